Background: an optimization exercise with open tools, aiming at small area, a short achievable clock period and few clock cycles per item. Do not read the settings as production practice.
Where RTL was checked, it was by simulation tests only, not by an equivalence proof against the original.
Runs are listed by start time; runs that overlapped did not see each other's results, and the first one shown may already differ from the original design.
The series may have gaps, and a smaller design here may also do less where the tests do not look.
The RTL of runs 8, 13 to 17, 20, 23, 26 and 28 was laid out without a check of its function.
No activity file was given, so power comes from the tool's default toggle rates.

===== run.sh =====
#!/bin/bash
# synth_recipe.tcl (not shown) runs the flow's synth.tcl, then flattens the netlist and writes it again
# the make line also repeats each setting of config.mk as NAME=value (left out here)
make -C /OpenROAD-flow-scripts/flow DESIGN_CONFIG=/design/flow/config.mk WORK_HOME=/design/flow/orfs CLKGATE_MAP_FILE= SYNTH_SCRIPT=/design/flow/synth_recipe.tcl finish

===== config.mk =====
export PLATFORM = sky130hd
export DESIGN_NAME = cnn_top
export DESIGN_NICKNAME = cnn_top
export VERILOG_FILES = /design/flow/design.v
export SDC_FILE = /design/flow/constraint.sdc
export NUM_CORES = 8
export LEC_CHECK = 0
export ABC_AREA = 1
export CAP_MARGIN = 20
export CORE_MARGIN = 2
export CORE_UTILIZATION = 30
export PLACE_DENSITY = 0.5
export SLEW_MARGIN = 20
export SYNTH_MEMORY_MAX_BITS = 65536

===== constraint.sdc =====
create_clock -name core_clock -period 16.0 [get_ports {clk}]
set_input_delay 3.2000 -clock core_clock [delete_from_list [all_inputs] [get_ports {clk}]]
set_output_delay 3.2000 -clock core_clock [all_outputs]
set_load 0.01 [all_outputs]

===== design.v =====
`timescale 1ns / 1ps
module control_fsm(
    input clk,
    input reset,
    input start,
    output reg busy,
    output reg [9:0] addr,
    output reg [1:0] band,
    output reg [3:0] m,
    output reg [3:0] i,
    output reg e,
    output reg ep,
    output reg en,
    output fin
);
    wire short_b = (band >= 2'd1);
    wire last_i = (i == (short_b ? 4'd9 : 4'd11));
    assign fin = (band == 2'd3) && (i == 4'd7) && (e == 1'b0);
    always @(posedge clk) begin
        ep <= busy ? ~e : start;
        en <= busy ? e : ~start;
    end
    always @(posedge clk or posedge reset) begin
        if (reset) begin
            busy <= 1'b0; addr <= 10'd0; band <= 2'd0; m <= 4'd0; i <= 4'd0; e <= 1'b0;
        end else if (!busy) begin
            busy <= start; e <= start; addr <= {9'd0, start};
        end else if (fin) begin
            busy <= 1'b0; addr <= 10'd0; band <= 2'd0; m <= 4'd0; i <= 4'd0; e <= 1'b0;
        end else if (!e) begin
            e <= 1'b1; addr <= addr + 10'd1;
        end else begin
            e <= 1'b0;
            if (!last_i) begin
                i <= i + 4'd1; addr <= addr + 10'd27;
            end else begin
                i <= 4'd0;
                if (m != 4'd13) begin
                    m <= m + 4'd1;
                    addr <= addr - (short_b ? 10'd251 : 10'd307);
                end else begin
                    m <= 4'd0; band <= band + 2'd1; addr <= addr - 10'd55;
                end
            end
        end
    end
endmodule
`timescale 1ns / 1ps
module processing_unit(
    input clk,
    input short_band,
    input ep,                    
    input en,                    
    input [7:0] pixel_in,
    output reg [15:0] conv
);
    localparam NDL = 28;
    localparam HB = 12;
    localparam HS = 10;
    reg [7:0] d [0:NDL-1];
    integer k;
    always @(posedge clk) begin
        d[0] <= pixel_in;
        for (k = 1; k < NDL; k = k + 1) d[k] <= d[k-1];
        if (short_band) d[2*HB-2] <= d[2*HS-3];
    end
    wire [7:0] y21 = ep ? d[0] : d[2*HB-2];
    wire [7:0] y11 = en ? d[2*HB] : d[2];
    wire [7:0] y01 = en ? d[2*HB+2] : d[4];
    wire [7:0] y20 = d[2*HB-1];
    wire [7:0] y10 = d[2*HB+1];
    wire [7:0] y00 = d[2*HB+3];
    wire ca_1;
    assign ca_1 = y20[2] ^ y20[4];
    wire ca_2;
    assign ca_2 = y20[2] & y20[4];
    wire ca_3;
    assign ca_3 = y20[3] ^ y20[5] ^ y20[6];
    wire ca_4;
    assign ca_4 = (y20[3] & y20[5]) | (y20[3] & y20[6]) | (y20[5] & y20[6]);
    wire ca_5;
    assign ca_5 = y10[5] ^ 1'b1 ^ ~y10[1];
    wire ca_6;
    assign ca_6 = (y10[5] & 1'b1) | (y10[5] & ~y10[1]) | (1'b1 & ~y10[1]);
    wire ca_7;
    assign ca_7 = y20[4] ^ y20[6];
    wire ca_8;
    assign ca_8 = y20[4] & y20[6];
    wire ca_9;
    assign ca_9 = y20[0] ^ y20[2] ^ y20[3];
    wire ca_10;
    assign ca_10 = (y20[0] & y20[2]) | (y20[0] & y20[3]) | (y20[2] & y20[3]);
    wire ca_11;
    assign ca_11 = y20[1] ^ y20[3] ^ y20[4];
    wire ca_12;
    assign ca_12 = (y20[1] & y20[3]) | (y20[1] & y20[4]) | (y20[3] & y20[4]);
    wire ca_13;
    assign ca_13 = y10[3] ^ y00[5];
    wire ca_14;
    assign ca_14 = y10[3] & y00[5];
    wire ca_15;
    assign ca_15 = y20[5] ^ y10[4] ^ y00[6];
    wire ca_16;
    assign ca_16 = (y20[5] & y10[4]) | (y20[5] & y00[6]) | (y10[4] & y00[6]);
    wire ca_17;
    assign ca_17 = 1'b1 ^ ~y10[0] ^ ca_1;
    wire ca_18;
    assign ca_18 = (1'b1 & ~y10[0]) | (1'b1 & ca_1) | (~y10[0] & ca_1);
    wire ca_19;
    assign ca_19 = y21[0] ^ y21[2] ^ y21[4];
    wire ca_20;
    assign ca_20 = (y21[0] & y21[2]) | (y21[0] & y21[4]) | (y21[2] & y21[4]);
    wire ca_21;
    assign ca_21 = ~y00[0] ^ ~y00[7] ^ ca_2;
    wire ca_22;
    assign ca_22 = (~y00[0] & ~y00[7]) | (~y00[0] & ca_2) | (~y00[7] & ca_2);
    wire ca_23;
    assign ca_23 = ca_3 ^ ca_5 ^ y21[1];
    wire ca_24;
    assign ca_24 = (ca_3 & ca_5) | (ca_3 & y21[1]) | (ca_5 & y21[1]);
    wire ca_25;
    assign ca_25 = y21[3] ^ y21[5] ^ y01[3];
    wire ca_26;
    assign ca_26 = (y21[3] & y21[5]) | (y21[3] & y01[3]) | (y21[5] & y01[3]);
    wire ca_27;
    assign ca_27 = ~y21[7] ^ ~y11[5];
    wire ca_28;
    assign ca_28 = ~y21[7] & ~y11[5];
    wire ca_29;
    assign ca_29 = y10[6] ^ ~y20[7] ^ ~y10[2];
    wire ca_30;
    assign ca_30 = (y10[6] & ~y20[7]) | (y10[6] & ~y10[2]) | (~y20[7] & ~y10[2]);
    wire ca_31;
    assign ca_31 = ~y00[1] ^ ca_7 ^ ca_4;
    wire ca_32;
    assign ca_32 = (~y00[1] & ca_7) | (~y00[1] & ca_4) | (ca_7 & ca_4);
    wire ca_33;
    assign ca_33 = ca_6 ^ y21[2] ^ y21[4];
    wire ca_34;
    assign ca_34 = (ca_6 & y21[2]) | (ca_6 & y21[4]) | (y21[2] & y21[4]);
    wire ca_35;
    assign ca_35 = y21[6] ^ y01[4] ^ ~y11[6];
    wire ca_36;
    assign ca_36 = (y21[6] & y01[4]) | (y21[6] & ~y11[6]) | (y01[4] & ~y11[6]);
    wire ca_37;
    assign ca_37 = y20[5] ^ 1'b1 ^ ~y20[7];
    wire ca_38;
    assign ca_38 = (y20[5] & 1'b1) | (y20[5] & ~y20[7]) | (1'b1 & ~y20[7]);
    wire ca_39;
    assign ca_39 = ~y10[3] ^ ~y10[7] ^ ~y00[2];
    wire ca_40;
    assign ca_40 = (~y10[3] & ~y10[7]) | (~y10[3] & ~y00[2]) | (~y10[7] & ~y00[2]);
    wire ca_41;
    assign ca_41 = ca_8 ^ y21[3] ^ y21[5];
    wire ca_42;
    assign ca_42 = (ca_8 & y21[3]) | (ca_8 & y21[5]) | (y21[3] & y21[5]);
    wire ca_43;
    assign ca_43 = y11[7] ^ y01[5] ^ ~y21[7];
    wire ca_44;
    assign ca_44 = (y11[7] & y01[5]) | (y11[7] & ~y21[7]) | (y01[5] & ~y21[7]);
    wire ca_45;
    assign ca_45 = y20[6] ^ 1'b1 ^ ~y10[4];
    wire ca_46;
    assign ca_46 = (y20[6] & 1'b1) | (y20[6] & ~y10[4]) | (1'b1 & ~y10[4]);
    wire ca_47;
    assign ca_47 = ~y00[3] ^ y21[4];
    wire ca_48;
    assign ca_48 = ~y00[3] & y21[4];
    wire ca_49;
    assign ca_49 = 1'b1 ^ ~y20[7];
    wire ca_50;
    assign ca_50 = 1'b1 & ~y20[7];
    wire ca_51;
    assign ca_51 = y20[0] ^ y20[1] ^ y10[0];
    wire ca_52;
    assign ca_52 = (y20[0] & y20[1]) | (y20[0] & y10[0]) | (y20[1] & y10[0]);
    wire ca_53;
    assign ca_53 = y00[2] ^ 1'b1;
    wire ca_54;
    assign ca_54 = y00[2] & 1'b1;
    wire ca_55;
    assign ca_55 = y20[1] ^ y20[2] ^ y10[1];
    wire ca_56;
    assign ca_56 = (y20[1] & y20[2]) | (y20[1] & y10[1]) | (y20[2] & y10[1]);
    wire ca_57;
    assign ca_57 = y00[3] ^ y21[1] ^ y21[3];
    wire ca_58;
    assign ca_58 = (y00[3] & y21[1]) | (y00[3] & y21[3]) | (y21[1] & y21[3]);
    wire ca_59;
    assign ca_59 = y10[2] ^ y00[4] ^ ca_9;
    wire ca_60;
    assign ca_60 = (y10[2] & y00[4]) | (y10[2] & ca_9) | (y00[4] & ca_9);
    wire ca_61;
    assign ca_61 = y21[0] ^ y21[2] ^ y21[4];
    wire ca_62;
    assign ca_62 = (y21[0] & y21[2]) | (y21[0] & y21[4]) | (y21[2] & y21[4]);
    wire ca_63;
    assign ca_63 = y01[0] ^ y01[4];
    wire ca_64;
    assign ca_64 = y01[0] & y01[4];
    wire ca_65;
    assign ca_65 = ca_13 ^ ca_10 ^ ca_11;
    wire ca_66;
    assign ca_66 = (ca_13 & ca_10) | (ca_13 & ca_11) | (ca_10 & ca_11);
    wire ca_67;
    assign ca_67 = y21[1] ^ y21[3] ^ y21[5];
    wire ca_68;
    assign ca_68 = (y21[1] & y21[3]) | (y21[1] & y21[5]) | (y21[3] & y21[5]);
    wire ca_69;
    assign ca_69 = y01[1] ^ y01[5] ^ ~y11[3];
    wire ca_70;
    assign ca_70 = (y01[1] & y01[5]) | (y01[1] & ~y11[3]) | (y01[5] & ~y11[3]);
    wire ca_71;
    assign ca_71 = ca_14 ^ ca_12 ^ ca_15;
    wire ca_72;
    assign ca_72 = (ca_14 & ca_12) | (ca_14 & ca_15) | (ca_12 & ca_15);
    wire ca_73;
    assign ca_73 = y21[6] ^ y01[2] ^ y01[6];
    wire ca_74;
    assign ca_74 = (y21[6] & y01[2]) | (y21[6] & y01[6]) | (y01[2] & y01[6]);
    wire ca_75;
    assign ca_75 = ~y11[4] ^ ca_17 ^ ca_19;
    wire ca_76;
    assign ca_76 = (~y11[4] & ca_17) | (~y11[4] & ca_19) | (ca_17 & ca_19);
    wire ca_77;
    assign ca_77 = ca_16 ^ ca_18 ^ ca_21;
    wire ca_78;
    assign ca_78 = (ca_16 & ca_18) | (ca_16 & ca_21) | (ca_18 & ca_21);
    wire ca_79;
    assign ca_79 = ~y01[0] ^ ~y01[7] ^ ca_27;
    wire ca_80;
    assign ca_80 = (~y01[0] & ~y01[7]) | (~y01[0] & ca_27) | (~y01[7] & ca_27);
    wire ca_81;
    assign ca_81 = ca_20 ^ ca_23 ^ ca_25;
    wire ca_82;
    assign ca_82 = (ca_20 & ca_23) | (ca_20 & ca_25) | (ca_23 & ca_25);
    wire ca_83;
    assign ca_83 = ca_29 ^ ca_22 ^ ~y01[1];
    wire ca_84;
    assign ca_84 = (ca_29 & ca_22) | (ca_29 & ~y01[1]) | (ca_22 & ~y01[1]);
    wire ca_85;
    assign ca_85 = ca_31 ^ ca_28 ^ ca_24;
    wire ca_86;
    assign ca_86 = (ca_31 & ca_28) | (ca_31 & ca_24) | (ca_28 & ca_24);
    wire ca_87;
    assign ca_87 = ca_26 ^ ca_33 ^ ca_35;
    wire ca_88;
    assign ca_88 = (ca_26 & ca_33) | (ca_26 & ca_35) | (ca_33 & ca_35);
    wire ca_89;
    assign ca_89 = ca_30 ^ ca_37 ^ ca_39;
    wire ca_90;
    assign ca_90 = (ca_30 & ca_37) | (ca_30 & ca_39) | (ca_37 & ca_39);
    wire ca_91;
    assign ca_91 = ~y01[2] ^ ca_32 ^ ca_34;
    wire ca_92;
    assign ca_92 = (~y01[2] & ca_32) | (~y01[2] & ca_34) | (ca_32 & ca_34);
    wire ca_93;
    assign ca_93 = ca_36 ^ ca_41 ^ ca_43;
    wire ca_94;
    assign ca_94 = (ca_36 & ca_41) | (ca_36 & ca_43) | (ca_41 & ca_43);
    wire ca_95;
    assign ca_95 = ca_38 ^ ca_40 ^ ca_45;
    wire ca_96;
    assign ca_96 = (ca_38 & ca_40) | (ca_38 & ca_45) | (ca_40 & ca_45);
    wire ca_97;
    assign ca_97 = y21[6] ^ y01[6] ^ ~y01[3];
    wire ca_98;
    assign ca_98 = (y21[6] & y01[6]) | (y21[6] & ~y01[3]) | (y01[6] & ~y01[3]);
    wire ca_99;
    assign ca_99 = ca_47 ^ ca_42 ^ ca_44;
    wire ca_100;
    assign ca_100 = (ca_47 & ca_42) | (ca_47 & ca_44) | (ca_42 & ca_44);
    wire ca_101;
    assign ca_101 = ~y10[5] ^ ~y00[4] ^ ca_49;
    wire ca_102;
    assign ca_102 = (~y10[5] & ~y00[4]) | (~y10[5] & ca_49) | (~y00[4] & ca_49);
    wire ca_103;
    assign ca_103 = ca_46 ^ y21[5] ^ ~y21[7];
    wire ca_104;
    assign ca_104 = (ca_46 & y21[5]) | (ca_46 & ~y21[7]) | (y21[5] & ~y21[7]);
    wire ca_105;
    assign ca_105 = ~y01[4] ^ ~y01[7] ^ ca_48;
    wire ca_106;
    assign ca_106 = (~y01[4] & ~y01[7]) | (~y01[4] & ca_48) | (~y01[7] & ca_48);
    wire ca_107;
    assign ca_107 = 1'b1 ^ ~y10[6] ^ ~y00[5];
    wire ca_108;
    assign ca_108 = (1'b1 & ~y10[6]) | (1'b1 & ~y00[5]) | (~y10[6] & ~y00[5]);
    wire ca_109;
    assign ca_109 = ca_50 ^ y21[6];
    wire ca_110;
    assign ca_110 = ca_50 & y21[6];
    wire ca_111;
    assign ca_111 = ca_53 ^ ca_51 ^ y21[0];
    wire ca_112;
    assign ca_112 = (ca_53 & ca_51) | (ca_53 & y21[0]) | (ca_51 & y21[0]);
    wire ca_113;
    assign ca_113 = ca_54 ^ ca_52 ^ ca_55;
    wire ca_114;
    assign ca_114 = (ca_54 & ca_52) | (ca_54 & ca_55) | (ca_52 & ca_55);
    wire ca_115;
    assign ca_115 = y01[3] ^ ~y11[1];
    wire ca_116;
    assign ca_116 = y01[3] & ~y11[1];
    wire ca_117;
    assign ca_117 = ca_56 ^ ~y11[2] ^ ca_63;
    wire ca_118;
    assign ca_118 = (ca_56 & ~y11[2]) | (ca_56 & ca_63) | (~y11[2] & ca_63);
    wire ca_119;
    assign ca_119 = ca_59 ^ ca_58 ^ ca_61;
    wire ca_120;
    assign ca_120 = (ca_59 & ca_58) | (ca_59 & ca_61) | (ca_58 & ca_61);
    wire ca_121;
    assign ca_121 = ca_60 ^ ca_64 ^ ca_65;
    wire ca_122;
    assign ca_122 = (ca_60 & ca_64) | (ca_60 & ca_65) | (ca_64 & ca_65);
    wire ca_123;
    assign ca_123 = ca_62 ^ ca_67 ^ ca_69;
    wire ca_124;
    assign ca_124 = (ca_62 & ca_67) | (ca_62 & ca_69) | (ca_67 & ca_69);
    wire ca_125;
    assign ca_125 = ca_66 ^ ca_71 ^ ca_68;
    wire ca_126;
    assign ca_126 = (ca_66 & ca_71) | (ca_66 & ca_68) | (ca_71 & ca_68);
    wire ca_127;
    assign ca_127 = ca_70 ^ ca_73 ^ ca_75;
    wire ca_128;
    assign ca_128 = (ca_70 & ca_73) | (ca_70 & ca_75) | (ca_73 & ca_75);
    wire ca_129;
    assign ca_129 = ca_72 ^ ca_74 ^ ca_77;
    wire ca_130;
    assign ca_130 = (ca_72 & ca_74) | (ca_72 & ca_77) | (ca_74 & ca_77);
    wire ca_131;
    assign ca_131 = ca_79 ^ ca_76 ^ ca_81;
    wire ca_132;
    assign ca_132 = (ca_79 & ca_76) | (ca_79 & ca_81) | (ca_76 & ca_81);
    wire ca_133;
    assign ca_133 = ca_78 ^ ca_83 ^ ca_80;
    wire ca_134;
    assign ca_134 = (ca_78 & ca_83) | (ca_78 & ca_80) | (ca_83 & ca_80);
    wire ca_135;
    assign ca_135 = ca_82 ^ ca_85 ^ ca_87;
    wire ca_136;
    assign ca_136 = (ca_82 & ca_85) | (ca_82 & ca_87) | (ca_85 & ca_87);
    wire ca_137;
    assign ca_137 = ca_89 ^ ca_84 ^ ca_86;
    wire ca_138;
    assign ca_138 = (ca_89 & ca_84) | (ca_89 & ca_86) | (ca_84 & ca_86);
    wire ca_139;
    assign ca_139 = ca_91 ^ ca_88 ^ ca_93;
    wire ca_140;
    assign ca_140 = (ca_91 & ca_88) | (ca_91 & ca_93) | (ca_88 & ca_93);
    wire ca_141;
    assign ca_141 = ca_90 ^ ca_95 ^ ca_97;
    wire ca_142;
    assign ca_142 = (ca_90 & ca_95) | (ca_90 & ca_97) | (ca_95 & ca_97);
    wire ca_143;
    assign ca_143 = ca_92 ^ ca_94 ^ ca_99;
    wire ca_144;
    assign ca_144 = (ca_92 & ca_94) | (ca_92 & ca_99) | (ca_94 & ca_99);
    wire ca_145;
    assign ca_145 = ca_101 ^ ca_96 ^ ca_98;
    wire ca_146;
    assign ca_146 = (ca_101 & ca_96) | (ca_101 & ca_98) | (ca_96 & ca_98);
    wire ca_147;
    assign ca_147 = ca_103 ^ ca_105 ^ ca_100;
    wire ca_148;
    assign ca_148 = (ca_103 & ca_105) | (ca_103 & ca_100) | (ca_105 & ca_100);
    wire ca_149;
    assign ca_149 = ca_107 ^ ca_102 ^ ~y01[5];
    wire ca_150;
    assign ca_150 = (ca_107 & ca_102) | (ca_107 & ~y01[5]) | (ca_102 & ~y01[5]);
    wire ca_151;
    assign ca_151 = ca_109 ^ ca_104 ^ ca_106;
    wire ca_152;
    assign ca_152 = (ca_109 & ca_104) | (ca_109 & ca_106) | (ca_104 & ca_106);
    wire ca_153;
    assign ca_153 = y10[7] ^ ~y00[6] ^ ca_108;
    wire ca_154;
    assign ca_154 = (y10[7] & ~y00[6]) | (y10[7] & ca_108) | (~y00[6] & ca_108);
    wire ca_155;
    assign ca_155 = ~y21[7] ^ ~y01[6] ^ ca_110;
    wire ca_156;
    assign ca_156 = (~y21[7] & ~y01[6]) | (~y21[7] & ca_110) | (~y01[6] & ca_110);
    wire ca_157;
    assign ca_157 = y20[0] ^ y00[1];
    wire ca_158;
    assign ca_158 = y20[0] & y00[1];
    wire ca_159;
    assign ca_159 = y21[2] ^ y01[2] ^ ~y11[0];
    wire ca_160;
    assign ca_160 = (y21[2] & y01[2]) | (y21[2] & ~y11[0]) | (y01[2] & ~y11[0]);
    wire ca_161;
    assign ca_161 = ca_113 ^ ca_115 ^ ca_112;
    wire ca_162;
    assign ca_162 = (ca_113 & ca_115) | (ca_113 & ca_112) | (ca_115 & ca_112);
    wire ca_163;
    assign ca_163 = ca_114 ^ ca_116 ^ ca_117;
    wire ca_164;
    assign ca_164 = (ca_114 & ca_116) | (ca_114 & ca_117) | (ca_116 & ca_117);
    wire ca_165;
    assign ca_165 = ca_118 ^ ca_121 ^ ca_120;
    wire ca_166;
    assign ca_166 = (ca_118 & ca_121) | (ca_118 & ca_120) | (ca_121 & ca_120);
    wire ca_167;
    assign ca_167 = ca_122 ^ ca_125 ^ ca_124;
    wire ca_168;
    assign ca_168 = (ca_122 & ca_125) | (ca_122 & ca_124) | (ca_125 & ca_124);
    wire ca_169;
    assign ca_169 = ca_126 ^ ca_129 ^ ca_128;
    wire ca_170;
    assign ca_170 = (ca_126 & ca_129) | (ca_126 & ca_128) | (ca_129 & ca_128);
    wire ca_171;
    assign ca_171 = ca_130 ^ ca_133 ^ ca_132;
    wire ca_172;
    assign ca_172 = (ca_130 & ca_133) | (ca_130 & ca_132) | (ca_133 & ca_132);
    wire ca_173;
    assign ca_173 = ca_134 ^ ca_137 ^ ca_136;
    wire ca_174;
    assign ca_174 = (ca_134 & ca_137) | (ca_134 & ca_136) | (ca_137 & ca_136);
    wire ca_175;
    assign ca_175 = ca_141 ^ ca_138 ^ ca_140;
    wire ca_176;
    assign ca_176 = (ca_141 & ca_138) | (ca_141 & ca_140) | (ca_138 & ca_140);
    wire ca_177;
    assign ca_177 = ca_142 ^ ca_145 ^ ca_144;
    wire ca_178;
    assign ca_178 = (ca_142 & ca_145) | (ca_142 & ca_144) | (ca_145 & ca_144);
    wire ca_179;
    assign ca_179 = ca_149 ^ ca_146 ^ ca_151;
    wire ca_180;
    assign ca_180 = (ca_149 & ca_146) | (ca_149 & ca_151) | (ca_146 & ca_151);
    wire ca_181;
    assign ca_181 = ca_153 ^ ca_150 ^ ca_155;
    wire ca_182;
    assign ca_182 = (ca_153 & ca_150) | (ca_153 & ca_155) | (ca_150 & ca_155);
    wire ca_183;
    assign ca_183 = y00[7] ^ y01[7] ^ ca_154;
    wire ca_184;
    assign ca_184 = (y00[7] & y01[7]) | (y00[7] & ca_154) | (y01[7] & ca_154);
    wire ca_185;
    assign ca_185 = y00[0] ^ y21[0];
    wire ca_186;
    assign ca_186 = y00[0] & y21[0];
    wire ca_187;
    assign ca_187 = ca_157 ^ y21[1] ^ y01[1];
    wire ca_188;
    assign ca_188 = (ca_157 & y21[1]) | (ca_157 & y01[1]) | (y21[1] & y01[1]);
    wire ca_189;
    assign ca_189 = ca_158 ^ ca_111 ^ ca_159;
    wire ca_190;
    assign ca_190 = (ca_158 & ca_111) | (ca_158 & ca_159) | (ca_111 & ca_159);
    wire ca_191;
    assign ca_191 = ca_160 ^ ca_57 ^ ca_161;
    wire ca_192;
    assign ca_192 = (ca_160 & ca_57) | (ca_160 & ca_161) | (ca_57 & ca_161);
    wire ca_193;
    assign ca_193 = ca_162 ^ ca_119 ^ ca_163;
    wire ca_194;
    assign ca_194 = (ca_162 & ca_119) | (ca_162 & ca_163) | (ca_119 & ca_163);
    wire ca_195;
    assign ca_195 = ca_123 ^ ca_164 ^ ca_165;
    wire ca_196;
    assign ca_196 = (ca_123 & ca_164) | (ca_123 & ca_165) | (ca_164 & ca_165);
    wire ca_197;
    assign ca_197 = ca_166 ^ ca_167 ^ ca_127;
    wire ca_198;
    assign ca_198 = (ca_166 & ca_167) | (ca_166 & ca_127) | (ca_167 & ca_127);
    wire ca_199;
    assign ca_199 = ca_168 ^ ca_131 ^ ca_169;
    wire ca_200;
    assign ca_200 = (ca_168 & ca_131) | (ca_168 & ca_169) | (ca_131 & ca_169);
    wire ca_201;
    assign ca_201 = ca_135 ^ ca_170 ^ ca_171;
    wire ca_202;
    assign ca_202 = (ca_135 & ca_170) | (ca_135 & ca_171) | (ca_170 & ca_171);
    wire ca_203;
    assign ca_203 = ca_139 ^ ca_172 ^ ca_173;
    wire ca_204;
    assign ca_204 = (ca_139 & ca_172) | (ca_139 & ca_173) | (ca_172 & ca_173);
    wire ca_205;
    assign ca_205 = ca_143 ^ ca_174 ^ ca_175;
    wire ca_206;
    assign ca_206 = (ca_143 & ca_174) | (ca_143 & ca_175) | (ca_174 & ca_175);
    wire ca_207;
    assign ca_207 = ca_147 ^ ca_176 ^ ca_177;
    wire ca_208;
    assign ca_208 = (ca_147 & ca_176) | (ca_147 & ca_177) | (ca_176 & ca_177);
    wire ca_209;
    assign ca_209 = ca_148 ^ ca_179 ^ ca_178;
    wire ca_210;
    assign ca_210 = (ca_148 & ca_179) | (ca_148 & ca_178) | (ca_179 & ca_178);
    wire ca_211;
    assign ca_211 = ca_152 ^ ca_181 ^ ca_180;
    wire ca_212;
    assign ca_212 = (ca_152 & ca_181) | (ca_152 & ca_180) | (ca_181 & ca_180);
    wire ca_213;
    assign ca_213 = ca_156 ^ ca_183 ^ ca_182;
    wire ca_214;
    assign ca_214 = (ca_156 & ca_183) | (ca_156 & ca_182) | (ca_183 & ca_182);
    reg [15:0] ps, pc;
    always @(posedge clk) begin
        ps <= {ca_184, ca_213, ca_211, ca_208, ca_206, ca_204, ca_202, ca_200, ca_198, ca_196, ca_194, ca_192, ca_190, ca_188, ca_186, y01[0]};
        pc <= {ca_214, ca_212, ca_210, ca_209, ca_207, ca_205, ca_203, ca_201, ca_199, ca_197, ca_195, ca_193, ca_191, ca_189, ca_187, ca_185};
    end
    wire [7:0] x22 = d[0];
    wire [7:0] x12 = d[2];
    wire cb_1;
    assign cb_1 = x22[2] ^ x12[0] ^ ps[4];
    wire cb_2;
    assign cb_2 = (x22[2] & x12[0]) | (x22[2] & ps[4]) | (x12[0] & ps[4]);
    wire cb_3;
    assign cb_3 = x22[3] ^ x12[1] ^ ps[5];
    wire cb_4;
    assign cb_4 = (x22[3] & x12[1]) | (x22[3] & ps[5]) | (x12[1] & ps[5]);
    wire cb_5;
    assign cb_5 = x22[4] ^ x12[2] ^ ps[6];
    wire cb_6;
    assign cb_6 = (x22[4] & x12[2]) | (x22[4] & ps[6]) | (x12[2] & ps[6]);
    wire cb_7;
    assign cb_7 = x22[0] ^ x22[5] ^ x22[7];
    wire cb_8;
    assign cb_8 = (x22[0] & x22[5]) | (x22[0] & x22[7]) | (x22[5] & x22[7]);
    wire cb_9;
    assign cb_9 = x12[3] ^ ps[7] ^ pc[7];
    wire cb_10;
    assign cb_10 = (x12[3] & ps[7]) | (x12[3] & pc[7]) | (ps[7] & pc[7]);
    wire cb_11;
    assign cb_11 = x22[1] ^ x22[6] ^ x12[4];
    wire cb_12;
    assign cb_12 = (x22[1] & x22[6]) | (x22[1] & x12[4]) | (x22[6] & x12[4]);
    wire cb_13;
    assign cb_13 = x12[7] ^ ps[8];
    wire cb_14;
    assign cb_14 = x12[7] & ps[8];
    wire cb_15;
    assign cb_15 = x22[2] ^ x12[5] ^ ps[9];
    wire cb_16;
    assign cb_16 = (x22[2] & x12[5]) | (x22[2] & ps[9]) | (x12[5] & ps[9]);
    wire cb_17;
    assign cb_17 = x22[3] ^ x12[6];
    wire cb_18;
    assign cb_18 = x22[3] & x12[6];
    wire cb_19;
    assign cb_19 = x22[4] ^ x22[7];
    wire cb_20;
    assign cb_20 = x22[4] & x22[7];
    wire cb_21;
    assign cb_21 = ps[1] ^ pc[1];
    wire cb_22;
    assign cb_22 = ps[1] & pc[1];
    wire cb_23;
    assign cb_23 = x22[0] ^ ps[2] ^ pc[2];
    wire cb_24;
    assign cb_24 = (x22[0] & ps[2]) | (x22[0] & pc[2]) | (ps[2] & pc[2]);
    wire cb_25;
    assign cb_25 = x22[1] ^ ps[3] ^ pc[3];
    wire cb_26;
    assign cb_26 = (x22[1] & ps[3]) | (x22[1] & pc[3]) | (ps[3] & pc[3]);
    wire cb_27;
    assign cb_27 = pc[4] ^ 1'b1 ^ ~x22[0];
    wire cb_28;
    assign cb_28 = (pc[4] & 1'b1) | (pc[4] & ~x22[0]) | (1'b1 & ~x22[0]);
    wire cb_29;
    assign cb_29 = ~x22[4] ^ ~x12[3];
    wire cb_30;
    assign cb_30 = ~x22[4] & ~x12[3];
    wire cb_31;
    assign cb_31 = pc[5] ^ ~x22[1] ^ ~x22[5];
    wire cb_32;
    assign cb_32 = (pc[5] & ~x22[1]) | (pc[5] & ~x22[5]) | (~x22[1] & ~x22[5]);
    wire cb_33;
    assign cb_33 = ~x12[4] ^ cb_2 ^ cb_3;
    wire cb_34;
    assign cb_34 = (~x12[4] & cb_2) | (~x12[4] & cb_3) | (cb_2 & cb_3);
    wire cb_35;
    assign cb_35 = pc[6] ^ ~x22[2] ^ ~x22[6];
    wire cb_36;
    assign cb_36 = (pc[6] & ~x22[2]) | (pc[6] & ~x22[6]) | (~x22[2] & ~x22[6]);
    wire cb_37;
    assign cb_37 = ~x12[5] ^ cb_4 ^ cb_5;
    wire cb_38;
    assign cb_38 = (~x12[5] & cb_4) | (~x12[5] & cb_5) | (cb_4 & cb_5);
    wire cb_39;
    assign cb_39 = 1'b1 ^ ~x22[3] ^ ~x12[6];
    wire cb_40;
    assign cb_40 = (1'b1 & ~x22[3]) | (1'b1 & ~x12[6]) | (~x22[3] & ~x12[6]);
    wire cb_41;
    assign cb_41 = cb_6 ^ cb_7 ^ cb_9;
    wire cb_42;
    assign cb_42 = (cb_6 & cb_7) | (cb_6 & cb_9) | (cb_7 & cb_9);
    wire cb_43;
    assign cb_43 = pc[8] ^ ~x22[4] ^ cb_13;
    wire cb_44;
    assign cb_44 = (pc[8] & ~x22[4]) | (pc[8] & cb_13) | (~x22[4] & cb_13);
    wire cb_45;
    assign cb_45 = cb_8 ^ cb_10 ^ cb_11;
    wire cb_46;
    assign cb_46 = (cb_8 & cb_10) | (cb_8 & cb_11) | (cb_10 & cb_11);
    wire cb_47;
    assign cb_47 = pc[9] ^ ~x22[5] ^ ~x22[7];
    wire cb_48;
    assign cb_48 = (pc[9] & ~x22[5]) | (pc[9] & ~x22[7]) | (~x22[5] & ~x22[7]);
    wire cb_49;
    assign cb_49 = cb_14 ^ cb_12 ^ cb_15;
    wire cb_50;
    assign cb_50 = (cb_14 & cb_12) | (cb_14 & cb_15) | (cb_12 & cb_15);
    wire cb_51;
    assign cb_51 = ps[10] ^ pc[10] ^ 1'b1;
    wire cb_52;
    assign cb_52 = (ps[10] & pc[10]) | (ps[10] & 1'b1) | (pc[10] & 1'b1);
    wire cb_53;
    assign cb_53 = ~x22[6] ^ cb_17 ^ cb_16;
    wire cb_54;
    assign cb_54 = (~x22[6] & cb_17) | (~x22[6] & cb_16) | (cb_17 & cb_16);
    wire cb_55;
    assign cb_55 = ps[11] ^ pc[11] ^ 1'b1;
    wire cb_56;
    assign cb_56 = (ps[11] & pc[11]) | (ps[11] & 1'b1) | (pc[11] & 1'b1);
    wire cb_57;
    assign cb_57 = ~x12[7] ^ cb_18 ^ cb_19;
    wire cb_58;
    assign cb_58 = (~x12[7] & cb_18) | (~x12[7] & cb_19) | (cb_18 & cb_19);
    wire cb_59;
    assign cb_59 = x22[5] ^ ps[12] ^ pc[12];
    wire cb_60;
    assign cb_60 = (x22[5] & ps[12]) | (x22[5] & pc[12]) | (ps[12] & pc[12]);
    wire cb_61;
    assign cb_61 = x22[6] ^ ps[13];
    wire cb_62;
    assign cb_62 = x22[6] & ps[13];
    wire cb_63;
    assign cb_63 = ps[0] ^ pc[0];
    wire cb_64;
    assign cb_64 = ps[0] & pc[0];
    wire cb_65;
    assign cb_65 = 1'b1 ^ ~x22[1] ^ ~x12[0];
    wire cb_66;
    assign cb_66 = (1'b1 & ~x22[1]) | (1'b1 & ~x12[0]) | (~x22[1] & ~x12[0]);
    wire cb_67;
    assign cb_67 = ~x22[2] ^ ~x12[1] ^ cb_22;
    wire cb_68;
    assign cb_68 = (~x22[2] & ~x12[1]) | (~x22[2] & cb_22) | (~x12[1] & cb_22);
    wire cb_69;
    assign cb_69 = ~x22[3] ^ ~x12[2] ^ cb_24;
    wire cb_70;
    assign cb_70 = (~x22[3] & ~x12[2]) | (~x22[3] & cb_24) | (~x12[2] & cb_24);
    wire cb_71;
    assign cb_71 = cb_29 ^ cb_26 ^ cb_1;
    wire cb_72;
    assign cb_72 = (cb_29 & cb_26) | (cb_29 & cb_1) | (cb_26 & cb_1);
    wire cb_73;
    assign cb_73 = cb_30 ^ cb_28 ^ cb_31;
    wire cb_74;
    assign cb_74 = (cb_30 & cb_28) | (cb_30 & cb_31) | (cb_28 & cb_31);
    wire cb_75;
    assign cb_75 = cb_32 ^ cb_35 ^ cb_34;
    wire cb_76;
    assign cb_76 = (cb_32 & cb_35) | (cb_32 & cb_34) | (cb_35 & cb_34);
    wire cb_77;
    assign cb_77 = cb_36 ^ cb_39 ^ cb_38;
    wire cb_78;
    assign cb_78 = (cb_36 & cb_39) | (cb_36 & cb_38) | (cb_39 & cb_38);
    wire cb_79;
    assign cb_79 = cb_40 ^ cb_43 ^ cb_42;
    wire cb_80;
    assign cb_80 = (cb_40 & cb_43) | (cb_40 & cb_42) | (cb_43 & cb_42);
    wire cb_81;
    assign cb_81 = cb_47 ^ cb_44 ^ cb_46;
    wire cb_82;
    assign cb_82 = (cb_47 & cb_44) | (cb_47 & cb_46) | (cb_44 & cb_46);
    wire cb_83;
    assign cb_83 = cb_48 ^ cb_51 ^ cb_50;
    wire cb_84;
    assign cb_84 = (cb_48 & cb_51) | (cb_48 & cb_50) | (cb_51 & cb_50);
    wire cb_85;
    assign cb_85 = cb_52 ^ cb_55 ^ cb_57;
    wire cb_86;
    assign cb_86 = (cb_52 & cb_55) | (cb_52 & cb_57) | (cb_55 & cb_57);
    wire cb_87;
    assign cb_87 = cb_20 ^ cb_56 ^ cb_59;
    wire cb_88;
    assign cb_88 = (cb_20 & cb_56) | (cb_20 & cb_59) | (cb_56 & cb_59);
    wire cb_89;
    assign cb_89 = pc[13] ^ 1'b1 ^ cb_61;
    wire cb_90;
    assign cb_90 = (pc[13] & 1'b1) | (pc[13] & cb_61) | (1'b1 & cb_61);
    wire cb_91;
    assign cb_91 = ps[14] ^ pc[14] ^ ~x22[7];
    wire cb_92;
    assign cb_92 = (ps[14] & pc[14]) | (ps[14] & ~x22[7]) | (pc[14] & ~x22[7]);
    wire cb_93;
    assign cb_93 = ps[15] ^ pc[15];
    wire cb_94;
    assign cb_94 = 1'b1 ^ ~x22[0];
    wire cb_95;
    assign cb_95 = 1'b1 & ~x22[0];
    wire cb_96;
    assign cb_96 = cb_64 ^ cb_21 ^ cb_65;
    wire cb_97;
    assign cb_97 = (cb_64 & cb_21) | (cb_64 & cb_65) | (cb_21 & cb_65);
    wire cb_98;
    assign cb_98 = cb_66 ^ cb_23 ^ cb_67;
    wire cb_99;
    assign cb_99 = (cb_66 & cb_23) | (cb_66 & cb_67) | (cb_23 & cb_67);
    wire cb_100;
    assign cb_100 = cb_25 ^ cb_68 ^ cb_69;
    wire cb_101;
    assign cb_101 = (cb_25 & cb_68) | (cb_25 & cb_69) | (cb_68 & cb_69);
    wire cb_102;
    assign cb_102 = cb_27 ^ cb_70 ^ cb_71;
    wire cb_103;
    assign cb_103 = (cb_27 & cb_70) | (cb_27 & cb_71) | (cb_70 & cb_71);
    wire cb_104;
    assign cb_104 = cb_72 ^ cb_33 ^ cb_73;
    wire cb_105;
    assign cb_105 = (cb_72 & cb_33) | (cb_72 & cb_73) | (cb_33 & cb_73);
    wire cb_106;
    assign cb_106 = cb_74 ^ cb_37 ^ cb_75;
    wire cb_107;
    assign cb_107 = (cb_74 & cb_37) | (cb_74 & cb_75) | (cb_37 & cb_75);
    wire cb_108;
    assign cb_108 = cb_41 ^ cb_76 ^ cb_77;
    wire cb_109;
    assign cb_109 = (cb_41 & cb_76) | (cb_41 & cb_77) | (cb_76 & cb_77);
    wire cb_110;
    assign cb_110 = cb_45 ^ cb_78 ^ cb_79;
    wire cb_111;
    assign cb_111 = (cb_45 & cb_78) | (cb_45 & cb_79) | (cb_78 & cb_79);
    wire cb_112;
    assign cb_112 = cb_49 ^ cb_80 ^ cb_81;
    wire cb_113;
    assign cb_113 = (cb_49 & cb_80) | (cb_49 & cb_81) | (cb_80 & cb_81);
    wire cb_114;
    assign cb_114 = cb_53 ^ cb_82 ^ cb_83;
    wire cb_115;
    assign cb_115 = (cb_53 & cb_82) | (cb_53 & cb_83) | (cb_82 & cb_83);
    wire cb_116;
    assign cb_116 = cb_54 ^ cb_85 ^ cb_84;
    wire cb_117;
    assign cb_117 = (cb_54 & cb_85) | (cb_54 & cb_84) | (cb_85 & cb_84);
    wire cb_118;
    assign cb_118 = cb_58 ^ cb_87 ^ cb_86;
    wire cb_119;
    assign cb_119 = (cb_58 & cb_87) | (cb_58 & cb_86) | (cb_87 & cb_86);
    wire cb_120;
    assign cb_120 = cb_60 ^ cb_89 ^ cb_88;
    wire cb_121;
    assign cb_121 = (cb_60 & cb_89) | (cb_60 & cb_88) | (cb_89 & cb_88);
    wire cb_122;
    assign cb_122 = cb_62 ^ cb_91 ^ cb_90;
    wire cb_123;
    assign cb_123 = (cb_62 & cb_91) | (cb_62 & cb_90) | (cb_91 & cb_90);
    wire cb_124;
    assign cb_124 = 1'b1 ^ cb_93 ^ cb_92;
    always @(posedge clk)
        conv <= {cb_124, cb_122, cb_120, cb_118, cb_115, cb_113, cb_111, cb_109, cb_107, cb_105, cb_103, cb_101, cb_99, cb_97, cb_95, cb_63} + {cb_123, cb_121, cb_119, cb_117, cb_116, cb_114, cb_112, cb_110, cb_108, cb_106, cb_104, cb_102, cb_100, cb_98, cb_96, cb_94};
endmodule
`timescale 1ns / 1ps
module max_pooling_layer_26x26(
    input clk,
    input first,
    input [15:0] conv,
    output reg [14:0] qmax
);
    wire [14:0] relu = conv[15] ? 15'd0 : conv[14:0];
    always @(posedge clk)
        qmax <= (first || relu > qmax) ? relu : qmax;
endmodule
`timescale 1ns / 1ps
module dense_layer(
    input clk,
    input busy,
    input init,
    input load_q,
    input [1:0] band,
    input [3:0] m,
    input [2:0] ip,
    input [14:0] q,
    output signed [31:0] score0,
    output signed [31:0] score1
);
    reg signed [27:0] acc0, acc1;
    assign score0 = acc0;
    assign score1 = acc1;
    reg [15:0] wt;
    always @(*) begin
        case ({band, m, ip})
            9'd10: wt = 16'hc944;
            9'd11: wt = 16'hb5fc;
            9'd12: wt = 16'hc939;
            9'd13: wt = 16'hdb18;
            9'd16: wt = 16'hff4b;
            9'd18: wt = 16'h231c;
            9'd19: wt = 16'h4cd4;
            9'd20: wt = 16'h33d4;
            9'd21: wt = 16'hb32d;
            9'd24: wt = 16'hffce;
            9'd26: wt = 16'h42cc;
            9'd27: wt = 16'h55f8;
            9'd28: wt = 16'h35b0;
            9'd29: wt = 16'h30f5;
            9'd32: wt = 16'h15f9;
            9'd34: wt = 16'h189c;
            9'd35: wt = 16'h64d5;
            9'd36: wt = 16'h59dd;
            9'd37: wt = 16'h51c3;
            9'd40: wt = 16'h52de;
            9'd42: wt = 16'h2cb3;
            9'd43: wt = 16'h5381;
            9'd44: wt = 16'h07ee;
            9'd45: wt = 16'h47e1;
            9'd48: wt = 16'h59f0;
            9'd50: wt = 16'h65b4;
            9'd51: wt = 16'h43e2;
            9'd52: wt = 16'h0d9a;
            9'd53: wt = 16'h24c4;
            9'd56: wt = 16'h3cda;
            9'd58: wt = 16'h44d3;
            9'd59: wt = 16'h3000;
            9'd60: wt = 16'he811;
            9'd61: wt = 16'h2ef2;
            9'd64: wt = 16'hd7db;
            9'd66: wt = 16'h54bc;
            9'd67: wt = 16'hfddc;
            9'd68: wt = 16'h37d9;
            9'd69: wt = 16'he9e6;
            9'd72: wt = 16'hedc6;
            9'd74: wt = 16'he8b7;
            9'd75: wt = 16'hdc32;
            9'd76: wt = 16'h2907;
            9'd77: wt = 16'h0e3d;
            9'd80: wt = 16'he211;
            9'd82: wt = 16'hc028;
            9'd83: wt = 16'hde51;
            9'd84: wt = 16'hec35;
            9'd85: wt = 16'hc42f;
            9'd88: wt = 16'he432;
            9'd90: wt = 16'hc130;
            9'd91: wt = 16'hd923;
            9'd92: wt = 16'hdf37;
            9'd93: wt = 16'hc12a;
            9'd96: wt = 16'h0d15;
            9'd98: wt = 16'hb124;
            9'd99: wt = 16'hbf3c;
            9'd100: wt = 16'h06ff;
            9'd101: wt = 16'hf809;
            9'd104: wt = 16'h263e;
            9'd106: wt = 16'h0924;
            9'd107: wt = 16'hfaf5;
            9'd108: wt = 16'hfd08;
            9'd109: wt = 16'he232;
            9'd128: wt = 16'hdf07;
            9'd138: wt = 16'hf047;
            9'd139: wt = 16'hd85c;
            9'd140: wt = 16'h2917;
            9'd144: wt = 16'hdc6e;
            9'd146: wt = 16'h26f5;
            9'd147: wt = 16'h0721;
            9'd148: wt = 16'h08e9;
            9'd152: wt = 16'h0945;
            9'd154: wt = 16'hf930;
            9'd155: wt = 16'h2ade;
            9'd156: wt = 16'hbe22;
            9'd160: wt = 16'hd5f2;
            9'd162: wt = 16'h0ded;
            9'd163: wt = 16'h02dd;
            9'd164: wt = 16'h0307;
            9'd168: wt = 16'h132a;
            9'd170: wt = 16'hecde;
            9'd171: wt = 16'h05cd;
            9'd172: wt = 16'hf803;
            9'd176: wt = 16'h2c15;
            9'd178: wt = 16'h66ca;
            9'd179: wt = 16'h54c6;
            9'd180: wt = 16'hfbd2;
            9'd184: wt = 16'h021c;
            9'd186: wt = 16'h25d4;
            9'd187: wt = 16'h0fd5;
            9'd188: wt = 16'h41de;
            9'd192: wt = 16'hf4ee;
            9'd194: wt = 16'h42b9;
            9'd195: wt = 16'h51b0;
            9'd196: wt = 16'h34e1;
            9'd200: wt = 16'h1ad9;
            9'd202: wt = 16'h0d01;
            9'd203: wt = 16'h22f8;
            9'd204: wt = 16'h4dd1;
            9'd208: wt = 16'h00d8;
            9'd210: wt = 16'h2bff;
            9'd211: wt = 16'h58d5;
            9'd212: wt = 16'h04fb;
            9'd216: wt = 16'hddbe;
            9'd218: wt = 16'h3bd7;
            9'd219: wt = 16'h1221;
            9'd220: wt = 16'hf2fd;
            9'd224: wt = 16'h0fd1;
            9'd226: wt = 16'h1316;
            9'd227: wt = 16'hbe4d;
            9'd228: wt = 16'heb5f;
            9'd232: wt = 16'he712;
            9'd234: wt = 16'hfbdc;
            9'd235: wt = 16'h1020;
            9'd236: wt = 16'hae0c;
            9'd256: wt = 16'h9d41;
            9'd266: wt = 16'hcbef;
            9'd267: wt = 16'h1a12;
            9'd268: wt = 16'hc8ff;
            9'd272: wt = 16'hdcf6;
            9'd274: wt = 16'hd832;
            9'd275: wt = 16'h1ced;
            9'd276: wt = 16'ha859;
            9'd280: wt = 16'hdf26;
            9'd282: wt = 16'h2040;
            9'd283: wt = 16'h1a10;
            9'd284: wt = 16'hf625;
            9'd288: wt = 16'he00c;
            9'd290: wt = 16'hf126;
            9'd291: wt = 16'h28d3;
            9'd292: wt = 16'hb712;
            9'd296: wt = 16'hc61d;
            9'd298: wt = 16'hc309;
            9'd299: wt = 16'hfa37;
            9'd300: wt = 16'he710;
            9'd304: wt = 16'he027;
            9'd306: wt = 16'hd03f;
            9'd307: wt = 16'hc601;
            9'd308: wt = 16'h1b17;
            9'd312: wt = 16'hed09;
            9'd314: wt = 16'h2f0a;
            9'd315: wt = 16'he921;
            9'd316: wt = 16'h08c0;
            9'd320: wt = 16'h0ff2;
            9'd322: wt = 16'hf920;
            9'd323: wt = 16'h1e0c;
            9'd324: wt = 16'h043a;
            9'd328: wt = 16'h2809;
            9'd330: wt = 16'h251d;
            9'd331: wt = 16'hccee;
            9'd332: wt = 16'h43c7;
            9'd336: wt = 16'he33d;
            9'd338: wt = 16'hed1e;
            9'd339: wt = 16'hdd1f;
            9'd340: wt = 16'h1627;
            9'd344: wt = 16'h0d0e;
            9'd346: wt = 16'h341b;
            9'd347: wt = 16'hf825;
            9'd348: wt = 16'hd418;
            9'd352: wt = 16'he130;
            9'd354: wt = 16'hf800;
            9'd355: wt = 16'haf49;
            9'd356: wt = 16'hdf40;
            9'd362: wt = 16'hbe24;
            9'd363: wt = 16'h1831;
            9'd364: wt = 16'hc16d;
            9'd384: wt = 16'h8d52;
            default: wt = 16'h0000;
        endcase
    end
    function [2:0] booth;
        input [2:0] b;
        case (b)
            3'b001, 3'b010: booth = 3'b010;
            3'b011:         booth = 3'b001;
            3'b100:         booth = 3'b101;
            3'b101, 3'b110: booth = 3'b110;
            default:        booth = 3'b000;
        endcase
    endfunction
    reg [5:0] wr0, wr1;       
    reg pv0, pv1;             
    reg [2:0] dig0, dig1;     
    reg [20:0] qs;            
    reg [3:0] cy0, cy1;
    always @(posedge clk) begin
        if (!busy) begin
            wr0 <= 6'd0; wr1 <= 6'd0; pv0 <= 1'b0; pv1 <= 1'b0;
            dig0 <= 3'd0; dig1 <= 3'd0;
        end else if (load_q) begin
            wr0 <= wt[7:2];  pv0 <= wt[1];  dig0 <= booth({wt[1:0], 1'b0});
            wr1 <= wt[15:10]; pv1 <= wt[9]; dig1 <= booth({wt[9:8], 1'b0});
        end else begin
            wr0 <= {2'b00, wr0[5:2]}; pv0 <= wr0[1]; dig0 <= booth({wr0[1:0], pv0});
            wr1 <= {2'b00, wr1[5:2]}; pv1 <= wr1[1]; dig1 <= booth({wr1[1:0], pv1});
        end
        qs <= load_q ? {6'd0, q} : {qs[18:0], 2'b00};
    end
    wire pp0_0 = ((dig0[1] & qs[0])) ^ dig0[2];
    wire pp0_1 = ((dig0[1] & qs[1]) | (dig0[0] & qs[0])) ^ dig0[2];
    wire pp0_2 = ((dig0[1] & qs[2]) | (dig0[0] & qs[1])) ^ dig0[2];
    wire pp0_3 = ((dig0[1] & qs[3]) | (dig0[0] & qs[2])) ^ dig0[2];
    wire pp0_4 = ((dig0[1] & qs[4]) | (dig0[0] & qs[3])) ^ dig0[2];
    wire pp0_5 = ((dig0[1] & qs[5]) | (dig0[0] & qs[4])) ^ dig0[2];
    wire pp0_6 = ((dig0[1] & qs[6]) | (dig0[0] & qs[5])) ^ dig0[2];
    wire pp0_7 = ((dig0[1] & qs[7]) | (dig0[0] & qs[6])) ^ dig0[2];
    wire pp0_8 = ((dig0[1] & qs[8]) | (dig0[0] & qs[7])) ^ dig0[2];
    wire pp0_9 = ((dig0[1] & qs[9]) | (dig0[0] & qs[8])) ^ dig0[2];
    wire pp0_10 = ((dig0[1] & qs[10]) | (dig0[0] & qs[9])) ^ dig0[2];
    wire pp0_11 = ((dig0[1] & qs[11]) | (dig0[0] & qs[10])) ^ dig0[2];
    wire pp0_12 = ((dig0[1] & qs[12]) | (dig0[0] & qs[11])) ^ dig0[2];
    wire pp0_13 = ((dig0[1] & qs[13]) | (dig0[0] & qs[12])) ^ dig0[2];
    wire pp0_14 = ((dig0[1] & qs[14]) | (dig0[0] & qs[13])) ^ dig0[2];
    wire pp0_15 = ((dig0[1] & qs[15]) | (dig0[0] & qs[14])) ^ dig0[2];
    wire pp0_16 = ((dig0[1] & qs[16]) | (dig0[0] & qs[15])) ^ dig0[2];
    wire pp0_17 = ((dig0[1] & qs[17]) | (dig0[0] & qs[16])) ^ dig0[2];
    wire pp0_18 = ((dig0[1] & qs[18]) | (dig0[0] & qs[17])) ^ dig0[2];
    wire pp0_19 = ((dig0[1] & qs[19]) | (dig0[0] & qs[18])) ^ dig0[2];
    wire pp0_20 = ((dig0[1] & qs[20]) | (dig0[0] & qs[19])) ^ dig0[2];
    wire pp0_21 = ((dig0[0] & qs[20])) ^ dig0[2];
    wire a0_0_s0 = acc0[0] ^ pp0_0 ^ dig0[2];
    wire a0_0_c0 = (acc0[0] & pp0_0) | (acc0[0] & dig0[2]) | (pp0_0 & dig0[2]);
    wire a0_0_s1 = acc0[1] ^ pp0_1 ^ a0_0_c0;
    wire a0_0_c1 = (acc0[1] & pp0_1) | (acc0[1] & a0_0_c0) | (pp0_1 & a0_0_c0);
    wire a0_0_s2 = acc0[2] ^ pp0_2 ^ a0_0_c1;
    wire a0_0_c2 = (acc0[2] & pp0_2) | (acc0[2] & a0_0_c1) | (pp0_2 & a0_0_c1);
    wire a0_0_s3 = acc0[3] ^ pp0_3 ^ a0_0_c2;
    wire a0_0_c3 = (acc0[3] & pp0_3) | (acc0[3] & a0_0_c2) | (pp0_3 & a0_0_c2);
    wire a0_0_s4 = acc0[4] ^ pp0_4 ^ a0_0_c3;
    wire a0_0_c4 = (acc0[4] & pp0_4) | (acc0[4] & a0_0_c3) | (pp0_4 & a0_0_c3);
    wire a0_0_s5 = acc0[5] ^ pp0_5 ^ a0_0_c4;
    wire a0_0_c5 = (acc0[5] & pp0_5) | (acc0[5] & a0_0_c4) | (pp0_5 & a0_0_c4);
    wire [5:0] sum0_0 = {a0_0_s5, a0_0_s4, a0_0_s3, a0_0_s2, a0_0_s1, a0_0_s0};
    wire co0_0 = a0_0_c5;
    wire a0_1_s0 = acc0[6] ^ pp0_6 ^ cy0[0];
    wire a0_1_c0 = (acc0[6] & pp0_6) | (acc0[6] & cy0[0]) | (pp0_6 & cy0[0]);
    wire a0_1_s1 = acc0[7] ^ pp0_7 ^ a0_1_c0;
    wire a0_1_c1 = (acc0[7] & pp0_7) | (acc0[7] & a0_1_c0) | (pp0_7 & a0_1_c0);
    wire a0_1_s2 = acc0[8] ^ pp0_8 ^ a0_1_c1;
    wire a0_1_c2 = (acc0[8] & pp0_8) | (acc0[8] & a0_1_c1) | (pp0_8 & a0_1_c1);
    wire a0_1_s3 = acc0[9] ^ pp0_9 ^ a0_1_c2;
    wire a0_1_c3 = (acc0[9] & pp0_9) | (acc0[9] & a0_1_c2) | (pp0_9 & a0_1_c2);
    wire a0_1_s4 = acc0[10] ^ pp0_10 ^ a0_1_c3;
    wire a0_1_c4 = (acc0[10] & pp0_10) | (acc0[10] & a0_1_c3) | (pp0_10 & a0_1_c3);
    wire a0_1_s5 = acc0[11] ^ pp0_11 ^ a0_1_c4;
    wire a0_1_c5 = (acc0[11] & pp0_11) | (acc0[11] & a0_1_c4) | (pp0_11 & a0_1_c4);
    wire [5:0] sum0_1 = {a0_1_s5, a0_1_s4, a0_1_s3, a0_1_s2, a0_1_s1, a0_1_s0};
    wire co0_1 = a0_1_c5;
    wire a0_2_s0 = acc0[12] ^ pp0_12 ^ cy0[1];
    wire a0_2_c0 = (acc0[12] & pp0_12) | (acc0[12] & cy0[1]) | (pp0_12 & cy0[1]);
    wire a0_2_s1 = acc0[13] ^ pp0_13 ^ a0_2_c0;
    wire a0_2_c1 = (acc0[13] & pp0_13) | (acc0[13] & a0_2_c0) | (pp0_13 & a0_2_c0);
    wire a0_2_s2 = acc0[14] ^ pp0_14 ^ a0_2_c1;
    wire a0_2_c2 = (acc0[14] & pp0_14) | (acc0[14] & a0_2_c1) | (pp0_14 & a0_2_c1);
    wire a0_2_s3 = acc0[15] ^ pp0_15 ^ a0_2_c2;
    wire a0_2_c3 = (acc0[15] & pp0_15) | (acc0[15] & a0_2_c2) | (pp0_15 & a0_2_c2);
    wire a0_2_s4 = acc0[16] ^ pp0_16 ^ a0_2_c3;
    wire a0_2_c4 = (acc0[16] & pp0_16) | (acc0[16] & a0_2_c3) | (pp0_16 & a0_2_c3);
    wire a0_2_s5 = acc0[17] ^ pp0_17 ^ a0_2_c4;
    wire a0_2_c5 = (acc0[17] & pp0_17) | (acc0[17] & a0_2_c4) | (pp0_17 & a0_2_c4);
    wire [5:0] sum0_2 = {a0_2_s5, a0_2_s4, a0_2_s3, a0_2_s2, a0_2_s1, a0_2_s0};
    wire co0_2 = a0_2_c5;
    wire a0_3_s0 = acc0[18] ^ pp0_18 ^ cy0[2];
    wire a0_3_c0 = (acc0[18] & pp0_18) | (acc0[18] & cy0[2]) | (pp0_18 & cy0[2]);
    wire a0_3_s1 = acc0[19] ^ pp0_19 ^ a0_3_c0;
    wire a0_3_c1 = (acc0[19] & pp0_19) | (acc0[19] & a0_3_c0) | (pp0_19 & a0_3_c0);
    wire a0_3_s2 = acc0[20] ^ pp0_20 ^ a0_3_c1;
    wire a0_3_c2 = (acc0[20] & pp0_20) | (acc0[20] & a0_3_c1) | (pp0_20 & a0_3_c1);
    wire a0_3_s3 = acc0[21] ^ pp0_21 ^ a0_3_c2;
    wire a0_3_c3 = (acc0[21] & pp0_21) | (acc0[21] & a0_3_c2) | (pp0_21 & a0_3_c2);
    wire a0_3_s4 = acc0[22] ^ dig0[2] ^ a0_3_c3;
    wire a0_3_c4 = (acc0[22] & dig0[2]) | (acc0[22] & a0_3_c3) | (dig0[2] & a0_3_c3);
    wire a0_3_s5 = acc0[23] ^ dig0[2] ^ a0_3_c4;
    wire a0_3_c5 = (acc0[23] & dig0[2]) | (acc0[23] & a0_3_c4) | (dig0[2] & a0_3_c4);
    wire [5:0] sum0_3 = {a0_3_s5, a0_3_s4, a0_3_s3, a0_3_s2, a0_3_s1, a0_3_s0};
    wire co0_3 = a0_3_c5;
    wire a0_4_s0 = acc0[24] ^ dig0[2] ^ cy0[3];
    wire a0_4_c0 = (acc0[24] & dig0[2]) | (acc0[24] & cy0[3]) | (dig0[2] & cy0[3]);
    wire a0_4_s1 = acc0[25] ^ dig0[2] ^ a0_4_c0;
    wire a0_4_c1 = (acc0[25] & dig0[2]) | (acc0[25] & a0_4_c0) | (dig0[2] & a0_4_c0);
    wire a0_4_s2 = acc0[26] ^ dig0[2] ^ a0_4_c1;
    wire a0_4_c2 = (acc0[26] & dig0[2]) | (acc0[26] & a0_4_c1) | (dig0[2] & a0_4_c1);
    wire a0_4_s3 = acc0[27] ^ dig0[2] ^ a0_4_c2;
    wire a0_4_c3 = (acc0[27] & dig0[2]) | (acc0[27] & a0_4_c2) | (dig0[2] & a0_4_c2);
    wire [3:0] sum0_4 = {a0_4_s3, a0_4_s2, a0_4_s1, a0_4_s0};
    wire pp1_0 = ((dig1[1] & qs[0])) ^ dig1[2];
    wire pp1_1 = ((dig1[1] & qs[1]) | (dig1[0] & qs[0])) ^ dig1[2];
    wire pp1_2 = ((dig1[1] & qs[2]) | (dig1[0] & qs[1])) ^ dig1[2];
    wire pp1_3 = ((dig1[1] & qs[3]) | (dig1[0] & qs[2])) ^ dig1[2];
    wire pp1_4 = ((dig1[1] & qs[4]) | (dig1[0] & qs[3])) ^ dig1[2];
    wire pp1_5 = ((dig1[1] & qs[5]) | (dig1[0] & qs[4])) ^ dig1[2];
    wire pp1_6 = ((dig1[1] & qs[6]) | (dig1[0] & qs[5])) ^ dig1[2];
    wire pp1_7 = ((dig1[1] & qs[7]) | (dig1[0] & qs[6])) ^ dig1[2];
    wire pp1_8 = ((dig1[1] & qs[8]) | (dig1[0] & qs[7])) ^ dig1[2];
    wire pp1_9 = ((dig1[1] & qs[9]) | (dig1[0] & qs[8])) ^ dig1[2];
    wire pp1_10 = ((dig1[1] & qs[10]) | (dig1[0] & qs[9])) ^ dig1[2];
    wire pp1_11 = ((dig1[1] & qs[11]) | (dig1[0] & qs[10])) ^ dig1[2];
    wire pp1_12 = ((dig1[1] & qs[12]) | (dig1[0] & qs[11])) ^ dig1[2];
    wire pp1_13 = ((dig1[1] & qs[13]) | (dig1[0] & qs[12])) ^ dig1[2];
    wire pp1_14 = ((dig1[1] & qs[14]) | (dig1[0] & qs[13])) ^ dig1[2];
    wire pp1_15 = ((dig1[1] & qs[15]) | (dig1[0] & qs[14])) ^ dig1[2];
    wire pp1_16 = ((dig1[1] & qs[16]) | (dig1[0] & qs[15])) ^ dig1[2];
    wire pp1_17 = ((dig1[1] & qs[17]) | (dig1[0] & qs[16])) ^ dig1[2];
    wire pp1_18 = ((dig1[1] & qs[18]) | (dig1[0] & qs[17])) ^ dig1[2];
    wire pp1_19 = ((dig1[1] & qs[19]) | (dig1[0] & qs[18])) ^ dig1[2];
    wire pp1_20 = ((dig1[1] & qs[20]) | (dig1[0] & qs[19])) ^ dig1[2];
    wire pp1_21 = ((dig1[0] & qs[20])) ^ dig1[2];
    wire a1_0_s0 = acc1[0] ^ pp1_0 ^ dig1[2];
    wire a1_0_c0 = (acc1[0] & pp1_0) | (acc1[0] & dig1[2]) | (pp1_0 & dig1[2]);
    wire a1_0_s1 = acc1[1] ^ pp1_1 ^ a1_0_c0;
    wire a1_0_c1 = (acc1[1] & pp1_1) | (acc1[1] & a1_0_c0) | (pp1_1 & a1_0_c0);
    wire a1_0_s2 = acc1[2] ^ pp1_2 ^ a1_0_c1;
    wire a1_0_c2 = (acc1[2] & pp1_2) | (acc1[2] & a1_0_c1) | (pp1_2 & a1_0_c1);
    wire a1_0_s3 = acc1[3] ^ pp1_3 ^ a1_0_c2;
    wire a1_0_c3 = (acc1[3] & pp1_3) | (acc1[3] & a1_0_c2) | (pp1_3 & a1_0_c2);
    wire a1_0_s4 = acc1[4] ^ pp1_4 ^ a1_0_c3;
    wire a1_0_c4 = (acc1[4] & pp1_4) | (acc1[4] & a1_0_c3) | (pp1_4 & a1_0_c3);
    wire a1_0_s5 = acc1[5] ^ pp1_5 ^ a1_0_c4;
    wire a1_0_c5 = (acc1[5] & pp1_5) | (acc1[5] & a1_0_c4) | (pp1_5 & a1_0_c4);
    wire [5:0] sum1_0 = {a1_0_s5, a1_0_s4, a1_0_s3, a1_0_s2, a1_0_s1, a1_0_s0};
    wire co1_0 = a1_0_c5;
    wire a1_1_s0 = acc1[6] ^ pp1_6 ^ cy1[0];
    wire a1_1_c0 = (acc1[6] & pp1_6) | (acc1[6] & cy1[0]) | (pp1_6 & cy1[0]);
    wire a1_1_s1 = acc1[7] ^ pp1_7 ^ a1_1_c0;
    wire a1_1_c1 = (acc1[7] & pp1_7) | (acc1[7] & a1_1_c0) | (pp1_7 & a1_1_c0);
    wire a1_1_s2 = acc1[8] ^ pp1_8 ^ a1_1_c1;
    wire a1_1_c2 = (acc1[8] & pp1_8) | (acc1[8] & a1_1_c1) | (pp1_8 & a1_1_c1);
    wire a1_1_s3 = acc1[9] ^ pp1_9 ^ a1_1_c2;
    wire a1_1_c3 = (acc1[9] & pp1_9) | (acc1[9] & a1_1_c2) | (pp1_9 & a1_1_c2);
    wire a1_1_s4 = acc1[10] ^ pp1_10 ^ a1_1_c3;
    wire a1_1_c4 = (acc1[10] & pp1_10) | (acc1[10] & a1_1_c3) | (pp1_10 & a1_1_c3);
    wire a1_1_s5 = acc1[11] ^ pp1_11 ^ a1_1_c4;
    wire a1_1_c5 = (acc1[11] & pp1_11) | (acc1[11] & a1_1_c4) | (pp1_11 & a1_1_c4);
    wire [5:0] sum1_1 = {a1_1_s5, a1_1_s4, a1_1_s3, a1_1_s2, a1_1_s1, a1_1_s0};
    wire co1_1 = a1_1_c5;
    wire a1_2_s0 = acc1[12] ^ pp1_12 ^ cy1[1];
    wire a1_2_c0 = (acc1[12] & pp1_12) | (acc1[12] & cy1[1]) | (pp1_12 & cy1[1]);
    wire a1_2_s1 = acc1[13] ^ pp1_13 ^ a1_2_c0;
    wire a1_2_c1 = (acc1[13] & pp1_13) | (acc1[13] & a1_2_c0) | (pp1_13 & a1_2_c0);
    wire a1_2_s2 = acc1[14] ^ pp1_14 ^ a1_2_c1;
    wire a1_2_c2 = (acc1[14] & pp1_14) | (acc1[14] & a1_2_c1) | (pp1_14 & a1_2_c1);
    wire a1_2_s3 = acc1[15] ^ pp1_15 ^ a1_2_c2;
    wire a1_2_c3 = (acc1[15] & pp1_15) | (acc1[15] & a1_2_c2) | (pp1_15 & a1_2_c2);
    wire a1_2_s4 = acc1[16] ^ pp1_16 ^ a1_2_c3;
    wire a1_2_c4 = (acc1[16] & pp1_16) | (acc1[16] & a1_2_c3) | (pp1_16 & a1_2_c3);
    wire a1_2_s5 = acc1[17] ^ pp1_17 ^ a1_2_c4;
    wire a1_2_c5 = (acc1[17] & pp1_17) | (acc1[17] & a1_2_c4) | (pp1_17 & a1_2_c4);
    wire [5:0] sum1_2 = {a1_2_s5, a1_2_s4, a1_2_s3, a1_2_s2, a1_2_s1, a1_2_s0};
    wire co1_2 = a1_2_c5;
    wire a1_3_s0 = acc1[18] ^ pp1_18 ^ cy1[2];
    wire a1_3_c0 = (acc1[18] & pp1_18) | (acc1[18] & cy1[2]) | (pp1_18 & cy1[2]);
    wire a1_3_s1 = acc1[19] ^ pp1_19 ^ a1_3_c0;
    wire a1_3_c1 = (acc1[19] & pp1_19) | (acc1[19] & a1_3_c0) | (pp1_19 & a1_3_c0);
    wire a1_3_s2 = acc1[20] ^ pp1_20 ^ a1_3_c1;
    wire a1_3_c2 = (acc1[20] & pp1_20) | (acc1[20] & a1_3_c1) | (pp1_20 & a1_3_c1);
    wire a1_3_s3 = acc1[21] ^ pp1_21 ^ a1_3_c2;
    wire a1_3_c3 = (acc1[21] & pp1_21) | (acc1[21] & a1_3_c2) | (pp1_21 & a1_3_c2);
    wire a1_3_s4 = acc1[22] ^ dig1[2] ^ a1_3_c3;
    wire a1_3_c4 = (acc1[22] & dig1[2]) | (acc1[22] & a1_3_c3) | (dig1[2] & a1_3_c3);
    wire a1_3_s5 = acc1[23] ^ dig1[2] ^ a1_3_c4;
    wire a1_3_c5 = (acc1[23] & dig1[2]) | (acc1[23] & a1_3_c4) | (dig1[2] & a1_3_c4);
    wire [5:0] sum1_3 = {a1_3_s5, a1_3_s4, a1_3_s3, a1_3_s2, a1_3_s1, a1_3_s0};
    wire co1_3 = a1_3_c5;
    wire a1_4_s0 = acc1[24] ^ dig1[2] ^ cy1[3];
    wire a1_4_c0 = (acc1[24] & dig1[2]) | (acc1[24] & cy1[3]) | (dig1[2] & cy1[3]);
    wire a1_4_s1 = acc1[25] ^ dig1[2] ^ a1_4_c0;
    wire a1_4_c1 = (acc1[25] & dig1[2]) | (acc1[25] & a1_4_c0) | (dig1[2] & a1_4_c0);
    wire a1_4_s2 = acc1[26] ^ dig1[2] ^ a1_4_c1;
    wire a1_4_c2 = (acc1[26] & dig1[2]) | (acc1[26] & a1_4_c1) | (dig1[2] & a1_4_c1);
    wire a1_4_s3 = acc1[27] ^ dig1[2] ^ a1_4_c2;
    wire a1_4_c3 = (acc1[27] & dig1[2]) | (acc1[27] & a1_4_c2) | (dig1[2] & a1_4_c2);
    wire [3:0] sum1_4 = {a1_4_s3, a1_4_s2, a1_4_s1, a1_4_s0};
    always @(posedge clk) begin
        if (init) begin
            acc0 <= 28'sd50;
            cy0 <= 4'd0;
        end else begin
            acc0 <= {sum0_4, sum0_3, sum0_2, sum0_1, sum0_0};
            cy0 <= {co0_3, co0_2, co0_1, co0_0};
        end
        if (init) begin
            acc1 <= 28'sd100;
            cy1 <= 4'd0;
        end else begin
            acc1 <= {sum1_4, sum1_3, sum1_2, sum1_1, sum1_0};
            cy1 <= {co1_3, co1_2, co1_1, co1_0};
        end
    end
endmodule
`timescale 1ns / 1ps
module cnn_top(
    input clk,
    input reset,
    input start,
    output [9:0] img_addr,
    input  [7:0] img_pixel,
    output reg prediction,
    output reg done,
    output signed [31:0] score0,
    output signed [31:0] score1
);
    wire busy, fin, e, ep, en;
    wire [15:0] conv;
    wire [1:0] band;
    wire [3:0] m;
    wire [3:0] i;
    wire [14:0] qmax;
    wire [1:0] g = {i[0], e};      
    reg init;
    control_fsm SEQ (
        .clk(clk), .reset(reset), .start(start), .busy(busy), .addr(img_addr),
        .band(band), .m(m), .i(i), .e(e), .ep(ep), .en(en), .fin(fin)
    );
    processing_unit CONV (
        .clk(clk), .short_band(band >= 2'd1), .ep(ep), .en(en),
        .pixel_in(img_pixel), .conv(conv)
    );
    max_pooling_layer_26x26 POOL (
        .clk(clk), .first(g == 2'd2), .conv(conv), .qmax(qmax)
    );
    dense_layer DENSE (
        .clk(clk), .busy(busy), .init(init), .load_q(g == 2'd2),
        .band(band), .m(m), .ip(i[3:1]), .q(qmax),
        .score0(score0), .score1(score1)
    );
    always @(posedge clk or posedge reset) begin
        if (reset) begin
            done <= 1'b0;
            init <= 1'b0;
        end else begin
            init <= start;
            if (start) done <= 1'b0;
            else if (fin) done <= 1'b1;
        end
    end
    always @(posedge clk)
        if (fin) prediction <= (score0 > score1) ? 1'b0 : 1'b1;
endmodule

==> results.py, run 1 <==
metrics = {
    "placed_design": {
        "io_buffers": 86,
        "place_hpwl_um": 53500,
        "place.gp.congestion": 0.964,
        "postPlaceCellArea_um2": 24000,
    },
    "critical_path": {
        "critPathRequiredTime_ps": 12800,
        "cp_num_buf_inv": 1,
        "timing.critical_path.max_delay_family": "buffers and inverters",
        "path_cells": "clkdlybuf4s50_1",
        "slowest_delay_ps": 590,
        "worstSetupStartpointType": "flip-flop",
        "crit_start": "SEQ.addr[0]$_DFF_PP0_",
        "endpoint_kind": "output pin",
        "r2r-start": "SEQ.band[1]$_DFFE_PP0P_",
        "cp_slowest_cell": "clkdlybuf4s50_1",
        "crit_fanout": 6,
        "worstPathArrival_ps": 1620,
        "worstSetupPathType": "flip-flop to output pin",
    },
    "cells_and_area": {
        "final_layout_size_suffix_gt1_share_pct": 4.74,
        "regArea_um2": 8670,
        "area_growth_pct": 13.8,
        "final_common_cell": "inv_1",
        "diodes": 0,
        "fill_cells": 7642,
        "fin_nets": 2931,
        "final_cell_mix": "467 x inv_1, 433 x nand2_1, 379 x dfxtp_1, 190 x fa_1, 182 x nor2_1",
        "final_area_um2": 25400,
        "multi_input_area_um2": 11400,
    },
    "cts": {
        "clk_pin_slew_ps": 60,
        "cts_buffer_depth": 3,
        "cts_tree": "done",
        "clock-sinks": 419,
        "htreeDepth": 2,
        "clockRootBuffer": "clkbuf_16",
        "hold_buffers": 0,
        "cts.repair.resized": 0,
        "insertion_delay_ps": 550,
        "numCtsBuffers": 43,
        "cts_setup_buffers": 0,
    },
    "pwr": {
        "peakVddDrop_uv": 158,
        "power_density_nw_per_um2": 174,
        "p_leak_nw": 12.0,
    },
    "global_route": {
        "grt_overflow": 0,
        "grt_pass1_vias": 17900,
        "grt_pass1_wl_um": 109000,
        "grtUsageTotal_pct": 18.5,
        "antenna_found_initial": 0,
        "grt_max_degree": 62,
    },
    "timing": {
        "setup_viol": 0,
        "finalHoldViolations": 0,
        "hold_ws_ps": 323,
        "period_share_pct": 30.1,
        "worst_slew_pin_slew_ps": 1060,
        "fin_setup_tns_ps": 0,
        "rsz0062_at_grt": "false",
        "finClkSkew_ps": 10.0,
        "slew_headroom_pct": 29.5,
        "min_period_ps": 4820,
        "fmax_mhz": 208,
        "slew_viol_final": 0,
    },
    "route": {
        "first_pass_iters": 6,
        "drc": 0,
        "via_per_inst": 4.81,
        "drt-total-wl_um": 71100,
        "final_antenna_net_count": 0,
        "num_vias": 17400,
        "drtIter0Drc": 1342,
        "wl_per_cell_um": 19.6,
    },
    "synth": {
        "ys_seq_area_share_pct": 38.9,
        "synthArstFlopShare_pct": 5.73,
        "ys_seq_elements": 419,
        "synth_edf_count": 16,
        "synth.avg_cell_area_um2": 8.66,
        "ys.flop_type": "dfxtp_1",
        "yosys_warnings": 6,
        "syn_nets": 2880,
        "synth_cell_types": 50,
        "postSynthCellCount": 2575,
        "syn_area_um2": 22300,
    },
    "die": {
        "io-pin-count": 87,
        "row_count": 99,
        "start_util_pct": 30.4,
        "core_um2": 73300,
        "dieArea_um2": 76600,
        "die_h_um": 277,
        "die_x_um": 277,
    },
    "min_path": {
        "min_from": "CONV.d[16][4]$_DFF_P_",
        "hp-class": "flip-flop to flip-flop",
    },
    "flow_run": {
        "drv_cap": 0,
    },
    "run_status": {
        "status": "finished clean",
    },
}
-- metal layers --
| metal | GRT usage, % | part of all wire, % | vias up |
|---|---|---|---|
| met5 | 0 | 0 | - |
| met4 | 6.47 | 3.8 | 0 |
| met3 | 3.72 | 6.5 | 143 |
| met2 | 29.6 | 45 | 621 |
| met1 | 25.0 | 45 | 8438 |
| li1 | - | - | 8187 |
-- cell type report --
type                    count  area share, %
clock buffers              58           4.66
clock inverters            20          0.651
multi-input cells        1580           44.8
inverters                 476           7.05
well taps                 959           4.73
repair buffers            106           3.98
flip-flops and latches    419           34.2
-- final timing paths --
check / to / slack, ps / cells past startpoint
worst max-delay path: img_addr[0] / 11180 / 1
worst min-delay path: CONV.d[17][4]$_DFF_P_ / 320 / 0
worst max register to register: SEQ.addr[8]$_DFF_PP0_ / 11830 / 18
worst min register to register: CONV.d[17][4]$_DFF_P_ / 320 / 0
max in group asynchronous: SEQ.m[3]$_DFFE_PP0P_ / 12220 / 2
min in group asynchronous: SEQ.m[2]$_DFFE_PP0P_ / 3160 / 2
-- sequential cells by signal, summed over array words and instances (netlist names), 4 cells and up --
| name | count |
|---|---|
| POOL.qmax | 15 |
| DENSE.cy0 | 4 |
| CONV.ps | 16 |
| SEQ.i | 4 |
| DENSE.qs | 21 |
| DENSE.cy1 | 4 |
| DENSE.acc1 | 28 |
| DENSE.wr0 | 6 |
| DENSE.acc0 | 28 |
| DENSE.wr1 | 6 |
| CONV.conv | 16 |
| CONV.pc | 16 |
| CONV.d | 224 |
| SEQ.addr | 10 |
| SEQ.m | 4 |
-- synthesized netlist by cell type (all sizes together) (3+ instances only) --
library cell    n  area (µm²)
xnor2           8        70.1
edfxtp         16         480
dfxtp         379        7590
ha            104        1300
o21bai          3        22.5
xor2           56         490
nand3         173         906
a211oi          3        22.5
a22oi           3        22.5
mux2i           3        30.0
inv           473        1780
o211ai         21         158
nand4          17         106
buf            62         363
fa            190        3800
a31oi           9        56.3
dfrtp          24         601
clkbuf         38         143
nand2         443        1690
mux2            5        56.3
o22ai          41         257
clkinv          3        11.3
a21boi          3        22.5
o221ai          5        43.8
or2             5        31.3
nor2          189         719
o21ai         140         701
nor3            6        30.0
a21oi         139         699
-- kinds of logic (layout without fill, tap and decap cells) --
logic type / count (synthesis) / in the layout / synth area share [%]
and+or+nand+nor: 836 / 836 / 15.7
AOI/OAI and AO/OA: 378 / 378 / 9.38
adders and majority gates: 294 / 294 / 22.9
DFF: 419 / 419 / 38.9
xor gates and xnor gates: 64 / 64 / 2.51
buffers and inverters: 576 / 660 / 10.3
muxes: 8 / 8 / 0.387
-- per-stage QoR --
step / util, % / cells / total power [mW] / setup slack [ps]
after global placement: 32.8 / 3540 / 3.45 / 11560
after global routing: 34.6 / 3618 / 4.86 / 11100
after CTS: 34.6 / 3618 / 4.47 / 11140
final: 34.6 / 3618 / 4.41 / 11180
after floorplan: - / 2575 / 2.91 / 12180
after detailed placement: 32.8 / 3540 / 3.49 / 11550
-- power breakdown --
part           internal, mW  leakage, nW  switching (mW)
combinational         0.882         7.72            1.17
clock                 0.539        0.667           0.419
sequential             1.29         3.65           0.108
Testbench counts, summed over its fixed seeds: cycles 32,832, items 36.
==> run 2, diff against run 1 <==
==> flow/run.sh (new file) <==
#!/bin/bash
bash standard.sh SETUP_SLACK_MARGIN=12.0 finish > standard.log 2>&1
==> standard.sh (new file) <==
#!/bin/bash
# synth_recipe.tcl (not shown) runs the flow's synth.tcl, then flattens the netlist and writes it again
# the make line also repeats each setting of config.mk as NAME=value (left out here)
make -C /OpenROAD-flow-scripts/flow DESIGN_CONFIG=/design/flow/config.mk WORK_HOME=/design/flow/orfs CLKGATE_MAP_FILE= SYNTH_SCRIPT=/design/flow/synth_recipe.tcl "${@:-finish}"
removed: run.sh
==> run 2 against run 1 <==
Effect of this change: highest routed layer unchanged; still clean on timing, DRC and antenna; final area grew 2.7%; die area did not move; critical endpoint is now img_addr[2]; sequential share of layout area is 0.50 points lower; worst hold slack about the same; combinational power is 6% higher; sequential power about the same; largest power group unchanged.
==> results.py, run 2 <==
metrics = {
    "cells_and_area": {
        "final_cell_mix": "466 x inv_1, 432 x nand2_1, 320 x dfxtp_1, 190 x fa_1, 182 x nor2_1",
        "diodes": 0,
        "fill_cells": 7621,
        "largest_register_ffs": 224,
        "area_growth_pct": 16.8,
        "fin_nets": 2995,
        "final_layout_size_suffix_gt1_share_pct": 12.3,
        "final_common_cell": "inv_1",
        "reg_top3": "CONV.d: 224 flops, DENSE.acc0: 28 flops, DENSE.acc1: 28 flops",
        "top_register": "CONV.d",
    },
    "route": {
        "drt-total-wl_um": 71600,
        "first_pass_iters": 5,
        "drc": 0,
        "num_vias": 17700,
        "final_antenna_net_count": 0,
        "wl_per_cell_um": 19.5,
        "drtIter0Drc": 1328,
        "via_per_inst": 4.80,
    },
    "cts": {
        "cts_buffer_depth": 3,
        "insertion_delay_ps": 550,
        "hold_buffers": 0,
        "cts_tree": "done",
        "clk_pin_slew_ps": 60,
        "clock-sinks": 419,
        "numCtsBuffers": 43,
        "htreeDepth": 2,
        "clockRootBuffer": "clkbuf_16",
    },
    "synth": {
        "synth_mux_area_share_pct": 0.387,
        "syn_area_um2": 22300,
        "syn_nets": 2880,
        "ys_seq_area_share_pct": 38.9,
        "yosys_warnings": 6,
        "synthSimpleGateAreaFrac_pct": 15.7,
        "synth_edf_count": 16,
        "synthArstFlopShare_pct": 5.73,
        "synth_xor_xnor_area_share_pct": 2.51,
        "synth.top_cells.by_count": "468 x inv_1, 433 x nand2_1, 379 x dfxtp_1",
        "ys.flop_type": "dfxtp_1",
        "yosys.area_share.adder_pct": 22.9,
        "synth_top_family_by_area": "adder cells",
        "synthTopCellsByArea": "dfxtp_1 34%, fa_1 17%, inv_1 7.9%",
        "postSynthCellCount": 2575,
        "synth_top_area_share_pct": 34.0,
        "synth_cell_types": 50,
        "synth_most_common_cell": "inv_1",
        "ys_seq_elements": 419,
        "synth-compound-area-share_pct": 9.38,
        "synth.avg_cell_area_um2": 8.66,
        "synth_top_cell_by_area": "dfxtp_1",
    },
    "timing": {
        "worst_slew_pin_slew_ps": 1060,
        "finClkSkew_ps": 10.6,
        "fin_setup_tns_ps": 0,
        "finalHoldViolations": 0,
        "slew_viol_final": 0,
        "setup_viol": 0,
        "rsz0062_at_grt": "true",
        "period_share_pct": 26.8,
        "slew_headroom_pct": 29.0,
        "hold_ws_ps": 323,
        "fmax_mhz": 233,
        "min_period_ps": 4290,
    },
    "critical_path": {
        "cp_num_buf_inv": 1,
        "rrSetupSlack_ps": 12030,
        "timing.critical_path.max_delay_family": "flip-flops",
        "worstSetupPathDepth": 1,
        "worstSetupStartpointType": "flip-flop",
        "path_cells": "buf_6",
        "critPathRequiredTime_ps": 12800,
        "worst_r2r_endpoint": "DENSE.wr0[1]$_SDFF_PN0_",
        "endpoint_kind": "output pin",
        "worstPathArrival_ps": 1090,
        "crit_fanout": 2,
        "r2r-start": "SEQ.i[3]$_DFFE_PP0P_",
        "cp_slowest_cell": "dfrtp_1",
        "reg2regPathDepth": 13,
        "slowest_delay_ps": 410,
        "worstSetupPathType": "flip-flop to output pin",
    },
    "placed_design": {
        "io_buffers": 86,
        "place_hpwl_um": 53500,
        "place.gp.congestion": 0.964,
    },
    "pwr": {
        "p_leak_nw": 12.5,
        "peakVddDrop_uv": 162,
        "finalPower_mw": 4.56,
        "power_density_nw_per_um2": 175,
    },
    "run_status": {
        "status": "finished clean",
    },
    "global_route": {
        "grt_max_degree": 62,
        "grt_pass1_wl_um": 110000,
        "grt_overflow": 0,
        "antenna_found_initial": 0,
        "grt_pass1_vias": 18200,
        "grtUsageTotal_pct": 18.7,
    },
    "flow_run": {
        "drv_cap": 0,
    },
    "min_path": {
        "min_to": "CONV.d[13][3]$_DFF_P_",
        "hp-class": "flip-flop to flip-flop",
        "holdPathStages": 0,
        "min_from": "CONV.d[12][3]$_DFF_P_",
    },
    "die": {
        "start_util_pct": 30.4,
        "die_x_um": 277,
        "core_um2": 73300,
        "io-pin-count": 87,
        "row_count": 99,
        "die_h_um": 277,
        "dieArea_um2": 76600,
    },
}
## run 2: cell counts after synthesis
No cell type changed its count.
## run 2: through the flow
| stage | area (µm²) | setup slack [ps] | util, % | std cells |
|---|---|---|---|---|
| after global routing | 26100 | 11660 | 35.5 | 3682 |
| after floorplan | 22300 | 12180 | - | 2575 |
| after detailed placement | 24000 | 11550 | 32.8 | 3540 |
| after CTS | 25900 | 11670 | 35.4 | 3672 |
| after global placement | 24000 | 11560 | 32.8 | 3540 |
| final | 26100 | 11710 | 35.5 | 3682 |
## run 2: cell families (layout without fill, tap and decap cells)
logic type	Yosys count	after routing
compound gates	378	378
flops	419	419
xor+xnor	64	64
simple gates	836	836
fa+ha+maj	294	294
mux	8	8
buf+inv	576	724
## run 2: layer usage
layer / vias to the layer above / track usage, % / routed length, µm
met5: - / 0 / 0
met4: 0 / 6.66 / 2710
met3: 143 / 3.74 / 4700
met2: 648 / 29.9 / 32500
met1: 8568 / 25.0 / 31800
li1: 8313 / - / -
## run 2: final cells by class
class                      count  area [µm²]  area share, %
clock inverter                20         165          0.634
sequential                   419        8770           33.7
clock buffer                  58        1180           4.54
inverter                     476        1800           6.90
timing repair buffer         170        1560           5.99
tap                          959        1200           4.60
multi-input combinational   1580       11400           43.7
## run 2: how the worst max path moves through the flow
stage	from	endpoint	slack, ps
5_1_grt	SEQ.addr[9]$_DFF_PP0_	img_addr[9]	11660
6_report	SEQ.addr[2]$_DFF_PP0_	img_addr[2]	11710
4_1_cts	SEQ.addr[0]$_DFF_PP0_	img_addr[0]	11670
3_3_place_gp	reset	SEQ.m[3]$_DFFE_PP0P_	11560
2_1_floorplan	DENSE.acc0[27]$_SDFF_PP0_	score0[28]	12180
3_5_place_dp	reset	SEQ.m[3]$_DFFE_PP0P_	11550
## run 2: report_power, final
group | switching (mW) | leakage (nW) | internal, mW
clock | 0.419 | 0.667 | 0.539
combinational | 1.23 | 8.22 | 0.969
sequential | 0.0993 | 3.66 | 1.31
## run 2: what timing repair did
item,CTS,global route
setup buffers,54,10
setup endpoints to repair,81,96
pin swaps,1,1
gates resized for setup,453,17
==> run 3, diff against run 2 <==
==> flow/run.sh (replaced) <==
#!/bin/bash
bash standard.sh SETUP_SLACK_MARGIN=12.25 finish > standard.log 2>&1
==> run 3 against run 2 <==
Effect of this change: still clean on timing, DRC and antenna; non-clock buffer count is 15 higher; worst setup slack worse by 8.7 ps; core utilization is 0.69 points higher; worst hold slack worse by 5.1 ps; routed wire length is 2.0% higher; fmax is 0.20% lower; first-iteration DRC count is 11% higher.
==> results.py, run 3 <==
metrics = {
    "pwr": {
        "clkPwrFrac_pct": 22.7,
        "finalPower_mw": 4.79,
        "peakVddDrop_uv": 165,
        "power_density_nw_per_um2": 180,
        "power.share.sequential_pct": 29.3,
        "combPwrFrac_pct": 48.0,
        "p_switching_mw": 1.84,
        "netSwitchingFraction_pct": 38.4,
        "p_leak_nw": 12.7,
        "p_int_mw": 2.95,
    },
    "cells_and_area": {
        "reg_top3": "CONV.d: 224 flops, DENSE.acc0: 28 flops, DENSE.acc1: 28 flops",
        "final_cell_mix": "460 x inv_1, 432 x nand2_1, 309 x dfxtp_1, 189 x fa_1, 182 x nor2_1",
        "regArea_um2": 8810,
        "fin_util_pct": 36.2,
        "multi_input_area_um2": 11500,
        "largest_register_ffs": 224,
        "fill_cells": 7573,
        "final_layout_size_suffix_gt1_share_pct": 14.4,
        "area_growth_pct": 19.1,
        "diodes": 0,
        "fin_nets": 3014,
        "top_register": "CONV.d",
        "finalNonFillerCells": 3703,
        "final_common_cell": "inv_1",
    },
    "synth": {
        "synth_edf_count": 16,
        "ys_seq_area_share_pct": 38.9,
        "yosys_warnings": 6,
        "synthArstFlopShare_pct": 5.73,
        "syn_nets": 2880,
        "ys_seq_elements": 419,
        "synth_top_cell_by_area": "dfxtp_1",
        "synth_most_common_cell": "inv_1",
        "synth_cell_types": 50,
        "postSynthCellCount": 2575,
        "synthTopCellsByArea": "dfxtp_1 34%, fa_1 17%, inv_1 7.9%",
        "synth_top_area_share_pct": 34.0,
        "synth.top_cells.by_count": "468 x inv_1, 433 x nand2_1, 379 x dfxtp_1",
        "syn_area_um2": 22300,
        "synth.avg_cell_area_um2": 8.66,
        "ys.flop_type": "dfxtp_1",
    },
    "critical_path": {
        "endpoint_kind": "output pin",
        "cp_slowest_cell": "dfrtp_2",
        "cp_num_buf_inv": 1,
        "worstSetupPathType": "flip-flop to output pin",
        "worstPathArrival_ps": 1100,
        "worstSetupStartpointType": "flip-flop",
        "crit_fanout": 2,
        "critPathRequiredTime_ps": 12800,
        "timing.critical_path.max_delay_family": "flip-flops",
        "slowest_delay_ps": 420,
        "path_cells": "buf_6",
    },
    "die": {
        "start_util_pct": 30.4,
        "io-pin-count": 87,
        "dieArea_um2": 76600,
        "die_h_um": 277,
        "die_x_um": 277,
        "row_count": 99,
        "core_um2": 73300,
    },
    "flow_run": {
        "drv_cap": 0,
    },
    "global_route": {
        "grt_max_degree": 62,
        "grt_pass1_wl_um": 112000,
        "grtUsageTotal_pct": 18.8,
        "antenna_found_initial": 0,
        "grt_overflow": 0,
        "grt_pass1_vias": 18300,
    },
    "cts": {
        "numCtsBuffers": 43,
        "cts_tree": "done",
        "cts_buffer_depth": 3,
        "htreeDepth": 2,
        "clockRootBuffer": "clkbuf_16",
        "insertion_delay_ps": 570,
        "clk_pin_slew_ps": 70,
        "clock-sinks": 419,
    },
    "timing": {
        "slew_headroom_pct": 39.7,
        "fin_setup_tns_ps": 0,
        "min_period_ps": 4300,
        "period_share_pct": 26.9,
        "worst_slew_pin_slew_ps": 905,
        "slew_viol_final": 0,
        "hold_ws_ps": 317,
        "finClkSkew_ps": 17.9,
        "fmax_mhz": 232,
        "finalHoldViolations": 0,
        "rsz0062_at_grt": "true",
        "setup_viol": 0,
    },
    "min_path": {
        "hp-class": "flip-flop to flip-flop",
    },
    "route": {
        "drt-total-wl_um": 73000,
        "first_pass_iters": 5,
        "num_vias": 17800,
        "via_per_inst": 4.81,
        "wl_per_cell_um": 19.7,
        "final_antenna_net_count": 0,
        "drc": 0,
        "drtIter0Drc": 1480,
    },
    "placed_design": {
        "dp.cells": 3539,
        "place.gp.congestion": 1.00,
        "io_buffers": 86,
        "place_hpwl_um": 53300,
    },
    "run_status": {
        "status": "finished clean",
    },
}
-- run 3: final timing paths --
kind | start | endpoint | slack [ps] | cells past startpoint
setup / recovery | SEQ.addr[0]$_DFF_PP0_ | img_addr[0] | 11700 | 1
hold / removal | CONV.d[1][4]$_DFF_P_ | CONV.d[2][4]$_DFF_P_ | 320 | 0
setup reg to reg | SEQ.en$_DFF_P_ | CONV.pc[8]$_DFF_P_ | 12400 | 9
hold reg to reg | CONV.d[1][4]$_DFF_P_ | CONV.d[2][4]$_DFF_P_ | 320 | 0
max in group asynchronous | reset | SEQ.band[0]$_DFFE_PP0P_ | 12610 | 2
min in group asynchronous | reset | done$_DFFE_PP0P_ | 3030 | 2
-- run 3: timing repair --
action / 4_1_cts / 5_1_grt
hold buffers: 0 / 0
gates cloned: 0 / 4
resized for setup: 465 / 57
endpoints found under the setup margin: 124 / 109
pin swaps: 0 / 7
setup buffers: 53 / 27
-- run 3: layout make-up --
| cell class | count | area share [%] |
|---|---|---|
| multi-input combinational | 1580 | 43.2 |
| tap | 959 | 4.52 |
| inverter | 476 | 6.86 |
| sequential | 419 | 33.1 |
| clock inverter | 32 | 1.64 |
| timing repair buffer | 185 | 6.33 |
| timing repair inverter | 4 | 0.0753 |
| clock buffer | 48 | 4.24 |
-- run 3: cell families after synthesis --
kind of cell | synth area share (%)
AOI/OAI and AO/OA | 9.38
xor gates and xnor gates | 2.51
adders and majority gates | 22.9
buffers and inverters | 10.3
DFF | 38.9
muxes | 0.387
and+or+nand+nor | 15.7
-- run 3: metal layers --
layer	part of all wire [%]	track usage [%]	wire (µm)
met1	45	26.0	33100
met5	0	0	0
met2	45	30.2	33000
met4	3.7	6.20	2710
met3	5.8	2.88	4250
-- run 3: through the flow --
step	cell area, µm²	setup slack [ps]
after floorplan	22300	12280
after global placement	24000	11530
after detailed placement	24000	11520
after CTS	26200	11670
after global routing	26600	11660
final	26600	11700
-- run 3: power by group through the flow --
| stage | Sequential, mW | Clock, mW | Combinational (mW) |
|---|---|---|---|
| 6_report | 1.41 | 1.09 | 2.30 |
| 5_1_grt | 1.43 | 1.17 | 2.64 |
| 4_1_cts | 1.41 | 1.12 | 2.19 |
| 3_5_place_dp | 1.43 | 0 | 2.07 |
| 3_3_place_gp | 1.42 | 0 | 2.04 |
| 2_1_floorplan | 1.42 | 0 | 1.49 |
==> run 4, diff against run 3 <==
==> flow/run.sh (replaced) <==
#!/bin/bash
bash standard.sh SETUP_SLACK_MARGIN=11.7 finish > standard.log 2>&1
==> run 4 against run 3 <==
Effect of this change: still clean; register-to-register slack worse by 390 ps; cell count decreased by 1.3%; sequential share of layout area increased by 1.2 points; critical path type unchanged.
==> results.py, run 4 <==
metrics = {
    "run_status": {
        "status": "finished clean",
    },
    "min_path": {
        "hp-class": "flip-flop to flip-flop",
        "holdPathStages": 0,
    },
    "placed_design": {
        "postPlaceCellArea_um2": 24000,
        "dp.cells": 3540,
        "place_hpwl_um": 53500,
        "pre_cts_ws_ps": 11550,
        "place.gp.congestion": 0.964,
        "io_buffers": 86,
    },
    "cts": {
        "cts_tree": "done",
        "clk_pin_slew_ps": 60,
        "numCtsBuffers": 43,
        "cts_buffer_depth": 3,
        "htreeDepth": 2,
        "clockRootBuffer": "clkbuf_16",
        "clock-sinks": 419,
        "insertion_delay_ps": 550,
    },
    "die": {
        "die_x_um": 277,
        "core_um2": 73300,
        "row_count": 99,
        "dieArea_um2": 76600,
        "io-pin-count": 87,
        "die_h_um": 277,
        "start_util_pct": 30.4,
    },
    "timing": {
        "slew_viol_final": 0,
        "finalHoldViolations": 0,
        "fin_setup_tns_ps": 0,
        "setup_ws_ps": 11700,
        "rsz0062_at_grt": "true",
        "fmax_mhz": 233,
        "period_share_pct": 26.9,
        "worst_slew_pin_slew_ps": 1060,
        "hold_ws_ps": 323,
        "setup_viol": 0,
        "min_period_ps": 4300,
        "finClkSkew_ps": 10.4,
        "slew_headroom_pct": 29.5,
    },
    "synth": {
        "synth_cell_types": 50,
        "postSynthCellCount": 2575,
        "synthTopCellsByArea": "dfxtp_1 34%, fa_1 17%, inv_1 7.9%",
        "synth_edf_count": 16,
        "syn_area_um2": 22300,
        "ys_seq_elements": 419,
        "yosys_warnings": 6,
        "syn_nets": 2880,
        "ys.flop_type": "dfxtp_1",
        "synth.top_cells.by_count": "468 x inv_1, 433 x nand2_1, 379 x dfxtp_1",
        "synth_top_cell_by_area": "dfxtp_1",
        "ys_seq_area_share_pct": 38.9,
        "synthArstFlopShare_pct": 5.73,
        "synth_top_area_share_pct": 34.0,
        "synth.avg_cell_area_um2": 8.66,
        "synth_most_common_cell": "inv_1",
    },
    "critical_path": {
        "crit_fanout": 2,
        "worstSetupStartpointType": "flip-flop",
        "slowest_delay_ps": 400,
        "endpoint_kind": "output pin",
        "timing.critical_path.max_delay_family": "flip-flops",
        "cp_num_buf_inv": 1,
        "worstSetupPathType": "flip-flop to output pin",
        "critPathRequiredTime_ps": 12800,
        "worstPathArrival_ps": 1100,
        "worstSetupPathDepth": 1,
        "reg2regPathDepth": 13,
        "cp_slowest_cell": "dfrtp_1",
        "path_cells": "buf_2",
    },
    "global_route": {
        "grt_pass1_wl_um": 110000,
        "antenna_found_initial": 0,
        "grtUsageTotal_pct": 18.6,
        "grt_max_degree": 62,
        "grt_overflow": 0,
        "grt_pass1_vias": 18000,
    },
    "cells_and_area": {
        "final_layout_size_suffix_gt1_share_pct": 10.7,
        "reg_top3": "CONV.d: 224 flops, DENSE.acc0: 28 flops, DENSE.acc1: 28 flops",
        "multi_input_area_um2": 11400,
        "finalNonFillerCells": 3656,
        "regArea_um2": 8760,
        "fill_cells": 7679,
        "top_register": "CONV.d",
        "largest_register_ffs": 224,
        "diodes": 0,
        "area_growth_pct": 14.2,
        "fin_nets": 2969,
        "final_area_um2": 25500,
        "final_cell_mix": "467 x inv_1, 433 x nand2_1, 334 x dfxtp_1, 190 x fa_1, 182 x nor2_1",
        "final_common_cell": "inv_1",
    },
    "pwr": {
        "combPwrFrac_pct": 46.7,
        "clkPwrFrac_pct": 21.7,
        "p_leak_nw": 12.3,
        "netSwitchingFraction_pct": 38.7,
        "power_density_nw_per_um2": 173,
        "peakVddDrop_uv": 158,
        "p_switching_mw": 1.71,
        "power.share.sequential_pct": 31.6,
        "p_int_mw": 2.71,
    },
    "route": {
        "num_vias": 17500,
        "wl_per_cell_um": 19.5,
        "drtIter0Drc": 1295,
        "first_pass_iters": 5,
        "drc": 0,
        "drt-total-wl_um": 71400,
        "via_per_inst": 4.79,
        "final_antenna_net_count": 0,
    },
    "flow_run": {
        "drv_cap": 0,
    },
}
[run 4: cell counts after synthesis]
Identical to the previous run, type by type.
[run 4: timing repair]
| item | in CTS | in global routing |
|---|---|---|
| hold endpoints to repair | 0 | 0 |
| endpoints found under the setup margin | 76 | 26 |
| hold buffers | 0 | 0 |
| pin swaps | 0 | 0 |
| gates resized for setup | 371 | 13 |
| buffers inserted | 32 | 6 |
| cloned | 0 | 0 |
[run 4: final timing paths]
check | from | to | slack, ps
max | SEQ.addr[9]$_DFF_PP0_ | img_addr[9] | 11700
min | CONV.d[16][5]$_DFF_P_ | CONV.d[17][5]$_DFF_P_ | 320
max reg2reg | CONV.d[0][7]$_DFF_P_ | CONV.conv[13]$_DFF_P_ | 12010
min reg2reg | CONV.d[16][5]$_DFF_P_ | CONV.d[17][5]$_DFF_P_ | 320
max in group asynchronous | reset | SEQ.m[3]$_DFFE_PP0P_ | 12220
min in group asynchronous | reset | SEQ.m[2]$_DFFE_PP0P_ | 3150
[run 4: logic make-up after synthesis]
logic type | after synthesis | synth area share, %
simple gates | 836 | 15.7
buf+inv | 576 | 10.3
flops | 419 | 38.9
compound gates | 378 | 9.38
fa+ha+maj | 294 | 22.9
xor+xnor | 64 | 2.51
mux | 8 | 0.387
[run 4: area by class of cell]
type	count	share of cell area [%]
clock inverters	20	0.649
flip-flops and latches	419	34.4
clock buffers	58	4.64
repair buffers	144	3.92
well taps	959	4.71
multi-input cells	1580	44.6
inverters	476	7.04
[run 4: power by group through the flow]
stage	logic [mW]	clock network, mW	registers, mW
2_1_floorplan	1.49	0	1.42
3_3_place_gp	2.03	0	1.42
3_5_place_dp	2.07	0	1.43
4_1_cts	2.08	0.988	1.40
5_1_grt	2.41	1.03	1.42
6_report	2.06	0.958	1.40
[run 4: per-stage QoR]
stage	power [mW]	utilization, %
final	4.41	34.7
after global routing	4.86	34.7
after CTS	4.46	34.6
after detailed placement	3.49	32.8
after global placement	3.45	32.8
after floorplan	2.91	-
[run 4: worst reg2reg max path, cell delays in order, from the launching register on]
cell	delay, ps
dfxtp_1	620
fa_1	530
fa_1	400
inv_1	70
fa_1	430
fa_1	500
inv_1	40
ha_1	340
a21oi_1	140
a21boi_0	330
o21ai_1	170
nand2_1	90
nand2_1	60
xor2_1	140
[run 4: routing by layer]
layer | part of all wire (%) | GRT usage, % | wire length, µm
met1 | 44 | 25.1 | 31700
met5 | 0 | 0 | 0
met2 | 45 | 29.7 | 32100
met3 | 6.8 | 3.73 | 4840
met4 | 3.8 | 6.58 | 2700
==> run 5, diff against run 4 <==
==> flow/run.sh (replaced) <==
#!/bin/bash
# Standard layout with two changes:
#  - synthesis is the standard flow's own script (synth_recipe.tcl) with only the ABC
#    mapping script replaced by flow/abc_map.script (area-oriented mapping);
#    registers are untouched by ABC;
#  - timing repair aims below the clock period: the resizer works on every
#    path with less than 11.7 ns of slack at the design's 16 ns clock.
# Full tool output goes to standard.log (and ORFS's logs under orfs/logs).
W=$PWD
cat > $W/my_synth.tcl <<EOT
proc abc {args} {
  set i [lsearch \$args -script]
  if {\$i >= 0} { lset args [expr {\$i + 1}] $W/flow/abc_map.script }
  yosys abc {*}\$args
}
source $W/synth_recipe.tcl
EOT
bash standard.sh SYNTH_SCRIPT=$W/my_synth.tcl SETUP_SLACK_MARGIN=11.7 finish > standard.log 2>&1
==> flow/abc_map.script (new file) <==
&get -n
&st
&dch -f
&nf -R 1000
&put
topo
==> run 5 against run 4 <==
Effect of this change: routed wire length decreased by 1.0%; fmax decreased by 3.5%; sequential cell count unchanged; area after synthesis decreased by 5.1%; sequential share of layout area increased by 0.23 points; core utilization increased by 1.7 points; still clean on timing, DRC and antenna; global-route usage increased by 0.88 points; final area about the same; first-iteration DRC count unchanged; register-to-register slack got worse by 190 ps.
==> results.py, run 5 <==
metrics = {
    "cts": {
        "cts_tree": "done",
        "numCtsBuffers": 45,
        "clock-sinks": 419,
        "insertion_delay_ps": 580,
        "hold_buffers": 0,
        "clk_pin_slew_ps": 60,
        "htreeDepth": 2,
        "clockRootBuffer": "clkbuf_16",
        "cts_buffer_depth": 3,
    },
    "cells_and_area": {
        "top_register": "CONV.d",
        "fin_nets": 2641,
        "area_growth_pct": 20.2,
        "final_cell_mix": "315 x dfxtp_1, 295 x clkinv_1, 190 x fa_1, 165 x nor2_1, 163 x a21oi_1",
        "final_common_cell": "dfxtp_1",
        "diodes": 0,
        "largest_register_ffs": 224,
        "fin_util_pct": 36.4,
        "reg_top3": "CONV.d: 224 flops, DENSE.acc0: 28 flops, DENSE.acc1: 28 flops",
        "final_layout_size_suffix_gt1_share_pct": 14.2,
    },
    "synth": {
        "syn_area_um2": 21200,
        "synth_top_area_share_pct": 35.8,
        "ys_seq_elements": 419,
        "ys.flop_type": "dfxtp_1",
        "synth_top_cell_by_area": "dfxtp_1",
        "synth.avg_cell_area_um2": 10.0,
        "synthArstFlopShare_pct": 5.73,
        "syn_nets": 2422,
        "synth_cell_types": 52,
        "synth_edf_count": 16,
        "synth_most_common_cell": "dfxtp_1",
        "postSynthCellCount": 2117,
        "yosys_warnings": 6,
        "synth.top_cells.by_count": "379 x dfxtp_1, 300 x clkinv_1, 190 x fa_1",
        "ys_seq_area_share_pct": 40.9,
        "synthTopCellsByArea": "dfxtp_1 36%, fa_1 18%, ha_1 6.1%",
    },
    "critical_path": {
        "cp_slowest_cell": "edfxtp_1",
        "slowest_delay_ps": 480,
        "worstSetupPathType": "flip-flop to output pin",
        "cp_num_buf_inv": 1,
        "crit_fanout": 1,
        "path_cells": "buf_2",
        "worstPathArrival_ps": 1250,
        "timing.critical_path.max_delay_family": "flip-flops",
        "endpoint_kind": "output pin",
        "critPathRequiredTime_ps": 12800,
        "worstSetupStartpointType": "flip-flop",
    },
    "route": {
        "final_antenna_net_count": 0,
        "drt-total-wl_um": 70700,
        "wl_per_cell_um": 21.3,
        "drtIter0Drc": 1295,
        "num_vias": 16500,
        "drc": 0,
        "first_pass_iters": 8,
        "via_per_inst": 4.98,
    },
    "timing": {
        "setup_viol": 0,
        "finClkSkew_ps": 17.8,
        "finalHoldViolations": 0,
        "period_share_pct": 27.8,
        "fin_setup_tns_ps": 0,
        "slew_viol_final": 0,
        "slew_headroom_pct": 34.7,
        "fmax_mhz": 225,
        "rsz0062_at_grt": "true",
        "worst_slew_pin_slew_ps": 967,
        "min_period_ps": 4450,
    },
    "global_route": {
        "grt_use_met3_pct": 3.99,
        "busiest_layer": "met2",
        "grt_pass1_wl_um": 109000,
        "gr-usage-met2_pct": 30.2,
        "grtUsageTotal_pct": 19.5,
        "grt.met1_usage_pct": 26.6,
        "grt_overflow": 0,
        "grt_pass1_vias": 17200,
        "grt_max_degree": 65,
        "antenna_found_initial": 1,
    },
    "placed_design": {
        "io_buffers": 86,
        "place.gp.congestion": 1.01,
        "place_hpwl_um": 52300,
    },
    "die": {
        "core_um2": 69900,
        "die_h_um": 270,
        "row_count": 97,
        "die_x_um": 270,
        "io-pin-count": 87,
        "start_util_pct": 30.3,
        "dieArea_um2": 72700,
    },
    "min_path": {
        "hp-class": "flip-flop to flip-flop",
    },
    "pwr": {
        "power_density_nw_per_um2": 179,
        "peakVddDrop_uv": 146,
        "p_leak_nw": 10.1,
    },
    "flow_run": {
        "drv_cap": 0,
    },
    "run_status": {
        "status": "finished clean",
    },
}
-- run 5: path summary, 6_finish.rpt --
path / startpoint / to / slack, ps / cells past startpoint
worst max-delay path: prediction$_DFFE_PP_ / prediction / 11550 / 1
worst min-delay path: CONV.d[13][1]$_DFF_P_ / CONV.d[14][1]$_DFF_P_ / 320 / 0
worst max register to register: SEQ.i[1]$_DFFE_PP0P_ / DENSE.dig0[2]$_SDFF_PN0_ / 11820 / 14
worst min register to register: CONV.d[13][1]$_DFF_P_ / CONV.d[14][1]$_DFF_P_ / 320 / 0
max in group asynchronous: reset / SEQ.band[1]$_DFFE_PP0P_ / 12570 / 2
min in group asynchronous: reset / SEQ.addr[0]$_DFF_PP0_ / 3000 / 2
-- run 5: kinds of logic (layout without fill, tap and decap cells) --
group	Yosys count	after routing	share of synthesized area (%)
and+or+nand+nor	492	492	10.5
AOI/OAI and AO/OA	505	505	14.5
DFF	419	419	40.9
muxes	27	27	1.41
xor gates and xnor gates	72	72	2.98
buffers and inverters	308	562	5.60
adders and majority gates	294	294	24.1
-- run 5: final cells by class --
class / count / area [µm²]
Clock buffer: 61 / 1310
Sequential cell: 419 / 8810
Timing Repair Buffer: 180 / 1420
Fill cell: 7136 / 44400
Inverter: 300 / 1130
Tap cell: 940 / 1180
Clock inverter: 21 / 244
Multi-Input combinational cell: 1390 / 11400
-- run 5: power breakdown --
part | total, mW | switching (mW) | internal, mW
combinational | 2.04 | 1.07 | 0.969
clock | 1.07 | 0.441 | 0.630
sequential | 1.43 | 0.123 | 1.31
total | 4.55 | 1.64 | 2.91
-- run 5: per-stage QoR --
stage	total power [mW]	area, µm²	hold WS [ps]	worst slack (ps)	instances
2_1_floorplan	2.88	21200	310	11730	2117
3_3_place_gp	3.35	23400	310	11290	3170
3_5_place_dp	3.38	23400	312	11310	3170
4_1_cts	4.54	25300	318	11500	3300
5_1_grt	5.01	25500	322	11520	3311
6_report	4.55	25500	316	11550	3311
-- run 5: per-layer routing --
metal / part of all wire, % / up-vias
met5: 0.018 / -
met1: 45 / 8066
met3: 7.2 / 172
li1: - / 7605
met2: 44 / 640
met4: 4.2 / 2
-- run 5: timing repair --
item,CTS,global route
pin swaps,0,3
setup buffers,48,11
resized for setup,423,34
setup endpoints to repair,82,35
==> run 6, diff against run 5 <==
==> flow/run.sh (replaced) <==
#!/bin/bash
bash standard.sh SETUP_SLACK_MARGIN=11.7 \
  "CTS_ARGS=-sink_clustering_enable -repair_clock_nets -buf_list sky130_fd_sc_hd__clkbuf_4 -dont_use_dummy_load" \
  finish > standard.log 2>&1
removed: flow/abc_map.script
==> run 6 against run 5 <==
Effect of this change: first-iteration DRC count rose by 4.2%; sequential share of layout area fell by 0.13 points; worst hold slack got worse by 55 ps; critical path type unchanged.
==> results.py, run 6 <==
metrics = {
    "run_status": {
        "status": "finished clean",
    },
    "cts": {
        "clock-sinks": 419,
        "clk_pin_slew_ps": 70,
        "htreeDepth": 3,
        "clockRootBuffer": "clkbuf_4",
        "hold_buffers": 0,
        "numCtsBuffers": 99,
        "cts_tree": "done",
        "insertion_delay_ps": 760,
        "cts_buffer_depth": 3,
    },
    "timing": {
        "fmax_mhz": 222,
        "slew_viol_final": 0,
        "setup_ws_ps": 11500,
        "rsz0062_at_grt": "true",
        "setup_viol": 0,
        "hold_ws_ps": 260,
        "worst_slew_pin_slew_ps": 1050,
        "slew_headroom_pct": 29.7,
        "min_period_ps": 4500,
        "finClkSkew_ps": 91.2,
        "period_share_pct": 28.1,
        "fin_setup_tns_ps": 0,
        "finalHoldViolations": 0,
    },
    "synth": {
        "synthTopCellsByArea": "dfxtp_1 34%, fa_1 17%, inv_1 7.9%",
        "syn_area_um2": 22300,
        "ys_seq_area_share_pct": 38.9,
        "synth_top_area_share_pct": 34.0,
        "yosys_warnings": 6,
        "ys_seq_elements": 419,
        "synth_cell_types": 50,
        "ys.flop_type": "dfxtp_1",
        "postSynthCellCount": 2575,
        "synth_edf_count": 16,
        "synth_top_cell_by_area": "dfxtp_1",
        "synth_most_common_cell": "inv_1",
        "synth.avg_cell_area_um2": 8.66,
        "syn_nets": 2880,
        "synth.top_cells.by_count": "468 x inv_1, 433 x nand2_1, 379 x dfxtp_1",
        "synthArstFlopShare_pct": 5.73,
    },
    "critical_path": {
        "crit_fanout": 2,
        "slowest_delay_ps": 420,
        "worstPathArrival_ps": 1300,
        "worstSetupStartpointType": "flip-flop",
        "rrSetupSlack_ps": 12020,
        "reg2regPathDepth": 16,
        "cp_slowest_cell": "dfrtp_2",
        "worstSetupPathDepth": 1,
        "worstSetupPathType": "flip-flop to output pin",
        "path_cells": "buf_6",
        "cp_num_buf_inv": 1,
        "r2r-start": "SEQ.i[2]$_DFFE_PP0P_",
        "crit_start": "SEQ.addr[0]$_DFF_PP0_",
        "critPathRequiredTime_ps": 12800,
        "endpoint_kind": "output pin",
        "timing.critical_path.max_delay_family": "flip-flops",
    },
    "pwr": {
        "peakVddDrop_uv": 157,
        "power_density_nw_per_um2": 165,
        "finalPower_mw": 4.19,
        "p_leak_nw": 12.3,
    },
    "cells_and_area": {
        "area_growth_pct": 14.0,
        "top_register": "CONV.d",
        "finalNonFillerCells": 3702,
        "fin_util_pct": 34.7,
        "fin_nets": 3049,
        "final_layout_size_suffix_gt1_share_pct": 13.0,
        "reg_top3": "CONV.d: 224 flops, DENSE.acc0: 28 flops, DENSE.acc1: 28 flops",
        "final_area_um2": 25400,
        "final_common_cell": "inv_1",
        "final_cell_mix": "467 x inv_1, 433 x nand2_1, 323 x dfxtp_1, 190 x fa_1, 182 x nor2_1",
        "largest_register_ffs": 224,
    },
    "route": {
        "final_antenna_net_count": 0,
        "num_vias": 17800,
        "drc": 0,
        "drt-total-wl_um": 71600,
        "first_pass_iters": 6,
        "drtIter0Drc": 1350,
        "wl_per_cell_um": 19.3,
        "via_per_inst": 4.82,
    },
    "global_route": {
        "grt_pass1_wl_um": 111000,
        "antenna_found_initial": 1,
        "grt_pass1_vias": 18500,
        "grt_overflow": 0,
        "grt_max_degree": 62,
        "grtUsageTotal_pct": 18.8,
    },
    "die": {
        "die_h_um": 277,
        "row_count": 99,
        "io-pin-count": 87,
        "core_um2": 73300,
        "dieArea_um2": 76600,
        "start_util_pct": 30.4,
        "die_x_um": 277,
    },
    "placed_design": {
        "io_buffers": 86,
        "place_hpwl_um": 53500,
        "pre_cts_ws_ps": 11550,
        "dp.cells": 3540,
        "place.gp.congestion": 0.964,
        "postPlaceCellArea_um2": 24000,
    },
    "min_path": {
        "holdPathStages": 0,
        "min_from": "CONV.d[6][4]$_DFF_P_",
        "hp-class": "flip-flop to flip-flop",
    },
    "flow_run": {
        "drv_cap": 0,
    },
}
-- run 6: worst paths after layout --
kind | endpoint
worst min register to register | CONV.d[7][4]$_DFF_P_
worst min-delay path | CONV.d[7][4]$_DFF_P_
worst max register to register | DENSE.dig1[0]$_SDFF_PN0_
worst max-delay path | img_addr[0]
min in group asynchronous | SEQ.i[3]$_DFFE_PP0P_
max in group asynchronous | SEQ.m[3]$_DFFE_PP0P_
-- run 6: layout make-up --
cell class	instances	area, µm²
timing repair buffer	168	1550
sequential	419	8770
multi-input combinational	1580	11400
tap	959	1200
inverter	476	1790
fill	7692	47900
antenna	1	2.50
clock buffer	99	743
-- run 6: kinds of logic (layout without fill, tap and decap cells) --
| group | after synthesis | after routing | synth area share (%) |
|---|---|---|---|
| DFF | 419 | 419 | 38.9 |
| adders and majority gates | 294 | 294 | 22.9 |
| and+or+nand+nor | 836 | 836 | 15.7 |
| xor gates and xnor gates | 64 | 64 | 2.51 |
| muxes | 8 | 8 | 0.387 |
| AOI/OAI and AO/OA | 378 | 378 | 9.38 |
| other | 0 | 1 | 0 |
| buffers and inverters | 576 | 743 | 10.3 |
-- run 6: what timing repair did --
| action | 4_1_cts | 5_1_grt |
|---|---|---|
| endpoints found under the setup margin | 76 | 82 |
| gates cloned | 0 | 0 |
| resized for setup | 450 | 6 |
| buffers inserted | 54 | 8 |
-- run 6: metal layers --
metal	vias up	wire length, µm	part of all wire (%)	GRT usage [%]
li1	8414	-	-	-
met4	0	2850	4.0	7.53
met3	167	4950	6.9	4.24
met2	677	32100	45	29.8
met5	-	0	0	0
met1	8572	31700	44	24.8
-- run 6: power by group --
part | switching (mW) | internal (mW) | total, mW
clock network | 0.358 | 0.280 | 0.638
registers | 0.0995 | 1.31 | 1.40
logic | 1.20 | 0.941 | 2.15
==> run 7, diff against run 6 <==
==> flow/run.sh (replaced) <==
#!/bin/bash
bash standard.sh SETUP_SLACK_MARGIN=11.7 \
  "CTS_ARGS=-sink_clustering_enable -repair_clock_nets -buf_list sky130_fd_sc_hd__clkbuf_8 -root_buf sky130_fd_sc_hd__clkbuf_16 -dont_use_dummy_load" \
  finish > standard.log 2>&1
==> run 7 against run 6 <==
Effect of this change: still clean on timing, DRC and antenna; power grew 1.1%; fmax is 5.6% higher; via count shrank 1.9%; sequential share of layout area is 0.50 points higher; combinational power fell by 5%; clock power grew 24%; routed wire length is 0.68% lower; worst setup slack gained 240 ps; critical endpoint unchanged; largest power group unchanged; highest routed layer unchanged.
==> results.py, run 7 <==
metrics = {
    "placed_design": {
        "dp.cells": 3540,
        "place_hpwl_um": 53500,
        "io_buffers": 86,
        "place.gp.congestion": 0.964,
    },
    "cells_and_area": {
        "area_growth_pct": 12.1,
        "fill_cells": 7700,
        "diodes": 0,
        "largest_register_ffs": 224,
        "top_register": "CONV.d",
        "finalNonFillerCells": 3635,
        "final_cell_mix": "467 x inv_1, 433 x nand2_1, 337 x dfxtp_1, 190 x fa_1, 182 x nor2_1",
        "final_layout_size_suffix_gt1_share_pct": 10.4,
        "fin_nets": 2983,
        "fin_util_pct": 34.1,
        "final_common_cell": "inv_1",
        "reg_top3": "CONV.d: 224 flops, DENSE.acc0: 28 flops, DENSE.acc1: 28 flops",
    },
    "timing": {
        "setup_viol": 0,
        "fin_setup_tns_ps": 0,
        "rsz0062_at_grt": "true",
        "finalHoldViolations": 0,
        "min_period_ps": 4260,
        "slew_headroom_pct": 29.2,
        "hold_ws_ps": 303,
        "worst_slew_pin_slew_ps": 1060,
        "slew_viol_final": 0,
        "fmax_mhz": 235,
        "finClkSkew_ps": 43.5,
        "period_share_pct": 26.6,
    },
    "die": {
        "dieArea_um2": 76600,
        "core_um2": 73300,
        "row_count": 99,
        "io-pin-count": 87,
        "die_h_um": 277,
        "start_util_pct": 30.4,
        "die_x_um": 277,
    },
    "pwr": {
        "power_density_nw_per_um2": 169,
        "finalPower_mw": 4.23,
        "peakVddDrop_uv": 158,
        "p_leak_nw": 12.1,
    },
    "cts": {
        "insertion_delay_ps": 530,
        "clockRootBuffer": "clkbuf_16",
        "clock-sinks": 419,
        "htreeDepth": 3,
        "cts_buffer_depth": 3,
        "clk_pin_slew_ps": 60,
        "cts_tree": "done",
        "numCtsBuffers": 67,
        "hold_buffers": 0,
    },
    "route": {
        "first_pass_iters": 8,
        "drt-total-wl_um": 71100,
        "wl_per_cell_um": 19.6,
        "drtIter0Drc": 1377,
        "num_vias": 17500,
        "final_antenna_net_count": 0,
        "drc": 0,
        "via_per_inst": 4.81,
    },
    "synth": {
        "synthArstFlopShare_pct": 5.73,
        "synth_edf_count": 16,
        "ys.flop_type": "dfxtp_1",
        "ys_seq_area_share_pct": 38.9,
        "syn_area_um2": 22300,
        "postSynthCellCount": 2575,
        "synth_top_area_share_pct": 34.0,
        "synth.avg_cell_area_um2": 8.66,
        "syn_nets": 2880,
        "ys_seq_elements": 419,
        "yosys_warnings": 6,
        "synthTopCellsByArea": "dfxtp_1 34%, fa_1 17%, inv_1 7.9%",
        "synth_top_cell_by_area": "dfxtp_1",
        "synth_cell_types": 50,
        "synth.top_cells.by_count": "468 x inv_1, 433 x nand2_1, 379 x dfxtp_1",
        "synth_most_common_cell": "inv_1",
    },
    "global_route": {
        "grt_pass1_vias": 18100,
        "grt_max_degree": 62,
        "grt_overflow": 0,
        "grtUsageTotal_pct": 18.7,
        "antenna_found_initial": 0,
        "grt_pass1_wl_um": 110000,
    },
    "critical_path": {
        "endpoint_kind": "output pin",
        "worstSetupPathType": "flip-flop to output pin",
        "rrSetupSlack_ps": 11980,
        "worstSetupStartpointType": "flip-flop",
        "r2r-start": "CONV.d[0][7]$_DFF_P_",
        "crit_start": "SEQ.addr[0]$_DFF_PP0_",
        "critPathRequiredTime_ps": 12800,
        "cp_slowest_cell": "dfrtp_2",
        "cp_num_buf_inv": 1,
        "path_cells": "clkbuf_2",
        "timing.critical_path.max_delay_family": "flip-flops",
        "worst_r2r_endpoint": "CONV.conv[13]$_DFF_P_",
        "worstPathArrival_ps": 1060,
        "slowest_delay_ps": 410,
        "endpoint": "img_addr[0]",
        "worstSetupPathDepth": 1,
        "crit_fanout": 2,
        "reg2regPathDepth": 13,
    },
    "flow_run": {
        "drv_cap": 0,
    },
    "run_status": {
        "status": "finished clean",
    },
    "min_path": {
        "hp-class": "flip-flop to flip-flop",
    },
}
-- run 7: cell counts after synthesis --
No cell type changed its count.
-- run 7: timing repair --
action	CTS	global route
setup endpoints to repair	76	24
setup buffers	24	4
gates resized for setup	343	17
-- run 7: final cells by class --
class / count / area (µm²) / share of cell area, %
Clock buffer: 67 / 1020 / 4.09
Inverter: 476 / 1790 / 7.17
Multi-Input combinational cell: 1580 / 11400 / 45.5
Sequential cell: 419 / 8740 / 35.0
Tap cell: 959 / 1200 / 4.80
Timing Repair Buffer: 134 / 866 / 3.46
-- run 7: through the flow --
step	worst slack (ps)	area [µm²]
3_5_place_dp	11550	24000
6_report	11740	25000
4_1_cts	11600	25000
5_1_grt	11700	25000
2_1_floorplan	12180	22300
3_3_place_gp	11560	24000
-- run 7: worst min-delay path by stage --
stage,start,end,slack (ps),cells after the start
2_1_floorplan,CONV.d[9][0]$_DFF_P_,CONV.d[10][0]$_DFF_P_,310,0
3_3_place_gp,CONV.d[1][2]$_DFF_P_,CONV.d[2][2]$_DFF_P_,310,0
3_5_place_dp,CONV.d[3][5]$_DFF_P_,CONV.d[4][5]$_DFF_P_,310,0
4_1_cts,CONV.d[15][3]$_DFF_P_,CONV.d[16][3]$_DFF_P_,300,0
5_1_grt,CONV.d[15][3]$_DFF_P_,CONV.d[16][3]$_DFF_P_,300,0
6_report,CONV.d[15][3]$_DFF_P_,CONV.d[16][3]$_DFF_P_,300,0
-- run 7: logic make-up after synthesis --
logic type,synth area share (%)
and+or+nand+nor,15.7
buffers and inverters,10.3
DFF,38.9
AOI/OAI and AO/OA,9.38
adders and majority gates,22.9
xor gates and xnor gates,2.51
muxes,0.387
-- run 7: power breakdown --
group          switching (mW)  leakage [nW]  total, mW  internal [mW]
Clock                   0.371         0.528      0.792          0.421
Combinational            1.19          7.93       2.04          0.853
Sequential             0.0957          3.65       1.40           1.30
Total                    1.66          12.1       4.23           2.58
-- run 7: layer usage --
layer  GRT usage (%)  share of wire (%)
met1            25.0                 44
met2            29.4                 45
met3            4.05                7.0
met4            7.27                3.9
met5               0                  0
==> run 8, diff against run 7 <==
--- a/design.v
+++ b/design.v
@@ -768,6 +768,1466 @@
         qmax <= (first || relu > qmax) ? relu : qmax;
 endmodule
 `timescale 1ns / 1ps
+module dense_rom(a, w);
+  input [8:0] a;
+  wire [8:0] a;
+  output [15:0] w;
+  wire [15:0] w;
+  wire _0000_;
+  wire _0001_;
+  wire _0002_;
+  wire _0003_;
+  wire _0004_;
+  wire _0005_;
+  wire _0006_;
+  wire _0007_;
+  wire _0008_;
+  wire _0009_;
+  wire _0010_;
+  wire _0011_;
+  wire _0012_;
+  wire _0013_;
+  wire _0014_;
+  wire _0015_;
+  wire _0016_;
+  wire _0017_;
+  wire _0018_;
+  wire _0019_;
+  wire _0020_;
+  wire _0021_;
+  wire _0022_;
+  wire _0023_;
+  wire _0024_;
+  wire _0025_;
+  wire _0026_;
+  wire _0027_;
+  wire _0028_;
+  wire _0029_;
+  wire _0030_;
+  wire _0031_;
+  wire _0032_;
+  wire _0033_;
+  wire _0034_;
+  wire _0035_;
+  wire _0036_;
+  wire _0037_;
+  wire _0038_;
+  wire _0039_;
+  wire _0040_;
+  wire _0041_;
+  wire _0042_;
+  wire _0043_;
+  wire _0044_;
+  wire _0045_;
+  wire _0046_;
+  wire _0047_;
+  wire _0048_;
+  wire _0049_;
+  wire _0050_;
+  wire _0051_;
+  wire _0052_;
+  wire _0053_;
+  wire _0054_;
+  wire _0055_;
+  wire _0056_;
+  wire _0057_;
+  wire _0058_;
+  wire _0059_;
+  wire _0060_;
+  wire _0061_;
+  wire _0062_;
+  wire _0063_;
+  wire _0064_;
+  wire _0065_;
+  wire _0066_;
+  wire _0067_;
+  wire _0068_;
+  wire _0069_;
+  wire _0070_;
+  wire _0071_;
+  wire _0072_;
+  wire _0073_;
+  wire _0074_;
+  wire _0075_;
+  wire _0076_;
+  wire _0077_;
+  wire _0078_;
+  wire _0079_;
+  wire _0080_;
+  wire _0081_;
+  wire _0082_;
+  wire _0083_;
+  wire _0084_;
+  wire _0085_;
+  wire _0086_;
+  wire _0087_;
+  wire _0088_;
+  wire _0089_;
+  wire _0090_;
+  wire _0091_;
+  wire _0092_;
+  wire _0093_;
+  wire _0094_;
+  wire _0095_;
+  wire _0096_;
+  wire _0097_;
+  wire _0098_;
+  wire _0099_;
+  wire _0100_;
+  wire _0101_;
+  wire _0102_;
+  wire _0103_;
+  wire _0104_;
+  wire _0105_;
+  wire _0106_;
+  wire _0107_;
+  wire _0108_;
+  wire _0109_;
+  wire _0110_;
+  wire _0111_;
+  wire _0112_;
+  wire _0113_;
+  wire _0114_;
+  wire _0115_;
+  wire _0116_;
+  wire _0117_;
+  wire _0118_;
+  wire _0119_;
+  wire _0120_;
+  wire _0121_;
+  wire _0122_;
+  wire _0123_;
+  wire _0124_;
+  wire _0125_;
+  wire _0126_;
+  wire _0127_;
+  wire _0128_;
+  wire _0129_;
+  wire _0130_;
+  wire _0131_;
+  wire _0132_;
+  wire _0133_;
+  wire _0134_;
+  wire _0135_;
+  wire _0136_;
+  wire _0137_;
+  wire _0138_;
+  wire _0139_;
+  wire _0140_;
+  wire _0141_;
+  wire _0142_;
+  wire _0143_;
+  wire _0144_;
+  wire _0145_;
+  wire _0146_;
+  wire _0147_;
+  wire _0148_;
+  wire _0149_;
+  wire _0150_;
+  wire _0151_;
+  wire _0152_;
+  wire _0153_;
+  wire _0154_;
+  wire _0155_;
+  wire _0156_;
+  wire _0157_;
+  wire _0158_;
+  wire _0159_;
+  wire _0160_;
+  wire _0161_;
+  wire _0162_;
+  wire _0163_;
+  wire _0164_;
+  wire _0165_;
+  wire _0166_;
+  wire _0167_;
+  wire _0168_;
+  wire _0169_;
+  wire _0170_;
+  wire _0171_;
+  wire _0172_;
+  wire _0173_;
+  wire _0174_;
+  wire _0175_;
+  wire _0176_;
+  wire _0177_;
+  wire _0178_;
+  wire _0179_;
+  wire _0180_;
+  wire _0181_;
+  wire _0182_;
+  wire _0183_;
+  wire _0184_;
+  wire _0185_;
+  wire _0186_;
+  wire _0187_;
+  wire _0188_;
+  wire _0189_;
+  wire _0190_;
+  wire _0191_;
+  wire _0192_;
+  wire _0193_;
+  wire _0194_;
+  wire _0195_;
+  wire _0196_;
+  wire _0197_;
+  wire _0198_;
+  wire _0199_;
+  wire _0200_;
+  wire _0201_;
+  wire _0202_;
+  wire _0203_;
+  wire _0204_;
+  wire _0205_;
+  wire _0206_;
+  wire _0207_;
+  wire _0208_;
+  wire _0209_;
+  wire _0210_;
+  wire _0211_;
+  wire _0212_;
+  wire _0213_;
+  wire _0214_;
+  wire _0215_;
+  wire _0216_;
+  wire _0217_;
+  wire _0218_;
+  wire _0219_;
+  wire _0220_;
+  wire _0221_;
+  wire _0222_;
+  wire _0223_;
+  wire _0224_;
+  wire _0225_;
+  wire _0226_;
+  wire _0227_;
+  wire _0228_;
+  wire _0229_;
+  wire _0230_;
+  wire _0231_;
+  wire _0232_;
+  wire _0233_;
+  wire _0234_;
+  wire _0235_;
+  wire _0236_;
+  wire _0237_;
+  wire _0238_;
+  wire _0239_;
+  wire _0240_;
+  wire _0241_;
+  wire _0242_;
+  wire _0243_;
+  wire _0244_;
+  wire _0245_;
+  wire _0246_;
+  wire _0247_;
+  wire _0248_;
+  wire _0249_;
+  wire _0250_;
+  wire _0251_;
+  wire _0252_;
+  wire _0253_;
+  wire _0254_;
+  wire _0255_;
+  wire _0256_;
+  wire _0257_;
+  wire _0258_;
+  wire _0259_;
+  wire _0260_;
+  wire _0261_;
+  wire _0262_;
+  wire _0263_;
+  wire _0264_;
+  wire _0265_;
+  wire _0266_;
+  wire _0267_;
+  wire _0268_;
+  wire _0269_;
+  wire _0270_;
+  wire _0271_;
+  wire _0272_;
+  wire _0273_;
+  wire _0274_;
+  wire _0275_;
+  wire _0276_;
+  wire _0277_;
+  wire _0278_;
+  wire _0279_;
+  wire _0280_;
+  wire _0281_;
+  wire _0282_;
+  wire _0283_;
+  wire _0284_;
+  wire _0285_;
+  wire _0286_;
+  wire _0287_;
+  wire _0288_;
+  wire _0289_;
+  wire _0290_;
+  wire _0291_;
+  wire _0292_;
+  wire _0293_;
+  wire _0294_;
+  wire _0295_;
+  wire _0296_;
+  wire _0297_;
+  wire _0298_;
+  wire _0299_;
+  wire _0300_;
+  wire _0301_;
+  wire _0302_;
+  wire _0303_;
+  wire _0304_;
+  wire _0305_;
+  wire _0306_;
+  wire _0307_;
+  wire _0308_;
+  wire _0309_;
+  wire _0310_;
+  wire _0311_;
+  wire _0312_;
+  wire _0313_;
+  wire _0314_;
+  wire _0315_;
+  wire _0316_;
+  wire _0317_;
+  wire _0318_;
+  wire _0319_;
+  wire _0320_;
+  wire _0321_;
+  wire _0322_;
+  wire _0323_;
+  wire _0324_;
+  wire _0325_;
+  wire _0326_;
+  wire _0327_;
+  wire _0328_;
+  wire _0329_;
+  wire _0330_;
+  wire _0331_;
+  wire _0332_;
+  wire _0333_;
+  wire _0334_;
+  wire _0335_;
+  wire _0336_;
+  wire _0337_;
+  wire _0338_;
+  wire _0339_;
+  wire _0340_;
+  wire _0341_;
+  wire _0342_;
+  wire _0343_;
+  wire _0344_;
+  wire _0345_;
+  wire _0346_;
+  wire _0347_;
+  wire _0348_;
+  wire _0349_;
+  wire _0350_;
+  wire _0351_;
+  wire _0352_;
+  wire _0353_;
+  wire _0354_;
+  wire _0355_;
+  wire _0356_;
+  wire _0357_;
+  wire _0358_;
+  wire _0359_;
+  wire _0360_;
+  wire _0361_;
+  wire _0362_;
+  wire _0363_;
+  wire _0364_;
+  wire _0365_;
+  wire _0366_;
+  wire _0367_;
+  wire _0368_;
+  wire _0369_;
+  wire _0370_;
+  wire _0371_;
+  wire _0372_;
+  wire _0373_;
+  wire _0374_;
+  wire _0375_;
+  wire _0376_;
+  wire _0377_;
+  wire _0378_;
+  wire _0379_;
+  wire _0380_;
+  wire _0381_;
+  wire _0382_;
+  wire _0383_;
+  wire _0384_;
+  wire _0385_;
+  wire _0386_;
+  wire _0387_;
+  wire _0388_;
+  wire _0389_;
+  wire _0390_;
+  wire _0391_;
+  wire _0392_;
+  wire _0393_;
+  wire _0394_;
+  wire _0395_;
+  wire _0396_;
+  wire _0397_;
+  wire _0398_;
+  wire _0399_;
+  wire _0400_;
+  wire _0401_;
+  wire _0402_;
+  wire _0403_;
+  wire _0404_;
+  wire _0405_;
+  wire _0406_;
+  wire _0407_;
+  wire _0408_;
+  wire _0409_;
+  wire _0410_;
+  wire _0411_;
+  wire _0412_;
+  wire _0413_;
+  wire _0414_;
+  wire _0415_;
+  wire _0416_;
+  wire _0417_;
+  wire _0418_;
+  wire _0419_;
+  wire _0420_;
+  wire _0421_;
+  wire _0422_;
+  wire _0423_;
+  wire _0424_;
+  wire _0425_;
+  wire _0426_;
+  wire _0427_;
+  wire _0428_;
+  wire _0429_;
+  wire _0430_;
+  wire _0431_;
+  wire _0432_;
+  wire _0433_;
+  wire _0434_;
+  wire _0435_;
+  wire _0436_;
+  wire _0437_;
+  wire _0438_;
+  wire _0439_;
+  wire _0440_;
+  wire _0441_;
+  wire _0442_;
+  wire _0443_;
+  wire _0444_;
+  wire _0445_;
+  wire _0446_;
+  wire _0447_;
+  wire _0448_;
+  wire _0449_;
+  wire _0450_;
+  wire _0451_;
+  wire _0452_;
+  wire _0453_;
+  wire _0454_;
+  wire _0455_;
+  wire _0456_;
+  wire _0457_;
+  wire _0458_;
+  wire _0459_;
+  wire _0460_;
+  wire _0461_;
+  wire _0462_;
+  wire _0463_;
+  wire _0464_;
+  wire _0465_;
+  wire _0466_;
+  wire _0467_;
+  wire _0468_;
+  wire _0469_;
+  wire _0470_;
+  wire _0471_;
+  wire _0472_;
+  wire _0473_;
+  wire _0474_;
+  wire _0475_;
+  wire _0476_;
+  wire _0477_;
+  wire _0478_;
+  wire _0479_;
+  wire _0480_;
+  wire _0481_;
+  wire _0482_;
+  wire _0483_;
+  wire _0484_;
+  wire _0485_;
+  wire _0486_;
+  wire _0487_;
+  wire _0488_;
+  wire _0489_;
+  wire _0490_;
+  wire _0491_;
+  wire _0492_;
+  wire _0493_;
+  wire _0494_;
+  wire _0495_;
+  wire _0496_;
+  wire _0497_;
+  wire _0498_;
+  wire _0499_;
+  wire _0500_;
+  wire _0501_;
+  wire _0502_;
+  wire _0503_;
+  wire _0504_;
+  wire _0505_;
+  wire _0506_;
+  wire _0507_;
+  wire _0508_;
+  wire _0509_;
+  wire _0510_;
+  wire _0511_;
+  wire _0512_;
+  wire _0513_;
+  wire _0514_;
+  wire _0515_;
+  wire _0516_;
+  wire _0517_;
+  wire _0518_;
+  wire _0519_;
+  wire _0520_;
+  wire _0521_;
+  wire _0522_;
+  wire _0523_;
+  wire _0524_;
+  wire _0525_;
+  wire _0526_;
+  wire _0527_;
+  wire _0528_;
+  wire _0529_;
+  wire _0530_;
+  wire _0531_;
+  wire _0532_;
+  wire _0533_;
+  wire _0534_;
+  wire _0535_;
+  wire _0536_;
+  wire _0537_;
+  wire _0538_;
+  wire _0539_;
+  wire _0540_;
+  wire _0541_;
+  wire _0542_;
+  wire _0543_;
+  wire _0544_;
+  wire _0545_;
+  wire _0546_;
+  wire _0547_;
+  wire _0548_;
+  wire _0549_;
+  wire _0550_;
+  wire _0551_;
+  wire _0552_;
+  wire _0553_;
+  wire _0554_;
+  wire _0555_;
+  wire _0556_;
+  wire _0557_;
+  wire _0558_;
+  wire _0559_;
+  wire _0560_;
+  wire _0561_;
+  wire _0562_;
+  wire _0563_;
+  wire _0564_;
+  wire _0565_;
+  wire _0566_;
+  wire _0567_;
+  wire _0568_;
+  wire _0569_;
+  wire _0570_;
+  wire _0571_;
+  wire _0572_;
+  wire _0573_;
+  wire _0574_;
+  wire _0575_;
+  wire _0576_;
+  wire _0577_;
+  wire _0578_;
+  wire _0579_;
+  wire _0580_;
+  wire _0581_;
+  wire _0582_;
+  wire _0583_;
+  wire _0584_;
+  wire _0585_;
+  wire _0586_;
+  wire _0587_;
+  wire _0588_;
+  wire _0589_;
+  wire _0590_;
+  wire _0591_;
+  wire _0592_;
+  wire _0593_;
+  wire _0594_;
+  wire _0595_;
+  wire _0596_;
+  wire _0597_;
+  wire _0598_;
+  wire _0599_;
+  wire _0600_;
+  wire _0601_;
+  wire _0602_;
+  wire _0603_;
+  wire _0604_;
+  wire _0605_;
+  wire _0606_;
+  wire _0607_;
+  wire _0608_;
+  wire _0609_;
+  wire _0610_;
+  wire _0611_;
+  wire _0612_;
+  wire _0613_;
+  wire _0614_;
+  wire _0615_;
+  wire _0616_;
+  wire _0617_;
+  wire _0618_;
+  wire _0619_;
+  wire _0620_;
+  wire _0621_;
+  wire _0622_;
+  wire _0623_;
+  wire _0624_;
+  wire _0625_;
+  wire _0626_;
+  wire _0627_;
+  wire _0628_;
+  wire _0629_;
+  wire _0630_;
+  wire _0631_;
+  wire _0632_;
+  wire _0633_;
+  wire _0634_;
+  wire _0635_;
+  wire _0636_;
+  wire _0637_;
+  wire _0638_;
+  wire _0639_;
+  wire _0640_;
+  wire _0641_;
+  wire _0642_;
+  wire _0643_;
+  wire _0644_;
+  wire _0645_;
+  wire _0646_;
+  wire _0647_;
+  wire _0648_;
+  wire _0649_;
+  wire _0650_;
+  wire _0651_;
+  wire _0652_;
+  wire _0653_;
+  wire _0654_;
+  wire _0655_;
+  wire _0656_;
+  wire _0657_;
+  wire _0658_;
+  wire _0659_;
+  wire _0660_;
+  wire _0661_;
+  wire _0662_;
+  wire _0663_;
+  wire _0664_;
+  wire _0665_;
+  wire _0666_;
+  wire _0667_;
+  wire _0668_;
+  wire _0669_;
+  wire _0670_;
+  wire _0671_;
+  wire _0672_;
+  wire _0673_;
+  wire _0674_;
+  wire _0675_;
+  wire _0676_;
+  wire _0677_;
+  wire _0678_;
+  wire _0679_;
+  wire _0680_;
+  wire _0681_;
+  wire _0682_;
+  wire _0683_;
+  wire _0684_;
+  wire _0685_;
+  wire _0686_;
+  wire _0687_;
+  wire _0688_;
+  wire _0689_;
+  wire _0690_;
+  wire _0691_;
+  wire _0692_;
+  wire _0693_;
+  wire _0694_;
+  wire _0695_;
+  wire _0696_;
+  wire _0697_;
+  wire _0698_;
+  wire _0699_;
+  wire _0700_;
+  wire _0701_;
+  wire _0702_;
+  wire _0703_;
+  wire _0704_;
+  wire _0705_;
+  wire _0706_;
+  wire _0707_;
+  wire _0708_;
+  wire _0709_;
+  wire _0710_;
+  wire _0711_;
+  wire _0712_;
+  wire _0713_;
+  wire _0714_;
+  wire _0715_;
+  wire _0716_;
+  wire _0717_;
+  wire _0718_;
+  assign _0159_ = a[5] & a[6];
+  assign _0170_ = ~(a[0] | a[2]);
+  assign _0180_ = ~(a[3] | a[4]);
+  assign _0191_ = _0180_ & _0170_;
+  assign _0202_ = ~(a[1] | a[0]);
+  assign _0213_ = a[4] | ~(a[2]);
+  assign _0224_ = _0202_ & ~(_0213_);
+  assign _0234_ = _0224_ | _0191_;
+  assign _0245_ = a[3] & ~(a[5]);
+  assign _0256_ = ~_0245_;
+  assign _0267_ = a[1] & a[0];
+  assign _0278_ = _0267_ & ~(a[2]);
+  assign _0288_ = ~a[1];
+  assign _0299_ = a[2] & ~(a[0]);
+  assign _0310_ = ~(_0299_ & _0288_);
+  assign _0321_ = _0310_ & ~(_0278_);
+  assign _0331_ = ~(_0321_ | _0256_);
+  assign _0342_ = a[4] & ~(a[5]);
+  assign _0353_ = _0342_ & ~(a[3]);
+  assign _0364_ = a[1] & ~(a[2]);
+  assign _0375_ = ~(_0364_ | _0170_);
+  assign _0385_ = _0353_ & ~(_0375_);
+  assign _0396_ = a[3] | a[5];
+  assign _0407_ = _0364_ & ~(a[0]);
+  assign _0418_ = _0407_ & ~(_0396_);
+  assign _0428_ = ~(_0418_ | _0385_);
+  assign _0439_ = _0331_ | ~(_0428_);
+  assign _0450_ = ~(a[2] | a[3]);
+  assign _0461_ = _0450_ & _0202_;
+  assign _0471_ = _0364_ & _0180_;
+  assign _0482_ = _0471_ | _0224_;
+  assign _0493_ = ~((_0461_ & a[4]) | _0482_);
+  assign _0503_ = a[1] ? a[2] : a[0];
+  assign _0514_ = ~(a[2] | a[4]);
+  assign _0524_ = _0202_ & _0514_;
+  assign _0535_ = ~(_0524_ | _0503_);
+  assign _0546_ = a[1] & ~(a[0]);
+  assign _0556_ = _0546_ | a[2];
+  assign _0567_ = _0535_ & ~(_0556_);
+  assign _0578_ = ~(_0567_ & _0493_);
+  assign _0588_ = a[5] & ~(a[4]);
+  assign _0599_ = ~_0588_;
+  assign _0610_ = ~a[3];
+  assign _0620_ = _0202_ & ~(_0610_);
+  assign _0631_ = _0620_ & ~(_0599_);
+  assign _0642_ = a[1] & ~(a[4]);
+  assign _0652_ = a[5] & ~(a[3]);
+  assign _0663_ = ~((_0652_ | _0642_) & _0170_);
+  assign _0674_ = _0663_ & ~(_0631_);
+  assign _0684_ = ~((_0674_ & _0578_) | a[6]);
+  assign _0695_ = _0684_ ^ _0439_;
+  assign _0696_ = ~((_0234_ & _0159_) | _0695_);
+  assign _0697_ = a[8] & ~(a[7]);
+  assign _0698_ = _0697_ & ~(_0696_);
+  assign _0699_ = a[5] & ~(a[6]);
+  assign _0700_ = a[3] & ~(a[4]);
+  assign _0701_ = ~a[0];
+  assign _0702_ = a[3] & a[4];
+  assign _0703_ = _0702_ & ~(_0701_);
+  assign _0704_ = ~((_0700_ & _0299_) | _0703_);
+  assign _0705_ = a[2] & ~(a[1]);
+  assign _0706_ = _0503_ & ~(_0705_);
+  assign _0707_ = _0704_ & ~(_0706_);
+  assign _0708_ = ~a[2];
+  assign _0709_ = a[4] & ~(a[3]);
+  assign _0710_ = _0709_ & ~(_0708_);
+  assign _0711_ = ~(a[1] | a[2]);
+  assign _0712_ = ~(_0700_ | _0709_);
+  assign _0713_ = ~(_0712_ & _0711_);
+  assign _0714_ = _0713_ & ~(_0710_);
+  assign _0715_ = _0714_ & _0707_;
+  assign _0716_ = _0699_ & ~(_0715_);
+  assign _0717_ = ~(a[4] | a[5]);
+  assign _0718_ = _0705_ & ~(_0717_);
+  assign _0000_ = ~_0718_;
+  assign _0001_ = a[4] & a[5];
+  assign _0002_ = ~_0001_;
+  assign _0003_ = a[5] ? _0180_ : _0700_;
+  assign _0004_ = _0002_ & ~(_0003_);
+  assign _0005_ = _0004_ & ~(_0000_);
+  assign _0006_ = ~_0180_;
+  assign _0007_ = ~(_0705_ & a[0]);
+  assign _0008_ = _0007_ | _0006_;
+  assign _0009_ = ~_0700_;
+  assign _0010_ = _0278_ & ~(_0009_);
+  assign _0011_ = _0008_ & ~(_0010_);
+  assign _0012_ = _0011_ & ~(_0005_);
+  assign _0013_ = _0170_ & ~(a[5]);
+  assign _0014_ = ~_0159_;
+  assign _0015_ = a[6] & ~(_0278_);
+  assign _0016_ = _0014_ & ~(_0015_);
+  assign _0017_ = _0016_ | _0013_;
+  assign _0018_ = _0012_ & ~(_0017_);
+  assign _0019_ = _0342_ & _0170_;
+  assign _0020_ = _0019_ & ~(a[1]);
+  assign _0021_ = ~(a[5] | a[6]);
+  assign _0022_ = _0021_ & ~(_0020_);
+  assign _0023_ = a[4] & ~(a[2]);
+  assign _0024_ = _0023_ & _0267_;
+  assign _0025_ = ~_0024_;
+  assign _0026_ = a[1] & a[3];
+  assign _0027_ = _0026_ & _0170_;
+  assign _0028_ = _0700_ & _0705_;
+  assign _0029_ = _0028_ | _0027_;
+  assign _0030_ = _0025_ & ~(_0029_);
+  assign _0031_ = ~_0364_;
+  assign _0032_ = _0588_ & ~(a[0]);
+  assign _0033_ = _0032_ & ~(_0031_);
+  assign _0034_ = ~(a[8] | a[7]);
+  assign _0035_ = ~_0034_;
+  assign _0036_ = _0035_ | _0033_;
+  assign _0037_ = ~((_0030_ & _0022_) | _0036_);
+  assign _0038_ = _0018_ | ~(_0037_);
+  assign _0039_ = a[7] & ~(a[8]);
+  assign _0040_ = ~_0039_;
+  assign _0041_ = a[0] & ~(a[3]);
+  assign _0042_ = _0041_ & _0364_;
+  assign _0043_ = ~_0042_;
+  assign _0044_ = ~(a[0] | a[3]);
+  assign _0045_ = _0514_ ? _0044_ : _0620_;
+  assign _0046_ = _0043_ & ~(_0045_);
+  assign _0047_ = _0159_ & ~(_0046_);
+  assign _0048_ = ~(_0047_ | _0040_);
+  assign _0049_ = ~(_0588_ & _0610_);
+  assign _0050_ = ~(_0049_ | _0310_);
+  assign _0051_ = a[6] & ~(_0050_);
+  assign _0052_ = ~(_0588_ & _0170_);
+  assign _0053_ = _0052_ & _0051_;
+  assign _0054_ = ~(_0053_ & _0046_);
+  assign _0055_ = ~(_0054_ & _0048_);
+  assign _0056_ = ~_0021_;
+  assign _0057_ = a[2] | a[5];
+  assign _0058_ = _0642_ & ~(_0057_);
+  assign _0059_ = _0058_ & ~(_0610_);
+  assign _0060_ = _0202_ & ~(a[3]);
+  assign _0061_ = _0060_ & ~(_0057_);
+  assign _0062_ = _0407_ & ~(_0256_);
+  assign _0063_ = _0062_ | _0061_;
+  assign _0064_ = _0063_ | _0059_;
+  assign _0065_ = ~_0699_;
+  assign _0066_ = _0364_ & _0709_;
+  assign _0067_ = _0066_ | _0065_;
+  assign _0068_ = a[4] & ~(_0310_);
+  assign _0069_ = ~_0068_;
+  assign _0070_ = ~(_0364_ | _0705_);
+  assign _0071_ = _0070_ | _0009_;
+  assign _0072_ = _0701_ & ~(_0071_);
+  assign _0073_ = _0069_ & ~(_0072_);
+  assign _0074_ = _0524_ & ~(a[3]);
+  assign _0075_ = _0074_ | ~(_0073_);
+  assign _0076_ = ~((_0075_ | _0067_) & (_0064_ | _0056_));
+  assign _0077_ = ~((_0076_ | _0055_) & (_0038_ | _0716_));
+  assign w[14] = _0077_ | _0698_;
+  assign _0078_ = a[1] & ~(a[6]);
+  assign _0079_ = ~a[5];
+  assign _0080_ = ~a[6];
+  assign _0081_ = ~_0652_;
+  assign _0082_ = ~(_0081_ | _0310_);
+  assign _0083_ = _0080_ & ~(_0082_);
+  assign _0084_ = _0353_ & ~(_0031_);
+  assign _0085_ = ~_0342_;
+  assign _0086_ = _0620_ & ~(_0085_);
+  assign _0087_ = _0086_ | _0084_;
+  assign _0088_ = ~(_0267_ & _0245_);
+  assign _0089_ = _0708_ & ~(_0088_);
+  assign _0090_ = _0089_ | _0061_;
+  assign _0091_ = _0090_ | _0087_;
+  assign _0092_ = _0091_ | ~(_0083_);
+  assign _0093_ = ~(_0092_ | _0010_);
+  assign _0094_ = _0079_ & ~(_0093_);
+  assign _0095_ = _0278_ & ~(_0049_);
+  assign _0096_ = _0599_ | _0310_;
+  assign _0097_ = ~((_0052_ | _0610_) & _0096_);
+  assign _0098_ = ~(_0097_ | _0095_);
+  assign _0099_ = ~_0098_;
+  assign _0100_ = ~(a[1] | a[4]);
+  assign _0101_ = a[6] & ~(_0712_);
+  assign _0102_ = ~((_0711_ | _0100_) & _0101_);
+  assign _0103_ = _0407_ & ~(_0006_);
+  assign _0104_ = _0103_ | _0503_;
+  assign _0105_ = _0102_ & ~(_0104_);
+  assign _0106_ = ~((_0099_ | _0094_) & _0105_);
+  assign _0107_ = ~(_0106_ | _0078_);
+  assign _0108_ = _0107_ | _0047_;
+  assign _0109_ = _0108_ & ~(_0599_);
+  assign _0110_ = ~((_0026_ & _0342_) | _0109_);
+  assign _0111_ = ~((_0110_ | a[2]) & a[6]);
+  assign _0112_ = ~_0013_;
+  assign _0113_ = _0712_ & ~(a[1]);
+  assign _0114_ = _0113_ | _0112_;
+  assign _0115_ = _0114_ & ~(_0111_);
+  assign _0116_ = _0711_ & ~(a[0]);
+  assign _0117_ = a[0] & a[3];
+  assign _0118_ = _0117_ & _0364_;
+  assign _0119_ = ~((_0116_ & _0009_) | _0118_);
+  assign _0120_ = a[5] & ~(_0119_);
+  assign _0121_ = ~(_0588_ | _0342_);
+  assign _0122_ = ~(_0121_ | _0310_);
+  assign _0123_ = ~((_0027_ & a[4]) | _0122_);
+  assign _0124_ = ~(_0049_ | _0031_);
+  assign _0125_ = _0124_ | a[6];
+  assign _0126_ = _0125_ | ~(_0123_);
+  assign _0127_ = ~((_0126_ | _0120_) & _0697_);
+  assign _0128_ = ~((_0059_ & a[0]) | _0099_);
+  assign _0129_ = ~((_0128_ | _0288_) & _0080_);
+  assign _0130_ = _0342_ & ~(a[0]);
+  assign _0131_ = ~(_0001_ & a[3]);
+  assign _0132_ = _0131_ & ~(_0130_);
+  assign _0133_ = a[2] | ~(a[0]);
+  assign _0134_ = _0288_ ? a[0] : _0133_;
+  assign _0135_ = _0066_ & ~(a[0]);
+  assign _0136_ = a[4] & ~(_0007_);
+  assign _0137_ = ~(_0136_ | _0135_);
+  assign _0138_ = ~((_0134_ | _0132_) & _0137_);
+  assign _0139_ = _0138_ | _0129_;
+  assign _0140_ = ~a[4];
+  assign _0141_ = a[0] & ~(_0245_);
+  assign _0142_ = _0141_ & ~(_0070_);
+  assign _0143_ = ~((_0142_ | _0620_) & _0140_);
+  assign _0144_ = _0124_ | _0020_;
+  assign _0145_ = _0013_ & ~(_0009_);
+  assign _0146_ = ~(_0396_ | _0310_);
+  assign _0147_ = _0146_ | _0145_;
+  assign _0148_ = _0147_ | _0144_;
+  assign _0149_ = _0143_ & ~(_0148_);
+  assign _0150_ = ~((_0149_ & a[6]) | _0035_);
+  assign _0151_ = ~_0407_;
+  assign _0152_ = ~(_0009_ | _0310_);
+  assign _0153_ = _0152_ | a[6];
+  assign _0154_ = ~(_0153_ | _0331_);
+  assign _0155_ = _0021_ & _0514_;
+  assign _0156_ = ~((_0155_ | _0154_) & (_0151_ | _0180_));
+  assign _0157_ = _0001_ & _0202_;
+  assign _0158_ = _0157_ & ~(a[3]);
+  assign _0160_ = ~(_0158_ | _0156_);
+  assign _0161_ = ~_0160_;
+  assign _0162_ = ~_0717_;
+  assign _0163_ = _0060_ & ~(_0162_);
+  assign _0164_ = ~_0163_;
+  assign _0165_ = _0086_ & ~(_0708_);
+  assign _0166_ = _0407_ & ~(_0085_);
+  assign _0167_ = _0166_ | _0080_;
+  assign _0168_ = _0167_ | _0165_;
+  assign _0169_ = _0164_ & ~(_0168_);
+  assign _0171_ = ~((_0169_ & _0128_) | _0040_);
+  assign _0172_ = ~((_0171_ & _0161_) | (_0150_ & _0139_));
+  assign w[13] = ~((_0127_ | _0115_) & _0172_);
+  assign _0173_ = _0213_ | _0159_;
+  assign _0174_ = _0173_ | _0149_;
+  assign _0175_ = _0695_ | ~(_0711_);
+  assign _0176_ = ~_0546_;
+  assign _0177_ = ~_0202_;
+  assign _0178_ = ~((_0078_ | _0015_) & (_0177_ | _0610_));
+  assign _0179_ = _0450_ & ~(_0288_);
+  assign _0181_ = a[2] | a[6];
+  assign _0182_ = ~(_0181_ | _0179_);
+  assign _0183_ = ~((_0182_ & _0176_) | (_0178_ & _0002_));
+  assign _0184_ = _0175_ & ~(_0183_);
+  assign _0185_ = _0007_ & ~(_0407_);
+  assign _0186_ = ~(_0185_ | _0049_);
+  assign _0187_ = _0086_ | _0080_;
+  assign _0188_ = _0164_ & ~(_0187_);
+  assign _0189_ = _0001_ | _0610_;
+  assign _0190_ = ~(_0189_ & _0162_);
+  assign _0192_ = ~((_0190_ & _0278_) | _0418_);
+  assign _0193_ = _0080_ & ~(_0165_);
+  assign _0194_ = ~(_0166_ | _0385_);
+  assign _0195_ = ~_0170_;
+  assign _0196_ = ~(_0049_ | _0195_);
+  assign _0197_ = _0288_ & ~(_0052_);
+  assign _0198_ = _0197_ | _0196_;
+  assign _0199_ = _0194_ & ~(_0198_);
+  assign _0200_ = ~((_0199_ & _0193_) | (_0192_ & _0188_));
+  assign _0201_ = _0200_ & ~(_0006_);
+  assign _0203_ = _0201_ | a[7];
+  assign _0204_ = _0203_ | _0186_;
+  assign _0205_ = ~((_0184_ & _0174_) | _0204_);
+  assign _0206_ = ~a[7];
+  assign _0207_ = ~a[8];
+  assign _0208_ = _0001_ & ~(a[3]);
+  assign _0209_ = ~_0208_;
+  assign _0210_ = _0209_ | _0321_;
+  assign _0211_ = _0210_ & ~(_0631_);
+  assign _0212_ = _0074_ | _0064_;
+  assign _0214_ = _0193_ & ~(_0212_);
+  assign _0215_ = _0044_ | ~(_0364_);
+  assign _0216_ = _0004_ & ~(_0215_);
+  assign _0217_ = _0588_ & _0364_;
+  assign _0218_ = ~(_0116_ & _0245_);
+  assign _0219_ = _0217_ | ~(_0218_);
+  assign _0220_ = ~(_0219_ | _0216_);
+  assign _0221_ = ~((_0220_ & _0188_) | (_0214_ & _0211_));
+  assign _0222_ = ~((_0221_ | _0206_) & _0207_);
+  assign _0223_ = _0407_ & ~(_0081_);
+  assign _0225_ = _0093_ & ~(_0223_);
+  assign _0226_ = ~(_0085_ | _0310_);
+  assign _0227_ = ~(_0226_ | _0103_);
+  assign _0228_ = ~(_0227_ & _0051_);
+  assign _0229_ = ~((_0228_ | _0216_) & _0697_);
+  assign w[12] = ~((_0229_ | _0225_) & (_0222_ | _0205_));
+  assign _0230_ = ~_0514_;
+  assign _0231_ = _0202_ & ~(_0396_);
+  assign _0232_ = _0231_ & ~(_0230_);
+  assign _0233_ = _0232_ | _0207_;
+  assign _0235_ = _0019_ & ~(_0610_);
+  assign _0236_ = ~_0235_;
+  assign _0237_ = ~_0154_;
+  assign _0238_ = a[6] & ~(_0095_);
+  assign _0239_ = ~(_0003_ & _0202_);
+  assign _0240_ = ~(_0239_ & _0238_);
+  assign _0241_ = _0240_ | _0084_;
+  assign _0242_ = _0709_ & _0202_;
+  assign _0243_ = _0242_ | _0061_;
+  assign _0244_ = _0026_ & _0023_;
+  assign _0246_ = _0701_ ? _0217_ : _0244_;
+  assign _0247_ = _0246_ | _0243_;
+  assign _0248_ = ~((_0247_ | _0237_) & (_0241_ | _0072_));
+  assign _0249_ = ~(_0248_ & _0236_);
+  assign _0250_ = ~(_0249_ & _0233_);
+  assign _0251_ = _0546_ & _0245_;
+  assign _0252_ = _0364_ & ~(_0001_);
+  assign _0253_ = ~_0252_;
+  assign _0254_ = _0450_ & ~(_0079_);
+  assign _0255_ = ~((_0254_ | _0051_) & (_0253_ | _0251_));
+  assign _0257_ = ~_0255_;
+  assign _0258_ = ~((_0180_ & _0079_) | _0032_);
+  assign _0259_ = _0258_ & _0535_;
+  assign _0260_ = ~((_0123_ | _0256_) & _0259_);
+  assign _0261_ = ~((_0260_ & _0080_) | (_0257_ & _0218_));
+  assign _0262_ = ~(_0072_ | _0016_);
+  assign _0263_ = _0008_ & ~(_0145_);
+  assign _0264_ = ~_0524_;
+  assign _0265_ = _0278_ & ~(_0599_);
+  assign _0266_ = ~(_0265_ | _0226_);
+  assign _0268_ = ~((_0081_ | _0264_) & _0266_);
+  assign _0269_ = _0263_ & ~(_0268_);
+  assign _0270_ = _0080_ & ~(_0020_);
+  assign _0271_ = ~(_0131_ | _0007_);
+  assign _0272_ = _0270_ & ~(_0271_);
+  assign _0273_ = ~(_0157_ | _0033_);
+  assign _0274_ = _0273_ & ~(_0082_);
+  assign _0275_ = ~((_0274_ & _0272_) | (_0269_ & _0262_));
+  assign _0276_ = _0071_ | a[5];
+  assign _0277_ = _0133_ & ~(_0276_);
+  assign _0279_ = _0034_ & ~(_0277_);
+  assign _0280_ = ~((_0025_ | _0396_) & _0279_);
+  assign _0281_ = ~((_0280_ | _0275_) & (_0261_ | _0233_));
+  assign w[11] = ~((_0250_ & a[7]) | _0281_);
+  assign _0282_ = ~(a[3] & a[5]);
+  assign _0283_ = _0170_ & ~(_0282_);
+  assign _0284_ = ~(_0283_ | _0042_);
+  assign _0285_ = a[4] & ~(a[6]);
+  assign _0286_ = _0284_ | ~(_0285_);
+  assign _0287_ = _0286_ & ~(_0107_);
+  assign _0289_ = ~_0697_;
+  assign _0290_ = _0703_ | _0289_;
+  assign _0291_ = _0642_ & _0170_;
+  assign _0292_ = ~((_0065_ | _0195_) & (_0191_ | a[5]));
+  assign _0293_ = ~((_0292_ & _0291_) | (_0113_ & _0013_));
+  assign _0294_ = _0152_ | _0146_;
+  assign _0295_ = _0294_ | _0197_;
+  assign _0296_ = _0295_ | ~(_0238_);
+  assign _0297_ = _0296_ | ~(_0293_);
+  assign _0298_ = a[7] & ~(a[6]);
+  assign _0300_ = ~((_0298_ & _0232_) | _0039_);
+  assign _0301_ = _0364_ & ~(_0079_);
+  assign _0302_ = ~_0041_;
+  assign _0303_ = ~((_0302_ & _0301_) | _0461_);
+  assign _0304_ = _0303_ & ~(_0066_);
+  assign _0305_ = ~((_0304_ & _0193_) | _0300_);
+  assign _0306_ = _0712_ | _0195_;
+  assign _0307_ = _0702_ & _0202_;
+  assign _0308_ = ~((_0307_ & a[2]) | _0024_);
+  assign _0309_ = ~((_0306_ | _0135_) & _0308_);
+  assign _0311_ = _0180_ & ~(_0708_);
+  assign _0312_ = _0311_ | _0642_;
+  assign _0313_ = _0312_ | _0022_;
+  assign _0314_ = _0309_ ? _0085_ : _0313_;
+  assign _0315_ = _0129_ | ~(_0314_);
+  assign _0316_ = _0034_ & ~(_0706_);
+  assign _0317_ = ~((_0311_ | _0130_) & (_0041_ | _0450_));
+  assign _0318_ = _0079_ & ~(_0251_);
+  assign _0319_ = _0318_ & _0704_;
+  assign _0320_ = ~((_0599_ | _0177_) & _0238_);
+  assign _0322_ = ~((_0319_ & _0317_) | _0320_);
+  assign _0323_ = _0316_ & ~(_0322_);
+  assign _0324_ = ~((_0323_ & _0315_) | (_0305_ & _0297_));
+  assign w[10] = ~((_0290_ | _0287_) & _0324_);
+  assign _0325_ = ~_0109_;
+  assign _0326_ = _0140_ & ~(_0113_);
+  assign _0327_ = _0170_ & ~(_0026_);
+  assign _0328_ = _0168_ | _0089_;
+  assign _0329_ = ~((_0327_ & _0326_) | _0328_);
+  assign _0330_ = _0024_ & ~(a[5]);
+  assign _0332_ = _0330_ | _0095_;
+  assign _0333_ = _0332_ | _0082_;
+  assign _0334_ = a[5] ? a[3] : _0180_;
+  assign _0335_ = _0334_ & _0116_;
+  assign _0336_ = _0193_ & ~(_0335_);
+  assign _0337_ = _0701_ ? _0066_ : _0244_;
+  assign _0338_ = _0337_ | ~(_0336_);
+  assign _0339_ = ~((_0338_ | _0333_) & _0039_);
+  assign _0340_ = ~((_0329_ & _0325_) | _0339_);
+  assign _0341_ = ~_0702_;
+  assign _0343_ = ~(_0024_ | _0116_);
+  assign _0344_ = _0341_ & ~(_0343_);
+  assign _0345_ = _0202_ & ~(_0023_);
+  assign _0346_ = ~(_0345_ & _0712_);
+  assign _0347_ = ~(_0346_ & _0238_);
+  assign _0348_ = a[6] & ~(_0106_);
+  assign _0349_ = ~(_0019_ | _0631_);
+  assign _0350_ = ~((_0353_ & _0705_) | _0271_);
+  assign _0351_ = ~(_0350_ & _0349_);
+  assign _0352_ = ~((_0351_ | _0348_) & (_0347_ | _0344_));
+  assign _0354_ = _0028_ & ~(_0701_);
+  assign _0355_ = _0208_ & _0278_;
+  assign _0356_ = _0118_ & ~(_0599_);
+  assign _0357_ = ~(_0356_ | _0355_);
+  assign _0358_ = _0357_ & ~(_0354_);
+  assign _0359_ = _0358_ & _0352_;
+  assign _0360_ = ~((_0014_ | _0140_) & _0034_);
+  assign _0361_ = ~_0238_;
+  assign _0362_ = _0044_ & ~(a[2]);
+  assign _0363_ = _0362_ | ~(_0696_);
+  assign _0365_ = ~((_0363_ & _0100_) | _0361_);
+  assign _0366_ = ~_0231_;
+  assign _0367_ = a[4] ? _0366_ : _0284_;
+  assign _0368_ = _0367_ & _0365_;
+  assign _0369_ = _0089_ | _0631_;
+  assign _0370_ = _0083_ & ~(_0369_);
+  assign _0371_ = ~_0370_;
+  assign _0372_ = _0700_ & _0364_;
+  assign _0373_ = ~(_0086_ | _0372_);
+  assign _0374_ = ~((_0027_ & a[5]) | _0355_);
+  assign _0376_ = ~(_0374_ & _0373_);
+  assign _0377_ = ~(_0159_ & _0288_);
+  assign _0378_ = ~((_0377_ | _0050_) & (_0376_ | _0371_));
+  assign _0379_ = _0378_ | _0289_;
+  assign _0380_ = ~((_0379_ | _0368_) & (_0360_ | _0359_));
+  assign w[9] = _0380_ | _0340_;
+  assign _0381_ = _0717_ & _0202_;
+  assign _0382_ = ~(_0381_ | _0152_);
+  assign _0383_ = _0058_ & ~(_0302_);
+  assign _0384_ = ~(_0705_ & _0079_);
+  assign _0386_ = _0712_ & ~(_0384_);
+  assign _0387_ = _0386_ | _0383_;
+  assign _0388_ = _0382_ & ~(_0387_);
+  assign _0389_ = _0111_ | ~(_0388_);
+  assign _0390_ = _0718_ & ~(a[3]);
+  assign _0391_ = _0390_ | _0056_;
+  assign _0392_ = _0071_ & ~(_0391_);
+  assign _0393_ = _0695_ | ~(_0392_);
+  assign _0394_ = _0393_ | _0118_;
+  assign _0395_ = ~_0060_;
+  assign _0397_ = _0395_ & ~(_0067_);
+  assign _0398_ = ~((_0397_ & _0012_) | _0035_);
+  assign _0399_ = ~(_0398_ & _0394_);
+  assign _0400_ = _0389_ & ~(_0399_);
+  assign _0401_ = ~(_0131_ | _0375_);
+  assign _0402_ = _0083_ & ~(_0401_);
+  assign _0403_ = ~((_0402_ & _0096_) | (_0365_ & _0428_));
+  assign _0404_ = _0293_ & ~(_0403_);
+  assign _0405_ = _0701_ & ~(_0276_);
+  assign _0406_ = _0383_ | _0135_;
+  assign _0408_ = _0406_ | _0405_;
+  assign _0409_ = _0408_ & ~(_0154_);
+  assign _0410_ = ~_0053_;
+  assign _0411_ = _0021_ & ~(_0066_);
+  assign _0412_ = ~((_0411_ & _0713_) | _0408_);
+  assign _0413_ = ~((_0412_ & _0410_) | _0235_);
+  assign _0414_ = _0413_ & ~(_0409_);
+  assign _0415_ = a[0] ? a[3] : _0071_;
+  assign _0416_ = ~_0300_;
+  assign _0417_ = _0026_ | ~(_0023_);
+  assign _0419_ = ~((_0417_ | _0079_) & _0416_);
+  assign _0420_ = ~(_0419_ | _0503_);
+  assign _0421_ = ~((_0415_ | _0065_) & _0420_);
+  assign _0422_ = ~((_0421_ | _0414_) & (_0404_ | _0289_));
+  assign w[8] = _0422_ | _0400_;
+  assign _0423_ = _0278_ & ~(_0702_);
+  assign _0424_ = _0701_ & ~(_0642_);
+  assign _0425_ = _0503_ | ~(_0424_);
+  assign _0426_ = _0056_ & ~(_0425_);
+  assign _0427_ = ~((_0426_ | _0423_) & (_0056_ | _0230_));
+  assign _0429_ = _0427_ | a[5];
+  assign _0430_ = _0053_ & ~(_0179_);
+  assign _0431_ = _0301_ | a[6];
+  assign _0432_ = ~(_0431_ | _0196_);
+  assign _0433_ = ~((_0068_ & _0256_) | _0337_);
+  assign _0434_ = ~(_0433_ & _0432_);
+  assign _0435_ = _0310_ & ~(_0364_);
+  assign _0436_ = a[3] & ~(_0435_);
+  assign _0437_ = _0159_ & ~(_0461_);
+  assign _0438_ = _0437_ & ~(_0436_);
+  assign _0440_ = ~(_0438_ | _0040_);
+  assign _0441_ = ~(_0440_ & _0434_);
+  assign _0442_ = ~((_0430_ & _0429_) | _0441_);
+  assign _0443_ = ~(_0411_ & _0696_);
+  assign _0444_ = ~(_0443_ & _0697_);
+  assign _0445_ = ~(_0131_ | _0310_);
+  assign _0446_ = a[5] & ~(_0224_);
+  assign _0447_ = ~((_0446_ | _0080_) & (_0121_ | _0043_));
+  assign _0448_ = _0447_ | _0445_;
+  assign _0449_ = ~((_0448_ | _0405_) & (_0140_ | _0080_));
+  assign _0451_ = _0353_ & ~(_0177_);
+  assign _0452_ = _0451_ | _0062_;
+  assign _0453_ = _0449_ & ~(_0452_);
+  assign _0454_ = _0331_ | _0080_;
+  assign _0455_ = ~(_0454_ | _0232_);
+  assign _0456_ = _0455_ | _0453_;
+  assign _0457_ = _0245_ | ~(_0267_);
+  assign _0458_ = ~((_0457_ & _0006_) | (_0009_ & a[5]));
+  assign _0459_ = _0051_ & ~(_0458_);
+  assign _0460_ = _0459_ & ~(_0013_);
+  assign _0462_ = ~((_0140_ | _0080_) & _0316_);
+  assign _0463_ = ~(_0133_ | _0180_);
+  assign _0464_ = ~((_0299_ | a[3]) & a[4]);
+  assign _0465_ = ~(_0464_ & _0021_);
+  assign _0466_ = ~((_0465_ | _0463_) & (_0131_ | _0321_));
+  assign _0467_ = _0466_ | _0462_;
+  assign _0468_ = ~((_0467_ | _0460_) & (_0456_ | _0444_));
+  assign w[7] = _0468_ | _0442_;
+  assign _0469_ = _0013_ | ~(_0372_);
+  assign _0470_ = ~((_0278_ & a[5]) | _0469_);
+  assign _0472_ = _0060_ & ~(_0001_);
+  assign _0473_ = _0472_ | _0470_;
+  assign _0474_ = _0473_ | _0168_;
+  assign _0475_ = _0474_ | _0241_;
+  assign _0476_ = _0270_ & ~(_0059_);
+  assign _0477_ = _0434_ ? _0206_ : _0476_;
+  assign _0478_ = _0475_ & ~(_0477_);
+  assign _0479_ = _0232_ & ~(_0207_);
+  assign _0480_ = _0478_ ? _0207_ : _0479_;
+  assign _0481_ = _0459_ & ~(_0145_);
+  assign _0483_ = _0288_ & ~(_0396_);
+  assign _0484_ = _0267_ & ~(_0282_);
+  assign _0485_ = _0484_ | _0483_;
+  assign _0486_ = ~((_0485_ & _0080_) | (_0341_ & _0546_));
+  assign _0487_ = a[4] ? _0310_ : _0056_;
+  assign _0488_ = _0486_ & ~(_0487_);
+  assign _0489_ = ~((_0486_ | _0068_) & _0316_);
+  assign _0490_ = _0489_ | _0488_;
+  assign _0491_ = ~((_0454_ | a[5]) & _0697_);
+  assign _0492_ = ~((_0491_ | _0453_) & (_0490_ | _0481_));
+  assign w[6] = _0492_ | _0480_;
+  assign _0494_ = _0089_ | _0588_;
+  assign _0495_ = _0231_ | _0191_;
+  assign _0496_ = _0495_ | _0080_;
+  assign _0497_ = _0699_ & ~(_0118_);
+  assign _0498_ = _0242_ | _0362_;
+  assign _0499_ = _0345_ | ~(_0498_);
+  assign _0500_ = ~((_0499_ & _0497_) | _0438_);
+  assign _0501_ = ~((_0496_ | _0494_) & _0500_);
+  assign _0502_ = _0226_ | _0200_;
+  assign _0504_ = a[5] ? _0642_ : _0556_;
+  assign _0505_ = _0189_ & ~(_0504_);
+  assign _0506_ = _0381_ | _0224_;
+  assign _0507_ = ~((_0506_ | _0505_) & _0051_);
+  assign _0508_ = ~_0316_;
+  assign _0509_ = _0652_ | _0267_;
+  assign _0510_ = _0509_ | _0717_;
+  assign _0511_ = ~(_0510_ | _0424_);
+  assign _0512_ = _0154_ & ~(_0511_);
+  assign _0513_ = ~((_0512_ & _0255_) | _0508_);
+  assign _0515_ = ~((_0513_ & _0507_) | (_0502_ & _0039_));
+  assign w[5] = ~((_0501_ | _0444_) & _0515_);
+  assign _0516_ = ~(_0213_ & a[5]);
+  assign _0517_ = _0267_ & ~(_0079_);
+  assign _0518_ = _0517_ | _0251_;
+  assign _0519_ = ~((_0302_ & _0057_) | a[1]);
+  assign _0520_ = _0519_ | _0706_;
+  assign _0521_ = _0520_ | _0518_;
+  assign _0522_ = ~((_0516_ & _0334_) | _0521_);
+  assign _0523_ = ~((_0423_ & _0209_) | _0062_);
+  assign _0525_ = _0472_ | _0197_;
+  assign _0526_ = _0354_ | _0058_;
+  assign _0527_ = _0526_ | _0525_;
+  assign _0528_ = _0523_ & ~(_0527_);
+  assign _0529_ = ~((_0528_ & _0188_) | a[8]);
+  assign _0530_ = ~((_0522_ | _0129_) & _0529_);
+  assign _0531_ = _0062_ | _0385_;
+  assign _0532_ = _0356_ | _0074_;
+  assign _0533_ = ~(_0532_ | _0531_);
+  assign _0534_ = ~(_0533_ & _0169_);
+  assign _0536_ = _0265_ | _0152_;
+  assign _0537_ = _0536_ | _0451_;
+  assign _0538_ = ~(_0537_ | _0135_);
+  assign _0539_ = ~((_0538_ & _0370_) | _0289_);
+  assign _0540_ = ~((_0539_ & _0534_) | _0416_);
+  assign _0541_ = _0023_ | ~(_0213_);
+  assign _0542_ = _0541_ & ~(_0160_);
+  assign _0543_ = _0699_ & ~(_0244_);
+  assign _0544_ = _0098_ ^ _0202_;
+  assign _0545_ = _0006_ & ~(_0425_);
+  assign _0547_ = ~((_0545_ | _0179_) & _0079_);
+  assign _0548_ = ~((_0547_ & _0053_) | (_0544_ & _0543_));
+  assign _0549_ = ~((_0542_ | _0056_) & _0548_);
+  assign _0550_ = ~((_0058_ & _0117_) | _0040_);
+  assign w[4] = ~((_0550_ & _0549_) | (_0540_ & _0530_));
+  assign _0551_ = ~_0712_;
+  assign _0552_ = _0551_ & ~(_0073_);
+  assign _0553_ = ~_0552_;
+  assign _0554_ = ~((_0553_ & _0427_) | (_0208_ & _0288_));
+  assign _0555_ = _0554_ & ~(_0289_);
+  assign _0557_ = _0429_ | ~(_0552_);
+  assign _0558_ = _0326_ & ~(_0026_);
+  assign _0559_ = ~((_0558_ & _0047_) | _0292_);
+  assign _0560_ = _0557_ & ~(_0559_);
+  assign _0561_ = ~_0353_;
+  assign _0562_ = ~_0028_;
+  assign _0563_ = ~((_0562_ | _0056_) & (_0007_ | _0561_));
+  assign _0564_ = _0563_ | _0631_;
+  assign _0565_ = ~_0066_;
+  assign _0566_ = ~(_0307_ | _0130_);
+  assign _0568_ = ~((_0566_ & _0088_) | (_0181_ & _0565_));
+  assign _0569_ = a[2] ? _0288_ : _0517_;
+  assign _0570_ = a[5] ? _0180_ : _0117_;
+  assign _0571_ = ~((_0570_ & a[6]) | (_0699_ & _0044_));
+  assign _0572_ = _0569_ & ~(_0571_);
+  assign _0573_ = _0572_ | _0568_;
+  assign _0574_ = _0573_ | _0564_;
+  assign _0575_ = _0574_ | _0203_;
+  assign _0576_ = _0516_ | ~(_0620_);
+  assign _0577_ = _0451_ | _0223_;
+  assign _0579_ = _0576_ & ~(_0577_);
+  assign _0580_ = _0217_ | ~(_0298_);
+  assign _0581_ = ~(_0580_ | _0089_);
+  assign _0582_ = ~((_0581_ & _0579_) | a[8]);
+  assign _0583_ = ~((_0582_ & _0575_) | (_0560_ & _0555_));
+  assign _0584_ = ~((_0327_ & _0079_) | _0206_);
+  assign _0585_ = _0584_ & ~(_0122_);
+  assign _0586_ = _0238_ & ~(_0470_);
+  assign w[3] = ~((_0586_ & _0585_) | _0583_);
+  assign _0587_ = _0070_ | _0085_;
+  assign _0589_ = _0587_ | _0436_;
+  assign _0590_ = _0125_ | _0059_;
+  assign _0591_ = ~_0709_;
+  assign _0592_ = ~((_0185_ | _0591_) & _0236_);
+  assign _0593_ = _0592_ | _0590_;
+  assign _0594_ = _0589_ & ~(_0593_);
+  assign _0595_ = a[2] ? a[5] : a[4];
+  assign _0596_ = ~(_0595_ | _0703_);
+  assign _0597_ = ~(_0596_ & _0088_);
+  assign _0598_ = ~((_0100_ & _0044_) | _0597_);
+  assign _0600_ = ~((_0598_ | _0410_) & _0316_);
+  assign _0601_ = ~((_0594_ & _0325_) | _0600_);
+  assign _0602_ = _0117_ | _0717_;
+  assign _0603_ = ~(_0602_ | _0483_);
+  assign _0604_ = _0603_ & ~(a[6]);
+  assign _0605_ = _0535_ & ~(_0710_);
+  assign _0606_ = ~((_0603_ | _0080_) & _0605_);
+  assign _0607_ = ~((_0604_ & _0005_) | _0606_);
+  assign _0608_ = ~((_0607_ & _0394_) | _0232_);
+  assign _0609_ = ~((_0159_ & a[4]) | _0040_);
+  assign _0611_ = ~((_0209_ | _0176_) & _0609_);
+  assign _0612_ = ~_0262_;
+  assign _0613_ = _0065_ | _0524_;
+  assign _0614_ = _0613_ | _0010_;
+  assign _0615_ = ~((_0614_ | _0498_) & (_0612_ | _0020_));
+  assign _0616_ = _0701_ & ~(_0070_);
+  assign _0617_ = _0616_ & ~(_0561_);
+  assign _0618_ = _0617_ ^ _0615_;
+  assign _0619_ = ~((_0618_ | _0444_) & (_0611_ | _0608_));
+  assign w[2] = _0619_ | _0601_;
+  assign _0621_ = _0031_ & ~(_0092_);
+  assign _0622_ = _0156_ | _0001_;
+  assign _0623_ = ~((_0622_ | _0621_) & (_0160_ | _0588_));
+  assign _0624_ = ~((_0435_ | _0514_) & _0188_);
+  assign _0625_ = ~((_0341_ | _0170_) & _0624_);
+  assign _0626_ = _0393_ & ~(_0625_);
+  assign _0627_ = ~((_0626_ & _0623_) | _0010_);
+  assign _0628_ = _0159_ | ~(_0697_);
+  assign _0629_ = _0004_ & ~(_0007_);
+  assign _0630_ = ~((_0652_ | _0264_) & a[6]);
+  assign _0632_ = _0050_ | _0059_;
+  assign _0633_ = ~(_0632_ | _0630_);
+  assign _0634_ = ~((_0134_ | _0256_) & _0633_);
+  assign _0635_ = ~((_0007_ | _0049_) & (_0282_ | _0195_));
+  assign _0636_ = _0211_ & ~(_0635_);
+  assign _0637_ = ~((_0636_ & _0272_) | _0035_);
+  assign _0638_ = ~((_0634_ | _0629_) & _0637_);
+  assign _0639_ = ~_0072_;
+  assign _0640_ = _0021_ & ~(_0331_);
+  assign _0641_ = _0162_ & ~(_0640_);
+  assign _0643_ = ~((_0641_ | _0461_) & (_0345_ | _0067_));
+  assign _0644_ = _0044_ & ~(_0001_);
+  assign _0645_ = _0644_ & ~(_0070_);
+  assign _0646_ = _0630_ | _0235_;
+  assign _0647_ = ~((_0646_ | _0645_) & _0416_);
+  assign _0648_ = ~((_0643_ & _0639_) | _0647_);
+  assign _0649_ = _0638_ & ~(_0648_);
+  assign w[1] = ~((_0628_ | _0627_) & _0649_);
+  assign _0650_ = ~((_0616_ | _0024_) & _0079_);
+  assign _0651_ = _0195_ & ~(_0650_);
+  assign _0653_ = ~(_0390_ | _0356_);
+  assign _0654_ = ~((_0327_ | a[6]) & _0653_);
+  assign _0655_ = _0654_ | _0277_;
+  assign _0656_ = ~((_0655_ | _0651_) & (_0715_ | _0065_));
+  assign _0657_ = _0152_ | _0136_;
+  assign _0658_ = _0657_ | ~(_0022_);
+  assign _0659_ = _0034_ & ~(_0208_);
+  assign _0660_ = ~(_0659_ & _0658_);
+  assign _0661_ = ~((_0656_ & _0395_) | _0660_);
+  assign _0662_ = _0411_ & _0293_;
+  assign _0664_ = _0662_ & ~(_0552_);
+  assign _0665_ = ~_0650_;
+  assign _0666_ = ~((_0497_ & _0493_) | _0040_);
+  assign _0667_ = ~((_0665_ | _0240_) & _0666_);
+  assign _0668_ = ~_0278_;
+  assign _0669_ = ~((_0503_ | _0591_) & (_0668_ | _0079_));
+  assign _0670_ = ~((_0669_ & _0112_) | (_0072_ & _0000_));
+  assign _0671_ = _0670_ & _0336_;
+  assign _0672_ = _0062_ | _0080_;
+  assign _0673_ = _0330_ | _0145_;
+  assign _0675_ = _0673_ | _0672_;
+  assign _0676_ = ~((_0675_ | _0537_) & _0697_);
+  assign _0677_ = ~((_0676_ | _0671_) & (_0667_ | _0664_));
+  assign w[0] = _0677_ | _0661_;
+  assign _0678_ = _0450_ | _0342_;
+  assign _0679_ = ~(_0202_ & a[6]);
+  assign _0680_ = _0679_ | _0678_;
+  assign _0681_ = ~(_0202_ & _0080_);
+  assign _0682_ = _0678_ & ~(_0681_);
+  assign _0683_ = _0682_ | _0695_;
+  assign _0685_ = ~((_0683_ & _0680_) | _0109_);
+  assign _0686_ = ~((_0553_ | _0079_) & _0214_);
+  assign _0687_ = ~(_0232_ | _0187_);
+  assign _0688_ = ~((_0687_ & _0098_) | _0300_);
+  assign _0689_ = _0471_ | ~(_0018_);
+  assign _0690_ = _0103_ & ~(_0018_);
+  assign _0691_ = ~(_0563_ | _0445_);
+  assign _0692_ = ~((_0691_ & _0476_) | _0035_);
+  assign _0693_ = _0692_ & ~(_0690_);
+  assign _0694_ = ~((_0693_ & _0689_) | (_0688_ & _0686_));
+  assign w[15] = ~((_0685_ | _0289_) & _0694_);
+endmodule
 module dense_layer(
     input clk,
     input busy,
@@ -783,180 +2243,8 @@
     reg signed [27:0] acc0, acc1;
     assign score0 = acc0;
     assign score1 = acc1;
-    reg [15:0] wt;
-    always @(*) begin
-        case ({band, m, ip})
-            9'd10: wt = 16'hc944;
-            9'd11: wt = 16'hb5fc;
-            9'd12: wt = 16'hc939;
-            9'd13: wt = 16'hdb18;
-            9'd16: wt = 16'hff4b;
-            9'd18: wt = 16'h231c;
-            9'd19: wt = 16'h4cd4;
-            9'd20: wt = 16'h33d4;
-            9'd21: wt = 16'hb32d;
-            9'd24: wt = 16'hffce;
-            9'd26: wt = 16'h42cc;
-            9'd27: wt = 16'h55f8;
-            9'd28: wt = 16'h35b0;
-            9'd29: wt = 16'h30f5;
-            9'd32: wt = 16'h15f9;
-            9'd34: wt = 16'h189c;
-            9'd35: wt = 16'h64d5;
-            9'd36: wt = 16'h59dd;
-            9'd37: wt = 16'h51c3;
-            9'd40: wt = 16'h52de;
-            9'd42: wt = 16'h2cb3;
-            9'd43: wt = 16'h5381;
-            9'd44: wt = 16'h07ee;
-            9'd45: wt = 16'h47e1;
-            9'd48: wt = 16'h59f0;
-            9'd50: wt = 16'h65b4;
-            9'd51: wt = 16'h43e2;
-            9'd52: wt = 16'h0d9a;
-            9'd53: wt = 16'h24c4;
-            9'd56: wt = 16'h3cda;
-            9'd58: wt = 16'h44d3;
-            9'd59: wt = 16'h3000;
-            9'd60: wt = 16'he811;
-            9'd61: wt = 16'h2ef2;
-            9'd64: wt = 16'hd7db;
-            9'd66: wt = 16'h54bc;
-            9'd67: wt = 16'hfddc;
-            9'd68: wt = 16'h37d9;
-            9'd69: wt = 16'he9e6;
-            9'd72: wt = 16'hedc6;
-            9'd74: wt = 16'he8b7;
-            9'd75: wt = 16'hdc32;
-            9'd76: wt = 16'h2907;
-            9'd77: wt = 16'h0e3d;
-            9'd80: wt = 16'he211;
-            9'd82: wt = 16'hc028;
-            9'd83: wt = 16'hde51;
-            9'd84: wt = 16'hec35;
-            9'd85: wt = 16'hc42f;
-            9'd88: wt = 16'he432;
-            9'd90: wt = 16'hc130;
-            9'd91: wt = 16'hd923;
-            9'd92: wt = 16'hdf37;
-            9'd93: wt = 16'hc12a;
-            9'd96: wt = 16'h0d15;
-            9'd98: wt = 16'hb124;
-            9'd99: wt = 16'hbf3c;
-            9'd100: wt = 16'h06ff;
-            9'd101: wt = 16'hf809;
-            9'd104: wt = 16'h263e;
-            9'd106: wt = 16'h0924;
-            9'd107: wt = 16'hfaf5;
-            9'd108: wt = 16'hfd08;
-            9'd109: wt = 16'he232;
-            9'd128: wt = 16'hdf07;
-            9'd138: wt = 16'hf047;
-            9'd139: wt = 16'hd85c;
-            9'd140: wt = 16'h2917;
-            9'd144: wt = 16'hdc6e;
-            9'd146: wt = 16'h26f5;
-            9'd147: wt = 16'h0721;
-            9'd148: wt = 16'h08e9;
-            9'd152: wt = 16'h0945;
-            9'd154: wt = 16'hf930;
-            9'd155: wt = 16'h2ade;
-            9'd156: wt = 16'hbe22;
-            9'd160: wt = 16'hd5f2;
-            9'd162: wt = 16'h0ded;
-            9'd163: wt = 16'h02dd;
-            9'd164: wt = 16'h0307;
-            9'd168: wt = 16'h132a;
-            9'd170: wt = 16'hecde;
-            9'd171: wt = 16'h05cd;
-            9'd172: wt = 16'hf803;
-            9'd176: wt = 16'h2c15;
-            9'd178: wt = 16'h66ca;
-            9'd179: wt = 16'h54c6;
-            9'd180: wt = 16'hfbd2;
-            9'd184: wt = 16'h021c;
-            9'd186: wt = 16'h25d4;
-            9'd187: wt = 16'h0fd5;
-            9'd188: wt = 16'h41de;
-            9'd192: wt = 16'hf4ee;
-            9'd194: wt = 16'h42b9;
-            9'd195: wt = 16'h51b0;
-            9'd196: wt = 16'h34e1;
-            9'd200: wt = 16'h1ad9;
-            9'd202: wt = 16'h0d01;
-            9'd203: wt = 16'h22f8;
-            9'd204: wt = 16'h4dd1;
-            9'd208: wt = 16'h00d8;
-            9'd210: wt = 16'h2bff;
-            9'd211: wt = 16'h58d5;
-            9'd212: wt = 16'h04fb;
-            9'd216: wt = 16'hddbe;
-            9'd218: wt = 16'h3bd7;
-            9'd219: wt = 16'h1221;
-            9'd220: wt = 16'hf2fd;
-            9'd224: wt = 16'h0fd1;
-            9'd226: wt = 16'h1316;
-            9'd227: wt = 16'hbe4d;
-            9'd228: wt = 16'heb5f;
-            9'd232: wt = 16'he712;
-            9'd234: wt = 16'hfbdc;
-            9'd235: wt = 16'h1020;
-            9'd236: wt = 16'hae0c;
-            9'd256: wt = 16'h9d41;
-            9'd266: wt = 16'hcbef;
-            9'd267: wt = 16'h1a12;
-            9'd268: wt = 16'hc8ff;
-            9'd272: wt = 16'hdcf6;
-            9'd274: wt = 16'hd832;
-            9'd275: wt = 16'h1ced;
-            9'd276: wt = 16'ha859;
-            9'd280: wt = 16'hdf26;
-            9'd282: wt = 16'h2040;
-            9'd283: wt = 16'h1a10;
-            9'd284: wt = 16'hf625;
-            9'd288: wt = 16'he00c;
-            9'd290: wt = 16'hf126;
-            9'd291: wt = 16'h28d3;
-            9'd292: wt = 16'hb712;
-            9'd296: wt = 16'hc61d;
-            9'd298: wt = 16'hc309;
-            9'd299: wt = 16'hfa37;
-            9'd300: wt = 16'he710;
-            9'd304: wt = 16'he027;
-            9'd306: wt = 16'hd03f;
-            9'd307: wt = 16'hc601;
-            9'd308: wt = 16'h1b17;
-            9'd312: wt = 16'hed09;
-            9'd314: wt = 16'h2f0a;
-            9'd315: wt = 16'he921;
-            9'd316: wt = 16'h08c0;
-            9'd320: wt = 16'h0ff2;
-            9'd322: wt = 16'hf920;
-            9'd323: wt = 16'h1e0c;
-            9'd324: wt = 16'h043a;
-            9'd328: wt = 16'h2809;
-            9'd330: wt = 16'h251d;
-            9'd331: wt = 16'hccee;
-            9'd332: wt = 16'h43c7;
-            9'd336: wt = 16'he33d;
-            9'd338: wt = 16'hed1e;
-            9'd339: wt = 16'hdd1f;
-            9'd340: wt = 16'h1627;
-            9'd344: wt = 16'h0d0e;
-            9'd346: wt = 16'h341b;
-            9'd347: wt = 16'hf825;
-            9'd348: wt = 16'hd418;
-            9'd352: wt = 16'he130;
-            9'd354: wt = 16'hf800;
-            9'd355: wt = 16'haf49;
-            9'd356: wt = 16'hdf40;
-            9'd362: wt = 16'hbe24;
-            9'd363: wt = 16'h1831;
-            9'd364: wt = 16'hc16d;
-            9'd384: wt = 16'h8d52;
-            default: wt = 16'h0000;
-        endcase
-    end
+    wire [15:0] wt;
+    dense_rom ROM (.a({band, m, ip}), .w(wt));
     function [2:0] booth;
         input [2:0] b;
         case (b)
==> run 8 against run 7 <==
Effect of this change: cell count is 4.2% lower; non-clock buffer count is 1 lower; combinational power hardly changed; global-route usage is 2.3 points higher; worst hold slack better by 1.1 ps; critical endpoint is now img_addr[8]; largest power group unchanged.
==> results.py, run 8 <==
metrics = {
    "synth": {
        "yosys_warnings": 6,
        "syn_nets": 2705,
        "ys_seq_elements": 419,
        "ys_seq_area_share_pct": 39.7,
        "ys.flop_type": "dfxtp_1",
        "synth_top_area_share_pct": 34.8,
        "synth.top_cells.by_count": "479 x inv_1, 379 x dfxtp_1, 305 x nand2_1",
        "synthTopCellsByArea": "dfxtp_1 35%, fa_1 17%, inv_1 8.2%",
        "synth_cell_types": 61,
        "postSynthCellCount": 2392,
        "synth_top_cell_by_area": "dfxtp_1",
        "synth_most_common_cell": "inv_1",
        "synthArstFlopShare_pct": 5.73,
        "syn_area_um2": 21800,
        "synth_edf_count": 16,
        "synth.avg_cell_area_um2": 9.13,
    },
    "cells_and_area": {
        "largest_register_ffs": 224,
        "reg_top3": "CONV.d: 224 flops, DENSE.acc0: 28 flops, DENSE.acc1: 28 flops",
        "final_cell_mix": "477 x inv_1, 331 x dfxtp_1, 305 x nand2_1, 210 x nor2_1, 190 x fa_1",
        "final_common_cell": "inv_1",
        "top_register": "CONV.d",
        "fin_nets": 2848,
        "area_growth_pct": 14.0,
        "final_layout_size_suffix_gt1_share_pct": 12.8,
        "final_area_um2": 24900,
    },
    "critical_path": {
        "rrSetupSlack_ps": 12000,
        "path_cells": "buf_2",
        "worstSetupStartpointType": "flip-flop",
        "cp_slowest_cell": "dfrtp_1",
        "worstSetupPathType": "flip-flop to output pin",
        "endpoint_kind": "output pin",
        "timing.critical_path.max_delay_family": "flip-flops",
        "crit_fanout": 2,
        "critPathRequiredTime_ps": 12800,
        "worstPathArrival_ps": 1100,
        "slowest_delay_ps": 420,
        "cp_num_buf_inv": 1,
    },
    "cts": {
        "htreeDepth": 3,
        "insertion_delay_ps": 580,
        "numCtsBuffers": 75,
        "cts_tree": "done",
        "cts_buffer_depth": 3,
        "hold_buffers": 0,
        "clk_pin_slew_ps": 60,
        "clock-sinks": 419,
        "clockRootBuffer": "clkbuf_16",
    },
    "placed_design": {
        "postPlaceCellArea_um2": 23700,
        "io_buffers": 86,
        "place.gp.congestion": 1.03,
        "place_hpwl_um": 61000,
    },
    "route": {
        "drc": 0,
        "num_vias": 16600,
        "wl_per_cell_um": 22.4,
        "via_per_inst": 4.76,
        "first_pass_iters": 5,
        "drt-total-wl_um": 77900,
        "drtIter0Drc": 1231,
        "final_antenna_net_count": 0,
    },
    "pwr": {
        "netSwitchingFraction_pct": 38.9,
        "p_int_mw": 2.64,
        "peakVddDrop_uv": 130,
        "power_density_nw_per_um2": 174,
        "p_leak_nw": 11.7,
        "combPwrFrac_pct": 47.8,
        "power.share.sequential_pct": 32.4,
        "p_switching_mw": 1.68,
        "clkPwrFrac_pct": 19.8,
    },
    "timing": {
        "min_period_ps": 4300,
        "worst_slew_pin_slew_ps": 1120,
        "rsz0062_at_grt": "true",
        "period_share_pct": 26.9,
        "finClkSkew_ps": 66.9,
        "setup_viol": 0,
        "slew_viol_final": 0,
        "fmax_mhz": 232,
        "finalHoldViolations": 0,
        "slew_headroom_pct": 24.5,
        "fin_setup_tns_ps": 0,
    },
    "global_route": {
        "grt_max_degree": 61,
        "grt_pass1_wl_um": 115000,
        "antenna_found_initial": 3,
        "grtUsageTotal_pct": 21.0,
        "grt_overflow": 0,
        "grt_pass1_vias": 17100,
    },
    "die": {
        "die_h_um": 274,
        "core_um2": 71700,
        "row_count": 98,
        "start_util_pct": 30.4,
        "io-pin-count": 87,
        "die_x_um": 274,
        "dieArea_um2": 74900,
    },
    "run_status": {
        "status": "finished clean",
    },
    "min_path": {
        "hp-class": "flip-flop to flip-flop",
    },
    "flow_run": {
        "drv_cap": 0,
    },
}
[run 8: changes by cell type after synthesis, moves of 10 or more]
cell	change
nand2_1	-128
nand3_1	-89
a21oi_1	-49
o21ai_0	-30
nor2_1	+26
buf_2	-18
inv_1	+11
a31oi_1	+10
o2111ai_1	+10
[run 8: path summary, 6_finish.rpt]
kind,end,startpoint,depth (start not counted)
worst max-delay path,img_addr[8],SEQ.addr[8]$_DFF_PP0_,1
worst min-delay path,CONV.d[2][3]$_DFF_P_,CONV.d[1][3]$_DFF_P_,0
worst max register to register,CONV.conv[12]$_DFF_P_,CONV.d[0][3]$_DFF_P_,14
worst min register to register,CONV.d[2][3]$_DFF_P_,CONV.d[1][3]$_DFF_P_,0
max in group asynchronous,SEQ.addr[5]$_DFF_PP0_,reset,3
min in group asynchronous,SEQ.e$_DFF_PP0_,reset,2
[run 8: layer usage]
metal / global-route usage, % / part of all wire [%] / vias up
li1: - / - / 7750
met1: 29.2 / 47 / 8197
met2: 32.4 / 44 / 511
met3: 4.70 / 6.4 / 112
met4: 6.23 / 2.6 / 4
met5: 0.963 / 0.14 / -
[run 8: layout make-up]
type,count,area (µm²)
Tap cell,950,1190
Multi-Input combinational cell,1410,11000
Antenna cell,1,2.50
Fill cell,7468,46900
Inverter,496,1880
Timing Repair Buffer,133,962
Sequential cell,419,8760
Clock buffer,75,1130
[run 8: repair_timing]
action	CTS	global route
gates cloned	0	0
setup endpoints to repair	76	19
setup buffers	21	4
gates resized for setup	366	22
hold endpoints to repair	0	0
[run 8: cell families after synthesis]
logic type | Yosys count | synth area share (%)
XOR/XNOR | 69 | 2.77
AO/OA/AOI/OAI | 350 | 9.56
flip-flops | 419 | 39.7
buffers and inverters | 563 | 10.1
adder cells (fa/ha/maj) | 302 | 23.8
multiplexers | 8 | 0.390
AND/OR/NAND/NOR | 681 | 13.6
[run 8: per-stage QoR]
step           power [mW]  instances  setup slack (ps)  utilization [%]  hold slack (ps)
2_1_floorplan        2.92       2392             12120                -              310
3_3_place_gp         3.44       3382             11580             33.0              310
3_5_place_dp         3.49       3382             11520             33.0              312
4_1_cts              4.37       3478             11660             34.5              302
5_1_grt              4.79       3484             11650             34.7              311
6_report             4.32       3484             11700             34.7              304
[run 8: power by group through the flow]
stage | clock network, mW | registers [mW] | logic, mW
after floorplan | 0 | 1.41 | 1.51
after global placement | 0 | 1.42 | 2.02
after detailed placement | 0 | 1.42 | 2.07
after CTS | 0.898 | 1.40 | 2.07
after global routing | 0.949 | 1.42 | 2.42
final | 0.857 | 1.40 | 2.07
--- run 9: outline of the changes from run 8 ---
design.v: 2515 -> 2221 lines; modules unchanged: 5
  processing_unit: edited, 710 -> 416 lines, shown in part
==> module processing_unit as of run 9, first 47 of 416 lines <==
module processing_unit(
    input clk,
    input short_band,
    input ep,                    
    input en,                    
    input [7:0] pixel_in,
    output reg [15:0] conv
);
    localparam NDL = 28;
    localparam HB = 12;
    localparam HS = 10;
    reg [7:0] d [0:NDL-1];
    integer k;
    always @(posedge clk) begin
        d[0] <= pixel_in;
        for (k = 1; k < NDL; k = k + 1) d[k] <= d[k-1];
        if (short_band) d[2*HB-2] <= d[2*HS-3];
    end
    wire [7:0] y21 = ep ? d[0] : d[2*HB-2];
    wire [7:0] y11 = en ? d[2*HB] : d[2];
    wire [7:0] y01 = en ? d[2*HB+2] : d[4];
    wire [7:0] y20 = d[2*HB-1];
    wire [7:0] y10 = d[2*HB+1];
    wire [7:0] y00 = d[2*HB+3];
    wire ca_1 = y20[2] ^ y20[4];
    wire ca_2 = y20[2] | y20[4];
    wire ca_3 = y20[3] ^ y20[5];
    wire ca_4 = y20[3] | y20[5];
    wire ca_5 = y10[1] ^ y00[0] ^ y00[7];
    wire ca_6 = (y10[1] & y00[0]) | (y10[1] & y00[7]) | (y00[0] & y00[7]);
    wire ca_7 = y20[4] ^ y20[6];
    wire ca_8 = y20[4] & y20[6];
    wire ca_9 = y20[0] ^ y20[2] ^ y20[3];
    wire ca_10 = (y20[0] & y20[2]) | (y20[0] & y20[3]) | (y20[2] & y20[3]);
    wire ca_11 = y20[1] ^ y20[3] ^ y20[4];
    wire ca_12 = (y20[1] & y20[3]) | (y20[1] & y20[4]) | (y20[3] & y20[4]);
    wire ca_13 = y10[3] ^ y00[5];
    wire ca_14 = y10[3] & y00[5];
    wire ca_15 = y20[5] ^ y10[4] ^ y00[6];
    wire ca_16 = (y20[5] & y10[4]) | (y20[5] & y00[6]) | (y10[4] & y00[6]);
    wire ca_17 = y21[0] ^ y21[2] ^ y21[4];
    wire ca_18 = (y21[0] & y21[2]) | (y21[0] & y21[4]) | (y21[2] & y21[4]);
    wire ca_19 = y10[0] ^ ca_1;
    wire ca_20 = y10[0] | ca_1;
    wire ca_21 = y20[6] ^ y10[5] ^ ca_2;
    wire ca_22 = (y20[6] & y10[5]) | (y20[6] & ca_2) | (y10[5] & ca_2);
    wire ca_23 = y21[1] ^ y21[3] ^ y21[5];
==> flow/run.sh (replaced) <==
#!/bin/bash
# The standard layout (standard.sh) with these make settings:
#  - timing repair aimed below the clock period: the resizer works on every
#    path with less than 11.7 ns of slack at the design's 16 ns clock;
#  - a clock tree without dummy loads: clkbuf_16 buffers, clusters of up to 24 sinks;
#  - half-adder cells added to the platform's don't-use list, so synthesis
#    extracts only full adders.
# Full tool output goes to standard.log (and ORFS's logs under orfs/logs).
bash standard.sh SETUP_SLACK_MARGIN=11.7 \
  "CTS_ARGS=-sink_clustering_enable -repair_clock_nets -dont_use_dummy_load -buf_list sky130_fd_sc_hd__clkbuf_16 -root_buf sky130_fd_sc_hd__clkbuf_16 -sink_clustering_size 24 -sink_clustering_max_diameter 80" \
  "DONT_USE_CELLS=sky130_fd_sc_hd__probe_p_8 sky130_fd_sc_hd__probec_p_8 sky130_fd_sc_hd__lpflow_bleeder_1 sky130_fd_sc_hd__lpflow_clkbufkapwr_1 sky130_fd_sc_hd__lpflow_clkbufkapwr_16 sky130_fd_sc_hd__lpflow_clkbufkapwr_2 sky130_fd_sc_hd__lpflow_clkbufkapwr_4 sky130_fd_sc_hd__lpflow_clkbufkapwr_8 sky130_fd_sc_hd__lpflow_clkinvkapwr_1 sky130_fd_sc_hd__lpflow_clkinvkapwr_16 sky130_fd_sc_hd__lpflow_clkinvkapwr_2 sky130_fd_sc_hd__lpflow_clkinvkapwr_4 sky130_fd_sc_hd__lpflow_clkinvkapwr_8 sky130_fd_sc_hd__lpflow_decapkapwr_12 sky130_fd_sc_hd__lpflow_decapkapwr_3 sky130_fd_sc_hd__lpflow_decapkapwr_4 sky130_fd_sc_hd__lpflow_decapkapwr_6 sky130_fd_sc_hd__lpflow_decapkapwr_8 sky130_fd_sc_hd__lpflow_inputiso0n_1 sky130_fd_sc_hd__lpflow_inputiso0p_1 sky130_fd_sc_hd__lpflow_inputiso1n_1 sky130_fd_sc_hd__lpflow_inputiso1p_1 sky130_fd_sc_hd__lpflow_inputisolatch_1 sky130_fd_sc_hd__lpflow_isobufsrc_1 sky130_fd_sc_hd__lpflow_isobufsrc_16 sky130_fd_sc_hd__lpflow_isobufsrc_2 sky130_fd_sc_hd__lpflow_isobufsrc_4 sky130_fd_sc_hd__lpflow_isobufsrc_8 sky130_fd_sc_hd__lpflow_isobufsrckapwr_16 sky130_fd_sc_hd__lpflow_lsbuf_lh_hl_isowell_tap_1 sky130_fd_sc_hd__lpflow_lsbuf_lh_hl_isowell_tap_2 sky130_fd_sc_hd__lpflow_lsbuf_lh_hl_isowell_tap_4 sky130_fd_sc_hd__lpflow_lsbuf_lh_isowell_4 sky130_fd_sc_hd__lpflow_lsbuf_lh_isowell_tap_1 sky130_fd_sc_hd__lpflow_lsbuf_lh_isowell_tap_2 sky130_fd_sc_hd__lpflow_lsbuf_lh_isowell_tap_4 sky130_fd_sc_hd__ha_1 sky130_fd_sc_hd__ha_2 sky130_fd_sc_hd__ha_4" \
  finish > standard.log 2>&1
==> run 9 against run 8 <==
Effect of this change: largest power group unchanged; fmax is 0.99% lower; largest cell class unchanged; cell count is 2.2% higher; critical path type unchanged; combinational power down 12%; non-clock buffer count rose by 34.
==> results.py, run 9 <==
metrics = {
    "pwr": {
        "peakVddDrop_uv": 94.4,
        "finalPower_mw": 3.85,
        "power_density_nw_per_um2": 159,
        "p_leak_nw": 11.2,
    },
    "die": {
        "start_util_pct": 30.4,
        "die_x_um": 271,
        "dieArea_um2": 73300,
        "core_um2": 70300,
        "io-pin-count": 87,
        "die_h_um": 271,
        "row_count": 97,
    },
    "critical_path": {
        "crit_start": "SEQ.addr[4]$_DFF_PP0_",
        "worstSetupPathType": "flip-flop to output pin",
        "critPathRequiredTime_ps": 12800,
        "crit_fanout": 2,
        "reg2regPathDepth": 9,
        "slowest_delay_ps": 420,
        "worst_r2r_endpoint": "CONV.pc[9]$_DFF_P_",
        "r2r-start": "SEQ.en$_DFF_P_",
        "worstSetupPathDepth": 1,
        "worstPathArrival_ps": 1140,
        "endpoint_kind": "output pin",
        "path_cells": "buf_2",
        "timing.critical_path.max_delay_family": "flip-flops",
        "cp_num_buf_inv": 1,
        "worstSetupStartpointType": "flip-flop",
        "cp_slowest_cell": "dfrtp_1",
        "rrSetupSlack_ps": 11960,
    },
    "synth": {
        "ys_seq_area_share_pct": 40.6,
        "syn_nets": 2697,
        "synth_top_area_share_pct": 35.5,
        "synth_top_cell_by_area": "dfxtp_1",
        "synthTopCellsByArea": "dfxtp_1 36%, fa_1 17%, inv_1 8.2%",
        "synthArstFlopShare_pct": 5.73,
        "ys.flop_type": "dfxtp_1",
        "synth.top_cells.by_count": "467 x inv_1, 383 x nand2_1, 379 x dfxtp_1",
        "yosys_warnings": 6,
        "postSynthCellCount": 2500,
        "synth_cell_types": 63,
        "syn_area_um2": 21400,
        "ys_seq_elements": 419,
        "synth_most_common_cell": "inv_1",
        "synth_edf_count": 16,
        "synth.avg_cell_area_um2": 8.54,
    },
    "cells_and_area": {
        "reg_top3": "CONV.d: 224 flops, DENSE.acc0: 28 flops, DENSE.acc1: 28 flops",
        "final_layout_size_suffix_gt1_share_pct": 11.9,
        "diodes": 0,
        "final_area_um2": 24200,
        "largest_register_ffs": 224,
        "regArea_um2": 8790,
        "area_growth_pct": 13.6,
        "multi_input_area_um2": 10500,
        "fill_cells": 7345,
        "top_register": "CONV.d",
        "fin_nets": 2821,
        "final_common_cell": "inv_1",
        "final_cell_mix": "466 x inv_1, 382 x nand2_1, 313 x dfxtp_1, 307 x nor2_1, 186 x fa_1",
    },
    "route": {
        "num_vias": 17400,
        "drtIter0Drc": 1325,
        "wl_per_cell_um": 23.1,
        "drt-total-wl_um": 82100,
        "final_antenna_net_count": 0,
        "drc": 0,
        "first_pass_iters": 5,
        "via_per_inst": 4.89,
    },
    "cts": {
        "cts_tree": "done",
        "clk_pin_slew_ps": 90,
        "hold_buffers": 0,
        "clockRootBuffer": "clkbuf_16",
        "htreeDepth": 1,
        "clock-sinks": 419,
        "insertion_delay_ps": 580,
        "cts_buffer_depth": 3,
        "numCtsBuffers": 26,
    },
    "global_route": {
        "grt_pass1_vias": 18100,
        "grt_pass1_wl_um": 122000,
        "grt_overflow": 0,
        "grt_max_degree": 61,
        "grtUsageTotal_pct": 22.4,
        "antenna_found_initial": 2,
    },
    "timing": {
        "fin_setup_tns_ps": 0,
        "finClkSkew_ps": 70.6,
        "fmax_mhz": 230,
        "setup_viol": 0,
        "finalHoldViolations": 0,
        "slew_headroom_pct": 38.6,
        "period_share_pct": 27.2,
        "min_period_ps": 4340,
        "worst_slew_pin_slew_ps": 911,
        "rsz0062_at_grt": "true",
        "slew_viol_final": 0,
    },
    "placed_design": {
        "place_hpwl_um": 63800,
        "postPlaceCellArea_um2": 23300,
        "place.gp.congestion": 1.06,
        "io_buffers": 86,
    },
    "run_status": {
        "status": "finished clean",
    },
    "min_path": {
        "hp-class": "flip-flop to flip-flop",
        "min_to": "CONV.d[14][0]$_DFF_P_",
        "min_from": "CONV.d[13][0]$_DFF_P_",
        "holdPathStages": 0,
    },
    "flow_run": {
        "drv_cap": 0,
    },
}
-- run 9: kinds of logic (layout without fill, tap and decap cells) --
kind of cell               count (synthesis)  in the layout  synth area share [%]
DFF                                      419            419                  40.6
xor gates and xnor gates                  91             91                  3.73
and+or+nand+nor                          881            881                  17.4
buffers and inverters                    553            675                  10.1
adders and majority gates                187            187                  17.5
muxes                                      8              8                 0.393
AOI/OAI and AO/OA                        361            361                  10.2
-- run 9: final cells by class --
class | instances | area share, %
sequential | 419 | 36.2
timing repair buffer | 167 | 5.28
inverter | 482 | 7.48
multi-input combinational | 1528 | 43.5
clock buffer | 26 | 2.68
tap | 940 | 4.85
-- run 9: repair_timing --
item | 4_1_cts | 5_1_grt
setup buffers | 46 | 6
endpoints found under the setup margin | 77 | 39
resized for setup | 411 | 22
-- run 9: power breakdown --
| group | internal, mW | total (mW) | switching [mW] |
|---|---|---|---|
| clock | 0.287 | 0.619 | 0.331 |
| combinational | 0.750 | 1.83 | 1.08 |
| sequential | 1.30 | 1.40 | 0.107 |
-- run 9: how the worst max path moves through the flow --
stage / end / slack (ps)
6_report: img_addr[4] / 11660
2_1_floorplan: DENSE.acc0[5]$_SDFF_PP1_ / 12100
5_1_grt: CONV.conv[14]$_DFF_P_ / 11610
3_5_place_dp: init$_DFF_PP0_ / 11310
3_3_place_gp: init$_DFF_PP0_ / 11370
4_1_cts: img_addr[4] / 11610
-- run 9: through the flow --
step                      hold slack (ps)  utilization [%]  std cells  setup WS [ps]
final                                 278             34.5       3562          11660
after detailed placement              312             33.1       3484          11310
after floorplan                       310                -       2500          12100
after global placement                311             33.1       3484          11370
after CTS                             285             34.4       3556          11610
after global routing                  290             34.5       3562          11610
-- run 9: metal layers --
metal | GRT usage [%] | vias to the layer above | share of wire, %
met1 | 30.8 | 8558 | 45
met2 | 35.4 | 659 | 44
li1 | - | 8043 | -
met5 | 0 | - | 0
met4 | 7.76 | 0 | 4.2
met3 | 3.80 | 173 | 6.7
Testbench counts for the RTL of run 9, summed over its fixed seeds: cycles 32,832, items 36.
==> run 10, diff against run 9 <==
==> flow/run.sh (replaced) <==
#!/bin/bash
# The standard layout (standard.sh) with these make settings:
#  - timing repair aimed below the clock period: the resizer works on every
#    path with less than 11.8 ns of slack at the design's 16 ns clock;
#  - a clock tree without dummy loads: clkbuf_8 buffers, clusters of up to 18 sinks;
#  - half-adder cells added to the platform's don't-use list, so synthesis
#    extracts only full adders.
# Full tool output goes to standard.log (and ORFS's logs under orfs/logs).
bash standard.sh SETUP_SLACK_MARGIN=11.8 \
  "CTS_ARGS=-sink_clustering_enable -repair_clock_nets -dont_use_dummy_load -buf_list sky130_fd_sc_hd__clkbuf_8 -root_buf sky130_fd_sc_hd__clkbuf_16 -sink_clustering_size 18 -sink_clustering_max_diameter 60" \
  "DONT_USE_CELLS=sky130_fd_sc_hd__probe_p_8 sky130_fd_sc_hd__probec_p_8 sky130_fd_sc_hd__lpflow_bleeder_1 sky130_fd_sc_hd__lpflow_clkbufkapwr_1 sky130_fd_sc_hd__lpflow_clkbufkapwr_16 sky130_fd_sc_hd__lpflow_clkbufkapwr_2 sky130_fd_sc_hd__lpflow_clkbufkapwr_4 sky130_fd_sc_hd__lpflow_clkbufkapwr_8 sky130_fd_sc_hd__lpflow_clkinvkapwr_1 sky130_fd_sc_hd__lpflow_clkinvkapwr_16 sky130_fd_sc_hd__lpflow_clkinvkapwr_2 sky130_fd_sc_hd__lpflow_clkinvkapwr_4 sky130_fd_sc_hd__lpflow_clkinvkapwr_8 sky130_fd_sc_hd__lpflow_decapkapwr_12 sky130_fd_sc_hd__lpflow_decapkapwr_3 sky130_fd_sc_hd__lpflow_decapkapwr_4 sky130_fd_sc_hd__lpflow_decapkapwr_6 sky130_fd_sc_hd__lpflow_decapkapwr_8 sky130_fd_sc_hd__lpflow_inputiso0n_1 sky130_fd_sc_hd__lpflow_inputiso0p_1 sky130_fd_sc_hd__lpflow_inputiso1n_1 sky130_fd_sc_hd__lpflow_inputiso1p_1 sky130_fd_sc_hd__lpflow_inputisolatch_1 sky130_fd_sc_hd__lpflow_isobufsrc_1 sky130_fd_sc_hd__lpflow_isobufsrc_16 sky130_fd_sc_hd__lpflow_isobufsrc_2 sky130_fd_sc_hd__lpflow_isobufsrc_4 sky130_fd_sc_hd__lpflow_isobufsrc_8 sky130_fd_sc_hd__lpflow_isobufsrckapwr_16 sky130_fd_sc_hd__lpflow_lsbuf_lh_hl_isowell_tap_1 sky130_fd_sc_hd__lpflow_lsbuf_lh_hl_isowell_tap_2 sky130_fd_sc_hd__lpflow_lsbuf_lh_hl_isowell_tap_4 sky130_fd_sc_hd__lpflow_lsbuf_lh_isowell_4 sky130_fd_sc_hd__lpflow_lsbuf_lh_isowell_tap_1 sky130_fd_sc_hd__lpflow_lsbuf_lh_isowell_tap_2 sky130_fd_sc_hd__lpflow_lsbuf_lh_isowell_tap_4 sky130_fd_sc_hd__ha_1 sky130_fd_sc_hd__ha_2 sky130_fd_sc_hd__ha_4" \
  finish > standard.log 2>&1
==> run 10 against run 9 <==
Effect of this change: register-to-register slack better by 40 ps; clock-buffer cell count up 12; highest routed layer unchanged; critical endpoint unchanged; still clean; first-iteration DRC count up 5.6%; via count up 0.93%; worst setup slack better by 57 ps; clock skew down 3.8 ps; sequential cell count unchanged.
==> results.py, run 10 <==
metrics = {
    "run_status": {
        "status": "finished clean",
    },
    "synth": {
        "synth_top_area_share_pct": 35.5,
        "synth_cell_types": 63,
        "yosys_warnings": 6,
        "ys_seq_elements": 419,
        "ys_seq_area_share_pct": 40.6,
        "syn_area_um2": 21400,
        "postSynthCellCount": 2500,
        "syn_nets": 2697,
        "synth_edf_count": 16,
        "ys.flop_type": "dfxtp_1",
        "synth_most_common_cell": "inv_1",
        "synthTopCellsByArea": "dfxtp_1 36%, fa_1 17%, inv_1 8.2%",
        "synth.top_cells.by_count": "467 x inv_1, 383 x nand2_1, 379 x dfxtp_1",
        "synth.avg_cell_area_um2": 8.54,
        "synthArstFlopShare_pct": 5.73,
        "synth_top_cell_by_area": "dfxtp_1",
    },
    "global_route": {
        "grt_overflow": 0,
        "grtUsageTotal_pct": 22.6,
        "grt_pass1_vias": 18300,
        "grt_max_degree": 61,
        "grt_pass1_wl_um": 122000,
        "antenna_found_initial": 2,
    },
    "die": {
        "core_um2": 70300,
        "start_util_pct": 30.4,
        "die_x_um": 271,
        "dieArea_um2": 73300,
        "io-pin-count": 87,
        "row_count": 97,
        "die_h_um": 271,
    },
    "cts": {
        "htreeDepth": 2,
        "cts_buffer_depth": 3,
        "numCtsBuffers": 38,
        "clockRootBuffer": "clkbuf_16",
        "cts_tree": "done",
        "insertion_delay_ps": 540,
        "clk_pin_slew_ps": 100,
        "clock-sinks": 419,
    },
    "route": {
        "num_vias": 17600,
        "drtIter0Drc": 1399,
        "first_pass_iters": 5,
        "drc": 0,
        "final_antenna_net_count": 0,
        "via_per_inst": 4.90,
        "drt-total-wl_um": 82700,
        "wl_per_cell_um": 23.0,
    },
    "timing": {
        "period_share_pct": 26.8,
        "slew_headroom_pct": 39.2,
        "finClkSkew_ps": 66.9,
        "worst_slew_pin_slew_ps": 902,
        "slew_viol_final": 0,
        "fmax_mhz": 233,
        "min_period_ps": 4290,
        "fin_setup_tns_ps": 0,
        "rsz0062_at_grt": "true",
        "setup_viol": 0,
        "finalHoldViolations": 0,
    },
    "placed_design": {
        "io_buffers": 86,
        "dp.cells": 3484,
        "place.gp.congestion": 1.06,
        "place_hpwl_um": 63800,
    },
    "critical_path": {
        "cp_num_buf_inv": 1,
        "timing.critical_path.max_delay_family": "flip-flops",
        "endpoint_kind": "output pin",
        "cp_slowest_cell": "dfrtp_1",
        "slowest_delay_ps": 420,
        "worstPathArrival_ps": 1090,
        "critPathRequiredTime_ps": 12800,
        "worstSetupStartpointType": "flip-flop",
        "worstSetupPathType": "flip-flop to output pin",
        "crit_fanout": 2,
        "path_cells": "buf_2",
    },
    "cells_and_area": {
        "fin_nets": 2849,
        "largest_register_ffs": 224,
        "area_growth_pct": 15.2,
        "diodes": 0,
        "final_layout_size_suffix_gt1_share_pct": 13.1,
        "final_cell_mix": "466 x inv_1, 381 x nand2_1, 312 x dfxtp_1, 307 x nor2_1, 186 x fa_1",
        "final_common_cell": "inv_1",
        "finalNonFillerCells": 3590,
        "reg_top3": "CONV.d: 224 flops, DENSE.acc0: 28 flops, DENSE.acc1: 28 flops",
        "top_register": "CONV.d",
    },
    "flow_run": {
        "drv_cap": 0,
    },
    "pwr": {
        "p_leak_nw": 11.3,
        "power_density_nw_per_um2": 160,
        "peakVddDrop_uv": 99.4,
    },
    "min_path": {
        "hp-class": "flip-flop to flip-flop",
    },
}
-- run 10: cell families (layout without fill, tap and decap cells) --
group	Yosys count	after routing	share of synthesized area (%)
AOI/OAI and AO/OA	361	361	10.2
buffers and inverters	553	703	10.1
DFF	419	419	40.6
adders and majority gates	187	187	17.5
and+or+nand+nor	881	881	17.4
muxes	8	8	0.393
xor gates and xnor gates	91	91	3.73
-- run 10: report_power, final --
part	total (mW)	switching [mW]	internal, mW	leakage, nW
clock network	0.581	0.340	0.241	0.299
logic	1.94	1.12	0.823	7.37
registers	1.41	0.112	1.30	3.66
-- run 10: what timing repair did --
action,4_1_cts,5_1_grt
hold buffers,0,0
endpoints found under the setup margin,79,89
resized for setup,464,21
buffers inserted,57,11
-- run 10: worst paths after layout --
path	depth (start not counted)	start	endpoint	slack (ps)
max	1	SEQ.addr[4]$_DFF_PP0_	img_addr[4]	11710
min	0	CONV.d[13][0]$_DFF_P_	CONV.d[14][0]$_DFF_P_	270
max reg2reg	9	SEQ.en$_DFF_P_	CONV.pc[9]$_DFF_P_	12000
min reg2reg	0	CONV.d[13][0]$_DFF_P_	CONV.d[14][0]$_DFF_P_	270
max in group asynchronous	2	reset	SEQ.addr[5]$_DFF_PP0_	12420
min in group asynchronous	2	reset	SEQ.addr[1]$_DFF_PP0_	3110
-- run 10: per-layer routing --
layer | share of wire [%] | vias to the layer above | global-route usage, %
met5 | 0 | - | 0
met4 | 4.4 | 0 | 8.93
met3 | 6.7 | 206 | 4.35
met2 | 44 | 681 | 35.4
met1 | 45 | 8620 | 30.7
li1 | - | 8088 | -
-- run 10: area by class of cell --
| type | instances | area, µm² |
|---|---|---|
| well taps | 940 | 1180 |
| fillers | 7298 | 45700 |
| multi-input cells | 1528 | 10600 |
| flip-flops and latches | 419 | 8790 |
| inverters | 482 | 1810 |
| clock buffers | 38 | 579 |
| repair buffers | 183 | 1670 |
-- run 10: through the flow --
| stage | hold slack (ps) | utilization, % | setup WS [ps] | power [mW] | instance area, µm² |
|---|---|---|---|---|---|
| final | 266 | 35.0 | 11710 | 3.93 | 24600 |
| after global routing | 275 | 35.0 | 11670 | 4.35 | 24600 |
| after CTS | 269 | 34.8 | 11660 | 3.93 | 24400 |
| after detailed placement | 312 | 33.1 | 11310 | 3.23 | 23300 |
| after global placement | 311 | 33.1 | 11370 | 3.20 | 23300 |
| after floorplan | 310 | - | 12100 | 2.74 | 21400 |
==> run 11, diff against run 10 <==
==> flow/run.sh (replaced) <==
#!/bin/bash
# The standard layout (standard.sh) with these make settings:
#  - timing repair aimed below the clock period: the resizer works on every
#    path with less than 11.9 ns of slack at the design's 16 ns clock;
#  - a clock tree without dummy loads: clkbuf_8 buffers, clusters of up to 18 sinks;
#  - half-adder cells added to the platform's don't-use list, so synthesis
#    extracts only full adders.
# Full tool output goes to standard.log (and ORFS's logs under orfs/logs).
bash standard.sh SETUP_SLACK_MARGIN=11.9 \
  "CTS_ARGS=-sink_clustering_enable -repair_clock_nets -dont_use_dummy_load -buf_list sky130_fd_sc_hd__clkbuf_8 -root_buf sky130_fd_sc_hd__clkbuf_16 -sink_clustering_size 18 -sink_clustering_max_diameter 60" \
  "DONT_USE_CELLS=sky130_fd_sc_hd__probe_p_8 sky130_fd_sc_hd__probec_p_8 sky130_fd_sc_hd__lpflow_bleeder_1 sky130_fd_sc_hd__lpflow_clkbufkapwr_1 sky130_fd_sc_hd__lpflow_clkbufkapwr_16 sky130_fd_sc_hd__lpflow_clkbufkapwr_2 sky130_fd_sc_hd__lpflow_clkbufkapwr_4 sky130_fd_sc_hd__lpflow_clkbufkapwr_8 sky130_fd_sc_hd__lpflow_clkinvkapwr_1 sky130_fd_sc_hd__lpflow_clkinvkapwr_16 sky130_fd_sc_hd__lpflow_clkinvkapwr_2 sky130_fd_sc_hd__lpflow_clkinvkapwr_4 sky130_fd_sc_hd__lpflow_clkinvkapwr_8 sky130_fd_sc_hd__lpflow_decapkapwr_12 sky130_fd_sc_hd__lpflow_decapkapwr_3 sky130_fd_sc_hd__lpflow_decapkapwr_4 sky130_fd_sc_hd__lpflow_decapkapwr_6 sky130_fd_sc_hd__lpflow_decapkapwr_8 sky130_fd_sc_hd__lpflow_inputiso0n_1 sky130_fd_sc_hd__lpflow_inputiso0p_1 sky130_fd_sc_hd__lpflow_inputiso1n_1 sky130_fd_sc_hd__lpflow_inputiso1p_1 sky130_fd_sc_hd__lpflow_inputisolatch_1 sky130_fd_sc_hd__lpflow_isobufsrc_1 sky130_fd_sc_hd__lpflow_isobufsrc_16 sky130_fd_sc_hd__lpflow_isobufsrc_2 sky130_fd_sc_hd__lpflow_isobufsrc_4 sky130_fd_sc_hd__lpflow_isobufsrc_8 sky130_fd_sc_hd__lpflow_isobufsrckapwr_16 sky130_fd_sc_hd__lpflow_lsbuf_lh_hl_isowell_tap_1 sky130_fd_sc_hd__lpflow_lsbuf_lh_hl_isowell_tap_2 sky130_fd_sc_hd__lpflow_lsbuf_lh_hl_isowell_tap_4 sky130_fd_sc_hd__lpflow_lsbuf_lh_isowell_4 sky130_fd_sc_hd__lpflow_lsbuf_lh_isowell_tap_1 sky130_fd_sc_hd__lpflow_lsbuf_lh_isowell_tap_2 sky130_fd_sc_hd__lpflow_lsbuf_lh_isowell_tap_4 sky130_fd_sc_hd__ha_1 sky130_fd_sc_hd__ha_2 sky130_fd_sc_hd__ha_4" \
  finish > standard.log 2>&1
==> run 11 against run 10 <==
Effect of this change: still clean; final area rose by 0.58%; first-iteration DRC count rose by 3.2%; worst setup slack improved by 1.4 ps; register-to-register slack improved by 30 ps; synthesized cell count did not move.
==> results.py, run 11 <==
metrics = {
    "run_status": {
        "status": "finished clean",
    },
    "timing": {
        "slew_viol_final": 0,
        "min_period_ps": 4290,
        "slew_headroom_pct": 39.4,
        "setup_ws_ps": 11710,
        "hold_ws_ps": 266,
        "setup_viol": 0,
        "finClkSkew_ps": 66.4,
        "finalHoldViolations": 0,
        "fin_setup_tns_ps": 0,
        "period_share_pct": 26.8,
        "rsz0062_at_grt": "true",
        "fmax_mhz": 233,
        "worst_slew_pin_slew_ps": 899,
    },
    "cells_and_area": {
        "finalNonFillerCells": 3604,
        "multi_input_area_um2": 10600,
        "area_growth_pct": 15.8,
        "largest_register_ffs": 224,
        "reg_top3": "CONV.d: 224 flops, DENSE.acc0: 28 flops, DENSE.acc1: 28 flops",
        "fin_util_pct": 35.2,
        "regArea_um2": 8800,
        "fin_nets": 2863,
        "fill_cells": 7286,
        "final_cell_mix": "462 x inv_1, 381 x nand2_1, 308 x dfxtp_1, 306 x nor2_1, 186 x fa_1",
        "diodes": 0,
        "final_area_um2": 24700,
        "top_register": "CONV.d",
        "final_common_cell": "inv_1",
        "final_layout_size_suffix_gt1_share_pct": 14.0,
    },
    "cts": {
        "clk_pin_slew_ps": 100,
        "htreeDepth": 2,
        "insertion_delay_ps": 540,
        "numCtsBuffers": 38,
        "cts_buffer_depth": 3,
        "cts_tree": "done",
        "clockRootBuffer": "clkbuf_16",
        "clock-sinks": 419,
    },
    "synth": {
        "synth_edf_count": 16,
        "synth_top_area_share_pct": 35.5,
        "synthArstFlopShare_pct": 5.73,
        "synth_most_common_cell": "inv_1",
        "syn_area_um2": 21400,
        "synthTopCellsByArea": "dfxtp_1 36%, fa_1 17%, inv_1 8.2%",
        "ys_seq_area_share_pct": 40.6,
        "yosys_warnings": 6,
        "synth_cell_types": 63,
        "ys_seq_elements": 419,
        "syn_nets": 2697,
        "ys.flop_type": "dfxtp_1",
        "postSynthCellCount": 2500,
        "synth_top_cell_by_area": "dfxtp_1",
        "synth.top_cells.by_count": "467 x inv_1, 383 x nand2_1, 379 x dfxtp_1",
        "synth.avg_cell_area_um2": 8.54,
    },
    "critical_path": {
        "crit_fanout": 2,
        "worstSetupPathType": "flip-flop to output pin",
        "cp_slowest_cell": "dfrtp_1",
        "worstSetupStartpointType": "flip-flop",
        "rrSetupSlack_ps": 12030,
        "cp_num_buf_inv": 1,
        "path_cells": "buf_2",
        "critPathRequiredTime_ps": 12800,
        "worstPathArrival_ps": 1090,
        "timing.critical_path.max_delay_family": "flip-flops",
        "slowest_delay_ps": 420,
        "endpoint_kind": "output pin",
    },
    "min_path": {
        "hp-class": "flip-flop to flip-flop",
    },
    "route": {
        "via_per_inst": 4.88,
        "wl_met2_um": 36600,
        "num_vias": 17600,
        "drc": 0,
        "final_antenna_net_count": 0,
        "top_layer": "met4",
        "met3WireLength_um": 5180,
        "drt-total-wl_um": 83300,
        "first_pass_iters": 5,
        "drtIter0Drc": 1444,
        "wl_per_cell_um": 23.1,
        "wl_met1_um": 37800,
    },
    "global_route": {
        "grt_overflow": 0,
        "antenna_found_initial": 2,
        "grtUsageTotal_pct": 22.6,
        "grt_pass1_wl_um": 122000,
        "grt_max_degree": 61,
        "grt_pass1_vias": 18300,
    },
    "placed_design": {
        "postPlaceCellArea_um2": 23300,
        "dp.cells": 3484,
        "pre_cts_ws_ps": 11310,
        "place_hpwl_um": 63800,
        "place.gp.congestion": 1.06,
        "io_buffers": 86,
    },
    "pwr": {
        "p_leak_nw": 11.4,
        "power_density_nw_per_um2": 161,
        "finalPower_mw": 3.97,
        "peakVddDrop_uv": 99.3,
    },
    "die": {
        "die_x_um": 271,
        "io-pin-count": 87,
        "dieArea_um2": 73300,
        "start_util_pct": 30.4,
        "row_count": 97,
        "core_um2": 70300,
        "die_h_um": 271,
    },
    "flow_run": {
        "drv_cap": 0,
    },
}
## run 11: cell count changes in the layout (fill, tap and decap cells not counted), moves of 2 or more
cell	previous run	this run
buf_4	97	108
clkinvlp_2	0	3
clkinvlp_4	0	4
dfxtp_1	312	308
dfxtp_2	53	55
dfxtp_4	14	16
inv_1	466	462
## run 11: routing by layer
layer	GRT usage [%]	vias up
met5	0	-
met4	8.93	0
met3	4.35	192
met2	35.4	621
met1	30.7	8656
li1	-	8116
## run 11: power by group
group / internal [mW] / total [mW] / switching, mW
registers: 1.30 / 1.41 / 0.112
clock network: 0.241 / 0.580 / 0.339
logic: 0.845 / 1.98 / 1.14
## run 11: worst paths after layout
check                      cells after the start                     to                   from
max                                            1            img_addr[4]  SEQ.addr[4]$_DFF_PP0_
min                                            0  CONV.d[14][0]$_DFF_P_  CONV.d[13][0]$_DFF_P_
max reg2reg                                   19  CONV.conv[14]$_DFF_P_   CONV.d[0][3]$_DFF_P_
min reg2reg                                    0  CONV.d[14][0]$_DFF_P_  CONV.d[13][0]$_DFF_P_
max in group asynchronous                      2  SEQ.addr[5]$_DFF_PP0_                  reset
min in group asynchronous                      2  SEQ.addr[1]$_DFF_PP0_                  reset
## run 11: kinds of logic (layout without fill, tap and decap cells)
kind of cell	after synthesis	count (layout)	synth area share, %
and+or+nand+nor	881	881	17.4
buffers and inverters	553	717	10.1
DFF	419	419	40.6
AOI/OAI and AO/OA	361	361	10.2
adders and majority gates	187	187	17.5
xor gates and xnor gates	91	91	3.73
muxes	8	8	0.393
## run 11: cell type report
type | instances | area share [%]
multi-input combinational | 1528 | 42.8
timing repair inverter | 3 | 0.0607
clock buffer | 38 | 2.34
timing repair buffer | 194 | 7.07
sequential | 419 | 35.6
inverter | 482 | 7.39
tap | 940 | 4.76
## run 11: timing repair
item | 4_1_cts | 5_1_grt
gates resized for setup | 474 | 25
pin swaps | 0 | 4
endpoints found under the hold margin | 0 | 0
gates cloned | 0 | 3
hold buffers | 0 | 0
setup endpoints to repair | 83 | 92
buffers inserted | 57 | 22
==> run 12, diff against run 11 <==
==> flow/run.sh (replaced) <==
#!/bin/bash
# The standard layout (standard.sh) with these make settings:
#  - timing repair aimed below the clock period: the resizer works on every
#    path with less than 11.7 ns of slack at the design's 16 ns clock;
#  - a clock tree without dummy loads: clkbuf_8 buffers, clusters of up to 18 sinks;
#  - half-adder cells added to the platform's don't-use list, so synthesis
#    extracts only full adders.
# Full tool output goes to standard.log (and ORFS's logs under orfs/logs).
bash standard.sh SETUP_SLACK_MARGIN=11.7 \
  "CTS_ARGS=-sink_clustering_enable -repair_clock_nets -dont_use_dummy_load -buf_list sky130_fd_sc_hd__clkbuf_8 -root_buf sky130_fd_sc_hd__clkbuf_16 -sink_clustering_size 18 -sink_clustering_max_diameter 60" \
  "DONT_USE_CELLS=sky130_fd_sc_hd__probe_p_8 sky130_fd_sc_hd__probec_p_8 sky130_fd_sc_hd__lpflow_bleeder_1 sky130_fd_sc_hd__lpflow_clkbufkapwr_1 sky130_fd_sc_hd__lpflow_clkbufkapwr_16 sky130_fd_sc_hd__lpflow_clkbufkapwr_2 sky130_fd_sc_hd__lpflow_clkbufkapwr_4 sky130_fd_sc_hd__lpflow_clkbufkapwr_8 sky130_fd_sc_hd__lpflow_clkinvkapwr_1 sky130_fd_sc_hd__lpflow_clkinvkapwr_16 sky130_fd_sc_hd__lpflow_clkinvkapwr_2 sky130_fd_sc_hd__lpflow_clkinvkapwr_4 sky130_fd_sc_hd__lpflow_clkinvkapwr_8 sky130_fd_sc_hd__lpflow_decapkapwr_12 sky130_fd_sc_hd__lpflow_decapkapwr_3 sky130_fd_sc_hd__lpflow_decapkapwr_4 sky130_fd_sc_hd__lpflow_decapkapwr_6 sky130_fd_sc_hd__lpflow_decapkapwr_8 sky130_fd_sc_hd__lpflow_inputiso0n_1 sky130_fd_sc_hd__lpflow_inputiso0p_1 sky130_fd_sc_hd__lpflow_inputiso1n_1 sky130_fd_sc_hd__lpflow_inputiso1p_1 sky130_fd_sc_hd__lpflow_inputisolatch_1 sky130_fd_sc_hd__lpflow_isobufsrc_1 sky130_fd_sc_hd__lpflow_isobufsrc_16 sky130_fd_sc_hd__lpflow_isobufsrc_2 sky130_fd_sc_hd__lpflow_isobufsrc_4 sky130_fd_sc_hd__lpflow_isobufsrc_8 sky130_fd_sc_hd__lpflow_isobufsrckapwr_16 sky130_fd_sc_hd__lpflow_lsbuf_lh_hl_isowell_tap_1 sky130_fd_sc_hd__lpflow_lsbuf_lh_hl_isowell_tap_2 sky130_fd_sc_hd__lpflow_lsbuf_lh_hl_isowell_tap_4 sky130_fd_sc_hd__lpflow_lsbuf_lh_isowell_4 sky130_fd_sc_hd__lpflow_lsbuf_lh_isowell_tap_1 sky130_fd_sc_hd__lpflow_lsbuf_lh_isowell_tap_2 sky130_fd_sc_hd__lpflow_lsbuf_lh_isowell_tap_4 sky130_fd_sc_hd__ha_1 sky130_fd_sc_hd__ha_2 sky130_fd_sc_hd__ha_4" \
  finish > standard.log 2>&1
==> run 12 against run 11 <==
Effect of this change: non-clock buffer count shrank 29; synthesized cell count is the same; die area is the same; sequential cell count unchanged; sequential power about the same; highest routed layer unchanged; fmax hardly changed; first-iteration DRC count down 6.0%; power down 3.7%; largest power group unchanged; clock skew fell by 5.0 ps; still clean on timing, DRC and antenna; cell count is 0.89% lower; area after synthesis unchanged.
==> results.py, run 12 <==
metrics = {
    "run_status": {
        "status": "finished clean",
    },
    "placed_design": {
        "io_buffers": 86,
        "place.gp.congestion": 1.06,
        "place_hpwl_um": 63800,
    },
    "route": {
        "drt-total-wl_um": 82400,
        "num_vias": 17500,
        "wl_per_cell_um": 23.1,
        "final_antenna_net_count": 0,
        "first_pass_iters": 5,
        "via_per_inst": 4.89,
        "drc": 0,
        "drtIter0Drc": 1357,
    },
    "critical_path": {
        "rrSetupSlack_ps": 11760,
        "crit_start": "SEQ.addr[4]$_DFF_PP0_",
        "cp_num_buf_inv": 1,
        "worstSetupPathType": "flip-flop to output pin",
        "worst_r2r_endpoint": "DENSE.wr0[5]$_SDFF_PN0_",
        "critPathRequiredTime_ps": 12800,
        "worstSetupStartpointType": "flip-flop",
        "cp_slowest_cell": "dfrtp_1",
        "r2r-start": "SEQ.i[3]$_DFFE_PP0P_",
        "path_cells": "buf_2",
        "timing.critical_path.max_delay_family": "flip-flops",
        "endpoint_kind": "output pin",
        "worstSetupPathDepth": 1,
        "crit_fanout": 2,
        "reg2regPathDepth": 13,
        "worstPathArrival_ps": 1080,
        "endpoint": "img_addr[4]",
        "slowest_delay_ps": 420,
    },
    "timing": {
        "fmax_mhz": 233,
        "setup_viol": 0,
        "min_period_ps": 4280,
        "finClkSkew_ps": 61.4,
        "period_share_pct": 26.8,
        "fin_setup_tns_ps": 0,
        "finalHoldViolations": 0,
        "hold_ws_ps": 266,
        "rsz0062_at_grt": "true",
        "worst_slew_pin_slew_ps": 907,
        "slew_viol_final": 0,
        "slew_headroom_pct": 38.9,
    },
    "cells_and_area": {
        "fin_nets": 2831,
        "final_cell_mix": "466 x inv_1, 382 x nand2_1, 313 x dfxtp_1, 307 x nor2_1, 186 x fa_1",
        "fill_cells": 7359,
        "top_register": "CONV.d",
        "largest_register_ffs": 224,
        "area_growth_pct": 12.7,
        "diodes": 0,
        "final_layout_size_suffix_gt1_share_pct": 12.4,
        "final_common_cell": "inv_1",
        "reg_top3": "CONV.d: 224 flops, DENSE.acc0: 28 flops, DENSE.acc1: 28 flops",
    },
    "cts": {
        "hold_buffers": 0,
        "clk_pin_slew_ps": 100,
        "cts_tree": "done",
        "clock-sinks": 419,
        "clockRootBuffer": "clkbuf_16",
        "insertion_delay_ps": 540,
        "htreeDepth": 2,
        "numCtsBuffers": 38,
        "cts_buffer_depth": 3,
    },
    "pwr": {
        "power_density_nw_per_um2": 159,
        "p_leak_nw": 11.1,
        "p_switching_mw": 1.54,
        "netSwitchingFraction_pct": 40.4,
        "clkPwrFrac_pct": 15.1,
        "p_int_mw": 2.28,
        "peakVddDrop_uv": 98.3,
        "power.share.sequential_pct": 36.5,
        "combPwrFrac_pct": 48.3,
    },
    "synth": {
        "synth_top_area_share_pct": 35.5,
        "syn_area_um2": 21400,
        "synth_edf_count": 16,
        "syn_nets": 2697,
        "synth.top_cells.by_count": "467 x inv_1, 383 x nand2_1, 379 x dfxtp_1",
        "synthTopCellsByArea": "dfxtp_1 36%, fa_1 17%, inv_1 8.2%",
        "synthArstFlopShare_pct": 5.73,
        "synth_top_cell_by_area": "dfxtp_1",
        "ys.flop_type": "dfxtp_1",
        "synth.avg_cell_area_um2": 8.54,
        "synth_most_common_cell": "inv_1",
        "postSynthCellCount": 2500,
        "ys_seq_elements": 419,
        "ys_seq_area_share_pct": 40.6,
        "yosys_warnings": 6,
        "synth_cell_types": 63,
    },
    "global_route": {
        "grt_pass1_vias": 18300,
        "antenna_found_initial": 2,
        "grt_max_degree": 61,
        "grt_pass1_wl_um": 122000,
        "grt_overflow": 0,
        "grtUsageTotal_pct": 22.6,
    },
    "die": {
        "core_um2": 70300,
        "die_h_um": 271,
        "die_x_um": 271,
        "dieArea_um2": 73300,
        "io-pin-count": 87,
        "row_count": 97,
        "start_util_pct": 30.4,
    },
    "flow_run": {
        "drv_cap": 0,
    },
    "min_path": {
        "hp-class": "flip-flop to flip-flop",
    },
}
==> run 12: power by group through the flow <==
stage / Clock [mW] / Combinational [mW] / Sequential, mW
floorplan: 0 / 1.33 / 1.41
global placement: 0 / 1.77 / 1.43
detailed placement: 0 / 1.80 / 1.43
CTS: 0.613 / 1.83 / 1.40
global route: 0.652 / 2.17 / 1.43
finish: 0.579 / 1.85 / 1.40
==> run 12: worst reg2reg max path, stage by stage, from the launching register on <==
cell and delay [ps]:
dfrtp_1 370, buf_4 210, inv_2 340, nand2_1 630, nand2_1 560, nand2_1 250
nor2_1 160, nand2_1 60, nand2_1 180, nand3_1 120, and2_4 210, a31oi_1 530
o311ai_1 320, a31oi_1 190
==> run 12: metal layers <==
layer	part of all wire [%]	routed length, µm	track usage, %
met2	44	36000	35.3
met3	6.8	5630	4.38
met1	45	37100	30.7
met4	4.4	3640	8.93
met5	0	0	0
==> run 12: worst min-delay path by stage <==
stage                                startpoint  cells past startpoint               endpoint  slack (ps)
after global placement     CONV.d[1][1]$_DFF_P_                      0   CONV.d[2][1]$_DFF_P_         310
after global routing      CONV.d[13][0]$_DFF_P_                      0  CONV.d[14][0]$_DFF_P_         270
after CTS                 CONV.d[13][0]$_DFF_P_                      0  CONV.d[14][0]$_DFF_P_         270
after floorplan            CONV.d[9][0]$_DFF_P_                      0  CONV.d[10][0]$_DFF_P_         310
final                     CONV.d[13][0]$_DFF_P_                      0  CONV.d[14][0]$_DFF_P_         270
after detailed placement  CONV.d[19][0]$_DFF_P_                      0  CONV.d[20][0]$_DFF_P_         310
==> run 12: cells by family after synthesis <==
kind of cell | count (synthesis) | synth area share, %
simple gates | 881 | 17.4
flops | 419 | 40.6
buf+inv | 553 | 10.1
xor+xnor | 91 | 3.73
compound gates | 361 | 10.2
fa+ha+maj | 187 | 17.5
mux | 8 | 0.393
==> run 12: per-stage QoR <==
step / utilization (%) / total power [mW] / setup slack (ps) / cells / instance area, µm²
after floorplan: - / 2.74 / 12100 / 2500 / 21400
after global placement: 33.1 / 3.20 / 11370 / 3484 / 23300
after detailed placement: 33.1 / 3.23 / 11310 / 3484 / 23300
after CTS: 34.1 / 3.84 / 11620 / 3569 / 24000
after global routing: 34.2 / 4.25 / 11680 / 3572 / 24100
final: 34.2 / 3.83 / 11720 / 3572 / 24100
==> run 12: final cells by class <==
| class | count | area (µm²) | area share (%) |
|---|---|---|---|
| clock buffers | 38 | 579 | 2.41 |
| inverters | 482 | 1810 | 7.54 |
| multi-input cells | 1528 | 10600 | 43.9 |
| flip-flops and latches | 419 | 8780 | 36.5 |
| well taps | 940 | 1180 | 4.89 |
| repair buffers | 165 | 1140 | 4.76 |
==> run 12: what timing repair did <==
action                                  CTS  global route
hold endpoints to repair                  0             0
buffers inserted                         47             3
pin swaps                                 0             0
endpoints found under the setup margin   77            24
gates resized for setup                 382            27
==> run 13, diff against run 12 <==
--- a/design.v
+++ b/design.v
@@ -1944,7 +1944,8 @@
     input [2:0] ip,
     input [14:0] q,
     output signed [31:0] score0,
-    output signed [31:0] score1
+    output signed [31:0] score1,
+    output gt                     
 );
     reg signed [27:0] acc0, acc1;
     assign score0 = acc0;
@@ -1966,6 +1967,7 @@
     reg [2:0] dig0, dig1;     
     reg [20:0] qs;            
     reg [3:0] cy0, cy1;
+    reg [3:0] bq;           
     always @(posedge clk) begin
         if (!busy) begin
             wr0 <= 6'd0; wr1 <= 6'd0; pv0 <= 1'b0; pv1 <= 1'b0;
@@ -2153,6 +2155,39 @@
     wire a1_4_s3 = acc1[27] ^ dig1[2] ^ a1_4_c2;
     wire a1_4_c3 = (acc1[27] & dig1[2]) | (acc1[27] & a1_4_c2) | (dig1[2] & a1_4_c2);
     wire [3:0] sum1_4 = {a1_4_s3, a1_4_s2, a1_4_s1, a1_4_s0};
+    wire bw_0 = (~acc1[0] & acc0[0]) | (~acc1[0] & 1'b0) | (acc0[0] & 1'b0);
+    wire bw_1 = (~acc1[1] & acc0[1]) | (~acc1[1] & bw_0) | (acc0[1] & bw_0);
+    wire bw_2 = (~acc1[2] & acc0[2]) | (~acc1[2] & bw_1) | (acc0[2] & bw_1);
+    wire bw_3 = (~acc1[3] & acc0[3]) | (~acc1[3] & bw_2) | (acc0[3] & bw_2);
+    wire bw_4 = (~acc1[4] & acc0[4]) | (~acc1[4] & bw_3) | (acc0[4] & bw_3);
+    wire bw_5 = (~acc1[5] & acc0[5]) | (~acc1[5] & bw_4) | (acc0[5] & bw_4);
+    wire bo_0 = bw_5;
+    wire bw_6 = (~acc1[6] & acc0[6]) | (~acc1[6] & bq[0]) | (acc0[6] & bq[0]);
+    wire bw_7 = (~acc1[7] & acc0[7]) | (~acc1[7] & bw_6) | (acc0[7] & bw_6);
+    wire bw_8 = (~acc1[8] & acc0[8]) | (~acc1[8] & bw_7) | (acc0[8] & bw_7);
+    wire bw_9 = (~acc1[9] & acc0[9]) | (~acc1[9] & bw_8) | (acc0[9] & bw_8);
+    wire bw_10 = (~acc1[10] & acc0[10]) | (~acc1[10] & bw_9) | (acc0[10] & bw_9);
+    wire bw_11 = (~acc1[11] & acc0[11]) | (~acc1[11] & bw_10) | (acc0[11] & bw_10);
+    wire bo_1 = bw_11;
+    wire bw_12 = (~acc1[12] & acc0[12]) | (~acc1[12] & bq[1]) | (acc0[12] & bq[1]);
+    wire bw_13 = (~acc1[13] & acc0[13]) | (~acc1[13] & bw_12) | (acc0[13] & bw_12);
+    wire bw_14 = (~acc1[14] & acc0[14]) | (~acc1[14] & bw_13) | (acc0[14] & bw_13);
+    wire bw_15 = (~acc1[15] & acc0[15]) | (~acc1[15] & bw_14) | (acc0[15] & bw_14);
+    wire bw_16 = (~acc1[16] & acc0[16]) | (~acc1[16] & bw_15) | (acc0[16] & bw_15);
+    wire bw_17 = (~acc1[17] & acc0[17]) | (~acc1[17] & bw_16) | (acc0[17] & bw_16);
+    wire bo_2 = bw_17;
+    wire bw_18 = (~acc1[18] & acc0[18]) | (~acc1[18] & bq[2]) | (acc0[18] & bq[2]);
+    wire bw_19 = (~acc1[19] & acc0[19]) | (~acc1[19] & bw_18) | (acc0[19] & bw_18);
+    wire bw_20 = (~acc1[20] & acc0[20]) | (~acc1[20] & bw_19) | (acc0[20] & bw_19);
+    wire bw_21 = (~acc1[21] & acc0[21]) | (~acc1[21] & bw_20) | (acc0[21] & bw_20);
+    wire bw_22 = (~acc1[22] & acc0[22]) | (~acc1[22] & bw_21) | (acc0[22] & bw_21);
+    wire bw_23 = (~acc1[23] & acc0[23]) | (~acc1[23] & bw_22) | (acc0[23] & bw_22);
+    wire bo_3 = bw_23;
+    wire bw_24 = (~acc1[24] & acc0[24]) | (~acc1[24] & bq[3]) | (acc0[24] & bq[3]);
+    wire bw_25 = (~acc1[25] & acc0[25]) | (~acc1[25] & bw_24) | (acc0[25] & bw_24);
+    wire bw_26 = (~acc1[26] & acc0[26]) | (~acc1[26] & bw_25) | (acc0[26] & bw_25);
+    wire bw_27 = (acc1[27] & ~acc0[27]) | (acc1[27] & bw_26) | (~acc0[27] & bw_26);
+    assign gt = bw_27;
     always @(posedge clk) begin
         if (init) begin
             acc0 <= 28'sd50;
@@ -2168,6 +2203,7 @@
             acc1 <= {sum1_4, sum1_3, sum1_2, sum1_1, sum1_0};
             cy1 <= {co1_3, co1_2, co1_1, co1_0};
         end
+        bq <= {bo_3, bo_2, bo_1, bo_0};
     end
 endmodule
 `timescale 1ns / 1ps
@@ -2182,7 +2218,7 @@
     output signed [31:0] score0,
     output signed [31:0] score1
 );
-    wire busy, fin, e, ep, en;
+    wire busy, fin, e, ep, en, gt;
     wire [15:0] conv;
     wire [1:0] band;
     wire [3:0] m;
@@ -2204,7 +2240,7 @@
     dense_layer DENSE (
         .clk(clk), .busy(busy), .init(init), .load_q(g == 2'd2),
         .band(band), .m(m), .ip(i[3:1]), .q(qmax),
-        .score0(score0), .score1(score1)
+        .score0(score0), .score1(score1), .gt(gt)
     );
     always @(posedge clk or posedge reset) begin
         if (reset) begin
@@ -2217,5 +2253,5 @@
         end
     end
     always @(posedge clk)
-        if (fin) prediction <= (score0 > score1) ? 1'b0 : 1'b1;
+        if (fin) prediction <= ~gt;
 endmodule
==> run 13 against run 12 <==
Effect of this change: die area down 1.2%; non-clock buffer count up 5; largest power group unchanged; global-route usage about the same; synthesized cell count fell by 3.0%; largest cell class unchanged.
==> results.py, run 13 <==
metrics = {
    "timing": {
        "setup_viol": 0,
        "rsz0062_at_grt": "true",
        "finClkSkew_ps": 64.5,
        "slew_headroom_pct": 35.0,
        "fin_setup_tns_ps": 0,
        "finalHoldViolations": 0,
        "period_share_pct": 27.1,
        "worst_slew_pin_slew_ps": 964,
        "fmax_mhz": 231,
        "min_period_ps": 4330,
        "hold_ws_ps": 286,
        "slew_viol_final": 0,
    },
    "synth": {
        "synthArstFlopShare_pct": 5.67,
        "synth.avg_cell_area_um2": 8.70,
        "yosys_warnings": 6,
        "postSynthCellCount": 2425,
        "ys_seq_area_share_pct": 41.5,
        "ys_seq_elements": 423,
        "synth.top_cells.by_count": "439 x inv_1, 383 x dfxtp_1, 354 x nand2_1",
        "synth_edf_count": 16,
        "synthTopCellsByArea": "dfxtp_1 36%, fa_1 18%, inv_1 7.8%",
        "syn_area_um2": 21100,
        "synth_most_common_cell": "inv_1",
        "synth_top_cell_by_area": "dfxtp_1",
        "syn_nets": 2622,
        "synth_top_area_share_pct": 36.3,
        "ys.flop_type": "dfxtp_1",
        "synth_cell_types": 62,
    },
    "placed_design": {
        "place_hpwl_um": 63500,
        "place.gp.congestion": 0.988,
        "io_buffers": 86,
    },
    "route": {
        "drtIter0Drc": 1195,
        "drc": 0,
        "via_per_inst": 4.84,
        "first_pass_iters": 5,
        "final_antenna_net_count": 0,
        "drt-total-wl_um": 81600,
        "wl_per_cell_um": 23.3,
        "num_vias": 17000,
    },
    "die": {
        "die_x_um": 269,
        "io-pin-count": 87,
        "die_h_um": 269,
        "start_util_pct": 30.2,
        "dieArea_um2": 72500,
        "core_um2": 69800,
        "row_count": 97,
    },
    "global_route": {
        "antenna_found_initial": 5,
        "grt_max_degree": 61,
        "grtUsageTotal_pct": 22.6,
        "grt_overflow": 0,
        "grt_pass1_vias": 17600,
        "grt_pass1_wl_um": 120000,
    },
    "critical_path": {
        "worstSetupPathType": "flip-flop to output pin",
        "crit_start": "SEQ.addr[8]$_DFF_PP0_",
        "endpoint_kind": "output pin",
        "cp_num_buf_inv": 1,
        "worstSetupStartpointType": "flip-flop",
        "path_cells": "buf_6",
        "worstPathArrival_ps": 1130,
        "timing.critical_path.max_delay_family": "flip-flops",
        "crit_fanout": 2,
        "r2r-start": "SEQ.ep$_DFF_P_",
        "cp_slowest_cell": "dfrtp_2",
        "critPathRequiredTime_ps": 12800,
        "slowest_delay_ps": 450,
    },
    "cells_and_area": {
        "fill_cells": 7382,
        "final_cell_mix": "438 x inv_1, 354 x nand2_1, 324 x dfxtp_1, 299 x nor2_1, 186 x fa_1",
        "diodes": 0,
        "fin_util_pct": 34.3,
        "final_layout_size_suffix_gt1_share_pct": 13.0,
        "final_common_cell": "inv_1",
        "top_register": "CONV.d",
        "area_growth_pct": 13.3,
        "reg_top3": "CONV.d: 224 flops, DENSE.acc0: 28 flops, DENSE.acc1: 28 flops",
        "multi_input_area_um2": 10300,
        "fin_nets": 2768,
        "regArea_um2": 8860,
        "largest_register_ffs": 224,
    },
    "pwr": {
        "power_density_nw_per_um2": 160,
        "peakVddDrop_uv": 126,
        "finalPower_mw": 3.83,
        "p_leak_nw": 11.0,
    },
    "cts": {
        "hold_buffers": 0,
        "cts_tree": "done",
        "clk_pin_slew_ps": 100,
        "insertion_delay_ps": 570,
        "htreeDepth": 2,
        "clock-sinks": 423,
        "cts_buffer_depth": 3,
        "clockRootBuffer": "clkbuf_16",
        "numCtsBuffers": 40,
    },
    "min_path": {
        "hp-class": "flip-flop to flip-flop",
        "min_from": "CONV.d[20][1]$_DFF_P_",
    },
    "run_status": {
        "status": "finished clean",
    },
    "flow_run": {
        "drv_cap": 0,
    },
}
## run 13: changes by cell type after synthesis, sizes merged, moves of 10 or more
cell,previous run,this run
nand2,393,368
inv,480,458
a21oi,70,88
nor2,326,315
nor3,30,20
## run 13: metal layers
metal	track usage (%)	part of all wire, %	vias to the layer above
met1	30.8	45	8360
met3	4.19	6.3	162
met2	35.6	44	587
met5	0	0.044	-
li1	-	-	7863
met4	8.20	4.0	6
## run 13: final cells by class
cell class / count / area share [%]
clock buffers: 40 / 2.54
repair buffers: 170 / 5.11
multi-input cells: 1476 / 43.1
inverters: 460 / 7.22
flip-flops and latches: 423 / 37.1
well taps: 940 / 4.92
## run 13: repair_timing
item | CTS | global route
setup endpoints to repair | 76 | 19
buffers inserted | 52 | 4
resized for setup | 396 | 12
cloned | 0 | 0
## run 13: logic make-up (layout without fill, tap and decap cells)
family                     after synthesis  after routing  share of synthesized area [%]
DFF                                    423            423                           41.5
adders and majority gates              189            189                           17.8
muxes                                    7              7                          0.344
xor gates and xnor gates                92             92                           3.82
buffers and inverters                  526            670                           9.76
and+or+nand+nor                        824            824                           16.4
AOI/OAI and AO/OA                      364            364                           10.4
## run 13: worst paths after layout
| check | to | slack, ps | depth (start not counted) |
|---|---|---|---|
| min | CONV.d[21][1]$_DFF_P_ | 290 | 0 |
| max reg2reg | CONV.pc[8]$_DFF_P_ | 11910 | 12 |
| max | img_addr[8] | 11670 | 1 |
| min reg2reg | CONV.d[21][1]$_DFF_P_ | 290 | 0 |
| max in group asynchronous | done$_DFFE_PP0P_ | 12480 | 2 |
| min in group asynchronous | SEQ.addr[3]$_DFF_PP0_ | 3050 | 2 |
## run 13: report_power, final
part           total (mW)  internal [mW]  switching, mW
Combinational        1.81          0.746           1.06
Clock               0.605          0.253          0.353
Sequential           1.41           1.31          0.102
## run 13: metrics by stage
stage	cell area (µm²)	std cells	setup WS, ps
after floorplan	21100	2425	12120
after global placement	23000	3413	11430
after detailed placement	23000	3413	11350
after CTS	23800	3505	11630
after global routing	23900	3509	11620
final	23900	3509	11670
==> run 14, diff against run 13 <==
--- a/config.mk
+++ b/config.mk
@@ -8,7 +8,7 @@
 export ABC_AREA = 1
 export CAP_MARGIN = 20
 export CORE_MARGIN = 2
-export CORE_UTILIZATION = 30
-export PLACE_DENSITY = 0.5
+export CORE_UTILIZATION = 50
+export PLACE_DENSITY = 0.65
 export SLEW_MARGIN = 20
 export SYNTH_MEMORY_MAX_BITS = 65536
==> run 14 against run 13 <==
Effect of this change: critical path type unchanged; cell count decreased by 12%; sequential cell count stayed put; synthesized cell count stayed put; still clean; clock power fell by 15%; global-route usage rose by 13 points; sequential share of layout area is 0.99 points higher; sequential power hardly changed; fmax decreased by 0.32%.
==> results.py, run 14 <==
metrics = {
    "run_status": {
        "status": "finished clean",
    },
    "route": {
        "drc": 0,
        "final_antenna_net_count": 0,
        "first_pass_iters": 6,
        "via_per_inst": 5.72,
        "num_vias": 17700,
        "wl_per_cell_um": 24.7,
        "drtIter0Drc": 2010,
        "drt-total-wl_um": 76500,
    },
    "die": {
        "core_um2": 41800,
        "dieArea_um2": 43900,
        "die_h_um": 209,
        "start_util_pct": 50.5,
        "row_count": 75,
        "die_x_um": 209,
        "io-pin-count": 87,
    },
    "flow_run": {
        "drv_cap": 0,
    },
    "cts": {
        "clock-sinks": 423,
        "clk_pin_slew_ps": 110,
        "cts_buffer_depth": 3,
        "insertion_delay_ps": 570,
        "hold_buffers": 0,
        "clockRootBuffer": "clkbuf_16",
        "numCtsBuffers": 31,
        "htreeDepth": 1,
        "cts_tree": "done",
    },
    "synth": {
        "synth_top_area_share_pct": 36.3,
        "syn_nets": 2622,
        "syn_area_um2": 21100,
        "synth_edf_count": 16,
        "synth_cell_types": 62,
        "ys_seq_area_share_pct": 41.5,
        "synth_most_common_cell": "inv_1",
        "ys_seq_elements": 423,
        "synthTopCellsByArea": "dfxtp_1 36%, fa_1 18%, inv_1 7.8%",
        "synthArstFlopShare_pct": 5.67,
        "yosys_warnings": 6,
        "postSynthCellCount": 2425,
        "synth_top_cell_by_area": "dfxtp_1",
        "synth.avg_cell_area_um2": 8.70,
        "synth.top_cells.by_count": "439 x inv_1, 383 x dfxtp_1, 354 x nand2_1",
        "ys.flop_type": "dfxtp_1",
    },
    "critical_path": {
        "endpoint": "img_addr[9]",
        "critPathRequiredTime_ps": 12800,
        "worstSetupStartpointType": "flip-flop",
        "worst_r2r_endpoint": "DENSE.acc0[5]$_SDFF_PP1_",
        "slowest_delay_ps": 420,
        "cp_num_buf_inv": 1,
        "endpoint_kind": "output pin",
        "timing.critical_path.max_delay_family": "flip-flops",
        "cp_slowest_cell": "dfrtp_1",
        "worstSetupPathType": "flip-flop to output pin",
        "crit_start": "SEQ.addr[9]$_DFF_PP0_",
        "path_cells": "buf_2",
        "rrSetupSlack_ps": 11840,
        "crit_fanout": 2,
        "r2r-start": "DENSE.dig0[2]$_SDFF_PN0_",
        "worstSetupPathDepth": 1,
        "reg2regPathDepth": 9,
        "worstPathArrival_ps": 1140,
    },
    "cells_and_area": {
        "final_common_cell": "inv_1",
        "top_register": "CONV.d",
        "diodes": 0,
        "reg_top3": "CONV.d: 224 flops, DENSE.acc0: 28 flops, DENSE.acc1: 28 flops",
        "finalNonFillerCells": 3098,
        "final_cell_mix": "438 x inv_1, 354 x nand2_1, 326 x dfxtp_1, 298 x nor2_1, 186 x fa_1",
        "fin_util_pct": 55.7,
        "fin_nets": 2758,
        "final_layout_size_suffix_gt1_share_pct": 12.4,
        "largest_register_ffs": 224,
        "area_growth_pct": 10.2,
    },
    "pwr": {
        "power_density_nw_per_um2": 164,
        "p_int_mw": 2.27,
        "p_switching_mw": 1.54,
        "netSwitchingFraction_pct": 40.5,
        "clkPwrFrac_pct": 13.5,
        "power.share.sequential_pct": 37.2,
        "combPwrFrac_pct": 49.3,
        "p_leak_nw": 10.9,
        "peakVddDrop_uv": 173,
    },
    "timing": {
        "finalHoldViolations": 0,
        "rsz0062_at_grt": "true",
        "fmax_mhz": 230,
        "worst_slew_pin_slew_ps": 1060,
        "setup_viol": 0,
        "finClkSkew_ps": 65.4,
        "slew_headroom_pct": 28.5,
        "period_share_pct": 27.1,
        "min_period_ps": 4340,
        "slew_viol_final": 0,
        "fin_setup_tns_ps": 0,
    },
    "global_route": {
        "grt_overflow": 0,
        "grt_max_degree": 61,
        "grtUsageTotal_pct": 35.3,
        "grt_pass1_vias": 18000,
        "antenna_found_initial": 2,
        "grt_pass1_wl_um": 114000,
    },
    "placed_design": {
        "dp.cells": 3002,
        "place.gp.congestion": 1.13,
        "place_hpwl_um": 59600,
        "io_buffers": 86,
    },
    "min_path": {
        "hp-class": "flip-flop to flip-flop",
    },
}
[run 14: cell count changes in the layout (fill, tap and decap cells not counted), sizes merged]
cell    previous run  this run
buf              160       159
clkinv             2         3
inv              458       457
clkbuf            40        31
[run 14: stage by stage]
| stage | setup WS [ps] | hold slack, ps | instance area [µm²] | total power [mW] |
|---|---|---|---|---|
| after floorplan | 12120 | 310 | 21100 | 2.75 |
| after CTS | 11660 | 287 | 23100 | 3.77 |
| after global placement | 11570 | 310 | 22400 | 3.13 |
| after global routing | 11620 | 289 | 23200 | 4.15 |
| final | 11660 | 274 | 23200 | 3.81 |
| after detailed placement | 11480 | 312 | 22400 | 3.24 |
[run 14: metal layers]
metal	vias to the layer above	routed length, µm	GRT usage [%]
li1	7837	-	-
met4	2	4200	16.1
met2	934	35100	57.3
met5	-	12	0
met1	8686	31100	46.3
met3	259	6140	6.24
[run 14: worst min-delay path by stage]
stage                     cells past startpoint  slack (ps)                     to                  start
after floorplan                               0         310  CONV.d[10][0]$_DFF_P_   CONV.d[9][0]$_DFF_P_
final                                         0         270  CONV.d[25][1]$_DFF_P_  CONV.d[24][1]$_DFF_P_
after CTS                                     0         290  CONV.d[25][1]$_DFF_P_  CONV.d[24][1]$_DFF_P_
after global placement                        0         310   CONV.d[2][0]$_DFF_P_   CONV.d[1][0]$_DFF_P_
after detailed placement                      0         310  CONV.d[21][5]$_DFF_P_  CONV.d[20][5]$_DFF_P_
after global routing                          0         290  CONV.d[25][1]$_DFF_P_  CONV.d[24][1]$_DFF_P_
[run 14: timing repair]
action	in CTS	in global routing
pin swaps	0	0
resized for setup	385	19
hold endpoints to repair	0	0
buffers inserted	58	7
setup endpoints to repair	76	27
[run 14: kinds of logic after synthesis]
kind of cell / synth area share (%)
and+or+nand+nor: 16.4
AOI/OAI and AO/OA: 10.4
buffers and inverters: 9.76
xor gates and xnor gates: 3.82
adders and majority gates: 17.8
muxes: 0.344
DFF: 41.5
[run 14: area by class of cell]
cell class / instances / area (µm²)
Multi-Input combinational cell: 1476 / 10300
Inverter: 460 / 1730
Timing Repair Buffer: 169 / 1220
Tap cell: 539 / 674
Fill cell: 3601 / 18500
Clock buffer: 31 / 460
Sequential cell: 423 / 8850
[run 14: power groups by stage]
stage | combinational (mW) | sequential (mW) | clock (mW)
final | 1.88 | 1.42 | 0.515
after floorplan | 1.32 | 1.43 | 0
after CTS | 1.83 | 1.42 | 0.524
after global routing | 2.15 | 1.44 | 0.560
after detailed placement | 1.79 | 1.45 | 0
after global placement | 1.69 | 1.44 | 0
==> run 15, diff against run 14 <==
==> flow/run.sh (replaced) <==
#!/bin/bash
# The standard layout (standard.sh) with these make settings:
#  - timing repair aimed below the clock period: the resizer works on every
#    path with less than 11.7 ns of slack at the design's 16 ns clock;
#  - a clock tree without dummy loads: clkbuf_8 buffers, clusters of up to 12 sinks;
#  - half-adder cells added to the platform's don't-use list, so synthesis
#    extracts only full adders.
# Full tool output goes to standard.log (and ORFS's logs under orfs/logs).
bash standard.sh SETUP_SLACK_MARGIN=11.7 \
  "CTS_ARGS=-sink_clustering_enable -repair_clock_nets -dont_use_dummy_load -buf_list sky130_fd_sc_hd__clkbuf_8 -root_buf sky130_fd_sc_hd__clkbuf_16 -sink_clustering_size 12 -sink_clustering_max_diameter 40" \
  "DONT_USE_CELLS=sky130_fd_sc_hd__probe_p_8 sky130_fd_sc_hd__probec_p_8 sky130_fd_sc_hd__lpflow_bleeder_1 sky130_fd_sc_hd__lpflow_clkbufkapwr_1 sky130_fd_sc_hd__lpflow_clkbufkapwr_16 sky130_fd_sc_hd__lpflow_clkbufkapwr_2 sky130_fd_sc_hd__lpflow_clkbufkapwr_4 sky130_fd_sc_hd__lpflow_clkbufkapwr_8 sky130_fd_sc_hd__lpflow_clkinvkapwr_1 sky130_fd_sc_hd__lpflow_clkinvkapwr_16 sky130_fd_sc_hd__lpflow_clkinvkapwr_2 sky130_fd_sc_hd__lpflow_clkinvkapwr_4 sky130_fd_sc_hd__lpflow_clkinvkapwr_8 sky130_fd_sc_hd__lpflow_decapkapwr_12 sky130_fd_sc_hd__lpflow_decapkapwr_3 sky130_fd_sc_hd__lpflow_decapkapwr_4 sky130_fd_sc_hd__lpflow_decapkapwr_6 sky130_fd_sc_hd__lpflow_decapkapwr_8 sky130_fd_sc_hd__lpflow_inputiso0n_1 sky130_fd_sc_hd__lpflow_inputiso0p_1 sky130_fd_sc_hd__lpflow_inputiso1n_1 sky130_fd_sc_hd__lpflow_inputiso1p_1 sky130_fd_sc_hd__lpflow_inputisolatch_1 sky130_fd_sc_hd__lpflow_isobufsrc_1 sky130_fd_sc_hd__lpflow_isobufsrc_16 sky130_fd_sc_hd__lpflow_isobufsrc_2 sky130_fd_sc_hd__lpflow_isobufsrc_4 sky130_fd_sc_hd__lpflow_isobufsrc_8 sky130_fd_sc_hd__lpflow_isobufsrckapwr_16 sky130_fd_sc_hd__lpflow_lsbuf_lh_hl_isowell_tap_1 sky130_fd_sc_hd__lpflow_lsbuf_lh_hl_isowell_tap_2 sky130_fd_sc_hd__lpflow_lsbuf_lh_hl_isowell_tap_4 sky130_fd_sc_hd__lpflow_lsbuf_lh_isowell_4 sky130_fd_sc_hd__lpflow_lsbuf_lh_isowell_tap_1 sky130_fd_sc_hd__lpflow_lsbuf_lh_isowell_tap_2 sky130_fd_sc_hd__lpflow_lsbuf_lh_isowell_tap_4 sky130_fd_sc_hd__ha_1 sky130_fd_sc_hd__ha_2 sky130_fd_sc_hd__ha_4" \
  finish > standard.log 2>&1
--- a/config.mk
+++ b/config.mk
@@ -8,7 +8,7 @@
 export ABC_AREA = 1
 export CAP_MARGIN = 20
 export CORE_MARGIN = 2
-export CORE_UTILIZATION = 50
-export PLACE_DENSITY = 0.65
+export CORE_UTILIZATION = 30
+export PLACE_DENSITY = 0.5
 export SLEW_MARGIN = 20
 export SYNTH_MEMORY_MAX_BITS = 65536
==> run 15 against run 14 <==
Effect of this change: power rose by 5.5%; clock power rose by 63%; clock skew increased by 9.2 ps; clock-buffer cell count rose by 42; fmax grew 0.64%; routed wire length is 6.7% higher; register-to-register slack gained 60 ps; first-iteration DRC count is 39% lower; die area increased by 65%; worst setup slack gained 27 ps; critical endpoint is now done.
==> results.py, run 15 <==
metrics = {
    "run_status": {
        "status": "finished clean",
    },
    "flow_run": {
        "drv_cap": 0,
    },
    "route": {
        "wl_per_cell_um": 23.2,
        "via_per_inst": 4.85,
        "first_pass_iters": 7,
        "num_vias": 17100,
        "drc": 0,
        "drt-total-wl_um": 81700,
        "final_antenna_net_count": 0,
        "drtIter0Drc": 1236,
    },
    "die": {
        "dieArea_um2": 72500,
        "die_h_um": 269,
        "core_um2": 69800,
        "die_x_um": 269,
        "start_util_pct": 30.2,
        "io-pin-count": 87,
        "row_count": 97,
    },
    "timing": {
        "fmax_mhz": 232,
        "min_period_ps": 4310,
        "worst_slew_pin_slew_ps": 954,
        "finalHoldViolations": 0,
        "setup_viol": 0,
        "fin_setup_tns_ps": 0,
        "period_share_pct": 27.0,
        "rsz0062_at_grt": "true",
        "finClkSkew_ps": 74.6,
        "slew_headroom_pct": 35.7,
        "slew_viol_final": 0,
    },
    "synth": {
        "ys_seq_area_share_pct": 41.5,
        "synth_top_cell_by_area": "dfxtp_1",
        "synth.avg_cell_area_um2": 8.70,
        "synth_most_common_cell": "inv_1",
        "synthArstFlopShare_pct": 5.67,
        "synth_top_area_share_pct": 36.3,
        "syn_area_um2": 21100,
        "postSynthCellCount": 2425,
        "yosys_warnings": 6,
        "synth_edf_count": 16,
        "synth.top_cells.by_count": "439 x inv_1, 383 x dfxtp_1, 354 x nand2_1",
        "synth_cell_types": 62,
        "syn_nets": 2622,
        "ys_seq_elements": 423,
        "synthTopCellsByArea": "dfxtp_1 36%, fa_1 18%, inv_1 7.8%",
        "ys.flop_type": "dfxtp_1",
    },
    "cells_and_area": {
        "area_growth_pct": 14.5,
        "final_layout_size_suffix_gt1_share_pct": 13.0,
        "regArea_um2": 8850,
        "fill_cells": 7368,
        "diodes": 0,
        "fin_util_pct": 34.6,
        "largest_register_ffs": 224,
        "fin_nets": 2774,
        "final_common_cell": "inv_1",
        "multi_input_area_um2": 10300,
        "reg_top3": "CONV.d: 224 flops, DENSE.acc0: 28 flops, DENSE.acc1: 28 flops",
        "top_register": "CONV.d",
        "final_cell_mix": "438 x inv_1, 354 x nand2_1, 328 x dfxtp_1, 298 x nor2_1, 186 x fa_1",
    },
    "cts": {
        "clockRootBuffer": "clkbuf_16",
        "numCtsBuffers": 73,
        "clk_pin_slew_ps": 70,
        "cts_buffer_depth": 3,
        "htreeDepth": 3,
        "cts_tree": "done",
        "insertion_delay_ps": 590,
        "clock-sinks": 423,
    },
    "critical_path": {
        "timing.critical_path.max_delay_family": "flip-flops",
        "crit_fanout": 2,
        "worstPathArrival_ps": 1120,
        "path_cells": "buf_6",
        "cp_num_buf_inv": 1,
        "worstSetupPathDepth": 1,
        "reg2regPathDepth": 12,
        "worstSetupStartpointType": "flip-flop",
        "slowest_delay_ps": 450,
        "cp_slowest_cell": "dfrtp_2",
        "critPathRequiredTime_ps": 12800,
        "worstSetupPathType": "flip-flop to output pin",
        "endpoint_kind": "output pin",
    },
    "pwr": {
        "peakVddDrop_uv": 123,
        "power_density_nw_per_um2": 166,
        "p_leak_nw": 11.1,
    },
    "global_route": {
        "grt_pass1_vias": 17800,
        "grt_pass1_wl_um": 120000,
        "grt_overflow": 0,
        "grtUsageTotal_pct": 22.7,
        "antenna_found_initial": 4,
        "grt_max_degree": 61,
    },
    "placed_design": {
        "place.gp.congestion": 0.988,
        "io_buffers": 86,
        "place_hpwl_um": 63500,
    },
    "min_path": {
        "hp-class": "flip-flop to flip-flop",
        "holdPathStages": 0,
    },
}
## run 15: cell counts after synthesis
No cell type changed its count.
## run 15: worst paths after layout
path,startpoint,to,slack (ps)
setup / recovery,done$_DFFE_PP0P_,done,11690
hold / removal,CONV.d[18][6]$_DFF_P_,CONV.d[19][6]$_DFF_P_,280
setup reg to reg,SEQ.ep$_DFF_P_,CONV.pc[8]$_DFF_P_,11900
hold reg to reg,CONV.d[18][6]$_DFF_P_,CONV.d[19][6]$_DFF_P_,280
max in group asynchronous,reset,init$_DFF_PP0_,12490
min in group asynchronous,reset,SEQ.i[3]$_DFFE_PP0P_,3070
## run 15: final cells by class
cell class	count	share of cell area [%]
clock buffers	73	4.58
multi-input cells	1476	42.7
well taps	940	4.87
flip-flops and latches	423	36.6
inverters	460	7.15
repair buffers	143	4.10
## run 15: kinds of logic after synthesis
group | Yosys count | synth area share, %
mux | 7 | 0.344
fa+ha+maj | 189 | 17.8
compound gates | 364 | 10.4
flops | 423 | 41.5
simple gates | 824 | 16.4
buf+inv | 526 | 9.76
xor+xnor | 92 | 3.82
## run 15: power breakdown
group | internal [mW] | switching, mW
Combinational | 0.717 | 1.04
Sequential | 1.31 | 0.110
Clock | 0.450 | 0.387
Total | 2.48 | 1.54
## run 15: per-stage QoR
step	worst slack (ps)	area, µm²	power [mW]	hold slack (ps)	instances
CTS	11620	24100	4.09	270	3513
global route	11640	24200	4.44	284	3515
finish	11690	24200	4.02	281	3515
floorplan	12120	21100	2.75	310	2425
detailed placement	11350	23000	3.24	312	3413
global placement	11430	23000	3.20	310	3413
## run 15: timing repair
item | 4_1_cts | 5_1_grt
hold endpoints to repair | 0 | 0
hold buffers | 0 | 0
pin swaps | 0 | 0
gates resized for setup | 389 | 11
buffers inserted | 27 | 2
setup endpoints to repair | 76 | 15
## run 15: per-layer routing
| metal | wire length [µm] | up-vias | track usage (%) |
|---|---|---|---|
| li1 | - | 7877 | - |
| met1 | 37400 | 8395 | 30.6 |
| met2 | 36200 | 613 | 35.7 |
| met3 | 4650 | 163 | 4.39 |
| met4 | 3350 | 4 | 8.87 |
| met5 | 24 | - | 0 |
==> run 16: too many edits to list; what changed since run 15 <==
design.v: 2257 -> 2155 lines; modules unchanged: 5
  dense_rom: edited, 1460 -> 1358 lines, shown in part
==> module dense_rom as of run 16, first 118 of 1358 lines <==
module dense_rom(a, w);
  input [8:0] a;
  wire [8:0] a;
  output [15:0] w;
  wire [15:0] w;
  wire _0000_;
  wire _0001_;
  wire _0002_;
  wire _0003_;
  wire _0004_;
  wire _0005_;
  wire _0006_;
  wire _0007_;
  wire _0008_;
  wire _0009_;
  wire _0010_;
  wire _0011_;
  wire _0012_;
  wire _0013_;
  wire _0014_;
  wire _0015_;
  wire _0016_;
  wire _0017_;
  wire _0018_;
  wire _0019_;
  wire _0020_;
  wire _0021_;
  wire _0022_;
  wire _0023_;
  wire _0024_;
  wire _0025_;
  wire _0026_;
  wire _0027_;
  wire _0028_;
  wire _0029_;
  wire _0030_;
  wire _0031_;
  wire _0032_;
  wire _0033_;
  wire _0034_;
  wire _0035_;
  wire _0036_;
  wire _0037_;
  wire _0038_;
  wire _0039_;
  wire _0040_;
  wire _0041_;
  wire _0042_;
  wire _0043_;
  wire _0044_;
  wire _0045_;
  wire _0046_;
  wire _0047_;
  wire _0048_;
  wire _0049_;
  wire _0050_;
  wire _0051_;
  wire _0052_;
  wire _0053_;
  wire _0054_;
  wire _0055_;
  wire _0056_;
  wire _0057_;
  wire _0058_;
  wire _0059_;
  wire _0060_;
  wire _0061_;
  wire _0062_;
  wire _0063_;
  wire _0064_;
  wire _0065_;
  wire _0066_;
  wire _0067_;
  wire _0068_;
  wire _0069_;
  wire _0070_;
  wire _0071_;
  wire _0072_;
  wire _0073_;
  wire _0074_;
  wire _0075_;
  wire _0076_;
  wire _0077_;
  wire _0078_;
  wire _0079_;
  wire _0080_;
  wire _0081_;
  wire _0082_;
  wire _0083_;
  wire _0084_;
  wire _0085_;
  wire _0086_;
  wire _0087_;
  wire _0088_;
  wire _0089_;
  wire _0090_;
  wire _0091_;
  wire _0092_;
  wire _0093_;
  wire _0094_;
  wire _0095_;
  wire _0096_;
  wire _0097_;
  wire _0098_;
  wire _0099_;
  wire _0100_;
  wire _0101_;
  wire _0102_;
  wire _0103_;
  wire _0104_;
  wire _0105_;
  wire _0106_;
  wire _0107_;
  wire _0108_;
  wire _0109_;
  wire _0110_;
  wire _0111_;
  wire _0112_;
==> flow/run.sh (replaced) <==
#!/bin/bash
# The standard layout (standard.sh) with these make settings:
#  - timing repair aimed below the clock period: the resizer works on every
#    path with less than 11.7 ns of slack at the design's 16 ns clock;
#  - a clock tree without dummy loads: clkbuf_8 buffers, clusters of up to 18 sinks;
#  - half-adder cells added to the platform's don't-use list, so synthesis
#    extracts only full adders.
# Full tool output goes to standard.log (and ORFS's logs under orfs/logs).
bash standard.sh SETUP_SLACK_MARGIN=11.7 \
  "CTS_ARGS=-sink_clustering_enable -repair_clock_nets -dont_use_dummy_load -buf_list sky130_fd_sc_hd__clkbuf_8 -root_buf sky130_fd_sc_hd__clkbuf_16 -sink_clustering_size 18 -sink_clustering_max_diameter 60" \
  "DONT_USE_CELLS=sky130_fd_sc_hd__probe_p_8 sky130_fd_sc_hd__probec_p_8 sky130_fd_sc_hd__lpflow_bleeder_1 sky130_fd_sc_hd__lpflow_clkbufkapwr_1 sky130_fd_sc_hd__lpflow_clkbufkapwr_16 sky130_fd_sc_hd__lpflow_clkbufkapwr_2 sky130_fd_sc_hd__lpflow_clkbufkapwr_4 sky130_fd_sc_hd__lpflow_clkbufkapwr_8 sky130_fd_sc_hd__lpflow_clkinvkapwr_1 sky130_fd_sc_hd__lpflow_clkinvkapwr_16 sky130_fd_sc_hd__lpflow_clkinvkapwr_2 sky130_fd_sc_hd__lpflow_clkinvkapwr_4 sky130_fd_sc_hd__lpflow_clkinvkapwr_8 sky130_fd_sc_hd__lpflow_decapkapwr_12 sky130_fd_sc_hd__lpflow_decapkapwr_3 sky130_fd_sc_hd__lpflow_decapkapwr_4 sky130_fd_sc_hd__lpflow_decapkapwr_6 sky130_fd_sc_hd__lpflow_decapkapwr_8 sky130_fd_sc_hd__lpflow_inputiso0n_1 sky130_fd_sc_hd__lpflow_inputiso0p_1 sky130_fd_sc_hd__lpflow_inputiso1n_1 sky130_fd_sc_hd__lpflow_inputiso1p_1 sky130_fd_sc_hd__lpflow_inputisolatch_1 sky130_fd_sc_hd__lpflow_isobufsrc_1 sky130_fd_sc_hd__lpflow_isobufsrc_16 sky130_fd_sc_hd__lpflow_isobufsrc_2 sky130_fd_sc_hd__lpflow_isobufsrc_4 sky130_fd_sc_hd__lpflow_isobufsrc_8 sky130_fd_sc_hd__lpflow_isobufsrckapwr_16 sky130_fd_sc_hd__lpflow_lsbuf_lh_hl_isowell_tap_1 sky130_fd_sc_hd__lpflow_lsbuf_lh_hl_isowell_tap_2 sky130_fd_sc_hd__lpflow_lsbuf_lh_hl_isowell_tap_4 sky130_fd_sc_hd__lpflow_lsbuf_lh_isowell_4 sky130_fd_sc_hd__lpflow_lsbuf_lh_isowell_tap_1 sky130_fd_sc_hd__lpflow_lsbuf_lh_isowell_tap_2 sky130_fd_sc_hd__lpflow_lsbuf_lh_isowell_tap_4 sky130_fd_sc_hd__ha_1 sky130_fd_sc_hd__ha_2 sky130_fd_sc_hd__ha_4" \
  finish > standard.log 2>&1
==> run 16 against run 15 <==
Effect of this change: worst setup slack improved by 62 ps; die area decreased by 1.3%; via count decreased by 3.5%; sequential cell count unchanged.
==> results.py, run 16 <==
metrics = {
    "route": {
        "drt-total-wl_um": 77600,
        "via_per_inst": 4.80,
        "drc": 0,
        "first_pass_iters": 6,
        "num_vias": 16500,
        "wl_per_cell_um": 22.6,
        "drtIter0Drc": 1362,
        "final_antenna_net_count": 0,
    },
    "pwr": {
        "p_leak_nw": 10.7,
        "finalPower_mw": 3.71,
        "power_density_nw_per_um2": 157,
        "peakVddDrop_uv": 92.8,
    },
    "die": {
        "io-pin-count": 87,
        "start_util_pct": 30.3,
        "row_count": 96,
        "core_um2": 68600,
        "die_x_um": 267,
        "dieArea_um2": 71500,
        "die_h_um": 267,
    },
    "cts": {
        "insertion_delay_ps": 530,
        "clock-sinks": 423,
        "clk_pin_slew_ps": 100,
        "hold_buffers": 0,
        "cts_buffer_depth": 3,
        "cts_tree": "done",
        "numCtsBuffers": 38,
        "htreeDepth": 2,
        "clockRootBuffer": "clkbuf_16",
    },
    "global_route": {
        "grt_overflow": 0,
        "grt_max_degree": 61,
        "grt_pass1_wl_um": 114000,
        "grt_pass1_vias": 16900,
        "grtUsageTotal_pct": 21.9,
        "antenna_found_initial": 2,
    },
    "timing": {
        "finClkSkew_ps": 43.7,
        "setup_viol": 0,
        "slew_headroom_pct": 20.5,
        "slew_viol_final": 0,
        "fmax_mhz": 235,
        "finalHoldViolations": 0,
        "rsz0062_at_grt": "false",
        "worst_slew_pin_slew_ps": 1180,
        "hold_ws_ps": 288,
        "min_period_ps": 4250,
        "fin_setup_tns_ps": 0,
        "period_share_pct": 26.6,
    },
    "synth": {
        "postSynthCellCount": 2355,
        "ys_seq_elements": 423,
        "synthArstFlopShare_pct": 5.67,
        "syn_nets": 2552,
        "synth_cell_types": 60,
        "synth.top_cells.by_count": "446 x inv_1, 383 x dfxtp_1, 316 x nand2_1",
        "synth_top_area_share_pct": 36.8,
        "synth_edf_count": 16,
        "synth_most_common_cell": "inv_1",
        "synthTopCellsByArea": "dfxtp_1 37%, fa_1 18%, inv_1 8.0%",
        "ys.flop_type": "dfxtp_1",
        "synth.avg_cell_area_um2": 8.84,
        "syn_area_um2": 20800,
        "synth_top_cell_by_area": "dfxtp_1",
        "ys_seq_area_share_pct": 42.0,
        "yosys_warnings": 6,
    },
    "critical_path": {
        "timing.critical_path.max_delay_family": "flip-flops",
        "crit_fanout": 2,
        "cp_slowest_cell": "dfrtp_1",
        "worstSetupStartpointType": "flip-flop",
        "endpoint_kind": "output pin",
        "cp_num_buf_inv": 1,
        "path_cells": "buf_2",
        "slowest_delay_ps": 400,
        "critPathRequiredTime_ps": 12800,
        "worstPathArrival_ps": 1050,
        "worstSetupPathType": "flip-flop to output pin",
    },
    "cells_and_area": {
        "final_area_um2": 23600,
        "final_layout_size_suffix_gt1_share_pct": 12.5,
        "reg_top3": "CONV.d: 224 flops, DENSE.acc0: 28 flops, DENSE.acc1: 28 flops",
        "final_cell_mix": "445 x inv_1, 325 x dfxtp_1, 314 x nand2_1, 278 x nor2_1, 186 x fa_1",
        "area_growth_pct": 13.5,
        "fin_nets": 2694,
        "final_common_cell": "inv_1",
        "top_register": "CONV.d",
        "largest_register_ffs": 224,
    },
    "placed_design": {
        "place.gp.congestion": 1.02,
        "io_buffers": 86,
        "postPlaceCellArea_um2": 22800,
        "place_hpwl_um": 60000,
    },
    "run_status": {
        "status": "finished clean",
    },
    "min_path": {
        "hp-class": "flip-flop to flip-flop",
    },
    "flow_run": {
        "drv_cap": 0,
    },
}
[run 16: changes by cell type after synthesis, moves of 12 or more]
cell | before | now
nor2_1 | 301 | 281
o21ai_0 | 116 | 131
nand2_1 | 354 | 316
inv_2 | 19 | 7
nand3_1 | 77 | 50
[run 16: logic make-up after synthesis]
| group | after synthesis | share of synthesized area, % |
|---|---|---|
| buffers and inverters | 526 | 9.78 |
| AO/OA/AOI/OAI | 386 | 11.3 |
| adder cells (fa/ha/maj) | 189 | 18.0 |
| XOR/XNOR | 97 | 4.08 |
| flip-flops | 423 | 42.0 |
| AND/OR/NAND/NOR | 725 | 14.3 |
| multiplexers | 9 | 0.457 |
[run 16: worst paths after layout]
path / from / to / slack, ps / cells past startpoint
setup / recovery: SEQ.addr[4]$_DFF_PP0_ / img_addr[4] / 11750 / 1
hold / removal: CONV.d[12][1]$_DFF_P_ / CONV.d[13][1]$_DFF_P_ / 290 / 0
setup reg to reg: SEQ.i[1]$_DFFE_PP0P_ / DENSE.wr1[0]$_SDFF_PN0_ / 11790 / 11
hold reg to reg: CONV.d[12][1]$_DFF_P_ / CONV.d[13][1]$_DFF_P_ / 290 / 0
max in group asynchronous: reset / init$_DFF_PP0_ / 12550 / 3
min in group asynchronous: reset / SEQ.addr[4]$_DFF_PP0_ / 2990 / 2
[run 16: area by class of cell]
type                            count  area, µm²
Timing Repair Buffer              173       1220
Clock buffer                       38        579
Antenna cell                        1       2.50
Tap cell                          931       1160
Inverter                          455       1710
Multi-Input combinational cell   1406      10100
Fill cell                        7221      45000
Sequential cell                   423       8860
[run 16: where the power goes]
part / internal [mW] / switching [mW]
Combinational: 0.736 / 0.989
Sequential: 1.31 / 0.0960
Clock: 0.242 / 0.341
[run 16: metrics by stage]
step	setup WS (ps)	utilization [%]	cells
global placement	11190	33.2	3331
detailed placement	11310	33.2	3331
global route	11700	34.4	3426
floorplan	12120	-	2355
finish	11750	34.4	3427
CTS	11640	34.3	3418
[run 16: timing repair]
action                     CTS  global route
gates resized for setup    355            25
buffers inserted            49             7
setup endpoints to repair   77            19
pin swaps                    0             1
gates cloned                 0             0
[run 16: per-layer routing]
metal / share of wire (%) / vias up / track usage, %
met5: 0.034 / - / 0
met4: 4.8 / 4 / 9.34
met3: 6.5 / 161 / 3.71
met2: 44 / 575 / 34.8
met1: 44 / 8076 / 29.3
li1: - / 7639 / -
==> run 17, diff against run 16 <==
--- a/config.mk
+++ b/config.mk
@@ -8,7 +8,7 @@
 export ABC_AREA = 1
 export CAP_MARGIN = 20
 export CORE_MARGIN = 2
-export CORE_UTILIZATION = 30
-export PLACE_DENSITY = 0.5
+export CORE_UTILIZATION = 50
+export PLACE_DENSITY = 0.65
 export SLEW_MARGIN = 20
 export SYNTH_MEMORY_MAX_BITS = 65536
==> run 17 against run 16 <==
Effect of this change: core utilization increased by 21 points; critical path depth unchanged; still clean; clock power decreased by 4.3%; global-route usage increased by 11 points; worst hold slack improved by 29 ps; clock skew increased by 47 ps; critical endpoint unchanged; synthesized cell count unchanged; die area decreased by 39%; final area decreased by 3.3%; fmax decreased by 0.15%; first-iteration DRC count increased by 13%; via count increased by 1.9%.
==> results.py, run 17 <==
metrics = {
    "critical_path": {
        "timing.critical_path.max_delay_family": "flip-flops",
        "crit_fanout": 3,
        "cp_slowest_cell": "dfrtp_1",
        "reg2regPathDepth": 11,
        "rrSetupSlack_ps": 11770,
        "worstPathArrival_ps": 1060,
        "critPathRequiredTime_ps": 12800,
        "cp_num_buf_inv": 1,
        "r2r-start": "SEQ.i[2]$_DFFE_PP0P_",
        "endpoint_kind": "output pin",
        "worst_r2r_endpoint": "DENSE.dig0[1]$_SDFF_PN0_",
        "path_cells": "buf_2",
        "slowest_delay_ps": 400,
        "worstSetupPathType": "flip-flop to output pin",
        "worstSetupStartpointType": "flip-flop",
    },
    "cts": {
        "clockRootBuffer": "clkbuf_16",
        "cts_buffer_depth": 3,
        "clock-sinks": 423,
        "numCtsBuffers": 36,
        "hold_buffers": 0,
        "insertion_delay_ps": 560,
        "htreeDepth": 2,
        "clk_pin_slew_ps": 100,
        "cts_tree": "done",
    },
    "timing": {
        "min_period_ps": 4260,
        "slew_viol_final": 0,
        "period_share_pct": 26.6,
        "rsz0062_at_grt": "true",
        "fin_setup_tns_ps": 0,
        "fmax_mhz": 235,
        "finClkSkew_ps": 90.4,
        "worst_slew_pin_slew_ps": 1200,
        "slew_headroom_pct": 19.8,
        "finalHoldViolations": 0,
        "setup_viol": 0,
    },
    "global_route": {
        "grt_max_degree": 61,
        "grt_overflow": 0,
        "busiest_layer": "met2",
        "antenna_found_initial": 0,
        "grt_use_met3_pct": 6.34,
        "gr-usage-met2_pct": 53.5,
        "grt.met1_usage_pct": 41.7,
        "grtUsageTotal_pct": 32.7,
        "grt_pass1_vias": 17200,
        "grt_pass1_wl_um": 106000,
    },
    "cells_and_area": {
        "diodes": 0,
        "fin_nets": 2670,
        "final_area_um2": 22800,
        "multi_input_area_um2": 10000,
        "final_cell_mix": "446 x inv_1, 324 x dfxtp_1, 315 x nand2_1, 278 x nor2_1, 186 x fa_1",
        "final_layout_size_suffix_gt1_share_pct": 11.5,
        "reg_top3": "CONV.d: 224 flops, DENSE.acc0: 28 flops, DENSE.acc1: 28 flops",
        "top_register": "CONV.d",
        "area_growth_pct": 9.78,
        "final_common_cell": "inv_1",
        "fill_cells": 3637,
        "regArea_um2": 8850,
        "largest_register_ffs": 224,
    },
    "die": {
        "die_h_um": 208,
        "start_util_pct": 50.8,
        "core_um2": 40900,
        "io-pin-count": 87,
        "die_x_um": 208,
        "row_count": 74,
        "dieArea_um2": 43300,
    },
    "min_path": {
        "hp-class": "flip-flop to flip-flop",
        "min_to": "CONV.d[20][6]$_DFF_P_",
        "holdPathStages": 0,
        "min_from": "CONV.d[19][6]$_DFF_P_",
    },
    "synth": {
        "synth_most_common_cell": "inv_1",
        "yosys_warnings": 6,
        "synth.avg_cell_area_um2": 8.84,
        "ys_seq_elements": 423,
        "synth_top_area_share_pct": 36.8,
        "ys.flop_type": "dfxtp_1",
        "postSynthCellCount": 2355,
        "syn_area_um2": 20800,
        "syn_nets": 2552,
        "synthArstFlopShare_pct": 5.67,
        "ys_seq_area_share_pct": 42.0,
        "synth_top_cell_by_area": "dfxtp_1",
        "synth_cell_types": 60,
        "synth_edf_count": 16,
        "synth.top_cells.by_count": "446 x inv_1, 383 x dfxtp_1, 316 x nand2_1",
        "synthTopCellsByArea": "dfxtp_1 37%, fa_1 18%, inv_1 8.0%",
    },
    "pwr": {
        "power_density_nw_per_um2": 163,
        "peakVddDrop_uv": 151,
        "p_leak_nw": 10.6,
    },
    "route": {
        "final_antenna_net_count": 0,
        "drc": 0,
        "drt-total-wl_um": 70200,
        "wl_per_cell_um": 23.4,
        "first_pass_iters": 6,
        "num_vias": 16800,
        "drtIter0Drc": 1536,
        "via_per_inst": 5.58,
    },
    "placed_design": {
        "postPlaceCellArea_um2": 22200,
        "place_hpwl_um": 54000,
        "io_buffers": 86,
        "place.gp.congestion": 1.10,
    },
    "run_status": {
        "status": "finished clean",
    },
    "flow_run": {
        "drv_cap": 0,
    },
}
run 17: cell count changes in the layout (fill, tap and decap cells not counted), moves of 2 or more:
cell             before  now
buf_2                63   71
buf_4                87   65
buf_6                 0    3
clkbuf_8             33   31
clkdlybuf4s15_2      11    1
dfrtp_2               4    2
dfxtp_2              43   49
dfxtp_4              15   10
nor2_2                5    7
nor2_4                4    2
run 17: area by class of cell:
type                       instances  share of cell area, %
tap                              532                   2.91
timing repair buffer             151                   4.45
multi-input combinational       1406                   44.0
sequential                       423                   38.8
clock buffer                      36                   2.42
inverter                         455                   7.48
run 17: cells by family (layout without fill, tap and decap cells):
family,count (synthesis),in the layout,share of synthesized area (%)
adders and majority gates,189,189,18.0
and+or+nand+nor,725,725,14.3
AOI/OAI and AO/OA,386,386,11.3
DFF,423,423,42.0
xor gates and xnor gates,97,97,4.08
muxes,9,9,0.457
buffers and inverters,526,642,9.78
run 17: what timing repair did:
action                                  in CTS  in global routing
resized for setup                          370                 17
endpoints found under the setup margin      77                 11
setup buffers                               45                  1
endpoints found under the hold margin        0                  0
pin swaps                                    0                  1
run 17: through the flow:
step	std cells	hold slack [ps]	power (mW)	util (%)	setup WS [ps]
detailed placement	2920	312	3.13	54.1	11340
floorplan	2355	310	2.69	-	12120
global route	3003	328	4.09	55.8	11690
global placement	2920	310	3.06	54.1	11360
CTS	3001	321	3.71	55.7	11620
finish	3003	317	3.73	55.8	11740
run 17: worst max-delay path by stage:
stage,start,to,slack (ps),cells after the start
after floorplan,DENSE.dig1[2]$_SDFF_PN0_,DENSE.acc1[5]$_SDFF_PP1_,12120,11
after global placement,start,SEQ.ep$_DFF_P_,11360,3
after detailed placement,start,SEQ.ep$_DFF_P_,11340,3
after CTS,DENSE.acc0[5]$_SDFF_PP1_,score0[5],11620,1
after global routing,CONV.d[2][1]$_DFF_P_,CONV.conv[15]$_DFF_P_,11690,18
final,SEQ.addr[4]$_DFF_PP0_,img_addr[4],11740,1
run 17: where the power goes:
group | switching [mW] | internal (mW)
registers | 0.102 | 1.31
logic | 1.01 | 0.748
clock network | 0.328 | 0.231
total | 1.44 | 2.29
run 17: per-layer routing:
metal | wire length (µm) | part of all wire, %
met1 | 28500 | 41
met2 | 32500 | 46
met3 | 5530 | 7.9
met4 | 3670 | 5.2
met5 | 0 | 0
==> run 18, diff against run 17 <==
--- a/design.v
+++ b/design.v
@@ -15,7 +15,7 @@
 );
     wire short_b = (band >= 2'd1);
     wire last_i = (i == (short_b ? 4'd9 : 4'd11));
-    assign fin = (band == 2'd3) && (i == 4'd7) && (e == 1'b0);
+    assign fin = (band == 2'd3) && (i == 4'd5) && (e == 1'b1);
     always @(posedge clk) begin
         ep <= busy ? ~e : start;
         en <= busy ? e : ~start;
--- a/config.mk
+++ b/config.mk
@@ -8,7 +8,7 @@
 export ABC_AREA = 1
 export CAP_MARGIN = 20
 export CORE_MARGIN = 2
-export CORE_UTILIZATION = 50
-export PLACE_DENSITY = 0.65
+export CORE_UTILIZATION = 30
+export PLACE_DENSITY = 0.5
 export SLEW_MARGIN = 20
 export SYNTH_MEMORY_MAX_BITS = 65536
==> run 18 against run 17 <==
Effect of this change: still clean on timing, DRC and antenna; core utilization shrank 22 points; sequential power is essentially flat; worst hold slack lost 26 ps; routed wire length grew 5.8%; via count shrank 1.9%; sequential share of layout area shrank 1.1 points; clock power grew 9.3%; cell count grew 13%; global-route usage shrank 12 points; fmax shrank 0.49%; final area grew 3.1%; worst setup slack lost 21 ps; highest routed layer is now met5.
==> results.py, run 18 <==
metrics = {
    "run_status": {
        "status": "finished clean",
    },
    "cells_and_area": {
        "largest_register_ffs": 224,
        "area_growth_pct": 13.0,
        "final_common_cell": "inv_1",
        "regArea_um2": 8870,
        "fin_util_pct": 34.3,
        "final_layout_size_suffix_gt1_share_pct": 13.2,
        "multi_input_area_um2": 10100,
        "fin_nets": 2662,
        "finalNonFillerCells": 3395,
        "final_cell_mix": "433 x inv_1, 325 x dfxtp_1, 303 x nand2_1, 263 x nor2_1, 186 x fa_1",
        "reg_top3": "CONV.d: 224 flops, DENSE.acc0: 28 flops, DENSE.acc1: 28 flops",
        "final_area_um2": 23600,
        "top_register": "CONV.d",
        "fill_cells": 7281,
    },
    "route": {
        "drc": 0,
        "final_antenna_net_count": 0,
        "num_vias": 16500,
        "first_pass_iters": 7,
        "via_per_inst": 4.85,
        "drtIter0Drc": 1357,
        "wl_per_cell_um": 21.9,
        "drt-total-wl_um": 74300,
    },
    "synth": {
        "syn_area_um2": 20800,
        "synth.avg_cell_area_um2": 8.93,
        "ys_seq_elements": 423,
        "synthArstFlopShare_pct": 5.67,
        "synth_edf_count": 16,
        "synth_top_cell_by_area": "dfxtp_1",
        "synth_top_area_share_pct": 36.8,
        "postSynthCellCount": 2334,
        "syn_nets": 2531,
        "yosys_warnings": 6,
        "ys.flop_type": "dfxtp_1",
        "synth_most_common_cell": "inv_1",
        "synth_cell_types": 68,
        "synth.top_cells.by_count": "434 x inv_1, 383 x dfxtp_1, 303 x nand2_1",
        "synthTopCellsByArea": "dfxtp_1 37%, fa_1 18%, inv_1 7.8%",
        "ys_seq_area_share_pct": 42.0,
    },
    "critical_path": {
        "critPathRequiredTime_ps": 12800,
        "worstSetupStartpointType": "flip-flop",
        "endpoint_kind": "output pin",
        "crit_fanout": 2,
        "worstPathArrival_ps": 1080,
        "worstSetupPathType": "flip-flop to output pin",
        "timing.critical_path.max_delay_family": "flip-flops",
        "path_cells": "buf_6",
        "cp_slowest_cell": "dfrtp_1",
        "slowest_delay_ps": 420,
        "cp_num_buf_inv": 1,
    },
    "placed_design": {
        "postPlaceCellArea_um2": 22700,
        "dp.cells": 3300,
        "pre_cts_ws_ps": 11470,
        "place_hpwl_um": 57300,
        "io_buffers": 86,
        "place.gp.congestion": 1.09,
    },
    "global_route": {
        "antenna_found_initial": 3,
        "grt_pass1_vias": 16800,
        "grt_max_degree": 61,
        "grt_overflow": 0,
        "grtUsageTotal_pct": 21.0,
        "grt_pass1_wl_um": 110000,
    },
    "cts": {
        "cts_tree": "done",
        "cts_buffer_depth": 3,
        "insertion_delay_ps": 560,
        "clockRootBuffer": "clkbuf_16",
        "numCtsBuffers": 41,
        "htreeDepth": 2,
        "clock-sinks": 423,
        "clk_pin_slew_ps": 110,
        "hold_buffers": 0,
    },
    "timing": {
        "slew_headroom_pct": 35.3,
        "hold_ws_ps": 292,
        "period_share_pct": 26.8,
        "fin_setup_tns_ps": 0,
        "rsz0062_at_grt": "true",
        "worst_slew_pin_slew_ps": 961,
        "finalHoldViolations": 0,
        "setup_ws_ps": 11720,
        "slew_viol_final": 0,
        "min_period_ps": 4280,
        "finClkSkew_ps": 92.5,
        "fmax_mhz": 234,
        "setup_viol": 0,
    },
    "die": {
        "die_h_um": 268,
        "core_um2": 68700,
        "row_count": 96,
        "die_x_um": 268,
        "dieArea_um2": 71600,
        "start_util_pct": 30.3,
        "io-pin-count": 87,
    },
    "min_path": {
        "hp-class": "flip-flop to flip-flop",
    },
    "flow_run": {
        "drv_cap": 0,
    },
    "pwr": {
        "power_density_nw_per_um2": 152,
        "peakVddDrop_uv": 128,
        "p_leak_nw": 10.9,
        "finalPower_mw": 3.57,
    },
}
[run 18: path summary, 6_finish.rpt]
kind                       cells past startpoint                   from                        to  slack, ps
max reg2reg                                   16   SEQ.m[0]$_DFFE_PP0P_  DENSE.dig1[0]$_SDFF_PN0_      11750
min reg2reg                                    0   CONV.d[3][4]$_DFF_P_      CONV.d[4][4]$_DFF_P_        290
max                                            1  SEQ.addr[3]$_DFF_PP0_               img_addr[3]      11720
min in group asynchronous                      2                  reset     SEQ.addr[1]$_DFF_PP0_       3070
max in group asynchronous                      2                  reset            init$_DFF_PP0_      12390
min                                            0   CONV.d[3][4]$_DFF_P_      CONV.d[4][4]$_DFF_P_        290
[run 18: cells by family (layout without fill, tap and decap cells)]
logic type / count (synthesis) / count (layout) / synth area share (%)
xor gates and xnor gates: 95 / 95 / 3.99
DFF: 423 / 423 / 42.0
and+or+nand+nor: 726 / 726 / 15.0
AOI/OAI and AO/OA: 371 / 371 / 10.9
adders and majority gates: 189 / 189 / 18.0
muxes: 6 / 6 / 0.306
buffers and inverters: 524 / 653 / 9.81
other: 0 / 1 / 0
[run 18: power breakdown]
part	leakage, nW	switching [mW]	internal [mW]	total (mW)
logic	6.88	0.916	0.660	1.58
registers	3.72	0.0991	1.29	1.39
clock network	0.320	0.352	0.258	0.610
[run 18: layer usage]
layer	vias up	part of all wire (%)	wire length [µm]	track usage [%]
met5	-	0.030	22	0
met4	4	4.9	3670	8.88
met3	192	7.9	5840	4.48
met2	656	44	32300	32.8
met1	8033	44	32400	28.2
li1	7566	-	-	-
[run 18: layout make-up]
cell class,instances,share of cell area [%]
Multi-Input combinational cell,1387,42.7
Sequential cell,423,37.7
Inverter,455,7.26
Tap cell,931,4.95
Timing Repair Buffer,157,4.78
Clock buffer,41,2.63
Antenna cell,1,0.0106
[run 18: timing repair]
action | 4_1_cts | 5_1_grt
endpoints found under the setup margin | 76 | 32
setup buffers | 46 | 7
gates cloned | 0 | 0
pin swaps | 0 | 1
gates resized for setup | 380 | 23
Testbench counts for the RTL of run 18, summed over its fixed seeds: cycles 32,724, items 36.
==> run 19, diff against run 18 <==
--- a/config.mk
+++ b/config.mk
@@ -8,7 +8,7 @@
 export ABC_AREA = 1
 export CAP_MARGIN = 20
 export CORE_MARGIN = 2
-export CORE_UTILIZATION = 30
-export PLACE_DENSITY = 0.5
+export CORE_UTILIZATION = 40
+export PLACE_DENSITY = 0.6
 export SLEW_MARGIN = 20
 export SYNTH_MEMORY_MAX_BITS = 65536
==> run 19 against run 18 <==
Effect of this change: still clean; cell count down 7.5%; critical path depth is the same; via count increased by 1.4%; sequential cell count is the same; sequential share of layout area increased by 0.59 points; final area down 1.7%; global-route usage grew 8.2 points; largest cell class unchanged; highest routed layer unchanged.
==> results.py, run 19 <==
metrics = {
    "synth": {
        "postSynthCellCount": 2334,
        "synth.top_cells.by_count": "434 x inv_1, 383 x dfxtp_1, 303 x nand2_1",
        "synth_cell_types": 68,
        "syn_nets": 2531,
        "synthTopCellsByArea": "dfxtp_1 37%, fa_1 18%, inv_1 7.8%",
        "synthArstFlopShare_pct": 5.67,
        "yosys_warnings": 6,
        "ys.flop_type": "dfxtp_1",
        "synth.avg_cell_area_um2": 8.93,
        "ys_seq_area_share_pct": 42.0,
        "syn_area_um2": 20800,
        "synth_top_cell_by_area": "dfxtp_1",
        "synth_top_area_share_pct": 36.8,
        "synth_most_common_cell": "inv_1",
        "ys_seq_elements": 423,
        "synth_edf_count": 16,
    },
    "critical_path": {
        "rrSetupSlack_ps": 11890,
        "path_cells": "buf_6",
        "worstSetupStartpointType": "flip-flop",
        "worstPathArrival_ps": 1110,
        "worstSetupPathType": "flip-flop to output pin",
        "critPathRequiredTime_ps": 12800,
        "timing.critical_path.max_delay_family": "flip-flops",
        "crit_fanout": 3,
        "cp_num_buf_inv": 1,
        "endpoint_kind": "output pin",
        "slowest_delay_ps": 430,
        "cp_slowest_cell": "dfrtp_1",
    },
    "min_path": {
        "hp-class": "flip-flop to flip-flop",
    },
    "global_route": {
        "grt_max_degree": 61,
        "antenna_found_initial": 4,
        "grt_overflow": 0,
        "grtUsageTotal_pct": 29.2,
        "grt_pass1_vias": 16800,
        "grt_pass1_wl_um": 113000,
    },
    "placed_design": {
        "io_buffers": 86,
        "place_hpwl_um": 60400,
        "postPlaceCellArea_um2": 22400,
        "place.gp.congestion": 1.04,
        "dp.cells": 3055,
    },
    "route": {
        "drt-total-wl_um": 77400,
        "wl_per_cell_um": 24.6,
        "drc": 0,
        "num_vias": 16700,
        "drtIter0Drc": 1406,
        "final_antenna_net_count": 0,
        "first_pass_iters": 6,
        "via_per_inst": 5.31,
    },
    "cts": {
        "clk_pin_slew_ps": 100,
        "hold_buffers": 0,
        "htreeDepth": 2,
        "clock-sinks": 423,
        "cts_buffer_depth": 3,
        "clockRootBuffer": "clkbuf_16",
        "insertion_delay_ps": 560,
        "numCtsBuffers": 40,
        "cts_tree": "done",
    },
    "cells_and_area": {
        "fin_nets": 2659,
        "largest_register_ffs": 224,
        "final_cell_mix": "434 x inv_1, 326 x dfxtp_1, 303 x nand2_1, 262 x nor2_1, 186 x fa_1",
        "area_growth_pct": 11.2,
        "fin_util_pct": 45.1,
        "top_register": "CONV.d",
        "final_area_um2": 23200,
        "reg_top3": "CONV.d: 224 flops, DENSE.acc0: 28 flops, DENSE.acc1: 28 flops",
        "final_common_cell": "inv_1",
        "final_layout_size_suffix_gt1_share_pct": 13.0,
        "finalNonFillerCells": 3142,
    },
    "pwr": {
        "power_density_nw_per_um2": 154,
        "p_int_mw": 2.20,
        "clkPwrFrac_pct": 16.7,
        "combPwrFrac_pct": 44.7,
        "peakVddDrop_uv": 143,
        "p_leak_nw": 10.9,
        "p_switching_mw": 1.38,
        "netSwitchingFraction_pct": 38.5,
        "finalPower_mw": 3.58,
        "power.share.sequential_pct": 38.6,
    },
    "die": {
        "dieArea_um2": 53900,
        "start_util_pct": 40.5,
        "die_h_um": 232,
        "core_um2": 51400,
        "die_x_um": 232,
        "row_count": 83,
        "io-pin-count": 87,
    },
    "timing": {
        "slew_viol_final": 0,
        "min_period_ps": 4310,
        "slew_headroom_pct": 31.4,
        "finClkSkew_ps": 53.0,
        "period_share_pct": 27.0,
        "setup_viol": 0,
        "fin_setup_tns_ps": 0,
        "rsz0062_at_grt": "true",
        "fmax_mhz": 232,
        "finalHoldViolations": 0,
        "worst_slew_pin_slew_ps": 1030,
    },
    "flow_run": {
        "drv_cap": 0,
    },
    "run_status": {
        "status": "finished clean",
    },
}
==> run 19: cell counts after synthesis <==
No cell type changed its count.
==> run 19: area by class of cell <==
class	instances	area, µm²
Multi-Input combinational cell	1387	10100
Clock buffer	40	607
Inverter	455	1710
Antenna cell	2	5.00
Timing Repair Buffer	155	1070
Fill cell	5083	28200
Tap cell	680	851
Sequential cell	423	8860
==> run 19: what timing repair did <==
action	CTS	global route
cloned	0	0
gates resized for setup	381	14
pin swaps	0	0
setup endpoints to repair	76	24
buffers inserted	42	3
==> run 19: layer usage <==
metal | global-route usage [%] | vias up | part of all wire (%)
li1 | - | 7548 | -
met1 | 40.1 | 8279 | 44
met2 | 44.5 | 693 | 44
met3 | 6.97 | 151 | 8.4
met4 | 11.3 | 4 | 3.9
met5 | 0 | - | 0.030
==> run 19: through the flow <==
step / worst slack (ps) / hold WS (ps)
floorplan: 12120 / 310
global placement: 11670 / 310
detailed placement: 11670 / 312
CTS: 11650 / 282
global route: 11640 / 282
finish: 11690 / 287
==> run 19: worst paths after layout <==
path,startpoint,to,cells past startpoint
worst max-delay path,SEQ.addr[4]$_DFF_PP0_,img_addr[4],1
min in group asynchronous,reset,SEQ.e$_DFF_PP0_,2
worst max register to register,DENSE.dig0[2]$_SDFF_PN0_,DENSE.acc0[5]$_SDFF_PP1_,9
max in group asynchronous,reset,SEQ.addr[1]$_DFF_PP0_,3
worst min register to register,CONV.d[1][2]$_DFF_P_,CONV.d[2][2]$_DFF_P_,0
worst min-delay path,CONV.d[1][2]$_DFF_P_,CONV.d[2][2]$_DFF_P_,0
==> run 19: cell families (layout without fill, tap and decap cells) <==
| group | count (synthesis) | after routing | synth area share, % |
|---|---|---|---|
| AO/OA/AOI/OAI | 371 | 371 | 10.9 |
| XOR/XNOR | 95 | 95 | 3.99 |
| adder cells (fa/ha/maj) | 189 | 189 | 18.0 |
| buffers and inverters | 524 | 650 | 9.81 |
| flip-flops | 423 | 423 | 42.0 |
| multiplexers | 6 | 6 | 0.306 |
| other | 0 | 2 | 0 |
| AND/OR/NAND/NOR | 726 | 726 | 15.0 |
==> run 19: power by group through the flow <==
stage               combinational, mW  clock [mW]  sequential (mW)
finish                           1.60       0.599             1.38
global route                     1.85       0.659             1.40
global placement                 1.53           0             1.41
detailed placement               1.58           0             1.41
floorplan                        1.16           0             1.40
CTS                              1.60       0.623             1.38
## Run 20: large edit since run 19, in outline
design.v: 2155 -> 2337 lines; modules unchanged: 3
  control_fsm: edited, 46 -> 46 lines
  processing_unit: edited, 416 -> 416 lines
  dense_rom: edited, 1358 -> 1540 lines, shown in part
==> module control_fsm, changes in run 20 <==
@@ -13,8 +13,8 @@
     output fin
 );
     wire short_b = (band >= 2'd1);
-    wire last_i = (i == (short_b ? 4'd9 : 4'd11));
-    assign fin = (band == 2'd3) && (i == 4'd5) && (e == 1'b1);
+    wire last_i = (i == (short_b ? 4'd13 : 4'd15));
+    assign fin = (band == 2'd2) && (i == 4'd5) && (e == 1'b1);
     always @(posedge clk) begin
         ep <= busy ? ~e : start;
         en <= busy ? e : ~start;
@@ -36,7 +36,7 @@
                 i <= 4'd0;
                 if (m != 4'd13) begin
                     m <= m + 4'd1;
-                    addr <= addr - (short_b ? 10'd251 : 10'd307);
+                    addr <= addr - (short_b ? 10'd363 : 10'd419);
                 end else begin
                     m <= 4'd0; band <= band + 2'd1; addr <= addr - 10'd55;
                 end
==> module processing_unit, changes in run 20 <==
@@ -6,9 +6,9 @@
     input [7:0] pixel_in,
     output reg [15:0] conv
 );
-    localparam NDL = 28;
-    localparam HB = 12;
-    localparam HS = 10;
+    localparam NDL = 36;
+    localparam HB = 16;
+    localparam HS = 14;
     reg [7:0] d [0:NDL-1];
     integer k;
     always @(posedge clk) begin
==> module dense_rom as of run 20, first 118 of 1540 lines <==
module dense_rom(a, w);
  input [8:0] a;
  wire [8:0] a;
  output [15:0] w;
  wire [15:0] w;
  wire _0000_;
  wire _0001_;
  wire _0002_;
  wire _0003_;
  wire _0004_;
  wire _0005_;
  wire _0006_;
  wire _0007_;
  wire _0008_;
  wire _0009_;
  wire _0010_;
  wire _0011_;
  wire _0012_;
  wire _0013_;
  wire _0014_;
  wire _0015_;
  wire _0016_;
  wire _0017_;
  wire _0018_;
  wire _0019_;
  wire _0020_;
  wire _0021_;
  wire _0022_;
  wire _0023_;
  wire _0024_;
  wire _0025_;
  wire _0026_;
  wire _0027_;
  wire _0028_;
  wire _0029_;
  wire _0030_;
  wire _0031_;
  wire _0032_;
  wire _0033_;
  wire _0034_;
  wire _0035_;
  wire _0036_;
  wire _0037_;
  wire _0038_;
  wire _0039_;
  wire _0040_;
  wire _0041_;
  wire _0042_;
  wire _0043_;
  wire _0044_;
  wire _0045_;
  wire _0046_;
  wire _0047_;
  wire _0048_;
  wire _0049_;
  wire _0050_;
  wire _0051_;
  wire _0052_;
  wire _0053_;
  wire _0054_;
  wire _0055_;
  wire _0056_;
  wire _0057_;
  wire _0058_;
  wire _0059_;
  wire _0060_;
  wire _0061_;
  wire _0062_;
  wire _0063_;
  wire _0064_;
  wire _0065_;
  wire _0066_;
  wire _0067_;
  wire _0068_;
  wire _0069_;
  wire _0070_;
  wire _0071_;
  wire _0072_;
  wire _0073_;
  wire _0074_;
  wire _0075_;
  wire _0076_;
  wire _0077_;
  wire _0078_;
  wire _0079_;
  wire _0080_;
  wire _0081_;
  wire _0082_;
  wire _0083_;
  wire _0084_;
  wire _0085_;
  wire _0086_;
  wire _0087_;
  wire _0088_;
  wire _0089_;
  wire _0090_;
  wire _0091_;
  wire _0092_;
  wire _0093_;
  wire _0094_;
  wire _0095_;
  wire _0096_;
  wire _0097_;
  wire _0098_;
  wire _0099_;
  wire _0100_;
  wire _0101_;
  wire _0102_;
  wire _0103_;
  wire _0104_;
  wire _0105_;
  wire _0106_;
  wire _0107_;
  wire _0108_;
  wire _0109_;
  wire _0110_;
  wire _0111_;
  wire _0112_;
==> run 20 against run 19 <==
Effect of this change: register-to-register slack better by 130 ps; critical endpoint is now img_addr[0]; sequential power up 11%; clock-buffer cell count unchanged; highest routed layer is now met4; die area up 10%; core utilization down 0.75 points; clock skew up 23 ps; non-clock buffer count up 5; worst hold slack better by 12 ps; sequential cell count up 64; largest power group unchanged; via count up 10%; clock power up 4.3%.
==> results.py, run 20 <==
metrics = {
    "synth": {
        "yosys_warnings": 6,
        "synth.top_cells.by_count": "462 x nand2_1, 461 x inv_1, 447 x dfxtp_1",
        "synth_cell_types": 57,
        "syn_nets": 2862,
        "synth_top_cell_by_area": "dfxtp_1",
        "syn_area_um2": 23100,
        "synth_top_area_share_pct": 38.8,
        "synthTopCellsByArea": "dfxtp_1 39%, fa_1 16%, nand2_1 7.5%",
        "ys.flop_type": "dfxtp_1",
        "synthArstFlopShare_pct": 4.93,
        "synth_most_common_cell": "nand2_1",
        "synth_edf_count": 16,
        "synth.avg_cell_area_um2": 8.65,
        "ys_seq_area_share_pct": 43.5,
        "ys_seq_elements": 487,
        "postSynthCellCount": 2665,
    },
    "global_route": {
        "grt_pass1_wl_um": 117000,
        "grtUsageTotal_pct": 26.4,
        "grt_pass1_vias": 18500,
        "antenna_found_initial": 0,
        "grt_max_degree": 62,
        "grt_overflow": 0,
    },
    "critical_path": {
        "crit_start": "SEQ.addr[0]$_DFF_PP0_",
        "cp_num_buf_inv": 1,
        "cp_slowest_cell": "dfrtp_2",
        "worstSetupPathType": "flip-flop to output pin",
        "timing.critical_path.max_delay_family": "flip-flops",
        "critPathRequiredTime_ps": 12800,
        "crit_fanout": 2,
        "slowest_delay_ps": 420,
        "worstPathArrival_ps": 1070,
        "worstSetupStartpointType": "flip-flop",
        "endpoint_kind": "output pin",
        "path_cells": "buf_6",
        "r2r-start": "CONV.d[0][3]$_DFF_P_",
    },
    "route": {
        "first_pass_iters": 8,
        "drt-total-wl_um": 77700,
        "num_vias": 18300,
        "drc": 0,
        "via_per_inst": 5.16,
        "final_antenna_net_count": 0,
        "drtIter0Drc": 1594,
        "wl_per_cell_um": 21.9,
    },
    "timing": {
        "setup_ws_ps": 11730,
        "finClkSkew_ps": 75.9,
        "period_share_pct": 26.7,
        "fin_setup_tns_ps": 0,
        "fmax_mhz": 234,
        "min_period_ps": 4270,
        "slew_viol_final": 0,
        "slew_headroom_pct": 31.6,
        "hold_ws_ps": 300,
        "finalHoldViolations": 0,
        "worst_slew_pin_slew_ps": 1020,
        "setup_viol": 0,
        "rsz0062_at_grt": "true",
    },
    "die": {
        "die_h_um": 244,
        "row_count": 88,
        "dieArea_um2": 59600,
        "io-pin-count": 87,
        "core_um2": 57400,
        "start_util_pct": 40.2,
        "die_x_um": 244,
    },
    "pwr": {
        "p_leak_nw": 12.3,
        "p_switching_mw": 1.56,
        "netSwitchingFraction_pct": 39.4,
        "combPwrFrac_pct": 45.6,
        "p_int_mw": 2.40,
        "power_density_nw_per_um2": 156,
        "peakVddDrop_uv": 147,
        "finalPower_mw": 3.97,
        "power.share.sequential_pct": 38.7,
        "clkPwrFrac_pct": 15.8,
    },
    "placed_design": {
        "place_hpwl_um": 58700,
        "pre_cts_ws_ps": 11470,
        "place.gp.congestion": 1.05,
        "io_buffers": 86,
        "dp.cells": 3457,
    },
    "cts": {
        "htreeDepth": 2,
        "clk_pin_slew_ps": 100,
        "cts_buffer_depth": 3,
        "clockRootBuffer": "clkbuf_16",
        "cts_tree": "done",
        "clock-sinks": 487,
        "insertion_delay_ps": 560,
        "numCtsBuffers": 40,
    },
    "min_path": {
        "min_from": "CONV.d[1][1]$_DFF_P_",
        "hp-class": "flip-flop to flip-flop",
    },
    "cells_and_area": {
        "top_register": "CONV.d",
        "final_cell_mix": "462 x nand2_1, 461 x inv_1, 391 x dfxtp_1, 306 x nor2_1, 186 x fa_1",
        "reg_top3": "CONV.d: 288 flops, DENSE.acc0: 28 flops, DENSE.acc1: 28 flops",
        "final_layout_size_suffix_gt1_share_pct": 11.8,
        "largest_register_ffs": 288,
        "area_growth_pct": 10.2,
        "final_common_cell": "nand2_1",
        "fin_nets": 2985,
        "finalNonFillerCells": 3552,
    },
    "run_status": {
        "status": "finished clean",
    },
    "flow_run": {
        "drv_cap": 0,
    },
}
==> run 20: cell types whose count changed in the layout (fill, tap and decap cells not counted), moves of 9 or more <==
cell / previous run / this run
a31oi_1: 17 / 8
dfxtp_1: 326 / 391
inv_1: 434 / 461
nand2_1: 303 / 462
nand3_1: 50 / 87
nand4_1: 14 / 32
nor2_1: 262 / 306
nor3_1: 28 / 37
==> run 20: final timing paths <==
check / endpoint / slack, ps / cells after the start
setup reg to reg: CONV.conv[15]$_DFF_P_ / 12020 / 14
max in group asynchronous: SEQ.addr[6]$_DFF_PP0_ / 12620 / 3
hold / removal: CONV.d[2][1]$_DFF_P_ / 300 / 0
hold reg to reg: CONV.d[2][1]$_DFF_P_ / 300 / 0
setup / recovery: img_addr[0] / 11730 / 1
min in group asynchronous: SEQ.addr[9]$_DFF_PP0_ / 2910 / 2
==> run 20: cell type report <==
class	count	area, µm²
multi-input cells	1621	10800
inverters	478	1800
diodes	1	2.50
flip-flops and latches	487	10100
fillers	5732	31900
well taps	765	957
repair buffers	160	1110
clock buffers	40	607
==> run 20: power groups by stage <==
stage / sequential, mW / clock, mW / combinational, mW
floorplan: 1.55 / 0 / 1.34
global placement: 1.56 / 0 / 1.75
detailed placement: 1.57 / 0 / 1.79
CTS: 1.54 / 0.653 / 1.81
global route: 1.56 / 0.694 / 2.09
finish: 1.53 / 0.625 / 1.81
==> run 20: routing by layer <==
metal | GRT usage (%) | wire length (µm) | up-vias
met2 | 41.9 | 34800 | 735
met5 | 0 | 0 | -
met4 | 10.7 | 3470 | 0
li1 | - | - | 8483
met1 | 35.4 | 33800 | 8935
met3 | 5.20 | 5620 | 188
==> run 20: per-stage QoR <==
stage | util [%] | cell area, µm²
CTS | 44.2 | 25300
detailed placement | 42.9 | 24600
floorplan | - | 23100
global route | 44.3 | 25400
global placement | 42.9 | 24600
finish | 44.3 | 25400
==> run 20: cell families (layout without fill, tap and decap cells) <==
kind of cell / Yosys count / count (layout) / share of synthesized area (%)
flip-flops: 487 / 487 / 43.5
XOR/XNOR: 86 / 86 / 3.27
multiplexers: 4 / 4 / 0.185
AND/OR/NAND/NOR: 1008 / 1008 / 18.8
AO/OA/AOI/OAI: 337 / 337 / 8.50
other: 0 / 1 / 0
buffers and inverters: 557 / 678 / 9.60
adder cells (fa/ha/maj): 186 / 186 / 16.2
==> run 20: what timing repair did <==
action                     4_1_cts  5_1_grt
setup endpoints to repair       76       15
buffers inserted                49        4
gates resized for setup        378       12
hold buffers                     0        0
==> run 21, diff against run 20 <==
==> design.v: back to that of run 18 <==
==> flow/run.sh (replaced) <==
#!/bin/bash
# The standard layout (standard.sh) with these changes:
#  - synthesis: the standard flow's own script (synth_recipe.tcl) with -noabc added to its
#    Yosys synth calls, so that the adders written out in the RTL reach
#    extract_fa as written (ABC still maps the whole design afterwards);
#    registers are not affected;
#  - timing repair aimed below the clock period: the resizer works on every
#    path with less than 11.7 ns of slack at the design's 16 ns clock;
#  - a clock tree without dummy loads: clkbuf_8 buffers (clkbuf_16 root),
#    clusters of up to 18 sinks;
#  - half-adder cells added to the platform's don't-use list, so synthesis
#    extracts only full adders.
# Full tool output goes to standard.log (and ORFS's logs under orfs/logs).
W=$PWD
sed 's/yosys synth -nofsm -noshare /yosys synth -nofsm -noshare -noabc /' synth_recipe.tcl > my_synth.tcl
grep -q -- '-noabc' my_synth.tcl || { echo "could not derive my_synth.tcl" > standard.log; exit 1; }
bash standard.sh SYNTH_SCRIPT=$W/my_synth.tcl SETUP_SLACK_MARGIN=11.7 \
  "CTS_ARGS=-sink_clustering_enable -repair_clock_nets -dont_use_dummy_load -buf_list sky130_fd_sc_hd__clkbuf_8 -root_buf sky130_fd_sc_hd__clkbuf_16 -sink_clustering_size 18 -sink_clustering_max_diameter 60" \
  "DONT_USE_CELLS=sky130_fd_sc_hd__probe_p_8 sky130_fd_sc_hd__probec_p_8 sky130_fd_sc_hd__lpflow_bleeder_1 sky130_fd_sc_hd__lpflow_clkbufkapwr_1 sky130_fd_sc_hd__lpflow_clkbufkapwr_16 sky130_fd_sc_hd__lpflow_clkbufkapwr_2 sky130_fd_sc_hd__lpflow_clkbufkapwr_4 sky130_fd_sc_hd__lpflow_clkbufkapwr_8 sky130_fd_sc_hd__lpflow_clkinvkapwr_1 sky130_fd_sc_hd__lpflow_clkinvkapwr_16 sky130_fd_sc_hd__lpflow_clkinvkapwr_2 sky130_fd_sc_hd__lpflow_clkinvkapwr_4 sky130_fd_sc_hd__lpflow_clkinvkapwr_8 sky130_fd_sc_hd__lpflow_decapkapwr_12 sky130_fd_sc_hd__lpflow_decapkapwr_3 sky130_fd_sc_hd__lpflow_decapkapwr_4 sky130_fd_sc_hd__lpflow_decapkapwr_6 sky130_fd_sc_hd__lpflow_decapkapwr_8 sky130_fd_sc_hd__lpflow_inputiso0n_1 sky130_fd_sc_hd__lpflow_inputiso0p_1 sky130_fd_sc_hd__lpflow_inputiso1n_1 sky130_fd_sc_hd__lpflow_inputiso1p_1 sky130_fd_sc_hd__lpflow_inputisolatch_1 sky130_fd_sc_hd__lpflow_isobufsrc_1 sky130_fd_sc_hd__lpflow_isobufsrc_16 sky130_fd_sc_hd__lpflow_isobufsrc_2 sky130_fd_sc_hd__lpflow_isobufsrc_4 sky130_fd_sc_hd__lpflow_isobufsrc_8 sky130_fd_sc_hd__lpflow_isobufsrckapwr_16 sky130_fd_sc_hd__lpflow_lsbuf_lh_hl_isowell_tap_1 sky130_fd_sc_hd__lpflow_lsbuf_lh_hl_isowell_tap_2 sky130_fd_sc_hd__lpflow_lsbuf_lh_hl_isowell_tap_4 sky130_fd_sc_hd__lpflow_lsbuf_lh_isowell_4 sky130_fd_sc_hd__lpflow_lsbuf_lh_isowell_tap_1 sky130_fd_sc_hd__lpflow_lsbuf_lh_isowell_tap_2 sky130_fd_sc_hd__lpflow_lsbuf_lh_isowell_tap_4 sky130_fd_sc_hd__ha_1 sky130_fd_sc_hd__ha_2 sky130_fd_sc_hd__ha_4" \
  finish > standard.log 2>&1
==> run 21 against run 20 <==
Effect of this change: worst setup slack worse by 52 ps; still clean; synthesized cell count is 14% lower; combinational power decreased by 9%; largest power group unchanged; first-iteration DRC count is 19% lower; sequential power down 9%; highest routed layer is now met5.
==> results.py, run 21 <==
metrics = {
    "cells_and_area": {
        "final_area_um2": 23200,
        "largest_register_ffs": 224,
        "final_common_cell": "inv_1",
        "top_register": "CONV.d",
        "fin_nets": 2632,
        "area_growth_pct": 12.7,
        "fill_cells": 5105,
        "multi_input_area_um2": 10100,
        "regArea_um2": 8910,
        "final_cell_mix": "375 x inv_1, 332 x nand2_1, 318 x dfxtp_1, 259 x nor2_1, 188 x fa_1",
        "reg_top3": "CONV.d: 224 flops, DENSE.acc0: 28 flops, DENSE.acc1: 28 flops",
        "diodes": 0,
        "final_layout_size_suffix_gt1_share_pct": 14.5,
    },
    "global_route": {
        "grt_max_degree": 64,
        "grt_pass1_vias": 16700,
        "grt_pass1_wl_um": 108000,
        "grtUsageTotal_pct": 27.6,
        "grt_overflow": 0,
        "antenna_found_initial": 4,
    },
    "pwr": {
        "power_density_nw_per_um2": 156,
        "p_leak_nw": 10.8,
        "finalPower_mw": 3.61,
        "peakVddDrop_uv": 147,
    },
    "placed_design": {
        "postPlaceCellArea_um2": 22200,
        "place.gp.congestion": 1.09,
        "io_buffers": 86,
        "place_hpwl_um": 55800,
    },
    "synth": {
        "yosys_warnings": 6,
        "syn_area_um2": 20600,
        "ys.flop_type": "dfxtp_1",
        "synth_edf_count": 16,
        "synthArstFlopShare_pct": 5.67,
        "ys_seq_elements": 423,
        "synth_most_common_cell": "dfxtp_1",
        "synthTopCellsByArea": "dfxtp_1 37%, fa_1 18%, inv_1 6.9%",
        "synth_top_cell_by_area": "dfxtp_1",
        "synth_top_area_share_pct": 37.2,
        "postSynthCellCount": 2281,
        "synth.avg_cell_area_um2": 9.03,
        "ys_seq_area_share_pct": 42.5,
        "synth_cell_types": 69,
        "synth.top_cells.by_count": "383 x dfxtp_1, 380 x inv_1, 335 x nand2_1",
        "syn_nets": 2480,
    },
    "timing": {
        "fin_setup_tns_ps": 0,
        "setup_viol": 0,
        "finClkSkew_ps": 93.6,
        "worst_slew_pin_slew_ps": 1040,
        "slew_headroom_pct": 30.2,
        "period_share_pct": 27.0,
        "finalHoldViolations": 0,
        "fmax_mhz": 231,
        "slew_viol_final": 0,
        "rsz0062_at_grt": "true",
        "min_period_ps": 4320,
    },
    "critical_path": {
        "path_cells": "buf_6",
        "rrSetupSlack_ps": 11820,
        "timing.critical_path.max_delay_family": "flip-flops",
        "cp_slowest_cell": "dfrtp_1",
        "endpoint_kind": "output pin",
        "crit_fanout": 2,
        "slowest_delay_ps": 430,
        "worstSetupStartpointType": "flip-flop",
        "critPathRequiredTime_ps": 12800,
        "worstPathArrival_ps": 1120,
        "worstSetupPathType": "flip-flop to output pin",
        "cp_num_buf_inv": 1,
        "worstSetupPathDepth": 1,
        "reg2regPathDepth": 10,
    },
    "cts": {
        "clk_pin_slew_ps": 100,
        "numCtsBuffers": 38,
        "clock-sinks": 423,
        "cts_tree": "done",
        "htreeDepth": 2,
        "cts_buffer_depth": 3,
        "insertion_delay_ps": 550,
        "clockRootBuffer": "clkbuf_16",
    },
    "die": {
        "dieArea_um2": 53300,
        "die_x_um": 231,
        "row_count": 83,
        "start_util_pct": 40.3,
        "core_um2": 51100,
        "die_h_um": 231,
        "io-pin-count": 87,
    },
    "min_path": {
        "hp-class": "flip-flop to flip-flop",
        "holdPathStages": 0,
    },
    "route": {
        "num_vias": 16400,
        "via_per_inst": 5.29,
        "first_pass_iters": 5,
        "drtIter0Drc": 1288,
        "wl_per_cell_um": 23.3,
        "drc": 0,
        "drt-total-wl_um": 72500,
        "final_antenna_net_count": 0,
    },
    "run_status": {
        "status": "finished clean",
    },
    "flow_run": {
        "drv_cap": 0,
    },
}
==> run 21: cell types whose count changed after synthesis, moves of 17 or more <==
| cell | before | now |
|---|---|---|
| a31oi_1 | 8 | 25 |
| dfxtp_1 | 447 | 383 |
| inv_1 | 461 | 380 |
| nand2_1 | 462 | 335 |
| nand3_1 | 87 | 54 |
| nand4_1 | 32 | 12 |
| nor2_1 | 307 | 260 |
==> run 21: power breakdown <==
group | internal (mW) | leakage, nW | switching [mW]
Clock | 0.241 | 0.299 | 0.335
Sequential | 1.29 | 3.72 | 0.0989
Combinational | 0.703 | 6.75 | 0.946
==> run 21: through the flow <==
| stage | utilization [%] | instances | hold slack (ps) | setup WS [ps] |
|---|---|---|---|---|
| floorplan | - | 2281 | 310 | 11970 |
| global placement | 43.4 | 3004 | 310 | 11250 |
| detailed placement | 43.4 | 3004 | 312 | 11490 |
| CTS | 45.2 | 3094 | 290 | 11510 |
| global route | 45.5 | 3111 | 291 | 11630 |
| finish | 45.5 | 3111 | 292 | 11680 |
==> run 21: layout make-up <==
cell class | count | area share, %
Sequential cell | 423 | 38.3
Multi-Input combinational cell | 1398 | 43.4
Timing Repair inverter | 2 | 0.0431
Tap cell | 680 | 3.66
Inverter | 393 | 6.41
Clock buffer | 38 | 2.49
Timing Repair Buffer | 177 | 5.62
==> run 21: what timing repair did <==
action	4_1_cts	5_1_grt
hold endpoints to repair	0	0
pin swaps	1	5
gates cloned	0	2
setup buffers	52	15
gates resized for setup	370	42
setup endpoints to repair	86	45
hold buffers	0	0
==> run 21: worst paths after layout <==
path | from | end
max | SEQ.addr[1]$_DFF_PP0_ | img_addr[1]
min | CONV.d[15][4]$_DFF_P_ | CONV.d[16][4]$_DFF_P_
max reg2reg | DENSE.dig1[2]$_SDFF_PN0_ | DENSE.acc1[5]$_SDFF_PP1_
min reg2reg | CONV.d[15][4]$_DFF_P_ | CONV.d[16][4]$_DFF_P_
max in group asynchronous | reset | SEQ.i[1]$_DFFE_PP0P_
min in group asynchronous | reset | SEQ.busy$_DFF_PP0_
==> run 21: cells by family after synthesis <==
family / count (synthesis) / synth area share, %
xor gates and xnor gates: 89 / 3.78
DFF: 423 / 42.5
adders and majority gates: 191 / 18.4
AOI/OAI and AO/OA: 372 / 11.2
muxes: 8 / 0.431
and+or+nand+nor: 738 / 15.0
buffers and inverters: 460 / 8.71
==> run 21: layer usage <==
metal	wire [µm]	vias up	track usage (%)
met5	24	-	0
met4	3970	4	13.5
met3	5120	195	5.08
met2	31800	602	42.5
met1	31500	8134	37.4
li1	-	7509	-
Testbench counts for the RTL of run 21, summed over its fixed seeds: cycles 32,724, items 36.
==> run 22, diff against run 21 <==
--- a/design.v
+++ b/design.v
@@ -17,16 +17,17 @@
     wire last_i = (i == (short_b ? 4'd9 : 4'd11));
     assign fin = (band == 2'd3) && (i == 4'd5) && (e == 1'b1);
     always @(posedge clk) begin
-        ep <= busy ? ~e : start;
-        en <= busy ? e : ~start;
+        ep <= busy & ~e;
+        en <= ~busy | e;
     end
     always @(posedge clk or posedge reset) begin
-        if (reset) begin
-            busy <= 1'b0; addr <= 10'd0; band <= 2'd0; m <= 4'd0; i <= 4'd0; e <= 1'b0;
-        end else if (!busy) begin
-            busy <= start; e <= start; addr <= {9'd0, start};
-        end else if (fin) begin
-            busy <= 1'b0; addr <= 10'd0; band <= 2'd0; m <= 4'd0; i <= 4'd0; e <= 1'b0;
+        if (reset) busy <= 1'b0;
+        else if (!busy) busy <= start;
+        else if (fin) busy <= 1'b0;
+    end
+    always @(posedge clk) begin
+        if (!busy || fin) begin
+            addr <= 10'd0; band <= 2'd0; m <= 4'd0; i <= 4'd0; e <= 1'b0;
         end else if (!e) begin
             e <= 1'b1; addr <= addr + 10'd1;
         end else begin
@@ -70,6 +71,7 @@
     wire [7:0] y20 = d[2*HB-1];
     wire [7:0] y10 = d[2*HB+1];
     wire [7:0] y00 = d[2*HB+3];
+    wire [7:0] y12 = d[1];
     wire ca_1 = y20[2] ^ y20[4];
     wire ca_2 = y20[2] | y20[4];
     wire ca_3 = y20[3] ^ y20[5];
==> flow/run.sh (replaced) <==
#!/bin/bash
# The standard layout (standard.sh) with these make settings:
#  - timing repair aimed below the clock period: the resizer works on every
#    path with less than 11.7 ns of slack at the design's 16 ns clock;
#  - a clock tree without dummy loads: clkbuf_8 buffers, clusters of up to 18 sinks;
#  - half-adder cells added to the platform's don't-use list, so synthesis
#    extracts only full adders.
# Full tool output goes to standard.log (and ORFS's logs under orfs/logs).
bash standard.sh SETUP_SLACK_MARGIN=11.7 \
  "CTS_ARGS=-sink_clustering_enable -repair_clock_nets -dont_use_dummy_load -buf_list sky130_fd_sc_hd__clkbuf_8 -root_buf sky130_fd_sc_hd__clkbuf_16 -sink_clustering_size 18 -sink_clustering_max_diameter 60" \
  "DONT_USE_CELLS=sky130_fd_sc_hd__probe_p_8 sky130_fd_sc_hd__probec_p_8 sky130_fd_sc_hd__lpflow_bleeder_1 sky130_fd_sc_hd__lpflow_clkbufkapwr_1 sky130_fd_sc_hd__lpflow_clkbufkapwr_16 sky130_fd_sc_hd__lpflow_clkbufkapwr_2 sky130_fd_sc_hd__lpflow_clkbufkapwr_4 sky130_fd_sc_hd__lpflow_clkbufkapwr_8 sky130_fd_sc_hd__lpflow_clkinvkapwr_1 sky130_fd_sc_hd__lpflow_clkinvkapwr_16 sky130_fd_sc_hd__lpflow_clkinvkapwr_2 sky130_fd_sc_hd__lpflow_clkinvkapwr_4 sky130_fd_sc_hd__lpflow_clkinvkapwr_8 sky130_fd_sc_hd__lpflow_decapkapwr_12 sky130_fd_sc_hd__lpflow_decapkapwr_3 sky130_fd_sc_hd__lpflow_decapkapwr_4 sky130_fd_sc_hd__lpflow_decapkapwr_6 sky130_fd_sc_hd__lpflow_decapkapwr_8 sky130_fd_sc_hd__lpflow_inputiso0n_1 sky130_fd_sc_hd__lpflow_inputiso0p_1 sky130_fd_sc_hd__lpflow_inputiso1n_1 sky130_fd_sc_hd__lpflow_inputiso1p_1 sky130_fd_sc_hd__lpflow_inputisolatch_1 sky130_fd_sc_hd__lpflow_isobufsrc_1 sky130_fd_sc_hd__lpflow_isobufsrc_16 sky130_fd_sc_hd__lpflow_isobufsrc_2 sky130_fd_sc_hd__lpflow_isobufsrc_4 sky130_fd_sc_hd__lpflow_isobufsrc_8 sky130_fd_sc_hd__lpflow_isobufsrckapwr_16 sky130_fd_sc_hd__lpflow_lsbuf_lh_hl_isowell_tap_1 sky130_fd_sc_hd__lpflow_lsbuf_lh_hl_isowell_tap_2 sky130_fd_sc_hd__lpflow_lsbuf_lh_hl_isowell_tap_4 sky130_fd_sc_hd__lpflow_lsbuf_lh_isowell_4 sky130_fd_sc_hd__lpflow_lsbuf_lh_isowell_tap_1 sky130_fd_sc_hd__lpflow_lsbuf_lh_isowell_tap_2 sky130_fd_sc_hd__lpflow_lsbuf_lh_isowell_tap_4 sky130_fd_sc_hd__ha_1 sky130_fd_sc_hd__ha_2 sky130_fd_sc_hd__ha_4" \
  finish > standard.log 2>&1
==> run 22 against run 21 <==
Effect of this change: fmax rose by 1.1%; combinational power is 9.7% lower; sequential cell count unchanged; clock-buffer cell count stayed put; global-route usage fell by 1.3 points; clock skew down 1.1 ps; via count up 0.55%.
==> results.py, run 22 <==
metrics = {
    "synth": {
        "synth_top_cell_by_area": "dfxtp_1",
        "syn_area_um2": 20700,
        "synth_most_common_cell": "inv_1",
        "yosys_warnings": 6,
        "synth_cell_types": 66,
        "synth_top_area_share_pct": 39.0,
        "synth.top_cells.by_count": "449 x inv_1, 404 x dfxtp_1, 325 x nand2_1",
        "postSynthCellCount": 2362,
        "ys.flop_type": "dfxtp_1",
        "synth.avg_cell_area_um2": 8.77,
        "syn_nets": 2559,
        "synthArstFlopShare_pct": 0.709,
        "synthTopCellsByArea": "dfxtp_1 39%, fa_1 18%, inv_1 8.1%",
        "ys_seq_area_share_pct": 41.7,
        "synth_edf_count": 16,
        "ys_seq_elements": 423,
    },
    "critical_path": {
        "reg2regPathDepth": 14,
        "r2r-start": "SEQ.i[2]$_SDFFE_PP0P_",
        "critPathRequiredTime_ps": 12800,
        "endpoint_kind": "output pin",
        "worstPathArrival_ps": 1080,
        "timing.critical_path.max_delay_family": "flip-flops",
        "worstSetupPathType": "flip-flop to output pin",
        "rrSetupSlack_ps": 11840,
        "worstSetupStartpointType": "flip-flop",
        "path_cells": "buf_6",
        "slowest_delay_ps": 420,
        "crit_fanout": 7,
        "cp_slowest_cell": "dfxtp_4",
        "worst_r2r_endpoint": "DENSE.dig0[0]$_SDFF_PN0_",
        "cp_num_buf_inv": 1,
    },
    "run_status": {
        "status": "finished clean",
    },
    "cts": {
        "clock-sinks": 423,
        "clk_pin_slew_ps": 80,
        "cts_buffer_depth": 3,
        "clockRootBuffer": "clkbuf_16",
        "numCtsBuffers": 38,
        "cts_tree": "done",
        "insertion_delay_ps": 550,
        "htreeDepth": 2,
    },
    "die": {
        "io-pin-count": 87,
        "dieArea_um2": 53600,
        "start_util_pct": 40.4,
        "die_h_um": 232,
        "row_count": 83,
        "die_x_um": 232,
        "core_um2": 51300,
    },
    "timing": {
        "setup_viol": 0,
        "slew_viol_final": 0,
        "worst_slew_pin_slew_ps": 948,
        "fmax_mhz": 234,
        "finalHoldViolations": 0,
        "period_share_pct": 26.7,
        "slew_headroom_pct": 36.0,
        "fin_setup_tns_ps": 0,
        "rsz0062_at_grt": "true",
        "finClkSkew_ps": 92.4,
        "min_period_ps": 4280,
    },
    "min_path": {
        "min_from": "CONV.d[1][3]$_DFF_P_",
        "hp-class": "flip-flop to flip-flop",
        "min_to": "CONV.d[2][3]$_DFF_P_",
        "holdPathStages": 0,
    },
    "pwr": {
        "power.share.sequential_pct": 39.9,
        "peakVddDrop_uv": 134,
        "p_leak_nw": 10.6,
        "clkPwrFrac_pct": 16.6,
        "p_switching_mw": 1.28,
        "netSwitchingFraction_pct": 37.5,
        "combPwrFrac_pct": 43.5,
        "p_int_mw": 2.14,
        "power_density_nw_per_um2": 149,
    },
    "cells_and_area": {
        "area_growth_pct": 11.2,
        "final_cell_mix": "449 x inv_1, 336 x dfxtp_1, 325 x nand2_1, 272 x nor2_1, 186 x fa_1",
        "final_common_cell": "inv_1",
        "fin_nets": 2684,
        "largest_register_ffs": 224,
        "diodes": 0,
        "reg_top3": "CONV.d: 224 flops, DENSE.acc0: 28 flops, DENSE.acc1: 28 flops",
        "final_area_um2": 23000,
        "final_layout_size_suffix_gt1_share_pct": 12.6,
        "top_register": "CONV.d",
    },
    "global_route": {
        "grt_overflow": 0,
        "grt.met1_usage_pct": 35.4,
        "grt_use_met3_pct": 5.51,
        "grtUsageTotal_pct": 26.3,
        "antenna_found_initial": 0,
        "gr-usage-met2_pct": 41.0,
        "grt_pass1_wl_um": 105000,
        "busiest_layer": "met2",
        "grt_pass1_vias": 16900,
        "grt_max_degree": 61,
    },
    "route": {
        "drtIter0Drc": 1439,
        "num_vias": 16500,
        "via_per_inst": 5.22,
        "first_pass_iters": 7,
        "wl_per_cell_um": 22.0,
        "final_antenna_net_count": 0,
        "drt-total-wl_um": 69600,
        "drc": 0,
    },
    "placed_design": {
        "place.gp.congestion": 1.09,
        "io_buffers": 86,
        "place_hpwl_um": 53200,
        "postPlaceCellArea_um2": 22300,
    },
    "flow_run": {
        "drv_cap": 0,
    },
}
## run 22: power groups by stage
| stage | Sequential, mW | Clock (mW) | Combinational (mW) |
|---|---|---|---|
| after detailed placement | 1.40 | 0 | 1.47 |
| after global routing | 1.38 | 0.631 | 1.75 |
| final | 1.36 | 0.569 | 1.49 |
| after CTS | 1.37 | 0.593 | 1.50 |
| after global placement | 1.39 | 0 | 1.45 |
| after floorplan | 1.37 | 0 | 1.14 |
## run 22: how the worst max path moves through the flow
stage                                          from                        to  slack, ps  cells past startpoint
after floorplan            DENSE.dig1[2]$_SDFF_PN0_  DENSE.acc1[5]$_SDFF_PP1_      12120                     11
after global placement               SEQ.en$_DFF_P_        CONV.pc[9]$_DFF_P_      11710                      8
after detailed placement       CONV.d[0][3]$_DFF_P_     CONV.conv[15]$_DFF_P_      11690                     18
after CTS                 DENSE.acc1[27]$_SDFF_PP0_                score1[28]      11650                      1
after global routing           CONV.d[0][3]$_DFF_P_     CONV.conv[15]$_DFF_P_      11480                     18
final                     DENSE.acc1[27]$_SDFF_PP0_                score1[28]      11720                      1
## run 22: final cells by class
type	count	area (µm²)
multi-input cells	1405	10000
well taps	680	851
inverters	465	1750
flip-flops and latches	423	8780
repair buffers	154	1040
fillers	5143	28300
clock buffers	38	579
## run 22: worst register-to-register path: stages, from the launching register on
cell and delay, ps:
dfxtp_1 310, buf_4 250, nand2_2 430, nor2_2 650, clkinv_1 570, nor2_2 600, nor2_1 100, o2111ai_1 250
a21oi_1 270, nor3_1 200, nand2_1 80, nand3_1 70, a21oi_1 90, nand2_1 120, a21oi_1 60
## run 22: per-layer routing
layer	vias up	routed length, µm
li1	7589	-
met2	728	30500
met4	0	3220
met5	-	0
met1	8047	30100
met3	171	5730
## run 22: cells by family (layout without fill, tap and decap cells)
group	after synthesis	count (layout)	synth area share (%)
compound gates	380	380	11.0
xor+xnor	91	91	3.85
fa+ha+maj	189	189	18.1
buf+inv	534	657	9.98
flops	423	423	41.7
mux	9	9	0.459
simple gates	736	736	14.8
## run 22: through the flow
| stage | setup slack (ps) | utilization, % | std cells | hold WS [ps] | power, mW |
|---|---|---|---|---|---|
| after floorplan | 12120 | - | 2362 | 310 | 2.51 |
| after global placement | 11710 | 43.4 | 3077 | 310 | 2.84 |
| after detailed placement | 11690 | 43.4 | 3077 | 312 | 2.87 |
| after CTS | 11650 | 44.8 | 3163 | 291 | 3.46 |
| after global routing | 11480 | 44.9 | 3165 | 293 | 3.76 |
| final | 11720 | 44.9 | 3165 | 286 | 3.42 |
## run 22: what timing repair did
item / in CTS / in global routing
setup buffers: 48 / 2
hold buffers: 0 / 0
gates resized for setup: 386 / 15
endpoints found under the setup margin: 77 / 25
gates cloned: 0 / 0
Testbench counts for the RTL of run 22, summed over its fixed seeds: cycles 32,760, items 36.
==> run 23, diff against run 22 <==
--- a/design.v
+++ b/design.v
@@ -321,148 +321,150 @@
     end
     wire [7:0] x22 = d[0];
     wire [7:0] x12 = d[2];
-    wire cb_1 = x22[2] ^ x22[0];
-    wire cb_2 = x22[2] | ~x22[0];
-    wire cb_3 = x22[3] ^ x12[1] ^ ps[5];
-    wire cb_4 = (x22[3] & x12[1]) | (x22[3] & ps[5]) | (x12[1] & ps[5]);
-    wire cb_5 = x22[4] ^ x12[2] ^ ps[6];
-    wire cb_6 = (x22[4] & x12[2]) | (x22[4] & ps[6]) | (x12[2] & ps[6]);
-    wire cb_7 = x22[0] ^ x22[3];
-    wire cb_8 = x22[0] | ~x22[3];
-    wire cb_9 = x22[5] ^ x22[7] ^ x12[3];
-    wire cb_10 = (x22[5] & x22[7]) | (x22[5] & x12[3]) | (x22[7] & x12[3]);
-    wire cb_11 = x22[1] ^ x22[6] ^ x12[4];
-    wire cb_12 = (x22[1] & x22[6]) | (x22[1] & x12[4]) | (x22[6] & x12[4]);
-    wire cb_13 = x12[7] ^ x22[4];
-    wire cb_14 = x12[7] & ~x22[4];
-    wire cb_15 = x22[2] ^ x12[5] ^ ps[9];
-    wire cb_16 = (x22[2] & x12[5]) | (x22[2] & ps[9]) | (x12[5] & ps[9]);
-    wire cb_17 = x22[3] ^ x22[6];
-    wire cb_18 = x22[3] | ~x22[6];
-    wire cb_19 = x22[4] ^ x22[7];
-    wire cb_20 = x22[4] | x22[7];
-    wire cb_21 = x22[1] ^ x12[0];
-    wire cb_22 = x22[1] & x12[0];
-    wire cb_23 = x22[0] ^ ps[2] ^ pc[2];
-    wire cb_24 = (x22[0] & ps[2]) | (x22[0] & pc[2]) | (ps[2] & pc[2]);
-    wire cb_25 = x22[3] ^ x12[2] ^ pc[3];
-    wire cb_26 = (x22[3] & x12[2]) | (x22[3] & pc[3]) | (x12[2] & pc[3]);
-    wire cb_27 = x22[4] ^ x12[3] ^ ps[4];
-    wire cb_28 = (x22[4] & x12[3]) | (x22[4] & ps[4]) | (x12[3] & ps[4]);
-    wire cb_29 = x12[0] ^ pc[4];
-    wire cb_30 = x12[0] & pc[4];
-    wire cb_31 = x22[1] ^ x22[5] ^ x12[4];
-    wire cb_32 = (x22[1] & x22[5]) | (x22[1] & x12[4]) | (x22[5] & x12[4]);
-    wire cb_33 = pc[5] ^ cb_2 ^ cb_3;
-    wire cb_34 = (pc[5] & cb_2) | (pc[5] & cb_3) | (cb_2 & cb_3);
-    wire cb_35 = x22[2] ^ x22[6] ^ x12[5];
-    wire cb_36 = (x22[2] & x22[6]) | (x22[2] & x12[5]) | (x22[6] & x12[5]);
-    wire cb_37 = pc[6] ^ cb_4 ^ cb_5;
-    wire cb_38 = (pc[6] & cb_4) | (pc[6] & cb_5) | (cb_4 & cb_5);
-    wire cb_39 = ps[7] ^ pc[7] ^ cb_7;
-    wire cb_40 = (ps[7] & pc[7]) | (ps[7] & cb_7) | (pc[7] & cb_7);
-    wire cb_41 = ~x12[6];
-    wire cb_42 = cb_41 ^ cb_6 ^ cb_9;
-    wire cb_43 = (cb_41 & cb_6) | (cb_41 & cb_9) | (cb_6 & cb_9);
-    wire cb_44 = ps[8] ^ pc[8] ^ cb_8;
-    wire cb_45 = (ps[8] & pc[8]) | (ps[8] & cb_8) | (pc[8] & cb_8);
-    wire cb_46 = ~cb_13;
-    wire cb_47 = cb_46 ^ cb_10 ^ cb_11;
-    wire cb_48 = (cb_46 & cb_10) | (cb_46 & cb_11) | (cb_10 & cb_11);
-    wire cb_49 = ~pc[9];
-    wire cb_50 = x22[5] ^ x22[7] ^ cb_49;
-    wire cb_51 = (x22[5] & x22[7]) | (x22[5] & cb_49) | (x22[7] & cb_49);
-    wire cb_52 = cb_14 ^ cb_12 ^ cb_15;
-    wire cb_53 = (cb_14 & cb_12) | (cb_14 & cb_15) | (cb_12 & cb_15);
-    wire cb_54 = x12[6] ^ ps[10] ^ pc[10];
-    wire cb_55 = (x12[6] & ps[10]) | (x12[6] & pc[10]) | (ps[10] & pc[10]);
-    wire cb_56 = cb_17 ^ cb_16;
-    wire cb_57 = cb_17 & cb_16;
-    wire cb_58 = ps[11] ^ pc[11] ^ cb_18;
-    wire cb_59 = (ps[11] & pc[11]) | (ps[11] & cb_18) | (pc[11] & cb_18);
-    wire cb_60 = x12[7] ^ cb_19;
-    wire cb_61 = x12[7] | cb_19;
-    wire cb_62 = x22[5] ^ ps[12] ^ pc[12];
-    wire cb_63 = (x22[5] & ps[12]) | (x22[5] & pc[12]) | (ps[12] & pc[12]);
-    wire cb_64 = x22[6] ^ ps[13];
-    wire cb_65 = x22[6] | ~ps[13];
-    wire cb_66 = ps[0] ^ x22[0];
-    wire cb_67 = ps[0] | ~x22[0];
-    wire cb_68 = ps[1] ^ pc[1];
-    wire cb_69 = ps[1] & pc[1];
-    wire cb_70 = x22[2] ^ x12[1] ^ cb_22;
-    wire cb_71 = (x22[2] & x12[1]) | (x22[2] & cb_22) | (x12[1] & cb_22);
-    wire cb_72 = x22[1] ^ ps[3] ^ cb_24;
-    wire cb_73 = (x22[1] & ps[3]) | (x22[1] & cb_24) | (ps[3] & cb_24);
-    wire cb_74 = ~cb_26;
-    wire cb_75 = cb_29 ^ cb_1 ^ cb_74;
-    wire cb_76 = (cb_29 & cb_1) | (cb_29 & cb_74) | (cb_1 & cb_74);
-    wire cb_77 = ~cb_30;
-    wire cb_78 = cb_77 ^ cb_28 ^ cb_31;
-    wire cb_79 = (cb_77 & cb_28) | (cb_77 & cb_31) | (cb_28 & cb_31);
-    wire cb_80 = ~cb_34;
-    wire cb_81 = cb_32 ^ cb_35 ^ cb_80;
-    wire cb_82 = (cb_32 & cb_35) | (cb_32 & cb_80) | (cb_35 & cb_80);
-    wire cb_83 = cb_39 ^ cb_38 ^ cb_42;
-    wire cb_84 = (cb_39 & cb_38) | (cb_39 & cb_42) | (cb_38 & cb_42);
-    wire cb_85 = cb_40 ^ cb_44 ^ cb_43;
-    wire cb_86 = (cb_40 & cb_44) | (cb_40 & cb_43) | (cb_44 & cb_43);
-    wire cb_87 = cb_45 ^ cb_48 ^ cb_52;
-    wire cb_88 = (cb_45 & cb_48) | (cb_45 & cb_52) | (cb_48 & cb_52);
-    wire cb_89 = cb_54 ^ cb_56 ^ cb_53;
-    wire cb_90 = (cb_54 & cb_56) | (cb_54 & cb_53) | (cb_56 & cb_53);
-    wire cb_91 = cb_55 ^ cb_60 ^ cb_57;
-    wire cb_92 = (cb_55 & cb_60) | (cb_55 & cb_57) | (cb_60 & cb_57);
-    wire cb_93 = cb_20 ^ cb_62 ^ cb_59;
-    wire cb_94 = (cb_20 & cb_62) | (cb_20 & cb_59) | (cb_62 & cb_59);
-    wire cb_95 = pc[13] ^ cb_64;
-    wire cb_96 = pc[13] & cb_64;
-    wire cb_97 = x22[7] ^ ps[14] ^ pc[14];
-    wire cb_98 = (x22[7] & ps[14]) | (x22[7] & pc[14]) | (ps[14] & pc[14]);
-    wire cb_99 = ps[15] ^ pc[15];
-    wire cb_100 = ps[15] | ~pc[15];
-    wire cb_101 = cb_67 ^ cb_68;
-    wire cb_102 = cb_67 & cb_68;
-    wire cb_103 = ~cb_70;
-    wire cb_104 = cb_69 ^ cb_23 ^ cb_103;
-    wire cb_105 = (cb_69 & cb_23) | (cb_69 & cb_103) | (cb_23 & cb_103);
-    wire cb_106 = ~cb_72;
-    wire cb_107 = cb_25 ^ cb_71 ^ cb_106;
-    wire cb_108 = (cb_25 & cb_71) | (cb_25 & cb_106) | (cb_71 & cb_106);
-    wire cb_109 = ~cb_27;
-    wire cb_110 = cb_109 ^ cb_73 ^ cb_75;
-    wire cb_111 = (cb_109 & cb_73) | (cb_109 & cb_75) | (cb_73 & cb_75);
-    wire cb_112 = ~cb_78;
-    wire cb_113 = cb_76 ^ cb_112 ^ cb_33;
-    wire cb_114 = (cb_76 & cb_112) | (cb_76 & cb_33) | (cb_112 & cb_33);
-    wire cb_115 = ~cb_37;
-    wire cb_116 = cb_79 ^ cb_115 ^ cb_81;
-    wire cb_117 = (cb_79 & cb_115) | (cb_79 & cb_81) | (cb_115 & cb_81);
-    wire cb_118 = ~cb_83;
-    wire cb_119 = cb_36 ^ cb_82 ^ cb_118;
-    wire cb_120 = (cb_36 & cb_82) | (cb_36 & cb_118) | (cb_82 & cb_118);
-    wire cb_121 = cb_47 ^ cb_84 ^ cb_85;
-    wire cb_122 = (cb_47 & cb_84) | (cb_47 & cb_85) | (cb_84 & cb_85);
-    wire cb_123 = ~cb_50;
-    wire cb_124 = cb_123 ^ cb_86 ^ cb_87;
-    wire cb_125 = (cb_123 & cb_86) | (cb_123 & cb_87) | (cb_86 & cb_87);
-    wire cb_126 = ~cb_51;
-    wire cb_127 = cb_126 ^ cb_88 ^ cb_89;
-    wire cb_128 = (cb_126 & cb_88) | (cb_126 & cb_89) | (cb_88 & cb_89);
-    wire cb_129 = cb_58 ^ cb_91 ^ cb_90;
-    wire cb_130 = (cb_58 & cb_91) | (cb_58 & cb_90) | (cb_91 & cb_90);
-    wire cb_131 = ~cb_61;
-    wire cb_132 = cb_131 ^ cb_92 ^ cb_93;
-    wire cb_133 = (cb_131 & cb_92) | (cb_131 & cb_93) | (cb_92 & cb_93);
-    wire cb_134 = cb_63 ^ cb_95 ^ cb_94;
-    wire cb_135 = (cb_63 & cb_95) | (cb_63 & cb_94) | (cb_95 & cb_94);
-    wire cb_136 = ~cb_97;
-    wire cb_137 = cb_65 ^ cb_96 ^ cb_136;
-    wire cb_138 = (cb_65 & cb_96) | (cb_65 & cb_136) | (cb_96 & cb_136);
-    wire cb_139 = cb_99 ^ cb_98;
-    wire cb_140 = cb_99 & ~cb_98;
+    wire cb_1 = ps[0] ^ x22[0];
+    wire cb_2 = ps[0] | ~x22[0];
+    wire cb_3 = x22[1] ^ x12[0];
+    wire cb_4 = x22[1] & x12[0];
+    wire cb_5 = ps[1] ^ pc[1] ^ cb_2;
+    wire cb_6 = (ps[1] & pc[1]) | (ps[1] & cb_2) | (pc[1] & cb_2);
+    wire cb_7 = x22[0] ^ ps[2] ^ pc[2];
+    wire cb_8 = (x22[0] & ps[2]) | (x22[0] & pc[2]) | (ps[2] & pc[2]);
+    wire cb_9 = x22[2] ^ x12[1] ^ cb_4;
+    wire cb_10 = (x22[2] & x12[1]) | (x22[2] & cb_4) | (x12[1] & cb_4);
+    wire cb_11 = ~cb_9;
+    wire cb_12 = cb_7 ^ cb_6 ^ cb_11;
+    wire cb_13 = (cb_7 & cb_6) | (cb_7 & cb_11) | (cb_6 & cb_11);
+    wire cb_14 = x22[3] ^ x12[2] ^ pc[3];
+    wire cb_15 = (x22[3] & x12[2]) | (x22[3] & pc[3]) | (x12[2] & pc[3]);
+    wire cb_16 = x22[1] ^ ps[3] ^ cb_8;
+    wire cb_17 = (x22[1] & ps[3]) | (x22[1] & cb_8) | (ps[3] & cb_8);
+    wire cb_18 = ~cb_16;
+    wire cb_19 = cb_14 ^ cb_10 ^ cb_18;
+    wire cb_20 = (cb_14 & cb_10) | (cb_14 & cb_18) | (cb_10 & cb_18);
+    wire cb_21 = x22[2] ^ x22[0];
+    wire cb_22 = x22[2] | ~x22[0];
+    wire cb_23 = x22[4] ^ x12[3] ^ ps[4];
+    wire cb_24 = (x22[4] & x12[3]) | (x22[4] & ps[4]) | (x12[3] & ps[4]);
+    wire cb_25 = x12[0] ^ pc[4] ^ cb_21;
+    wire cb_26 = (x12[0] & pc[4]) | (x12[0] & cb_21) | (pc[4] & cb_21);
+    wire cb_27 = ~cb_25;
+    wire cb_28 = cb_15 ^ cb_23 ^ cb_27;
+    wire cb_29 = (cb_15 & cb_23) | (cb_15 & cb_27) | (cb_23 & cb_27);
+    wire cb_30 = ~cb_17;
+    wire cb_31 = cb_30 ^ cb_28 ^ cb_20;
+    wire cb_32 = (cb_30 & cb_28) | (cb_30 & cb_20) | (cb_28 & cb_20);
+    wire cb_33 = x22[3] ^ x12[1] ^ ps[5];
+    wire cb_34 = (x22[3] & x12[1]) | (x22[3] & ps[5]) | (x12[1] & ps[5]);
+    wire cb_35 = x22[1] ^ x22[5] ^ x12[4];
+    wire cb_36 = (x22[1] & x22[5]) | (x22[1] & x12[4]) | (x22[5] & x12[4]);
+    wire cb_37 = pc[5] ^ cb_22 ^ cb_33;
+    wire cb_38 = (pc[5] & cb_22) | (pc[5] & cb_33) | (cb_22 & cb_33);
+    wire cb_39 = ~cb_26;
+    wire cb_40 = cb_24 ^ cb_35 ^ cb_39;
+    wire cb_41 = (cb_24 & cb_35) | (cb_24 & cb_39) | (cb_35 & cb_39);
+    wire cb_42 = ~cb_37;
+    wire cb_43 = cb_42 ^ cb_29 ^ cb_40;
+    wire cb_44 = (cb_42 & cb_29) | (cb_42 & cb_40) | (cb_29 & cb_40);
+    wire cb_45 = x22[4] ^ x12[2] ^ ps[6];
+    wire cb_46 = (x22[4] & x12[2]) | (x22[4] & ps[6]) | (x12[2] & ps[6]);
+    wire cb_47 = x22[2] ^ x22[6] ^ x12[5];
+    wire cb_48 = (x22[2] & x22[6]) | (x22[2] & x12[5]) | (x22[6] & x12[5]);
+    wire cb_49 = pc[6] ^ cb_34 ^ cb_45;
+    wire cb_50 = (pc[6] & cb_34) | (pc[6] & cb_45) | (cb_34 & cb_45);
+    wire cb_51 = cb_36 ^ cb_47 ^ cb_41;
+    wire cb_52 = (cb_36 & cb_47) | (cb_36 & cb_41) | (cb_47 & cb_41);
+    wire cb_53 = ~cb_44;
+    wire cb_54 = cb_38 ^ cb_49 ^ cb_53;
+    wire cb_55 = (cb_38 & cb_49) | (cb_38 & cb_53) | (cb_49 & cb_53);
+    wire cb_56 = x22[0] ^ x22[3];
+    wire cb_57 = x22[0] | ~x22[3];
+    wire cb_58 = x22[5] ^ x22[7] ^ x12[3];
+    wire cb_59 = (x22[5] & x22[7]) | (x22[5] & x12[3]) | (x22[7] & x12[3]);
+    wire cb_60 = ps[7] ^ pc[7] ^ cb_56;
+    wire cb_61 = (ps[7] & pc[7]) | (ps[7] & cb_56) | (pc[7] & cb_56);
+    wire cb_62 = ~cb_46;
+    wire cb_63 = x12[6] ^ cb_62 ^ cb_48;
+    wire cb_64 = (x12[6] & cb_62) | (x12[6] & cb_48) | (cb_62 & cb_48);
+    wire cb_65 = cb_58 ^ cb_60 ^ cb_50;
+    wire cb_66 = (cb_58 & cb_60) | (cb_58 & cb_50) | (cb_60 & cb_50);
+    wire cb_67 = ~cb_65;
+    wire cb_68 = cb_63 ^ cb_67 ^ cb_52;
+    wire cb_69 = (cb_63 & cb_67) | (cb_63 & cb_52) | (cb_67 & cb_52);
+    wire cb_70 = x22[1] ^ x22[6] ^ x12[4];
+    wire cb_71 = (x22[1] & x22[6]) | (x22[1] & x12[4]) | (x22[6] & x12[4]);
+    wire cb_72 = x12[7] ^ ps[8] ^ pc[8];
+    wire cb_73 = (x12[7] & ps[8]) | (x12[7] & pc[8]) | (ps[8] & pc[8]);
+    wire cb_74 = cb_57 ^ cb_59 ^ cb_70;
+    wire cb_75 = (cb_57 & cb_59) | (cb_57 & cb_70) | (cb_59 & cb_70);
+    wire cb_76 = cb_72 ^ cb_61 ^ cb_74;
+    wire cb_77 = (cb_72 & cb_61) | (cb_72 & cb_74) | (cb_61 & cb_74);
+    wire cb_78 = ~cb_66;
+    wire cb_79 = x22[4] ^ cb_64 ^ cb_78;
+    wire cb_80 = (x22[4] & cb_64) | (x22[4] & cb_78) | (cb_64 & cb_78);
+    wire cb_81 = ~cb_76;
+    wire cb_82 = cb_81 ^ cb_79 ^ cb_69;
+    wire cb_83 = (cb_81 & cb_79) | (cb_81 & cb_69) | (cb_79 & cb_69);
+    wire cb_84 = x22[2] ^ x12[5] ^ ps[9];
+    wire cb_85 = (x22[2] & x12[5]) | (x22[2] & ps[9]) | (x12[5] & ps[9]);
+    wire cb_86 = ~pc[9];
+    wire cb_87 = x22[5] ^ x22[7] ^ cb_86;
+    wire cb_88 = (x22[5] & x22[7]) | (x22[5] & cb_86) | (x22[7] & cb_86);
+    wire cb_89 = cb_71 ^ cb_73 ^ cb_84;
+    wire cb_90 = (cb_71 & cb_73) | (cb_71 & cb_84) | (cb_73 & cb_84);
+    wire cb_91 = ~cb_87;
+    wire cb_92 = cb_91 ^ cb_75 ^ cb_89;
+    wire cb_93 = (cb_91 & cb_75) | (cb_91 & cb_89) | (cb_75 & cb_89);
+    wire cb_94 = ~cb_80;
+    wire cb_95 = cb_77 ^ cb_92 ^ cb_94;
+    wire cb_96 = (cb_77 & cb_92) | (cb_77 & cb_94) | (cb_92 & cb_94);
+    wire cb_97 = x22[3] ^ x22[6];
+    wire cb_98 = x22[3] | ~x22[6];
+    wire cb_99 = x12[6] ^ ps[10] ^ pc[10];
+    wire cb_100 = (x12[6] & ps[10]) | (x12[6] & pc[10]) | (ps[10] & pc[10]);
+    wire cb_101 = cb_97 ^ cb_85 ^ cb_99;
+    wire cb_102 = (cb_97 & cb_85) | (cb_97 & cb_99) | (cb_85 & cb_99);
+    wire cb_103 = ~cb_88;
+    wire cb_104 = cb_103 ^ cb_90 ^ cb_101;
+    wire cb_105 = (cb_103 & cb_90) | (cb_103 & cb_101) | (cb_90 & cb_101);
+    wire cb_106 = cb_93 ^ cb_104 ^ cb_96;
+    wire cb_107 = (cb_93 & cb_104) | (cb_93 & cb_96) | (cb_104 & cb_96);
+    wire cb_108 = x22[4] ^ x22[7];
+    wire cb_109 = x22[4] | x22[7];
+    wire cb_110 = ps[11] ^ pc[11] ^ cb_98;
+    wire cb_111 = (ps[11] & pc[11]) | (ps[11] & cb_98) | (pc[11] & cb_98);
+    wire cb_112 = ~cb_100;
+    wire cb_113 = x12[7] ^ cb_108 ^ cb_112;
+    wire cb_114 = (x12[7] & cb_108) | (x12[7] & cb_112) | (cb_108 & cb_112);
+    wire cb_115 = ~cb_113;
+    wire cb_116 = cb_110 ^ cb_102 ^ cb_115;
+    wire cb_117 = (cb_110 & cb_102) | (cb_110 & cb_115) | (cb_102 & cb_115);
+    wire cb_118 = cb_105 ^ cb_116 ^ cb_107;
+    wire cb_119 = (cb_105 & cb_116) | (cb_105 & cb_107) | (cb_116 & cb_107);
+    wire cb_120 = x22[5] ^ ps[12] ^ pc[12];
+    wire cb_121 = (x22[5] & ps[12]) | (x22[5] & pc[12]) | (ps[12] & pc[12]);
+    wire cb_122 = cb_109 ^ cb_120 ^ cb_111;
+    wire cb_123 = (cb_109 & cb_120) | (cb_109 & cb_111) | (cb_120 & cb_111);
+    wire cb_124 = ~cb_114;
+    wire cb_125 = cb_124 ^ cb_122 ^ cb_117;
+    wire cb_126 = (cb_124 & cb_122) | (cb_124 & cb_117) | (cb_122 & cb_117);
+    wire cb_127 = x22[6] ^ ps[13];
+    wire cb_128 = x22[6] | ~ps[13];
+    wire cb_129 = pc[13] ^ cb_127 ^ cb_121;
+    wire cb_130 = (pc[13] & cb_127) | (pc[13] & cb_121) | (cb_127 & cb_121);
+    wire cb_131 = cb_129 ^ cb_123 ^ cb_126;
+    wire cb_132 = (cb_129 & cb_123) | (cb_129 & cb_126) | (cb_123 & cb_126);
+    wire cb_133 = x22[7] ^ ps[14] ^ pc[14];
+    wire cb_134 = (x22[7] & ps[14]) | (x22[7] & pc[14]) | (ps[14] & pc[14]);
+    wire cb_135 = ~cb_133;
+    wire cb_136 = cb_128 ^ cb_135 ^ cb_130;
+    wire cb_137 = (cb_128 & cb_135) | (cb_128 & cb_130) | (cb_135 & cb_130);
+    wire cb_138 = ps[15] ^ pc[15];
+    wire cb_139 = ps[15] | ~pc[15];
+    wire cb_140 = ~cb_134;
+    wire cb_141 = cb_138 ^ cb_140 ^ cb_137;
+    wire cb_142 = (cb_138 & cb_140) | (cb_138 & cb_137) | (cb_140 & cb_137);
     always @(posedge clk)
-        conv <= {~cb_139, cb_137, cb_133, cb_132, cb_128, cb_125, cb_122, cb_121, ~cb_117, cb_114, cb_111, ~cb_108, cb_105, cb_102, ~cb_21, pc[0]} + {cb_138, cb_135, cb_134, cb_130, cb_129, cb_127, cb_124, ~cb_120, ~cb_119, ~cb_116, cb_113, cb_110, ~cb_107, cb_104, cb_101, cb_66};
+        conv <= {cb_141, cb_136, cb_131, cb_125, cb_118, cb_106, cb_95, ~cb_82, ~cb_68, ~cb_51, ~cb_43, ~cb_31, cb_13, cb_12, ~cb_3, pc[0]} + {1'b0, cb_132, 1'b0, cb_119, 1'b0, 1'b0, ~cb_83, 1'b0, cb_55, cb_54, ~cb_32, 1'b0, ~cb_19, 1'b0, cb_5, cb_1};
 endmodule
 `timescale 1ns / 1ps
 module max_pooling_layer_26x26(
==> run 23 against run 22 <==
Effect of this change: non-clock buffer count is 1 higher; register-to-register slack worse by 160 ps; clock-buffer cell count is 3 lower; clock skew is 27 ps lower; area after synthesis is 0.71% lower; largest cell class unchanged; highest routed layer is now met5.
==> results.py, run 23 <==
metrics = {
    "die": {
        "start_util_pct": 40.3,
        "dieArea_um2": 53200,
        "io-pin-count": 87,
        "die_x_um": 231,
        "core_um2": 51100,
        "die_h_um": 231,
        "row_count": 83,
    },
    "route": {
        "drc": 0,
        "final_antenna_net_count": 0,
        "drtIter0Drc": 1316,
        "num_vias": 16300,
        "via_per_inst": 5.23,
        "drt-total-wl_um": 74600,
        "first_pass_iters": 6,
        "wl_per_cell_um": 24.0,
    },
    "cells_and_area": {
        "final_layout_size_suffix_gt1_share_pct": 13.1,
        "final_area_um2": 22900,
        "regArea_um2": 8750,
        "fill_cells": 5157,
        "final_cell_mix": "430 x inv_1, 338 x dfxtp_1, 304 x nand2_1, 258 x nor2_1, 192 x fa_1",
        "reg_top3": "CONV.d: 224 flops, DENSE.acc0: 28 flops, DENSE.acc1: 28 flops",
        "largest_register_ffs": 224,
        "fin_nets": 2634,
        "top_register": "CONV.d",
        "multi_input_area_um2": 9960,
        "final_common_cell": "inv_1",
        "area_growth_pct": 11.3,
    },
    "synth": {
        "synth_cell_types": 61,
        "synth_top_cell_by_area": "dfxtp_1",
        "synthArstFlopShare_pct": 0.709,
        "synth.top_cells.by_count": "431 x inv_1, 404 x dfxtp_1, 305 x nand2_1",
        "syn_nets": 2511,
        "synth_edf_count": 16,
        "syn_area_um2": 20600,
        "ys_seq_elements": 423,
        "postSynthCellCount": 2308,
        "synth_xor_xnor_area_share_pct": 3.75,
        "synthSimpleGateAreaFrac_pct": 14.6,
        "ys_seq_area_share_pct": 42.0,
        "synth_most_common_cell": "inv_1",
        "yosys_warnings": 6,
        "synth-compound-area-share_pct": 10.8,
        "synth_top_area_share_pct": 39.3,
        "yosys.area_share.adder_pct": 18.8,
        "ys.flop_type": "dfxtp_1",
        "synthTopCellsByArea": "dfxtp_1 39%, fa_1 19%, inv_1 7.9%",
        "synth.avg_cell_area_um2": 8.91,
        "synth_top_family_by_area": "adder cells",
        "synth_mux_area_share_pct": 0.262,
    },
    "timing": {
        "rsz0062_at_grt": "true",
        "worst_slew_pin_slew_ps": 1120,
        "fmax_mhz": 232,
        "fin_setup_tns_ps": 0,
        "slew_viol_final": 0,
        "setup_viol": 0,
        "min_period_ps": 4320,
        "slew_headroom_pct": 23.2,
        "finalHoldViolations": 0,
        "period_share_pct": 27.0,
        "finClkSkew_ps": 65.3,
    },
    "min_path": {
        "min_from": "CONV.d[13][5]$_DFF_P_",
        "hp-class": "flip-flop to flip-flop",
        "holdPathStages": 0,
        "min_to": "CONV.d[14][5]$_DFF_P_",
    },
    "placed_design": {
        "io_buffers": 86,
        "place_hpwl_um": 58200,
        "place.gp.congestion": 1.03,
        "postPlaceCellArea_um2": 22200,
    },
    "critical_path": {
        "path_cells": "buf_4 > inv_2 > nand2_1 > nor2_1 > inv_1 > nor2_1 > o21ai_0 > or2_2 > o2111ai_1 > o31ai_1 > nand2_1 > a21oi_1",
        "critPathRequiredTime_ps": 16420,
        "worstPathArrival_ps": 4740,
        "reg2regPathDepth": 12,
        "cp_slowest_cell": "nor2_1",
        "cp_num_buf_inv": 3,
        "crit_fanout": 20,
        "timing.critical_path.max_delay_family": "simple AND/OR/NAND/NOR gates",
        "worstSetupPathDepth": 12,
        "worstSetupPathType": "flip-flop to flip-flop",
        "worstSetupStartpointType": "flip-flop",
        "endpoint_kind": "flip-flop",
        "rrSetupSlack_ps": 11680,
        "r2r-start": "SEQ.m[2]$_SDFFE_PP0P_",
        "worst_r2r_endpoint": "DENSE.wr0[0]$_SDFF_PN0_",
        "slowest_delay_ps": 790,
    },
    "cts": {
        "clockRootBuffer": "clkbuf_16",
        "cts_buffer_depth": 3,
        "numCtsBuffers": 35,
        "clk_pin_slew_ps": 90,
        "cts_tree": "done",
        "hold_buffers": 0,
        "clock-sinks": 423,
        "insertion_delay_ps": 560,
        "htreeDepth": 2,
    },
    "flow_run": {
        "drv_cap": 0,
    },
    "global_route": {
        "antenna_found_initial": 5,
        "grtUsageTotal_pct": 28.4,
        "grt_pass1_vias": 16600,
        "grt_overflow": 0,
        "grt_max_degree": 61,
        "grt_pass1_wl_um": 110000,
    },
    "pwr": {
        "power.share.sequential_pct": 38.0,
        "p_switching_mw": 1.39,
        "combPwrFrac_pct": 46.7,
        "netSwitchingFraction_pct": 38.4,
        "power_density_nw_per_um2": 158,
        "p_int_mw": 2.22,
        "finalPower_mw": 3.61,
        "clkPwrFrac_pct": 15.3,
        "peakVddDrop_uv": 133,
        "p_leak_nw": 10.6,
    },
    "run_status": {
        "status": "finished clean",
    },
}
## run 23: cell count changes in the layout (fill, tap and decap cells not counted), sizes merged, moves of 8 or more
cell / change
inv: -14
nand2: -22
nand4: +8
nor2: -16
o21ai: -8
## run 23: what timing repair did
item / CTS / global route
endpoints found under the setup margin: 80 / 28
setup buffers: 37 / 5
resized for setup: 388 / 23
## run 23: stage by stage
stage	setup slack, ps	hold WS, ps	instances	utilization [%]
floorplan	12100	310	2308	-
global placement	11350	310	3032	43.4
detailed placement	11620	312	3032	43.4
CTS	11630	309	3104	44.6
global route	11590	317	3109	44.8
finish	11680	308	3111	44.8
## run 23: worst max path at each step
| stage | start | to | slack, ps |
|---|---|---|---|
| after floorplan | DENSE.dig0[2]$_SDFF_PN0_ | DENSE.acc0[5]$_SDFF_PP1_ | 12100 |
| after global placement | SEQ.m[2]$_SDFFE_PP0P_ | DENSE.wr0[1]$_SDFF_PN0_ | 11350 |
| after detailed placement | CONV.d[0][3]$_DFF_P_ | CONV.conv[14]$_DFF_P_ | 11620 |
| after CTS | DENSE.acc0[27]$_SDFF_PP0_ | score0[30] | 11630 |
| after global routing | CONV.d[0][2]$_DFF_P_ | CONV.conv[15]$_DFF_P_ | 11590 |
| final | SEQ.m[2]$_SDFFE_PP0P_ | DENSE.wr0[0]$_SDFF_PN0_ | 11680 |
## run 23: final cells by class
class	count	share of cell area (%)
antenna	2	0.0219
clock buffer	35	2.35
inverter	450	7.39
multi-input combinational	1366	43.5
sequential	423	38.2
tap	680	3.72
timing repair buffer	155	4.76
## run 23: logic make-up (layout without fill, tap and decap cells)
family	Yosys count	after routing
compound gates	364	364
xor+xnor	88	88
fa+ha+maj	195	195
buf+inv	519	640
flops	423	423
mux	5	5
other cells	0	2
simple gates	714	714
## run 23: power by group through the flow
stage / logic [mW] / clock network, mW / registers [mW]
4_1_cts: 1.66 / 0.575 / 1.37
6_report: 1.68 / 0.552 / 1.37
3_3_place_gp: 1.58 / 0 / 1.40
2_1_floorplan: 1.24 / 0 / 1.38
5_1_grt: 1.96 / 0.613 / 1.39
3_5_place_dp: 1.64 / 0 / 1.41
## run 23: per-layer routing
layer	share of wire (%)	track usage, %	up-vias
met1	44	39.2	8051
met5	0.017	0	-
met4	3.6	9.35	2
li1	-	-	7444
met2	44	44.5	635
met3	7.7	5.78	148
==> run 24, diff against run 23 <==
==> design.v: back to that of run 22 <==
==> flow/run.sh (replaced) <==
#!/bin/bash
# The standard layout (standard.sh) with these make settings:
#  - timing repair aimed below the clock period: the resizer works on every
#    path with less than 11.6 ns of slack at the design's 16 ns clock;
#  - a clock tree without dummy loads: clkbuf_8 buffers, clusters of up to 18 sinks;
#  - half-adder cells added to the platform's don't-use list, so synthesis
#    extracts only full adders.
# Full tool output goes to standard.log (and ORFS's logs under orfs/logs).
bash standard.sh SETUP_SLACK_MARGIN=11.6 \
  "CTS_ARGS=-sink_clustering_enable -repair_clock_nets -dont_use_dummy_load -buf_list sky130_fd_sc_hd__clkbuf_8 -root_buf sky130_fd_sc_hd__clkbuf_16 -sink_clustering_size 18 -sink_clustering_max_diameter 60" \
  "DONT_USE_CELLS=sky130_fd_sc_hd__probe_p_8 sky130_fd_sc_hd__probec_p_8 sky130_fd_sc_hd__lpflow_bleeder_1 sky130_fd_sc_hd__lpflow_clkbufkapwr_1 sky130_fd_sc_hd__lpflow_clkbufkapwr_16 sky130_fd_sc_hd__lpflow_clkbufkapwr_2 sky130_fd_sc_hd__lpflow_clkbufkapwr_4 sky130_fd_sc_hd__lpflow_clkbufkapwr_8 sky130_fd_sc_hd__lpflow_clkinvkapwr_1 sky130_fd_sc_hd__lpflow_clkinvkapwr_16 sky130_fd_sc_hd__lpflow_clkinvkapwr_2 sky130_fd_sc_hd__lpflow_clkinvkapwr_4 sky130_fd_sc_hd__lpflow_clkinvkapwr_8 sky130_fd_sc_hd__lpflow_decapkapwr_12 sky130_fd_sc_hd__lpflow_decapkapwr_3 sky130_fd_sc_hd__lpflow_decapkapwr_4 sky130_fd_sc_hd__lpflow_decapkapwr_6 sky130_fd_sc_hd__lpflow_decapkapwr_8 sky130_fd_sc_hd__lpflow_inputiso0n_1 sky130_fd_sc_hd__lpflow_inputiso0p_1 sky130_fd_sc_hd__lpflow_inputiso1n_1 sky130_fd_sc_hd__lpflow_inputiso1p_1 sky130_fd_sc_hd__lpflow_inputisolatch_1 sky130_fd_sc_hd__lpflow_isobufsrc_1 sky130_fd_sc_hd__lpflow_isobufsrc_16 sky130_fd_sc_hd__lpflow_isobufsrc_2 sky130_fd_sc_hd__lpflow_isobufsrc_4 sky130_fd_sc_hd__lpflow_isobufsrc_8 sky130_fd_sc_hd__lpflow_isobufsrckapwr_16 sky130_fd_sc_hd__lpflow_lsbuf_lh_hl_isowell_tap_1 sky130_fd_sc_hd__lpflow_lsbuf_lh_hl_isowell_tap_2 sky130_fd_sc_hd__lpflow_lsbuf_lh_hl_isowell_tap_4 sky130_fd_sc_hd__lpflow_lsbuf_lh_isowell_4 sky130_fd_sc_hd__lpflow_lsbuf_lh_isowell_tap_1 sky130_fd_sc_hd__lpflow_lsbuf_lh_isowell_tap_2 sky130_fd_sc_hd__lpflow_lsbuf_lh_isowell_tap_4 sky130_fd_sc_hd__ha_1 sky130_fd_sc_hd__ha_2 sky130_fd_sc_hd__ha_4" \
  finish > standard.log 2>&1
==> run 24 against run 23 <==
Effect of this change: sequential share of layout area about the same; clock skew increased by 26 ps; clock power is 3% higher; first-iteration DRC count up 8.6%; area after synthesis is 0.72% higher; via count hardly changed; combinational power shrank 14%; critical endpoint is now score1[2]; final area hardly changed; fmax fell by 0.95%; critical path depth down 11; highest routed layer is now met4; worst hold slack got worse by 18 ps; worst setup slack worse by 41 ps.
==> results.py, run 24 <==
metrics = {
    "synth": {
        "synth_cell_types": 66,
        "postSynthCellCount": 2362,
        "synthArstFlopShare_pct": 0.709,
        "synth_top_cell_by_area": "dfxtp_1",
        "syn_area_um2": 20700,
        "synth_top_area_share_pct": 39.0,
        "ys_seq_elements": 423,
        "syn_nets": 2559,
        "synthTopCellsByArea": "dfxtp_1 39%, fa_1 18%, inv_1 8.1%",
        "synth_most_common_cell": "inv_1",
        "synth.avg_cell_area_um2": 8.77,
        "synth_edf_count": 16,
        "ys_seq_area_share_pct": 41.7,
        "yosys_warnings": 6,
        "ys.flop_type": "dfxtp_1",
        "synth.top_cells.by_count": "449 x inv_1, 404 x dfxtp_1, 325 x nand2_1",
    },
    "global_route": {
        "grt_pass1_vias": 16600,
        "grt.met1_usage_pct": 35.3,
        "grt_max_degree": 61,
        "antenna_found_initial": 0,
        "grt_use_met3_pct": 5.22,
        "gr-usage-met2_pct": 40.4,
        "grtUsageTotal_pct": 26.0,
        "grt_pass1_wl_um": 103000,
        "grt_overflow": 0,
        "busiest_layer": "met2",
    },
    "timing": {
        "slew_headroom_pct": 35.4,
        "slew_viol_final": 0,
        "fin_setup_tns_ps": 0,
        "period_share_pct": 27.2,
        "finalHoldViolations": 0,
        "min_period_ps": 4360,
        "rsz0062_at_grt": "true",
        "fmax_mhz": 229,
        "worst_slew_pin_slew_ps": 956,
        "setup_ws_ps": 11640,
        "setup_viol": 0,
        "finClkSkew_ps": 91.1,
    },
    "critical_path": {
        "cp_num_buf_inv": 1,
        "crit_fanout": 3,
        "worstSetupPathType": "flip-flop to output pin",
        "endpoint_kind": "output pin",
        "slowest_delay_ps": 380,
        "timing.critical_path.max_delay_family": "flip-flops",
        "critPathRequiredTime_ps": 12800,
        "worstPathArrival_ps": 1160,
        "cp_slowest_cell": "dfxtp_2",
        "path_cells": "clkdlybuf4s15_2",
        "worstSetupStartpointType": "flip-flop",
    },
    "die": {
        "core_um2": 51300,
        "die_x_um": 232,
        "start_util_pct": 40.4,
        "die_h_um": 232,
        "dieArea_um2": 53600,
        "io-pin-count": 87,
        "row_count": 83,
    },
    "pwr": {
        "power_density_nw_per_um2": 148,
        "p_leak_nw": 10.4,
        "peakVddDrop_uv": 134,
        "finalPower_mw": 3.39,
    },
    "run_status": {
        "status": "finished clean",
    },
    "cts": {
        "htreeDepth": 2,
        "clock-sinks": 423,
        "clockRootBuffer": "clkbuf_16",
        "cts_buffer_depth": 3,
        "cts_tree": "done",
        "numCtsBuffers": 38,
        "hold_buffers": 0,
        "insertion_delay_ps": 550,
        "clk_pin_slew_ps": 80,
    },
    "route": {
        "drc": 0,
        "first_pass_iters": 7,
        "via_per_inst": 5.22,
        "wl_per_cell_um": 22.0,
        "final_antenna_net_count": 0,
        "num_vias": 16300,
        "drt-total-wl_um": 68600,
        "drtIter0Drc": 1429,
    },
    "flow_run": {
        "drv_cap": 0,
    },
    "min_path": {
        "hp-class": "flip-flop to flip-flop",
    },
    "cells_and_area": {
        "area_growth_pct": 10.6,
        "largest_register_ffs": 224,
        "final_common_cell": "inv_1",
        "final_layout_size_suffix_gt1_share_pct": 9.13,
        "final_cell_mix": "449 x inv_1, 354 x dfxtp_1, 325 x nand2_1, 272 x nor2_1, 186 x fa_1",
        "fin_nets": 2641,
        "reg_top3": "CONV.d: 224 flops, DENSE.acc0: 28 flops, DENSE.acc1: 28 flops",
        "top_register": "CONV.d",
        "diodes": 0,
    },
    "placed_design": {
        "pre_cts_ws_ps": 11690,
        "io_buffers": 86,
        "place.gp.congestion": 1.09,
        "place_hpwl_um": 53200,
    },
}
## run 24: cell count changes after synthesis, moves of 5 or more
cell,delta
fa_1,-6
a21oi_1,+6
nand4_1,-7
nor2_1,+12
o22ai_1,+6
nor2_2,+6
nand3_1,-6
inv_2,-5
o21ai_0,+6
inv_1,+18
a31oi_1,-6
nand2_1,+20
## run 24: logic make-up (layout without fill, tap and decap cells)
kind of cell	count (synthesis)	in the layout	share of synthesized area, %
muxes	9	9	0.459
buffers and inverters	534	614	9.98
xor gates and xnor gates	91	91	3.85
and+or+nand+nor	736	736	14.8
adders and majority gates	189	189	18.1
DFF	423	423	41.7
AOI/OAI and AO/OA	380	380	11.0
## run 24: cell type report
cell class / instances / area [µm²]
Clock buffer: 38 / 579
Fill cell: 5153 / 28400
Inverter: 465 / 1750
Multi-Input combinational cell: 1405 / 10000
Sequential cell: 423 / 8750
Tap cell: 680 / 851
Timing Repair Buffer: 111 / 950
## run 24: where the power goes
group          internal (mW)  total [mW]  switching, mW
clock network          0.241       0.568          0.327
registers               1.27        1.37          0.101
logic                  0.604        1.45          0.845
total                   2.12        3.39           1.27
## run 24: final timing paths
path,startpoint,to,slack (ps),cells past startpoint
setup / recovery,DENSE.acc1[2]$_SDFF_PP1_,score1[2],11640,1
hold / removal,CONV.d[1][3]$_DFF_P_,CONV.d[2][3]$_DFF_P_,290,0
setup reg to reg,SEQ.i[2]$_SDFFE_PP0P_,DENSE.dig0[0]$_SDFF_PN0_,11840,14
hold reg to reg,CONV.d[1][3]$_DFF_P_,CONV.d[2][3]$_DFF_P_,290,0
max in group asynchronous,reset,done$_DFFE_PP0P_,12970,2
min in group asynchronous,reset,init$_DFF_PP0_,2830,2
## run 24: timing repair
| action | CTS | global route |
|---|---|---|
| buffers inserted | 5 | 2 |
| endpoints found under the setup margin | 76 | 44 |
| gates cloned | 0 | 0 |
| resized for setup | 218 | 44 |
## run 24: stage by stage
| step | instances | instance area, µm² | hold WS (ps) | util, % |
|---|---|---|---|---|
| 5_1_grt | 3122 | 22900 | 300 | 44.6 |
| 2_1_floorplan | 2362 | 20700 | 310 | - |
| 6_report | 3122 | 22900 | 289 | 44.6 |
| 3_3_place_gp | 3077 | 22300 | 310 | 43.4 |
| 3_5_place_dp | 3077 | 22300 | 312 | 43.4 |
| 4_1_cts | 3120 | 22900 | 291 | 44.7 |
## run 24: metal layers
metal	part of all wire (%)	wire length, µm
met1	44	30000
met2	43	29700
met3	8.0	5520
met4	4.9	3400
met5	0	0
Testbench counts for the RTL of run 24, summed over its fixed seeds: cycles 32,760, items 36.
==> run 25, diff against run 24 <==
==> flow/run.sh (replaced) <==
#!/bin/bash
# The standard layout (standard.sh) with these make settings:
#  - timing repair aimed below the clock period: the resizer works on every
#    path with less than 11.75 ns of slack at the design's 16 ns clock;
#  - a clock tree without dummy loads: clkbuf_8 buffers, clusters of up to 18 sinks;
#  - half-adder cells added to the platform's don't-use list, so synthesis
#    extracts only full adders.
# Full tool output goes to standard.log (and ORFS's logs under orfs/logs).
bash standard.sh SETUP_SLACK_MARGIN=11.75 \
  "CTS_ARGS=-sink_clustering_enable -repair_clock_nets -dont_use_dummy_load -buf_list sky130_fd_sc_hd__clkbuf_8 -root_buf sky130_fd_sc_hd__clkbuf_16 -sink_clustering_size 18 -sink_clustering_max_diameter 60" \
  "DONT_USE_CELLS=sky130_fd_sc_hd__probe_p_8 sky130_fd_sc_hd__probec_p_8 sky130_fd_sc_hd__lpflow_bleeder_1 sky130_fd_sc_hd__lpflow_clkbufkapwr_1 sky130_fd_sc_hd__lpflow_clkbufkapwr_16 sky130_fd_sc_hd__lpflow_clkbufkapwr_2 sky130_fd_sc_hd__lpflow_clkbufkapwr_4 sky130_fd_sc_hd__lpflow_clkbufkapwr_8 sky130_fd_sc_hd__lpflow_clkinvkapwr_1 sky130_fd_sc_hd__lpflow_clkinvkapwr_16 sky130_fd_sc_hd__lpflow_clkinvkapwr_2 sky130_fd_sc_hd__lpflow_clkinvkapwr_4 sky130_fd_sc_hd__lpflow_clkinvkapwr_8 sky130_fd_sc_hd__lpflow_decapkapwr_12 sky130_fd_sc_hd__lpflow_decapkapwr_3 sky130_fd_sc_hd__lpflow_decapkapwr_4 sky130_fd_sc_hd__lpflow_decapkapwr_6 sky130_fd_sc_hd__lpflow_decapkapwr_8 sky130_fd_sc_hd__lpflow_inputiso0n_1 sky130_fd_sc_hd__lpflow_inputiso0p_1 sky130_fd_sc_hd__lpflow_inputiso1n_1 sky130_fd_sc_hd__lpflow_inputiso1p_1 sky130_fd_sc_hd__lpflow_inputisolatch_1 sky130_fd_sc_hd__lpflow_isobufsrc_1 sky130_fd_sc_hd__lpflow_isobufsrc_16 sky130_fd_sc_hd__lpflow_isobufsrc_2 sky130_fd_sc_hd__lpflow_isobufsrc_4 sky130_fd_sc_hd__lpflow_isobufsrc_8 sky130_fd_sc_hd__lpflow_isobufsrckapwr_16 sky130_fd_sc_hd__lpflow_lsbuf_lh_hl_isowell_tap_1 sky130_fd_sc_hd__lpflow_lsbuf_lh_hl_isowell_tap_2 sky130_fd_sc_hd__lpflow_lsbuf_lh_hl_isowell_tap_4 sky130_fd_sc_hd__lpflow_lsbuf_lh_isowell_4 sky130_fd_sc_hd__lpflow_lsbuf_lh_isowell_tap_1 sky130_fd_sc_hd__lpflow_lsbuf_lh_isowell_tap_2 sky130_fd_sc_hd__lpflow_lsbuf_lh_isowell_tap_4 sky130_fd_sc_hd__ha_1 sky130_fd_sc_hd__ha_2 sky130_fd_sc_hd__ha_4" \
  finish > standard.log 2>&1
==> run 25 against run 24 <==
Effect of this change: critical path type unchanged; critical path depth is the same; still clean; largest power group unchanged; fmax up 1.8%; sequential cell count stayed put.
==> results.py, run 25 <==
metrics = {
    "run_status": {
        "status": "finished clean",
    },
    "placed_design": {
        "place.gp.congestion": 1.09,
        "pre_cts_ws_ps": 11690,
        "postPlaceCellArea_um2": 22300,
        "io_buffers": 86,
        "dp.cells": 3077,
        "place_hpwl_um": 53200,
    },
    "pwr": {
        "finalPower_mw": 3.45,
        "netSwitchingFraction_pct": 37.5,
        "power_density_nw_per_um2": 148,
        "p_leak_nw": 10.7,
        "power.share.sequential_pct": 39.6,
        "combPwrFrac_pct": 43.9,
        "p_int_mw": 2.16,
        "clkPwrFrac_pct": 16.5,
        "peakVddDrop_uv": 133,
        "p_switching_mw": 1.29,
    },
    "critical_path": {
        "endpoint_kind": "output pin",
        "rrSetupSlack_ps": 11820,
        "worstSetupStartpointType": "flip-flop",
        "crit_fanout": 7,
        "path_cells": "buf_6",
        "cp_num_buf_inv": 1,
        "reg2regPathDepth": 14,
        "worstPathArrival_ps": 1080,
        "worst_r2r_endpoint": "DENSE.dig0[0]$_SDFF_PN0_",
        "worstSetupPathType": "flip-flop to output pin",
        "slowest_delay_ps": 420,
        "cp_slowest_cell": "dfxtp_4",
        "critPathRequiredTime_ps": 12800,
        "r2r-start": "SEQ.i[2]$_SDFFE_PP0P_",
        "timing.critical_path.max_delay_family": "flip-flops",
    },
    "timing": {
        "hold_ws_ps": 285,
        "worst_slew_pin_slew_ps": 993,
        "finalHoldViolations": 0,
        "fin_setup_tns_ps": 0,
        "period_share_pct": 26.8,
        "rsz0062_at_grt": "true",
        "slew_viol_final": 0,
        "min_period_ps": 4280,
        "finClkSkew_ps": 93.2,
        "slew_headroom_pct": 32.9,
        "setup_viol": 0,
        "setup_ws_ps": 11720,
        "fmax_mhz": 234,
    },
    "synth": {
        "synthTopCellsByArea": "dfxtp_1 39%, fa_1 18%, inv_1 8.1%",
        "synth.avg_cell_area_um2": 8.77,
        "ys_seq_elements": 423,
        "syn_area_um2": 20700,
        "ys_seq_area_share_pct": 41.7,
        "synth_top_cell_by_area": "dfxtp_1",
        "synth_top_area_share_pct": 39.0,
        "synthArstFlopShare_pct": 0.709,
        "ys.flop_type": "dfxtp_1",
        "postSynthCellCount": 2362,
        "yosys_warnings": 6,
        "syn_nets": 2559,
        "synth_edf_count": 16,
        "synth.top_cells.by_count": "449 x inv_1, 404 x dfxtp_1, 325 x nand2_1",
        "synth_most_common_cell": "inv_1",
        "synth_cell_types": 66,
    },
    "global_route": {
        "grt_overflow": 0,
        "antenna_found_initial": 0,
        "grtUsageTotal_pct": 26.3,
        "grt_pass1_wl_um": 104000,
        "grt_pass1_vias": 16900,
        "grt_max_degree": 61,
    },
    "min_path": {
        "min_to": "CONV.d[2][3]$_DFF_P_",
        "holdPathStages": 0,
        "min_from": "CONV.d[1][3]$_DFF_P_",
        "hp-class": "flip-flop to flip-flop",
    },
    "route": {
        "drtIter0Drc": 1424,
        "drc": 0,
        "drt-total-wl_um": 69500,
        "wl_per_cell_um": 21.9,
        "num_vias": 16500,
        "first_pass_iters": 9,
        "via_per_inst": 5.21,
        "final_antenna_net_count": 0,
    },
    "cts": {
        "hold_buffers": 0,
        "clock-sinks": 423,
        "cts_buffer_depth": 3,
        "insertion_delay_ps": 550,
        "clockRootBuffer": "clkbuf_16",
        "clk_pin_slew_ps": 90,
        "htreeDepth": 2,
        "numCtsBuffers": 38,
        "cts_tree": "done",
    },
    "flow_run": {
        "drv_cap": 0,
    },
    "cells_and_area": {
        "diodes": 0,
        "top_register": "CONV.d",
        "final_layout_size_suffix_gt1_share_pct": 13.0,
        "finalNonFillerCells": 3169,
        "area_growth_pct": 12.3,
        "largest_register_ffs": 224,
        "final_cell_mix": "449 x inv_1, 332 x dfxtp_1, 325 x nand2_1, 272 x nor2_1, 186 x fa_1",
        "reg_top3": "CONV.d: 224 flops, DENSE.acc0: 28 flops, DENSE.acc1: 28 flops",
        "fin_nets": 2688,
        "fin_util_pct": 45.3,
        "final_area_um2": 23300,
        "final_common_cell": "inv_1",
        "fill_cells": 5109,
    },
    "die": {
        "start_util_pct": 40.4,
        "core_um2": 51300,
        "dieArea_um2": 53600,
        "die_x_um": 232,
        "io-pin-count": 87,
        "row_count": 83,
        "die_h_um": 232,
    },
}
-- run 25: cell counts after synthesis --
Identical to the previous run, type by type.
-- run 25: repair_timing --
| action | in CTS | in global routing |
|---|---|---|
| buffers inserted | 49 | 5 |
| gates resized for setup | 424 | 18 |
| setup endpoints to repair | 79 | 44 |
-- run 25: how the worst max path moves through the flow --
stage	start	to	slack, ps	depth (start not counted)
floorplan	DENSE.dig1[2]$_SDFF_PN0_	DENSE.acc1[5]$_SDFF_PP1_	12120	11
global placement	SEQ.en$_DFF_P_	CONV.pc[9]$_DFF_P_	11710	8
detailed placement	CONV.d[0][3]$_DFF_P_	CONV.conv[15]$_DFF_P_	11690	18
CTS	DENSE.acc1[27]$_SDFF_PP0_	score1[28]	11650	1
global route	CONV.d[0][3]$_DFF_P_	CONV.conv[15]$_DFF_P_	11580	18
finish	DENSE.acc1[27]$_SDFF_PP0_	score1[28]	11720	1
-- run 25: cell type report --
class                      instances  area, µm²  area share (%)
clock buffer                      38        579            2.49
inverter                         465       1750            7.50
multi-input combinational       1405      10000            43.1
sequential                       423       8790            37.8
tap                              680        851            3.66
timing repair buffer             158       1260            5.43
-- run 25: logic make-up (layout without fill, tap and decap cells) --
logic type / count (synthesis) / in the layout / share of synthesized area [%]
multiplexers: 9 / 9 / 0.459
adder cells (fa/ha/maj): 189 / 189 / 18.1
XOR/XNOR: 91 / 91 / 3.85
flip-flops: 423 / 423 / 41.7
buffers and inverters: 534 / 661 / 9.98
AND/OR/NAND/NOR: 736 / 736 / 14.8
AO/OA/AOI/OAI: 380 / 380 / 11.0
-- run 25: power by group through the flow --
stage / clock, mW / sequential, mW / combinational, mW
finish: 0.570 / 1.37 / 1.51
global route: 0.630 / 1.39 / 1.78
CTS: 0.593 / 1.37 / 1.52
detailed placement: 0 / 1.40 / 1.47
global placement: 0 / 1.39 / 1.45
floorplan: 0 / 1.37 / 1.14
-- run 25: routing by layer --
metal / vias to the layer above / track usage (%) / wire [µm]
met3: 178 / 5.50 / 5590
met2: 718 / 41.0 / 30600
met1: 8015 / 35.3 / 30100
li1: 7599 / - / -
met5: - / 0 / 0
met4: 0 / 11.2 / 3230
==> run 26: too many edits to list; what changed since run 25 <==
design.v: 2157 -> 2152 lines; modules unchanged: 4
  control_fsm: edited, 47 -> 47 lines
  dense_layer: edited, 272 -> 267 lines, shown in part
==> module control_fsm, changes in run 26 <==
@@ -14,7 +14,7 @@
 );
     wire short_b = (band >= 2'd1);
     wire last_i = (i == (short_b ? 4'd9 : 4'd11));
-    assign fin = (band == 2'd3) && (i == 4'd5) && (e == 1'b1);
+    assign fin = (band == 2'd3) && (i == 4'd5) && (e == 1'b0);
     always @(posedge clk) begin
         ep <= busy & ~e;
         en <= ~busy | e;
==> module dense_layer as of run 26, first 51 of 267 lines <==
module dense_layer(
    input clk,
    input busy,
    input init,
    input load_q,
    input [1:0] band,
    input [3:0] m,
    input [2:0] ip,
    input [14:0] q,
    output signed [31:0] score0,
    output signed [31:0] score1,
    output gt                     
);
    reg signed [27:0] acc0, acc1;
    assign score0 = acc0;
    assign score1 = acc1;
    wire [15:0] wt;
    dense_rom ROM (.a({band, m, ip}), .w(wt));
    function [2:0] booth;
        input [2:0] b;
        case (b)
            3'b001, 3'b010: booth = 3'b010;
            3'b011:         booth = 3'b001;
            3'b100:         booth = 3'b101;
            3'b101, 3'b110: booth = 3'b110;
            default:        booth = 3'b000;
        endcase
    endfunction
    reg [5:0] wr0, wr1;       
    reg pv0, pv1;             
    reg [2:0] dig0, dig1;     
    reg [20:0] qs;            
    reg [2:0] cy0, cy1;
    reg [2:0] bq;           
    always @(posedge clk) begin
        if (!busy) begin
            wr0 <= 6'd0; wr1 <= 6'd0; pv0 <= 1'b0; pv1 <= 1'b0;
            dig0 <= 3'd0; dig1 <= 3'd0;
        end else if (load_q) begin
            wr0 <= wt[7:2];  pv0 <= wt[1];  dig0 <= booth({wt[1:0], 1'b0});
            wr1 <= wt[15:10]; pv1 <= wt[9]; dig1 <= booth({wt[9:8], 1'b0});
        end else begin
            wr0 <= {2'b00, wr0[5:2]}; pv0 <= wr0[1]; dig0 <= booth({wr0[1:0], pv0});
            wr1 <= {2'b00, wr1[5:2]}; pv1 <= wr1[1]; dig1 <= booth({wr1[1:0], pv1});
        end
        qs <= load_q ? {6'd0, q} : {qs[18:0], 2'b00};
    end
    wire pp0_0 = ((dig0[1] & qs[0])) ^ dig0[2];
    wire pp0_1 = ((dig0[1] & qs[1]) | (dig0[0] & qs[0])) ^ dig0[2];
    wire pp0_2 = ((dig0[1] & qs[2]) | (dig0[0] & qs[1])) ^ dig0[2];
    wire pp0_3 = ((dig0[1] & qs[3]) | (dig0[0] & qs[2])) ^ dig0[2];
==> flow/run.sh (replaced) <==
#!/bin/bash
# The standard layout (standard.sh) with these make settings:
#  - timing repair aimed below the clock period: the resizer works on every
#    path with less than 11.7 ns of slack at the design's 16 ns clock;
#  - a clock tree without dummy loads: clkbuf_8 buffers, clusters of up to 18 sinks;
#  - half-adder cells added to the platform's don't-use list, so synthesis
#    extracts only full adders.
# Full tool output goes to standard.log (and ORFS's logs under orfs/logs).
bash standard.sh SETUP_SLACK_MARGIN=11.7 \
  "CTS_ARGS=-sink_clustering_enable -repair_clock_nets -dont_use_dummy_load -buf_list sky130_fd_sc_hd__clkbuf_8 -root_buf sky130_fd_sc_hd__clkbuf_16 -sink_clustering_size 18 -sink_clustering_max_diameter 60" \
  "DONT_USE_CELLS=sky130_fd_sc_hd__probe_p_8 sky130_fd_sc_hd__probec_p_8 sky130_fd_sc_hd__lpflow_bleeder_1 sky130_fd_sc_hd__lpflow_clkbufkapwr_1 sky130_fd_sc_hd__lpflow_clkbufkapwr_16 sky130_fd_sc_hd__lpflow_clkbufkapwr_2 sky130_fd_sc_hd__lpflow_clkbufkapwr_4 sky130_fd_sc_hd__lpflow_clkbufkapwr_8 sky130_fd_sc_hd__lpflow_clkinvkapwr_1 sky130_fd_sc_hd__lpflow_clkinvkapwr_16 sky130_fd_sc_hd__lpflow_clkinvkapwr_2 sky130_fd_sc_hd__lpflow_clkinvkapwr_4 sky130_fd_sc_hd__lpflow_clkinvkapwr_8 sky130_fd_sc_hd__lpflow_decapkapwr_12 sky130_fd_sc_hd__lpflow_decapkapwr_3 sky130_fd_sc_hd__lpflow_decapkapwr_4 sky130_fd_sc_hd__lpflow_decapkapwr_6 sky130_fd_sc_hd__lpflow_decapkapwr_8 sky130_fd_sc_hd__lpflow_inputiso0n_1 sky130_fd_sc_hd__lpflow_inputiso0p_1 sky130_fd_sc_hd__lpflow_inputiso1n_1 sky130_fd_sc_hd__lpflow_inputiso1p_1 sky130_fd_sc_hd__lpflow_inputisolatch_1 sky130_fd_sc_hd__lpflow_isobufsrc_1 sky130_fd_sc_hd__lpflow_isobufsrc_16 sky130_fd_sc_hd__lpflow_isobufsrc_2 sky130_fd_sc_hd__lpflow_isobufsrc_4 sky130_fd_sc_hd__lpflow_isobufsrc_8 sky130_fd_sc_hd__lpflow_isobufsrckapwr_16 sky130_fd_sc_hd__lpflow_lsbuf_lh_hl_isowell_tap_1 sky130_fd_sc_hd__lpflow_lsbuf_lh_hl_isowell_tap_2 sky130_fd_sc_hd__lpflow_lsbuf_lh_hl_isowell_tap_4 sky130_fd_sc_hd__lpflow_lsbuf_lh_isowell_4 sky130_fd_sc_hd__lpflow_lsbuf_lh_isowell_tap_1 sky130_fd_sc_hd__lpflow_lsbuf_lh_isowell_tap_2 sky130_fd_sc_hd__lpflow_lsbuf_lh_isowell_tap_4 sky130_fd_sc_hd__ha_1 sky130_fd_sc_hd__ha_2 sky130_fd_sc_hd__ha_4" \
  finish > standard.log 2>&1
==> run 26 against run 25 <==
Effect of this change: critical path depth rose by 16; cell count fell by 0.32%; clock-buffer cell count fell by 1; sequential share of layout area barely moved; sequential power barely moved; critical endpoint is now DENSE.dig0[0]$_SDFF_PN0_.
==> results.py, run 26 <==
metrics = {
    "die": {
        "row_count": 83,
        "start_util_pct": 40.5,
        "die_x_um": 232,
        "dieArea_um2": 53700,
        "die_h_um": 232,
        "io-pin-count": 87,
        "core_um2": 51300,
    },
    "cells_and_area": {
        "largest_register_ffs": 224,
        "final_common_cell": "inv_1",
        "finalNonFillerCells": 3159,
        "fill_cells": 5133,
        "final_cell_mix": "434 x inv_1, 329 x dfxtp_1, 309 x nand2_1, 253 x nor2_1, 186 x fa_1",
        "reg_top3": "CONV.d: 224 flops, DENSE.acc0: 28 flops, DENSE.acc1: 28 flops",
        "top_register": "CONV.d",
        "fin_nets": 2676,
        "final_layout_size_suffix_gt1_share_pct": 14.3,
        "final_area_um2": 23100,
        "multi_input_area_um2": 10100,
        "area_growth_pct": 11.2,
        "regArea_um2": 8720,
    },
    "placed_design": {
        "place_hpwl_um": 56900,
        "io_buffers": 86,
        "place.gp.congestion": 1.12,
        "postPlaceCellArea_um2": 22300,
        "dp.cells": 3063,
        "pre_cts_ws_ps": 11590,
    },
    "run_status": {
        "status": "finished clean",
    },
    "critical_path": {
        "worstSetupStartpointType": "flip-flop",
        "r2r-start": "SEQ.i[3]$_SDFFE_PP0P_",
        "worstSetupPathType": "flip-flop to flip-flop",
        "cp_num_buf_inv": 4,
        "worstSetupPathDepth": 17,
        "rrSetupSlack_ps": 11730,
        "crit_fanout": 16,
        "path_cells": "buf_4 > inv_2 > nand2_4 > nor2_4 > clkinv_1 > nor2_1 > inv_1 > nand2_1 > nor4_1 > o21ai_0 > a21oi_1 > nor3_1 > nand2_1 > nand3_1 > a21oi_1 > nand2_1 > a21oi_1",
        "reg2regPathDepth": 17,
        "cp_slowest_cell": "clkinv_1",
        "endpoint_kind": "flip-flop",
        "endpoint": "DENSE.dig0[0]$_SDFF_PN0_",
        "critPathRequiredTime_ps": 16400,
        "slowest_delay_ps": 600,
        "worst_r2r_endpoint": "DENSE.dig0[0]$_SDFF_PN0_",
        "worstPathArrival_ps": 4680,
        "crit_start": "SEQ.i[3]$_SDFFE_PP0P_",
        "timing.critical_path.max_delay_family": "simple AND/OR/NAND/NOR gates",
    },
    "global_route": {
        "grtUsageTotal_pct": 27.7,
        "grt_pass1_vias": 16900,
        "grt_overflow": 0,
        "grt_max_degree": 57,
        "grt_pass1_wl_um": 109000,
        "antenna_found_initial": 3,
    },
    "synth": {
        "synth_most_common_cell": "inv_1",
        "ys.flop_type": "dfxtp_1",
        "synth_top_area_share_pct": 38.7,
        "synth.avg_cell_area_um2": 8.84,
        "synthArstFlopShare_pct": 0.714,
        "ys_seq_area_share_pct": 41.3,
        "synth_xor_xnor_area_share_pct": 3.88,
        "synth.top_cells.by_count": "438 x inv_1, 401 x dfxtp_1, 309 x nand2_1",
        "yosys_warnings": 6,
        "synth_cell_types": 64,
        "syn_area_um2": 20800,
        "synthSimpleGateAreaFrac_pct": 15.2,
        "yosys.area_share.adder_pct": 17.9,
        "synth_mux_area_share_pct": 0.458,
        "ys_seq_elements": 420,
        "synth_top_family_by_area": "adder cells",
        "synth_edf_count": 16,
        "synth-compound-area-share_pct": 11.1,
        "synth_top_cell_by_area": "dfxtp_1",
        "postSynthCellCount": 2349,
        "synthTopCellsByArea": "dfxtp_1 39%, fa_1 18%, inv_1 7.9%",
        "syn_nets": 2546,
    },
    "cts": {
        "numCtsBuffers": 37,
        "cts_buffer_depth": 3,
        "hold_buffers": 0,
        "insertion_delay_ps": 550,
        "cts_tree": "done",
        "clock-sinks": 420,
        "htreeDepth": 2,
        "clk_pin_slew_ps": 100,
        "clockRootBuffer": "clkbuf_16",
    },
    "timing": {
        "fin_setup_tns_ps": 0,
        "finClkSkew_ps": 66.7,
        "finalHoldViolations": 0,
        "setup_viol": 0,
        "slew_viol_final": 0,
        "setup_ws_ps": 11730,
        "period_share_pct": 26.7,
        "slew_headroom_pct": 26.7,
        "worst_slew_pin_slew_ps": 1090,
        "rsz0062_at_grt": "false",
        "min_period_ps": 4270,
        "fmax_mhz": 234,
    },
    "route": {
        "via_per_inst": 5.28,
        "first_pass_iters": 5,
        "num_vias": 16700,
        "drtIter0Drc": 1428,
        "wl_per_cell_um": 23.4,
        "drt-total-wl_um": 73900,
        "drc": 0,
        "final_antenna_net_count": 0,
    },
    "pwr": {
        "finalPower_mw": 3.52,
        "power_density_nw_per_um2": 152,
        "peakVddDrop_uv": 116,
        "p_leak_nw": 10.7,
    },
    "flow_run": {
        "drv_cap": 0,
    },
    "min_path": {
        "hp-class": "flip-flop to flip-flop",
    },
}
-- run 26: cell count changes after synthesis, moves of 6 or more --
cell,delta
nor2_1,-20
nand2_1,-16
inv_1,-11
nand2_2,+10
o221ai_1,+7
buf_4,+6
nor4_1,+6
-- run 26: cell families after synthesis --
kind of cell / count (synthesis)
adder cells (fa/ha/maj): 186
buffers and inverters: 531
XOR/XNOR: 92
AO/OA/AOI/OAI: 384
flip-flops: 420
AND/OR/NAND/NOR: 727
multiplexers: 9
-- run 26: power breakdown --
part           total (mW)  switching (mW)  internal [mW]  leakage (nW)
Clock               0.572           0.336          0.236         0.292
Combinational        1.59           0.933          0.658          6.76
Sequential           1.36          0.0877           1.27          3.60
-- run 26: per-stage QoR --
| stage | util (%) | hold WS [ps] |
|---|---|---|
| after global placement | 43.4 | 310 |
| after global routing | 45.0 | 304 |
| after detailed placement | 43.4 | 312 |
| final | 45.0 | 308 |
| after CTS | 44.7 | 311 |
| after floorplan | - | 310 |
-- run 26: how the worst min path moves through the flow --
stage | slack (ps) | depth (start not counted) | start | to
final | 310 | 0 | CONV.d[14][2]$_DFF_P_ | CONV.d[15][2]$_DFF_P_
after global routing | 300 | 0 | CONV.d[14][2]$_DFF_P_ | CONV.d[15][2]$_DFF_P_
after CTS | 310 | 0 | CONV.d[1][3]$_DFF_P_ | CONV.d[2][3]$_DFF_P_
after detailed placement | 310 | 0 | CONV.d[3][4]$_DFF_P_ | CONV.d[4][4]$_DFF_P_
after global placement | 310 | 0 | CONV.d[1][2]$_DFF_P_ | CONV.d[2][2]$_DFF_P_
after floorplan | 310 | 0 | CONV.d[9][0]$_DFF_P_ | CONV.d[10][0]$_DFF_P_
-- run 26: timing repair --
| action | CTS | global route |
|---|---|---|
| endpoints found under the setup margin | 79 | 16 |
| endpoints found under the hold margin | 0 | 0 |
| buffers inserted | 41 | 12 |
| cloned | 0 | 4 |
| gates resized for setup | 384 | 23 |
-- run 26: area by class of cell --
cell class / count / area share, %
inverters: 461 / 7.56
diodes: 2 / 0.0217
flip-flops and latches: 420 / 37.8
repair buffers: 157 / 4.56
repair inverters: 4 / 0.0867
well taps: 680 / 3.69
multi-input cells: 1398 / 43.8
clock buffers: 37 / 2.45
-- run 26: worst register-to-register path: stages, from the launching register on --
cell      delay, ps
dfxtp_1         310
buf_4           230
inv_2           270
nand2_4         280
nor2_4          310
clkinv_1        600
nor2_1          600
inv_1           160
nand2_1          90
nor4_1           60
o21ai_0         290
a21oi_1         280
nor3_1          210
nand2_1          80
nand3_1         100
a21oi_1          80
nand2_1         130
a21oi_1          60
-- run 26: metal layers --
layer,vias to the layer above,wire length (µm),track usage (%)
met5,-,0,0
met4,0,3500,12.1
met3,168,5930,5.61
met2,733,32000,42.3
met1,8187,32400,38.2
li1,7585,-,-
==> run 27, diff against run 26 <==
--- a/design.v
+++ b/design.v
@@ -15,7 +15,7 @@
 );
     wire short_b = (band >= 2'd1);
     wire last_i = (i == (short_b ? 4'd9 : 4'd11));
-    assign fin = (band == 2'd3) && (i == 4'd5) && (e == 1'b0);
+    assign fin = (band == 2'd3) && (i == 4'd6) && (e == 1'b0);
     always @(posedge clk) begin
         ep <= busy & ~e;
         en <= ~busy | e;
@@ -1866,8 +1866,8 @@
     reg pv0, pv1;             
     reg [2:0] dig0, dig1;     
     reg [20:0] qs;            
-    reg [2:0] cy0, cy1;
-    reg [2:0] bq;           
+    reg [4:0] cy0, cy1;
+    reg [4:0] bq;           
     always @(posedge clk) begin
         if (!busy) begin
             wr0 <= 6'd0; wr1 <= 6'd0; pv0 <= 1'b0; pv1 <= 1'b0;
@@ -1913,59 +1913,63 @@
     wire a0_0_c3 = (acc0[3] & pp0_3) | (acc0[3] & a0_0_c2) | (pp0_3 & a0_0_c2);
     wire a0_0_s4 = acc0[4] ^ pp0_4 ^ a0_0_c3;
     wire a0_0_c4 = (acc0[4] & pp0_4) | (acc0[4] & a0_0_c3) | (pp0_4 & a0_0_c3);
-    wire a0_0_s5 = acc0[5] ^ pp0_5 ^ a0_0_c4;
-    wire a0_0_c5 = (acc0[5] & pp0_5) | (acc0[5] & a0_0_c4) | (pp0_5 & a0_0_c4);
-    wire a0_0_s6 = acc0[6] ^ pp0_6 ^ a0_0_c5;
-    wire a0_0_c6 = (acc0[6] & pp0_6) | (acc0[6] & a0_0_c5) | (pp0_6 & a0_0_c5);
-    wire [6:0] sum0_0 = {a0_0_s6, a0_0_s5, a0_0_s4, a0_0_s3, a0_0_s2, a0_0_s1, a0_0_s0};
-    wire co0_0 = a0_0_c6;
-    wire a0_1_s0 = acc0[7] ^ pp0_7 ^ cy0[0];
-    wire a0_1_c0 = (acc0[7] & pp0_7) | (acc0[7] & cy0[0]) | (pp0_7 & cy0[0]);
-    wire a0_1_s1 = acc0[8] ^ pp0_8 ^ a0_1_c0;
-    wire a0_1_c1 = (acc0[8] & pp0_8) | (acc0[8] & a0_1_c0) | (pp0_8 & a0_1_c0);
-    wire a0_1_s2 = acc0[9] ^ pp0_9 ^ a0_1_c1;
-    wire a0_1_c2 = (acc0[9] & pp0_9) | (acc0[9] & a0_1_c1) | (pp0_9 & a0_1_c1);
-    wire a0_1_s3 = acc0[10] ^ pp0_10 ^ a0_1_c2;
-    wire a0_1_c3 = (acc0[10] & pp0_10) | (acc0[10] & a0_1_c2) | (pp0_10 & a0_1_c2);
-    wire a0_1_s4 = acc0[11] ^ pp0_11 ^ a0_1_c3;
-    wire a0_1_c4 = (acc0[11] & pp0_11) | (acc0[11] & a0_1_c3) | (pp0_11 & a0_1_c3);
-    wire a0_1_s5 = acc0[12] ^ pp0_12 ^ a0_1_c4;
-    wire a0_1_c5 = (acc0[12] & pp0_12) | (acc0[12] & a0_1_c4) | (pp0_12 & a0_1_c4);
-    wire a0_1_s6 = acc0[13] ^ pp0_13 ^ a0_1_c5;
-    wire a0_1_c6 = (acc0[13] & pp0_13) | (acc0[13] & a0_1_c5) | (pp0_13 & a0_1_c5);
-    wire [6:0] sum0_1 = {a0_1_s6, a0_1_s5, a0_1_s4, a0_1_s3, a0_1_s2, a0_1_s1, a0_1_s0};
-    wire co0_1 = a0_1_c6;
-    wire a0_2_s0 = acc0[14] ^ pp0_14 ^ cy0[1];
-    wire a0_2_c0 = (acc0[14] & pp0_14) | (acc0[14] & cy0[1]) | (pp0_14 & cy0[1]);
-    wire a0_2_s1 = acc0[15] ^ pp0_15 ^ a0_2_c0;
-    wire a0_2_c1 = (acc0[15] & pp0_15) | (acc0[15] & a0_2_c0) | (pp0_15 & a0_2_c0);
-    wire a0_2_s2 = acc0[16] ^ pp0_16 ^ a0_2_c1;
-    wire a0_2_c2 = (acc0[16] & pp0_16) | (acc0[16] & a0_2_c1) | (pp0_16 & a0_2_c1);
-    wire a0_2_s3 = acc0[17] ^ pp0_17 ^ a0_2_c2;
-    wire a0_2_c3 = (acc0[17] & pp0_17) | (acc0[17] & a0_2_c2) | (pp0_17 & a0_2_c2);
-    wire a0_2_s4 = acc0[18] ^ pp0_18 ^ a0_2_c3;
-    wire a0_2_c4 = (acc0[18] & pp0_18) | (acc0[18] & a0_2_c3) | (pp0_18 & a0_2_c3);
-    wire a0_2_s5 = acc0[19] ^ pp0_19 ^ a0_2_c4;
-    wire a0_2_c5 = (acc0[19] & pp0_19) | (acc0[19] & a0_2_c4) | (pp0_19 & a0_2_c4);
-    wire a0_2_s6 = acc0[20] ^ pp0_20 ^ a0_2_c5;
-    wire a0_2_c6 = (acc0[20] & pp0_20) | (acc0[20] & a0_2_c5) | (pp0_20 & a0_2_c5);
-    wire [6:0] sum0_2 = {a0_2_s6, a0_2_s5, a0_2_s4, a0_2_s3, a0_2_s2, a0_2_s1, a0_2_s0};
-    wire co0_2 = a0_2_c6;
-    wire a0_3_s0 = acc0[21] ^ pp0_21 ^ cy0[2];
-    wire a0_3_c0 = (acc0[21] & pp0_21) | (acc0[21] & cy0[2]) | (pp0_21 & cy0[2]);
-    wire a0_3_s1 = acc0[22] ^ dig0[2] ^ a0_3_c0;
-    wire a0_3_c1 = (acc0[22] & dig0[2]) | (acc0[22] & a0_3_c0) | (dig0[2] & a0_3_c0);
-    wire a0_3_s2 = acc0[23] ^ dig0[2] ^ a0_3_c1;
-    wire a0_3_c2 = (acc0[23] & dig0[2]) | (acc0[23] & a0_3_c1) | (dig0[2] & a0_3_c1);
-    wire a0_3_s3 = acc0[24] ^ dig0[2] ^ a0_3_c2;
-    wire a0_3_c3 = (acc0[24] & dig0[2]) | (acc0[24] & a0_3_c2) | (dig0[2] & a0_3_c2);
-    wire a0_3_s4 = acc0[25] ^ dig0[2] ^ a0_3_c3;
-    wire a0_3_c4 = (acc0[25] & dig0[2]) | (acc0[25] & a0_3_c3) | (dig0[2] & a0_3_c3);
-    wire a0_3_s5 = acc0[26] ^ dig0[2] ^ a0_3_c4;
-    wire a0_3_c5 = (acc0[26] & dig0[2]) | (acc0[26] & a0_3_c4) | (dig0[2] & a0_3_c4);
-    wire a0_3_s6 = acc0[27] ^ dig0[2] ^ a0_3_c5;
-    wire a0_3_c6 = (acc0[27] & dig0[2]) | (acc0[27] & a0_3_c5) | (dig0[2] & a0_3_c5);
-    wire [6:0] sum0_3 = {a0_3_s6, a0_3_s5, a0_3_s4, a0_3_s3, a0_3_s2, a0_3_s1, a0_3_s0};
+    wire [4:0] sum0_0 = {a0_0_s4, a0_0_s3, a0_0_s2, a0_0_s1, a0_0_s0};
+    wire co0_0 = a0_0_c4;
+    wire a0_1_s0 = acc0[5] ^ pp0_5 ^ cy0[0];
+    wire a0_1_c0 = (acc0[5] & pp0_5) | (acc0[5] & cy0[0]) | (pp0_5 & cy0[0]);
+    wire a0_1_s1 = acc0[6] ^ pp0_6 ^ a0_1_c0;
+    wire a0_1_c1 = (acc0[6] & pp0_6) | (acc0[6] & a0_1_c0) | (pp0_6 & a0_1_c0);
+    wire a0_1_s2 = acc0[7] ^ pp0_7 ^ a0_1_c1;
+    wire a0_1_c2 = (acc0[7] & pp0_7) | (acc0[7] & a0_1_c1) | (pp0_7 & a0_1_c1);
+    wire a0_1_s3 = acc0[8] ^ pp0_8 ^ a0_1_c2;
+    wire a0_1_c3 = (acc0[8] & pp0_8) | (acc0[8] & a0_1_c2) | (pp0_8 & a0_1_c2);
+    wire a0_1_s4 = acc0[9] ^ pp0_9 ^ a0_1_c3;
+    wire a0_1_c4 = (acc0[9] & pp0_9) | (acc0[9] & a0_1_c3) | (pp0_9 & a0_1_c3);
+    wire [4:0] sum0_1 = {a0_1_s4, a0_1_s3, a0_1_s2, a0_1_s1, a0_1_s0};
+    wire co0_1 = a0_1_c4;
+    wire a0_2_s0 = acc0[10] ^ pp0_10 ^ cy0[1];
+    wire a0_2_c0 = (acc0[10] & pp0_10) | (acc0[10] & cy0[1]) | (pp0_10 & cy0[1]);
+    wire a0_2_s1 = acc0[11] ^ pp0_11 ^ a0_2_c0;
+    wire a0_2_c1 = (acc0[11] & pp0_11) | (acc0[11] & a0_2_c0) | (pp0_11 & a0_2_c0);
+    wire a0_2_s2 = acc0[12] ^ pp0_12 ^ a0_2_c1;
+    wire a0_2_c2 = (acc0[12] & pp0_12) | (acc0[12] & a0_2_c1) | (pp0_12 & a0_2_c1);
+    wire a0_2_s3 = acc0[13] ^ pp0_13 ^ a0_2_c2;
+    wire a0_2_c3 = (acc0[13] & pp0_13) | (acc0[13] & a0_2_c2) | (pp0_13 & a0_2_c2);
+    wire a0_2_s4 = acc0[14] ^ pp0_14 ^ a0_2_c3;
+    wire a0_2_c4 = (acc0[14] & pp0_14) | (acc0[14] & a0_2_c3) | (pp0_14 & a0_2_c3);
+    wire [4:0] sum0_2 = {a0_2_s4, a0_2_s3, a0_2_s2, a0_2_s1, a0_2_s0};
+    wire co0_2 = a0_2_c4;
+    wire a0_3_s0 = acc0[15] ^ pp0_15 ^ cy0[2];
+    wire a0_3_c0 = (acc0[15] & pp0_15) | (acc0[15] & cy0[2]) | (pp0_15 & cy0[2]);
+    wire a0_3_s1 = acc0[16] ^ pp0_16 ^ a0_3_c0;
+    wire a0_3_c1 = (acc0[16] & pp0_16) | (acc0[16] & a0_3_c0) | (pp0_16 & a0_3_c0);
+    wire a0_3_s2 = acc0[17] ^ pp0_17 ^ a0_3_c1;
+    wire a0_3_c2 = (acc0[17] & pp0_17) | (acc0[17] & a0_3_c1) | (pp0_17 & a0_3_c1);
+    wire a0_3_s3 = acc0[18] ^ pp0_18 ^ a0_3_c2;
+    wire a0_3_c3 = (acc0[18] & pp0_18) | (acc0[18] & a0_3_c2) | (pp0_18 & a0_3_c2);
+    wire a0_3_s4 = acc0[19] ^ pp0_19 ^ a0_3_c3;
+    wire a0_3_c4 = (acc0[19] & pp0_19) | (acc0[19] & a0_3_c3) | (pp0_19 & a0_3_c3);
+    wire [4:0] sum0_3 = {a0_3_s4, a0_3_s3, a0_3_s2, a0_3_s1, a0_3_s0};
+    wire co0_3 = a0_3_c4;
+    wire a0_4_s0 = acc0[20] ^ pp0_20 ^ cy0[3];
+    wire a0_4_c0 = (acc0[20] & pp0_20) | (acc0[20] & cy0[3]) | (pp0_20 & cy0[3]);
+    wire a0_4_s1 = acc0[21] ^ pp0_21 ^ a0_4_c0;
+    wire a0_4_c1 = (acc0[21] & pp0_21) | (acc0[21] & a0_4_c0) | (pp0_21 & a0_4_c0);
+    wire a0_4_s2 = acc0[22] ^ dig0[2] ^ a0_4_c1;
+    wire a0_4_c2 = (acc0[22] & dig0[2]) | (acc0[22] & a0_4_c1) | (dig0[2] & a0_4_c1);
+    wire a0_4_s3 = acc0[23] ^ dig0[2] ^ a0_4_c2;
+    wire a0_4_c3 = (acc0[23] & dig0[2]) | (acc0[23] & a0_4_c2) | (dig0[2] & a0_4_c2);
+    wire a0_4_s4 = acc0[24] ^ dig0[2] ^ a0_4_c3;
+    wire a0_4_c4 = (acc0[24] & dig0[2]) | (acc0[24] & a0_4_c3) | (dig0[2] & a0_4_c3);
+    wire [4:0] sum0_4 = {a0_4_s4, a0_4_s3, a0_4_s2, a0_4_s1, a0_4_s0};
+    wire co0_4 = a0_4_c4;
+    wire a0_5_s0 = acc0[25] ^ dig0[2] ^ cy0[4];
+    wire a0_5_c0 = (acc0[25] & dig0[2]) | (acc0[25] & cy0[4]) | (dig0[2] & cy0[4]);
+    wire a0_5_s1 = acc0[26] ^ dig0[2] ^ a0_5_c0;
+    wire a0_5_c1 = (acc0[26] & dig0[2]) | (acc0[26] & a0_5_c0) | (dig0[2] & a0_5_c0);
+    wire a0_5_s2 = acc0[27] ^ dig0[2] ^ a0_5_c1;
+    wire a0_5_c2 = (acc0[27] & dig0[2]) | (acc0[27] & a0_5_c1) | (dig0[2] & a0_5_c1);
+    wire [2:0] sum0_5 = {a0_5_s2, a0_5_s1, a0_5_s0};
     wire pp1_0 = ((dig1[1] & qs[0])) ^ dig1[2];
     wire pp1_1 = ((dig1[1] & qs[1]) | (dig1[0] & qs[0])) ^ dig1[2];
     wire pp1_2 = ((dig1[1] & qs[2]) | (dig1[0] & qs[1])) ^ dig1[2];
@@ -1998,107 +2002,113 @@
     wire a1_0_c3 = (acc1[3] & pp1_3) | (acc1[3] & a1_0_c2) | (pp1_3 & a1_0_c2);
     wire a1_0_s4 = acc1[4] ^ pp1_4 ^ a1_0_c3;
     wire a1_0_c4 = (acc1[4] & pp1_4) | (acc1[4] & a1_0_c3) | (pp1_4 & a1_0_c3);
-    wire a1_0_s5 = acc1[5] ^ pp1_5 ^ a1_0_c4;
-    wire a1_0_c5 = (acc1[5] & pp1_5) | (acc1[5] & a1_0_c4) | (pp1_5 & a1_0_c4);
-    wire a1_0_s6 = acc1[6] ^ pp1_6 ^ a1_0_c5;
-    wire a1_0_c6 = (acc1[6] & pp1_6) | (acc1[6] & a1_0_c5) | (pp1_6 & a1_0_c5);
-    wire [6:0] sum1_0 = {a1_0_s6, a1_0_s5, a1_0_s4, a1_0_s3, a1_0_s2, a1_0_s1, a1_0_s0};
-    wire co1_0 = a1_0_c6;
-    wire a1_1_s0 = acc1[7] ^ pp1_7 ^ cy1[0];
-    wire a1_1_c0 = (acc1[7] & pp1_7) | (acc1[7] & cy1[0]) | (pp1_7 & cy1[0]);
-    wire a1_1_s1 = acc1[8] ^ pp1_8 ^ a1_1_c0;
-    wire a1_1_c1 = (acc1[8] & pp1_8) | (acc1[8] & a1_1_c0) | (pp1_8 & a1_1_c0);
-    wire a1_1_s2 = acc1[9] ^ pp1_9 ^ a1_1_c1;
-    wire a1_1_c2 = (acc1[9] & pp1_9) | (acc1[9] & a1_1_c1) | (pp1_9 & a1_1_c1);
-    wire a1_1_s3 = acc1[10] ^ pp1_10 ^ a1_1_c2;
-    wire a1_1_c3 = (acc1[10] & pp1_10) | (acc1[10] & a1_1_c2) | (pp1_10 & a1_1_c2);
-    wire a1_1_s4 = acc1[11] ^ pp1_11 ^ a1_1_c3;
-    wire a1_1_c4 = (acc1[11] & pp1_11) | (acc1[11] & a1_1_c3) | (pp1_11 & a1_1_c3);
-    wire a1_1_s5 = acc1[12] ^ pp1_12 ^ a1_1_c4;
-    wire a1_1_c5 = (acc1[12] & pp1_12) | (acc1[12] & a1_1_c4) | (pp1_12 & a1_1_c4);
-    wire a1_1_s6 = acc1[13] ^ pp1_13 ^ a1_1_c5;
-    wire a1_1_c6 = (acc1[13] & pp1_13) | (acc1[13] & a1_1_c5) | (pp1_13 & a1_1_c5);
-    wire [6:0] sum1_1 = {a1_1_s6, a1_1_s5, a1_1_s4, a1_1_s3, a1_1_s2, a1_1_s1, a1_1_s0};
-    wire co1_1 = a1_1_c6;
-    wire a1_2_s0 = acc1[14] ^ pp1_14 ^ cy1[1];
-    wire a1_2_c0 = (acc1[14] & pp1_14) | (acc1[14] & cy1[1]) | (pp1_14 & cy1[1]);
-    wire a1_2_s1 = acc1[15] ^ pp1_15 ^ a1_2_c0;
-    wire a1_2_c1 = (acc1[15] & pp1_15) | (acc1[15] & a1_2_c0) | (pp1_15 & a1_2_c0);
-    wire a1_2_s2 = acc1[16] ^ pp1_16 ^ a1_2_c1;
-    wire a1_2_c2 = (acc1[16] & pp1_16) | (acc1[16] & a1_2_c1) | (pp1_16 & a1_2_c1);
-    wire a1_2_s3 = acc1[17] ^ pp1_17 ^ a1_2_c2;
-    wire a1_2_c3 = (acc1[17] & pp1_17) | (acc1[17] & a1_2_c2) | (pp1_17 & a1_2_c2);
-    wire a1_2_s4 = acc1[18] ^ pp1_18 ^ a1_2_c3;
-    wire a1_2_c4 = (acc1[18] & pp1_18) | (acc1[18] & a1_2_c3) | (pp1_18 & a1_2_c3);
-    wire a1_2_s5 = acc1[19] ^ pp1_19 ^ a1_2_c4;
-    wire a1_2_c5 = (acc1[19] & pp1_19) | (acc1[19] & a1_2_c4) | (pp1_19 & a1_2_c4);
-    wire a1_2_s6 = acc1[20] ^ pp1_20 ^ a1_2_c5;
-    wire a1_2_c6 = (acc1[20] & pp1_20) | (acc1[20] & a1_2_c5) | (pp1_20 & a1_2_c5);
-    wire [6:0] sum1_2 = {a1_2_s6, a1_2_s5, a1_2_s4, a1_2_s3, a1_2_s2, a1_2_s1, a1_2_s0};
-    wire co1_2 = a1_2_c6;
-    wire a1_3_s0 = acc1[21] ^ pp1_21 ^ cy1[2];
-    wire a1_3_c0 = (acc1[21] & pp1_21) | (acc1[21] & cy1[2]) | (pp1_21 & cy1[2]);
-    wire a1_3_s1 = acc1[22] ^ dig1[2] ^ a1_3_c0;
-    wire a1_3_c1 = (acc1[22] & dig1[2]) | (acc1[22] & a1_3_c0) | (dig1[2] & a1_3_c0);
-    wire a1_3_s2 = acc1[23] ^ dig1[2] ^ a1_3_c1;
-    wire a1_3_c2 = (acc1[23] & dig1[2]) | (acc1[23] & a1_3_c1) | (dig1[2] & a1_3_c1);
-    wire a1_3_s3 = acc1[24] ^ dig1[2] ^ a1_3_c2;
-    wire a1_3_c3 = (acc1[24] & dig1[2]) | (acc1[24] & a1_3_c2) | (dig1[2] & a1_3_c2);
-    wire a1_3_s4 = acc1[25] ^ dig1[2] ^ a1_3_c3;
-    wire a1_3_c4 = (acc1[25] & dig1[2]) | (acc1[25] & a1_3_c3) | (dig1[2] & a1_3_c3);
-    wire a1_3_s5 = acc1[26] ^ dig1[2] ^ a1_3_c4;
-    wire a1_3_c5 = (acc1[26] & dig1[2]) | (acc1[26] & a1_3_c4) | (dig1[2] & a1_3_c4);
-    wire a1_3_s6 = acc1[27] ^ dig1[2] ^ a1_3_c5;
-    wire a1_3_c6 = (acc1[27] & dig1[2]) | (acc1[27] & a1_3_c5) | (dig1[2] & a1_3_c5);
-    wire [6:0] sum1_3 = {a1_3_s6, a1_3_s5, a1_3_s4, a1_3_s3, a1_3_s2, a1_3_s1, a1_3_s0};
+    wire [4:0] sum1_0 = {a1_0_s4, a1_0_s3, a1_0_s2, a1_0_s1, a1_0_s0};
+    wire co1_0 = a1_0_c4;
+    wire a1_1_s0 = acc1[5] ^ pp1_5 ^ cy1[0];
+    wire a1_1_c0 = (acc1[5] & pp1_5) | (acc1[5] & cy1[0]) | (pp1_5 & cy1[0]);
+    wire a1_1_s1 = acc1[6] ^ pp1_6 ^ a1_1_c0;
+    wire a1_1_c1 = (acc1[6] & pp1_6) | (acc1[6] & a1_1_c0) | (pp1_6 & a1_1_c0);
+    wire a1_1_s2 = acc1[7] ^ pp1_7 ^ a1_1_c1;
+    wire a1_1_c2 = (acc1[7] & pp1_7) | (acc1[7] & a1_1_c1) | (pp1_7 & a1_1_c1);
+    wire a1_1_s3 = acc1[8] ^ pp1_8 ^ a1_1_c2;
+    wire a1_1_c3 = (acc1[8] & pp1_8) | (acc1[8] & a1_1_c2) | (pp1_8 & a1_1_c2);
+    wire a1_1_s4 = acc1[9] ^ pp1_9 ^ a1_1_c3;
+    wire a1_1_c4 = (acc1[9] & pp1_9) | (acc1[9] & a1_1_c3) | (pp1_9 & a1_1_c3);
+    wire [4:0] sum1_1 = {a1_1_s4, a1_1_s3, a1_1_s2, a1_1_s1, a1_1_s0};
+    wire co1_1 = a1_1_c4;
+    wire a1_2_s0 = acc1[10] ^ pp1_10 ^ cy1[1];
+    wire a1_2_c0 = (acc1[10] & pp1_10) | (acc1[10] & cy1[1]) | (pp1_10 & cy1[1]);
+    wire a1_2_s1 = acc1[11] ^ pp1_11 ^ a1_2_c0;
+    wire a1_2_c1 = (acc1[11] & pp1_11) | (acc1[11] & a1_2_c0) | (pp1_11 & a1_2_c0);
+    wire a1_2_s2 = acc1[12] ^ pp1_12 ^ a1_2_c1;
+    wire a1_2_c2 = (acc1[12] & pp1_12) | (acc1[12] & a1_2_c1) | (pp1_12 & a1_2_c1);
+    wire a1_2_s3 = acc1[13] ^ pp1_13 ^ a1_2_c2;
+    wire a1_2_c3 = (acc1[13] & pp1_13) | (acc1[13] & a1_2_c2) | (pp1_13 & a1_2_c2);
+    wire a1_2_s4 = acc1[14] ^ pp1_14 ^ a1_2_c3;
+    wire a1_2_c4 = (acc1[14] & pp1_14) | (acc1[14] & a1_2_c3) | (pp1_14 & a1_2_c3);
+    wire [4:0] sum1_2 = {a1_2_s4, a1_2_s3, a1_2_s2, a1_2_s1, a1_2_s0};
+    wire co1_2 = a1_2_c4;
+    wire a1_3_s0 = acc1[15] ^ pp1_15 ^ cy1[2];
+    wire a1_3_c0 = (acc1[15] & pp1_15) | (acc1[15] & cy1[2]) | (pp1_15 & cy1[2]);
+    wire a1_3_s1 = acc1[16] ^ pp1_16 ^ a1_3_c0;
+    wire a1_3_c1 = (acc1[16] & pp1_16) | (acc1[16] & a1_3_c0) | (pp1_16 & a1_3_c0);
+    wire a1_3_s2 = acc1[17] ^ pp1_17 ^ a1_3_c1;
+    wire a1_3_c2 = (acc1[17] & pp1_17) | (acc1[17] & a1_3_c1) | (pp1_17 & a1_3_c1);
+    wire a1_3_s3 = acc1[18] ^ pp1_18 ^ a1_3_c2;
+    wire a1_3_c3 = (acc1[18] & pp1_18) | (acc1[18] & a1_3_c2) | (pp1_18 & a1_3_c2);
+    wire a1_3_s4 = acc1[19] ^ pp1_19 ^ a1_3_c3;
+    wire a1_3_c4 = (acc1[19] & pp1_19) | (acc1[19] & a1_3_c3) | (pp1_19 & a1_3_c3);
+    wire [4:0] sum1_3 = {a1_3_s4, a1_3_s3, a1_3_s2, a1_3_s1, a1_3_s0};
+    wire co1_3 = a1_3_c4;
+    wire a1_4_s0 = acc1[20] ^ pp1_20 ^ cy1[3];
+    wire a1_4_c0 = (acc1[20] & pp1_20) | (acc1[20] & cy1[3]) | (pp1_20 & cy1[3]);
+    wire a1_4_s1 = acc1[21] ^ pp1_21 ^ a1_4_c0;
+    wire a1_4_c1 = (acc1[21] & pp1_21) | (acc1[21] & a1_4_c0) | (pp1_21 & a1_4_c0);
+    wire a1_4_s2 = acc1[22] ^ dig1[2] ^ a1_4_c1;
+    wire a1_4_c2 = (acc1[22] & dig1[2]) | (acc1[22] & a1_4_c1) | (dig1[2] & a1_4_c1);
+    wire a1_4_s3 = acc1[23] ^ dig1[2] ^ a1_4_c2;
+    wire a1_4_c3 = (acc1[23] & dig1[2]) | (acc1[23] & a1_4_c2) | (dig1[2] & a1_4_c2);
+    wire a1_4_s4 = acc1[24] ^ dig1[2] ^ a1_4_c3;
+    wire a1_4_c4 = (acc1[24] & dig1[2]) | (acc1[24] & a1_4_c3) | (dig1[2] & a1_4_c3);
+    wire [4:0] sum1_4 = {a1_4_s4, a1_4_s3, a1_4_s2, a1_4_s1, a1_4_s0};
+    wire co1_4 = a1_4_c4;
+    wire a1_5_s0 = acc1[25] ^ dig1[2] ^ cy1[4];
+    wire a1_5_c0 = (acc1[25] & dig1[2]) | (acc1[25] & cy1[4]) | (dig1[2] & cy1[4]);
+    wire a1_5_s1 = acc1[26] ^ dig1[2] ^ a1_5_c0;
+    wire a1_5_c1 = (acc1[26] & dig1[2]) | (acc1[26] & a1_5_c0) | (dig1[2] & a1_5_c0);
+    wire a1_5_s2 = acc1[27] ^ dig1[2] ^ a1_5_c1;
+    wire a1_5_c2 = (acc1[27] & dig1[2]) | (acc1[27] & a1_5_c1) | (dig1[2] & a1_5_c1);
+    wire [2:0] sum1_5 = {a1_5_s2, a1_5_s1, a1_5_s0};
     wire bw_0 = (~acc1[0] & acc0[0]) | (~acc1[0] & 1'b0) | (acc0[0] & 1'b0);
     wire bw_1 = (~acc1[1] & acc0[1]) | (~acc1[1] & bw_0) | (acc0[1] & bw_0);
     wire bw_2 = (~acc1[2] & acc0[2]) | (~acc1[2] & bw_1) | (acc0[2] & bw_1);
     wire bw_3 = (~acc1[3] & acc0[3]) | (~acc1[3] & bw_2) | (acc0[3] & bw_2);
     wire bw_4 = (~acc1[4] & acc0[4]) | (~acc1[4] & bw_3) | (acc0[4] & bw_3);
-    wire bw_5 = (~acc1[5] & acc0[5]) | (~acc1[5] & bw_4) | (acc0[5] & bw_4);
+    wire bo_0 = bw_4;
+    wire bw_5 = (~acc1[5] & acc0[5]) | (~acc1[5] & bq[0]) | (acc0[5] & bq[0]);
     wire bw_6 = (~acc1[6] & acc0[6]) | (~acc1[6] & bw_5) | (acc0[6] & bw_5);
-    wire bo_0 = bw_6;
-    wire bw_7 = (~acc1[7] & acc0[7]) | (~acc1[7] & bq[0]) | (acc0[7] & bq[0]);
+    wire bw_7 = (~acc1[7] & acc0[7]) | (~acc1[7] & bw_6) | (acc0[7] & bw_6);
     wire bw_8 = (~acc1[8] & acc0[8]) | (~acc1[8] & bw_7) | (acc0[8] & bw_7);
     wire bw_9 = (~acc1[9] & acc0[9]) | (~acc1[9] & bw_8) | (acc0[9] & bw_8);
-    wire bw_10 = (~acc1[10] & acc0[10]) | (~acc1[10] & bw_9) | (acc0[10] & bw_9);
+    wire bo_1 = bw_9;
+    wire bw_10 = (~acc1[10] & acc0[10]) | (~acc1[10] & bq[1]) | (acc0[10] & bq[1]);
     wire bw_11 = (~acc1[11] & acc0[11]) | (~acc1[11] & bw_10) | (acc0[11] & bw_10);
     wire bw_12 = (~acc1[12] & acc0[12]) | (~acc1[12] & bw_11) | (acc0[12] & bw_11);
     wire bw_13 = (~acc1[13] & acc0[13]) | (~acc1[13] & bw_12) | (acc0[13] & bw_12);
-    wire bo_1 = bw_13;
-    wire bw_14 = (~acc1[14] & acc0[14]) | (~acc1[14] & bq[1]) | (acc0[14] & bq[1]);
-    wire bw_15 = (~acc1[15] & acc0[15]) | (~acc1[15] & bw_14) | (acc0[15] & bw_14);
+    wire bw_14 = (~acc1[14] & acc0[14]) | (~acc1[14] & bw_13) | (acc0[14] & bw_13);
+    wire bo_2 = bw_14;
+    wire bw_15 = (~acc1[15] & acc0[15]) | (~acc1[15] & bq[2]) | (acc0[15] & bq[2]);
     wire bw_16 = (~acc1[16] & acc0[16]) | (~acc1[16] & bw_15) | (acc0[16] & bw_15);
     wire bw_17 = (~acc1[17] & acc0[17]) | (~acc1[17] & bw_16) | (acc0[17] & bw_16);
     wire bw_18 = (~acc1[18] & acc0[18]) | (~acc1[18] & bw_17) | (acc0[18] & bw_17);
     wire bw_19 = (~acc1[19] & acc0[19]) | (~acc1[19] & bw_18) | (acc0[19] & bw_18);
-    wire bw_20 = (~acc1[20] & acc0[20]) | (~acc1[20] & bw_19) | (acc0[20] & bw_19);
-    wire bo_2 = bw_20;
-    wire bw_21 = (~acc1[21] & acc0[21]) | (~acc1[21] & bq[2]) | (acc0[21] & bq[2]);
+    wire bo_3 = bw_19;
+    wire bw_20 = (~acc1[20] & acc0[20]) | (~acc1[20] & bq[3]) | (acc0[20] & bq[3]);
+    wire bw_21 = (~acc1[21] & acc0[21]) | (~acc1[21] & bw_20) | (acc0[21] & bw_20);
     wire bw_22 = (~acc1[22] & acc0[22]) | (~acc1[22] & bw_21) | (acc0[22] & bw_21);
     wire bw_23 = (~acc1[23] & acc0[23]) | (~acc1[23] & bw_22) | (acc0[23] & bw_22);
     wire bw_24 = (~acc1[24] & acc0[24]) | (~acc1[24] & bw_23) | (acc0[24] & bw_23);
-    wire bw_25 = (~acc1[25] & acc0[25]) | (~acc1[25] & bw_24) | (acc0[25] & bw_24);
+    wire bo_4 = bw_24;
+    wire bw_25 = (~acc1[25] & acc0[25]) | (~acc1[25] & bq[4]) | (acc0[25] & bq[4]);
     wire bw_26 = (~acc1[26] & acc0[26]) | (~acc1[26] & bw_25) | (acc0[26] & bw_25);
     wire bw_27 = (acc1[27] & ~acc0[27]) | (acc1[27] & bw_26) | (~acc0[27] & bw_26);
     assign gt = bw_27;
     always @(posedge clk) begin
         if (init) begin
             acc0 <= 28'sd50;
-            cy0 <= 3'd0;
+            cy0 <= 5'd0;
         end else begin
-            acc0 <= {sum0_3, sum0_2, sum0_1, sum0_0};
-            cy0 <= {co0_2, co0_1, co0_0};
+            acc0 <= {sum0_5, sum0_4, sum0_3, sum0_2, sum0_1, sum0_0};
+            cy0 <= {co0_4, co0_3, co0_2, co0_1, co0_0};
         end
         if (init) begin
             acc1 <= 28'sd100;
-            cy1 <= 3'd0;
+            cy1 <= 5'd0;
         end else begin
-            acc1 <= {sum1_3, sum1_2, sum1_1, sum1_0};
-            cy1 <= {co1_2, co1_1, co1_0};
+            acc1 <= {sum1_5, sum1_4, sum1_3, sum1_2, sum1_1, sum1_0};
+            cy1 <= {co1_4, co1_3, co1_2, co1_1, co1_0};
         end
-        bq <= {bo_2, bo_1, bo_0};
+        bq <= {bo_4, bo_3, bo_2, bo_1, bo_0};
     end
 endmodule
 `timescale 1ns / 1ps
==> run 27 against run 26 <==
Effect of this change: still clean on timing, DRC and antenna; worst hold slack got worse by 2.8 ps; clock skew fell by 14 ps; synthesized cell count increased by 0.60%; global-route usage up 0.14 points; core utilization is 0.22 points lower; critical endpoint is now score1[2]; largest cell class unchanged.
==> results.py, run 27 <==
metrics = {
    "die": {
        "die_h_um": 232,
        "start_util_pct": 40.5,
        "die_x_um": 232,
        "core_um2": 51400,
        "dieArea_um2": 53900,
        "row_count": 83,
        "io-pin-count": 87,
    },
    "critical_path": {
        "path_cells": "buf_4",
        "endpoint_kind": "output pin",
        "slowest_delay_ps": 370,
        "worstSetupPathType": "flip-flop to output pin",
        "worstSetupStartpointType": "flip-flop",
        "crit_start": "DENSE.acc1[2]$_SDFF_PP1_",
        "r2r-start": "SEQ.m[2]$_SDFFE_PP0P_",
        "cp_slowest_cell": "dfxtp_1",
        "cp_num_buf_inv": 1,
        "critPathRequiredTime_ps": 12800,
        "timing.critical_path.max_delay_family": "flip-flops",
        "crit_fanout": 3,
        "worstPathArrival_ps": 1050,
    },
    "cts": {
        "numCtsBuffers": 37,
        "htreeDepth": 2,
        "hold_buffers": 0,
        "cts_tree": "done",
        "insertion_delay_ps": 520,
        "clock-sinks": 426,
        "clockRootBuffer": "clkbuf_16",
        "cts_buffer_depth": 3,
        "clk_pin_slew_ps": 100,
    },
    "synth": {
        "synth.avg_cell_area_um2": 8.82,
        "synth_most_common_cell": "inv_1",
        "yosys.area_share.adder_pct": 17.9,
        "synth_top_family_by_area": "adder cells",
        "postSynthCellCount": 2363,
        "ys.flop_type": "dfxtp_1",
        "ys_seq_area_share_pct": 41.8,
        "synth_cell_types": 66,
        "synthTopCellsByArea": "dfxtp_1 39%, fa_1 18%, inv_1 8.0%",
        "synth-compound-area-share_pct": 11.0,
        "synth_top_area_share_pct": 39.1,
        "synthSimpleGateAreaFrac_pct": 15.2,
        "yosys_warnings": 6,
        "syn_nets": 2560,
        "synthArstFlopShare_pct": 0.704,
        "synth.top_cells.by_count": "442 x inv_1, 407 x dfxtp_1, 308 x nand2_1",
        "synth_mux_area_share_pct": 0.456,
        "ys_seq_elements": 426,
        "synth_edf_count": 16,
        "synth_top_cell_by_area": "dfxtp_1",
        "synth_xor_xnor_area_share_pct": 3.83,
        "syn_area_um2": 20800,
    },
    "route": {
        "first_pass_iters": 5,
        "drc": 0,
        "drtIter0Drc": 1375,
        "via_per_inst": 5.27,
        "final_antenna_net_count": 0,
        "num_vias": 16600,
        "drt-total-wl_um": 74100,
        "wl_per_cell_um": 23.5,
    },
    "cells_and_area": {
        "final_layout_size_suffix_gt1_share_pct": 12.4,
        "reg_top3": "CONV.d: 224 flops, DENSE.acc0: 28 flops, DENSE.acc1: 28 flops",
        "final_common_cell": "inv_1",
        "fin_nets": 2674,
        "final_cell_mix": "442 x inv_1, 345 x dfxtp_1, 307 x nand2_1, 281 x nor2_1, 186 x fa_1",
        "final_area_um2": 23000,
        "area_growth_pct": 10.5,
        "top_register": "CONV.d",
        "diodes": 0,
        "largest_register_ffs": 224,
    },
    "timing": {
        "finalHoldViolations": 0,
        "slew_headroom_pct": 24.2,
        "slew_viol_final": 0,
        "rsz0062_at_grt": "true",
        "setup_viol": 0,
        "finClkSkew_ps": 53.0,
        "fin_setup_tns_ps": 0,
        "period_share_pct": 26.6,
        "fmax_mhz": 235,
        "worst_slew_pin_slew_ps": 1110,
        "min_period_ps": 4250,
    },
    "global_route": {
        "antenna_found_initial": 1,
        "grt_pass1_vias": 17000,
        "grt_pass1_wl_um": 109000,
        "grt_overflow": 0,
        "grtUsageTotal_pct": 27.9,
        "grt_max_degree": 63,
    },
    "placed_design": {
        "place.gp.congestion": 1.07,
        "io_buffers": 86,
        "postPlaceCellArea_um2": 22400,
        "place_hpwl_um": 56800,
    },
    "run_status": {
        "status": "finished clean",
    },
    "min_path": {
        "min_from": "CONV.d[3][2]$_DFF_P_",
        "hp-class": "flip-flop to flip-flop",
    },
    "pwr": {
        "peakVddDrop_uv": 122,
        "power_density_nw_per_um2": 142,
        "p_leak_nw": 10.7,
    },
    "flow_run": {
        "drv_cap": 0,
    },
}
-- run 27: changes by cell type in the layout (fill, tap and decap cells not counted), moves of 5 or more --
| cell | previous run | this run |
|---|---|---|
| xor2_1 | 74 | 68 |
| nor2_1 | 253 | 281 |
| dfxtp_1 | 329 | 345 |
| inv_1 | 434 | 442 |
| nand3_1 | 50 | 55 |
| nand2_2 | 18 | 10 |
| dfxtp_2 | 52 | 46 |
| xnor2_1 | 18 | 23 |
| buf_4 | 74 | 67 |
| inv_2 | 17 | 10 |
-- run 27: logic make-up after synthesis --
kind of cell               count (synthesis)
AOI/OAI and AO/OA                        379
adders and majority gates                186
buffers and inverters                    530
and+or+nand+nor                          742
DFF                                      426
muxes                                      9
xor gates and xnor gates                  91
-- run 27: timing repair --
action	CTS	global route
setup endpoints to repair	79	18
resized for setup	376	16
gates cloned	0	0
buffers inserted	33	0
pin swaps	0	0
-- run 27: worst paths after layout --
path / endpoint / slack, ps / cells after the start
setup / recovery: score1[2] / 11750 / 1
hold / removal: CONV.d[4][2]$_DFF_P_ / 300 / 0
setup reg to reg: DENSE.dig1[0]$_SDFF_PN0_ / 11810 / 17
hold reg to reg: CONV.d[4][2]$_DFF_P_ / 300 / 0
max in group asynchronous: init$_DFF_PP0_ / 13000 / 2
min in group asynchronous: SEQ.busy$_DFF_PP0_ / 2860 / 2
-- run 27: final cells by class --
type | count | area (µm²)
inverter | 459 | 1740
tap | 680 | 851
sequential | 426 | 8820
timing repair buffer | 146 | 955
clock buffer | 37 | 566
multi-input combinational | 1407 | 10100
fill | 5160 | 28400
-- run 27: power by group --
group | total [mW] | switching (mW) | internal (mW) | leakage [nW]
Combinational | 1.39 | 0.818 | 0.570 | 6.79
Clock | 0.569 | 0.333 | 0.236 | 0.292
Sequential | 1.31 | 0.0680 | 1.25 | 3.65
-- run 27: stage by stage --
step / instances / setup WS, ps / util (%) / power [mW] / hold slack, ps
2_1_floorplan: 2363 / 12170 / - / 2.43 / 310
3_3_place_gp: 3085 / 10980 / 43.6 / 2.70 / 310
3_5_place_dp: 3085 / 11600 / 43.6 / 2.74 / 312
4_1_cts: 3155 / 11610 / 44.7 / 3.32 / 309
5_1_grt: 3155 / 11530 / 44.8 / 3.59 / 309
6_report: 3155 / 11750 / 44.8 / 3.27 / 305
-- run 27: layer usage --
metal / share of wire, % / GRT usage (%) / wire (µm)
met5: 0 / 0 / 0
met4: 4.5 / 11.6 / 3320
met3: 8.1 / 6.16 / 6020
met2: 44 / 43.2 / 32400
met1: 44 / 37.6 / 32300
Testbench counts for the RTL of run 27, summed over its fixed seeds: cycles 32,796, items 36.
==> run 28: too many edits to list; what changed since run 27 <==
design.v: 2162 -> 2167 lines; modules unchanged: 4
  control_fsm: edited, 47 -> 47 lines
  dense_layer: edited, 277 -> 282 lines, shown in part
==> module control_fsm, changes in run 28 <==
@@ -14,7 +14,7 @@
 );
     wire short_b = (band >= 2'd1);
     wire last_i = (i == (short_b ? 4'd9 : 4'd11));
-    assign fin = (band == 2'd3) && (i == 4'd6) && (e == 1'b0);
+    assign fin = (band == 2'd3) && (i == 4'd6) && (e == 1'b1);
     always @(posedge clk) begin
         ep <= busy & ~e;
         en <= ~busy | e;
==> module dense_layer as of run 28, first 51 of 282 lines <==
module dense_layer(
    input clk,
    input busy,
    input init,
    input load_q,
    input [1:0] band,
    input [3:0] m,
    input [2:0] ip,
    input [14:0] q,
    output signed [31:0] score0,
    output signed [31:0] score1,
    output gt                     
);
    reg signed [27:0] acc0, acc1;
    assign score0 = acc0;
    assign score1 = acc1;
    wire [15:0] wt;
    dense_rom ROM (.a({band, m, ip}), .w(wt));
    function [2:0] booth;
        input [2:0] b;
        case (b)
            3'b001, 3'b010: booth = 3'b010;
            3'b011:         booth = 3'b001;
            3'b100:         booth = 3'b101;
            3'b101, 3'b110: booth = 3'b110;
            default:        booth = 3'b000;
        endcase
    endfunction
    reg [5:0] wr0, wr1;       
    reg pv0, pv1;             
    reg [2:0] dig0, dig1;     
    reg [20:0] qs;            
    reg [5:0] cy0, cy1;
    reg [5:0] bq;           
    always @(posedge clk) begin
        if (!busy) begin
            wr0 <= 6'd0; wr1 <= 6'd0; pv0 <= 1'b0; pv1 <= 1'b0;
            dig0 <= 3'd0; dig1 <= 3'd0;
        end else if (load_q) begin
            wr0 <= wt[7:2];  pv0 <= wt[1];  dig0 <= booth({wt[1:0], 1'b0});
            wr1 <= wt[15:10]; pv1 <= wt[9]; dig1 <= booth({wt[9:8], 1'b0});
        end else begin
            wr0 <= {2'b00, wr0[5:2]}; pv0 <= wr0[1]; dig0 <= booth({wr0[1:0], pv0});
            wr1 <= {2'b00, wr1[5:2]}; pv1 <= wr1[1]; dig1 <= booth({wr1[1:0], pv1});
        end
        qs <= load_q ? {6'd0, q} : {qs[18:0], 2'b00};
    end
    wire pp0_0 = ((dig0[1] & qs[0])) ^ dig0[2];
    wire pp0_1 = ((dig0[1] & qs[1]) | (dig0[0] & qs[0])) ^ dig0[2];
    wire pp0_2 = ((dig0[1] & qs[2]) | (dig0[0] & qs[1])) ^ dig0[2];
    wire pp0_3 = ((dig0[1] & qs[3]) | (dig0[0] & qs[2])) ^ dig0[2];
==> run 28 against run 27 <==
Effect of this change: still clean; final area rose by 0.67%; register-to-register slack improved by 140 ps; worst setup slack got worse by 13 ps; non-clock buffer count did not move; cell count rose by 0.48%; core utilization rose by 0.21 points; worst hold slack got worse by 27 ps; first-iteration DRC count rose by 1.7%; routed wire length rose by 1.0%; combinational power rose by 6%; clock power barely moved; global-route usage rose by 0.28 points; largest cell class unchanged.
==> results.py, run 28 <==
metrics = {
    "timing": {
        "finClkSkew_ps": 71.2,
        "setup_viol": 0,
        "period_share_pct": 26.7,
        "slew_headroom_pct": 12.4,
        "min_period_ps": 4260,
        "hold_ws_ps": 278,
        "fin_setup_tns_ps": 0,
        "fmax_mhz": 234,
        "worst_slew_pin_slew_ps": 1280,
        "setup_ws_ps": 11740,
        "finalHoldViolations": 0,
        "rsz0062_at_grt": "true",
        "slew_viol_final": 0,
    },
    "placed_design": {
        "place_hpwl_um": 58000,
        "dp.cells": 3091,
        "io_buffers": 86,
        "place.gp.congestion": 1.07,
        "pre_cts_ws_ps": 11680,
    },
    "flow_run": {
        "drv_cap": 0,
    },
    "global_route": {
        "grt_max_degree": 63,
        "grt_overflow": 0,
        "grt_pass1_vias": 17000,
        "antenna_found_initial": 2,
        "grtUsageTotal_pct": 28.2,
        "grt_pass1_wl_um": 110000,
    },
    "route": {
        "drt-total-wl_um": 74800,
        "wl_per_cell_um": 23.6,
        "drc": 0,
        "first_pass_iters": 7,
        "final_antenna_net_count": 0,
        "via_per_inst": 5.22,
        "drtIter0Drc": 1399,
        "num_vias": 16600,
    },
    "pwr": {
        "peakVddDrop_uv": 132,
        "combPwrFrac_pct": 43.1,
        "power_density_nw_per_um2": 148,
        "p_int_mw": 2.13,
        "p_leak_nw": 10.7,
        "clkPwrFrac_pct": 16.6,
        "power.share.sequential_pct": 40.3,
        "p_switching_mw": 1.30,
        "netSwitchingFraction_pct": 37.9,
    },
    "synth": {
        "synth_mux_area_share_pct": 0.454,
        "ys.flop_type": "dfxtp_1",
        "syn_area_um2": 21000,
        "synth_top_area_share_pct": 39.2,
        "postSynthCellCount": 2380,
        "yosys_warnings": 6,
        "synth_top_family_by_area": "adder cells",
        "synth_edf_count": 16,
        "yosys.area_share.adder_pct": 17.9,
        "synth_top_cell_by_area": "dfxtp_1",
        "synth_most_common_cell": "inv_1",
        "synthSimpleGateAreaFrac_pct": 14.6,
        "synth-compound-area-share_pct": 11.2,
        "ys_seq_elements": 429,
        "synthArstFlopShare_pct": 0.699,
        "synth.avg_cell_area_um2": 8.81,
        "synth_cell_types": 69,
        "ys_seq_area_share_pct": 41.8,
        "synthTopCellsByArea": "dfxtp_1 39%, fa_1 18%, inv_1 8.1%",
        "synth_xor_xnor_area_share_pct": 3.96,
        "syn_nets": 2577,
        "synth.top_cells.by_count": "451 x inv_1, 410 x dfxtp_1, 320 x nand2_1",
    },
    "critical_path": {
        "crit_fanout": 2,
        "path_cells": "buf_2",
        "critPathRequiredTime_ps": 12800,
        "timing.critical_path.max_delay_family": "flip-flops",
        "cp_slowest_cell": "dfxtp_2",
        "endpoint_kind": "output pin",
        "worstSetupStartpointType": "flip-flop",
        "cp_num_buf_inv": 1,
        "worstSetupPathType": "flip-flop to output pin",
        "reg2regPathDepth": 17,
        "slowest_delay_ps": 380,
        "worstPathArrival_ps": 1060,
        "worstSetupPathDepth": 1,
    },
    "die": {
        "die_h_um": 233,
        "die_x_um": 233,
        "dieArea_um2": 54200,
        "core_um2": 51500,
        "start_util_pct": 40.7,
        "row_count": 83,
        "io-pin-count": 87,
    },
    "cts": {
        "insertion_delay_ps": 540,
        "cts_tree": "done",
        "numCtsBuffers": 36,
        "cts_buffer_depth": 3,
        "hold_buffers": 0,
        "clk_pin_slew_ps": 120,
        "clockRootBuffer": "clkbuf_16",
        "htreeDepth": 2,
        "clock-sinks": 429,
    },
    "cells_and_area": {
        "final_layout_size_suffix_gt1_share_pct": 12.6,
        "top_register": "CONV.d",
        "fin_nets": 2689,
        "final_cell_mix": "451 x inv_1, 342 x dfxtp_1, 320 x nand2_1, 268 x nor2_1, 186 x fa_1",
        "fin_util_pct": 45.0,
        "finalNonFillerCells": 3170,
        "reg_top3": "CONV.d: 224 flops, DENSE.acc0: 28 flops, DENSE.acc1: 28 flops",
        "area_growth_pct": 10.5,
        "largest_register_ffs": 224,
        "final_common_cell": "inv_1",
        "diodes": 0,
    },
    "min_path": {
        "holdPathStages": 0,
        "hp-class": "flip-flop to flip-flop",
    },
    "run_status": {
        "status": "finished clean",
    },
}
## run 28: cell count changes in the layout (fill, tap and decap cells not counted), sizes merged, moves of 5 or more
cell,before,now
nor2,296,284
inv,454,469
nand2,321,331
a31oi,18,13
a21oi,90,95
xor2,68,76
nand4,13,4
xnor2,23,18
## run 28: worst paths after layout
check / start / to / slack [ps]
setup reg to reg: SEQ.i[1]$_SDFFE_PP0P_ / DENSE.wr0[3]$_SDFF_PN0_ / 11950
max in group asynchronous: reset / init$_DFF_PP0_ / 12990
hold / removal: CONV.d[3][5]$_DFF_P_ / CONV.d[4][5]$_DFF_P_ / 280
setup / recovery: DENSE.acc1[2]$_SDFF_PP1_ / score1[2] / 11740
min in group asynchronous: reset / SEQ.busy$_DFF_PP0_ / 2870
hold reg to reg: CONV.d[3][5]$_DFF_P_ / CONV.d[4][5]$_DFF_P_ / 280
## run 28: layout make-up
class / count / area [µm²]
sequential: 429 / 8900
tap: 680 / 851
inverter: 472 / 1770
timing repair buffer: 146 / 970
multi-input combinational: 1407 / 10100
clock buffer: 36 / 552
fill: 5232 / 28300
## run 28: per-layer routing
layer	wire length (µm)	track usage, %
met1	32400	37.5
met3	5670	5.94
met5	13	0
met2	33300	44.2
met4	3520	12.3
## run 28: kinds of logic after synthesis
| kind of cell | count (synthesis) |
|---|---|
| AO/OA/AOI/OAI | 387 |
| AND/OR/NAND/NOR | 728 |
| buffers and inverters | 544 |
| flip-flops | 429 |
| adder cells (fa/ha/maj) | 189 |
| multiplexers | 9 |
| XOR/XNOR | 94 |
## run 28: power by group through the flow
stage	sequential, mW	combinational [mW]	clock (mW)
2_1_floorplan	1.39	1.12	0
3_3_place_gp	1.41	1.43	0
3_5_place_dp	1.42	1.46	0
4_1_cts	1.38	1.48	0.596
5_1_grt	1.40	1.75	0.635
6_report	1.38	1.48	0.571
## run 28: what timing repair did
action,4_1_cts,5_1_grt
buffers inserted,41,2
resized for setup,376,27
endpoints found under the setup margin,78,20
## run 28: metrics by stage
stage,total power [mW],cell area (µm²)
2_1_floorplan,2.51,21000
3_3_place_gp,2.84,22500
3_5_place_dp,2.87,22500
4_1_cts,3.46,23100
5_1_grt,3.79,23200
6_report,3.43,23200
==> run 29, diff against run 28 <==
==> design.v: back to that of run 27 <==
--- a/config.mk
+++ b/config.mk
@@ -8,7 +8,7 @@
 export ABC_AREA = 1
 export CAP_MARGIN = 20
 export CORE_MARGIN = 2
-export CORE_UTILIZATION = 40
-export PLACE_DENSITY = 0.6
+export CORE_UTILIZATION = 50
+export PLACE_DENSITY = 0.7
 export SLEW_MARGIN = 20
 export SYNTH_MEMORY_MAX_BITS = 65536
==> run 29 against run 28 <==
Effect of this change: still clean; worst setup slack got worse by 55 ps; routed wire length shrank 4.5%; register-to-register slack worse by 230 ps; clock skew up 6.4 ps; clock power shrank 0.9%; sequential cell count down 3; via count is 3.0% higher; cell count shrank 4.8%; synthesized cell count shrank 0.71%; combinational power down 5%; critical path type unchanged; highest routed layer unchanged.
==> results.py, run 29 <==
metrics = {
    "run_status": {
        "status": "finished clean",
    },
    "timing": {
        "period_share_pct": 27.0,
        "setup_viol": 0,
        "fmax_mhz": 232,
        "finalHoldViolations": 0,
        "finClkSkew_ps": 77.5,
        "setup_ws_ps": 11680,
        "fin_setup_tns_ps": 0,
        "slew_headroom_pct": 30.8,
        "min_period_ps": 4320,
        "rsz0062_at_grt": "true",
        "slew_viol_final": 0,
        "worst_slew_pin_slew_ps": 1030,
    },
    "critical_path": {
        "worstSetupPathType": "flip-flop to output pin",
        "crit_fanout": 3,
        "worstPathArrival_ps": 1120,
        "worstSetupStartpointType": "flip-flop",
        "worst_r2r_endpoint": "DENSE.wr0[3]$_SDFF_PN0_",
        "endpoint_kind": "output pin",
        "reg2regPathDepth": 16,
        "rrSetupSlack_ps": 11720,
        "r2r-start": "SEQ.m[0]$_SDFFE_PP0P_",
        "critPathRequiredTime_ps": 12800,
    },
    "synth": {
        "postSynthCellCount": 2363,
        "synthArstFlopShare_pct": 0.704,
        "synth_cell_types": 66,
        "syn_area_um2": 20800,
        "yosys.area_share.adder_pct": 17.9,
        "synthTopCellsByArea": "dfxtp_1 39%, fa_1 18%, inv_1 8.0%",
        "ys_seq_area_share_pct": 41.8,
        "synth.avg_cell_area_um2": 8.82,
        "ys.flop_type": "dfxtp_1",
        "ys_seq_elements": 426,
        "syn_nets": 2560,
        "synth_edf_count": 16,
        "synthSimpleGateAreaFrac_pct": 15.2,
        "synth_xor_xnor_area_share_pct": 3.83,
        "synth_mux_area_share_pct": 0.456,
        "synth_top_area_share_pct": 39.1,
        "synth_top_cell_by_area": "dfxtp_1",
        "synth-compound-area-share_pct": 11.0,
        "synth_top_family_by_area": "adder cells",
        "yosys_warnings": 6,
        "synth_most_common_cell": "inv_1",
        "synth.top_cells.by_count": "442 x inv_1, 407 x dfxtp_1, 308 x nand2_1",
    },
    "min_path": {
        "min_to": "CONV.d[15][6]$_DFF_P_",
        "holdPathStages": 0,
        "min_from": "CONV.d[14][6]$_DFF_P_",
        "hp-class": "flip-flop to flip-flop",
    },
    "pwr": {
        "power.share.sequential_pct": 40.0,
        "clkPwrFrac_pct": 17.2,
        "combPwrFrac_pct": 42.8,
        "finalPower_mw": 3.29,
        "netSwitchingFraction_pct": 37.5,
        "p_switching_mw": 1.23,
        "p_leak_nw": 10.7,
        "p_int_mw": 2.06,
        "peakVddDrop_uv": 178,
        "power_density_nw_per_um2": 143,
    },
    "route": {
        "drc": 0,
        "drtIter0Drc": 1863,
        "num_vias": 17100,
        "drt-total-wl_um": 71500,
        "via_per_inst": 5.65,
        "wl_per_cell_um": 23.7,
        "first_pass_iters": 6,
        "final_antenna_net_count": 0,
    },
    "global_route": {
        "grt_max_degree": 63,
        "grt_pass1_wl_um": 107000,
        "grtUsageTotal_pct": 33.3,
        "grt_pass1_vias": 17400,
        "grt_overflow": 0,
        "antenna_found_initial": 4,
    },
    "cells_and_area": {
        "top_register": "CONV.d",
        "fill_cells": 3618,
        "regArea_um2": 8830,
        "final_layout_size_suffix_gt1_share_pct": 12.8,
        "fin_nets": 2682,
        "final_cell_mix": "442 x inv_1, 340 x dfxtp_1, 308 x nand2_1, 280 x nor2_1, 186 x fa_1",
        "multi_input_area_um2": 10100,
        "final_common_cell": "inv_1",
        "area_growth_pct": 10.2,
        "largest_register_ffs": 224,
        "finalNonFillerCells": 3018,
        "reg_top3": "CONV.d: 224 flops, DENSE.acc0: 28 flops, DENSE.acc1: 28 flops",
    },
    "placed_design": {
        "dp.cells": 2932,
        "pre_cts_ws_ps": 11710,
        "place.gp.congestion": 1.13,
        "io_buffers": 86,
        "place_hpwl_um": 54000,
    },
    "flow_run": {
        "drv_cap": 0,
    },
    "cts": {
        "clockRootBuffer": "clkbuf_16",
        "clock-sinks": 426,
        "hold_buffers": 0,
        "htreeDepth": 2,
        "numCtsBuffers": 37,
        "insertion_delay_ps": 530,
        "clk_pin_slew_ps": 90,
        "cts_buffer_depth": 3,
        "cts_tree": "done",
    },
    "die": {
        "dieArea_um2": 43300,
        "die_h_um": 208,
        "io-pin-count": 87,
        "core_um2": 41000,
        "start_util_pct": 50.8,
        "die_x_um": 208,
        "row_count": 74,
    },
}
-- run 29: layer usage --
| layer | part of all wire (%) | up-vias | track usage, % |
|---|---|---|---|
| met4 | 4.8 | 4 | 15.0 |
| met5 | 0.038 | - | 0 |
| li1 | - | 7605 | - |
| met3 | 9.9 | 212 | 7.98 |
| met2 | 44 | 949 | 51.8 |
| met1 | 41 | 8289 | 44.2 |
-- run 29: timing repair --
| item | 4_1_cts | 5_1_grt |
|---|---|---|
| setup buffers | 41 | 5 |
| setup endpoints to repair | 76 | 33 |
| resized for setup | 350 | 29 |
-- run 29: cell type report --
type,instances,share of cell area (%)
antenna,3,0.0327
clock buffer,37,2.46
inverter,459,7.56
multi-input combinational,1407,43.9
sequential,426,38.4
tap,532,2.90
timing repair buffer,154,4.73
-- run 29: cells by family (layout without fill, tap and decap cells) --
logic type | Yosys count | in the layout
AOI/OAI and AO/OA | 379 | 379
adders and majority gates | 186 | 186
xor gates and xnor gates | 91 | 91
DFF | 426 | 426
buffers and inverters | 530 | 650
muxes | 9 | 9
other | 0 | 3
and+or+nand+nor | 742 | 742
-- run 29: how the worst max path moves through the flow --
stage                                    startpoint                       end  slack [ps]  depth (start not counted)
after floorplan           DENSE.acc0[27]$_SDFF_PP0_                score0[28]       12170                          1
final                     DENSE.acc1[27]$_SDFF_PP0_                score1[28]       11680                          2
after CTS                 DENSE.acc1[27]$_SDFF_PP0_                score1[29]       11650                          2
after global routing      DENSE.acc1[27]$_SDFF_PP0_                score1[30]       11650                          2
after global placement        SEQ.i[3]$_SDFFE_PP0P_  DENSE.dig1[0]$_SDFF_PN0_       11700                         17
after detailed placement   DENSE.dig0[2]$_SDFF_PN0_  DENSE.acc0[4]$_SDFF_PP1_       11710                          8
-- run 29: power groups by stage --
stage	clock network (mW)	registers, mW	logic (mW)
2_1_floorplan	0	1.31	1.12
3_3_place_gp	0	1.34	1.32
3_5_place_dp	0	1.34	1.39
4_1_cts	0.579	1.32	1.40
5_1_grt	0.612	1.33	1.63
6_report	0.566	1.31	1.41
-- run 29: critical path, cell delays in order, from the launching register on --
cell and delay (ps):
dfxtp_4 360, buf_4 130, buf_2 130
-- run 29: per-stage QoR --
stage               cell area, µm²  hold WS (ps)  utilization (%)
floorplan                    20800           310                -
global placement             22200           310             54.1
detailed placement           22200           312             54.1
CTS                          23000           318             56.0
global route                 23000           318             56.0
finish                       23000           316             56.0
Testbench counts for the RTL of run 29, summed over its fixed seeds: cycles 32,796, items 36.
==> run 30, diff against run 29 <==
--- a/flow/run.sh
+++ b/flow/run.sh
@@ -7,6 +7,6 @@
 #    extracts only full adders.
 # Full tool output goes to standard.log (and ORFS's logs under orfs/logs).
 bash standard.sh SETUP_SLACK_MARGIN=11.7 \
-  "CTS_ARGS=-sink_clustering_enable -repair_clock_nets -dont_use_dummy_load -buf_list sky130_fd_sc_hd__clkbuf_8 -root_buf sky130_fd_sc_hd__clkbuf_16 -sink_clustering_size 18 -sink_clustering_max_diameter 60" \
+  "CTS_ARGS=-sink_clustering_enable -repair_clock_nets -dont_use_dummy_load -buf_list {sky130_fd_sc_hd__clkbuf_4 sky130_fd_sc_hd__clkbuf_8} -root_buf sky130_fd_sc_hd__clkbuf_16 -sink_clustering_size 18 -sink_clustering_max_diameter 60" \
   "DONT_USE_CELLS=sky130_fd_sc_hd__probe_p_8 sky130_fd_sc_hd__probec_p_8 sky130_fd_sc_hd__lpflow_bleeder_1 sky130_fd_sc_hd__lpflow_clkbufkapwr_1 sky130_fd_sc_hd__lpflow_clkbufkapwr_16 sky130_fd_sc_hd__lpflow_clkbufkapwr_2 sky130_fd_sc_hd__lpflow_clkbufkapwr_4 sky130_fd_sc_hd__lpflow_clkbufkapwr_8 sky130_fd_sc_hd__lpflow_clkinvkapwr_1 sky130_fd_sc_hd__lpflow_clkinvkapwr_16 sky130_fd_sc_hd__lpflow_clkinvkapwr_2 sky130_fd_sc_hd__lpflow_clkinvkapwr_4 sky130_fd_sc_hd__lpflow_clkinvkapwr_8 sky130_fd_sc_hd__lpflow_decapkapwr_12 sky130_fd_sc_hd__lpflow_decapkapwr_3 sky130_fd_sc_hd__lpflow_decapkapwr_4 sky130_fd_sc_hd__lpflow_decapkapwr_6 sky130_fd_sc_hd__lpflow_decapkapwr_8 sky130_fd_sc_hd__lpflow_inputiso0n_1 sky130_fd_sc_hd__lpflow_inputiso0p_1 sky130_fd_sc_hd__lpflow_inputiso1n_1 sky130_fd_sc_hd__lpflow_inputiso1p_1 sky130_fd_sc_hd__lpflow_inputisolatch_1 sky130_fd_sc_hd__lpflow_isobufsrc_1 sky130_fd_sc_hd__lpflow_isobufsrc_16 sky130_fd_sc_hd__lpflow_isobufsrc_2 sky130_fd_sc_hd__lpflow_isobufsrc_4 sky130_fd_sc_hd__lpflow_isobufsrc_8 sky130_fd_sc_hd__lpflow_isobufsrckapwr_16 sky130_fd_sc_hd__lpflow_lsbuf_lh_hl_isowell_tap_1 sky130_fd_sc_hd__lpflow_lsbuf_lh_hl_isowell_tap_2 sky130_fd_sc_hd__lpflow_lsbuf_lh_hl_isowell_tap_4 sky130_fd_sc_hd__lpflow_lsbuf_lh_isowell_4 sky130_fd_sc_hd__lpflow_lsbuf_lh_isowell_tap_1 sky130_fd_sc_hd__lpflow_lsbuf_lh_isowell_tap_2 sky130_fd_sc_hd__lpflow_lsbuf_lh_isowell_tap_4 sky130_fd_sc_hd__ha_1 sky130_fd_sc_hd__ha_2 sky130_fd_sc_hd__ha_4" \
   finish > standard.log 2>&1
--- a/config.mk
+++ b/config.mk
@@ -8,7 +8,7 @@
 export ABC_AREA = 1
 export CAP_MARGIN = 20
 export CORE_MARGIN = 2
-export CORE_UTILIZATION = 50
-export PLACE_DENSITY = 0.7
+export CORE_UTILIZATION = 40
+export PLACE_DENSITY = 0.6
 export SLEW_MARGIN = 20
 export SYNTH_MEMORY_MAX_BITS = 65536
==> run 30 against run 29 <==
Effect of this change: critical path type unchanged; highest routed layer is now met4; worst setup slack improved by 68 ps; fmax rose by 1.6%; worst hold slack worse by 11 ps; still clean on timing, DRC and antenna; non-clock buffer count decreased by 8.
==> results.py, run 30 <==
metrics = {
    "run_status": {
        "status": "finished clean",
    },
    "critical_path": {
        "worstSetupPathType": "flip-flop to output pin",
        "worstSetupStartpointType": "flip-flop",
        "slowest_delay_ps": 370,
        "endpoint": "score1[2]",
        "endpoint_kind": "output pin",
        "r2r-start": "SEQ.m[2]$_SDFFE_PP0P_",
        "worstPathArrival_ps": 1050,
        "rrSetupSlack_ps": 11810,
        "worstSetupPathDepth": 1,
        "cp_slowest_cell": "dfxtp_1",
        "reg2regPathDepth": 17,
        "path_cells": "buf_4",
        "cp_num_buf_inv": 1,
        "crit_fanout": 3,
        "crit_start": "DENSE.acc1[2]$_SDFF_PP1_",
        "critPathRequiredTime_ps": 12800,
        "timing.critical_path.max_delay_family": "flip-flops",
        "worst_r2r_endpoint": "DENSE.dig1[0]$_SDFF_PN0_",
    },
    "cells_and_area": {
        "final_common_cell": "inv_1",
        "final_layout_size_suffix_gt1_share_pct": 12.4,
        "fin_nets": 2674,
        "finalNonFillerCells": 3155,
        "final_cell_mix": "442 x inv_1, 345 x dfxtp_1, 307 x nand2_1, 281 x nor2_1, 186 x fa_1",
        "largest_register_ffs": 224,
        "reg_top3": "CONV.d: 224 flops, DENSE.acc0: 28 flops, DENSE.acc1: 28 flops",
        "diodes": 0,
        "area_growth_pct": 10.5,
        "top_register": "CONV.d",
        "fin_util_pct": 44.8,
        "final_area_um2": 23000,
    },
    "pwr": {
        "peakVddDrop_uv": 122,
        "p_leak_nw": 10.7,
        "power_density_nw_per_um2": 142,
        "finalPower_mw": 3.27,
    },
    "timing": {
        "period_share_pct": 26.6,
        "setup_viol": 0,
        "slew_viol_final": 0,
        "min_period_ps": 4250,
        "setup_ws_ps": 11750,
        "finalHoldViolations": 0,
        "hold_ws_ps": 305,
        "worst_slew_pin_slew_ps": 1110,
        "fin_setup_tns_ps": 0,
        "finClkSkew_ps": 53.0,
        "fmax_mhz": 235,
        "rsz0062_at_grt": "true",
        "slew_headroom_pct": 24.2,
    },
    "route": {
        "via_per_inst": 5.27,
        "final_antenna_net_count": 0,
        "drtIter0Drc": 1375,
        "num_vias": 16600,
        "wl_per_cell_um": 23.5,
        "drt-total-wl_um": 74100,
        "first_pass_iters": 5,
        "drc": 0,
    },
    "synth": {
        "synth_top_area_share_pct": 39.1,
        "syn_nets": 2560,
        "synth_most_common_cell": "inv_1",
        "yosys_warnings": 6,
        "ys_seq_elements": 426,
        "ys_seq_area_share_pct": 41.8,
        "ys.flop_type": "dfxtp_1",
        "synthTopCellsByArea": "dfxtp_1 39%, fa_1 18%, inv_1 8.0%",
        "postSynthCellCount": 2363,
        "syn_area_um2": 20800,
        "synth_top_cell_by_area": "dfxtp_1",
        "synth_edf_count": 16,
        "synth_cell_types": 66,
        "synthArstFlopShare_pct": 0.704,
        "synth.avg_cell_area_um2": 8.82,
        "synth.top_cells.by_count": "442 x inv_1, 407 x dfxtp_1, 308 x nand2_1",
    },
    "global_route": {
        "grt_max_degree": 63,
        "antenna_found_initial": 1,
        "grtUsageTotal_pct": 27.9,
        "grt_pass1_wl_um": 109000,
        "grt_overflow": 0,
        "grt_pass1_vias": 17000,
    },
    "die": {
        "start_util_pct": 40.5,
        "die_h_um": 232,
        "row_count": 83,
        "dieArea_um2": 53900,
        "io-pin-count": 87,
        "die_x_um": 232,
        "core_um2": 51400,
    },
    "placed_design": {
        "postPlaceCellArea_um2": 22400,
        "pre_cts_ws_ps": 11600,
        "place.gp.congestion": 1.07,
        "place_hpwl_um": 56800,
        "io_buffers": 86,
        "dp.cells": 3085,
    },
    "cts": {
        "clockRootBuffer": "clkbuf_16",
        "cts_buffer_depth": 3,
        "cts_tree": "done",
        "hold_buffers": 0,
        "clock-sinks": 426,
        "htreeDepth": 2,
        "numCtsBuffers": 37,
        "clk_pin_slew_ps": 100,
        "insertion_delay_ps": 520,
    },
    "flow_run": {
        "drv_cap": 0,
    },
    "min_path": {
        "hp-class": "flip-flop to flip-flop",
    },
}
run 30: area by class of cell:
cell class	instances	area, µm²
fill	5160	28400
multi-input combinational	1407	10100
sequential	426	8820
inverter	459	1740
timing repair buffer	146	955
tap	680	851
clock buffer	37	566
run 30: logic make-up (layout without fill, tap and decap cells):
group / count (synthesis) / in the layout / synth area share [%]
mux: 9 / 9 / 0.456
xor+xnor: 91 / 91 / 3.83
buf+inv: 530 / 642 / 9.89
simple gates: 742 / 742 / 15.2
compound gates: 379 / 379 / 11.0
flops: 426 / 426 / 41.8
fa+ha+maj: 186 / 186 / 17.9
run 30: report_power, final:
group | leakage, nW | switching (mW) | internal (mW)
Sequential | 3.65 | 0.0680 | 1.25
Combinational | 6.79 | 0.818 | 0.570
Clock | 0.292 | 0.333 | 0.236
run 30: repair_timing:
action | in CTS | in global routing
resized for setup | 376 | 16
endpoints found under the setup margin | 79 | 18
setup buffers | 33 | 0
gates cloned | 0 | 0
run 30: routing by layer:
| layer | wire, µm | GRT usage, % | up-vias |
|---|---|---|---|
| met4 | 3320 | 11.6 | 0 |
| met1 | 32300 | 37.6 | 8187 |
| met5 | 0 | 0 | - |
| met2 | 32400 | 43.2 | 679 |
| met3 | 6020 | 6.16 | 188 |
| li1 | - | - | 7586 |
run 30: how the worst min path moves through the flow:
stage | cells past startpoint | slack (ps) | to | startpoint
after floorplan | 0 | 310 | CONV.d[10][0]$_DFF_P_ | CONV.d[9][0]$_DFF_P_
after global placement | 0 | 310 | CONV.d[2][4]$_DFF_P_ | CONV.d[1][4]$_DFF_P_
after detailed placement | 0 | 310 | CONV.d[6][4]$_DFF_P_ | CONV.d[5][4]$_DFF_P_
after CTS | 0 | 310 | CONV.d[4][2]$_DFF_P_ | CONV.d[3][2]$_DFF_P_
after global routing | 0 | 310 | CONV.d[4][2]$_DFF_P_ | CONV.d[3][2]$_DFF_P_
final | 0 | 300 | CONV.d[4][2]$_DFF_P_ | CONV.d[3][2]$_DFF_P_

==> separate check: timing with driven ports <==
No port has a modelled driver above. Below, the same layouts with a new extraction and two added sets of constraints.
Step 1: set_driving_cell puts a clkbuf_16 on clk and a buf_2 on each other input, an assumption about the parent block.
Step 2 times the ports against the registers' clock, not the clock port: input delays grow and output delays shrink by t, the midpoint of the rising clock arrivals with the driver on.
Slacks: ideal ports / drivers / drivers and shift; pairs: ideal ports / drivers.
run | t, ns | setup WS [ns] | worst setup path at the end | slew at the worst register clock pin (ns) | worst data-port slew with drivers (ns)
run 1 | 0.603 | 11.184 / 11.130 / 11.645 | input, reset recovery | 0.07 / 0.07 | 0.04
run 2 | 0.603 | 11.706 / 11.652 / 11.715 | input to register | 0.07 / 0.07 | 0.04
run 3 | 0.613 | 11.697 / 11.644 / 11.782 | input to register | 0.07 / 0.07 | 0.05
run 4 | 0.602 | 11.704 / 11.651 / 11.643 | input, reset recovery | 0.07 / 0.07 | 0.04
run 5 | 0.633 | 11.548 / 11.487 / 11.639 | input to register | 0.07 / 0.07 | 0.03
run 6 | 0.771 | 11.505 / 11.454 / 11.594 | input, reset recovery | 0.07 / 0.07 | 0.04
run 7 | 0.567 | 11.742 / 11.687 / 11.621 | input, reset recovery | 0.06 / 0.06 | 0.04
run 8 | 0.603 | 11.698 / 11.636 / 11.731 | input to register | 0.06 / 0.06 | 0.14
run 9 | 0.599 | 11.655 / 11.597 / 11.871 | input to register | 0.09 / 0.09 | 0.12
run 10 | 0.568 | 11.713 / 11.653 / 11.847 | input to register | 0.11 / 0.11 | 0.13
run 11 | 0.567 | 11.714 / 11.654 / 11.847 | input to register | 0.11 / 0.11 | 0.12
run 12 | 0.567 | 11.716 / 11.656 / 11.758 | register to register | 0.11 / 0.11 | 0.12
run 13 | 0.599 | 11.672 / 11.610 / 11.611 | input to register | 0.11 / 0.11 | 0.12
run 14 | 0.599 | 11.658 / 11.601 / 11.753 | input to register | 0.11 / 0.11 | 0.05
run 15 | 0.599 | 11.685 / 11.625 / 11.585 | input to register | 0.07 / 0.07 | 0.12
run 16 | 0.561 | 11.747 / 11.691 / 11.454 | input to register | 0.11 / 0.11 | 0.11
run 17 | 0.568 | 11.741 / 11.687 / 11.426 | input to register | 0.11 / 0.11 | 0.05
run 18 | 0.578 | 11.720 / 11.658 / 11.750 | register to register | 0.11 / 0.11 | 0.09
run 19 | 0.588 | 11.685 / 11.624 / 11.671 | input to register | 0.11 / 0.11 | 0.04
run 20 | 0.582 | 11.728 / 11.667 / 11.763 | input to register | 0.11 / 0.11 | 0.04
run 21 | 0.561 | 11.676 / 11.619 / 11.682 | input to register | 0.10 / 0.10 | 0.04
run 22 | 0.561 | 11.722 / 11.660 / 11.840 | register to register | 0.11 / 0.11 | 0.06
run 23 | 0.580 | 11.683 / 11.645 / 11.683 | register to register | 0.11 / 0.11 | 0.05
run 24 | 0.560 | 11.642 / 11.581 / 11.845 | register to register | 0.11 / 0.11 | 0.06
run 25 | 0.563 | 11.719 / 11.658 / 11.819 | register to register | 0.11 / 0.11 | 0.07
run 26 | 0.573 | 11.725 / 11.681 / 11.725 | register to register | 0.10 / 0.10 | 0.05
run 27 | 0.564 | 11.748 / 11.691 / 11.806 | register to register | 0.11 / 0.11 | 0.05
run 28 | 0.578 | 11.735 / 11.673 / 11.949 | register to register | 0.12 / 0.12 | 0.13
run 29 | 0.564 | 11.681 / 11.620 / 11.722 | register to register | 0.11 / 0.11 | 0.05
run 30 | 0.564 | 11.748 / 11.691 / 11.806 | register to register | 0.11 / 0.11 | 0.05
After both steps every run listed still meets setup and hold. The setup slack of run 17, which loses most, moves by -0.054 ns with the drivers and by -0.315 ns with both steps. The worst setup slack also covers recovery checks on asynchronous resets.
